Background: an optimization exercise with open tools, aiming at small area, a short achievable clock period and few clock cycles per item. Do not read the settings as production practice.
RTL that was checked went through simulation tests only; none was proved equivalent to the original.
Order is by start time. A run may have started before the one above it ended, and the first run may already hold edits.
Some runs may be left out. An edit can pass the tests and still lose a function that they never use.
Function not checked in runs 2, 4, 6, 7, 9, 11 to 15, 20, 22 to 24, 27, 30 to 32, 35 to 38, 43, 46, 49, 51 and 52: the RTL went through the layout flow alone.
The flow treats the clock pin as an ideal source, which a real chip does not have.
Power and IR drop assume default switching activity.

===== run.sh =====
#!/bin/bash
# synth_recipe.tcl (not shown) runs the flow's synth.tcl, then flattens the netlist and writes it again
# the make line also repeats each setting of config.mk as NAME=value (left out here)
make -C /OpenROAD-flow-scripts/flow DESIGN_CONFIG=/design/flow/config.mk WORK_HOME=/design/flow/orfs CLKGATE_MAP_FILE= SYNTH_SCRIPT=/design/flow/synth_recipe.tcl finish

===== config.mk =====
export PLATFORM = sky130hd
export DESIGN_NAME = booth
export DESIGN_NICKNAME = booth
export VERILOG_FILES = /design/flow/design.v
export SDC_FILE = /design/flow/constraint.sdc
export NUM_CORES = 4
export LEC_CHECK = 0
export CAP_MARGIN = 20
export CORE_MARGIN = 2
export CORE_UTILIZATION = 40
export SLEW_MARGIN = 20

===== constraint.sdc =====
create_clock -name core_clock -period 4.0 [get_ports {clk}]
set_input_delay 0.8000 -clock core_clock [delete_from_list [all_inputs] [get_ports {clk}]]
set_output_delay 0.8000 -clock core_clock [all_outputs]
set_load 0.01 [all_outputs]

===== design.v =====
module booth (
    input  wire        clk  ,
    input  wire        rst_n,
    input  wire [15:0] x    ,
    input  wire [15:0] y    ,
    input  wire        start,
    output reg  [31:0] z    ,
    output wire        busy
);
assign busy = 1'b0;
wire signed [15:0] xs = x;
wire signed [15:0] ys = y;
wire signed [31:0] p  = xs * ys;
always @(posedge clk)
    if (start)
        z <= p;
endmodule

==> summary.txt, run 1 <==
Layout
  • Final core occ: 57.9%
  • Share of post-route cells with drive strength above 1: 36.0%
  • Ant. Diodes: 0
  • Final nets: 1806
  • Fillers: 2275
  • Top flop regs: z: 32 flops
  • Max reg flops: 32
  • Most flops, register: z
  • Syn-to-layout area delta: 42.9%

STA
  • Min Hold Slack: 1.26 ns
  • Setup violators final: 26
  • Final Hold Fails: 0
  • Upper clock frequency limit: 167 MHz
  • Tcrit/Tclk final: 149%
  • Worst Setup Slack, final: -1.97 ns
  • Slew Limit Fails: 0
  • Sum Neg Setup Slack: -39.36 ns
  • RSZ-0062 raised after global routing: true
  • Tmin final: 5.97 ns

Outcome
  • Violated checks: negative setup slack
  • Status: complete, but fails checks

Synth
  • Post-synth top cells: 287 x inv_1, 262 x fa_1, 131 x nand2_1
  • Synth Instances: 1124
  • Number of synthesized flops with an enable pin: 32
  • Main synth FF type: edfxtp_1
  • Synthesized area: 0.0109 mm^2
  • Post-synthesis sequential area ratio: 8.85%
  • Synth top area share: 48.3%
  • Netlist cell types: 42
  • Synth async-reset ratio: 0%
  • Yosys warnings: 1
  • Register bit total from synthesis: 32
  • Most common cell in the netlist: inv_1
  • Mapped Avg Cell Area: 9.66 um^2
  • Post-synth top area cell: fa_1
  • Top post-synthesis cells by area: fa_1 48%, inv_1 9.9%, ha_1 9.4%

CTS
  • Clk sinks: 32
  • Clock transition at path regs: 0.05 ns
  • CTS tree: built
  • Clock buffer depth: 2
  • H-tree Lvls: 2
  • Hold buffers post-CTS: 0
  • CTS Buf Count: 5
  • Clock tree root buffer cell: clkbuf_16

Global routing
  • Vias in the first global route: 10.1k
  • Largest net degree at the start of global routing: 33
  • Initial antenna violation count: 0
  • Global-route wire length before repair: 48600 um
  • GR Overflow Total: 0
  • Global Route Usage Sum: 22.0%

Min path
  • Min-Delay Path Class: primary input to flop

Critical path
  • CP cell instances: buf_12 > buf_12 > buf_4 > buf_6 > buf_6 > and2_4 > fa_1 > fa_1 > ha_4 > inv_2 > fa_1 > fa_1 > fa_1 > inv_2 > ha_4 > or4_4 > o21ai_4 > buf_4 > a2111oi_4 > o21ai_2 > o21ai_4 > a21o_1 > a21o_1 > xor2_1
  • Crit start category: primary input
  • Kind of critical path: primary input to flop
  • Crit path top cell by count: fa_1
  • Setup crit end kind: flop
  • Worst path required time: 4.03 ns
  • Maximum fanout along the worst path: 5
  • Worst path arrival time: 6.00 ns
  • Max incr delay on CP: 0.54 ns
  • CP max stage cell: fa_1

Die
  • Die width: 169 um
  • I/O pin cnt: 68
  • Die H: 169 um
  • Total die area: 0.0285 mm^2
  • # rows: 60
  • Initial core utilization: 40.5%
  • Core Region: 0.0268 mm^2

Route
  • DRT Wirelength: 28700 um
  • Routed Antenna Nets: 0
  • Via count: 8609
  • DRT Pass-1 Iters: 4
  • WL/cell: 16.2 um
  • Vias per inst: 4.87
  • DRC: 0
  • Initial DRC Count: 302

Place
  • IO Port Bufs: 65
  • Routability cong.: 0.834
  • Detailed placement HPWL: 22100 um

Run
  • Max Cap Viol: 0
==> per-layer routing <==
layer	part of all wire, %	global-route usage, %
met1	37	24.8
met2	55	42.4
met3	5.0	3.46
met4	3.7	6.45
met5	0	0
==> timing repair <==
item / in CTS / in global routing
resized for setup: 268 / 127
gates cloned: 8 / 2
setup endpoints to repair: 27 / 27
buffers inserted: 83 / 19
pin swaps: 113 / 110
==> worst max-delay path, delay by kind of cell <==
| kind | cells | cell delay (ns) |
|---|---|---|
| buf+inv | 8 | 0.79 |
| fa+ha+maj | 7 | 2.80 |
| compound gates | 6 | 0.80 |
| xor+xnor | 1 | 0.13 |
| simple gates | 2 | 0.67 |
==> cell type report <==
cell class / instances / area [um^2] / area share [%]
Tap cell: 341 / 427 / 2.75
Multi-Input combinational cell: 768 / 9550 / 61.5
Clock inverter: 1 / 5.00 / 0.0323
Sequential cell: 32 / 961 / 6.19
Timing Repair Buffer: 333 / 3370 / 21.7
Clock buffer: 6 / 129 / 0.831
Inverter: 287 / 1080 / 6.98
==> metrics by stage <==
step / setup WS (ns) / cell area [um^2] / std cells
finish: -1.97 / 15500 / 1768
global route: -2.13 / 15500 / 1768
CTS: -2.09 / 15100 / 1757
detailed placement: -2.72 / 13700 / 1660
global placement: -2.75 / 13700 / 1660
floorplan: -1.88 / 11500 / 1124
==> kinds of logic (layout without fill, tap and decap cells) <==
group | Yosys count | count (layout) | synth area share [%]
AO/OA/AOI/OAI | 80 | 80 | 5.07
XOR/XNOR | 36 | 36 | 2.90
other | 1 | 1 | 0.0345
flip-flops | 32 | 32 | 8.85
adder cells (fa/ha/maj) | 344 | 344 | 57.7
buffers and inverters | 324 | 627 | 11.3
AND/OR/NAND/NOR | 307 | 307 | 14.1
==> cell usage in the layout, fill, tap and decap left out, types with 7 or more instances in the layout <==
cell	count
fa_1	239
ha_4	23
xor2_1	9
clkbuf_16	7
and2_1	87
nor2_1	20
inv_2	33
and2_4	35
a21o_1	18
xnor2_1	22
nand2_2	28
clkdlybuf4s50_1	34
inv_1	252
a21oi_2	9
buf_12	28
buf_8	12
buf_2	10
fa_2	23
buf_6	52
nand2_1	96
edfxtp_1	32
a21oi_1	10
buf_4	183
ha_1	55
==> final timing paths <==
check | cells past startpoint | start | slack (ns) | end
setup / recovery | 24 | x[7] | -1.97 | z[23]
hold / removal | 5 | y[1] | 1.26 | z[1]
Testbench counts, summed over its fixed seeds: cycles 3,200, items 3,200.
Power of run 1 is left out: the tool's default activity adds up to more than one toggle a clock period on the data nets, which glitch-free logic cannot reach.
--- run 2: outline of the changes from run 1 ---
design.v: 17 -> 404 lines; modules unchanged: 0
  booth: edited, 17 -> 404 lines, not shown
==> run 2 against run 1 <==
Against the previous run: the layout still fails its checks (negative setup slack); sequential share of layout area fell by 0.23 points; global-route usage up 7.3 points; non-clock buffer count increased by 182.
==> summary.txt, run 2 <==
Min path
  • Hold Path Sink: z[0]
  • Worst Min Path Start: y[1]
  • Min-Delay Path Class: primary input to flop
  • Hold Crit Depth: 3 (-2)

Global routing
  • Largest net degree at the start of global routing: 33 (unchanged)
  • Global Route Usage Sum: 29.3% (+7.3 points)
  • Initial antenna violation count: 1 (+1)
  • Global-route wire length before repair: 61700 um (+27%)
  • GR Overflow Total: 0 (unchanged)
  • Vias in the first global route: 11.7k (+16%)

Synth
  • Synth async-reset ratio: 0% (unchanged)
  • Synth Instances: 1384 (+23%)
  • Top post-synthesis cells by area: fa_1 17%, edfxtp_1 9.6%, a21oi_1 8.1%
  • Mapped Avg Cell Area: 7.23 um^2 (-25%)
  • Yosys warnings: 1 (unchanged)
  • Post-synth top cells: 172 x nand2_1, 161 x a21oi_1, 121 x clkbuf_1
  • Main synth FF type: edfxtp_1
  • Synth top area share: 16.6% (-32 points)
  • Number of synthesized flops with an enable pin: 32 (unchanged)
  • Post-synthesis sequential area ratio: 9.61% (+0.76 points)
  • Synthesized area: 0.0100 mm^2 (-7.9%)
  • Netlist cell types: 67 (+60%)
  • Post-synth top area cell: fa_1
  • Most common cell in the netlist: nand2_1
  • Register bit total from synthesis: 32 (unchanged)

CTS
  • Hold buffers post-CTS: 0 (unchanged)
  • CTS Buf Count: 5 (unchanged)
  • Clock buffer depth: 2 (unchanged)
  • Clock transition at path regs: 0.05 ns (about the same)
  • CTS tree: built
  • H-tree Lvls: 2 (unchanged)
  • Clk sinks: 32 (unchanged)
  • Clock tree root buffer cell: clkbuf_16

Route
  • Routed Antenna Nets: 0 (unchanged)
  • WL/cell: 19.3 um (+19%)
  • Initial DRC Count: 1161 (+280%)
  • DRT Wirelength: 40100 um (+40%)
  • Via count: 12.1k (+41%)
  • Vias per inst: 5.83 (+20%)
  • DRC: 0 (unchanged)
  • DRT Pass-1 Iters: 5 (+1)

Layout
  • Fin cells: 2076 (+17%)
  • Max reg flops: 32 (unchanged)
  • Final nets: 1926 (+6.6%)
  • Share of post-route cells with drive strength above 1: 44.9% (+8.9 points)
  • Most frequent cells in the layout: 374 x buf_4, 160 x nand2_1, 124 x a21oi_1
  • Most common cell after layout, fill and taps aside: buf_4
  • Most flops, register: z
  • Top flop regs: z: 32 flops
  • Syn-to-layout area delta: 61.1%

Critical path
  • Max incr delay on CP: 0.57 ns (+0.03 ns)
  • Worst path arrival time: 5.53 ns (-0.47 ns)
  • Kind of critical path: primary input to flop
  • CP max stage cell: fa_2
  • Crit start category: primary input
  • Family with the most delay on the worst path: adder cells
  • Buf/Inv on CP: 7 (-1)
  • Setup crit end kind: flop
  • Worst path required time: 4.03 ns (about the same)
  • CP cell instances: buf_8 > buf_8 > xor2_4 > and2_4 > buf_4 > buf_6 > a22oi_2 > o21ai_2 > fa_1 > fa_2 > inv_2 > fa_2 > fa_2 > ha_4 > ha_4 > buf_6 > buf_6 > nand4_1 > o41ai_4 > o21ai_1 > a211oi_1 > nor2_1
  • Maximum fanout along the worst path: 6 (+1)

Die
  • Initial core utilization: 40.9% (+0.36 points)
  • Core Region: 0.0245 mm^2 (-8.7%)
  • Die H: 162 um (-3.9%)
  • I/O pin cnt: 68 (unchanged)
  • Die width: 162 um (-3.9%)
  • Total die area: 0.0263 mm^2 (-7.7%)
  • # rows: 57 (-5.0%)

Outcome
  • Violated checks: negative setup slack
  • Status: complete, but fails checks

STA
  • Tmin final: 5.50 ns (-0.474 ns)
  • Slew Limit Fails: 0 (unchanged)
  • Tcrit/Tclk final: 137% (-12 points)
  • Setup violators final: 24 (-7.7%)
  • Upper clock frequency limit: 182 MHz (+8.6%)
  • Worst Setup Slack, final: -1.50 ns (+0.474 ns)
  • Slew margin rel.: 51.2%
  • RSZ-0062 raised after global routing: true
  • Min Hold Slack: 1.12 ns (-0.131 ns)
  • Final Hold Fails: 0 (unchanged)
  • Worst Max-Slew Pin Slew: 0.724 ns

Place
  • Detailed placement HPWL: 28100 um (+27%)
  • Routability cong.: 0.970 (+16%)
  • IO Port Bufs: 65 (unchanged)
  • Dpl ws: -2.29 ns (+0.433 ns)
  • DP Cell Count: 1981 (+19%)

Run
  • Max Cap Viol: 0 (unchanged)
-- run 2: changes by cell type after synthesis, moves of 85 or more --
cell,previous run,this run
a21oi_1,23,161
and2_1,122,10
clkbuf_1,31,121
fa_1,262,83
inv_1,287,105
o21ai_0,9,94
-- run 2: how the worst max path moves through the flow --
| stage | start | to | slack [ns] | cells after the start |
|---|---|---|---|---|
| 2_1_floorplan | y[4] | z[28] | -1.62 | 23 |
| 3_3_place_gp | y[5] | z[27] | -2.21 | 19 |
| 3_5_place_dp | y[5] | z[28] | -2.29 | 22 |
| 4_1_cts | y[2] | z[26] | -1.58 | 25 |
| 5_1_grt | x[7] | z[26] | -1.69 | 24 |
| 6_report | y[6] | z[31] | -1.50 | 22 |
-- run 2: layout make-up --
type,count,area (um^2)
antenna,1,2.50
clock buffer,6,129
clock inverter,2,16.3
fill,1915,8360
inverter,108,414
multi-input combinational,1088,9640
sequential,32,961
tap,324,405
timing repair buffer,515,4540
-- run 2: stage by stage --
stage / instance area [um^2] / utilization (%) / setup TNS (ns)
after floorplan: 10300 / - / -26.48
after global placement: 13500 / 55.1 / -44.32
after detailed placement: 13500 / 55.1 / -46.19
after CTS: 15400 / 63.0 / -24.67
after global routing: 16100 / 65.8 / -27.77
final: 16100 / 65.8 / -24.79
-- run 2: metal layers --
layer | up-vias | GRT usage (%) | wire, um
met5 | - | 0 | 0
met4 | 0 | 11.3 | 1810
met3 | 124 | 1.81 | 2770
met2 | 590 | 49.1 | 18800
met1 | 5774 | 39.7 | 16700
li1 | 5617 | - | -
-- run 2: repair_timing --
| item | CTS | global route |
|---|---|---|
| buffers inserted | 67 | 23 |
| cloned | 4 | 1 |
| pin swaps | 117 | 84 |
| setup endpoints to repair | 25 | 25 |
| gates resized for setup | 371 | 151 |
-- run 2: tightest hold or removal path, cell delays in order --
cell     delay [ns]
buf_12         0.12
buf_4          0.21
xnor2_1        0.17
-- run 2: kinds of logic after synthesis --
logic type	Yosys count	synth area share, %
AO/OA/AOI/OAI	497	31.7
XOR/XNOR	58	5.08
adder cells (fa/ha/maj)	181	27.9
buffers and inverters	264	10.5
flip-flops	32	9.61
multiplexers	3	0.300
other	1	0.0375
AND/OR/NAND/NOR	348	14.8
Power of run 2 is not shown: the default activity estimate is doubtful for this run.
--- run 3: outline of the changes from run 2 ---
design.v: 404 -> 434 lines; modules unchanged: 0
  booth: edited, 404 -> 426 lines, shown in part
  mfa: new, 4 lines
  mha: new, 4 lines
==> module booth as of run 3, first 15 of 426 lines <==
module booth (
    input  wire        clk  ,
    input  wire        rst_n,
    input  wire [15:0] x    ,
    input  wire [15:0] y    ,
    input  wire        start,
    output wire [31:0] z    ,
    output wire        busy
);
assign busy = 1'b0;
wire neg0 = y[1];
wire one0 = y[0] ^ 1'b0;
wire two0 = (y[1] & ~y[0] & ~1'b0) | (~y[1] & y[0] & 1'b0);
wire neg1 = y[3];
wire one1 = y[2] ^ y[1];
==> module mfa as of run 3 <==
module mfa (input wire a, input wire b, input wire c, output wire s, output wire co);
assign s  = a ^ b ^ c;
assign co = (a & b) | (a & c) | (b & c);
endmodule
==> module mha as of run 3 <==
module mha (input wire a, input wire b, output wire s, output wire co);
assign s  = a ^ b;
assign co = a & b;
endmodule
--- a/config.mk
+++ b/config.mk
@@ -9,3 +9,5 @@
 export CORE_MARGIN = 2
 export CORE_UTILIZATION = 40
 export SLEW_MARGIN = 20
+export SYNTH_HIERARCHICAL = 1
+export SYNTH_MINIMUM_KEEP_SIZE = 0
==> run 3 against run 2 <==
Against the previous run: now clean on timing, DRC and antenna; maximum frequency up 39%; via count down 6.7%; first-iteration DRC count down 11%; critical endpoint is now qb[20].
==> summary.txt, run 3 <==
CTS
  • Clock tree root buffer cell: clkbuf_16
  • Clock transition at path regs: 0.05 ns (about the same)
  • H-tree Lvls: 3 (+1)
  • Clock buffer depth: 2 (unchanged)
  • CTS tree: built
  • CTS Buf Count: 9 (+4)
  • Clk sinks: 62 (+94%)

Route
  • Routed Antenna Nets: 0 (unchanged)
  • Vias per inst: 5.78 (-0.89%)
  • Via count: 11.3k (-6.7%)
  • DRT Wirelength: 35300 um (-12%)
  • WL/cell: 18.1 um (-6.5%)
  • DRT Pass-1 Iters: 6 (+1)
  • Initial DRC Count: 1039 (-11%)
  • DRC: 0 (unchanged)

Layout
  • Top flop regs: qa: 32 flops, qb: 30 flops
  • Syn-to-layout area delta: 31.5%
  • Share of post-route cells with drive strength above 1: 24.8% (-20 points)
  • Most flops, register: qa
  • Ant. Diodes: 0 (-1)
  • Max reg flops: 32 (unchanged)
  • Most common cell after layout, fill and taps aside: buf_4
  • Final core occ: 53.7% (-12 points)
  • Most frequent cells in the layout: 233 x buf_4, 175 x nand2_1, 143 x a21oi_1
  • Fin cells: 1954 (-5.9%)
  • Final nets: 1793 (-6.9%)

Synth
  • Post-synth top cells: 177 x nand2_1, 162 x a21oi_1, 154 x o21ai_0
  • Top post-synthesis cells by area: edfxtp_1 17%, fa_1 16%, a21oi_1 7.3%
  • Main synth FF type: edfxtp_1
  • Netlist cell types: 46 (-31%)
  • Number of synthesized flops with an enable pin: 62 (+94%)
  • Synth async-reset ratio: 0% (unchanged)
  • Mapped Avg Cell Area: 7.68 um^2 (+6.3%)
  • Register bit total from synthesis: 62 (+94%)
  • Post-synth top area cell: edfxtp_1
  • Synth Instances: 1438 (+3.9%)
  • Synth top area share: 16.9% (+0.24 points)
  • Post-synthesis sequential area ratio: 16.9% (+7.2 points)
  • Most common cell in the netlist: nand2_1
  • Yosys warnings: 7 (+6)
  • Synthesized area: 0.0110 mm^2 (+10%)

Critical path
  • Family with the most delay on the worst path: adder cells
  • CP max stage cell: fa_2
  • Kind of critical path: primary input to flop
  • Crit start category: primary input
  • Worst path required time: 4.07 ns (+0.04 ns)
  • Maximum fanout along the worst path: 5 (-1)
  • CP cell instances: dlygate4sd2_1 > bufbuf_16 > maj3_1 > o22ai_2 > a21oi_1 > fa_1 > fa_2 > fa_1 > fa_2 > ha_4
  • Setup crit end kind: flop
  • Worst path arrival time: 4.03 ns (-1.50 ns)
  • Max incr delay on CP: 0.59 ns (+0.02 ns)
  • Buf/Inv on CP: 2 (-5)

STA
  • Min Hold Slack: 1.07 ns (-0.0573 ns)
  • Setup violators final: 0 (-100%)
  • RSZ-0062 raised after global routing: false
  • Tmin final: 3.95 ns (-1.54 ns)
  • Tcrit/Tclk final: 98.8% (-39 points)
  • Slew margin rel.: 51.9% (+0.68 points)
  • Final Hold Fails: 0 (unchanged)
  • Worst Max-Slew Pin Slew: 0.721 ns (-0.00259 ns)
  • Slew Limit Fails: 0 (unchanged)
  • Worst Setup Slack, final: 0.0465 ns (+1.54 ns)
  • Upper clock frequency limit: 253 MHz (+39%)

Run
  • Max Cap Viol: 0 (unchanged)

Pwr
  • Total power: 8.10 mW
  • Peak supply drop: 0.286 mV
  • PD cells: 558 mW/mm^2
  • Leak: 5.86 nW

Die
  • Die width: 170 um (+5.0%)
  • Die H: 170 um (+5.0%)
  • # rows: 60 (+5.3%)
  • Total die area: 0.0290 mm^2 (+10%)
  • I/O pin cnt: 68 (unchanged)
  • Initial core utilization: 40.9% (about the same)
  • Core Region: 0.0270 mm^2 (+10%)

Min path
  • Hold Crit Depth: 1 (-2)
  • Worst Min Path Start: start
  • Min-Delay Path Class: primary input to flop
  • Hold Path Sink: qa[2]

Global routing
  • Global-route wire length before repair: 56000 um (-9.2%)
  • Global Route Usage Sum: 24.5% (-4.8 points)
  • Initial antenna violation count: 0 (-1)
  • Vias in the first global route: 10.5k (-10%)
  • GR Overflow Total: 0 (unchanged)
  • Largest net degree at the start of global routing: 37 (+12%)

Outcome
  • Status: no timing/DRC/antenna violations

Place
  • Routability cong.: 0.889 (-8.4%)
  • IO Port Bufs: 65 (unchanged)
  • DP Cell Count: 1898 (-4.2%)
  • Dpl ws: -0.609 ns (+1.68 ns)
  • Detailed placement HPWL: 27300 um (-3.1%)
run 3: cell types whose count changed after synthesis, sizes merged, moves of 13 or more:
cell | previous run | this run
inv | 105 | 29
a22oi | 59 | 0
o21ai | 96 | 154
nand3 | 22 | 78
o22ai | 44 | 97
maj3 | 40 | 75
edfxtp | 32 | 62
o221ai | 17 | 0
buf | 33 | 48
a211oi | 16 | 2
nor2b | 17 | 4
run 3: layout make-up:
type	count	area, um^2
clock buffers	11	233
clock inverters	5	50.0
fillers	2502	12500
inverters	29	124
multi-input cells	1173	8860
flip-flops and latches	62	1860
well taps	341	427
repair buffers	333	2960
run 3: repair_timing:
action / in CTS / in global routing
buffers inserted: 30 / 8
gates resized for setup: 102 / 61
pin swaps: 30 / 40
hold buffers: 0 / 0
gates cloned: 3 / 0
endpoints found under the setup margin: 38 / 26
run 3: through the flow:
stage               cell area (um^2)  setup TNS, ns
floorplan                      11200         -0.107
global placement               13400         -12.37
detailed placement             13400         -13.27
CTS                            14300              0
global route                   14500              0
finish                         14500              0
run 3: routing by layer:
| layer | vias to the layer above | share of wire [%] | track usage (%) |
|---|---|---|---|
| met5 | - | 0 | 0 |
| met4 | 0 | 1.7 | 6.39 |
| met3 | 37 | 5.6 | 1.47 |
| met2 | 384 | 47 | 40.6 |
| met1 | 5357 | 46 | 35.0 |
| li1 | 5514 | - | - |
run 3: logic make-up (layout without fill, tap and decap cells):
family	after synthesis	in the layout	share of synthesized area, %
muxes	8	8	0.725
other	1	1	0.0340
and+or+nand+nor	379	379	14.7
AOI/OAI and AO/OA	502	502	26.3
buffers and inverters	203	378	6.93
DFF	62	62	16.9
xor gates and xnor gates	58	58	4.60
adders and majority gates	225	225	29.9
run 3: Yosys stat by module (local to each module, per instance):
module | cells inside | times used | area, um^2
mfa | 1 | 90 | 20.0
mha | 1 | 29 | 12.5
booth | 1319 | 1 | 8880
run 3: worst max-delay path by stage:
stage                     start      to  slack, ns  depth (start not counted)
after CTS                  x[6]  qb[15]      0.001                         11
after global placement     x[9]  qb[16]      -0.58                         11
after floorplan            y[4]  qb[18]      -0.02                         12
final                     x[13]  qb[20]       0.05                         10
after global routing      x[13]  qb[15]      0.002                         12
after detailed placement   x[9]  qb[16]      -0.61                         11
run 3: report_power, final:
group | internal, mW | switching (mW)
combinational | 3.02 | 3.09
sequential | 1.18 | 0.0820
clock | 0.476 | 0.251
total | 4.68 | 3.42
Testbench counts for the RTL of run 3, summed over its fixed seeds: cycles 3,200, items 3,200.
--- run 4: outline of the changes from run 3 ---
design.v: 434 -> 426 lines; modules unchanged: 0
  booth: edited, 426 -> 426 lines, shown in part
  removed: mfa, mha
==> module booth as of run 4, first 24 of 426 lines <==
module booth (
    input  wire        clk  ,
    input  wire        rst_n,
    input  wire [15:0] x    ,
    input  wire [15:0] y    ,
    input  wire        start,
    output wire [31:0] z    ,
    output wire        busy
);
assign busy = 1'b0;
wire neg0 = y[1];
wire one0 = y[0] ^ 1'b0;
wire two0 = (y[1] & ~y[0] & ~1'b0) | (~y[1] & y[0] & 1'b0);
wire neg1 = y[3];
wire one1 = y[2] ^ y[1];
wire two1 = (y[3] & ~y[2] & ~y[1]) | (~y[3] & y[2] & y[1]);
wire neg2 = y[5];
wire one2 = y[4] ^ y[3];
wire two2 = (y[5] & ~y[4] & ~y[3]) | (~y[5] & y[4] & y[3]);
wire neg3 = y[7];
wire one3 = y[6] ^ y[5];
wire two3 = (y[7] & ~y[6] & ~y[5]) | (~y[7] & y[6] & y[5]);
wire neg4 = y[9];
wire one4 = y[8] ^ y[7];
--- a/config.mk
+++ b/config.mk
@@ -9,5 +9,3 @@
 export CORE_MARGIN = 2
 export CORE_UTILIZATION = 40
 export SLEW_MARGIN = 20
-export SYNTH_HIERARCHICAL = 1
-export SYNTH_MINIMUM_KEEP_SIZE = 0
==> run 4 against run 3 <==
Against the previous run: clock power grew 19%; synthesized cell count grew 1.6%; count of clock-buffer cells in the layout grew 1; still clean on timing, DRC and antenna; largest power group unchanged; worst setup slack gained 0.035 ns; critical path depth is the same; highest routed layer unchanged; area after synthesis grew 2.8%; via count grew 2.5%; die area grew 2.8%; critical endpoint is now qb[18].
==> summary.txt, run 4 <==
Min path
  • Min-Delay Path Class: primary input to flop
  • Hold Path Sink: qb[0]
  • Hold Crit Depth: 2 (+1)
  • Worst Min Path Start: y[1]

Place
  • Detailed placement HPWL: 27400 um (+0.56%)
  • Routability cong.: 0.896 (+0.80%)
  • Post-DP Area: 0.0138 mm^2 (+2.8%)
  • IO Port Bufs: 65 (unchanged)
  • Dpl ws: -0.606 ns (+0.00347 ns)
  • DP Cell Count: 1982 (+4.4%)

Critical path
  • Maximum fanout along the worst path: 8 (+3)
  • Kind of critical path: primary input to flop
  • Crit path top cell by count: fa_1
  • CP max stage cell: fa_1
  • Family with the most delay on the worst path: adder cells
  • Buf/Inv on CP: 3 (+1)
  • Setup crit end kind: flop
  • Worst path arrival time: 3.99 ns (-0.04 ns)
  • CP cell instances: dlygate4sd2_1 > buf_4 > maj3_1 > o21ai_2 > fa_1 > fa_2 > fa_1 > fa_1 > inv_1 > ha_1
  • Max incr delay on CP: 0.52 ns (-0.07 ns)
  • Crit start category: primary input
  • Worst path required time: 4.07 ns (about the same)

Synth
  • Top post-synthesis cells by area: edfxtp_1 16%, fa_1 16%, a21oi_1 7.9%
  • Mapped Avg Cell Area: 7.77 um^2 (+1.2%)
  • Register bit total from synthesis: 62 (unchanged)
  • Post-synth top cells: 179 x a21oi_1, 128 x clkbuf_1, 126 x nor2_1
  • Post-synthesis sequential area ratio: 16.4% (-0.47 points)
  • Synth top area share: 16.4% (-0.47 points)
  • Yosys warnings: 1 (-6)
  • Most common cell in the netlist: a21oi_1
  • Synthesized area: 0.0114 mm^2 (+2.8%)
  • Synth Instances: 1461 (+1.6%)
  • Post-synth top area cell: edfxtp_1
  • Number of synthesized flops with an enable pin: 62 (unchanged)
  • Netlist cell types: 70 (+52%)
  • Synth async-reset ratio: 0% (unchanged)
  • Main synth FF type: edfxtp_1

CTS
  • Clock buffer depth: 2 (unchanged)
  • Clock transition at path regs: 0.06 ns (about the same)
  • Clock tree root buffer cell: clkbuf_16
  • Clk sinks: 62 (unchanged)
  • H-tree Lvls: 3 (unchanged)
  • CTS tree: built
  • CTS Buf Count: 9 (unchanged)

Global routing
  • GR Overflow Total: 0 (unchanged)
  • Global Route Usage Sum: 22.9% (-1.6 points)
  • Global-route wire length before repair: 56300 um (+0.46%)
  • Largest net degree at the start of global routing: 58 (+57%)
  • Vias in the first global route: 10.6k (+1.8%)
  • Initial antenna violation count: 0 (unchanged)

Die
  • I/O pin cnt: 68 (unchanged)
  • Core Region: 0.0279 mm^2 (+3.1%)
  • Die H: 173 um (+1.4%)
  • # rows: 61 (+1.7%)
  • Die width: 173 um (+1.4%)
  • Initial core utilization: 40.8% (-0.093 points)
  • Total die area: 0.0298 mm^2 (+2.8%)

Route
  • Via count: 11.6k (+2.5%)
  • Initial DRC Count: 1302 (+25%)
  • Vias per inst: 5.74 (-0.67%)
  • Routed Antenna Nets: 0 (unchanged)
  • DRT Pass-1 Iters: 6 (unchanged)
  • DRC: 0 (unchanged)
  • WL/cell: 17.6 um (-2.3%)
  • DRT Wirelength: 35600 um (+0.82%)

Layout
  • Final nets: 1819 (+1.5%)
  • Share of post-route cells with drive strength above 1: 24.8% (-0.027 points)
  • Final core occ: 53.0% (-0.77 points)
  • Top flop regs: qa: 32 flops, qb: 30 flops
  • Most common cell after layout, fill and taps aside: buf_4
  • Most frequent cells in the layout: 236 x buf_4, 172 x a21oi_1, 124 x nand2_1
  • Fin cells: 2017 (+3.2%)
  • Most flops, register: qa
  • Ant. Diodes: 0 (unchanged)
  • Syn-to-layout area delta: 29.9%
  • Max reg flops: 32 (unchanged)
  • Final instance area: 0.0148 mm^2 (+1.6%)

STA
  • Upper clock frequency limit: 255 MHz (+0.90%)
  • Worst Max-Slew Pin Slew: 0.770 ns (+0.0492 ns)
  • Tmin final: 3.92 ns (-0.0354 ns)
  • Slew Limit Fails: 0 (unchanged)
  • Final Hold Fails: 0 (unchanged)
  • Sum Neg Setup Slack: 0 ns (unchanged)
  • RSZ-0062 raised after global routing: true
  • Setup violators final: 0 (unchanged)
  • Worst Setup Slack, final: 0.0819 ns (+0.0354 ns)
  • Tcrit/Tclk final: 98.0% (-0.89 points)
  • Slew margin rel.: 48.6% (-3.3 points)

Pwr
  • Peak supply drop: 0.313 mV (+9.7%)
  • Leak: 6.04 nW (+3.1%)
  • PD cells: 562 mW/mm^2 (+0.80%)

Outcome
  • Status: no timing/DRC/antenna violations

Run
  • Max Cap Viol: 0 (unchanged)
-- run 4: changes by cell type after synthesis, sizes merged, moves of 40 or more --
cell / change
a211oi: +64
maj3: -44
o22ai: -53
nand3: -59
o21ai: -62
nand2: -52
nor2: +40
inv: +68
-- run 4: how the worst max path moves through the flow --
stage,from,endpoint,slack (ns),depth (start not counted)
2_1_floorplan,y[5],qb[15],-0.02,13
3_3_place_gp,y[2],qb[17],-0.60,13
3_5_place_dp,y[2],qb[15],-0.61,11
4_1_cts,x[10],qb[16],0.001,10
5_1_grt,qb[0],z[26],-0.11,10
6_report,x[14],qb[18],0.08,10
-- run 4: through the flow --
step	hold WS [ns]	power [mW]
2_1_floorplan	0.899	4.97
5_1_grt	0.980	9.09
6_report	0.955	8.30
3_3_place_gp	1.27	7.15
4_1_cts	0.953	8.25
3_5_place_dp	1.28	7.24
-- run 4: kinds of logic (layout without fill, tap and decap cells) --
logic type | Yosys count | after routing | synth area share [%]
buffers and inverters | 267 | 445 | 8.99
AO/OA/AOI/OAI | 541 | 541 | 31.2
adder cells (fa/ha/maj) | 181 | 181 | 25.1
XOR/XNOR | 61 | 61 | 4.70
AND/OR/NAND/NOR | 348 | 348 | 13.6
other | 1 | 1 | 0.0330
flip-flops | 62 | 62 | 16.4
-- run 4: repair_timing --
action                     in CTS  in global routing
setup endpoints to repair      27                 27
cloned                          3                  1
setup buffers                  13                  2
pin swaps                      19                 28
hold buffers                    0                  0
resized for setup             107                 70
-- run 4: layout make-up --
type | count | area [um^2]
Tap cell | 378 | 473
Sequential cell | 62 | 1860
Fill cell | 2618 | 13100
Multi-Input combinational cell | 1132 | 8860
Clock buffer | 12 | 236
Inverter | 100 | 379
Clock inverter | 4 | 95.1
Timing Repair Buffer | 329 | 2840
-- run 4: layer usage --
metal	part of all wire (%)	global-route usage [%]
met5	0	0
met4	2.4	6.45
met3	6.0	2.32
met2	46	37.8
met1	45	32.0
-- run 4: power breakdown --
group | total, mW | internal (mW) | switching (mW)
clock | 0.866 | 0.607 | 0.259
sequential | 1.26 | 1.18 | 0.0830
combinational | 6.17 | 2.97 | 3.20
==> inputs of run 5 (changes only) <==
==> design.v: back to that of run 3 <==
--- a/config.mk
+++ b/config.mk
@@ -5,7 +5,10 @@
 export SDC_FILE = /design/flow/constraint.sdc
 export NUM_CORES = 4
 export LEC_CHECK = 0
+export ABC_AREA = 1
 export CAP_MARGIN = 20
 export CORE_MARGIN = 2
 export CORE_UTILIZATION = 40
 export SLEW_MARGIN = 20
+export SYNTH_HIERARCHICAL = 1
+export SYNTH_MINIMUM_KEEP_SIZE = 0
==> run 5 against run 4 <==
Against the previous run: final cell count is 25% lower; critical endpoint is now qb[20]; total power is 1.0% higher; worst setup slack worse by 0.021 ns; maximum frequency shrank 0.54%; via count shrank 33%.
==> summary.txt, run 5 <==
Layout
  • Register area: 0.00186 mm^2 (unchanged)
  • Syn-to-layout area delta: 30.8%
  • Area of the multi-input gates: 0.00677 mm^2 (-24%)
  • Most common cell after layout, fill and taps aside: nand2_1
  • Most flops, register: qa
  • Max reg flops: 32 (unchanged)
  • Share of post-route cells with drive strength above 1: 21.5% (-3.2 points)
  • Most frequent cells in the layout: 249 x nand2_1, 131 x xor2_1, 129 x inv_1
  • Ant. Diodes: 0 (unchanged)
  • Final nets: 1416 (-22%)
  • Fillers: 1983 (-24%)
  • Top flop regs: qa: 32 flops, qb: 30 flops

Synth
  • Synth Instances: 1067 (-27%)
  • Top post-synthesis cells by area: edfxtp_1 21%, fa_1 20%, xor2_1 14%
  • Netlist cell types: 30 (-57%)
  • Register bit total from synthesis: 62 (unchanged)
  • Most common cell in the netlist: nand2_1
  • Mapped Avg Cell Area: 8.37 um^2 (+7.7%)
  • Synthesized area: 0.00893 mm^2 (-21%)
  • Main synth FF type: edfxtp_1
  • Yosys warnings: 7 (+6)
  • Post-synth top area cell: edfxtp_1
  • Synth top area share: 20.8% (+4.5 points)
  • Number of synthesized flops with an enable pin: 62 (unchanged)
  • Synth async-reset ratio: 0% (unchanged)
  • Post-synth top cells: 264 x nand2_1, 142 x xor2_1, 137 x inv_1
  • Post-synthesis sequential area ratio: 20.8% (+4.5 points)

STA
  • Slew Limit Fails: 0 (unchanged)
  • Sum Neg Setup Slack: 0 ns (unchanged)
  • Upper clock frequency limit: 254 MHz (-0.54%)
  • Tmin final: 3.94 ns (+0.0214 ns)
  • Final Hold Fails: 0 (unchanged)
  • Setup violators final: 0 (unchanged)
  • Worst Setup Slack, final: 0.0605 ns (-0.0214 ns)
  • Slew margin rel.: 60.6% (+12 points)
  • Worst Max-Slew Pin Slew: 0.591 ns (-0.179 ns)
  • Min Hold Slack: 1.00 ns (+0.0497 ns)
  • Tcrit/Tclk final: 98.5% (+0.54 points)
  • RSZ-0062 raised after global routing: true

CTS
  • Clk sinks: 62 (unchanged)
  • H-tree Lvls: 3 (unchanged)
  • CTS tree: built
  • Clock tree root buffer cell: clkbuf_16
  • Clock transition at path regs: 0.06 ns (about the same)
  • Clock buffer depth: 2 (unchanged)
  • CTS Buf Count: 9 (unchanged)

Critical path
  • Worst path required time: 4.07 ns (about the same)
  • Setup crit end kind: flop
  • CP cell instances: clkdlybuf4s15_1 > or2_4 > nand2_4 > nand2_8 > buf_16 > o22ai_4 > xor2_2 > fa_2 > fa_1 > fa_1 > fa_1 > ha_1
  • Maximum fanout along the worst path: 6 (-2)
  • Kind of critical path: primary input to flop
  • Crit start category: primary input
  • CP max stage cell: fa_1
  • Worst path arrival time: 4.01 ns (+0.02 ns)
  • Crit path top cell by count: fa_1
  • Max incr delay on CP: 0.55 ns (+0.03 ns)

Die
  • Initial core utilization: 40.8% (about the same)
  • Die H: 153 um (-11%)
  • Die width: 153 um (-11%)
  • # rows: 54 (-11%)
  • Core Region: 0.0219 mm^2 (-21%)
  • Total die area: 0.0235 mm^2 (-21%)
  • I/O pin cnt: 68 (unchanged)

Global routing
  • Vias in the first global route: 7510 (-29%)
  • Global-route wire length before repair: 38200 um (-32%)
  • Largest net degree at the start of global routing: 28 (-52%)
  • Initial antenna violation count: 0 (unchanged)
  • GR Overflow Total: 0 (unchanged)
  • Global Route Usage Sum: 20.0% (-3.0 points)

Place
  • IO Port Bufs: 65 (unchanged)
  • Routability cong.: 0.903 (+0.86%)
  • Detailed placement HPWL: 18700 um (-32%)
  • Dpl ws: -0.654 ns (-0.0487 ns)

Pwr
  • Logic pwr share: 73.7% (-0.7 points)
  • Internal power: 4.63 mW (-2.6%)
  • Flop pwr share: 16.0% (+0.8 points)
  • Peak supply drop: 0.326 mV (+3.9%)
  • Leak: 5.53 nW (-8.4%)
  • Switching share of power: 44.8% (+2.1 points)
  • Total power: 8.38 mW (+1.0%)
  • Clock share of power: 10.3% (about the same)
  • NetSw: 3.75 mW (+5.9%)
  • PD cells: 718 mW/mm^2 (+28%)

Outcome
  • Status: no timing/DRC/antenna violations

Run
  • Max Cap Viol: 0 (unchanged)

Route
  • DRC: 0 (unchanged)
  • Via count: 7728 (-33%)
  • Routed Antenna Nets: 0 (unchanged)
  • DRT Pass-1 Iters: 5 (-1)
  • WL/cell: 15.9 um (-10%)
  • DRT Wirelength: 24000 um (-32%)
  • Initial DRC Count: 482 (-63%)
  • Vias per inst: 5.10 (-11%)

Min path
  • Min-Delay Path Class: primary input to flop
## run 5: changes by cell type after synthesis, moves of 64 or more
cell	delta
a21oi_1	-157
nand2_1	+139
clkbuf_1	-113
xor2_1	+113
o21ai_0	-88
nor2_1	-71
a211oi_1	-64
o22ai_1	+64
## run 5: through the flow
| stage | utilization [%] | instances | cell area, um^2 |
|---|---|---|---|
| after floorplan | - | 1067 | 8930 |
| after global placement | 47.8 | 1459 | 10500 |
| after detailed placement | 47.8 | 1459 | 10500 |
| after CTS | 50.7 | 1487 | 11100 |
| after global routing | 53.4 | 1515 | 11700 |
| final | 53.4 | 1515 | 11700 |
## run 5: what timing repair did
item	in CTS	in global routing
setup endpoints to repair	23	20
buffers inserted	12	28
hold buffers	0	0
pin swaps	28	44
resized for setup	68	94
cloned	1	1
endpoints found under the hold margin	0	0
## run 5: kinds of logic (layout without fill, tap and decap cells)
kind of cell	Yosys count	count (layout)	share of synthesized area [%]
flip-flops	62	62	20.8
adder cells (fa/ha/maj)	150	150	28.6
AND/OR/NAND/NOR	370	370	16.7
XOR/XNOR	142	142	13.9
buffers and inverters	189	357	8.73
other	1	1	0.0420
AO/OA/AOI/OAI	153	153	11.2
## run 5: area by class of cell
type	instances	area share, %
clock buffers	10	1.96
multi-input cells	816	58.0
repair buffers	201	15.5
flip-flops and latches	62	15.9
well taps	280	3.00
repair inverters	1	0.0643
inverters	140	4.76
clock inverters	5	0.846
## run 5: worst paths after layout
check	slack [ns]	from	end	cells past startpoint
max	0.06	y[7]	qb[20]	12
min	1.00	start	qa[0]	1
## run 5: layer usage
layer  share of wire [%]  global-route usage, %  vias up
met2                  47                   33.0      216
met5                   0                      0        -
met1                  46                   28.0     3676
li1                    -                      -     3801
met4                 2.3                   5.29        0
met3                 4.7                   2.18       35
## run 5: Yosys stat by module, one instance, submodules excluded
module  cell area, um^2  cells inside  flops+latches  times used
mha                12.5             1              0          29
booth              6770           948             62           1
mfa                20.0             1              0          90
## run 5: power groups by stage
stage	combinational [mW]	sequential [mW]	clock, mW
3_5_place_dp	5.98	1.36	0
5_1_grt	7.09	1.37	0.906
4_1_cts	6.12	1.35	0.884
3_3_place_gp	5.90	1.35	0
6_report	6.18	1.34	0.864
2_1_floorplan	3.82	1.32	0
## run 5: worst max-delay path, delay by kind of cell
kind / cells / cell delay [ns]
AO/OA/AOI/OAI: 1 / 0.15
XOR/XNOR: 1 / 0.11
buffers and inverters: 2 / 0.34
AND/OR/NAND/NOR: 3 / 0.45
adder cells (fa/ha/maj): 5 / 2.16
Testbench counts for the RTL of run 5, summed over its fixed seeds: cycles 3,200, items 3,200.
--- run 6: outline of the changes from run 5 ---
design.v: 434 -> 579 lines; modules unchanged: 2
  booth: edited, 426 -> 565 lines, not shown
  mbs: new, 3 lines
  mbsn: new, 3 lines
==> module mbs as of run 6 <==
module mbs (input wire xj, input wire xm, input wire one, input wire two, input wire neg, output wire pp);
assign pp = ((one & xj) | (two & xm)) ^ neg;
endmodule
==> module mbsn as of run 6 <==
module mbsn (input wire xj, input wire xm, input wire one, input wire two, input wire neg, output wire pp);
assign pp = ~(((one & xj) | (two & xm)) ^ neg);
endmodule
==> run 6 against run 5 <==
Against the previous run: still clean; clock power shrank 47%; sequential share of layout area shrank 2.8 points; utilization fell by 2.0 points; final cell count increased by 36%; maximum frequency rose by 0.85%; largest cell class unchanged.
==> summary.txt, run 6 <==
Outcome
  • Status: no timing/DRC/antenna violations

Pwr
  • Leak: 7.04 nW (+27%)
  • PD cells: 578 mW/mm^2 (-20%)
  • Total power: 7.12 mW (-15%)
  • Peak supply drop: 0.615 mV (+89%)

Layout
  • Top flop regs: qa: 22 flops, qb: 21 flops, qlo: 11 flops
  • Most common cell after layout, fill and taps aside: nand2_1
  • Area of the multi-input gates: 0.00748 mm^2 (+11%)
  • Most frequent cells in the layout: 811 x nand2_1, 220 x inv_1, 167 x nand3_1
  • Share of post-route cells with drive strength above 1: 12.9% (-8.7 points)
  • Register area: 0.00162 mm^2 (-13%)
  • Final core occ: 51.3% (-2.0 points)
  • Final nets: 1927 (+36%)
  • Fin cells: 2066 (+36%)
  • Most flops, register: qa
  • Max reg flops: 22 (-31%)
  • Syn-to-layout area delta: 27.1%
  • Fillers: 2398 (+21%)
  • Ant. Diodes: 0 (unchanged)

Synth
  • Complex-gate fraction of the synthesized area: 1.41% (-9.8 points)
  • Simple-gate share of the synthesized area: 43.5% (+27 points)
  • Mapped Avg Cell Area: 6.28 um^2 (-25%)
  • Post-synth top area cell: nand2_1
  • Main synth FF type: edfxtp_1
  • Mux share of post-synthesis cell area: 0.812% (+0.81 points)
  • Synth async-reset ratio: 0% (unchanged)
  • XOR/XNOR Fraction of Synth Area: 1.35% (-13 points)
  • Most common cell in the netlist: nand2_1
  • Main combinational cell family by area after synthesis: simple AND/OR/NAND/NOR gates
  • Register bit total from synthesis: 54 (-13%)
  • Post-synthesis sequential area ratio: 16.7% (-4.1 points)
  • Adder-cell area share of the yosys netlist: 26.6% (-2.0 points)
  • Synthesized area: 0.00971 mm^2 (+8.7%)
  • Post-synth top cells: 830 x nand2_1, 225 x inv_1, 167 x nand3_1
  • Synth Instances: 1545 (+45%)
  • Synth top area share: 32.1% (+11 points)
  • Yosys warnings: 7 (unchanged)
  • Top post-synthesis cells by area: nand2_1 32%, fa_1 19%, edfxtp_1 17%
  • Number of synthesized flops with an enable pin: 54 (-13%)
  • Netlist cell types: 27 (-10%)

STA
  • Worst Max-Slew Pin Slew: 0.773 ns (+0.181 ns)
  • Sum Neg Setup Slack: 0 ns (unchanged)
  • Upper clock frequency limit: 256 MHz (+0.85%)
  • Slew margin rel.: 48.5% (-12 points)
  • Tcrit/Tclk final: 97.7% (-0.83 points)
  • Setup violators final: 0 (unchanged)
  • Final Hold Fails: 0 (unchanged)
  • Slew Limit Fails: 0 (unchanged)
  • Tmin final: 3.91 ns (-0.0332 ns)

Route
  • Vias per inst: 4.90 (-3.9%)
  • Initial DRC Count: 907 (+88%)
  • Via count: 10.1k (+31%)
  • DRT Pass-1 Iters: 5 (unchanged)
  • DRC: 0 (unchanged)
  • Routed Antenna Nets: 0 (unchanged)
  • DRT Wirelength: 28900 um (+20%)
  • WL/cell: 14.0 um (-12%)

Die
  • # rows: 57 (+5.6%)
  • Die H: 160 um (+4.1%)
  • Die width: 160 um (+4.1%)
  • Initial core utilization: 40.4% (-0.42 points)
  • Total die area: 0.0255 mm^2 (+8.4%)
  • I/O pin cnt: 68 (unchanged)
  • Core Region: 0.0240 mm^2 (+9.8%)

Run
  • Max Cap Viol: 0 (unchanged)

Critical path
  • CP max stage cell: fa_1
  • Crit start category: primary input
  • Buf/Inv on CP: 2 (unchanged)
  • Crit path top cell by count: nand2_1
  • Kind of critical path: primary input to flop
  • Worst path required time: 4.05 ns (-0.02 ns)
  • Maximum fanout along the worst path: 5 (-1)
  • Worst path arrival time: 3.96 ns (-0.05 ns)
  • Family with the most delay on the worst path: adder cells
  • CP cell instances: dlygate4sd2_1 > nand2_1 > inv_2 > mux2_4 > nand2_2 > nand2_1 > nand2_1 > nand2_1 > fa_1 > fa_2 > fa_1 > fa_1 > ha_1
  • Max incr delay on CP: 0.51 ns (-0.04 ns)
  • Setup crit end kind: flop

Min path
  • Min-Delay Path Class: primary input to flop

CTS
  • Clock transition at path regs: 0.07 ns (about the same)
  • Clk sinks: 54 (-13%)
  • CTS tree: built
  • Clock buffer depth: 2 (unchanged)
  • H-tree Lvls: 2 (-1)
  • Clock tree root buffer cell: clkbuf_16
  • Hold buffers post-CTS: 0 (unchanged)
  • CTS Buf Count: 5 (-4)

Place
  • IO Port Bufs: 65 (unchanged)
  • DP Cell Count: 2034 (+39%)
  • Detailed placement HPWL: 22100 um (+18%)
  • Routability cong.: 0.860 (-4.8%)

Global routing
  • GR Overflow Total: 0 (unchanged)
  • Vias in the first global route: 9139 (+22%)
  • Initial antenna violation count: 0 (unchanged)
  • Global-route wire length before repair: 46500 um (+22%)
  • Largest net degree at the start of global routing: 36 (+29%)
  • Global Route Usage Sum: 22.6% (+2.7 points)
run 6: changes by cell type in the layout (fill, tap and decap cells not counted), moves of 10 or more:
cell | previous run | this run
buf_12 | 7 | 17
nand2_1 | 249 | 811
xor2_2 | 11 | 0
xor2_1 | 131 | 12
inv_1 | 129 | 220
nor2_4 | 0 | 10
o22ai_2 | 32 | 0
nor2_1 | 55 | 30
buf_4 | 115 | 95
nand2_2 | 11 | 23
nand3_1 | 28 | 167
o22ai_1 | 79 | 0
run 6: layout make-up:
class / count / area share [%]
Multi-Input combinational cell: 1266 / 60.7
Clock buffer: 5 / 1.01
Inverter: 226 / 6.90
Timing Repair Buffer: 188 / 14.8
Sequential cell: 54 / 13.1
Tap cell: 324 / 3.29
Clock inverter: 3 / 0.233
run 6: cells by family after synthesis:
kind of cell    count (synthesis)
compound gates                 24
xor+xnor                       15
fa+ha+maj                     151
buf+inv                       237
flops                          54
mux                             7
other cells                     1
simple gates                 1056
run 6: final timing paths:
kind | start | to | slack [ns] | depth (start not counted)
worst min-delay path | start | qlo[1] | 1.12 | 1
worst max-delay path | y[10] | qb[10] | 0.09 | 13
run 6: through the flow:
step | hold slack, ns | setup WS (ns) | area, um^2
floorplan | 0.912 | 0.00979 | 9750
global placement | 1.44 | -0.648 | 11700
detailed placement | 1.44 | -0.711 | 11700
CTS | 1.13 | 0.00106 | 12100
global route | 1.18 | -0.00218 | 12300
finish | 1.12 | 0.0937 | 12300
run 6: power by group:
| part | total (mW) | switching, mW | internal, mW |
|---|---|---|---|
| clock | 0.455 | 0.215 | 0.240 |
| sequential | 1.16 | 0.0744 | 1.09 |
| combinational | 5.51 | 2.98 | 2.53 |
run 6: layer usage:
| metal | track usage, % | vias up | wire length (um) |
|---|---|---|---|
| met3 | 1.74 | 32 | 1710 |
| met5 | 0 | - | 0 |
| met2 | 36.9 | 316 | 13100 |
| met1 | 32.9 | 4631 | 13600 |
| li1 | - | 5151 | - |
| met4 | 5.36 | 0 | 526 |
run 6: per-module statistics from Yosys (local to each module, per instance):
module	copies in the design	flip-flops and latches	cells inside	cell area, um^2
mfa	90	0	1	20.0
booth	1	54	474	3800
mha	29	0	1	12.5
mbs	128	0	7	27.5
mbsn	8	0	7	27.5
run 6: timing repair:
item / CTS / global route
setup endpoints to repair: 29 / 19
resized for setup: 71 / 53
pin swaps: 26 / 36
setup buffers: 7 / 11
gates cloned: 5 / 1
==> inputs of run 7 (changes only) <==
--- a/design.v
+++ b/design.v
@@ -550,17 +550,14 @@
 wire s243, c244;
 mha us243 (.a(pp7_16), .b(pp7_15), .s(s243), .co(c244));
 wire s245 = ~c244;
-wire [10:0] lo = {s37, c24, s21, s15, s9, s5, c2, pp1_0, pp0_1, pp0_0} + {s39, s31, s23, s17, s11, s7, s3, s1, 1'b0, neg0};
-reg [10:0] qlo;
-reg [21:0] qa;
-reg [20:0] qb;
-wire [21:0] qbw = {1'b0, qb[20], qb[19], qb[18], qb[17], qb[16], qb[15], qb[14], qb[13], qb[12], qb[11], qb[10], qb[9], qb[8], qb[7], qb[6], qb[5], qb[4], qb[3], qb[2], qb[1], qb[0]};
-assign z = {qa + qbw + qlo[10], qlo[9:0]};
+reg [31:0] qa;
+reg [29:0] qb;
+wire [31:0] qbw = {1'b0, qb[29], qb[28], qb[27], qb[26], qb[25], qb[24], qb[23], qb[22], qb[21], qb[20], qb[19], qb[18], qb[17], qb[16], qb[15], qb[14], qb[13], qb[12], qb[11], qb[10], qb[9], qb[8], qb[7], qb[6], qb[5], qb[4], qb[3], qb[2], qb[1], 1'b0, qb[0]};
+assign z = qa + qbw;
 always @(posedge clk)
     if (start) begin
-        qlo <= lo;
-        qa <= {s245, c242, c239, c235, c230, c224, c217, c209, c200, c190, c179, c167, c154, c140, c126, c112, c98, c84, s81, c60, c50, s47};
-        qb <= {s243, s241, s238, s234, s229, s223, s216, s208, s199, s189, s178, s166, s153, s139, s125, s111, s97, s83, s71, s59, s49};
+        qa <= {s245, c242, c239, c235, c230, c224, c217, c209, c200, c190, c179, c167, c154, c140, c126, c112, c98, c84, s81, c60, c50, s47, s37, c24, s21, s15, s9, s5, c2, pp1_0, pp0_1, pp0_0};
+        qb <= {s243, s241, s238, s234, s229, s223, s216, s208, s199, s189, s178, s166, s153, s139, s125, s111, s97, s83, s71, s59, s49, s39, s31, s23, s17, s11, s7, s3, s1, neg0};
     end
 endmodule
 module mfa (input wire a, input wire b, input wire c, output wire s, output wire co);
==> run 7 against run 6 <==
Against the previous run: clock power grew 62%; combinational power grew 4.7%; first-iteration DRC count decreased by 23%; final cell count up 5.8%; wire length increased by 1.7%; critical endpoint is now qb[18].
==> summary.txt, run 7 <==
Route
  • DRT Wirelength: 29400 um (+1.7%)
  • Vias per inst: 4.82 (-1.7%)
  • WL/cell: 13.4 um (-3.9%)
  • Via count: 10.5k (+4.0%)
  • Routed Antenna Nets: 0 (unchanged)
  • DRT Pass-1 Iters: 6 (+1)
  • DRC: 0 (unchanged)
  • Initial DRC Count: 698 (-23%)

Synth
  • Most common cell in the netlist: nand2_1
  • Post-synth top cells: 886 x nand2_1, 249 x inv_1, 156 x nand3_1
  • Post-synth top area cell: nand2_1
  • Register bit total from synthesis: 62 (+15%)
  • Main synth FF type: edfxtp_1
  • Number of synthesized flops with an enable pin: 62 (+15%)
  • Mapped Avg Cell Area: 6.27 um^2 (-0.20%)
  • Post-synthesis sequential area ratio: 17.9% (+1.2 points)
  • Synth Instances: 1658 (+7.3%)
  • Synthesized area: 0.0104 mm^2 (+7.1%)
  • Yosys warnings: 7 (unchanged)
  • Synth top area share: 32.0% (-0.11 points)
  • Synth async-reset ratio: 0% (unchanged)
  • Netlist cell types: 25 (-7.4%)
  • Top post-synthesis cells by area: nand2_1 32%, edfxtp_1 18%, fa_1 17%

Pwr
  • PD cells: 601 mW/mm^2 (+4.1%)
  • Peak supply drop: 0.712 mV (+16%)
  • Leak: 7.42 nW (+5.5%)

Die
  • Initial core utilization: 40.3% (about the same)
  • Core Region: 0.0258 mm^2 (+7.2%)
  • I/O pin cnt: 68 (unchanged)
  • Total die area: 0.0273 mm^2 (+6.9%)
  • # rows: 59 (+3.5%)
  • Die width: 165 um (+3.4%)
  • Die H: 165 um (+3.4%)

Layout
  • Fillers: 2620 (+9.3%)
  • Max reg flops: 32 (+45%)
  • Syn-to-layout area delta: 24.0%
  • Ant. Diodes: 0 (unchanged)
  • Final nets: 2030 (+5.3%)
  • Most flops, register: qa
  • Share of post-route cells with drive strength above 1: 12.5% (-0.37 points)
  • Most frequent cells in the layout: 877 x nand2_1, 245 x inv_1, 156 x nand3_1
  • Most common cell after layout, fill and taps aside: nand2_1
  • Final core occ: 50.0% (-1.3 points)
  • Top flop regs: qa: 32 flops, qb: 30 flops
  • Final instance area: 0.0129 mm^2 (+4.5%)

CTS
  • CTS tree: built
  • Clock buffer depth: 2 (unchanged)
  • Clock transition at path regs: 0.05 ns (-0.02 ns)
  • H-tree Lvls: 3 (+1)
  • Clk sinks: 62 (+15%)
  • Clock tree root buffer cell: clkbuf_16
  • CTS Buf Count: 9 (+4)
  • Hold buffers post-CTS: 0 (unchanged)

Place
  • IO Port Bufs: 65 (unchanged)
  • Dpl ws: -0.666 ns (+0.0458 ns)
  • Detailed placement HPWL: 23700 um (+7.6%)
  • Post-DP Area: 0.0124 mm^2 (+6.1%)
  • Routability cong.: 0.908 (+5.7%)

STA
  • Upper clock frequency limit: 254 MHz (-0.88%)
  • Tmin final: 3.94 ns (+0.0347 ns)
  • Min Hold Slack: 0.934 ns (-0.184 ns)
  • Final Hold Fails: 0 (unchanged)
  • Tcrit/Tclk final: 98.5% (+0.87 points)
  • Setup violators final: 0 (unchanged)
  • Slew Limit Fails: 0 (unchanged)
  • Worst Setup Slack, final: 0.0590 ns (-0.0347 ns)

Global routing
  • Global-route wire length before repair: 48100 um (+3.4%)
  • Largest net degree at the start of global routing: 37 (+2.8%)
  • Global Route Usage Sum: 22.4% (-0.27 points)
  • Initial antenna violation count: 0 (unchanged)
  • Vias in the first global route: 9644 (+5.5%)
  • GR Overflow Total: 0 (unchanged)

Run
  • Max Cap Viol: 0 (unchanged)

Outcome
  • Status: no timing/DRC/antenna violations

Critical path
  • Kind of critical path: primary input to flop
  • Crit start category: primary input
  • Maximum fanout along the worst path: 5 (unchanged)
  • Worst path required time: 4.07 ns (+0.02 ns)
  • Setup crit end kind: flop
  • Worst path arrival time: 4.01 ns (+0.05 ns)

Min path
  • Min-Delay Path Class: primary input to flop
[run 7: logic make-up after synthesis]
logic type	synth area share, %
simple gates	44.6
buf+inv	9.35
flops	17.9
other cells	0.0361
mux	0.758
fa+ha+maj	24.6
compound gates	1.48
xor+xnor	1.26
[run 7: path summary, 6_finish.rpt]
path | start | to | slack, ns | cells after the start
setup / recovery | x[15] | qb[18] | 0.06 | 11
hold / removal | start | qb[0] | 0.93 | 1
[run 7: critical path, cell delays in order]
cell             delay [ns]
clkdlybuf4s50_1        0.46
buf_4                  0.16
nand2_1                0.08
nand3_1                0.10
nand2_2                0.10
buf_4                  0.15
fa_1                   0.52
fa_2                   0.41
fa_1                   0.52
fa_1                   0.42
ha_1                   0.30
[run 7: cell type report]
cell class	instances	area, um^2	area share (%)
Clock buffer	10	229	1.78
Multi-Input combinational cell	1348	7770	60.3
Clock inverter	6	62.6	0.485
Tap cell	335	419	3.25
Sequential cell	62	1860	14.4
Timing Repair Buffer	167	1590	12.3
Inverter	257	965	7.48
[run 7: stage by stage]
stage,cells,power [mW],setup TNS (ns)
floorplan,1666,4.81,0
global placement,2162,6.87,-13.97
detailed placement,2162,6.98,-15.13
CTS,2185,7.81,0
global route,2185,8.64,-0.000205
finish,2185,7.75,0
[run 7: routing by layer]
layer	up-vias	track usage [%]	share of wire (%)
met5	-	0	0
met1	4803	31.4	47
met2	244	37.1	47
li1	5450	-	-
met3	39	1.37	4.3
met4	0	6.76	2.1
[run 7: timing repair]
action                     CTS  global route
pin swaps                   14            18
setup buffers                6             0
cloned                       2             0
resized for setup           51            31
setup endpoints to repair   25            16
[run 7: Yosys stat by module (local to each module, per instance)]
module | area, um^2 | copies in the design | cells inside | flip-flops and latches
mbs | 27.5 | 128 | 7 | 0
mfa | 20.0 | 90 | 1 | 0
mbsn | 27.5 | 8 | 7 | 0
booth | 4490 | 1 | 587 | 62
mha | 12.5 | 29 | 1 | 0
[run 7: where the power goes]
group | switching, mW | internal (mW)
Clock | 0.258 | 0.479
Sequential | 0.0837 | 1.17
Combinational | 3.24 | 2.53
## Run 8: large edit since run 7, in outline
design.v: 576 -> 907 lines; modules unchanged: 4
  booth: edited, 562 -> 877 lines, not shown
  menc: new, 4 lines, not shown
  minv: new, 3 lines
  mand: new, 3 lines
  mxor: new, 3 lines
  mao: new, 3 lines, not shown
==> module minv as of run 8 <==
module minv (input wire a, output wire y);
assign y = ~a;
endmodule
==> module mand as of run 8 <==
module mand (input wire a, input wire b, output wire y);
assign y = a & b;
endmodule
==> module mxor as of run 8 <==
module mxor (input wire a, input wire b, output wire y);
assign y = a ^ b;
endmodule
--- a/config.mk
+++ b/config.mk
@@ -5,7 +5,6 @@
 export SDC_FILE = /design/flow/constraint.sdc
 export NUM_CORES = 4
 export LEC_CHECK = 0
-export ABC_AREA = 1
 export CAP_MARGIN = 20
 export CORE_MARGIN = 2
 export CORE_UTILIZATION = 40
==> run 8 against run 7 <==
Against the previous run: first-iteration DRC count is 58% lower; hold slack better by 0.15 ns; largest power group unchanged; sequential power up 4%; area after synthesis down 18%; utilization is 6.1 points higher; sequential share of layout area decreased by 0.65 points.
==> summary.txt, run 8 <==
Synth
  • Synthesized area: 0.00850 mm^2 (-18%)
  • Post-synth top cells: 136 x a22oi_2, 128 x xnor2_1, 90 x fa_1
  • Synth Instances: 671 (-60%)
  • Post-synthesis sequential area ratio: 19.1% (+1.2 points)
  • Register bit total from synthesis: 54 (-13%)
  • Synth top area share: 21.2% (-11 points)
  • Top post-synthesis cells by area: fa_1 21%, a22oi_2 20%, edfxtp_1 19%
  • Mapped Avg Cell Area: 12.7 um^2 (+100%)
  • Most common cell in the netlist: a22oi_2
  • Netlist cell types: 14 (-44%)
  • Main synth FF type: edfxtp_1
  • Yosys warnings: 7 (unchanged)
  • Post-synth top area cell: fa_1
  • Number of synthesized flops with an enable pin: 54 (-13%)
  • Synth async-reset ratio: 0% (unchanged)

Critical path
  • Kind of critical path: primary input to flop
  • Worst path required time: 4.06 ns (about the same)
  • Worst path arrival time: 3.98 ns (-0.03 ns)
  • Maximum fanout along the worst path: 7 (+2)
  • Max incr delay on CP: 0.53 ns (about the same)
  • CP max stage cell: fa_1
  • CP Capture Point: qb[9]
  • Crit start category: primary input
  • CP cell instances: clkbuf_2 > buf_12 > buf_12 > xor2_4 > buf_12 > a22oi_2 > xnor2_1 > fa_1 > fa_2 > fa_1 > fa_1 > ha_1
  • Setup crit end kind: flop
  • Worst setup path startpoint: y[7]

Die
  • Core Region: 0.0210 mm^2 (-19%)
  • Total die area: 0.0224 mm^2 (-18%)
  • Die width: 150 um (-9.3%)
  • Initial core utilization: 40.6% (+0.22 points)
  • # rows: 53 (-10%)
  • Die H: 150 um (-9.3%)
  • I/O pin cnt: 68 (unchanged)

Global routing
  • GR Overflow Total: 0 (unchanged)
  • Global-route wire length before repair: 35600 um (-26%)
  • Vias in the first global route: 6800 (-29%)
  • Largest net degree at the start of global routing: 27 (-27%)
  • Global Route Usage Sum: 20.4% (-2.0 points)
  • Initial antenna violation count: 0 (unchanged)

Pwr
  • PD cells: 670 mW/mm^2 (+11%)
  • Peak supply drop: 0.343 mV (-52%)
  • Total power: 7.88 mW (+1.6%)
  • Leak: 4.71 nW (-37%)

CTS
  • H-tree Lvls: 2 (-1)
  • Clock buffer depth: 2 (unchanged)
  • CTS resizes: 67 (+31%)
  • CTS Buf Count: 5 (-4)
  • Clk sinks: 54 (-13%)
  • Post-CTS Setup Bufs: 24 (+18)
  • Clock tree root buffer cell: clkbuf_16
  • Hold buffers post-CTS: 0 (unchanged)
  • CTS tree: built
  • Clock transition at path regs: 0.07 ns (+0.02 ns)

Layout
  • Final core occ: 56.1% (+6.1 points)
  • Fillers: 1768 (-33%)
  • Most common cell after layout, fill and taps aside: a22oi_2
  • Most frequent cells in the layout: 136 x a22oi_2, 117 x buf_4, 107 x xnor2_1
  • Final nets: 1075 (-47%)
  • Fin cells: 1167 (-47%)
  • Share of post-route cells with drive strength above 1: 45.2% (+33 points)
  • Syn-to-layout area delta: 38.3%
  • Most flops, register: qa
  • Top flop regs: qa: 22 flops, qb: 21 flops, qlo: 11 flops
  • Final instance area: 0.0118 mm^2 (-8.8%)
  • Max reg flops: 22 (-31%)
  • Ant. Diodes: 0 (unchanged)

STA
  • Min Hold Slack: 1.09 ns (+0.153 ns)
  • Slew Limit Fails: 0 (unchanged)
  • Final Hold Fails: 0 (unchanged)
  • Upper clock frequency limit: 255 MHz (+0.52%)
  • Worst Setup Slack, final: 0.0792 ns (+0.0202 ns)
  • Tcrit/Tclk final: 98.0% (-0.51 points)
  • Tmin final: 3.92 ns (-0.0202 ns)
  • Setup violators final: 0 (unchanged)
  • Slew margin rel.: 53.0%
  • Sum Neg Setup Slack: 0 ns (unchanged)
  • RSZ-0062 raised after global routing: false
  • Worst Max-Slew Pin Slew: 0.704 ns

Min path
  • Min-Delay Path Class: primary input to flop

Route
  • Vias per inst: 5.29 (+9.8%)
  • Via count: 6178 (-41%)
  • Initial DRC Count: 291 (-58%)
  • DRT Pass-1 Iters: 4 (-2)
  • Routed Antenna Nets: 0 (unchanged)
  • DRT Wirelength: 21900 um (-26%)
  • WL/cell: 18.7 um (+39%)
  • DRC: 0 (unchanged)

Place
  • Dpl ws: -0.737 ns (-0.0715 ns)
  • DP Cell Count: 1127 (-48%)
  • Detailed placement HPWL: 16800 um (-29%)
  • Post-DP Area: 0.0110 mm^2 (-12%)
  • Routability cong.: 0.854 (-6.0%)
  • IO Port Bufs: 65 (unchanged)

Run
  • Max Cap Viol: 0 (unchanged)

Outcome
  • Status: no timing/DRC/antenna violations
==> run 8: cell count changes in the layout (fill, tap and decap cells not counted), sizes merged, moves of 58 or more <==
| cell | previous run | this run |
|---|---|---|
| a21o | 1 | 59 |
| xnor2 | 0 | 128 |
| nand3 | 163 | 0 |
| buf | 104 | 175 |
| a22oi | 0 | 136 |
| nor2 | 58 | 0 |
| nand2 | 911 | 8 |
| inv | 256 | 9 |
==> run 8: worst min-delay path by stage <==
stage | from | end | slack (ns) | depth (start not counted)
final | start | qa[21] | 1.09 | 1
after global routing | start | qlo[0] | 1.13 | 1
after CTS | start | qlo[1] | 1.11 | 1
after detailed placement | start | qa[21] | 1.43 | 1
after global placement | start | qb[19] | 1.42 | 1
after floorplan | start | qa[0] | 0.91 | 0
==> run 8: cell families (layout without fill, tap and decap cells) <==
family / Yosys count / after routing / synth area share [%]
compound gates: 203 / 203 / 26.4
xor+xnor: 175 / 175 / 18.0
fa+ha+maj: 149 / 149 / 29.9
flops: 54 / 54 / 19.1
simple gates: 48 / 48 / 3.30
buf+inv: 41 / 251 / 3.27
other cells: 1 / 12 / 0.0441
==> run 8: area by class of cell <==
type | count | area [um^2] | share of cell area, %
flip-flops and latches | 54 | 1620 | 13.8
inverters | 8 | 30.0 | 0.255
multi-input cells | 587 | 7180 | 61.1
clock buffers | 5 | 125 | 1.06
clock inverters | 3 | 43.8 | 0.372
repair buffers | 235 | 2410 | 20.5
well taps | 275 | 344 | 2.93
==> run 8: power breakdown <==
group          switching (mW)  internal [mW]  total [mW]
sequential             0.0792           1.22        1.30
combinational            2.81           3.26        6.07
clock                   0.215          0.297       0.512
==> run 8: per-module statistics from Yosys (local to each module, per instance) <==
module | cells | copies in the design | cell area (um^2) | flops+latches
mfa | 1 | 90 | 20.0 | 0
mao | 1 | 59 | 7.51 | 0
mbsn | 2 | 8 | 21.3 | 0
menc | 4 | 8 | 31.3 | 0
booth | 88 | 1 | 1870 | 54
mxor | 1 | 31 | 8.76 | 0
minv | 1 | 8 | 3.75 | 0
mha | 1 | 59 | 12.5 | 0
mbs | 2 | 128 | 21.3 | 0
mand | 1 | 32 | 6.26 | 0
==> run 8: worst max-delay path, delay by kind of cell <==
kind / cells / cell delay, ns
fa+ha+maj: 5 / 2.16
buf+inv: 4 / 0.50
xor+xnor: 2 / 0.31
compound gates: 1 / 0.19
==> run 8: per-layer routing <==
metal  vias to the layer above  routed length, um  GRT usage (%)
met5                         -                  0              0
met4                         0                301           5.19
met3                        23               1090           2.65
li1                       2868                  -              -
met1                      3130               9530           27.2
met2                       157              10900           35.1
Testbench counts for the RTL of run 8, summed over its fixed seeds: cycles 3,200, items 3,200.
--- run 9: outline of the changes from run 8 ---
design.v: 907 -> 969 lines; modules unchanged: 9
  booth: edited, 877 -> 939 lines, shown in part
==> module booth, changes in run 9, first 25 of 695 lines <==
@@ -550,328 +550,390 @@
 mha us243 (.a(pp7_16), .b(pp7_15), .s(s243), .co(c244));
 wire s245;
 minv us245 (.a(c244), .y(s245));
-wire lp246, lg247;
-mha ulp246 (.a(pp0_0), .b(y[1]), .s(lp246), .co(lg247));
-wire lp248, lg249;
-mha ulp248 (.a(pp1_0), .b(s1), .s(lp248), .co(lg249));
-wire lp250, lg251;
-mha ulp250 (.a(c2), .b(s3), .s(lp250), .co(lg251));
-wire lp252, lg253;
-mha ulp252 (.a(s5), .b(s7), .s(lp252), .co(lg253));
-wire lp254, lg255;
-mha ulp254 (.a(s9), .b(s11), .s(lp254), .co(lg255));
-wire lp256, lg257;
-mha ulp256 (.a(s15), .b(s17), .s(lp256), .co(lg257));
-wire lp258, lg259;
-mha ulp258 (.a(s21), .b(s23), .s(lp258), .co(lg259));
-wire lp260, lg261;
-mha ulp260 (.a(c24), .b(s31), .s(lp260), .co(lg261));
-wire lp262, lg263;
-mha ulp262 (.a(s37), .b(s39), .s(lp262), .co(lg263));
-wire lq264;
-mand ulq264 (.a(lp248), .b(pp0_1), .y(lq264));
-wire lg265;
==> run 9 against run 8 <==
Against the previous run: worst setup slack got worse by 0.016 ns; hold slack got worse by 0.23 ns; wire length increased by 2.1%; critical path depth decreased by 1; still clean on timing, DRC and antenna; count of clock-buffer cells in the layout increased by 4.
==> summary.txt, run 9 <==
STA
  • Tmin final: 3.94 ns (+0.0158 ns)
  • Worst Max-Slew Pin Slew: 0.830 ns (+0.126 ns)
  • Slew margin rel.: 44.7% (-8.4 points)
  • Final Hold Fails: 0 (unchanged)
  • Setup violators final: 0 (unchanged)
  • Slew Limit Fails: 0 (unchanged)
  • Tcrit/Tclk final: 98.4% (+0.40 points)
  • Upper clock frequency limit: 254 MHz (-0.40%)

Pwr
  • Flop pwr share: 16.6% (+0.2 points)
  • Leak: 4.87 nW (+3.3%)
  • Clock share of power: 8.9% (+2.4 points)
  • Internal power: 4.93 mW (+3.2%)
  • Logic pwr share: 74.5% (-2.5 points)
  • PD cells: 687 mW/mm^2 (+2.6%)
  • Switching share of power: 40.3% (+0.94 points)
  • Peak supply drop: 0.320 mV (-6.6%)
  • NetSw: 3.33 mW (+7.4%)

Die
  • Die width: 154 um (+2.8%)
  • Core Region: 0.0220 mm^2 (+4.8%)
  • # rows: 54 (+1.9%)
  • Total die area: 0.0237 mm^2 (+5.6%)
  • I/O pin cnt: 68 (unchanged)
  • Initial core utilization: 40.9% (+0.37 points)
  • Die H: 154 um (+2.8%)

Layout
  • Final nets: 1103 (+2.6%)
  • Share of post-route cells with drive strength above 1: 41.3% (-3.8 points)
  • Most flops, register: qa
  • Fin cells: 1204 (+3.2%)
  • Most common cell after layout, fill and taps aside: a22oi_2
  • Most frequent cells in the layout: 136 x a22oi_2, 108 x xnor2_1, 107 x buf_4
  • Final instance area: 0.0120 mm^2 (+2.2%)
  • Ant. Diodes: 0 (unchanged)
  • Syn-to-layout area delta: 33.7%
  • Max reg flops: 32 (+45%)
  • Top flop regs: qa: 32 flops, qb: 30 flops

Synth
  • Post-synth top cells: 136 x a22oi_2, 128 x xnor2_1, 90 x fa_1
  • Top post-synthesis cells by area: edfxtp_1 21%, fa_1 20%, a22oi_2 19%
  • Synth top area share: 20.7% (-0.48 points)
  • Synth Instances: 715 (+6.6%)
  • Main synth FF type: edfxtp_1
  • Yosys warnings: 7 (unchanged)
  • Mapped Avg Cell Area: 12.6 um^2 (-0.77%)
  • Most common cell in the netlist: a22oi_2
  • Synthesized area: 0.00899 mm^2 (+5.7%)
  • Post-synth top area cell: edfxtp_1
  • Synth async-reset ratio: 0% (unchanged)
  • Number of synthesized flops with an enable pin: 62 (+15%)
  • Netlist cell types: 14 (unchanged)
  • Register bit total from synthesis: 62 (+15%)
  • Post-synthesis sequential area ratio: 20.7% (+1.6 points)

Outcome
  • Status: no timing/DRC/antenna violations

Critical path
  • CP cell instances: dlygate4sd2_1 > buf_6 > xor2_4 > buf_12 > a22oi_2 > xnor2_2 > fa_1 > fa_2 > fa_1 > fa_1 > ha_1
  • Maximum fanout along the worst path: 12 (+5)
  • Worst path arrival time: 4.02 ns (+0.04 ns)
  • Max incr delay on CP: 0.50 ns (-0.03 ns)
  • Crit start category: primary input
  • Family with the most delay on the worst path: adder cells
  • Setup crit end kind: flop
  • Crit path top cell by count: fa_1
  • CP max stage cell: fa_1
  • Buf/Inv on CP: 3 (-1)
  • Kind of critical path: primary input to flop
  • Worst path required time: 4.08 ns (+0.02 ns)

Route
  • Via count: 6393 (+3.5%)
  • Routed Antenna Nets: 0 (unchanged)
  • WL/cell: 18.5 um (-1.1%)
  • DRC: 0 (unchanged)
  • WL met2: 11700 um (+6.7%)
  • Vias per inst: 5.31 (+0.30%)
  • Initial DRC Count: 326 (+12%)
  • Top Metal Used: met4
  • DRT Wirelength: 22300 um (+2.1%)
  • Met1 WL: 9530 um (about the same)
  • DRT Pass-1 Iters: 4 (unchanged)
  • Met3 WL post-DR: 637 um (-42%)

CTS
  • CTS Buf Count: 9 (+4)
  • Clock transition at path regs: 0.06 ns (about the same)
  • Clk sinks: 62 (+15%)
  • CTS tree: built
  • Clock buffer depth: 2 (unchanged)
  • Hold buffers post-CTS: 0 (unchanged)
  • H-tree Lvls: 3 (+1)
  • Clock tree root buffer cell: clkbuf_16

Min path
  • Hold Crit Depth: 2 (+1)
  • Hold Path Sink: qb[0]
  • Min-Delay Path Class: primary input to flop
  • Worst Min Path Start: y[1]

Global routing
  • Layer with the highest usage: met2
  • Largest net degree at the start of global routing: 38 (+41%)
  • Initial antenna violation count: 0 (unchanged)
  • Met3 GRT Util: 2.82% (+0.17 points)
  • Met2 usage: 36.2% (+1.0 points)
  • GR Overflow Total: 0 (unchanged)
  • Grt met1 use: 24.7% (-2.6 points)
  • Vias in the first global route: 7161 (+5.3%)
  • Global-route wire length before repair: 37300 um (+4.8%)
  • Global Route Usage Sum: 19.9% (-0.53 points)

Place
  • Post-DP Area: 0.0113 mm^2 (+3.1%)
  • Detailed placement HPWL: 18200 um (+8.1%)
  • DP Cell Count: 1174 (+4.2%)
  • Routability cong.: 0.868 (+1.6%)
  • IO Port Bufs: 65 (unchanged)

Run
  • Max Cap Viol: 0 (unchanged)
-- run 9: cell types whose count changed after synthesis, sizes merged --
cell	previous run	this run
and2	32	50
a21o	59	77
edfxtp	54	62
-- run 9: how the worst max path moves through the flow --
stage	from	endpoint	slack, ns	cells past startpoint
after global routing	y[6]	qb[18]	-0.008	11
after global placement	y[9]	qb[16]	-0.55	12
after detailed placement	y[9]	qb[13]	-0.60	13
after floorplan	y[8]	qb[16]	-0.03	9
after CTS	y[5]	qb[17]	0.002	12
final	y[6]	qb[18]	0.06	11
-- run 9: kinds of logic (layout without fill, tap and decap cells) --
| group | count (synthesis) | after routing | synth area share (%) |
|---|---|---|---|
| AO/OA/AOI/OAI | 221 | 221 | 26.5 |
| AND/OR/NAND/NOR | 66 | 66 | 4.37 |
| other | 1 | 12 | 0.0417 |
| adder cells (fa/ha/maj) | 149 | 149 | 28.3 |
| buffers and inverters | 41 | 239 | 3.09 |
| XOR/XNOR | 175 | 175 | 17.1 |
| flip-flops | 62 | 62 | 20.7 |
-- run 9: stage by stage --
stage          setup TNS (ns)  power [mW]  utilization (%)  setup slack (ns)  hold WS (ns)
3_3_place_gp           -13.60        7.38             51.4            -0.549          1.44
4_1_cts                     0        8.38             54.0           0.00247         0.981
6_report                    0        8.26             54.7            0.0634         0.860
2_1_floorplan         -0.0894        5.75                -           -0.0344         0.899
3_5_place_dp           -15.57        7.51             51.4            -0.596          1.46
5_1_grt               -0.0112        9.09             54.7          -0.00822         0.862
-- run 9: power by group through the flow --
stage / clock (mW) / combinational (mW) / sequential (mW)
after global routing: 0.793 / 6.91 / 1.40
final: 0.736 / 6.15 / 1.37
after floorplan: 0 / 4.39 / 1.36
after CTS: 0.754 / 6.25 / 1.38
after global placement: 0 / 6.00 / 1.38
after detailed placement: 0 / 6.12 / 1.39
-- run 9: layout make-up --
| type | instances | area (um^2) |
|---|---|---|
| Clock inverter | 7 | 57.6 |
| Inverter | 8 | 30.0 |
| Timing Repair Buffer | 215 | 2130 |
| Fill cell | 1818 | 9940 |
| Sequential cell | 62 | 1860 |
| Clock buffer | 9 | 225 |
| Multi-Input combinational cell | 623 | 7370 |
| Tap cell | 280 | 350 |
-- run 9: timing repair --
| action | in CTS | in global routing |
|---|---|---|
| setup buffers | 9 | 3 |
| endpoints found under the setup margin | 41 | 28 |
| cloned | 2 | 1 |
| resized for setup | 46 | 48 |
| pin swaps | 29 | 27 |
==> inputs of run 10 (changes only) <==
==> design.v: back to that of run 8 <==
--- a/config.mk
+++ b/config.mk
@@ -8,6 +8,7 @@
 export CAP_MARGIN = 20
 export CORE_MARGIN = 2
 export CORE_UTILIZATION = 40
+export GPL_TIMING_DRIVEN = 0
 export SLEW_MARGIN = 20
 export SYNTH_HIERARCHICAL = 1
 export SYNTH_MINIMUM_KEEP_SIZE = 0
==> run 10 against run 9 <==
Against the previous run: still clean; hold slack improved by 0.021 ns; final area fell by 3.7%; non-clock buffer count shrank 8; critical path type unchanged; count of clock-buffer cells in the layout decreased by 4; sequential power decreased by 5%.
==> summary.txt, run 10 <==
Die
  • # rows: 53 (-1.9%)
  • Core Region: 0.0210 mm^2 (-4.6%)
  • Initial core utilization: 40.6% (-0.37 points)
  • Die width: 150 um (-2.7%)
  • Die H: 150 um (-2.7%)
  • I/O pin cnt: 68 (unchanged)
  • Total die area: 0.0224 mm^2 (-5.3%)

STA
  • Tcrit/Tclk final: 98.3% (about the same)
  • Min Hold Slack: 0.882 ns (+0.0215 ns)
  • Final Hold Fails: 0 (unchanged)
  • Tmin final: 3.93 ns (-0.00339 ns)
  • RSZ-0062 raised after global routing: true
  • Setup violators final: 0 (unchanged)
  • Upper clock frequency limit: 254 MHz (about the same)
  • Slew margin rel.: 50.7% (+6.1 points)
  • Worst Max-Slew Pin Slew: 0.739 ns (-0.0911 ns)
  • Slew Limit Fails: 0 (unchanged)

Critical path
  • Maximum fanout along the worst path: 14 (+2)
  • Worst path arrival time: 3.99 ns (-0.03 ns)
  • Worst path required time: 4.06 ns (-0.02 ns)
  • Kind of critical path: primary input to flop
  • Max incr delay on CP: 0.50 ns (about the same)
  • CP cell instances: buf_12 > buf_16 > xor2_4 > buf_12 > buf_4 > a22oi_2 > xnor2_2 > fa_2 > fa_2 > fa_1 > fa_1 > ha_1
  • Crit start category: primary input
  • Setup crit end kind: flop
  • CP max stage cell: fa_1

Pwr
  • Clock share of power: 5.5% (-3.4 points)
  • Peak supply drop: 0.552 mV (+73%)
  • NetSw: 3.21 mW (-3.5%)
  • Total power: 8.38 mW (+1.4%)
  • Flop pwr share: 15.5% (-1.1 points)
  • Internal power: 5.16 mW (+4.8%)
  • Switching share of power: 38.4% (-2.0 points)
  • Logic pwr share: 79.0% (+4.5 points)
  • Leak: 4.63 nW (-5.0%)
  • PD cells: 724 mW/mm^2 (+5.3%)

Place
  • Detailed placement HPWL: 15000 um (-18%)
  • Routability cong.: 0.805 (-7.3%)
  • DP Cell Count: 1028 (-12%)
  • IO Port Bufs: 65 (unchanged)

Global routing
  • Global Route Usage Sum: 20.7% (+0.86 points)
  • Largest net degree at the start of global routing: 55 (+45%)
  • Global-route wire length before repair: 36200 um (-3.1%)
  • Layer with the highest usage: met2
  • Vias in the first global route: 6756 (-5.7%)
  • GR Overflow Total: 0 (unchanged)
  • Met2 usage: 36.7% (+0.51 points)
  • Initial antenna violation count: 0 (unchanged)
  • Met3 GRT Util: 3.02% (+0.20 points)
  • Grt met1 use: 26.3% (+1.6 points)

CTS
  • CTS tree: built
  • Clk sinks: 54 (-13%)
  • Clock buffer depth: 2 (unchanged)
  • H-tree Lvls: 2 (-1)
  • Clock tree root buffer cell: clkbuf_16
  • Hold buffers post-CTS: 0 (unchanged)
  • Clock transition at path regs: 0.08 ns (+0.02 ns)
  • CTS Buf Count: 5 (-4)

Route
  • WL/cell: 19.7 um (+6.5%)
  • DRT Pass-1 Iters: 4 (unchanged)
  • Via count: 6153 (-3.8%)
  • Routed Antenna Nets: 0 (unchanged)
  • DRT Wirelength: 22500 um (+0.72%)
  • Initial DRC Count: 339 (+4.0%)
  • DRC: 0 (unchanged)
  • Vias per inst: 5.40 (+1.7%)

Layout
  • Fin cells: 1139 (-5.4%)
  • Max reg flops: 22 (-31%)
  • Syn-to-layout area delta: 36.2%
  • Most frequent cells in the layout: 136 x a22oi_2, 115 x buf_4, 96 x xnor2_1
  • Most flops, register: qa
  • Final core occ: 55.2% (+0.50 points)
  • Area of the multi-input gates: 0.00729 mm^2 (-1.0%)
  • Ant. Diodes: 0 (unchanged)
  • Top flop regs: qa: 22 flops, qb: 21 flops, qlo: 11 flops
  • Fillers: 1766 (-2.9%)
  • Most common cell after layout, fill and taps aside: a22oi_2
  • Register area: 0.00162 mm^2 (-13%)
  • Final nets: 1047 (-5.1%)
  • Share of post-route cells with drive strength above 1: 46.8% (+5.4 points)

Synth
  • Number of synthesized flops with an enable pin: 54 (-13%)
  • Mapped Avg Cell Area: 12.7 um^2 (+0.77%)
  • Post-synthesis sequential area ratio: 19.1% (-1.6 points)
  • Netlist cell types: 14 (unchanged)
  • Post-synth top cells: 136 x a22oi_2, 128 x xnor2_1, 90 x fa_1
  • Synth Instances: 671 (-6.2%)
  • Main synth FF type: edfxtp_1
  • Synthesized area: 0.00850 mm^2 (-5.4%)
  • Synth top area share: 21.2% (+0.48 points)
  • Synth async-reset ratio: 0% (unchanged)
  • Most common cell in the netlist: a22oi_2
  • Post-synth top area cell: fa_1
  • Top post-synthesis cells by area: fa_1 21%, a22oi_2 20%, edfxtp_1 19%
  • Yosys warnings: 7 (unchanged)
  • Register bit total from synthesis: 54 (-13%)

Run
  • Max Cap Viol: 0 (unchanged)

Outcome
  • Status: no timing/DRC/antenna violations

Min path
  • Min-Delay Path Class: primary input to flop
==> run 10: final cells by class <==
type	instances	area share (%)
Tap cell	275	2.97
Timing Repair Buffer	174	16.3
Buffer	33	2.14
Sequential cell	54	14.0
Clock buffer	5	1.08
Multi-Input combinational cell	587	63.0
Inverter	8	0.259
Clock inverter	3	0.205
==> run 10: worst paths after layout <==
path	startpoint	end	slack, ns	cells past startpoint
worst max-delay path	y[5]	qb[6]	0.07	12
worst min-delay path	y[1]	qlo[0]	0.88	2
==> run 10: per-stage QoR <==
step	setup TNS (ns)	setup slack [ns]	instance area, um^2
finish	0	0.0668	11600
global route	-0.0514	-0.0420	11600
CTS	0	0.00592	11100
detailed placement	-33.36	-1.23	9930
global placement	-90.13	-2.27	9810
floorplan	-0.0894	-0.0344	8810
==> run 10: modules after synthesis, one instance, submodules excluded, a selection <==
module | cells | copies in the design | cell area [um^2] | flip-flops and latches
booth | 88 | 1 | 1870 | 54
menc | 4 | 8 | 31.3 | 0
mbsn | 2 | 8 | 21.3 | 0
mfa | 1 | 90 | 20.0 | 0
mao | 1 | 59 | 7.51 | 0
minv | 1 | 8 | 3.75 | 0
==> run 10: per-layer routing <==
layer	wire [um]	share of wire, %
met1	9550	42
met2	11500	51
met3	806	3.6
met4	587	2.6
met5	0	0
==> run 10: power by group through the flow <==
stage	logic [mW]	clock network, mW	registers [mW]
6_report	6.62	0.462	1.30
5_1_grt	7.46	0.494	1.33
4_1_cts	6.57	0.478	1.30
3_5_place_dp	6.28	0	1.31
3_3_place_gp	6.13	0	1.31
2_1_floorplan	4.20	0	1.29
==> run 10: cells by family after synthesis <==
kind of cell / Yosys count / synth area share [%]
AND/OR/NAND/NOR: 48 / 3.30
flip-flops: 54 / 19.1
XOR/XNOR: 175 / 18.0
other: 1 / 0.0441
adder cells (fa/ha/maj): 149 / 29.9
AO/OA/AOI/OAI: 203 / 26.4
buffers and inverters: 41 / 3.27
==> run 10: worst max-delay path, delay by kind of cell <==
kind	cells	cell delay [ns]
adder cells (fa/ha/maj)	5	2.09
buffers and inverters	4	0.61
XOR/XNOR	2	0.28
AO/OA/AOI/OAI	1	0.19
==> run 10: repair_timing <==
item,CTS,global route
setup endpoints to repair,39,24
buffers inserted,75,28
gates resized for setup,101,68
gates cloned,0,1
pin swaps,33,31
hold endpoints to repair,0,0
Testbench counts for the RTL of run 10, summed over its fixed seeds: cycles 3,200, items 3,200.
==> inputs of run 11 (changes only) <==
==> design.v: back to that of run 9 <==
==> run 11 against run 10 <==
Against the previous run: largest cell class unchanged; largest power group unchanged; first-iteration DRC count up 17%; hold slack worse by 0.17 ns; area after synthesis up 5.7%; maximum frequency down 0.27%; critical path depth up 1; flip-flop and latch count up 8; count of clock-buffer cells in the layout up 5; utilization down 1.1 points; highest routed layer unchanged; non-clock buffer count down 11; sequential share of layout area up 1.6 points; total power up 10%; still clean; critical path type unchanged; sequential power up 5%.
==> summary.txt, run 11 <==
Synth
  • Top post-synthesis cells by area: edfxtp_1 21%, fa_1 20%, a22oi_2 19%
  • Yosys warnings: 7 (unchanged)
  • Mapped Avg Cell Area: 12.6 um^2 (-0.77%)
  • Synth Instances: 715 (+6.6%)
  • Synth top area share: 20.7% (-0.48 points)
  • Main synth FF type: edfxtp_1
  • Synth async-reset ratio: 0% (unchanged)
  • Post-synth top area cell: edfxtp_1
  • Most common cell in the netlist: a22oi_2
  • Number of synthesized flops with an enable pin: 62 (+15%)
  • Netlist cell types: 14 (unchanged)
  • Register bit total from synthesis: 62 (+15%)
  • Post-synth top cells: 136 x a22oi_2, 128 x xnor2_1, 90 x fa_1
  • Post-synthesis sequential area ratio: 20.7% (+1.6 points)
  • Synthesized area: 0.00899 mm^2 (+5.7%)

CTS
  • CTS Buf Count: 9 (+4)
  • Clock tree root buffer cell: clkbuf_16
  • Clock buffer depth: 2 (unchanged)
  • CTS tree: built
  • H-tree Lvls: 3 (+1)
  • Clock transition at path regs: 0.05 ns (-0.03 ns)
  • Clk sinks: 62 (+15%)

Layout
  • Share of post-route cells with drive strength above 1: 41.9% (-4.9 points)
  • Most flops, register: qa
  • Most common cell after layout, fill and taps aside: a22oi_2
  • Most frequent cells in the layout: 136 x a22oi_2, 109 x xnor2_1, 108 x buf_4
  • Final core occ: 54.2% (-1.1 points)
  • Syn-to-layout area delta: 32.3%
  • Final nets: 1085 (+3.6%)
  • Fin cells: 1185 (+4.0%)
  • Ant. Diodes: 0 (unchanged)
  • Top flop regs: qa: 32 flops, qb: 30 flops
  • Max reg flops: 32 (+45%)
  • Register area: 0.00186 mm^2 (+15%)
  • Area of the multi-input gates: 0.00737 mm^2 (+1.1%)
  • Fillers: 1821 (+3.1%)

Pwr
  • PD cells: 777 mW/mm^2 (+7.3%)
  • Peak supply drop: 0.437 mV (-21%)
  • Leak: 4.82 nW (+4.1%)

Die
  • Core Region: 0.0220 mm^2 (+4.8%)
  • Die width: 154 um (+2.8%)
  • Die H: 154 um (+2.8%)
  • Initial core utilization: 40.9% (+0.37 points)
  • Total die area: 0.0237 mm^2 (+5.6%)
  • # rows: 54 (+1.9%)
  • I/O pin cnt: 68 (unchanged)

Route
  • Vias per inst: 5.45 (+0.90%)
  • Via count: 6459 (+5.0%)
  • WL/cell: 20.1 um (+1.8%)
  • Initial DRC Count: 396 (+17%)
  • DRC: 0 (unchanged)
  • DRT Wirelength: 23800 um (+5.9%)
  • Routed Antenna Nets: 0 (unchanged)
  • DRT Pass-1 Iters: 4 (unchanged)

STA
  • Upper clock frequency limit: 254 MHz (-0.27%)
  • Tmin final: 3.94 ns (+0.0107 ns)
  • Slew margin rel.: 57.5% (+6.7 points)
  • Tcrit/Tclk final: 98.6% (+0.27 points)
  • Setup violators final: 0 (unchanged)
  • Worst Max-Slew Pin Slew: 0.638 ns (-0.101 ns)
  • Final Hold Fails: 0 (unchanged)
  • Slew Limit Fails: 0 (unchanged)

Outcome
  • Status: no timing/DRC/antenna violations

Critical path
  • CP max stage cell: fa_2
  • CP cell instances: buf_2 > buf_12 > nand2_1 > o22ai_4 > buf_12 > buf_6 > a22oi_2 > xnor2_2 > fa_2 > fa_2 > fa_1 > fa_1 > ha_1
  • Worst setup path startpoint: y[3]
  • Max incr delay on CP: 0.55 ns (+0.05 ns)
  • Setup crit end kind: flop
  • Family with the most delay on the worst path: adder cells
  • Crit start category: primary input
  • Maximum fanout along the worst path: 7 (-7)
  • Kind of critical path: primary input to flop
  • Worst path required time: 4.08 ns (+0.02 ns)
  • Worst path arrival time: 4.03 ns (+0.04 ns)
  • Buf/Inv on CP: 4 (unchanged)

Global routing
  • Vias in the first global route: 7149 (+5.8%)
  • Initial antenna violation count: 0 (unchanged)
  • Global Route Usage Sum: 20.6% (-0.091 points)
  • Global-route wire length before repair: 38300 um (+5.8%)
  • GR Overflow Total: 0 (unchanged)
  • Largest net degree at the start of global routing: 60 (+9.1%)

Min path
  • Min-Delay Path Class: primary input to flop
  • Worst Min Path Start: start

Place
  • DP Cell Count: 1077 (+4.8%)
  • Detailed placement HPWL: 15400 um (+3.1%)
  • Routability cong.: 0.807 (+0.20%)
  • IO Port Bufs: 65 (unchanged)

Run
  • Max Cap Viol: 0 (unchanged)
==> run 11: changes by cell type after synthesis <==
cell and change:
edfxtp_1 +8, and2_1 +18, a21o_1 +18
==> run 11: modules after synthesis, one instance, submodules excluded, a selection <==
| module | times used | flops+latches | cells inside |
|---|---|---|---|
| mxor | 31 | 0 | 1 |
| mfa | 90 | 0 | 1 |
| mand | 50 | 0 | 1 |
| menc | 8 | 0 | 4 |
| mao | 77 | 0 | 1 |
| mbs | 128 | 0 | 2 |
| mbsn | 8 | 0 | 2 |
==> run 11: repair_timing <==
item                                    in CTS  in global routing
hold buffers                                 0                  0
endpoints found under the setup margin      51                 30
cloned                                       2                  2
gates resized for setup                     74                 49
pin swaps                                   21                 30
buffers inserted                            68                 21
==> run 11: final cells by class <==
type                            instances  share of cell area, %
Clock inverter                          5                  0.631
Multi-Input combinational cell        624                   62.0
Sequential cell                        62                   15.7
Inverter                                8                  0.252
Timing Repair Buffer                  163                   14.5
Buffer                                 33                   2.08
Clock buffer                           10                   1.93
Tap cell                              280                   2.95
==> run 11: cells by family after synthesis <==
group | synth area share [%]
buffers and inverters | 3.09
adders and majority gates | 28.3
xor gates and xnor gates | 17.1
other | 0.0417
AOI/OAI and AO/OA | 26.5
and+or+nand+nor | 4.37
DFF | 20.7
==> run 11: power by group <==
group / total (mW) / switching [mW] / internal (mW)
clock network: 0.843 / 0.304 / 0.539
logic: 7.03 / 3.17 / 3.86
registers: 1.37 / 0.0839 / 1.29
==> run 11: path summary, 6_finish.rpt <==
check / end / depth (start not counted)
worst min-delay path: qa[25] / 1
worst max-delay path: qb[15] / 13
==> run 11: stage by stage <==
stage	setup slack [ns]	power [mW]	instance area (um^2)	hold slack (ns)	setup TNS, ns
2_1_floorplan	-0.0344	5.75	9300	0.899	-0.0894
3_3_place_gp	-2.25	8.05	10300	1.80	-83.67
3_5_place_dp	-1.27	8.15	10400	1.07	-30.92
4_1_cts	0.00511	9.22	11600	0.711	0
5_1_grt	-0.00854	10.1	11900	0.711	-0.00854
6_report	0.0561	9.24	11900	0.716	0
==> run 11: routing by layer <==
metal  wire length, um  part of all wire, %  vias up  track usage (%)
met4               756                  3.2        0             7.92
met5                 0                    0        -                0
li1                  -                    -     2976                -
met2             12000                   51      167             36.5
met1              9880                   42     3272             25.4
met3              1130                  4.7       44             3.27
## Run 12: large edit since run 11, in outline
design.v: 969 -> 939 lines; modules unchanged: 9
  booth: edited, 939 -> 903 lines, not shown
  mx3: new, 3 lines
  mmaj: new, 3 lines
==> module mx3 as of run 12 <==
module mx3 (input wire a, input wire b, input wire c, output wire s);
assign s = a ^ b ^ c;
endmodule
==> module mmaj as of run 12 <==
module mmaj (input wire a, input wire b, input wire c, output wire co);
assign co = (a & b) | (a & c) | (b & c);
endmodule
--- a/config.mk
+++ b/config.mk
@@ -8,7 +8,6 @@
 export CAP_MARGIN = 20
 export CORE_MARGIN = 2
 export CORE_UTILIZATION = 40
-export GPL_TIMING_DRIVEN = 0
 export SLEW_MARGIN = 20
 export SYNTH_HIERARCHICAL = 1
 export SYNTH_MINIMUM_KEEP_SIZE = 0
==> run 12 against run 11 <==
Against the previous run: synthesized cell count fell by 2.5%; flip-flop and latch count fell by 8; final cell count rose by 5.2%; wire length rose by 0.90%; total power fell by 2.1%; count of clock-buffer cells in the layout fell by 5; area after synthesis fell by 1.1%.
==> summary.txt, run 12 <==
Synth
  • Number of synthesized flops with an enable pin: 54 (-13%)
  • Main synth FF type: edfxtp_1
  • Synthesized area: 0.00889 mm^2 (-1.1%)
  • Netlist cell types: 16 (+2)
  • Post-synthesis sequential area ratio: 18.2% (-2.5 points)
  • Simple-gate share of the synthesized area: 3.15% (-1.2 points)
  • Post-synth top area cell: a22oi_2
  • Register bit total from synthesis: 54 (-13%)
  • Top post-synthesis cells by area: a22oi_2 19%, edfxtp_1 18%, fa_1 14%
  • Most common cell in the netlist: a22oi_2
  • Mapped Avg Cell Area: 12.8 um^2 (+1.5%)
  • Complex-gate fraction of the synthesized area: 25.2% (-1.2 points)
  • Main combinational cell family by area after synthesis: adder cells
  • Post-synth top cells: 136 x a22oi_2, 128 x xnor2_1, 64 x fa_1
  • Adder-cell area share of the yosys netlist: 26.0% (-2.3 points)
  • Yosys warnings: 7 (unchanged)
  • Synth async-reset ratio: 0% (unchanged)
  • Mux share of post-synthesis cell area: 0% (unchanged)
  • XOR/XNOR Fraction of Synth Area: 24.2% (+7.1 points)
  • Synth top area share: 19.1% (-1.6 points)
  • Synth Instances: 697 (-2.5%)

Layout
  • Final nets: 1124 (+3.6%)
  • Top flop regs: qa: 22 flops, qb: 21 flops, qlo: 11 flops
  • Share of post-route cells with drive strength above 1: 47.8% (+5.9 points)
  • Final instance area: 0.0124 mm^2 (+4.1%)
  • Syn-to-layout area delta: 39.3%
  • Most flops, register: qa
  • Ant. Diodes: 0 (unchanged)
  • Fin cells: 1247 (+5.2%)
  • Most frequent cells in the layout: 171 x buf_4, 136 x a22oi_2, 109 x xnor2_1
  • Most common cell after layout, fill and taps aside: buf_4
  • Max reg flops: 22 (-31%)

Route
  • Via count: 6578 (+1.8%)
  • WL met2: 11600 um (-3.7%)
  • DRC: 0 (unchanged)
  • Vias per inst: 5.28 (-3.2%)
  • WL/cell: 19.3 um (-4.1%)
  • DRT Pass-1 Iters: 4 (unchanged)
  • Initial DRC Count: 300 (-24%)
  • Top Metal Used: met4
  • Routed Antenna Nets: 0 (unchanged)
  • DRT Wirelength: 24000 um (+0.90%)
  • Met3 WL post-DR: 778 um (-31%)
  • Met1 WL: 11000 um (+12%)

STA
  • Worst Setup Slack, final: 0.0729 ns (+0.0168 ns)
  • Upper clock frequency limit: 255 MHz (+0.43%)
  • Worst Max-Slew Pin Slew: 0.733 ns (+0.0949 ns)
  • RSZ-0062 raised after global routing: true
  • Slew Limit Fails: 0 (unchanged)
  • Min Hold Slack: 1.09 ns (+0.377 ns)
  • Final Hold Fails: 0 (unchanged)
  • Setup violators final: 0 (unchanged)
  • Tmin final: 3.93 ns (-0.0168 ns)
  • Slew margin rel.: 51.1% (-6.3 points)
  • Tcrit/Tclk final: 98.2% (-0.42 points)

Critical path
  • Kind of critical path: primary input to flop
  • Crit start category: primary input
  • Maximum fanout along the worst path: 7 (unchanged)
  • Setup crit end kind: flop
  • Worst path required time: 4.07 ns (about the same)
  • Worst path arrival time: 3.99 ns (-0.04 ns)

Global routing
  • Global-route wire length before repair: 38700 um (+1.0%)
  • GR Overflow Total: 0 (unchanged)
  • Global Route Usage Sum: 20.8% (+0.14 points)
  • Vias in the first global route: 7067 (-1.1%)
  • Initial antenna violation count: 0 (unchanged)
  • Largest net degree at the start of global routing: 29 (-52%)

Pwr
  • PD cells: 731 mW/mm^2 (-5.9%)
  • Peak supply drop: 0.476 mV (+8.9%)
  • Leak: 5.20 nW (+7.9%)

CTS
  • Hold buffers post-CTS: 0 (unchanged)
  • Clock transition at path regs: 0.08 ns (+0.03 ns)
  • H-tree Lvls: 2 (-1)
  • CTS tree: built
  • Clock buffer depth: 2 (unchanged)
  • Clk sinks: 54 (-13%)
  • CTS Buf Count: 5 (-4)
  • Clock tree root buffer cell: clkbuf_16

Die
  • Initial core utilization: 40.7% (-0.19 points)
  • Die H: 153 um (-0.53%)
  • Total die area: 0.0234 mm^2 (-1.1%)
  • Die width: 153 um (-0.53%)
  • I/O pin cnt: 68 (unchanged)
  • # rows: 54 (unchanged)
  • Core Region: 0.0218 mm^2 (-0.62%)

Outcome
  • Status: no timing/DRC/antenna violations

Place
  • IO Port Bufs: 65 (unchanged)
  • Detailed placement HPWL: 18400 um (+19%)
  • Routability cong.: 0.864 (+7.1%)
  • Dpl ws: -0.715 ns (+0.552 ns)
  • Post-DP Area: 0.0114 mm^2 (+10%)
  • DP Cell Count: 1189 (+10%)

Run
  • Max Cap Viol: 0 (unchanged)

Min path
  • Min-Delay Path Class: primary input to flop
run 12: cell types whose count changed in the layout (fill, tap and decap cells not counted), sizes merged, moves of 18 or more:
cell,change
maj3,+26
xor3,+26
and2,-18
clkdlybuf4s50,+18
buf,+82
fa,-26
a21o,-19
run 12: worst max-delay path, stage by stage:
cell           delay, ns
dlygate4sd2_1       0.24
buf_6               0.13
buf_6               0.13
xor2_4              0.16
buf_12              0.14
a22oi_2             0.19
xnor2_2             0.15
fa_1                0.47
fa_2                0.41
xor3_1              0.44
xor3_1              0.47
ha_4                0.25
run 12: layout make-up:
class	count	area, um^2
clock buffers	5	125
clock inverters	3	16.3
fillers	1839	9440
inverters	8	30.0
multi-input cells	613	7510
flip-flops and latches	54	1620
well taps	280	350
repair buffers	284	2730
run 12: timing repair:
item	in CTS	in global routing
setup buffers	27	23
gates resized for setup	61	42
pin swaps	36	37
gates cloned	1	1
endpoints found under the setup margin	30	17
run 12: kinds of logic after synthesis:
group	after synthesis
AO/OA/AOI/OAI	203
XOR/XNOR	201
adder cells (fa/ha/maj)	149
flip-flops	54
AND/OR/NAND/NOR	48
buffers and inverters	41
other	1
run 12: path summary, 6_finish.rpt:
check  startpoint  endpoint  cells after the start
min         start    qlo[5]                      1
max          y[7]     qb[7]                     12
run 12: per-layer routing:
layer / vias up / global-route usage [%]
li1: 3107 / -
met1: 3299 / 28.9
met2: 132 / 34.8
met3: 40 / 2.01
met4: 0 / 5.38
met5: - / 0
run 12: power by group:
group | internal, mW | switching (mW) | leakage [nW]
registers | 1.22 | 0.0894 | 0.525
clock network | 0.230 | 0.230 | 0.0672
logic | 4.20 | 3.08 | 4.61
run 12: stage by stage:
step                total power [mW]  util (%)  TNS (ns)
global route                    9.84      56.7   -0.0229
finish                          9.05      56.7         0
global placement                8.05      52.3    -15.13
CTS                             9.03      55.3         0
detailed placement              8.19      52.3    -16.95
floorplan                       6.32         -         0
run 12: modules after synthesis (local to each module, per instance):
module / copies in the design / flops+latches
booth: 1 / 54
mand: 32 / 0
mao: 59 / 0
mbs: 128 / 0
mbsn: 8 / 0
menc: 8 / 0
mfa: 64 / 0
mha: 59 / 0
minv: 8 / 0
mmaj: 26 / 0
mx3: 26 / 0
mxor: 31 / 0
==> run 13: too many edits to list; what changed since run 12 <==
design.v: 939 -> 1003 lines; modules unchanged: 11
  booth: edited, 903 -> 967 lines, not shown
==> run 13 against run 12 <==
Against the previous run: still clean; count of clock-buffer cells in the layout up 1; worst setup slack improved by 0.031 ns; flip-flop and latch count unchanged; sequential power about the same; sequential share of layout area down 0.76 points; largest power group unchanged; highest routed layer unchanged.
==> summary.txt, run 13 <==
Layout
  • Ant. Diodes: 0 (unchanged)
  • Most flops, register: qa
  • Max reg flops: 22 (unchanged)
  • Most common cell after layout, fill and taps aside: buf_4
  • Fin cells: 1355 (+8.7%)
  • Top flop regs: qa: 22 flops, qb: 21 flops, qlo: 11 flops
  • Final nets: 1124 (unchanged)
  • Most frequent cells in the layout: 189 x buf_4, 136 x a22oi_2, 115 x xnor2_1
  • Share of post-route cells with drive strength above 1: 47.6% (-0.15 points)
  • Fillers: 2110 (+15%)
  • Final instance area: 0.0131 mm^2 (+6.2%)
  • Syn-to-layout area delta: 33.5%
  • Final core occ: 54.2% (-2.5 points)

Global routing
  • GR Overflow Total: 0 (unchanged)
  • Initial antenna violation count: 0 (unchanged)
  • Largest net degree at the start of global routing: 29 (unchanged)
  • Global-route wire length before repair: 39700 um (+2.8%)
  • Global Route Usage Sum: 19.2% (-1.5 points)
  • Vias in the first global route: 7589 (+7.4%)

CTS
  • Clock tree root buffer cell: clkbuf_16
  • H-tree Lvls: 2 (unchanged)
  • Hold buffers post-CTS: 0 (unchanged)
  • Clock buffer depth: 2 (unchanged)
  • CTS Buf Count: 5 (unchanged)
  • Clk sinks: 54 (unchanged)
  • Clock transition at path regs: 0.07 ns (about the same)
  • CTS tree: built

Critical path
  • Maximum fanout along the worst path: 7 (unchanged)
  • Setup crit end kind: flop
  • CP max stage cell: xor3_1
  • Worst path required time: 4.06 ns (about the same)
  • Worst path arrival time: 3.96 ns (-0.03 ns)
  • Max incr delay on CP: 0.47 ns (about the same)
  • CP cell instances: clkdlybuf4s50_1 > buf_4 > nand2b_1 > o22ai_2 > buf_4 > a22oi_2 > xnor2_1 > xor3_1 > maj3_2 > maj3_2 > xor3_1 > ha_1
  • Kind of critical path: primary input to flop
  • Crit start category: primary input
  • CP Capture Point: qb[10]
  • Worst setup path startpoint: y[9]

Route
  • Initial DRC Count: 272 (-9.3%)
  • DRC: 0 (unchanged)
  • DRT Wirelength: 24200 um (+0.84%)
  • Vias per inst: 5.20 (-1.4%)
  • DRT Pass-1 Iters: 4 (unchanged)
  • WL/cell: 17.9 um (-7.2%)
  • Via count: 7051 (+7.2%)
  • Routed Antenna Nets: 0 (unchanged)

Synth
  • Post-synth top area cell: xor3_1
  • Synth Instances: 761 (+9.2%)
  • Top post-synthesis cells by area: xor3_1 22%, a22oi_2 17%, edfxtp_1 16%
  • Post-synthesis sequential area ratio: 16.5% (-1.8 points)
  • Main synth FF type: edfxtp_1
  • Netlist cell types: 15 (-1)
  • Synthesized area: 0.00985 mm^2 (+11%)
  • Synth top area share: 21.7% (+2.6 points)
  • Post-synth top cells: 136 x a22oi_2, 128 x xnor2_1, 90 x maj3_2, 90 x xor3_1
  • Synth async-reset ratio: 0% (unchanged)
  • Number of synthesized flops with an enable pin: 54 (unchanged)
  • Mapped Avg Cell Area: 12.9 um^2 (+1.5%)
  • Most common cell in the netlist: a22oi_2
  • Register bit total from synthesis: 54 (unchanged)
  • Yosys warnings: 7 (unchanged)

Run
  • Max Cap Viol: 0 (unchanged)

STA
  • Upper clock frequency limit: 257 MHz (+0.80%)
  • Slew Limit Fails: 0 (unchanged)
  • RSZ-0062 raised after global routing: false
  • Sum Neg Setup Slack: 0 ns (unchanged)
  • Slew margin rel.: 53.8% (+2.6 points)
  • Tmin final: 3.90 ns (-0.0314 ns)
  • Worst Max-Slew Pin Slew: 0.694 ns (-0.0393 ns)
  • Worst Setup Slack, final: 0.104 ns (+0.0314 ns)
  • Setup violators final: 0 (unchanged)
  • Min Hold Slack: 1.08 ns (-0.00951 ns)
  • Final Hold Fails: 0 (unchanged)
  • Tcrit/Tclk final: 97.4% (-0.78 points)

Min path
  • Min-Delay Path Class: primary input to flop
  • Worst Min Path Start: start

Place
  • Detailed placement HPWL: 19400 um (+5.3%)
  • Routability cong.: 0.855 (-1.1%)
  • DP Cell Count: 1335 (+12%)
  • Post-DP Area: 0.0127 mm^2 (+11%)
  • Dpl ws: -0.451 ns (+0.265 ns)
  • IO Port Bufs: 65 (unchanged)

Die
  • # rows: 57 (+5.6%)
  • Initial core utilization: 40.6% (-0.11 points)
  • Die H: 161 um (+5.1%)
  • Total die area: 0.0259 mm^2 (+11%)
  • I/O pin cnt: 68 (unchanged)
  • Die width: 161 um (+5.1%)
  • Core Region: 0.0242 mm^2 (+11%)

Pwr
  • Peak supply drop: 0.757 mV (+59%)
  • PD cells: 720 mW/mm^2 (-1.5%)
  • Total power: 9.46 mW (+4.5%)
  • Leak: 5.85 nW (+13%)

Outcome
  • Status: no timing/DRC/antenna violations
run 13: cell types whose count changed after synthesis:
cell	previous run	this run
fa_1	64	0
maj3_2	26	90
xor3_1	26	90
run 13: Yosys stat by module (local to each module, per instance):
module / flops+latches / times used
mand: 0 / 32
booth: 54 / 1
mha: 0 / 59
mbsn: 0 / 8
mx3: 0 / 90
mmaj: 0 / 90
mxor: 0 / 31
menc: 0 / 8
mbs: 0 / 128
mao: 0 / 59
minv: 0 / 8
run 13: layout make-up:
class	instances	area [um^2]	share of cell area [%]
well taps	324	405	3.08
repair buffers	284	2660	20.2
clock buffers	6	129	0.980
multi-input cells	677	8270	62.9
flip-flops and latches	54	1620	12.3
clock inverters	2	37.5	0.285
inverters	8	30.0	0.228
run 13: worst min path at each step:
stage | endpoint | slack (ns) | cells past startpoint
floorplan | qa[0] | 0.91 | 0
global placement | qa[5] | 1.40 | 1
detailed placement | qa[5] | 1.42 | 1
CTS | qa[0] | 1.09 | 1
global route | qa[5] | 1.11 | 1
finish | qa[5] | 1.08 | 1
run 13: kinds of logic (layout without fill, tap and decap cells):
| kind of cell | after synthesis | in the layout | share of synthesized area [%] |
|---|---|---|---|
| compound gates | 203 | 203 | 22.8 |
| xor+xnor | 265 | 265 | 37.3 |
| fa+ha+maj | 149 | 149 | 17.8 |
| buf+inv | 41 | 300 | 2.82 |
| flops | 54 | 54 | 16.5 |
| other cells | 1 | 12 | 0.0381 |
| simple gates | 48 | 48 | 2.84 |
run 13: worst max-delay path, delay by kind of cell:
kind            cells  cell delay [ns]
simple gates        1             0.07
xor+xnor            3             1.06
compound gates      2             0.21
fa+ha+maj           3             0.98
buf+inv             3             0.82
run 13: metal layers:
layer | track usage (%) | up-vias | share of wire [%]
met5 | 0 | - | 0
met4 | 4.46 | 0 | 1.7
met3 | 2.17 | 25 | 3.2
met2 | 34.8 | 105 | 50
met1 | 24.6 | 3505 | 45
li1 | - | 3416 | -
run 13: where the power goes:
group	total, mW	switching (mW)	internal, mW
logic	7.64	3.06	4.57
registers	1.31	0.0835	1.23
clock network	0.517	0.220	0.297
total	9.46	3.36	6.10
run 13: timing repair:
item,in CTS,in global routing
gates resized for setup,16,17
setup buffers,9,3
pin swaps,7,11
endpoints found under the setup margin,20,18
--- run 14: outline of the changes from run 13 ---
design.v: 1003 -> 929 lines; modules unchanged: 11
  booth: edited, 967 -> 893 lines, shown in part
==> module booth, changes in run 14, first 23 of 928 lines <==
@@ -8,628 +8,554 @@
     output wire        busy
 );
 assign busy = 1'b0;
-wire one0, two0;
-menc ue0 (.y2(y[1]), .y1(y[0]), .y0(1'b0), .one(one0), .two(two0));
-wire one1, two1;
-menc ue1 (.y2(y[3]), .y1(y[2]), .y0(y[1]), .one(one1), .two(two1));
-wire one2, two2;
-menc ue2 (.y2(y[5]), .y1(y[4]), .y0(y[3]), .one(one2), .two(two2));
-wire one3, two3;
-menc ue3 (.y2(y[7]), .y1(y[6]), .y0(y[5]), .one(one3), .two(two3));
-wire one4, two4;
-menc ue4 (.y2(y[9]), .y1(y[8]), .y0(y[7]), .one(one4), .two(two4));
-wire one5, two5;
-menc ue5 (.y2(y[11]), .y1(y[10]), .y0(y[9]), .one(one5), .two(two5));
-wire one6, two6;
-menc ue6 (.y2(y[13]), .y1(y[12]), .y0(y[11]), .one(one6), .two(two6));
-wire one7, two7;
-menc ue7 (.y2(y[15]), .y1(y[14]), .y0(y[13]), .one(one7), .two(two7));
+wire one0_0, two0_0;
+menc ue0_0 (.y2(y[1]), .y1(y[0]), .y0(1'b0), .one(one0_0), .two(two0_0));
+wire one0_1, two0_1;
==> run 14 against run 13 <==
Against the previous run: total power down 15%; utilization is 2.1 points higher; area after synthesis decreased by 11%; clock power is 14% lower; wire length shrank 8.1%; flip-flop and latch count stayed put; first-iteration DRC count grew 9.6%.
==> summary.txt, run 14 <==
Layout
  • Final core occ: 56.3% (+2.1 points)
  • Most frequent cells in the layout: 149 x buf_4, 136 x a22oi_2, 108 x xnor2_1
  • Share of post-route cells with drive strength above 1: 46.1% (-1.6 points)
  • Max reg flops: 22 (unchanged)
  • Most common cell after layout, fill and taps aside: buf_4
  • Syn-to-layout area delta: 39.1%
  • Final instance area: 0.0122 mm^2 (-7.4%)
  • Most flops, register: qa
  • Ant. Diodes: 0 (unchanged)
  • Final nets: 1139 (+1.3%)
  • Top flop regs: qa: 22 flops, qb: 21 flops, qlo: 11 flops

Synth
  • Most common cell in the netlist: a22oi_2
  • Mapped Avg Cell Area: 12.4 um^2 (-3.8%)
  • Post-synth top area cell: fa_1
  • Yosys warnings: 7 (unchanged)
  • Main synth FF type: edfxtp_1
  • Register bit total from synthesis: 54 (unchanged)
  • Synth Instances: 703 (-7.6%)
  • Post-synthesis sequential area ratio: 18.5% (+2.1 points)
  • Post-synth top cells: 136 x a22oi_2, 128 x xnor2_1, 90 x fa_1
  • Netlist cell types: 14 (-1)
  • Synthesized area: 0.00875 mm^2 (-11%)
  • Top post-synthesis cells by area: fa_1 21%, a22oi_2 19%, edfxtp_1 19%
  • Number of synthesized flops with an enable pin: 54 (unchanged)
  • Synth async-reset ratio: 0% (unchanged)
  • Synth top area share: 20.6% (-1.1 points)

Die
  • # rows: 54 (-5.3%)
  • Total die area: 0.0231 mm^2 (-11%)
  • Die width: 152 um (-5.6%)
  • Core Region: 0.0216 mm^2 (-11%)
  • I/O pin cnt: 68 (unchanged)
  • Initial core utilization: 40.5% (-0.15 points)
  • Die H: 152 um (-5.6%)

STA
  • Min Hold Slack: 1.18 ns (+0.0937 ns)
  • Slew Limit Fails: 0 (unchanged)
  • RSZ-0062 raised after global routing: true
  • Worst Max-Slew Pin Slew: 0.952 ns (+0.258 ns)
  • Setup violators final: 0 (unchanged)
  • Tmin final: 3.94 ns (+0.0453 ns)
  • Final Hold Fails: 0 (unchanged)
  • Upper clock frequency limit: 254 MHz (-1.2%)
  • Tcrit/Tclk final: 98.5% (+1.1 points)
  • Slew margin rel.: 36.6% (-17 points)

CTS
  • Clock buffer depth: 2 (unchanged)
  • CTS Buf Count: 5 (unchanged)
  • H-tree Lvls: 2 (unchanged)
  • CTS tree: built
  • Clock transition at path regs: 0.07 ns (about the same)
  • Clock tree root buffer cell: clkbuf_16
  • Hold buffers post-CTS: 0 (unchanged)
  • Clk sinks: 54 (unchanged)

Route
  • Vias per inst: 5.17 (-0.72%)
  • WL/cell: 18.0 um (+0.88%)
  • DRC: 0 (unchanged)
  • Routed Antenna Nets: 0 (unchanged)
  • Initial DRC Count: 298 (+9.6%)
  • DRT Wirelength: 22300 um (-8.1%)
  • DRT Pass-1 Iters: 4 (unchanged)
  • Via count: 6380 (-9.5%)

Pwr
  • Peak supply drop: 0.305 mV (-60%)
  • Total power: 8.01 mW (-15%)
  • PD cells: 658 mW/mm^2 (-8.5%)
  • Leak: 4.93 nW (-16%)

Outcome
  • Status: no timing/DRC/antenna violations

Global routing
  • Global Route Usage Sum: 19.4% (+0.15 points)
  • Initial antenna violation count: 0 (unchanged)
  • Global-route wire length before repair: 36000 um (-9.4%)
  • GR Overflow Total: 0 (unchanged)
  • Vias in the first global route: 6795 (-10%)
  • Largest net degree at the start of global routing: 39 (+34%)

Critical path
  • Maximum fanout along the worst path: 11 (+4)
  • Setup crit end kind: flop
  • Worst path arrival time: 4.00 ns (+0.04 ns)
  • Crit start category: primary input
  • Worst path required time: 4.06 ns (about the same)
  • Kind of critical path: primary input to flop

Place
  • Routability cong.: 0.846 (-1.0%)
  • Detailed placement HPWL: 17700 um (-8.7%)
  • Post-DP Area: 0.0111 mm^2 (-13%)
  • IO Port Bufs: 65 (unchanged)

Run
  • Max Cap Viol: 0 (unchanged)

Min path
  • Worst Min Path Start: start
  • Min-Delay Path Class: primary input to flop
  • Hold Crit Depth: 1 (unchanged)
  • Hold Path Sink: qlo[3]
run 14: kinds of logic after synthesis:
| kind of cell | Yosys count | share of synthesized area, % |
|---|---|---|
| xor+xnor | 183 | 18.3 |
| flops | 54 | 18.5 |
| fa+ha+maj | 149 | 29.0 |
| compound gates | 211 | 26.8 |
| other cells | 1 | 0.0429 |
| buf+inv | 41 | 3.17 |
| simple gates | 64 | 4.12 |
run 14: metrics by stage:
stage | instances | setup slack (ns) | TNS [ns]
floorplan | 717 | 0.00510 | 0
global placement | 1180 | -0.688 | -19.11
detailed placement | 1180 | -0.792 | -21.71
CTS | 1209 | 0.000982 | 0
global route | 1235 | -0.0108 | -0.0127
finish | 1235 | 0.0589 | 0
run 14: worst max-delay path by stage:
| stage | from | endpoint | cells after the start |
|---|---|---|---|
| after floorplan | y[10] | qb[10] | 8 |
| after global placement | y[4] | qb[6] | 9 |
| after detailed placement | y[4] | qlo[10] | 12 |
| after CTS | y[8] | qb[8] | 10 |
| after global routing | y[10] | qb[10] | 11 |
| final | x[8] | qb[8] | 10 |
run 14: area by class of cell:
class,count,area (um^2)
clock buffers,5,125
clock inverters,2,15.0
fillers,1809,9450
inverters,8,30.0
well taps,280,350
repair buffers,264,2550
multi-input cells,622,7480
flip-flops and latches,54,1620
run 14: power breakdown:
part,internal [mW],total (mW),switching (mW)
registers,1.22,1.30,0.0795
clock network,0.229,0.444,0.215
logic,3.35,6.27,2.93
total,4.79,8.01,3.22
run 14: per-layer routing:
layer / GRT usage [%] / wire [um] / up-vias / part of all wire [%]
li1: - / - / 3035 / -
met3: 2.85 / 867 / 21 / 3.9
met2: 31.8 / 10900 / 121 / 49
met4: 5.38 / 291 / 0 / 1.3
met1: 26.9 / 10300 / 3203 / 46
met5: 0 / 0 / - / 0
run 14: per-module statistics from Yosys (local to each module, per instance), excerpt:
| module | flops+latches | cells |
|---|---|---|
| mha | 0 | 1 |
| mbsn | 0 | 2 |
| mao | 0 | 1 |
| mbs | 0 | 2 |
| mfa | 0 | 1 |
| minv | 0 | 1 |
| mand | 0 | 1 |
| booth | 54 | 88 |
run 14: worst max-delay path, stage by stage:
cell,delay (ns)
clkdlybuf4s50_1,0.45
buf_12,0.17
buf_4,0.13
a22oi_2,0.15
xnor2_2,0.15
fa_2,0.49
fa_2,0.38
fa_1,0.52
fa_1,0.44
ha_1,0.30
run 14: what timing repair did:
item                       4_1_cts  5_1_grt
resized for setup               91       57
pin swaps                       36       36
buffers inserted                25       30
setup endpoints to repair       31       24
## Run 15: large edit since run 14, in outline
design.v: 929 -> 945 lines; modules unchanged: 11
  booth: edited, 893 -> 909 lines, not shown
==> run 15 against run 14 <==
Against the previous run: maximum frequency is essentially flat; count of clock-buffer cells in the layout unchanged; via count rose by 4.3%; final cell count rose by 3.7%; wire length is 1.5% higher; worst setup slack worse by 0.0018 ns; die area is 2.8% higher; combinational power is 1% lower; critical path type unchanged; critical endpoint is now qb[7].
==> summary.txt, run 15 <==
Synth
  • Synth async-reset ratio: 0% (unchanged)
  • Synthesized area: 0.00900 mm^2 (+2.9%)
  • Post-synthesis sequential area ratio: 18.0% (-0.52 points)
  • Post-synth top area cell: fa_1
  • Mapped Avg Cell Area: 12.2 um^2 (-1.6%)
  • Yosys warnings: 7 (unchanged)
  • Number of synthesized flops with an enable pin: 54 (unchanged)
  • Synth Instances: 735 (+4.6%)
  • Post-synth top cells: 136 x a22oi_2, 128 x xnor2_1, 90 x fa_1
  • Top post-synthesis cells by area: fa_1 20%, a22oi_2 19%, edfxtp_1 18%
  • Synth top area share: 20.0% (-0.57 points)
  • Register bit total from synthesis: 54 (unchanged)
  • Most common cell in the netlist: a22oi_2
  • Main synth FF type: edfxtp_1
  • Netlist cell types: 14 (unchanged)

Route
  • Routed Antenna Nets: 0 (unchanged)
  • DRC: 0 (unchanged)
  • DRT Pass-1 Iters: 4 (unchanged)
  • WL/cell: 17.6 um (-2.2%)
  • DRT Wirelength: 22600 um (+1.5%)
  • Via count: 6652 (+4.3%)
  • Vias per inst: 5.19 (+0.52%)
  • Initial DRC Count: 229 (-23%)

CTS
  • Clock tree root buffer cell: clkbuf_16
  • Clk sinks: 54 (unchanged)
  • CTS Buf Count: 5 (unchanged)
  • Clock buffer depth: 2 (unchanged)
  • Clock transition at path regs: 0.07 ns (about the same)
  • H-tree Lvls: 2 (unchanged)
  • CTS tree: built

Pwr
  • PD cells: 646 mW/mm^2 (-1.8%)
  • Peak supply drop: 0.402 mV (+32%)
  • Leak: 5.03 nW (+2.1%)

Place
  • Routability cong.: 0.870 (+2.9%)
  • IO Port Bufs: 65 (unchanged)
  • DP Cell Count: 1257 (+6.5%)
  • Detailed placement HPWL: 18700 um (+5.4%)

Critical path
  • Worst path arrival time: 4.00 ns (about the same)
  • Worst path required time: 4.05 ns (about the same)
  • Maximum fanout along the worst path: 10 (-1)
  • Kind of critical path: primary input to flop
  • Setup crit end kind: flop
  • Crit start category: primary input
  • Worst setup path startpoint: x[11]

Layout
  • Fin cells: 1281 (+3.7%)
  • Final nets: 1184 (+4.0%)
  • Ant. Diodes: 0 (unchanged)
  • Fillers: 1811 (+0.11%)
  • Max reg flops: 22 (unchanged)
  • Share of post-route cells with drive strength above 1: 45.3% (-0.82 points)
  • Most flops, register: qa
  • Area of the multi-input gates: 0.00766 mm^2 (+2.4%)
  • Register area: 0.00162 mm^2 (unchanged)
  • Most frequent cells in the layout: 182 x buf_4, 136 x a22oi_2, 106 x xnor2_1
  • Final core occ: 55.9% (-0.40 points)
  • Most common cell after layout, fill and taps aside: buf_4
  • Top flop regs: qa: 22 flops, qb: 21 flops, qlo: 11 flops
  • Syn-to-layout area delta: 36.4%

Min path
  • Min-Delay Path Class: primary input to flop
  • Worst Min Path Start: start
  • Hold Crit Depth: 1 (unchanged)
  • Hold Path Sink: qb[18]

Die
  • Die H: 154 um (+1.4%)
  • Core Region: 0.0220 mm^2 (+1.6%)
  • Initial core utilization: 41.0% (+0.52 points)
  • Total die area: 0.0237 mm^2 (+2.8%)
  • I/O pin cnt: 68 (unchanged)
  • # rows: 54 (unchanged)
  • Die width: 154 um (+1.4%)

Global routing
  • Vias in the first global route: 7244 (+6.6%)
  • Largest net degree at the start of global routing: 30 (-23%)
  • GR Overflow Total: 0 (unchanged)
  • Initial antenna violation count: 0 (unchanged)
  • Global-route wire length before repair: 37600 um (+4.3%)
  • Global Route Usage Sum: 19.7% (+0.35 points)

STA
  • Tmin final: 3.94 ns (+0.00185 ns)
  • Final Hold Fails: 0 (unchanged)
  • Tcrit/Tclk final: 98.6% (about the same)
  • Slew margin rel.: 49.4% (+13 points)
  • Worst Max-Slew Pin Slew: 0.759 ns (-0.192 ns)
  • Upper clock frequency limit: 254 MHz (about the same)
  • Setup violators final: 0 (unchanged)
  • Slew Limit Fails: 0 (unchanged)

Run
  • Max Cap Viol: 0 (unchanged)

Outcome
  • Status: no timing/DRC/antenna violations
==> run 15: cell types whose count changed after synthesis <==
cell / previous run / this run
nand2_1: 16 / 24
nand2b_1: 16 / 24
o22ai_2: 16 / 24
xor2_1: 55 / 63
==> run 15: kinds of logic (layout without fill, tap and decap cells) <==
group,Yosys count,count (layout),share of synthesized area [%]
other cells,1,18,0.0417
fa+ha+maj,149,149,28.2
simple gates,80,80,4.89
compound gates,219,219,27.2
flops,54,54,18.0
buf+inv,41,290,3.09
xor+xnor,191,191,18.6
==> run 15: report_power, final <==
group | internal, mW | total, mW | switching [mW]
clock network | 0.230 | 0.444 | 0.214
logic | 3.30 | 6.19 | 2.89
registers | 1.22 | 1.30 | 0.0830
==> run 15: area by class of cell <==
type	count	area share, %
clock inverters	3	0.133
well taps	280	2.85
flip-flops and latches	54	13.2
clock buffers	5	1.02
multi-input cells	657	62.4
repair buffers	274	20.1
inverters	8	0.245
==> run 15: worst max path at each step <==
stage	end	cells past startpoint	slack (ns)
finish	qb[7]	10	0.06
global route	qb[4]	12	-0.007
CTS	qb[6]	11	0.005
detailed placement	qb[9]	9	-0.80
global placement	qb[5]	9	-0.74
floorplan	qb[7]	9	0.05
==> run 15: per-module statistics from Yosys (local to each module, per instance), a selection <==
module	cell area [um^2]	cells inside
mand	6.26	1
mbs	21.3	2
mbsn	21.3	2
mfa	20.0	1
mha	12.5	1
minv	3.75	1
mxor	8.76	1
==> run 15: worst max-delay path: stages <==
cell and delay, ns:
clkdlybuf4s50_1 0.45, buf_12 0.17, buf_4 0.14, a22oi_2 0.20
xnor2_2 0.12, fa_2 0.43, fa_2 0.55, fa_1 0.42
fa_1 0.44, ha_1 0.27
==> run 15: repair_timing <==
action,CTS,global route
hold buffers,0,0
resized for setup,77,48
pin swaps,36,25
setup endpoints to repair,32,19
cloned,0,0
setup buffers,9,11
==> run 15: layer usage <==
layer	part of all wire (%)	track usage [%]	up-vias
met5	0	0	-
met4	0.87	3.47	0
met3	3.0	2.25	13
met2	50	34.1	87
met1	47	27.1	3376
li1	-	-	3176
==> run 15: stage by stage <==
stage          setup TNS, ns  worst slack, ns  hold slack, ns  power (mW)  instance area, um^2
3_5_place_dp          -22.74           -0.801            1.46        7.31                11500
4_1_cts                    0          0.00456            1.13        7.99                12000
5_1_grt             -0.00748         -0.00748            1.16        8.72                12300
6_report                   0           0.0570            1.11        7.93                12300
2_1_floorplan              0           0.0461           0.912        5.47                 9080
3_3_place_gp          -20.51           -0.738            1.43        7.14                11500
==> inputs of run 16 (changes only) <==
==> design.v: back to that of run 8 <==
--- a/config.mk
+++ b/config.mk
@@ -7,7 +7,8 @@
 export LEC_CHECK = 0
 export CAP_MARGIN = 20
 export CORE_MARGIN = 2
-export CORE_UTILIZATION = 40
+export CORE_UTILIZATION = 60
+export PLACE_DENSITY = 0.7
 export SLEW_MARGIN = 20
 export SYNTH_HIERARCHICAL = 1
 export SYNTH_MINIMUM_KEEP_SIZE = 0
==> run 16 against run 15 <==
Against the previous run: the layout now fails its checks (negative setup slack); clock power grew 15%; count of clock-buffer cells in the layout grew 1; flip-flop and latch count is the same; first-iteration DRC count grew 86%; die area shrank 36%; maximum frequency shrank 1.8%; area after synthesis shrank 5.6%; sequential share of layout area grew 0.57 points; global-route usage grew 12 points; sequential power is essentially flat; combinational power is essentially flat; non-clock buffer count shrank 25; critical endpoint is now qb[9].
==> summary.txt, run 16 <==
Outcome
  • Status: complete, but fails checks
  • Violated checks: negative setup slack

Layout
  • Final nets: 1089 (-8.0%)
  • Share of post-route cells with drive strength above 1: 46.1% (+0.88 points)
  • Max reg flops: 22 (unchanged)
  • Most common cell after layout, fill and taps aside: a22oi_2
  • Fillers: 704 (-61%)
  • Top flop regs: qa: 22 flops, qb: 21 flops, qlo: 11 flops
  • Most flops, register: qa
  • Syn-to-layout area delta: 38.5%
  • Ant. Diodes: 0 (unchanged)
  • Final core occ: 84.8% (+29 points)
  • Most frequent cells in the layout: 136 x a22oi_2, 125 x buf_4, 102 x xnor2_1

Global routing
  • Global Route Usage Sum: 31.5% (+12 points)
  • Vias in the first global route: 6853 (-5.4%)
  • Initial antenna violation count: 0 (unchanged)
  • GR Overflow Total: 0 (unchanged)
  • Global-route wire length before repair: 35900 um (-4.4%)
  • Largest net degree at the start of global routing: 45 (+50%)

Synth
  • Main combinational cell family by area after synthesis: adder cells
  • XOR/XNOR Fraction of Synth Area: 18.0% (-0.55 points)
  • Mapped Avg Cell Area: 12.7 um^2 (+3.4%)
  • Number of synthesized flops with an enable pin: 54 (unchanged)
  • Main synth FF type: edfxtp_1
  • Complex-gate fraction of the synthesized area: 26.4% (-0.76 points)
  • Simple-gate share of the synthesized area: 3.30% (-1.6 points)
  • Synth top area share: 21.2% (+1.2 points)
  • Adder-cell area share of the yosys netlist: 29.9% (+1.7 points)
  • Netlist cell types: 14 (unchanged)
  • Most common cell in the netlist: a22oi_2
  • Post-synth top cells: 136 x a22oi_2, 128 x xnor2_1, 90 x fa_1
  • Mux share of post-synthesis cell area: 0% (unchanged)
  • Synthesized area: 0.00850 mm^2 (-5.6%)
  • Synth Instances: 671 (-8.7%)
  • Top post-synthesis cells by area: fa_1 21%, a22oi_2 20%, edfxtp_1 19%
  • Yosys warnings: 7 (unchanged)
  • Register bit total from synthesis: 54 (unchanged)
  • Post-synthesis sequential area ratio: 19.1% (+1.1 points)
  • Post-synth top area cell: fa_1
  • Synth async-reset ratio: 0% (unchanged)

Run
  • Max Cap Viol: 0 (unchanged)

Critical path
  • Maximum fanout along the worst path: 3 (-7)
  • Worst path arrival time: 4.07 ns (+0.07 ns)
  • Worst setup path startpoint: y[0]
  • CP cell instances: clkbuf_2 > buf_6 > xor2_4 > a22oi_2 > xor2_2 > buf_4 > fa_2 > fa_2 > fa_1 > fa_1 > ha_1
  • Kind of critical path: primary input to flop
  • Max incr delay on CP: 0.50 ns (-0.05 ns)
  • CP max stage cell: fa_1
  • Worst path required time: 4.06 ns (about the same)
  • Crit start category: primary input
  • CP Capture Point: qb[9]
  • Setup crit end kind: flop

Pwr
  • Leak: 4.83 nW (-4.0%)
  • Total power: 7.98 mW (+0.63%)
  • Peak supply drop: 0.507 mV (+26%)
  • PD cells: 678 mW/mm^2 (+4.9%)

Die
  • Core Region: 0.0139 mm^2 (-37%)
  • Die width: 123 um (-20%)
  • Total die area: 0.0151 mm^2 (-36%)
  • # rows: 43 (-20%)
  • I/O pin cnt: 68 (unchanged)
  • Die H: 123 um (-20%)
  • Initial core utilization: 61.2% (+20 points)

Route
  • Vias per inst: 6.06 (+17%)
  • DRC: 0 (unchanged)
  • Initial DRC Count: 426 (+86%)
  • DRT Wirelength: 24000 um (+6.0%)
  • Via count: 6583 (-1.0%)
  • WL/cell: 22.1 um (+25%)
  • DRT Pass-1 Iters: 5 (+1)
  • Routed Antenna Nets: 0 (unchanged)

Min path
  • Hold Crit Depth: 3 (+2)
  • Min-Delay Path Class: primary input to flop

STA
  • Upper clock frequency limit: 249 MHz (-1.8%)
  • Worst Setup Slack, final: -0.0146 ns (-0.0716 ns)
  • Worst Max-Slew Pin Slew: 1.11 ns (+0.349 ns)
  • Tcrit/Tclk final: 100% (+1.8 points)
  • Slew margin rel.: 26.1% (-23 points)
  • Setup violators final: 2 (+2)
  • Sum Neg Setup Slack: -0.0157 ns (-0.0157 ns)
  • Slew Limit Fails: 0 (unchanged)
  • Tmin final: 4.01 ns (+0.0716 ns)
  • Final Hold Fails: 0 (unchanged)

CTS
  • CTS tree: built
  • Clock buffer depth: 2 (unchanged)
  • Clk sinks: 54 (unchanged)
  • CTS Buf Count: 5 (unchanged)
  • Hold buffers post-CTS: 0 (unchanged)
  • Clock transition at path regs: 0.07 ns (about the same)
  • Clock tree root buffer cell: clkbuf_16
  • H-tree Lvls: 2 (unchanged)

Place
  • Routability cong.: 0.903 (+3.8%)
  • Detailed placement HPWL: 16400 um (-12%)
  • IO Port Bufs: 65 (unchanged)
  • Dpl ws: -0.645 ns (+0.156 ns)
run 16: through the flow:
step | hold WS [ns] | area (um^2) | instances
final | 1.18 | 11800 | 1086
after global placement | 1.54 | 10800 | 1036
after floorplan | 0.912 | 8810 | 682
after global routing | 1.22 | 11800 | 1086
after detailed placement | 1.57 | 10800 | 1036
after CTS | 1.17 | 11500 | 1072
run 16: layout make-up:
class	instances	area (um^2)	share of cell area, %
Multi-Input combinational cell	587	7190	61.1
Clock buffer	6	129	1.09
Timing Repair Buffer	249	2530	21.5
Tap cell	180	225	1.91
Inverter	8	30.0	0.255
Sequential cell	54	1620	13.8
Clock inverter	2	37.5	0.319
run 16: metal layers:
layer  GRT usage (%)  vias up  part of all wire, %
met3            6.04       68                  6.8
met5               0        -                    0
met4            10.8        0                  3.1
met2            52.8      285                   50
li1                -     2890                    -
met1            40.9     3340                   40
run 16: timing repair:
item                       4_1_cts  5_1_grt
gates cloned                     2        2
setup buffers                   28       17
pin swaps                       39       52
setup endpoints to repair       28       21
gates resized for setup         75       54
run 16: cell families after synthesis:
kind of cell | Yosys count
AND/OR/NAND/NOR | 48
flip-flops | 54
AO/OA/AOI/OAI | 203
adder cells (fa/ha/maj) | 149
XOR/XNOR | 175
other | 1
buffers and inverters | 41
run 16: power by group:
| group | total, mW | switching [mW] | internal, mW |
|---|---|---|---|
| clock network | 0.511 | 0.215 | 0.296 |
| logic | 6.17 | 2.91 | 3.26 |
| registers | 1.30 | 0.0833 | 1.22 |
| total | 7.98 | 3.21 | 4.77 |
run 16: modules after synthesis (local to each module, per instance):
module	copies in the design	flops+latches	area, um^2
mand	32	0	6.26
mxor	31	0	8.76
mha	59	0	12.5
mfa	90	0	20.0
booth	1	54	1870
mbsn	8	0	21.3
menc	8	0	31.3
mbs	128	0	21.3
mao	59	0	7.51
minv	8	0	3.75
run 16: worst min path at each step:
| stage | endpoint | from | slack [ns] |
|---|---|---|---|
| 6_report | qlo[0] | y[1] | 1.18 |
| 3_5_place_dp | qa[21] | start | 1.57 |
| 5_1_grt | qlo[0] | y[1] | 1.22 |
| 3_3_place_gp | qa[21] | start | 1.54 |
| 4_1_cts | qlo[0] | y[1] | 1.17 |
| 2_1_floorplan | qa[0] | start | 0.91 |
run 16: critical path: cells and delay by family:
family,cells,cell delay (ns)
compound gates,1,0.27
xor+xnor,2,0.47
buf+inv,3,0.40
fa+ha+maj,5,2.13
Testbench counts for the RTL of run 16, summed over its fixed seeds: cycles 3,200, items 3,200.
==> inputs of run 17 (changes only) <==
--- a/config.mk
+++ b/config.mk
@@ -7,8 +7,8 @@
 export LEC_CHECK = 0
 export CAP_MARGIN = 20
 export CORE_MARGIN = 2
-export CORE_UTILIZATION = 60
-export PLACE_DENSITY = 0.7
+export CORE_UTILIZATION = 80
+export PLACE_DENSITY = 0.9
 export SLEW_MARGIN = 20
 export SYNTH_HIERARCHICAL = 1
 export SYNTH_MINIMUM_KEEP_SIZE = 0
==> run 17 against run 16 <==
Against the previous run: the flow now stops in detailed placement; area after synthesis unchanged; synthesized cell count unchanged.
==> summary.txt, run 17 <==
Outcome
  • Status: stopped before the end
  • Failed at: detailed placement
  • Run Error: [ERROR DPL-0038] Utilization greater than 100%, impossible to legalize

Die
  • # rows: 37 (-14%)
  • Initial core utilization: 82.3% (+21 points)
  • I/O pin cnt: 68 (unchanged)
  • Die H: 107 um (-13%)
  • Die width: 107 um (-13%)

Synth
  • Top post-synthesis cells by area: fa_1 21%, a22oi_2 20%, edfxtp_1 19%
  • Number of synthesized flops with an enable pin: 54 (unchanged)
  • Register bit total from synthesis: 54 (unchanged)
  • Synthesized area: 0.00850 mm^2 (unchanged)
  • Synth Instances: 671 (unchanged)
  • Post-synthesis sequential area ratio: 19.1% (unchanged)
  • Synth async-reset ratio: 0% (unchanged)
  • Post-synth top cells: 136 x a22oi_2, 128 x xnor2_1, 90 x fa_1
  • Main synth FF type: edfxtp_1
  • Most common cell in the netlist: a22oi_2
  • Post-synth top area cell: fa_1
  • Synth top area share: 21.2% (unchanged)
  • Mapped Avg Cell Area: 12.7 um^2 (unchanged)
  • Netlist cell types: 14 (unchanged)
  • Yosys warnings: 7 (unchanged)

Place
  • Routability cong.: 0.941 (+4.2%)
  • IO Port Bufs: 65 (unchanged)
-- run 17: cell families after synthesis --
group,synth area share [%]
AOI/OAI and AO/OA,26.4
xor gates and xnor gates,18.0
other,0.0441
adders and majority gates,29.9
buffers and inverters,3.27
and+or+nand+nor,3.30
DFF,19.1
-- run 17: how the worst min path moves through the flow --
stage | from | cells past startpoint | slack (ns) | endpoint
floorplan | start | 0 | 0.91 | qa[0]
global placement | start | 1 | 1.42 | qa[21]
-- run 17: Yosys stat by module (local to each module, per instance) --
module	cell area, um^2	copies in the design	cells
booth	1870	1	88
mand	6.26	32	1
mao	7.51	59	1
mbs	21.3	128	2
mbsn	21.3	8	2
menc	31.3	8	4
mfa	20.0	90	1
mha	12.5	59	1
minv	3.75	8	1
mxor	8.76	31	1
-- run 17: stage by stage --
stage | instances | TNS (ns) | hold slack, ns | cell area (um^2) | worst slack [ns]
floorplan | 682 | -0.0894 | 0.912 | 8810 | -0.0344
global placement | 982 | -16.42 | 1.42 | 10700 | -0.676
==> inputs of run 18 (changes only) <==
==> flow/run.sh (new file) <==
#!/bin/bash
set -euo pipefail
export RECOVER_POWER=50
bash standard.sh > standard.log 2>&1
==> standard.sh (new file) <==
#!/bin/bash
# synth_recipe.tcl (not shown) runs the flow's synth.tcl, then flattens the netlist and writes it again
# the make line also repeats each setting of config.mk as NAME=value (left out here)
make -C /OpenROAD-flow-scripts/flow DESIGN_CONFIG=/design/flow/config.mk WORK_HOME=/design/flow/orfs CLKGATE_MAP_FILE= SYNTH_SCRIPT=/design/flow/synth_recipe.tcl "${@:-finish}"
--- a/config.mk
+++ b/config.mk
@@ -7,8 +7,7 @@
 export LEC_CHECK = 0
 export CAP_MARGIN = 20
 export CORE_MARGIN = 2
-export CORE_UTILIZATION = 80
-export PLACE_DENSITY = 0.9
+export CORE_UTILIZATION = 40
 export SLEW_MARGIN = 20
 export SYNTH_HIERARCHICAL = 1
 export SYNTH_MINIMUM_KEEP_SIZE = 0
removed: run.sh
==> run 18 against run 17 <==
Against the previous run: the layout now fails its checks (max-capacitance violations, max-slew violations); area after synthesis unchanged; synthesized cell count did not move.
==> summary.txt, run 18 <==
Synth
  • Synth async-reset ratio: 0% (unchanged)
  • Top post-synthesis cells by area: fa_1 21%, a22oi_2 20%, edfxtp_1 19%
  • Main synth FF type: edfxtp_1
  • Mapped Avg Cell Area: 12.7 um^2 (unchanged)
  • Synthesized area: 0.00850 mm^2 (unchanged)
  • Post-synth top cells: 136 x a22oi_2, 128 x xnor2_1, 90 x fa_1
  • Yosys warnings: 7 (unchanged)
  • Register bit total from synthesis: 54 (unchanged)
  • Netlist cell types: 14 (unchanged)
  • Post-synth top area cell: fa_1
  • Post-synthesis sequential area ratio: 19.1% (unchanged)
  • Synth Instances: 671 (unchanged)
  • Most common cell in the netlist: a22oi_2
  • Number of synthesized flops with an enable pin: 54 (unchanged)
  • Synth top area share: 21.2% (unchanged)

STA
  • Setup violators final: 0
  • Slew Limit Fails: 27
  • Worst Max-Slew Pin Slew: 1.67 ns
  • RSZ-0062 raised after global routing: false
  • Final Hold Fails: 0
  • Worst Setup Slack, final: 0.0840 ns
  • Tcrit/Tclk final: 97.9%
  • Slew margin rel.: -11.3%
  • Upper clock frequency limit: 255 MHz
  • Tmin final: 3.92 ns

Die
  • # rows: 53 (+43%)
  • Die width: 150 um (+40%)
  • I/O pin cnt: 68 (unchanged)
  • Core Region: 0.0210 mm^2
  • Die H: 150 um (+40%)
  • Total die area: 0.0224 mm^2
  • Initial core utilization: 40.6% (-42 points)

Global routing
  • Initial antenna violation count: 0
  • Global Route Usage Sum: 20.4%
  • Largest net degree at the start of global routing: 27
  • Vias in the first global route: 6800
  • GR Overflow Total: 0
  • Global-route wire length before repair: 35600 um

Critical path
  • Crit start category: primary input
  • Max incr delay on CP: 0.53 ns
  • Kind of critical path: primary input to flop
  • CP cell instances: clkbuf_2 > buf_12 > buf_12 > xor2_4 > buf_12 > a22oi_2 > xnor2_1 > fa_1 > fa_2 > fa_1 > fa_1 > ha_1
  • Worst path arrival time: 3.97 ns
  • CP max stage cell: fa_1
  • Maximum fanout along the worst path: 7
  • Setup crit end kind: flop
  • Worst path required time: 4.06 ns

Place
  • Dpl ws: -0.737 ns
  • Post-DP Area: 0.0110 mm^2
  • Routability cong.: 0.854 (-9.2%)
  • Detailed placement HPWL: 16800 um
  • IO Port Bufs: 65 (unchanged)

Min path
  • Min-Delay Path Class: primary input to flop

Layout
  • Most common cell after layout, fill and taps aside: a22oi_2
  • Top flop regs: qa: 22 flops, qb: 21 flops, qlo: 11 flops
  • Most flops, register: qa
  • Final nets: 1075
  • Max reg flops: 22
  • Final instance area: 0.0117 mm^2
  • Final core occ: 56.0%
  • Syn-to-layout area delta: 38.0%
  • Ant. Diodes: 0
  • Most frequent cells in the layout: 135 x a22oi_2, 113 x buf_4, 107 x xnor2_1
  • Share of post-route cells with drive strength above 1: 44.5%

Pwr
  • PD cells: 669 mW/mm^2
  • Peak supply drop: 0.343 mV
  • Leak: 4.70 nW

Route
  • Routed Antenna Nets: 0
  • Via count: 6161
  • DRT Wirelength: 21900 um
  • Initial DRC Count: 299
  • DRT Pass-1 Iters: 4
  • Vias per inst: 5.28
  • DRC: 0
  • WL/cell: 18.8 um

CTS
  • CTS Buf Count: 5
  • Clk sinks: 54
  • Clock tree root buffer cell: clkbuf_16
  • Hold buffers post-CTS: 0
  • Clock buffer depth: 2
  • CTS tree: built
  • Clock transition at path regs: 0.07 ns
  • H-tree Lvls: 2

Run
  • Max Cap Viol: 1

Outcome
  • Violated checks: max-capacitance violations, max-slew violations
  • Status: complete, but fails checks
## run 18: cell counts after synthesis
No cell type changed its count.
## run 18: modules after synthesis, one instance, submodules excluded
module / cell area (um^2) / cells inside
mbsn: 21.3 / 2
mbs: 21.3 / 2
mxor: 8.76 / 1
booth: 1870 / 88
mha: 12.5 / 1
mand: 6.26 / 1
mfa: 20.0 / 1
minv: 3.75 / 1
menc: 31.3 / 4
mao: 7.51 / 1
## run 18: cells by family (layout without fill, tap and decap cells)
logic type,after synthesis,in the layout,synth area share [%]
flip-flops,54,54,19.1
AO/OA/AOI/OAI,203,203,26.4
XOR/XNOR,175,175,18.0
buffers and inverters,41,251,3.27
adder cells (fa/ha/maj),149,149,29.9
other,1,12,0.0441
AND/OR/NAND/NOR,48,48,3.30
## run 18: critical path: cells and delay by family
kind / cells / cell delay, ns
buffers and inverters: 4 / 0.50
adder cells (fa/ha/maj): 5 / 2.16
AO/OA/AOI/OAI: 1 / 0.19
XOR/XNOR: 2 / 0.31
## run 18: layout make-up
cell class              instances  area, um^2
clock buffers                   5         125
clock inverters                 3        43.8
fillers                      1773        9220
inverters                       8        30.0
multi-input cells             587        7180
flip-flops and latches         54        1620
well taps                     275         344
repair buffers                235        2390
## run 18: final timing paths
| check | start | to | slack (ns) | cells past startpoint |
|---|---|---|---|---|
| min | y[1] | qlo[0] | 1.34 | 3 |
| max | y[7] | qb[9] | 0.08 | 12 |
## run 18: power breakdown
part | total (mW) | switching, mW | leakage (nW) | internal (mW)
clock | 0.513 | 0.216 | 0.0842 | 0.297
sequential | 1.29 | 0.0773 | 0.526 | 1.22
combinational | 6.05 | 2.81 | 4.09 | 3.24
## run 18: per-stage QoR
stage | hold WS (ns) | std cells | TNS, ns | power [mW]
after global routing | 1.38 | 1167 | 0 | 8.68
after CTS | 1.11 | 1159 | 0 | 7.94
after detailed placement | 1.43 | 1127 | -21.43 | 7.22
after global placement | 1.42 | 1127 | -19.75 | 7.06
after floorplan | 0.912 | 682 | -0.0894 | 5.49
final | 1.34 | 1167 | 0 | 7.85
## run 18: layer usage
layer / up-vias / GRT usage [%] / wire length (um)
li1: 2869 / - / -
met1: 3147 / 27.2 / 9920
met2: 123 / 35.1 / 10900
met3: 22 / 2.65 / 782
met4: 0 / 5.19 / 298
met5: - / 0 / 0
## run 18: repair_timing
| item | in CTS | in global routing |
|---|---|---|
| resized for setup | 67 | 48 |
| cloned | 1 | 0 |
| setup endpoints to repair | 32 | 20 |
| buffers inserted | 24 | 10 |
| pin swaps | 29 | 26 |
==> inputs of run 19 (changes only) <==
==> flow/run.sh (replaced) <==
#!/bin/bash
set -euo pipefail
export RECOVER_POWER=100
bash standard.sh > standard.log 2>&1
==> run 19 against run 18 <==
Against the previous run: the layout still fails its checks (max-capacitance violations, max-slew violations); utilization is 0.27 points lower; final cell count stayed put; total power fell by 2.5%; synthesized cell count is the same; largest power group unchanged.
==> summary.txt, run 19 <==
Outcome
  • Status: complete, but fails checks
  • Violated checks: max-capacitance violations, max-slew violations

Route
  • DRC: 0 (unchanged)
  • DRT Wirelength: 21900 um (-0.33%)
  • Routed Antenna Nets: 0 (unchanged)
  • WL/cell: 18.7 um (-0.33%)
  • Initial DRC Count: 270 (-9.7%)
  • Via count: 6183 (+0.36%)
  • Vias per inst: 5.30 (+0.36%)
  • DRT Pass-1 Iters: 6 (+2)

Synth
  • Post-synth top area cell: fa_1
  • Mux share of post-synthesis cell area: 0% (unchanged)
  • Most common cell in the netlist: a22oi_2
  • Adder-cell area share of the yosys netlist: 29.9% (unchanged)
  • Register bit total from synthesis: 54 (unchanged)
  • Netlist cell types: 14 (unchanged)
  • Top post-synthesis cells by area: fa_1 21%, a22oi_2 20%, edfxtp_1 19%
  • Main synth FF type: edfxtp_1
  • Mapped Avg Cell Area: 12.7 um^2 (unchanged)
  • Synth Instances: 671 (unchanged)
  • Complex-gate fraction of the synthesized area: 26.4% (unchanged)
  • Post-synthesis sequential area ratio: 19.1% (unchanged)
  • Synth top area share: 21.2% (unchanged)
  • Synth async-reset ratio: 0% (unchanged)
  • Yosys warnings: 7 (unchanged)
  • Main combinational cell family by area after synthesis: adder cells
  • XOR/XNOR Fraction of Synth Area: 18.0% (unchanged)
  • Simple-gate share of the synthesized area: 3.30% (unchanged)
  • Number of synthesized flops with an enable pin: 54 (unchanged)
  • Post-synth top cells: 136 x a22oi_2, 128 x xnor2_1, 90 x fa_1
  • Synthesized area: 0.00850 mm^2 (unchanged)

Pwr
  • Flop pwr share: 16.9% (+0.4 points)
  • Leak: 4.69 nW (-0.16%)
  • Internal power: 4.58 mW (-3.6%)
  • Total power: 7.65 mW (-2.5%)
  • Switching share of power: 40.2% (+0.65 points)
  • Peak supply drop: 0.314 mV (-8.3%)
  • NetSw: 3.07 mW (-0.95%)
  • Clock share of power: 6.7% (+0.2 points)
  • PD cells: 655 mW/mm^2 (-2.1%)
  • Logic pwr share: 76.4% (-0.6 points)

Place
  • Dpl ws: -0.737 ns (unchanged)
  • IO Port Bufs: 65 (unchanged)
  • DP Cell Count: 1127 (unchanged)
  • Post-DP Area: 0.0110 mm^2 (unchanged)
  • Routability cong.: 0.854 (unchanged)
  • Detailed placement HPWL: 16800 um (unchanged)

Run
  • Max Cap Viol: 1 (unchanged)

Layout
  • Final instance area: 0.0117 mm^2 (-0.49%)
  • Most frequent cells in the layout: 129 x a22oi_2, 112 x buf_4, 108 x xnor2_1
  • Max reg flops: 22 (unchanged)
  • Share of post-route cells with drive strength above 1: 43.3% (-1.2 points)
  • Ant. Diodes: 0 (unchanged)
  • Most flops, register: qa
  • Final core occ: 55.7% (-0.27 points)
  • Final nets: 1075 (unchanged)
  • Top flop regs: qa: 22 flops, qb: 21 flops, qlo: 11 flops
  • Syn-to-layout area delta: 37.4%
  • Most common cell after layout, fill and taps aside: a22oi_2
  • Fin cells: 1167 (unchanged)

STA
  • Setup violators final: 0 (unchanged)
  • Sum Neg Setup Slack: 0 ns (unchanged)
  • Worst Setup Slack, final: 0.0763 ns (-0.00767 ns)
  • Min Hold Slack: 1.34 ns (+0.00119 ns)
  • Slew margin rel.: -11.6% (-0.24 points)
  • Upper clock frequency limit: 255 MHz (-0.20%)
  • Tcrit/Tclk final: 98.1% (+0.19 points)
  • Worst Max-Slew Pin Slew: 1.67 ns (+0.00363 ns)
  • Final Hold Fails: 0 (unchanged)
  • Slew Limit Fails: 27 (unchanged)
  • Tmin final: 3.92 ns (+0.00767 ns)

Critical path
  • Worst path required time: 4.06 ns (about the same)
  • Kind of critical path: primary input to flop
  • CP cell instances: clkbuf_2 > buf_12 > buf_12 > xor2_4 > buf_12 > a22oi_2 > xnor2_1 > fa_1 > fa_2 > fa_1 > fa_1 > ha_1
  • Maximum fanout along the worst path: 7 (unchanged)
  • CP max stage cell: fa_1
  • Crit start category: primary input
  • Worst path arrival time: 3.98 ns (about the same)
  • Max incr delay on CP: 0.53 ns (about the same)
  • Setup crit end kind: flop

Global routing
  • Global Route Usage Sum: 20.4% (unchanged)
  • Initial antenna violation count: 0 (unchanged)
  • Vias in the first global route: 6800 (unchanged)
  • GR Overflow Total: 0 (unchanged)
  • Largest net degree at the start of global routing: 27 (unchanged)
  • Global-route wire length before repair: 35600 um (unchanged)

Die
  • # rows: 53 (unchanged)
  • Initial core utilization: 40.6% (unchanged)
  • I/O pin cnt: 68 (unchanged)
  • Core Region: 0.0210 mm^2 (unchanged)
  • Total die area: 0.0224 mm^2 (unchanged)
  • Die H: 150 um (unchanged)
  • Die width: 150 um (unchanged)

Min path
  • Hold Path Sink: qlo[0]
  • Hold Crit Depth: 3 (unchanged)
  • Worst Min Path Start: y[1]
  • Min-Delay Path Class: primary input to flop

CTS
  • Hold buffers post-CTS: 0 (unchanged)
  • Clk sinks: 54 (unchanged)
  • H-tree Lvls: 2 (unchanged)
  • CTS Buf Count: 5 (unchanged)
  • Clock transition at path regs: 0.07 ns (about the same)
  • Clock tree root buffer cell: clkbuf_16
  • Clock buffer depth: 2 (unchanged)
  • CTS tree: built
## run 19: cell count changes in the layout (fill, tap and decap cells not counted), moves of 3 or more
cell	change
a22oi_1	+6
a22oi_2	-6
clkdlybuf4s50_1	-21
dlygate4sd3_1	+21
fa_1	+3
fa_2	-3
## run 19: per-layer routing
layer | vias to the layer above | routed length, um | global-route usage (%)
met5 | - | 0 | 0
met4 | 0 | 293 | 5.19
met3 | 24 | 1140 | 2.65
met2 | 164 | 10900 | 35.1
met1 | 3126 | 9550 | 27.2
li1 | 2869 | - | -
## run 19: how the worst max path moves through the flow
stage / slack, ns / from / depth (start not counted) / endpoint
after floorplan: -0.03 / y[8] / 9 / qb[7]
after global placement: -0.71 / y[6] / 9 / qb[11]
after detailed placement: -0.74 / y[1] / 11 / qb[5]
after CTS: 0.004 / y[6] / 15 / qlo[9]
after global routing: -0.002 / y[7] / 16 / qlo[9]
final: 0.08 / y[7] / 12 / qb[9]
## run 19: Yosys stat by module, one instance, submodules excluded
module | times used | cells inside | flip-flops and latches
mxor | 31 | 1 | 0
mao | 59 | 1 | 0
mbsn | 8 | 2 | 0
minv | 8 | 1 | 0
mha | 59 | 1 | 0
menc | 8 | 4 | 0
mfa | 90 | 1 | 0
mand | 32 | 1 | 0
booth | 1 | 88 | 54
mbs | 128 | 2 | 0
## run 19: cell type report
cell class | count | area (um^2)
clock buffer | 5 | 125
clock inverter | 3 | 43.8
fill | 1785 | 9280
inverter | 8 | 30.0
multi-input combinational | 587 | 7130
sequential | 54 | 1620
tap | 275 | 344
timing repair buffer | 235 | 2380
## run 19: critical path, delay by kind of cell
| kind | cells | cell delay, ns |
|---|---|---|
| adders and majority gates | 5 | 2.17 |
| buffers and inverters | 4 | 0.50 |
| xor gates and xnor gates | 2 | 0.32 |
| AOI/OAI and AO/OA | 1 | 0.19 |
## run 19: what timing repair did
action / CTS / global route
pin swaps: 29 / 26
cloned: 1 / 0
setup buffers: 24 / 10
setup endpoints to repair: 32 / 20
gates resized for setup: 67 / 48
## run 19: power groups by stage
stage / sequential [mW] / clock [mW] / combinational (mW)
CTS: 1.30 / 0.530 / 6.11
global placement: 1.31 / 0 / 5.75
detailed placement: 1.31 / 0 / 5.91
global route: 1.32 / 0.547 / 6.62
finish: 1.29 / 0.512 / 5.85
floorplan: 1.29 / 0 / 4.20
==> inputs of run 20 (changes only) <==
==> design.v: back to that of run 9 <==
==> flow/run.sh (replaced) <==
#!/bin/bash
set -euo pipefail
export BUFFER_PORTS_ARGS="-buffer_cell sky130_fd_sc_hd__buf_2"
bash standard.sh > standard.log 2>&1
==> run 20 against run 19 <==
Against the previous run: the run now finishes clean; sequential share of layout area rose by 3.3 points; global-route usage decreased by 1.5 points; non-clock buffer count shrank 78; final area fell by 7.1%; die area rose by 5.6%; area after synthesis grew 5.7%; critical path depth decreased by 3; via count decreased by 0.44%; worst setup slack gained 0.012 ns; maximum frequency rose by 0.31%; clock power increased by 56%; wire length decreased by 3.7%.
==> summary.txt, run 20 <==
Critical path
  • Setup crit end kind: flop
  • CP cell instances: buf_2 > xor2_4 > a22oi_2 > xnor2_1 > fa_2 > fa_2 > fa_1 > fa_1 > ha_1
  • Worst path required time: 4.08 ns (+0.02 ns)
  • CP Capture Point: qb[17]
  • Worst setup path startpoint: y[5]
  • CP max stage cell: fa_1
  • Max incr delay on CP: 0.51 ns (-0.02 ns)
  • Maximum fanout along the worst path: 11 (+4)
  • Crit start category: primary input
  • Kind of critical path: primary input to flop
  • Worst path arrival time: 3.99 ns (about the same)

Synth
  • Synth top area share: 20.7% (-0.48 points)
  • Top post-synthesis cells by area: edfxtp_1 21%, fa_1 20%, a22oi_2 19%
  • Yosys warnings: 7 (unchanged)
  • Netlist cell types: 14 (unchanged)
  • Main synth FF type: edfxtp_1
  • Synth Instances: 715 (+6.6%)
  • Register bit total from synthesis: 62 (+15%)
  • Synth async-reset ratio: 0% (unchanged)
  • Number of synthesized flops with an enable pin: 62 (+15%)
  • Post-synthesis sequential area ratio: 20.7% (+1.6 points)
  • Most common cell in the netlist: a22oi_2
  • Post-synth top cells: 136 x a22oi_2, 128 x xnor2_1, 90 x fa_1
  • Mapped Avg Cell Area: 12.6 um^2 (-0.77%)
  • Synthesized area: 0.00899 mm^2 (+5.7%)
  • Post-synth top area cell: edfxtp_1

Pwr
  • Internal power: 4.33 mW (-5.4%)
  • Flop pwr share: 18.0% (+1.1 points)
  • Clock share of power: 10.5% (+3.8 points)
  • NetSw: 3.26 mW (+6.2%)
  • Logic pwr share: 71.5% (-4.9 points)
  • Switching share of power: 42.9% (+2.8 points)
  • Peak supply drop: 0.338 mV (+7.4%)
  • Leak: 4.38 nW (-6.7%)
  • PD cells: 700 mW/mm^2 (+6.9%)

Layout
  • Final core occ: 49.4% (-6.3 points)
  • Syn-to-layout area delta: 20.7%
  • Most flops, register: qa
  • Max reg flops: 32 (+45%)
  • Final nets: 1045 (-2.8%)
  • Most common cell after layout, fill and taps aside: a22oi_2
  • Most frequent cells in the layout: 136 x a22oi_2, 128 x xnor2_1, 82 x buf_4
  • Fillers: 1943 (+8.9%)
  • Share of post-route cells with drive strength above 1: 39.5% (-3.8 points)
  • Top flop regs: qa: 32 flops, qb: 30 flops
  • Ant. Diodes: 0 (unchanged)

Run
  • Max Cap Viol: 0 (-1)

Global routing
  • GR Overflow Total: 0 (unchanged)
  • Global Route Usage Sum: 18.9% (-1.5 points)
  • Global-route wire length before repair: 35800 um (+0.52%)
  • Largest net degree at the start of global routing: 43 (+59%)
  • Vias in the first global route: 6823 (+0.34%)
  • Initial antenna violation count: 0 (unchanged)

Route
  • WL/cell: 18.4 um (-1.9%)
  • DRC: 0 (unchanged)
  • DRT Wirelength: 21100 um (-3.7%)
  • Routed Antenna Nets: 0 (unchanged)
  • Via count: 6156 (-0.44%)
  • DRT Pass-1 Iters: 4 (-2)
  • Initial DRC Count: 250 (-7.4%)
  • Vias per inst: 5.37 (+1.4%)

Outcome
  • Status: no timing/DRC/antenna violations

Die
  • Die width: 154 um (+2.8%)
  • Die H: 154 um (+2.8%)
  • Total die area: 0.0237 mm^2 (+5.6%)
  • I/O pin cnt: 68 (unchanged)
  • Initial core utilization: 40.9% (+0.37 points)
  • Core Region: 0.0220 mm^2 (+4.8%)
  • # rows: 54 (+1.9%)

CTS
  • Hold buffers post-CTS: 0 (unchanged)
  • Clock transition at path regs: 0.06 ns (about the same)
  • H-tree Lvls: 3 (+1)
  • CTS Buf Count: 9 (+4)
  • Clock tree root buffer cell: clkbuf_16
  • Clock buffer depth: 2 (unchanged)
  • Clk sinks: 62 (+15%)
  • CTS tree: built

STA
  • RSZ-0062 raised after global routing: false
  • Slew margin rel.: 40.6% (+52 points)
  • Tcrit/Tclk final: 97.8% (-0.30 points)
  • Setup violators final: 0 (unchanged)
  • Tmin final: 3.91 ns (-0.0121 ns)
  • Worst Max-Slew Pin Slew: 0.892 ns (-0.782 ns)
  • Final Hold Fails: 0 (unchanged)
  • Slew Limit Fails: 0 (-100%)
  • Sum Neg Setup Slack: 0 ns (unchanged)
  • Upper clock frequency limit: 256 MHz (+0.31%)

Place
  • IO Port Bufs: 65 (unchanged)
  • Routability cong.: 0.855 (about the same)
  • Detailed placement HPWL: 17400 um (+3.4%)

Min path
  • Min-Delay Path Class: primary input to flop
-- run 20: cell families after synthesis --
group,after synthesis,synth area share (%)
AO/OA/AOI/OAI,221,26.5
XOR/XNOR,175,17.1
adder cells (fa/ha/maj),149,28.3
buffers and inverters,41,3.09
flip-flops,62,20.7
other,1,0.0417
AND/OR/NAND/NOR,66,4.37
-- run 20: metrics by stage --
stage               hold WS [ns]  total power [mW]  setup WS (ns)  cell area [um^2]  std cells
detailed placement          1.33              6.94         -0.263             10500       1130
global route                1.06              8.47         0.0137             10800       1146
global placement            1.34              6.82         -0.203             10500       1130
floorplan                  0.899              5.75        -0.0344              9300        726
finish                      1.04              7.60         0.0884             10800       1146
CTS                         1.02              7.79          0.102             10800       1146
-- run 20: worst min-delay path by stage --
| stage | to | from | cells after the start | slack [ns] |
|---|---|---|---|---|
| floorplan | qb[0] | y[1] | 0 | 0.90 |
| global placement | z[31] | qa[31] | 2 | 1.34 |
| detailed placement | z[31] | qa[31] | 2 | 1.33 |
| CTS | qa[1] | x[1] | 3 | 1.02 |
| global route | qa[1] | x[1] | 3 | 1.06 |
| finish | qa[1] | x[1] | 3 | 1.04 |
-- run 20: worst max-delay path: cells and delay by family --
family / cells / cell delay (ns)
compound gates: 1 / 0.16
xor+xnor: 2 / 0.71
fa+ha+maj: 5 / 2.10
buf+inv: 1 / 0.22
-- run 20: repair_timing --
item,4_1_cts,5_1_grt
gates resized for setup,0,0
endpoints found under the setup margin,0,1
buffers inserted,0,0
-- run 20: area by class of cell --
class / count / area, um^2 / area share [%]
clock inverters: 7 / 80.1 / 0.738
well taps: 280 / 350 / 3.23
repair buffers: 157 / 1140 / 10.5
multi-input cells: 623 / 7160 / 66.0
inverters: 8 / 30.0 / 0.277
flip-flops and latches: 62 / 1860 / 17.2
clock buffers: 9 / 225 / 2.08
-- run 20: power by group through the flow --
stage | clock network (mW) | registers [mW] | logic, mW
after global routing | 0.851 | 1.40 | 6.22
after global placement | 0 | 1.38 | 5.44
after floorplan | 0 | 1.36 | 4.39
after CTS | 0.817 | 1.38 | 5.60
after detailed placement | 0 | 1.39 | 5.55
final | 0.798 | 1.37 | 5.43
-- run 20: per-layer routing --
metal  share of wire (%)  global-route usage, %  up-vias
li1                    -                      -     2884
met1                  44                   23.9     3159
met2                  52                   34.4       94
met3                 2.5                   2.51       19
met4                 1.2                   4.36        0
met5                   0                      0        -
==> inputs of run 21 (changes only) <==
==> design.v: back to that of run 8 <==
==> run 21 against run 20 <==
Against the previous run: still clean; critical path depth rose by 2; utilization rose by 0.14 points; via count fell by 5.0%; wire length fell by 1.8%; sequential power fell by 6%; final area fell by 4.3%; area after synthesis fell by 5.4%; sequential share of layout area fell by 1.5 points; maximum frequency rose by 0.32%; synthesized cell count fell by 6.2%; highest routed layer unchanged.
==> summary.txt, run 21 <==
Outcome
  • Status: no timing/DRC/antenna violations

Synth
  • Post-synthesis sequential area ratio: 19.1% (-1.6 points)
  • Post-synth top area cell: fa_1
  • Mapped Avg Cell Area: 12.7 um^2 (+0.77%)
  • Register bit total from synthesis: 54 (-13%)
  • Number of synthesized flops with an enable pin: 54 (-13%)
  • Synth async-reset ratio: 0% (unchanged)
  • Most common cell in the netlist: a22oi_2
  • Main synth FF type: edfxtp_1
  • Netlist cell types: 14 (unchanged)
  • Synthesized area: 0.00850 mm^2 (-5.4%)
  • Top post-synthesis cells by area: fa_1 21%, a22oi_2 20%, edfxtp_1 19%
  • Synth Instances: 671 (-6.2%)
  • Post-synth top cells: 136 x a22oi_2, 128 x xnor2_1, 90 x fa_1
  • Synth top area share: 21.2% (+0.48 points)
  • Yosys warnings: 7 (unchanged)

STA
  • Slew Limit Fails: 0 (unchanged)
  • Tcrit/Tclk final: 97.5% (-0.31 points)
  • Upper clock frequency limit: 256 MHz (+0.32%)
  • Setup violators final: 0 (unchanged)
  • Worst Setup Slack, final: 0.101 ns (+0.0124 ns)
  • Tmin final: 3.90 ns (-0.0124 ns)
  • Worst Max-Slew Pin Slew: 0.697 ns (-0.195 ns)
  • Slew margin rel.: 53.6% (+13 points)
  • RSZ-0062 raised after global routing: false
  • Final Hold Fails: 0 (unchanged)

Pwr
  • Leak: 4.13 nW (-5.7%)
  • PD cells: 680 mW/mm^2 (-2.9%)
  • Peak supply drop: 0.464 mV (+37%)

Die
  • Die H: 150 um (-2.7%)
  • I/O pin cnt: 68 (unchanged)
  • Core Region: 0.0210 mm^2 (-4.6%)
  • Die width: 150 um (-2.7%)
  • # rows: 53 (-1.9%)
  • Total die area: 0.0224 mm^2 (-5.3%)
  • Initial core utilization: 40.6% (-0.37 points)

Place
  • Dpl ws: -0.276 ns (-0.0128 ns)
  • Routability cong.: 0.873 (+2.1%)
  • IO Port Bufs: 65 (unchanged)
  • Detailed placement HPWL: 16600 um (-4.8%)

Global routing
  • Largest net degree at the start of global routing: 28 (-35%)
  • Initial antenna violation count: 0 (unchanged)
  • Global-route wire length before repair: 33900 um (-5.2%)
  • Global Route Usage Sum: 19.5% (+0.63 points)
  • Vias in the first global route: 6454 (-5.4%)
  • GR Overflow Total: 0 (unchanged)

Layout
  • Max reg flops: 22 (-31%)
  • Share of post-route cells with drive strength above 1: 42.3% (+2.8 points)
  • Fillers: 1917 (-1.3%)
  • Ant. Diodes: 0 (unchanged)
  • Register area: 0.00162 mm^2 (-13%)
  • Final nets: 1005 (-3.8%)
  • Final core occ: 49.5% (+0.14 points)
  • Top flop regs: qa: 22 flops, qb: 21 flops, qlo: 11 flops
  • Area of the multi-input gates: 0.00695 mm^2 (-3.0%)
  • Most flops, register: qa
  • Most frequent cells in the layout: 136 x a22oi_2, 125 x xnor2_1, 83 x buf_4
  • Syn-to-layout area delta: 22.1%
  • Most common cell after layout, fill and taps aside: a22oi_2

Critical path
  • Crit start category: primary input
  • Max incr delay on CP: 0.51 ns (about the same)
  • Worst path required time: 4.06 ns (-0.02 ns)
  • Setup crit end kind: flop
  • Family with the most delay on the worst path: adder cells
  • Maximum fanout along the worst path: 6 (-5)
  • Worst path arrival time: 3.96 ns (-0.03 ns)
  • Crit path top cell by count: fa_1
  • CP max stage cell: fa_2
  • Buf/Inv on CP: 3 (+2)
  • Kind of critical path: primary input to flop
  • CP cell instances: clkbuf_4 > buf_12 > xor2_4 > buf_4 > a22oi_2 > xnor2_1 > fa_2 > fa_1 > fa_1 > fa_1 > ha_1

CTS
  • H-tree Lvls: 2 (-1)
  • Clock buffer depth: 2 (unchanged)
  • CTS Buf Count: 5 (-4)
  • Clock tree root buffer cell: clkbuf_16
  • CTS tree: built
  • Hold buffers post-CTS: 0 (unchanged)
  • Clk sinks: 54 (-13%)
  • Clock transition at path regs: 0.08 ns (+0.02 ns)

Route
  • WL/cell: 18.9 um (+2.6%)
  • DRC: 0 (unchanged)
  • Via count: 5850 (-5.0%)
  • DRT Wirelength: 20700 um (-1.8%)
  • Vias per inst: 5.33 (-0.73%)
  • Routed Antenna Nets: 0 (unchanged)
  • DRT Pass-1 Iters: 4 (unchanged)
  • Initial DRC Count: 283 (+13%)

Min path
  • Min-Delay Path Class: primary input to flop

Run
  • Max Cap Viol: 0 (unchanged)
-- run 21: logic make-up after synthesis --
kind of cell | share of synthesized area, %
other cells | 0.0441
flops | 19.1
compound gates | 26.4
fa+ha+maj | 29.9
simple gates | 3.30
buf+inv | 3.27
xor+xnor | 18.0
-- run 21: cell type report --
| class | instances | area share, % |
|---|---|---|
| sequential | 54 | 15.6 |
| clock buffer | 5 | 1.21 |
| clock inverter | 3 | 0.458 |
| inverter | 8 | 0.289 |
| multi-input combinational | 587 | 66.9 |
| tap | 275 | 3.31 |
| timing repair buffer | 165 | 12.2 |
-- run 21: per-stage QoR --
stage	cell area [um^2]	power, mW	std cells	hold WS (ns)	TNS, ns
2_1_floorplan	8810	5.49	682	0.912	-0.0894
3_3_place_gp	10100	6.47	1088	1.21	-3.43
3_5_place_dp	10100	6.62	1088	1.21	-4.61
4_1_cts	10300	7.20	1096	1.10	0
5_1_grt	10400	7.88	1097	1.11	0
6_report	10400	7.06	1097	1.07	0
-- run 21: where the power goes --
group | total (mW) | switching (mW) | internal [mW]
registers | 1.29 | 0.0761 | 1.22
clock network | 0.529 | 0.230 | 0.300
logic | 5.24 | 2.69 | 2.54
total | 7.06 | 3.00 | 4.06
-- run 21: timing repair --
action / 4_1_cts / 5_1_grt
setup buffers: 0 / 1
setup endpoints to repair: 0 / 10
resized for setup: 0 / 15
-- run 21: Yosys stat by module (local to each module, per instance), a selection --
module	flip-flops and latches	times used	cell area, um^2
minv	0	8	3.75
mha	0	59	12.5
menc	0	8	31.3
mxor	0	31	8.76
mao	0	59	7.51
mand	0	32	6.26
mfa	0	90	20.0
mbs	0	128	21.3
booth	54	1	1870
-- run 21: worst paths after layout --
kind,from,end,slack [ns],cells after the start
worst max-delay path,y[1],qb[5],0.10,11
worst min-delay path,start,qb[18],1.07,1
-- run 21: layer usage --
layer  GRT usage, %  wire length (um)  part of all wire [%]  vias to the layer above
met5              0                 0                     0                        -
met2           34.7             10500                    51                      111
met3           2.29               800                   3.9                       22
met4           4.76               360                   1.7                        0
met1           25.4              9030                    44                     2991
li1               -                 -                     -                     2726
Testbench counts for the RTL of run 21, summed over its fixed seeds: cycles 3,200, items 3,200.
==> run 22: too many edits to list; what changed since run 21 <==
design.v: 907 -> 909 lines; modules unchanged: 9
  booth: edited, 877 -> 873 lines, shown in part
  mx3: new, 3 lines
  mmaj: new, 3 lines
==> module booth, changes in run 22, first 17 of 1077 lines <==
@@ -8,296 +8,296 @@
     output wire        busy
 );
 assign busy = 1'b0;
-wire one0, two0;
-menc ue0 (.y2(y[1]), .y1(y[0]), .y0(1'b0), .one(one0), .two(two0));
-wire one1, two1;
-menc ue1 (.y2(y[3]), .y1(y[2]), .y0(y[1]), .one(one1), .two(two1));
-wire one2, two2;
-menc ue2 (.y2(y[5]), .y1(y[4]), .y0(y[3]), .one(one2), .two(two2));
-wire one3, two3;
-menc ue3 (.y2(y[7]), .y1(y[6]), .y0(y[5]), .one(one3), .two(two3));
-wire one4, two4;
-menc ue4 (.y2(y[9]), .y1(y[8]), .y0(y[7]), .one(one4), .two(two4));
-wire one5, two5;
-menc ue5 (.y2(y[11]), .y1(y[10]), .y0(y[9]), .one(one5), .two(two5));
-wire one6, two6;
==> module mx3 as of run 22 <==
module mx3 (input wire a, input wire b, input wire c, output wire s);
assign s = a ^ b ^ c;
endmodule
==> module mmaj as of run 22 <==
module mmaj (input wire a, input wire b, input wire c, output wire co);
assign co = (a & b) | (a & c) | (b & c);
endmodule
==> run 22 against run 21 <==
Against the previous run: the layout now fails its checks (negative setup slack); hold slack better by 0.0062 ns; sequential power hardly changed; combinational power is 12% higher; total power is 7.7% higher; global-route usage is 0.90 points higher; largest cell class unchanged; largest power group unchanged.
==> summary.txt, run 22 <==
Outcome
  • Status: complete, but fails checks
  • Violated checks: negative setup slack

Global routing
  • Initial antenna violation count: 1 (+1)
  • Global Route Usage Sum: 20.4% (+0.90 points)
  • Largest net degree at the start of global routing: 30 (+7.1%)
  • GR Overflow Total: 0 (unchanged)
  • Global-route wire length before repair: 35300 um (+4.1%)
  • Vias in the first global route: 6685 (+3.6%)

STA
  • Slew Limit Fails: 0 (unchanged)
  • Worst Max-Slew Pin Slew: 0.699 ns (+0.00245 ns)
  • Slew margin rel.: 53.4% (-0.16 points)
  • Final Hold Fails: 0 (unchanged)
  • Setup violators final: 2 (+2)
  • Sum Neg Setup Slack: -0.114 ns (-0.114 ns)
  • Tcrit/Tclk final: 102% (+4.0 points)
  • Worst Setup Slack, final: -0.0605 ns (-0.161 ns)
  • Tmin final: 4.06 ns (+0.161 ns)
  • Min Hold Slack: 1.08 ns (+0.00622 ns)
  • Upper clock frequency limit: 246 MHz (-4.0%)
  • RSZ-0062 raised after global routing: true

Synth
  • Synth async-reset ratio: 0% (unchanged)
  • Mux share of post-synthesis cell area: 0% (unchanged)
  • Synthesized area: 0.00844 mm^2 (-0.71%)
  • Simple-gate share of the synthesized area: 3.32% (+0.023 points)
  • Synth top area share: 21.3% (+0.15 points)
  • Post-synth top cells: 136 x a22oi_2, 128 x xnor2_1, 90 x fa_1
  • Post-synthesis sequential area ratio: 18.5% (-0.58 points)
  • Yosys warnings: 7 (unchanged)
  • Adder-cell area share of the yosys netlist: 30.1% (+0.21 points)
  • Main combinational cell family by area after synthesis: adder cells
  • Top post-synthesis cells by area: fa_1 21%, a22oi_2 20%, edfxtp_1 18%
  • Complex-gate fraction of the synthesized area: 26.6% (+0.19 points)
  • Main synth FF type: edfxtp_1
  • Post-synth top area cell: fa_1
  • Register bit total from synthesis: 52 (-3.7%)
  • XOR/XNOR Fraction of Synth Area: 18.2% (+0.13 points)
  • Mapped Avg Cell Area: 12.6 um^2 (-0.41%)
  • Most common cell in the netlist: a22oi_2
  • Netlist cell types: 14 (unchanged)
  • Synth Instances: 669 (-0.30%)
  • Number of synthesized flops with an enable pin: 52 (-3.7%)

Layout
  • Most flops, register: qa
  • Top flop regs: qa: 20 flops, qb: 19 flops, qlo: 13 flops
  • Most frequent cells in the layout: 136 x a22oi_2, 118 x buf_4, 110 x xnor2_1
  • Syn-to-layout area delta: 28.9%
  • Max reg flops: 20 (-9.1%)
  • Most common cell after layout, fill and taps aside: a22oi_2
  • Share of post-route cells with drive strength above 1: 48.9% (+6.6 points)
  • Final nets: 1040 (+3.5%)

Route
  • WL/cell: 19.2 um (+1.6%)
  • Vias per inst: 5.32 (-0.30%)
  • Via count: 6024 (+3.0%)
  • DRT Pass-1 Iters: 4 (unchanged)
  • DRT Wirelength: 21700 um (+5.0%)
  • Initial DRC Count: 297 (+4.9%)
  • DRC: 0 (unchanged)
  • Routed Antenna Nets: 0 (unchanged)

CTS
  • Clock tree root buffer cell: clkbuf_16
  • Clock buffer depth: 2 (unchanged)
  • CTS tree: built
  • Clk sinks: 52 (-3.7%)
  • CTS Buf Count: 5 (unchanged)
  • Hold buffers post-CTS: 0 (unchanged)
  • H-tree Lvls: 2 (unchanged)
  • Clock transition at path regs: 0.09 ns (about the same)

Die
  • Core Region: 0.0209 mm^2 (-0.32%)
  • I/O pin cnt: 68 (unchanged)
  • # rows: 53 (unchanged)
  • Total die area: 0.0223 mm^2 (-0.69%)
  • Initial core utilization: 40.4% (-0.16 points)
  • Die H: 149 um (-0.34%)
  • Die width: 149 um (-0.34%)

Place
  • IO Port Bufs: 65 (unchanged)
  • Routability cong.: 0.858 (-1.8%)
  • Detailed placement HPWL: 17200 um (+3.9%)
  • Dpl ws: -0.553 ns (-0.277 ns)

Pwr
  • Clock share of power: 6.1% (-1.4 points)
  • Total power: 7.60 mW (+7.7%)
  • NetSw: 3.18 mW (+6.1%)
  • Switching share of power: 41.9% (-0.60 points)
  • Logic pwr share: 77.1% (+2.9 points)
  • Internal power: 4.41 mW (+8.8%)
  • Flop pwr share: 16.8% (-1.5 points)
  • Leak: 4.39 nW (+6.3%)
  • PD cells: 698 mW/mm^2 (+2.7%)
  • Peak supply drop: 0.441 mV (-5.1%)

Run
  • Max Cap Viol: 0 (unchanged)

Critical path
  • Worst setup path startpoint: y[1]
  • CP Capture Point: qlo[11]
  • Maximum fanout along the worst path: 5 (-1)
  • Setup crit end kind: flop
  • Kind of critical path: primary input to flop
  • Worst path required time: 4.06 ns (about the same)
  • Crit start category: primary input
  • Worst path arrival time: 4.12 ns (+0.16 ns)

Min path
  • Hold Crit Depth: 3 (+2)
  • Min-Delay Path Class: primary input to flop
  • Worst Min Path Start: y[1]
  • Hold Path Sink: qlo[0]
[run 22: cell count changes after synthesis, sizes merged]
cell	change
edfxtp	-2
[run 22: cells by family after synthesis]
family / Yosys count
AND/OR/NAND/NOR: 48
AO/OA/AOI/OAI: 203
adder cells (fa/ha/maj): 149
XOR/XNOR: 175
flip-flops: 52
other: 1
buffers and inverters: 41
[run 22: metrics by stage]
stage	cell area (um^2)	cells	utilization, %
2_1_floorplan	8800	680	-
3_3_place_gp	10200	1104	48.9
3_5_place_dp	10200	1104	48.9
4_1_cts	10700	1133	51.1
5_1_grt	10900	1132	52.1
6_report	10900	1133	52.1
[run 22: per-layer routing]
metal	track usage (%)	share of wire (%)
met5	0	0
met4	4.00	1.0
met3	2.45	4.4
met2	35.0	50
met1	28.0	44
[run 22: cell type report]
type	instances	area [um^2]
Multi-Input combinational cell	587	7210
Sequential cell	52	1560
Clock buffer	5	125
Fill cell	1818	10000
Tap cell	275	344
Clock inverter	3	21.3
Timing Repair Buffer	202	1590
Antenna cell	1	2.50
Inverter	8	30.0
[run 22: worst max-delay path, stage by stage]
cell	delay [ns]
buf_12	0.11
buf_12	0.12
xor2_4	0.20
buf_6	0.13
a22oi_2	0.23
xnor2_2	0.14
fa_1	0.44
fa_1	0.45
ha_2	0.21
ha_4	0.17
ha_4	0.24
ha_4	0.24
a21o_1	0.15
a21o_1	0.16
a21o_1	0.16
xor2_1	0.15
[run 22: modules after synthesis (local to each module, per instance), a selection]
module / copies in the design / cell area, um^2 / cells inside / flops+latches
booth: 1 / 1810 / 86 / 52
mand: 32 / 6.26 / 1 / 0
mao: 59 / 7.51 / 1 / 0
mbsn: 8 / 21.3 / 2 / 0
menc: 8 / 31.3 / 4 / 0
mha: 59 / 12.5 / 1 / 0
minv: 8 / 3.75 / 1 / 0
[run 22: power by group through the flow]
stage / clock network, mW / logic [mW] / registers (mW)
3_3_place_gp: 0 / 5.49 / 1.29
6_report: 0.463 / 5.86 / 1.28
3_5_place_dp: 0 / 5.68 / 1.30
2_1_floorplan: 0 / 4.41 / 1.27
4_1_cts: 0.485 / 5.86 / 1.28
5_1_grt: 0.498 / 6.62 / 1.31
[run 22: what timing repair did]
| item | in CTS | in global routing |
|---|---|---|
| resized for setup | 27 | 39 |
| pin swaps | 33 | 32 |
| setup buffers | 21 | 0 |
| endpoints found under the setup margin | 16 | 16 |
==> run 23: too many edits to list; what changed since run 22 <==
design.v: 909 -> 921 lines; modules unchanged: 11
  booth: edited, 873 -> 885 lines, not shown
==> run 23 against run 22 <==
Against the previous run: now clean on timing, DRC and antenna; critical path depth down 5; first-iteration DRC count up 0.67%; worst setup slack better by 0.16 ns; wire length down 1.9%.
==> summary.txt, run 23 <==
STA
  • RSZ-0062 raised after global routing: false
  • Final Hold Fails: 0 (unchanged)
  • Worst Max-Slew Pin Slew: 0.776 ns (+0.0774 ns)
  • Tcrit/Tclk final: 97.4% (-4.1 points)
  • Sum Neg Setup Slack: 0 ns (+0.114 ns)
  • Slew Limit Fails: 0 (unchanged)
  • Tmin final: 3.90 ns (-0.163 ns)
  • Upper clock frequency limit: 257 MHz (+4.2%)
  • Slew margin rel.: 48.2% (-5.2 points)
  • Setup violators final: 0 (-2)

Min path
  • Min-Delay Path Class: primary input to flop
  • Worst Min Path Start: start

CTS
  • Hold buffers post-CTS: 0 (unchanged)
  • Clock transition at path regs: 0.08 ns (about the same)
  • H-tree Lvls: 2 (unchanged)
  • Clock tree root buffer cell: clkbuf_16
  • CTS Buf Count: 5 (unchanged)
  • Clock buffer depth: 2 (unchanged)
  • Clk sinks: 56 (+7.7%)
  • CTS tree: built

Synth
  • Main combinational cell family by area after synthesis: adder cells
  • Synth Instances: 679 (+1.5%)
  • Simple-gate share of the synthesized area: 3.48% (+0.16 points)
  • Adder-cell area share of the yosys netlist: 29.5% (-0.56 points)
  • Number of synthesized flops with an enable pin: 56 (+7.7%)
  • Main synth FF type: edfxtp_1
  • Synthesized area: 0.00860 mm^2 (+1.9%)
  • Mux share of post-synthesis cell area: 0% (unchanged)
  • Register bit total from synthesis: 56 (+7.7%)
  • Complex-gate fraction of the synthesized area: 26.4% (-0.24 points)
  • Mapped Avg Cell Area: 12.7 um^2 (+0.41%)
  • Most common cell in the netlist: a22oi_2
  • Post-synth top area cell: fa_1
  • Post-synth top cells: 136 x a22oi_2, 128 x xnor2_1, 90 x fa_1
  • Synth async-reset ratio: 0% (unchanged)
  • XOR/XNOR Fraction of Synth Area: 17.8% (-0.34 points)
  • Top post-synthesis cells by area: fa_1 21%, a22oi_2 20%, edfxtp_1 20%
  • Synth top area share: 20.9% (-0.40 points)
  • Netlist cell types: 14 (unchanged)
  • Yosys warnings: 7 (unchanged)
  • Post-synthesis sequential area ratio: 19.5% (+1.0 points)

Die
  • Die H: 151 um (+0.92%)
  • Total die area: 0.0227 mm^2 (+1.9%)
  • Initial core utilization: 40.8% (+0.38 points)
  • Core Region: 0.0211 mm^2 (+0.95%)
  • Die width: 151 um (+0.92%)
  • # rows: 53 (unchanged)
  • I/O pin cnt: 68 (unchanged)

Layout
  • Max reg flops: 24 (+20%)
  • Fillers: 1916 (+5.4%)
  • Most frequent cells in the layout: 136 x a22oi_2, 125 x xnor2_1, 87 x buf_4
  • Most flops, register: qa
  • Most common cell after layout, fill and taps aside: a22oi_2
  • Ant. Diodes: 0 (-1)
  • Top flop regs: qa: 24 flops, qb: 23 flops, qlo: 9 flops
  • Syn-to-layout area delta: 20.4%
  • Final nets: 1009 (-3.0%)
  • Final core occ: 49.1% (-3.0 points)
  • Final instance area: 0.0104 mm^2 (-4.8%)
  • Share of post-route cells with drive strength above 1: 41.3% (-7.6 points)
  • Fin cells: 1101 (-2.8%)

Critical path
  • Worst path required time: 4.05 ns (about the same)
  • Crit start category: primary input
  • Kind of critical path: primary input to flop
  • Setup crit end kind: flop
  • Maximum fanout along the worst path: 4 (-1)
  • Worst setup path startpoint: y[0]
  • Worst path arrival time: 3.95 ns (-0.17 ns)

Global routing
  • Vias in the first global route: 6409 (-4.1%)
  • Initial antenna violation count: 0 (-1)
  • Global-route wire length before repair: 34900 um (-1.2%)
  • Largest net degree at the start of global routing: 30 (unchanged)
  • GR Overflow Total: 0 (unchanged)
  • Global Route Usage Sum: 20.0% (-0.38 points)

Place
  • Detailed placement HPWL: 17200 um (-0.42%)
  • Routability cong.: 0.885 (+3.2%)
  • IO Port Bufs: 65 (unchanged)
  • DP Cell Count: 1093 (-1.0%)
  • Post-DP Area: 0.0102 mm^2 (-0.40%)

Route
  • Vias per inst: 5.34 (+0.34%)
  • DRT Pass-1 Iters: 4 (unchanged)
  • DRC: 0 (unchanged)
  • Routed Antenna Nets: 0 (unchanged)
  • WL/cell: 19.4 um (+0.96%)
  • Initial DRC Count: 299 (+0.67%)
  • Via count: 5874 (-2.5%)
  • DRT Wirelength: 21300 um (-1.9%)

Pwr
  • Peak supply drop: 0.314 mV (-29%)
  • Leak: 4.11 nW (-6.3%)
  • PD cells: 676 mW/mm^2 (-3.2%)
  • Total power: 7.00 mW (-7.8%)

Outcome
  • Status: no timing/DRC/antenna violations

Run
  • Max Cap Viol: 0 (unchanged)
[run 23: cell types whose count changed after synthesis, sizes merged]
cell,change
a21o,+3
and2,+3
edfxtp,+4
[run 23: worst paths after layout]
check                    end  slack [ns]  depth (start not counted)
worst max-delay path   qb[8]        0.10                         11
worst min-delay path  qb[19]        1.11                          1
[run 23: through the flow]
step	hold WS, ns	worst slack [ns]
after floorplan	0.912	-0.0357
after global placement	1.21	-0.211
after detailed placement	1.21	-0.231
after CTS	1.13	0.0854
after global routing	1.14	0.0136
final	1.11	0.102
[run 23: kinds of logic after synthesis]
| logic type | count (synthesis) |
|---|---|
| simple gates | 51 |
| flops | 56 |
| xor+xnor | 175 |
| compound gates | 206 |
| buf+inv | 41 |
| other cells | 1 |
| fa+ha+maj | 149 |
[run 23: routing by layer]
metal / track usage, % / up-vias / routed length [um]
li1: - / 2748 / -
met5: 0 / - / 0
met1: 27.4 / 2977 / 9700
met2: 32.9 / 124 / 10100
met3: 3.52 / 25 / 1120
met4: 5.09 / 0 / 411
[run 23: where the power goes]
group | internal (mW) | switching [mW]
sequential | 1.23 | 0.0811
clock | 0.296 | 0.225
combinational | 2.46 | 2.71
[run 23: repair_timing]
item	4_1_cts	5_1_grt
buffers inserted	0	0
gates resized for setup	0	4
endpoints found under the setup margin	0	6
[run 23: area by class of cell]
class | count | area (um^2) | area share (%)
multi-input cells | 593 | 6980 | 67.4
flip-flops and latches | 56 | 1680 | 16.2
repair buffers | 161 | 1160 | 11.2
well taps | 275 | 344 | 3.32
clock buffers | 6 | 129 | 1.24
clock inverters | 2 | 35.0 | 0.338
inverters | 8 | 30.0 | 0.290
[run 23: worst max-delay path: stages]
cell      delay (ns)
buf_2           0.13
nand2b_1        0.17
o22ai_4         0.22
buf_4           0.17
a22oi_2         0.05
xnor2_1         0.17
fa_1            0.49
fa_1            0.47
fa_1            0.57
fa_1            0.42
ha_1            0.28
[run 23: modules after synthesis, one instance, submodules excluded]
module / cells / area [um^2] / flops+latches
menc: 4 / 31.3 / 0
minv: 1 / 3.75 / 0
mand: 1 / 6.26 / 0
mbs: 2 / 21.3 / 0
mfa: 1 / 20.0 / 0
mbsn: 2 / 21.3 / 0
mha: 1 / 12.5 / 0
mao: 1 / 7.51 / 0
booth: 90 / 1930 / 56
mxor: 1 / 8.76 / 0
## Run 24: large edit since run 23, in outline
design.v: 921 -> 913 lines; modules unchanged: 11
  booth: edited, 885 -> 877 lines, shown in part
==> module booth, changes in run 24, first 26 of 522 lines <==
@@ -564,322 +564,314 @@
 mha ulp256 (.a(s15), .b(s17), .s(lp256), .co(lg257));
 wire lp258, lg259;
 mha ulp258 (.a(s21), .b(s23), .s(lp258), .co(lg259));
-wire lq260;
-mand ulq260 (.a(lp248), .b(pp0_1), .y(lq260));
-wire lg261;
-mao ulg261 (.g1(lg253), .p1(lp252), .g0(lg251), .g(lg261));
-wire lq262;
-mand ulq262 (.a(lp252), .b(lp250), .y(lq262));
-wire lg263;
-mao ulg263 (.g1(lg257), .p1(lp256), .g0(lg255), .g(lg263));
+wire lp260, lg261;
+mha ulp260 (.a(c24), .b(s31), .s(lp260), .co(lg261));
+wire lp262, lg263;
+mha ulp262 (.a(s37), .b(s39), .s(lp262), .co(lg263));
 wire lq264;
-mand ulq264 (.a(lp256), .b(lp254), .y(lq264));
-wire la265;
-mand ula265 (.a(pp0_1), .b(lg247), .y(la265));
-wire lg266;
-mao ulg266 (.g1(lg249), .p1(lq260), .g0(lg247), .g(lg266));
+mand ulq264 (.a(lp248), .b(pp0_1), .y(lq264));
+wire lg265;
+mao ulg265 (.g1(lg253), .p1(lp252), .g0(lg251), .g(lg265));
+wire lq266;
==> run 24 against run 23 <==
Against the previous run: synthesized cell count decreased by 1.2%; final cell count increased by 1.5%; critical path depth increased by 1; worst setup slack got worse by 0.056 ns.
==> summary.txt, run 24 <==
Outcome
  • Status: no timing/DRC/antenna violations

Synth
  • Post-synth top area cell: fa_1
  • Synth Instances: 671 (-1.2%)
  • Top post-synthesis cells by area: fa_1 21%, a22oi_2 20%, edfxtp_1 19%
  • XOR/XNOR Fraction of Synth Area: 18.0% (+0.21 points)
  • Register bit total from synthesis: 54 (-3.6%)
  • Number of synthesized flops with an enable pin: 54 (-3.6%)
  • Most common cell in the netlist: a22oi_2
  • Post-synth top cells: 136 x a22oi_2, 128 x xnor2_1, 90 x fa_1
  • Simple-gate share of the synthesized area: 3.30% (-0.18 points)
  • Mapped Avg Cell Area: 12.7 um^2 (about the same)
  • Synth async-reset ratio: 0% (unchanged)
  • Mux share of post-synthesis cell area: 0% (unchanged)
  • Netlist cell types: 14 (unchanged)
  • Main combinational cell family by area after synthesis: adder cells
  • Post-synthesis sequential area ratio: 19.1% (-0.47 points)
  • Main synth FF type: edfxtp_1
  • Synthesized area: 0.00850 mm^2 (-1.2%)
  • Complex-gate fraction of the synthesized area: 26.4% (+0.049 points)
  • Adder-cell area share of the yosys netlist: 29.9% (+0.35 points)
  • Yosys warnings: 7 (unchanged)
  • Synth top area share: 21.2% (+0.25 points)

Global routing
  • Global-route wire length before repair: 35300 um (+0.99%)
  • Largest net degree at the start of global routing: 29 (-3.3%)
  • Vias in the first global route: 6601 (+3.0%)
  • Global Route Usage Sum: 20.3% (+0.25 points)
  • GR Overflow Total: 0 (unchanged)
  • Initial antenna violation count: 0 (unchanged)

CTS
  • Clock transition at path regs: 0.08 ns (about the same)
  • H-tree Lvls: 2 (unchanged)
  • Clk sinks: 54 (-3.6%)
  • Clock tree root buffer cell: clkbuf_16
  • Clock buffer depth: 2 (unchanged)
  • CTS tree: built
  • CTS Buf Count: 5 (unchanged)
  • Hold buffers post-CTS: 0 (unchanged)

Layout
  • Ant. Diodes: 0 (unchanged)
  • Final nets: 1026 (+1.7%)
  • Final core occ: 50.7% (+1.6 points)
  • Share of post-route cells with drive strength above 1: 43.7% (+2.4 points)
  • Syn-to-layout area delta: 25.1%
  • Most frequent cells in the layout: 136 x a22oi_2, 125 x xnor2_1, 98 x buf_4
  • Fillers: 1875 (-2.1%)
  • Top flop regs: qa: 22 flops, qb: 21 flops, qlo: 11 flops
  • Most common cell after layout, fill and taps aside: a22oi_2
  • Most flops, register: qa
  • Max reg flops: 22 (-8.3%)

Die
  • # rows: 53 (unchanged)
  • Initial core utilization: 40.6% (-0.23 points)
  • Core Region: 0.0210 mm^2 (-0.63%)
  • I/O pin cnt: 68 (unchanged)
  • Die width: 150 um (-0.57%)
  • Die H: 150 um (-0.57%)
  • Total die area: 0.0224 mm^2 (-1.1%)

Critical path
  • Crit start category: primary input
  • Setup crit end kind: flop
  • Worst path required time: 4.06 ns (about the same)
  • Maximum fanout along the worst path: 8 (+4)
  • Family with the most delay on the worst path: adder cells
  • Worst setup path startpoint: y[3]
  • Buf/Inv on CP: 3 (+1)
  • CP cell instances: clkbuf_4 > buf_6 > nand2b_4 > o22ai_4 > buf_12 > a22oi_2 > xnor2_1 > fa_1 > fa_2 > fa_1 > fa_1 > ha_1
  • Max incr delay on CP: 0.53 ns (-0.04 ns)
  • CP max stage cell: fa_1
  • Kind of critical path: primary input to flop
  • Worst path arrival time: 4.01 ns (+0.06 ns)
  • Crit path top cell by count: fa_1

STA
  • Setup violators final: 0 (unchanged)
  • Tcrit/Tclk final: 98.8% (+1.4 points)
  • Tmin final: 3.95 ns (+0.0560 ns)
  • Slew margin rel.: 49.6% (+1.4 points)
  • Slew Limit Fails: 0 (unchanged)
  • Worst Setup Slack, final: 0.0462 ns (-0.0560 ns)
  • Worst Max-Slew Pin Slew: 0.755 ns (-0.0210 ns)
  • Upper clock frequency limit: 253 MHz (-1.4%)
  • Final Hold Fails: 0 (unchanged)

Place
  • Dpl ws: -0.302 ns (-0.0710 ns)
  • Detailed placement HPWL: 16800 um (-1.9%)
  • Routability cong.: 0.935 (+5.7%)
  • IO Port Bufs: 65 (unchanged)

Route
  • Routed Antenna Nets: 0 (unchanged)
  • DRC: 0 (unchanged)
  • DRT Wirelength: 21300 um (+0.10%)
  • Vias per inst: 5.29 (-0.77%)
  • WL/cell: 19.1 um (-1.4%)
  • Via count: 5919 (+0.77%)
  • Initial DRC Count: 299 (unchanged)
  • DRT Pass-1 Iters: 4 (unchanged)

Min path
  • Worst Min Path Start: start
  • Min-Delay Path Class: primary input to flop

Pwr
  • PD cells: 666 mW/mm^2 (-1.4%)
  • Leak: 4.25 nW (+3.4%)
  • Peak supply drop: 0.413 mV (+31%)

Run
  • Max Cap Viol: 0 (unchanged)
[run 24: changes by cell type after synthesis]
cell      delta
edfxtp_1     -2
and2_1       -3
a21o_1       -3
[run 24: Yosys stat by module (local to each module, per instance), a selection]
module / times used / area, um^2 / cells inside / flip-flops and latches
menc: 8 / 31.3 / 4 / 0
mha: 59 / 12.5 / 1 / 0
booth: 1 / 1870 / 88 / 54
mand: 32 / 6.26 / 1 / 0
mao: 59 / 7.51 / 1 / 0
mfa: 90 / 20.0 / 1 / 0
mbs: 128 / 21.3 / 2 / 0
[run 24: path summary, 6_finish.rpt]
path                     end  slack (ns)  cells past startpoint
worst max-delay path   qb[6]        0.05                     12
worst min-delay path  qa[21]        1.11                      1
[run 24: power by group]
group | switching, mW | total, mW | leakage [nW] | internal [mW]
Combinational | 2.71 | 5.27 | 3.64 | 2.57
Sequential | 0.0762 | 1.29 | 0.526 | 1.21
Clock | 0.226 | 0.524 | 0.0842 | 0.297
Total | 3.01 | 7.09 | 4.25 | 4.08
[run 24: per-layer routing]
layer / wire length (um) / GRT usage [%]
met3: 906 / 2.44
met1: 9570 / 27.8
met2: 10600 / 34.5
met4: 265 / 4.58
met5: 0 / 0
[run 24: through the flow]
stage | area [um^2] | std cells | setup TNS, ns | hold WS, ns | power [mW]
final | 10600 | 1118 | 0 | 1.11 | 7.09
after global routing | 10600 | 1118 | -0.0191 | 1.14 | 7.90
after CTS | 10400 | 1105 | 0 | 1.13 | 7.18
after detailed placement | 10300 | 1097 | -5.05 | 1.21 | 6.61
after global placement | 10300 | 1097 | -3.82 | 1.21 | 6.46
after floorplan | 8820 | 682 | -0.0973 | 0.912 | 5.48
[run 24: cells by family (layout without fill, tap and decap cells)]
kind of cell	after synthesis	in the layout
other	1	12
flip-flops	54	54
AO/OA/AOI/OAI	203	203
XOR/XNOR	175	175
AND/OR/NAND/NOR	48	48
buffers and inverters	41	202
adder cells (fa/ha/maj)	149	149
[run 24: final cells by class]
class | instances | area (um^2) | area share (%)
Inverter | 8 | 30.0 | 0.282
Tap cell | 275 | 344 | 3.24
Timing Repair Buffer | 186 | 1510 | 14.2
Clock buffer | 5 | 125 | 1.18
Clock inverter | 3 | 43.8 | 0.412
Sequential cell | 54 | 1620 | 15.2
Multi-Input combinational cell | 587 | 6960 | 65.4
[run 24: repair_timing]
action | CTS | global route
setup endpoints to repair | 0 | 12
hold endpoints to repair | 0 | 0
resized for setup | 0 | 8
setup buffers | 0 | 12
==> inputs of run 25 (changes only) <==
==> design.v: back to that of run 8 <==
==> flow/run.sh (replaced) <==
#!/bin/bash
set -euo pipefail
export BUFFER_PORTS_ARGS="-buffer_cell sky130_fd_sc_hd__buf_2"
export PRE_FLOORPLAN_TCL="$PWD/flow/downsize.tcl"
bash standard.sh > standard.log 2>&1
==> flow/downsize.tcl (new file) <==
# Start the layout from the smallest drive strength of each combinational
# cell that synthesis picked; timing repair later sizes up what it needs.
set db [ord::get_db]
set block [ord::get_db_block]
set n 0
foreach inst [$block getInsts] {
  set m [[$inst getMaster] getName]
  if {![regexp {^(sky130_fd_sc_hd__([a-z0-9]+))_([0-9]+)$} $m -> base short drive]} { continue }
  if {[regexp {^(s?e?df|dl|conb|tap|fill|decap|clk)} $short]} { continue }
  foreach d {0 1 2} {
    if {$d >= $drive} { break }
    set cand ${base}_$d
    set cm [$db findMaster $cand]
    if {$cm eq "NULL" || $cm eq ""} { continue }
    replace_cell [$inst getName] $cand
    incr n
    break
  }
}
puts "downsize.tcl: resized $n instances"
==> run 25 against run 24 <==
Against the previous run: global-route usage fell by 0.31 points; final cell count fell by 7.2%; clock power fell by 2%; first-iteration DRC count rose by 12%.
==> summary.txt, run 25 <==
Outcome
  • Status: no timing/DRC/antenna violations

STA
  • Setup violators final: 0 (unchanged)
  • Upper clock frequency limit: 255 MHz (+0.74%)
  • Tcrit/Tclk final: 98.1% (-0.73 points)
  • Worst Setup Slack, final: 0.0752 ns (+0.0290 ns)
  • RSZ-0062 raised after global routing: true
  • Slew margin rel.: 39.0% (-11 points)
  • Tmin final: 3.92 ns (-0.0290 ns)
  • Worst Max-Slew Pin Slew: 0.915 ns (+0.160 ns)
  • Slew Limit Fails: 0 (unchanged)
  • Final Hold Fails: 0 (unchanged)
  • Sum Neg Setup Slack: 0 ns (unchanged)

CTS
  • Clock buffer depth: 2 (unchanged)
  • H-tree Lvls: 2 (unchanged)
  • Clk sinks: 54 (unchanged)
  • CTS tree: built
  • CTS Buf Count: 5 (unchanged)
  • Clock transition at path regs: 0.07 ns (about the same)
  • Clock tree root buffer cell: clkbuf_16

Critical path
  • CP cell instances: buf_8 > buf_8 > buf_6 > o22ai_4 > buf_4 > buf_8 > a22oi_1 > xnor2_1 > fa_1 > fa_1 > fa_1 > fa_1 > ha_1
  • Max incr delay on CP: 0.55 ns (+0.02 ns)
  • Crit start category: primary input
  • Crit path top cell by count: fa_1
  • Maximum fanout along the worst path: 6 (-2)
  • Worst path arrival time: 3.98 ns (-0.03 ns)
  • Worst path required time: 4.05 ns (about the same)
  • Kind of critical path: primary input to flop
  • CP max stage cell: fa_1
  • Setup crit end kind: flop

Place
  • Post-DP Area: 0.00893 mm^2 (-13%)
  • Routability cong.: 0.890 (-4.8%)
  • Detailed placement HPWL: 15000 um (-11%)
  • IO Port Bufs: 65 (unchanged)
  • Dpl ws: -0.403 ns (-0.101 ns)

Layout
  • Share of post-route cells with drive strength above 1: 24.0% (-20 points)
  • Ant. Diodes: 0 (unchanged)
  • Fillers: 1662 (-11%)
  • Most flops, register: qa
  • Final nets: 986 (-3.9%)
  • Most frequent cells in the layout: 132 x a22oi_1, 124 x xnor2_1, 77 x fa_1
  • Most common cell after layout, fill and taps aside: a22oi_1
  • Top flop regs: qa: 22 flops, qb: 21 flops, qlo: 11 flops
  • Max reg flops: 22 (unchanged)
  • Final instance area: 0.00937 mm^2 (-12%)

Min path
  • Hold Path Sink: qa[19]
  • Worst Min Path Start: start
  • Min-Delay Path Class: primary input to flop
  • Hold Crit Depth: 1 (unchanged)

Route
  • Initial DRC Count: 334 (+12%)
  • DRT Pass-1 Iters: 5 (+1)
  • Routed Antenna Nets: 0 (unchanged)
  • DRC: 0 (unchanged)
  • WL/cell: 19.1 um (about the same)
  • Vias per inst: 5.65 (+6.7%)
  • DRT Wirelength: 19800 um (-7.3%)
  • Via count: 5857 (-1.0%)

Global routing
  • Vias in the first global route: 6090 (-7.7%)
  • GR Overflow Total: 0 (unchanged)
  • Initial antenna violation count: 0 (unchanged)
  • Largest net degree at the start of global routing: 38 (+31%)
  • Global Route Usage Sum: 20.0% (-0.31 points)
  • Global-route wire length before repair: 31900 um (-9.6%)

Synth
  • Synth Instances: 671 (unchanged)
  • Yosys warnings: 7 (unchanged)

Die
  • Total die area: 0.0202 mm^2 (-9.8%)
  • Die H: 142 um (-5.0%)
  • Die width: 142 um (-5.0%)
  • Core Region: 0.0187 mm^2 (-11%)
  • I/O pin cnt: 68 (unchanged)
  • # rows: 50 (-5.7%)
  • Initial core utilization: 40.9% (+0.31 points)

Pwr
  • PD cells: 739 mW/mm^2 (+11%)
  • Peak supply drop: 0.267 mV (-35%)
  • Leak: 3.92 nW (-7.7%)

Run
  • Max Cap Viol: 0 (unchanged)
[run 25: per-stage QoR]
stage               utilization [%]  hold slack, ns  total power, mW  instances
CTS                            49.0            1.20             6.99       1032
finish                         50.1            1.18             6.92       1037
global placement               47.7            1.22             6.19       1022
floorplan                         -           0.912             4.95        682
global route                   50.1            1.23             7.75       1037
detailed placement             47.7            1.21             6.39       1022
[run 25: how the worst max path moves through the flow]
| stage | to | from | depth (start not counted) |
|---|---|---|---|
| after floorplan | qb[11] | y[4] | 9 |
| after detailed placement | qb[11] | y[4] | 9 |
| after global placement | qb[6] | y[4] | 9 |
| final | qb[4] | y[3] | 13 |
| after global routing | qlo[9] | y[3] | 15 |
| after CTS | qb[10] | y[0] | 13 |
[run 25: layout make-up]
class                           count  area (um^2)  area share, %
Multi-Input combinational cell    587         6190           66.0
Sequential cell                    54         1620           17.3
Timing Repair Buffer              146         1070           11.5
Tap cell                          234          293           3.12
Clock buffer                        6          129           1.37
Clock inverter                      2         37.5          0.400
Inverter                            8         30.0          0.320
[run 25: what timing repair did]
item,in CTS,in global routing
hold buffers,0,0
resized for setup,8,36
setup endpoints to repair,9,13
pin swaps,4,22
setup buffers,2,5
cloned,0,2
[run 25: critical path, delay by kind of cell]
family	cells	cell delay [ns]
xor+xnor	1	0.17
fa+ha+maj	5	2.12
buf+inv	5	0.63
compound gates	2	0.24
[run 25: metal layers]
metal  wire length [um]  share of wire, %  GRT usage (%)
met5                  0                 0              0
met4                168              0.85           3.47
met3               1070               5.4           3.06
met2               9670                49           34.8
met1               8870                45           26.7
[run 25: power by group]
group	leakage (nW)	internal, mW	switching, mW
registers	0.526	1.22	0.0803
logic	3.32	2.44	2.67
clock network	0.0771	0.296	0.216
Testbench counts for the RTL of run 25, summed over its fixed seeds: cycles 3,200, items 3,200.
==> inputs of run 26 (changes only) <==
==> flow/run.sh (replaced) <==
#!/bin/bash
set -euo pipefail
export BUFFER_PORTS_ARGS="-buffer_cell sky130_fd_sc_hd__buf_1"
export PRE_FLOORPLAN_TCL="$PWD/flow/downsize.tcl"
bash standard.sh > standard.log 2>&1
--- a/config.mk
+++ b/config.mk
@@ -8,6 +8,7 @@
 export CAP_MARGIN = 20
 export CORE_MARGIN = 2
 export CORE_UTILIZATION = 40
+export CTS_BUF_LIST = sky130_fd_sc_hd__clkbuf_8
 export SLEW_MARGIN = 20
 export SYNTH_HIERARCHICAL = 1
 export SYNTH_MINIMUM_KEEP_SIZE = 0
==> run 26 against run 25 <==
Against the previous run: count of clock-buffer cells in the layout down 1; utilization grew 0.11 points; still clean; non-clock buffer count increased by 17; die area did not move.
==> summary.txt, run 26 <==
STA
  • Final Hold Fails: 0 (unchanged)
  • Tcrit/Tclk final: 98.6% (+0.50 points)
  • Slew margin rel.: 50.1% (+11 points)
  • Upper clock frequency limit: 253 MHz (-0.51%)
  • Setup violators final: 0 (unchanged)
  • Slew Limit Fails: 0 (unchanged)
  • Worst Max-Slew Pin Slew: 0.748 ns (-0.167 ns)
  • Min Hold Slack: 0.934 ns (-0.251 ns)
  • Tmin final: 3.94 ns (+0.0201 ns)
  • Worst Setup Slack, final: 0.0551 ns (-0.0201 ns)

CTS
  • Clock transition at path regs: 0.10 ns (+0.03 ns)
  • Clock tree root buffer cell: clkbuf_8
  • H-tree Lvls: 2 (unchanged)
  • CTS Buf Count: 5 (unchanged)
  • Clock buffer depth: 2 (unchanged)
  • Clk sinks: 54 (unchanged)
  • CTS tree: built

Die
  • # rows: 50 (unchanged)
  • Die width: 142 um (unchanged)
  • I/O pin cnt: 68 (unchanged)
  • Core Region: 0.0187 mm^2 (unchanged)
  • Die H: 142 um (unchanged)
  • Total die area: 0.0202 mm^2 (unchanged)
  • Initial core utilization: 40.9% (unchanged)

Critical path
  • Crit start category: primary input
  • Worst path required time: 4.08 ns (+0.03 ns)
  • Worst path arrival time: 4.03 ns (+0.05 ns)
  • Kind of critical path: primary input to flop
  • Setup crit end kind: flop
  • Maximum fanout along the worst path: 6 (unchanged)
  • CP cell instances: buf_6 > buf_4 > nand2b_4 > o22ai_4 > buf_12 > buf_4 > a22oi_1 > xnor2_1 > fa_1 > fa_1 > ha_4 > and2_0 > and2_0 > a21o_1 > a21o_1 > xor2_1
  • Max incr delay on CP: 0.54 ns (about the same)
  • Worst setup path startpoint: y[4]
  • CP max stage cell: fa_1

Synth
  • Yosys warnings: 7 (unchanged)
  • Synth Instances: 671 (unchanged)

Route
  • DRT Pass-1 Iters: 5 (unchanged)
  • DRT Wirelength: 19600 um (-0.77%)
  • Initial DRC Count: 365 (+9.3%)
  • Routed Antenna Nets: 0 (unchanged)
  • Vias per inst: 5.57 (-1.4%)
  • WL/cell: 18.6 um (-2.3%)
  • DRC: 0 (unchanged)
  • Via count: 5864 (+0.12%)

Pwr
  • Leak: 3.81 nW (-3.0%)
  • PD cells: 716 mW/mm^2 (-3.1%)
  • Peak supply drop: 0.319 mV (+20%)

Layout
  • Final instance area: 0.00939 mm^2 (+0.21%)
  • Register area: 0.00162 mm^2 (unchanged)
  • Ant. Diodes: 0 (unchanged)
  • Top flop regs: qa: 22 flops, qb: 21 flops, qlo: 11 flops
  • Final core occ: 50.2% (+0.11 points)
  • Most common cell after layout, fill and taps aside: a22oi_1
  • Fin cells: 1053 (+1.5%)
  • Most frequent cells in the layout: 133 x a22oi_1, 127 x xnor2_1, 87 x buf_4
  • Max reg flops: 22 (unchanged)
  • Most flops, register: qa
  • Fillers: 1673 (+0.66%)
  • Final nets: 1003 (+1.7%)
  • Share of post-route cells with drive strength above 1: 18.7% (-5.4 points)
  • Area of the multi-input gates: 0.00622 mm^2 (+0.55%)

Global routing
  • Global Route Usage Sum: 19.8% (-0.17 points)
  • GR Overflow Total: 0 (unchanged)
  • Global-route wire length before repair: 31700 um (-0.45%)
  • Vias in the first global route: 6310 (+3.6%)
  • Initial antenna violation count: 0 (unchanged)
  • Largest net degree at the start of global routing: 41 (+7.9%)

Place
  • Post-DP Area: 0.00891 mm^2 (-0.25%)
  • IO Port Bufs: 65 (unchanged)
  • DP Cell Count: 1033 (+1.1%)
  • Detailed placement HPWL: 15100 um (+1.2%)
  • Dpl ws: -0.509 ns (-0.106 ns)
  • Routability cong.: 0.880 (-1.2%)

Min path
  • Min-Delay Path Class: primary input to flop
  • Worst Min Path Start: start

Run
  • Max Cap Viol: 0 (unchanged)

Outcome
  • Status: no timing/DRC/antenna violations
==> run 26: worst max-delay path, delay by kind of cell <==
family	cells	cell delay (ns)
simple gates	3	0.47
compound gates	4	0.74
fa+ha+maj	3	1.15
buf+inv	4	0.53
xor+xnor	2	0.34
==> run 26: routing by layer <==
layer	global-route usage (%)	vias to the layer above	wire length, um
li1	-	2723	-
met1	26.0	2943	8430
met2	33.8	182	9830
met3	3.84	16	1180
met4	4.79	0	186
met5	0	-	0
==> run 26: path summary, 6_finish.rpt <==
check | slack, ns | cells past startpoint | end
hold / removal | 0.93 | 1 | qb[18]
setup / recovery | 0.06 | 16 | qlo[9]
==> run 26: what timing repair did <==
item                       CTS  global route
pin swaps                    0            30
gates cloned                 0             2
gates resized for setup      5            51
setup endpoints to repair   17            22
hold buffers                 0             0
setup buffers                0            10
==> run 26: stage by stage <==
step           total power [mW]    TNS, ns
2_1_floorplan              4.95          0
3_3_place_gp               6.07      -9.52
3_5_place_dp               6.24     -10.82
4_1_cts                    6.67  -0.000189
5_1_grt                    7.52    -0.0148
6_report                   6.72          0
==> run 26: area by class of cell <==
type                    instances  area share [%]
clock buffers                   5           0.733
clock inverters                 2           0.360
inverters                       8           0.320
multi-input cells             587            66.2
flip-flops and latches         54            17.3
well taps                     234            3.12
repair buffers                163            12.0
==> run 26: where the power goes <==
| part | internal (mW) | switching [mW] | leakage (nW) |
|---|---|---|---|
| sequential | 1.22 | 0.0807 | 0.526 |
| combinational | 2.36 | 2.69 | 3.23 |
| clock | 0.182 | 0.202 | 0.0517 |
| total | 3.75 | 2.97 | 3.81 |
==> inputs of run 27 (changes only) <==
==> design.v: back to that of run 23 <==
==> flow/run.sh (replaced) <==
#!/bin/bash
set -euo pipefail
export BUFFER_PORTS_ARGS="-buffer_cell sky130_fd_sc_hd__buf_2"
export PRE_FLOORPLAN_TCL="$PWD/flow/downsize.tcl"
bash standard.sh > standard.log 2>&1
--- a/config.mk
+++ b/config.mk
@@ -8,7 +8,6 @@
 export CAP_MARGIN = 20
 export CORE_MARGIN = 2
 export CORE_UTILIZATION = 40
-export CTS_BUF_LIST = sky130_fd_sc_hd__clkbuf_8
 export SLEW_MARGIN = 20
 export SYNTH_HIERARCHICAL = 1
 export SYNTH_MINIMUM_KEEP_SIZE = 0
==> run 27 against run 26 <==
Against the previous run: hold slack worse by 0.055 ns; utilization is 0.17 points lower; sequential power hardly changed; count of clock-buffer cells in the layout is 1 higher; clock power is 34% higher.
==> summary.txt, run 27 <==
Layout
  • Final nets: 1001 (-0.20%)
  • Fillers: 1696 (+1.4%)
  • Fin cells: 1078 (+2.4%)
  • Share of post-route cells with drive strength above 1: 22.6% (+3.9 points)
  • Most flops, register: qa
  • Most common cell after layout, fill and taps aside: a22oi_1
  • Top flop regs: qa: 24 flops, qb: 23 flops, qlo: 9 flops
  • Ant. Diodes: 0 (unchanged)
  • Max reg flops: 24 (+9.1%)
  • Most frequent cells in the layout: 135 x a22oi_1, 128 x xnor2_1, 88 x fa_1

Pwr
  • Peak supply drop: 0.370 mV (+16%)
  • PD cells: 720 mW/mm^2 (+0.62%)
  • Leak: 3.95 nW (+3.6%)

Critical path
  • Crit start category: primary input
  • Maximum fanout along the worst path: 5 (-1)
  • Kind of critical path: primary input to flop
  • Setup crit end kind: flop
  • Worst path required time: 4.06 ns (-0.02 ns)
  • Worst path arrival time: 4.00 ns (-0.03 ns)
  • CP Capture Point: qb[7]
  • Worst setup path startpoint: y[4]

Run
  • Max Cap Viol: 0 (unchanged)

Min path
  • Min-Delay Path Class: primary input to flop
  • Hold Crit Depth: 2 (+1)

Global routing
  • Largest net degree at the start of global routing: 37 (-9.8%)
  • GR Overflow Total: 0 (unchanged)
  • Initial antenna violation count: 0 (unchanged)
  • Global-route wire length before repair: 32700 um (+3.1%)
  • Vias in the first global route: 6142 (-2.7%)
  • Global Route Usage Sum: 20.5% (+0.71 points)

STA
  • Worst Max-Slew Pin Slew: 0.890 ns (+0.142 ns)
  • Slew Limit Fails: 0 (unchanged)
  • Setup violators final: 0 (unchanged)
  • Min Hold Slack: 0.879 ns (-0.0553 ns)
  • Slew margin rel.: 40.7% (-9.4 points)
  • Tcrit/Tclk final: 98.7% (about the same)
  • Tmin final: 3.95 ns (+0.00345 ns)
  • Upper clock frequency limit: 253 MHz (about the same)
  • Final Hold Fails: 0 (unchanged)

CTS
  • H-tree Lvls: 2 (unchanged)
  • Hold buffers post-CTS: 0 (unchanged)
  • Clock transition at path regs: 0.08 ns (-0.02 ns)
  • Clock tree root buffer cell: clkbuf_16
  • CTS Buf Count: 5 (unchanged)
  • CTS tree: built
  • Clock buffer depth: 2 (unchanged)
  • Clk sinks: 56 (+3.7%)

Route
  • Vias per inst: 5.54 (-0.44%)
  • DRC: 0 (unchanged)
  • WL/cell: 19.0 um (+1.8%)
  • Via count: 5977 (+1.9%)
  • DRT Pass-1 Iters: 6 (+1)
  • Routed Antenna Nets: 0 (unchanged)
  • Initial DRC Count: 294 (-19%)
  • DRT Wirelength: 20500 um (+4.2%)

Die
  • Die width: 143 um (+0.64%)
  • Initial core utilization: 41.1% (+0.27 points)
  • # rows: 50 (unchanged)
  • Core Region: 0.0188 mm^2 (+0.67%)
  • Die H: 143 um (+0.64%)
  • I/O pin cnt: 68 (unchanged)
  • Total die area: 0.0205 mm^2 (+1.3%)

Place
  • Routability cong.: 0.894 (+1.6%)
  • IO Port Bufs: 65 (unchanged)
  • DP Cell Count: 1063 (+2.9%)
  • Detailed placement HPWL: 15600 um (+3.2%)

Outcome
  • Status: no timing/DRC/antenna violations

Synth
  • Synth Instances: 679 (+1.2%)
  • Yosys warnings: 7 (unchanged)
==> run 27: final cells by class <==
cell class                      count  area (um^2)  area share, %
Tap cell                          260          325           3.45
Sequential cell                    56         1680           17.8
Timing Repair Buffer              151          998           10.6
Clock inverter                      2         35.0          0.372
Clock buffer                        6          129           1.37
Multi-Input combinational cell    595         6230           66.1
Inverter                            8         30.0          0.319
==> run 27: what timing repair did <==
action / 4_1_cts / 5_1_grt
setup buffers: 0 / 5
cloned: 0 / 2
hold endpoints to repair: 0 / 0
setup endpoints to repair: 2 / 11
pin swaps: 2 / 12
gates resized for setup: 1 / 20
==> run 27: how the worst min path moves through the flow <==
stage	from	to	slack [ns]
floorplan	start	qa[0]	0.91
global placement	qlo[7]	z[7]	1.21
detailed placement	qlo[6]	z[6]	1.21
CTS	y[1]	qlo[0]	0.93
global route	y[1]	qlo[0]	0.90
finish	y[1]	qlo[0]	0.88
==> run 27: where the power goes <==
group | switching, mW | internal [mW] | leakage, nW
logic | 2.64 | 2.32 | 3.32
registers | 0.0798 | 1.23 | 0.545
clock network | 0.218 | 0.295 | 0.0808
total | 2.94 | 3.85 | 3.95
==> run 27: routing by layer <==
layer	GRT usage (%)	wire, um
met1	28.7	9060
met2	33.3	9760
met3	3.66	1330
met4	4.79	312
met5	0	0
==> run 27: worst max-delay path: stages <==
cell and delay [ns]:
buf_2 0.14, nand2b_2 0.25, o22ai_4 0.27, buf_4 0.16
a22oi_1 0.07, xnor2_1 0.16, fa_1 0.44, fa_1 0.48
fa_1 0.54, fa_1 0.41, ha_1 0.28
==> run 27: through the flow <==
stage               worst slack (ns)  power, mW  util (%)  setup TNS, ns  instance area (um^2)
finish                        0.0517       6.79      50.1              0                  9430
global route                -0.00311       7.58      50.1       -0.00311                  9430
CTS                          0.00530       6.86      49.2              0                  9260
detailed placement            -0.366       6.30      48.2          -5.35                  9080
global placement              -0.330       6.13      48.2          -4.74                  9080
floorplan                    0.00740       4.96         -              0                  7950
==> inputs of run 28 (changes only) <==
==> design.v: back to that of run 8 <==
--- a/config.mk
+++ b/config.mk
@@ -8,6 +8,7 @@
 export CAP_MARGIN = 20
 export CORE_MARGIN = 2
 export CORE_UTILIZATION = 40
+export SETUP_SLACK_MARGIN = 0.3
 export SLEW_MARGIN = 20
 export SYNTH_HIERARCHICAL = 1
 export SYNTH_MINIMUM_KEEP_SIZE = 0
==> run 28 against run 27 <==
Against the previous run: hold slack better by 0.25 ns; die area is 1.3% lower; largest cell class unchanged; still clean; count of clock-buffer cells in the layout shrank 1; final area up 9.0%.
==> summary.txt, run 28 <==
Outcome
  • Status: no timing/DRC/antenna violations

Critical path
  • Kind of critical path: primary input to flop
  • Worst path required time: 4.06 ns (about the same)
  • Worst path arrival time: 3.89 ns (-0.11 ns)
  • Maximum fanout along the worst path: 6 (+1)
  • Setup crit end kind: flop
  • Crit start category: primary input

STA
  • Slew margin rel.: 34.7% (-6.0 points)
  • Slew Limit Fails: 0 (unchanged)
  • Worst Max-Slew Pin Slew: 0.980 ns (+0.0896 ns)
  • Setup violators final: 0 (unchanged)
  • Tmin final: 3.84 ns (-0.113 ns)
  • Tcrit/Tclk final: 95.9% (-2.8 points)
  • Final Hold Fails: 0 (unchanged)
  • Upper clock frequency limit: 261 MHz (+2.9%)
  • RSZ-0062 raised after global routing: true

Layout
  • Most frequent cells in the layout: 117 x xnor2_1, 107 x a22oi_1, 73 x buf_4
  • Final nets: 1010 (+0.90%)
  • Ant. Diodes: 0 (unchanged)
  • Max reg flops: 22 (-8.3%)
  • Fillers: 1554 (-8.4%)
  • Area of the multi-input gates: 0.00666 mm^2 (+7.0%)
  • Register area: 0.00162 mm^2 (-3.6%)
  • Final instance area: 0.0103 mm^2 (+9.0%)
  • Most common cell after layout, fill and taps aside: xnor2_1
  • Most flops, register: qa
  • Share of post-route cells with drive strength above 1: 35.6% (+13 points)
  • Top flop regs: qa: 22 flops, qb: 21 flops, qlo: 11 flops

Pwr
  • Total power: 7.26 mW (+7.0%)
  • PD cells: 707 mW/mm^2 (-1.8%)
  • Leak: 4.18 nW (+5.9%)
  • Peak supply drop: 0.341 mV (-7.8%)

Global routing
  • Global Route Usage Sum: 21.1% (+0.60 points)
  • Layer with the highest usage: met2
  • Met3 GRT Util: 2.79% (-0.86 points)
  • Vias in the first global route: 6359 (+3.5%)
  • Initial antenna violation count: 0 (unchanged)
  • Largest net degree at the start of global routing: 40 (+8.1%)
  • Global-route wire length before repair: 33300 um (+1.7%)
  • GR Overflow Total: 0 (unchanged)
  • Met2 usage: 36.6% (+3.3 points)
  • Grt met1 use: 28.0% (-0.70 points)

Min path
  • Min-Delay Path Class: primary input to flop

Synth
  • Synth Instances: 671 (-1.2%)
  • Yosys warnings: 7 (unchanged)

CTS
  • H-tree Lvls: 2 (unchanged)
  • Clock transition at path regs: 0.07 ns (about the same)
  • Clock buffer depth: 2 (unchanged)
  • CTS tree: built
  • Clk sinks: 54 (-3.6%)
  • Clock tree root buffer cell: clkbuf_16
  • CTS Buf Count: 5 (unchanged)

Place
  • Post-DP Area: 0.00918 mm^2 (+1.0%)
  • IO Port Bufs: 65 (unchanged)
  • Detailed placement HPWL: 15300 um (-2.3%)
  • Routability cong.: 0.879 (-1.6%)

Die
  • Die H: 142 um (-0.64%)
  • I/O pin cnt: 68 (unchanged)
  • Die width: 142 um (-0.64%)
  • Initial core utilization: 40.9% (-0.27 points)
  • # rows: 50 (unchanged)
  • Core Region: 0.0187 mm^2 (-0.66%)
  • Total die area: 0.0202 mm^2 (-1.3%)

Route
  • Vias per inst: 5.72 (+3.1%)
  • WL/cell: 19.9 um (+5.1%)
  • Initial DRC Count: 490 (+67%)
  • Via count: 6068 (+1.5%)
  • DRT Pass-1 Iters: 5 (-1)
  • DRT Wirelength: 21200 um (+3.4%)
  • DRC: 0 (unchanged)
  • Routed Antenna Nets: 0 (unchanged)

Run
  • Max Cap Viol: 0 (unchanged)
-- run 28: path summary, 6_finish.rpt --
check             endpoint  start  slack [ns]  cells past startpoint
hold / removal      qlo[0]   y[1]        1.13                      3
setup / recovery     qb[4]   y[1]        0.16                     13
-- run 28: per-stage QoR --
| stage | std cells | utilization [%] | hold WS (ns) | TNS (ns) | setup WS (ns) |
|---|---|---|---|---|---|
| after floorplan | 682 | - | 0.912 | 0 | 0.105 |
| after global placement | 1019 | 49.1 | 1.21 | -5.12 | -0.321 |
| after detailed placement | 1019 | 49.1 | 1.21 | -5.65 | -0.350 |
| after CTS | 1047 | 52.6 | 1.12 | 0 | 0.197 |
| after global routing | 1061 | 54.9 | 1.14 | 0 | 0.0599 |
| final | 1061 | 54.9 | 1.13 | 0 | 0.164 |
-- run 28: metal layers --
layer	part of all wire, %	vias up
met4	1.6	0
met5	0	-
li1	-	2740
met3	5.6	26
met1	43	3087
met2	50	215
-- run 28: cell type report --
cell class	instances	area share (%)
repair buffers	170	14.8
clock inverters	3	0.195
clock buffers	5	1.22
multi-input cells	587	64.9
inverters	8	0.292
well taps	234	2.85
flip-flops and latches	54	15.8
-- run 28: critical path, cell delays in order --
cell and delay [ns]:
buf_12 0.11, buf_6 0.11, o22ai_4 0.21, buf_6 0.13
buf_12 0.09, buf_16 0.11, a22oi_1 0.08, xnor2_1 0.22
fa_2 0.45, fa_1 0.40, fa_1 0.39, fa_1 0.47
ha_1 0.31
-- run 28: timing repair --
item | CTS | global route
setup endpoints to repair | 24 | 24
pin swaps | 39 | 55
gates resized for setup | 60 | 59
hold buffers | 0 | 0
endpoints found under the hold margin | 0 | 0
gates cloned | 2 | 2
buffers inserted | 18 | 12
-- run 28: where the power goes --
group / switching [mW] / internal, mW / leakage (nW)
registers: 0.0771 / 1.22 / 0.526
logic: 2.80 / 2.71 / 3.58
clock network: 0.225 / 0.233 / 0.0679
total: 3.10 / 4.16 / 4.18
Testbench counts for the RTL of run 28, summed over its fixed seeds: cycles 3,200, items 3,200.
==> inputs of run 29 (changes only) <==
--- a/config.mk
+++ b/config.mk
@@ -8,7 +8,7 @@
 export CAP_MARGIN = 20
 export CORE_MARGIN = 2
 export CORE_UTILIZATION = 40
-export SETUP_SLACK_MARGIN = 0.3
+export SETUP_SLACK_MARGIN = 0.6
 export SLEW_MARGIN = 20
 export SYNTH_HIERARCHICAL = 1
 export SYNTH_MINIMUM_KEEP_SIZE = 0
==> run 29 against run 28 <==
Against the previous run: global-route usage rose by 0.94 points; sequential power barely moved; total power rose by 7.3%; count of clock-buffer cells in the layout did not move; worst setup slack got worse by 0.049 ns; first-iteration DRC count fell by 36%; clock power fell by 1%.
==> summary.txt, run 29 <==
Die
  • Die H: 142 um (unchanged)
  • Core Region: 0.0187 mm^2 (unchanged)
  • Die width: 142 um (unchanged)
  • # rows: 50 (unchanged)
  • Initial core utilization: 40.9% (unchanged)
  • I/O pin cnt: 68 (unchanged)
  • Total die area: 0.0202 mm^2 (unchanged)

Route
  • Vias per inst: 5.68 (-0.64%)
  • DRT Pass-1 Iters: 9 (+4)
  • DRC: 0 (unchanged)
  • WL/cell: 20.2 um (+1.2%)
  • Via count: 6177 (+1.8%)
  • Routed Antenna Nets: 0 (unchanged)
  • DRT Wirelength: 21900 um (+3.6%)
  • Initial DRC Count: 316 (-36%)

CTS
  • Clock buffer depth: 2 (unchanged)
  • Clk sinks: 54 (unchanged)
  • H-tree Lvls: 2 (unchanged)
  • CTS tree: built
  • Clock tree root buffer cell: clkbuf_16
  • CTS Buf Count: 5 (unchanged)
  • Clock transition at path regs: 0.07 ns (about the same)

STA
  • Slew margin rel.: 36.3% (+1.6 points)
  • Setup violators final: 0 (unchanged)
  • Final Hold Fails: 0 (unchanged)
  • Worst Max-Slew Pin Slew: 0.956 ns (-0.0238 ns)
  • Upper clock frequency limit: 257 MHz (-1.3%)
  • Min Hold Slack: 1.20 ns (+0.0705 ns)
  • Tcrit/Tclk final: 97.1% (+1.2 points)
  • Sum Neg Setup Slack: 0 ns (unchanged)
  • Tmin final: 3.88 ns (+0.0486 ns)
  • Worst Setup Slack, final: 0.116 ns (-0.0486 ns)
  • Slew Limit Fails: 0 (unchanged)
  • RSZ-0062 raised after global routing: true

Layout
  • Top flop regs: qa: 22 flops, qb: 21 flops, qlo: 11 flops
  • Most common cell after layout, fill and taps aside: xnor2_1
  • Max reg flops: 22 (unchanged)
  • Fillers: 1477 (-5.0%)
  • Share of post-route cells with drive strength above 1: 42.9% (+7.4 points)
  • Final nets: 1036 (+2.6%)
  • Ant. Diodes: 0 (unchanged)
  • Most flops, register: qa
  • Most frequent cells in the layout: 106 x xnor2_1, 101 x a22oi_1, 82 x buf_4
  • Fin cells: 1087 (+2.5%)

Critical path
  • Crit start category: primary input
  • Setup crit end kind: flop
  • Worst path arrival time: 3.95 ns (+0.06 ns)
  • Worst path required time: 4.07 ns (about the same)
  • Kind of critical path: primary input to flop
  • Maximum fanout along the worst path: 4 (-2)

Global routing
  • Met2 usage: 36.8% (+0.15 points)
  • Met3 GRT Util: 3.47% (+0.67 points)
  • Grt met1 use: 29.4% (+1.4 points)
  • Layer with the highest usage: met2
  • Vias in the first global route: 6581 (+3.5%)
  • Largest net degree at the start of global routing: 41 (+2.5%)
  • Global Route Usage Sum: 22.0% (+0.94 points)
  • GR Overflow Total: 0 (unchanged)
  • Global-route wire length before repair: 34800 um (+4.5%)
  • Initial antenna violation count: 0 (unchanged)

Min path
  • Min-Delay Path Class: primary input to flop
  • Hold Path Sink: qb[18]
  • Hold Crit Depth: 1 (-2)
  • Worst Min Path Start: start

Run
  • Max Cap Viol: 0 (unchanged)

Pwr
  • PD cells: 712 mW/mm^2 (+0.68%)
  • Peak supply drop: 0.380 mV (+12%)
  • Total power: 7.79 mW (+7.3%)
  • Leak: 4.42 nW (+5.8%)

Synth
  • Synth Instances: 671 (unchanged)
  • Yosys warnings: 7 (unchanged)

Place
  • DP Cell Count: 1028 (+0.88%)
  • Detailed placement HPWL: 15100 um (-0.94%)
  • Routability cong.: 0.906 (+3.1%)
  • Dpl ws: -0.353 ns (-0.00339 ns)
  • IO Port Bufs: 65 (unchanged)

Outcome
  • Status: no timing/DRC/antenna violations
run 29: worst max path at each step:
stage,slack (ns),startpoint,endpoint,cells after the start
after floorplan,0.10,y[2],qb[7],9
after detailed placement,-0.35,y[5],qb[6],9
final,0.12,y[1],qb[6],12
after CTS,0.1,y[2],qb[6],11
after global placement,-0.30,y[5],qb[7],9
after global routing,0.05,y[1],qb[7],12
run 29: power by group:
part | internal (mW) | switching, mW
Sequential | 1.22 | 0.0773
Combinational | 3.05 | 2.99
Clock | 0.233 | 0.219
run 29: what timing repair did:
action                                  CTS  global route
cloned                                    6             1
resized for setup                       124            69
endpoints found under the setup margin   42            42
pin swaps                                60            65
hold buffers                              0             0
setup buffers                            30            14
run 29: worst max-delay path, stage by stage:
cell	delay [ns]
buf_12	0.11
buf_6	0.12
o22ai_4	0.22
buf_12	0.16
buf_4	0.10
a22oi_2	0.06
xnor2_2	0.18
fa_2	0.38
fa_2	0.55
fa_2	0.50
fa_2	0.58
ha_4	0.19
run 29: per-stage QoR:
step                util, %  area [um^2]
detailed placement     49.5         9260
CTS                    55.7        10400
floorplan                 -         8060
global route           58.5        10900
global placement       49.5         9260
finish                 58.5        10900
run 29: routing by layer:
metal | part of all wire (%) | up-vias
met3 | 5.9 | 36
met5 | 0 | -
met4 | 2.2 | 0
met1 | 42 | 3144
li1 | - | 2797
met2 | 50 | 200
run 29: cell type report:
type,count,area (um^2),area share (%)
tap,234,293,2.68
clock buffer,5,125,1.14
multi-input combinational,588,6980,63.8
clock inverter,3,20.0,0.183
inverter,8,30.0,0.274
timing repair buffer,195,1870,17.1
sequential,54,1620,14.8
==> inputs of run 30 (changes only) <==
--- a/design.v
+++ b/design.v
@@ -718,156 +718,112 @@
 wire hq357;
 mand uhq357 (.a(hp335), .b(hp333), .y(hq357));
 wire hg358;
-mao uhg358 (.g1(hg298), .p1(hp297), .g0(hg337), .g(hg358));
+mao uhg358 (.g1(hg338), .p1(hq339), .g0(hg337), .g(hg358));
 wire hg359;
-mao uhg359 (.g1(hg338), .p1(hq339), .g0(hg337), .g(hg359));
-wire hg360;
-mao uhg360 (.g1(hg306), .p1(hp305), .g0(hg340), .g(hg360));
-wire hq361;
-mand uhq361 (.a(hp305), .b(hq341), .y(hq361));
-wire hg362;
-mao uhg362 (.g1(hg342), .p1(hq343), .g0(hg340), .g(hg362));
-wire hq363;
-mand uhq363 (.a(hq343), .b(hq341), .y(hq363));
-wire hg364;
-mao uhg364 (.g1(hg314), .p1(hp313), .g0(hg344), .g(hg364));
-wire hq365;
-mand uhq365 (.a(hp313), .b(hq345), .y(hq365));
-wire hg366;
-mao uhg366 (.g1(hg346), .p1(hq347), .g0(hg344), .g(hg366));
-wire hq367;
-mand uhq367 (.a(hq347), .b(hq345), .y(hq367));
+mao uhg359 (.g1(hg342), .p1(hq343), .g0(hg340), .g(hg359));
+wire hq360;
+mand uhq360 (.a(hq343), .b(hq341), .y(hq360));
+wire hg361;
+mao uhg361 (.g1(hg346), .p1(hq347), .g0(hg344), .g(hg361));
+wire hq362;
+mand uhq362 (.a(hq347), .b(hq345), .y(hq362));
+wire hg363;
+mao uhg363 (.g1(hg350), .p1(hq351), .g0(hg348), .g(hg363));
+wire hq364;
+mand uhq364 (.a(hq351), .b(hq349), .y(hq364));
+wire hg365;
+mao uhg365 (.g1(hg354), .p1(hq355), .g0(hg352), .g(hg365));
+wire hq366;
+mand uhq366 (.a(hq355), .b(hq353), .y(hq366));
+wire hg367;
+mao uhg367 (.g1(hg359), .p1(hq360), .g0(hg358), .g(hg367));
 wire hg368;
-mao uhg368 (.g1(hg322), .p1(hp321), .g0(hg348), .g(hg368));
+mao uhg368 (.g1(hg363), .p1(hq364), .g0(hg361), .g(hg368));
 wire hq369;
-mand uhq369 (.a(hp321), .b(hq349), .y(hq369));
+mand uhq369 (.a(hq364), .b(hq362), .y(hq369));
 wire hg370;
-mao uhg370 (.g1(hg350), .p1(hq351), .g0(hg348), .g(hg370));
-wire hq371;
-mand uhq371 (.a(hq351), .b(hq349), .y(hq371));
+mao uhg370 (.g1(hg368), .p1(hq369), .g0(hg367), .g(hg370));
+wire hg371;
+mao uhg371 (.g1(hg361), .p1(hq362), .g0(hg367), .g(hg371));
 wire hg372;
-mao uhg372 (.g1(hg330), .p1(hp329), .g0(hg352), .g(hg372));
-wire hq373;
-mand uhq373 (.a(hp329), .b(hq353), .y(hq373));
+mao uhg372 (.g1(hg365), .p1(hq366), .g0(hg370), .g(hg372));
+wire hg373;
+mao uhg373 (.g1(hg340), .p1(hq341), .g0(hg358), .g(hg373));
 wire hg374;
-mao uhg374 (.g1(hg354), .p1(hq355), .g0(hg352), .g(hg374));
-wire hq375;
-mand uhq375 (.a(hq355), .b(hq353), .y(hq375));
-wire ha376;
-mand uha376 (.a(qa[21]), .b(hg356), .y(ha376));
-wire hq377;
-mand uhq377 (.a(qa[21]), .b(hq357), .y(hq377));
+mao uhg374 (.g1(hg344), .p1(hq345), .g0(hg367), .g(hg374));
+wire hg375;
+mao uhg375 (.g1(hg348), .p1(hq349), .g0(hg371), .g(hg375));
+wire hg376;
+mao uhg376 (.g1(hg352), .p1(hq353), .g0(hg370), .g(hg376));
+wire hg377;
+mao uhg377 (.g1(hg356), .p1(hq357), .g0(hg372), .g(hg377));
 wire hg378;
-mao uhg378 (.g1(hg302), .p1(hp301), .g0(hg359), .g(hg378));
+mao uhg378 (.g1(hg298), .p1(hp297), .g0(hg337), .g(hg378));
 wire hg379;
-mao uhg379 (.g1(hg340), .p1(hq341), .g0(hg359), .g(hg379));
+mao uhg379 (.g1(hg302), .p1(hp301), .g0(hg358), .g(hg379));
 wire hg380;
-mao uhg380 (.g1(hg360), .p1(hq361), .g0(hg359), .g(hg380));
+mao uhg380 (.g1(hg306), .p1(hp305), .g0(hg373), .g(hg380));
 wire hg381;
-mao uhg381 (.g1(hg362), .p1(hq363), .g0(hg359), .g(hg381));
+mao uhg381 (.g1(hg310), .p1(hp309), .g0(hg367), .g(hg381));
 wire hg382;
-mao uhg382 (.g1(hg318), .p1(hp317), .g0(hg366), .g(hg382));
-wire hq383;
-mand uhq383 (.a(hp317), .b(hq367), .y(hq383));
+mao uhg382 (.g1(hg314), .p1(hp313), .g0(hg374), .g(hg382));
+wire hg383;
+mao uhg383 (.g1(hg318), .p1(hp317), .g0(hg371), .g(hg383));
 wire hg384;
-mao uhg384 (.g1(hg348), .p1(hq349), .g0(hg366), .g(hg384));
-wire hq385;
-mand uhq385 (.a(hq349), .b(hq367), .y(hq385));
+mao uhg384 (.g1(hg322), .p1(hp321), .g0(hg375), .g(hg384));
+wire hg385;
+mao uhg385 (.g1(hg326), .p1(hp325), .g0(hg370), .g(hg385));
 wire hg386;
-mao uhg386 (.g1(hg368), .p1(hq369), .g0(hg366), .g(hg386));
-wire hq387;
-mand uhq387 (.a(hq369), .b(hq367), .y(hq387));
-wire hg388;
-mao uhg388 (.g1(hg370), .p1(hq371), .g0(hg366), .g(hg388));
-wire hq389;
-mand uhq389 (.a(hq371), .b(hq367), .y(hq389));
-wire hg390;
-mao uhg390 (.g1(hg334), .p1(hp333), .g0(hg374), .g(hg390));
-wire hq391;
-mand uhq391 (.a(hp333), .b(hq375), .y(hq391));
-wire hg392;
-mao uhg392 (.g1(hg356), .p1(hq357), .g0(hg374), .g(hg392));
-wire hq393;
-mand uhq393 (.a(hq357), .b(hq375), .y(hq393));
-wire hg394;
-mao uhg394 (.g1(ha376), .p1(hq377), .g0(hg374), .g(hg394));
-wire hq395;
-mand uhq395 (.a(hq377), .b(hq375), .y(hq395));
-wire hg396;
-mao uhg396 (.g1(hg310), .p1(hp309), .g0(hg381), .g(hg396));
-wire hg397;
-mao uhg397 (.g1(hg344), .p1(hq345), .g0(hg381), .g(hg397));
-wire hg398;
-mao uhg398 (.g1(hg364), .p1(hq365), .g0(hg381), .g(hg398));
-wire hg399;
-mao uhg399 (.g1(hg366), .p1(hq367), .g0(hg381), .g(hg399));
-wire hg400;
-mao uhg400 (.g1(hg382), .p1(hq383), .g0(hg381), .g(hg400));
-wire hg401;
-mao uhg401 (.g1(hg384), .p1(hq385), .g0(hg381), .g(hg401));
-wire hg402;
-mao uhg402 (.g1(hg386), .p1(hq387), .g0(hg381), .g(hg402));
-wire hg403;
-mao uhg403 (.g1(hg388), .p1(hq389), .g0(hg381), .g(hg403));
-wire hg404;
-mao uhg404 (.g1(hg326), .p1(hp325), .g0(hg403), .g(hg404));
-wire hg405;
-mao uhg405 (.g1(hg352), .p1(hq353), .g0(hg403), .g(hg405));
-wire hg406;
-mao uhg406 (.g1(hg372), .p1(hq373), .g0(hg403), .g(hg406));
-wire hg407;
-mao uhg407 (.g1(hg374), .p1(hq375), .g0(hg403), .g(hg407));
-wire hg408;
-mao uhg408 (.g1(hg390), .p1(hq391), .g0(hg403), .g(hg408));
-wire hg409;
-mao uhg409 (.g1(hg392), .p1(hq393), .g0(hg403), .g(hg409));
-wire hg410;
-mao uhg410 (.g1(hg394), .p1(hq395), .g0(hg403), .g(hg410));
-wire hs411;
-mxor uhs411 (.a(hp295), .b(qlo[10]), .y(hs411));
-wire hs412;
-mxor uhs412 (.a(hp297), .b(hg337), .y(hs412));
-wire hs413;
-mxor uhs413 (.a(hp299), .b(hg358), .y(hs413));
-wire hs414;
-mxor uhs414 (.a(hp301), .b(hg359), .y(hs414));
-wire hs415;
-mxor uhs415 (.a(hp303), .b(hg378), .y(hs415));
-wire hs416;
-mxor uhs416 (.a(hp305), .b(hg379), .y(hs416));
-wire hs417;
-mxor uhs417 (.a(hp307), .b(hg380), .y(hs417));
-wire hs418;
-mxor uhs418 (.a(hp309), .b(hg381), .y(hs418));
-wire hs419;
-mxor uhs419 (.a(hp311), .b(hg396), .y(hs419));
-wire hs420;
-mxor uhs420 (.a(hp313), .b(hg397), .y(hs420));
-wire hs421;
-mxor uhs421 (.a(hp315), .b(hg398), .y(hs421));
-wire hs422;
-mxor uhs422 (.a(hp317), .b(hg399), .y(hs422));
-wire hs423;
-mxor uhs423 (.a(hp319), .b(hg400), .y(hs423));
-wire hs424;
-mxor uhs424 (.a(hp321), .b(hg401), .y(hs424));
-wire hs425;
-mxor uhs425 (.a(hp323), .b(hg402), .y(hs425));
-wire hs426;
-mxor uhs426 (.a(hp325), .b(hg403), .y(hs426));
-wire hs427;
-mxor uhs427 (.a(hp327), .b(hg404), .y(hs427));
-wire hs428;
-mxor uhs428 (.a(hp329), .b(hg405), .y(hs428));
-wire hs429;
-mxor uhs429 (.a(hp331), .b(hg406), .y(hs429));
-wire hs430;
-mxor uhs430 (.a(hp333), .b(hg407), .y(hs430));
-wire hs431;
-mxor uhs431 (.a(hp335), .b(hg408), .y(hs431));
-wire hs432;
-mxor uhs432 (.a(qa[21]), .b(hg409), .y(hs432));
-assign z = {hs432, hs431, hs430, hs429, hs428, hs427, hs426, hs425, hs424, hs423, hs422, hs421, hs420, hs419, hs418, hs417, hs416, hs415, hs414, hs413, hs412, hs411, qlo[9], qlo[8], qlo[7], qlo[6], qlo[5], qlo[4], qlo[3], qlo[2], qlo[1], qlo[0]};
+mao uhg386 (.g1(hg330), .p1(hp329), .g0(hg376), .g(hg386));
+wire hg387;
+mao uhg387 (.g1(hg334), .p1(hp333), .g0(hg372), .g(hg387));
+wire ha388;
+mand uha388 (.a(qa[21]), .b(hg377), .y(ha388));
+wire hs389;
+mxor uhs389 (.a(hp295), .b(qlo[10]), .y(hs389));
+wire hs390;
+mxor uhs390 (.a(hp297), .b(hg337), .y(hs390));
+wire hs391;
+mxor uhs391 (.a(hp299), .b(hg378), .y(hs391));
+wire hs392;
+mxor uhs392 (.a(hp301), .b(hg358), .y(hs392));
+wire hs393;
+mxor uhs393 (.a(hp303), .b(hg379), .y(hs393));
+wire hs394;
+mxor uhs394 (.a(hp305), .b(hg373), .y(hs394));
+wire hs395;
+mxor uhs395 (.a(hp307), .b(hg380), .y(hs395));
+wire hs396;
+mxor uhs396 (.a(hp309), .b(hg367), .y(hs396));
+wire hs397;
+mxor uhs397 (.a(hp311), .b(hg381), .y(hs397));
+wire hs398;
+mxor uhs398 (.a(hp313), .b(hg374), .y(hs398));
+wire hs399;
+mxor uhs399 (.a(hp315), .b(hg382), .y(hs399));
+wire hs400;
+mxor uhs400 (.a(hp317), .b(hg371), .y(hs400));
+wire hs401;
+mxor uhs401 (.a(hp319), .b(hg383), .y(hs401));
+wire hs402;
+mxor uhs402 (.a(hp321), .b(hg375), .y(hs402));
+wire hs403;
+mxor uhs403 (.a(hp323), .b(hg384), .y(hs403));
+wire hs404;
+mxor uhs404 (.a(hp325), .b(hg370), .y(hs404));
+wire hs405;
+mxor uhs405 (.a(hp327), .b(hg385), .y(hs405));
+wire hs406;
+mxor uhs406 (.a(hp329), .b(hg376), .y(hs406));
+wire hs407;
+mxor uhs407 (.a(hp331), .b(hg386), .y(hs407));
+wire hs408;
+mxor uhs408 (.a(hp333), .b(hg372), .y(hs408));
+wire hs409;
+mxor uhs409 (.a(hp335), .b(hg387), .y(hs409));
+wire hs410;
+mxor uhs410 (.a(qa[21]), .b(hg377), .y(hs410));
+assign z = {hs410, hs409, hs408, hs407, hs406, hs405, hs404, hs403, hs402, hs401, hs400, hs399, hs398, hs397, hs396, hs395, hs394, hs393, hs392, hs391, hs390, hs389, qlo[9], qlo[8], qlo[7], qlo[6], qlo[5], qlo[4], qlo[3], qlo[2], qlo[1], qlo[0]};
 always @(posedge clk)
     if (start) begin
         qlo <= {lg285, ls294, ls293, ls292, ls291, ls290, ls289, ls288, ls287, ls286, lp246};
--- a/config.mk
+++ b/config.mk
@@ -8,7 +8,6 @@
 export CAP_MARGIN = 20
 export CORE_MARGIN = 2
 export CORE_UTILIZATION = 40
-export SETUP_SLACK_MARGIN = 0.6
 export SLEW_MARGIN = 20
 export SYNTH_HIERARCHICAL = 1
 export SYNTH_MINIMUM_KEEP_SIZE = 0
==> run 30 against run 29 <==
Against the previous run: still clean; synthesized cell count down 2.7%; final cell count down 6.6%; critical path depth down 1; first-iteration DRC count up 63%; sequential power about the same; via count down 7.8%; maximum frequency down 1.9%; flip-flop and latch count unchanged; combinational power down 19%; wire length down 12%; final area down 17%.
==> summary.txt, run 30 <==
Outcome
  • Status: no timing/DRC/antenna violations

STA
  • Final Hold Fails: 0 (unchanged)
  • Slew margin rel.: 61.5% (+25 points)
  • Worst Setup Slack, final: 0.0389 ns (-0.0767 ns)
  • Tmin final: 3.96 ns (+0.0767 ns)
  • Slew Limit Fails: 0 (unchanged)
  • Tcrit/Tclk final: 99.0% (+1.9 points)
  • Min Hold Slack: 1.00 ns (-0.193 ns)
  • RSZ-0062 raised after global routing: true
  • Worst Max-Slew Pin Slew: 0.578 ns (-0.378 ns)
  • Upper clock frequency limit: 252 MHz (-1.9%)
  • Setup violators final: 0 (unchanged)

Layout
  • Most frequent cells in the layout: 135 x a22oi_1, 127 x xnor2_1, 78 x fa_1
  • Most flops, register: qa
  • Final core occ: 49.0% (-9.5 points)
  • Final nets: 964 (-6.9%)
  • Share of post-route cells with drive strength above 1: 22.9% (-20 points)
  • Top flop regs: qa: 22 flops, qb: 21 flops, qlo: 11 flops
  • Ant. Diodes: 0 (unchanged)
  • Final instance area: 0.00911 mm^2 (-17%)
  • Max reg flops: 22 (unchanged)
  • Most common cell after layout, fill and taps aside: a22oi_1

Critical path
  • Kind of critical path: primary input to flop
  • Worst path required time: 4.06 ns (about the same)
  • Crit start category: primary input
  • Setup crit end kind: flop
  • Maximum fanout along the worst path: 13 (+9)
  • Worst path arrival time: 4.02 ns (+0.07 ns)

Place
  • Dpl ws: -0.352 ns (+0.000697 ns)
  • Detailed placement HPWL: 14600 um (-3.2%)
  • IO Port Bufs: 65 (unchanged)
  • Routability cong.: 0.876 (-3.3%)
  • Post-DP Area: 0.00886 mm^2 (-4.3%)

Global routing
  • Global Route Usage Sum: 19.8% (-2.2 points)
  • Initial antenna violation count: 0 (unchanged)
  • Largest net degree at the start of global routing: 32 (-22%)
  • Vias in the first global route: 5984 (-9.1%)
  • GR Overflow Total: 0 (unchanged)
  • Global-route wire length before repair: 31200 um (-10%)

Route
  • Vias per inst: 5.61 (-1.3%)
  • Top Metal Used: met4
  • DRT Pass-1 Iters: 7 (-2)
  • Met1 WL: 8210 um (-11%)
  • Routed Antenna Nets: 0 (unchanged)
  • WL met2: 9620 um (-12%)
  • DRT Wirelength: 19200 um (-12%)
  • Initial DRC Count: 515 (+63%)
  • DRC: 0 (unchanged)
  • Via count: 5694 (-7.8%)
  • WL/cell: 18.9 um (-6.2%)
  • Met3 WL post-DR: 1090 um (-16%)

Pwr
  • Peak supply drop: 0.307 mV (-19%)
  • Total power: 6.63 mW (-15%)
  • PD cells: 727 mW/mm^2 (+2.2%)
  • Leak: 3.76 nW (-15%)

CTS
  • H-tree Lvls: 2 (unchanged)
  • Clock transition at path regs: 0.09 ns (+0.02 ns)
  • Hold buffers post-CTS: 0 (unchanged)
  • CTS tree: built
  • Clock tree root buffer cell: clkbuf_16
  • CTS Buf Count: 5 (unchanged)
  • Clk sinks: 54 (unchanged)
  • Clock buffer depth: 2 (unchanged)

Die
  • Die width: 141 um (-0.79%)
  • Initial core utilization: 40.5% (-0.39 points)
  • # rows: 50 (unchanged)
  • Die H: 141 um (-0.79%)
  • I/O pin cnt: 68 (unchanged)
  • Total die area: 0.0199 mm^2 (-1.6%)
  • Core Region: 0.0186 mm^2 (-0.67%)

Min path
  • Min-Delay Path Class: primary input to flop

Synth
  • Yosys warnings: 7 (unchanged)
  • Synth Instances: 653 (-2.7%)

Run
  • Max Cap Viol: 0 (unchanged)
## run 30: power by group
part / leakage, nW / internal, mW / total [mW] / switching, mW
logic: 3.17 / 2.34 / 4.88 / 2.53
clock network: 0.0679 / 0.233 / 0.461 / 0.228
registers: 0.526 / 1.22 / 1.29 / 0.0753
## run 30: critical path, cell delays in order
cell and delay (ns):
buf_2 0.14, nand2b_1 0.18, o22ai_4 0.21, buf_8 0.17
a22oi_1 0.10, xnor2_2 0.17, fa_1 0.48, fa_2 0.55
fa_1 0.47, fa_1 0.45, ha_1 0.28
## run 30: path summary, 6_finish.rpt
kind	from	endpoint	cells after the start
worst max-delay path	y[0]	qb[6]	11
worst min-delay path	y[1]	qlo[0]	3
## run 30: routing by layer
layer,global-route usage [%],vias to the layer above
li1,-,2608
met1,26.4,2877
met2,33.6,190
met3,3.06,19
met4,5.89,0
met5,0,-
## run 30: area by class of cell
type | count | area [um^2]
clock buffers | 5 | 125
well taps | 234 | 293
clock inverters | 3 | 20.0
fillers | 1675 | 9470
repair buffers | 142 | 1030
multi-input cells | 569 | 6000
inverters | 8 | 30.0
flip-flops and latches | 54 | 1620
## run 30: metrics by stage
stage               instances  TNS, ns
floorplan                 664        0
global placement         1005    -5.41
detailed placement       1005    -5.71
CTS                      1014        0
global route             1015  -0.0850
finish                   1015        0
## run 30: timing repair
| action | 4_1_cts | 5_1_grt |
|---|---|---|
| pin swaps | 1 | 4 |
| resized for setup | 3 | 17 |
| setup buffers | 1 | 1 |
| setup endpoints to repair | 7 | 11 |
==> inputs of run 31 (changes only) <==
--- a/design.v
+++ b/design.v
@@ -582,251 +582,243 @@
 mao ulg269 (.g1(lg261), .p1(lp260), .g0(lg259), .g(lg269));
 wire lq270;
 mand ulq270 (.a(lp260), .b(lp258), .y(lq270));
-wire la271;
-mand ula271 (.a(pp0_1), .b(lg247), .y(la271));
+wire lg271;
+mao ulg271 (.g1(lg249), .p1(lq264), .g0(lg247), .g(lg271));
 wire lg272;
-mao ulg272 (.g1(lg249), .p1(lq264), .g0(lg247), .g(lg272));
-wire lg273;
-mao ulg273 (.g1(lg255), .p1(lp254), .g0(lg265), .g(lg273));
-wire lq274;
-mand ulq274 (.a(lp254), .b(lq266), .y(lq274));
+mao ulg272 (.g1(lg267), .p1(lq268), .g0(lg265), .g(lg272));
+wire lq273;
+mand ulq273 (.a(lq268), .b(lq266), .y(lq273));
+wire lg274;
+mao ulg274 (.g1(lg272), .p1(lq273), .g0(lg271), .g(lg274));
 wire lg275;
-mao ulg275 (.g1(lg267), .p1(lq268), .g0(lg265), .g(lg275));
-wire lq276;
-mand ulq276 (.a(lq268), .b(lq266), .y(lq276));
-wire lg277;
-mao ulg277 (.g1(lg263), .p1(lp262), .g0(lg269), .g(lg277));
-wire lq278;
-mand ulq278 (.a(lp262), .b(lq270), .y(lq278));
+mao ulg275 (.g1(lg265), .p1(lq266), .g0(lg271), .g(lg275));
+wire lg276;
+mao ulg276 (.g1(lg269), .p1(lq270), .g0(lg274), .g(lg276));
+wire la277;
+mand ula277 (.a(pp0_1), .b(lg247), .y(la277));
+wire lg278;
+mao ulg278 (.g1(lg251), .p1(lp250), .g0(lg271), .g(lg278));
 wire lg279;
-mao ulg279 (.g1(lg251), .p1(lp250), .g0(lg272), .g(lg279));
+mao ulg279 (.g1(lg255), .p1(lp254), .g0(lg275), .g(lg279));
 wire lg280;
-mao ulg280 (.g1(lg265), .p1(lq266), .g0(lg272), .g(lg280));
+mao ulg280 (.g1(lg259), .p1(lp258), .g0(lg274), .g(lg280));
 wire lg281;
-mao ulg281 (.g1(lg273), .p1(lq274), .g0(lg272), .g(lg281));
-wire lg282;
-mao ulg282 (.g1(lg275), .p1(lq276), .g0(lg272), .g(lg282));
-wire lg283;
-mao ulg283 (.g1(lg259), .p1(lp258), .g0(lg282), .g(lg283));
-wire lg284;
-mao ulg284 (.g1(lg269), .p1(lq270), .g0(lg282), .g(lg284));
-wire lg285;
-mao ulg285 (.g1(lg277), .p1(lq278), .g0(lg282), .g(lg285));
+mao ulg281 (.g1(lg263), .p1(lp262), .g0(lg276), .g(lg281));
+wire ls282;
+mxor uls282 (.a(pp0_1), .b(lg247), .y(ls282));
+wire ls283;
+mxor uls283 (.a(lp248), .b(la277), .y(ls283));
+wire ls284;
+mxor uls284 (.a(lp250), .b(lg271), .y(ls284));
+wire ls285;
+mxor uls285 (.a(lp252), .b(lg278), .y(ls285));
 wire ls286;
-mxor uls286 (.a(pp0_1), .b(lg247), .y(ls286));
+mxor uls286 (.a(lp254), .b(lg275), .y(ls286));
 wire ls287;
-mxor uls287 (.a(lp248), .b(la271), .y(ls287));
+mxor uls287 (.a(lp256), .b(lg279), .y(ls287));
 wire ls288;
-mxor uls288 (.a(lp250), .b(lg272), .y(ls288));
+mxor uls288 (.a(lp258), .b(lg274), .y(ls288));
 wire ls289;
-mxor uls289 (.a(lp252), .b(lg279), .y(ls289));
+mxor uls289 (.a(lp260), .b(lg280), .y(ls289));
 wire ls290;
-mxor uls290 (.a(lp254), .b(lg280), .y(ls290));
-wire ls291;
-mxor uls291 (.a(lp256), .b(lg281), .y(ls291));
-wire ls292;
-mxor uls292 (.a(lp258), .b(lg282), .y(ls292));
-wire ls293;
-mxor uls293 (.a(lp260), .b(lg283), .y(ls293));
-wire ls294;
-mxor uls294 (.a(lp262), .b(lg284), .y(ls294));
+mxor uls290 (.a(lp262), .b(lg276), .y(ls290));
 reg [10:0] qlo;
 reg [21:0] qa;
 reg [20:0] qb;
+wire hp291, hg292;
+mha uhp291 (.a(qa[0]), .b(qb[0]), .s(hp291), .co(hg292));
+wire hp293, hg294;
+mha uhp293 (.a(qa[1]), .b(qb[1]), .s(hp293), .co(hg294));
 wire hp295, hg296;
-mha uhp295 (.a(qa[0]), .b(qb[0]), .s(hp295), .co(hg296));
+mha uhp295 (.a(qa[2]), .b(qb[2]), .s(hp295), .co(hg296));
 wire hp297, hg298;
-mha uhp297 (.a(qa[1]), .b(qb[1]), .s(hp297), .co(hg298));
+mha uhp297 (.a(qa[3]), .b(qb[3]), .s(hp297), .co(hg298));
 wire hp299, hg300;
-mha uhp299 (.a(qa[2]), .b(qb[2]), .s(hp299), .co(hg300));
+mha uhp299 (.a(qa[4]), .b(qb[4]), .s(hp299), .co(hg300));
 wire hp301, hg302;
-mha uhp301 (.a(qa[3]), .b(qb[3]), .s(hp301), .co(hg302));
+mha uhp301 (.a(qa[5]), .b(qb[5]), .s(hp301), .co(hg302));
 wire hp303, hg304;
-mha uhp303 (.a(qa[4]), .b(qb[4]), .s(hp303), .co(hg304));
+mha uhp303 (.a(qa[6]), .b(qb[6]), .s(hp303), .co(hg304));
 wire hp305, hg306;
-mha uhp305 (.a(qa[5]), .b(qb[5]), .s(hp305), .co(hg306));
+mha uhp305 (.a(qa[7]), .b(qb[7]), .s(hp305), .co(hg306));
 wire hp307, hg308;
-mha uhp307 (.a(qa[6]), .b(qb[6]), .s(hp307), .co(hg308));
+mha uhp307 (.a(qa[8]), .b(qb[8]), .s(hp307), .co(hg308));
 wire hp309, hg310;
-mha uhp309 (.a(qa[7]), .b(qb[7]), .s(hp309), .co(hg310));
+mha uhp309 (.a(qa[9]), .b(qb[9]), .s(hp309), .co(hg310));
 wire hp311, hg312;
-mha uhp311 (.a(qa[8]), .b(qb[8]), .s(hp311), .co(hg312));
+mha uhp311 (.a(qa[10]), .b(qb[10]), .s(hp311), .co(hg312));
 wire hp313, hg314;
-mha uhp313 (.a(qa[9]), .b(qb[9]), .s(hp313), .co(hg314));
+mha uhp313 (.a(qa[11]), .b(qb[11]), .s(hp313), .co(hg314));
 wire hp315, hg316;
-mha uhp315 (.a(qa[10]), .b(qb[10]), .s(hp315), .co(hg316));
+mha uhp315 (.a(qa[12]), .b(qb[12]), .s(hp315), .co(hg316));
 wire hp317, hg318;
-mha uhp317 (.a(qa[11]), .b(qb[11]), .s(hp317), .co(hg318));
+mha uhp317 (.a(qa[13]), .b(qb[13]), .s(hp317), .co(hg318));
 wire hp319, hg320;
-mha uhp319 (.a(qa[12]), .b(qb[12]), .s(hp319), .co(hg320));
+mha uhp319 (.a(qa[14]), .b(qb[14]), .s(hp319), .co(hg320));
 wire hp321, hg322;
-mha uhp321 (.a(qa[13]), .b(qb[13]), .s(hp321), .co(hg322));
+mha uhp321 (.a(qa[15]), .b(qb[15]), .s(hp321), .co(hg322));
 wire hp323, hg324;
-mha uhp323 (.a(qa[14]), .b(qb[14]), .s(hp323), .co(hg324));
+mha uhp323 (.a(qa[16]), .b(qb[16]), .s(hp323), .co(hg324));
 wire hp325, hg326;
-mha uhp325 (.a(qa[15]), .b(qb[15]), .s(hp325), .co(hg326));
+mha uhp325 (.a(qa[17]), .b(qb[17]), .s(hp325), .co(hg326));
 wire hp327, hg328;
-mha uhp327 (.a(qa[16]), .b(qb[16]), .s(hp327), .co(hg328));
+mha uhp327 (.a(qa[18]), .b(qb[18]), .s(hp327), .co(hg328));
 wire hp329, hg330;
-mha uhp329 (.a(qa[17]), .b(qb[17]), .s(hp329), .co(hg330));
+mha uhp329 (.a(qa[19]), .b(qb[19]), .s(hp329), .co(hg330));
 wire hp331, hg332;
-mha uhp331 (.a(qa[18]), .b(qb[18]), .s(hp331), .co(hg332));
-wire hp333, hg334;
-mha uhp333 (.a(qa[19]), .b(qb[19]), .s(hp333), .co(hg334));
-wire hp335, hg336;
-mha uhp335 (.a(qa[20]), .b(qb[20]), .s(hp335), .co(hg336));
-wire hg337;
-mao uhg337 (.g1(hg296), .p1(hp295), .g0(qlo[10]), .g(hg337));
+mha uhp331 (.a(qa[20]), .b(qb[20]), .s(hp331), .co(hg332));
+wire hg333;
+mao uhg333 (.g1(hg292), .p1(hp291), .g0(qlo[10]), .g(hg333));
+wire hg334;
+mao uhg334 (.g1(hg296), .p1(hp295), .g0(hg294), .g(hg334));
+wire hq335;
+mand uhq335 (.a(hp295), .b(hp293), .y(hq335));
+wire hg336;
+mao uhg336 (.g1(hg300), .p1(hp299), .g0(hg298), .g(hg336));
+wire hq337;
+mand uhq337 (.a(hp299), .b(hp297), .y(hq337));
 wire hg338;
-mao uhg338 (.g1(hg300), .p1(hp299), .g0(hg298), .g(hg338));
+mao uhg338 (.g1(hg304), .p1(hp303), .g0(hg302), .g(hg338));
 wire hq339;
-mand uhq339 (.a(hp299), .b(hp297), .y(hq339));
+mand uhq339 (.a(hp303), .b(hp301), .y(hq339));
 wire hg340;
-mao uhg340 (.g1(hg304), .p1(hp303), .g0(hg302), .g(hg340));
+mao uhg340 (.g1(hg308), .p1(hp307), .g0(hg306), .g(hg340));
 wire hq341;
-mand uhq341 (.a(hp303), .b(hp301), .y(hq341));
+mand uhq341 (.a(hp307), .b(hp305), .y(hq341));
 wire hg342;
-mao uhg342 (.g1(hg308), .p1(hp307), .g0(hg306), .g(hg342));
+mao uhg342 (.g1(hg312), .p1(hp311), .g0(hg310), .g(hg342));
 wire hq343;
-mand uhq343 (.a(hp307), .b(hp305), .y(hq343));
+mand uhq343 (.a(hp311), .b(hp309), .y(hq343));
 wire hg344;
-mao uhg344 (.g1(hg312), .p1(hp311), .g0(hg310), .g(hg344));
+mao uhg344 (.g1(hg316), .p1(hp315), .g0(hg314), .g(hg344));
 wire hq345;
-mand uhq345 (.a(hp311), .b(hp309), .y(hq345));
+mand uhq345 (.a(hp315), .b(hp313), .y(hq345));
 wire hg346;
-mao uhg346 (.g1(hg316), .p1(hp315), .g0(hg314), .g(hg346));
+mao uhg346 (.g1(hg320), .p1(hp319), .g0(hg318), .g(hg346));
 wire hq347;
-mand uhq347 (.a(hp315), .b(hp313), .y(hq347));
+mand uhq347 (.a(hp319), .b(hp317), .y(hq347));
 wire hg348;
-mao uhg348 (.g1(hg320), .p1(hp319), .g0(hg318), .g(hg348));
+mao uhg348 (.g1(hg324), .p1(hp323), .g0(hg322), .g(hg348));
 wire hq349;
-mand uhq349 (.a(hp319), .b(hp317), .y(hq349));
+mand uhq349 (.a(hp323), .b(hp321), .y(hq349));
 wire hg350;
-mao uhg350 (.g1(hg324), .p1(hp323), .g0(hg322), .g(hg350));
+mao uhg350 (.g1(hg328), .p1(hp327), .g0(hg326), .g(hg350));
 wire hq351;
-mand uhq351 (.a(hp323), .b(hp321), .y(hq351));
+mand uhq351 (.a(hp327), .b(hp325), .y(hq351));
 wire hg352;
-mao uhg352 (.g1(hg328), .p1(hp327), .g0(hg326), .g(hg352));
+mao uhg352 (.g1(hg332), .p1(hp331), .g0(hg330), .g(hg352));
 wire hq353;
-mand uhq353 (.a(hp327), .b(hp325), .y(hq353));
+mand uhq353 (.a(hp331), .b(hp329), .y(hq353));
 wire hg354;
-mao uhg354 (.g1(hg332), .p1(hp331), .g0(hg330), .g(hg354));
-wire hq355;
-mand uhq355 (.a(hp331), .b(hp329), .y(hq355));
-wire hg356;
-mao uhg356 (.g1(hg336), .p1(hp335), .g0(hg334), .g(hg356));
-wire hq357;
-mand uhq357 (.a(hp335), .b(hp333), .y(hq357));
-wire hg358;
-mao uhg358 (.g1(hg338), .p1(hq339), .g0(hg337), .g(hg358));
+mao uhg354 (.g1(hg334), .p1(hq335), .g0(hg333), .g(hg354));
+wire hg355;
+mao uhg355 (.g1(hg338), .p1(hq339), .g0(hg336), .g(hg355));
+wire hq356;
+mand uhq356 (.a(hq339), .b(hq337), .y(hq356));
+wire hg357;
+mao uhg357 (.g1(hg342), .p1(hq343), .g0(hg340), .g(hg357));
+wire hq358;
+mand uhq358 (.a(hq343), .b(hq341), .y(hq358));
 wire hg359;
-mao uhg359 (.g1(hg342), .p1(hq343), .g0(hg340), .g(hg359));
+mao uhg359 (.g1(hg346), .p1(hq347), .g0(hg344), .g(hg359));
 wire hq360;
-mand uhq360 (.a(hq343), .b(hq341), .y(hq360));
+mand uhq360 (.a(hq347), .b(hq345), .y(hq360));
 wire hg361;
-mao uhg361 (.g1(hg346), .p1(hq347), .g0(hg344), .g(hg361));
+mao uhg361 (.g1(hg350), .p1(hq351), .g0(hg348), .g(hg361));
 wire hq362;
-mand uhq362 (.a(hq347), .b(hq345), .y(hq362));
+mand uhq362 (.a(hq351), .b(hq349), .y(hq362));
 wire hg363;
-mao uhg363 (.g1(hg350), .p1(hq351), .g0(hg348), .g(hg363));
-wire hq364;
-mand uhq364 (.a(hq351), .b(hq349), .y(hq364));
-wire hg365;
-mao uhg365 (.g1(hg354), .p1(hq355), .g0(hg352), .g(hg365));
-wire hq366;
-mand uhq366 (.a(hq355), .b(hq353), .y(hq366));
+mao uhg363 (.g1(hg355), .p1(hq356), .g0(hg354), .g(hg363));
+wire hg364;
+mao uhg364 (.g1(hg359), .p1(hq360), .g0(hg357), .g(hg364));
+wire hq365;
+mand uhq365 (.a(hq360), .b(hq358), .y(hq365));
+wire hg366;
+mao uhg366 (.g1(hg364), .p1(hq365), .g0(hg363), .g(hg366));
 wire hg367;
-mao uhg367 (.g1(hg359), .p1(hq360), .g0(hg358), .g(hg367));
+mao uhg367 (.g1(hg357), .p1(hq358), .g0(hg363), .g(hg367));
 wire hg368;
-mao uhg368 (.g1(hg363), .p1(hq364), .g0(hg361), .g(hg368));
-wire hq369;
-mand uhq369 (.a(hq364), .b(hq362), .y(hq369));
+mao uhg368 (.g1(hg361), .p1(hq362), .g0(hg366), .g(hg368));
+wire hg369;
+mao uhg369 (.g1(hg336), .p1(hq337), .g0(hg354), .g(hg369));
 wire hg370;
-mao uhg370 (.g1(hg368), .p1(hq369), .g0(hg367), .g(hg370));
+mao uhg370 (.g1(hg340), .p1(hq341), .g0(hg363), .g(hg370));
 wire hg371;
-mao uhg371 (.g1(hg361), .p1(hq362), .g0(hg367), .g(hg371));
+mao uhg371 (.g1(hg344), .p1(hq345), .g0(hg367), .g(hg371));
 wire hg372;
-mao uhg372 (.g1(hg365), .p1(hq366), .g0(hg370), .g(hg372));
+mao uhg372 (.g1(hg348), .p1(hq349), .g0(hg366), .g(hg372));
 wire hg373;
-mao uhg373 (.g1(hg340), .p1(hq341), .g0(hg358), .g(hg373));
+mao uhg373 (.g1(hg352), .p1(hq353), .g0(hg368), .g(hg373));
 wire hg374;
-mao uhg374 (.g1(hg344), .p1(hq345), .g0(hg367), .g(hg374));
+mao uhg374 (.g1(hg294), .p1(hp293), .g0(hg333), .g(hg374));
 wire hg375;
-mao uhg375 (.g1(hg348), .p1(hq349), .g0(hg371), .g(hg375));
+mao uhg375 (.g1(hg298), .p1(hp297), .g0(hg354), .g(hg375));
 wire hg376;
-mao uhg376 (.g1(hg352), .p1(hq353), .g0(hg370), .g(hg376));
+mao uhg376 (.g1(hg302), .p1(hp301), .g0(hg369), .g(hg376));
 wire hg377;
-mao uhg377 (.g1(hg356), .p1(hq357), .g0(hg372), .g(hg377));
+mao uhg377 (.g1(hg306), .p1(hp305), .g0(hg363), .g(hg377));
 wire hg378;
-mao uhg378 (.g1(hg298), .p1(hp297), .g0(hg337), .g(hg378));
+mao uhg378 (.g1(hg310), .p1(hp309), .g0(hg370), .g(hg378));
 wire hg379;
-mao uhg379 (.g1(hg302), .p1(hp301), .g0(hg358), .g(hg379));
+mao uhg379 (.g1(hg314), .p1(hp313), .g0(hg367), .g(hg379));
 wire hg380;
-mao uhg380 (.g1(hg306), .p1(hp305), .g0(hg373), .g(hg380));
+mao uhg380 (.g1(hg318), .p1(hp317), .g0(hg371), .g(hg380));
 wire hg381;
-mao uhg381 (.g1(hg310), .p1(hp309), .g0(hg367), .g(hg381));
+mao uhg381 (.g1(hg322), .p1(hp321), .g0(hg366), .g(hg381));
 wire hg382;
-mao uhg382 (.g1(hg314), .p1(hp313), .g0(hg374), .g(hg382));
+mao uhg382 (.g1(hg326), .p1(hp325), .g0(hg372), .g(hg382));
 wire hg383;
-mao uhg383 (.g1(hg318), .p1(hp317), .g0(hg371), .g(hg383));
-wire hg384;
-mao uhg384 (.g1(hg322), .p1(hp321), .g0(hg375), .g(hg384));
-wire hg385;
-mao uhg385 (.g1(hg326), .p1(hp325), .g0(hg370), .g(hg385));
-wire hg386;
-mao uhg386 (.g1(hg330), .p1(hp329), .g0(hg376), .g(hg386));
-wire hg387;
-mao uhg387 (.g1(hg334), .p1(hp333), .g0(hg372), .g(hg387));
-wire ha388;
-mand uha388 (.a(qa[21]), .b(hg377), .y(ha388));
+mao uhg383 (.g1(hg330), .p1(hp329), .g0(hg368), .g(hg383));
+wire ha384;
+mand uha384 (.a(qa[21]), .b(hg373), .y(ha384));
+wire hs385;
+mxor uhs385 (.a(hp291), .b(qlo[10]), .y(hs385));
+wire hs386;
+mxor uhs386 (.a(hp293), .b(hg333), .y(hs386));
+wire hs387;
+mxor uhs387 (.a(hp295), .b(hg374), .y(hs387));
+wire hs388;
+mxor uhs388 (.a(hp297), .b(hg354), .y(hs388));
 wire hs389;
-mxor uhs389 (.a(hp295), .b(qlo[10]), .y(hs389));
+mxor uhs389 (.a(hp299), .b(hg375), .y(hs389));
 wire hs390;
-mxor uhs390 (.a(hp297), .b(hg337), .y(hs390));
+mxor uhs390 (.a(hp301), .b(hg369), .y(hs390));
 wire hs391;
-mxor uhs391 (.a(hp299), .b(hg378), .y(hs391));
+mxor uhs391 (.a(hp303), .b(hg376), .y(hs391));
 wire hs392;
-mxor uhs392 (.a(hp301), .b(hg358), .y(hs392));
+mxor uhs392 (.a(hp305), .b(hg363), .y(hs392));
 wire hs393;
-mxor uhs393 (.a(hp303), .b(hg379), .y(hs393));
+mxor uhs393 (.a(hp307), .b(hg377), .y(hs393));
 wire hs394;
-mxor uhs394 (.a(hp305), .b(hg373), .y(hs394));
+mxor uhs394 (.a(hp309), .b(hg370), .y(hs394));
 wire hs395;
-mxor uhs395 (.a(hp307), .b(hg380), .y(hs395));
+mxor uhs395 (.a(hp311), .b(hg378), .y(hs395));
 wire hs396;
-mxor uhs396 (.a(hp309), .b(hg367), .y(hs396));
+mxor uhs396 (.a(hp313), .b(hg367), .y(hs396));
 wire hs397;
-mxor uhs397 (.a(hp311), .b(hg381), .y(hs397));
+mxor uhs397 (.a(hp315), .b(hg379), .y(hs397));
 wire hs398;
-mxor uhs398 (.a(hp313), .b(hg374), .y(hs398));
+mxor uhs398 (.a(hp317), .b(hg371), .y(hs398));
 wire hs399;
-mxor uhs399 (.a(hp315), .b(hg382), .y(hs399));
+mxor uhs399 (.a(hp319), .b(hg380), .y(hs399));
 wire hs400;
-mxor uhs400 (.a(hp317), .b(hg371), .y(hs400));
+mxor uhs400 (.a(hp321), .b(hg366), .y(hs400));
 wire hs401;
-mxor uhs401 (.a(hp319), .b(hg383), .y(hs401));
+mxor uhs401 (.a(hp323), .b(hg381), .y(hs401));
 wire hs402;
-mxor uhs402 (.a(hp321), .b(hg375), .y(hs402));
+mxor uhs402 (.a(hp325), .b(hg372), .y(hs402));
 wire hs403;
-mxor uhs403 (.a(hp323), .b(hg384), .y(hs403));
+mxor uhs403 (.a(hp327), .b(hg382), .y(hs403));
 wire hs404;
-mxor uhs404 (.a(hp325), .b(hg370), .y(hs404));
+mxor uhs404 (.a(hp329), .b(hg368), .y(hs404));
 wire hs405;
-mxor uhs405 (.a(hp327), .b(hg385), .y(hs405));
+mxor uhs405 (.a(hp331), .b(hg383), .y(hs405));
 wire hs406;
-mxor uhs406 (.a(hp329), .b(hg376), .y(hs406));
-wire hs407;
-mxor uhs407 (.a(hp331), .b(hg386), .y(hs407));
-wire hs408;
-mxor uhs408 (.a(hp333), .b(hg372), .y(hs408));
-wire hs409;
-mxor uhs409 (.a(hp335), .b(hg387), .y(hs409));
-wire hs410;
-mxor uhs410 (.a(qa[21]), .b(hg377), .y(hs410));
-assign z = {hs410, hs409, hs408, hs407, hs406, hs405, hs404, hs403, hs402, hs401, hs400, hs399, hs398, hs397, hs396, hs395, hs394, hs393, hs392, hs391, hs390, hs389, qlo[9], qlo[8], qlo[7], qlo[6], qlo[5], qlo[4], qlo[3], qlo[2], qlo[1], qlo[0]};
+mxor uhs406 (.a(qa[21]), .b(hg373), .y(hs406));
+assign z = {hs406, hs405, hs404, hs403, hs402, hs401, hs400, hs399, hs398, hs397, hs396, hs395, hs394, hs393, hs392, hs391, hs390, hs389, hs388, hs387, hs386, hs385, qlo[9], qlo[8], qlo[7], qlo[6], qlo[5], qlo[4], qlo[3], qlo[2], qlo[1], qlo[0]};
 always @(posedge clk)
     if (start) begin
-        qlo <= {lg285, ls294, ls293, ls292, ls291, ls290, ls289, ls288, ls287, ls286, lp246};
+        qlo <= {lg281, ls290, ls289, ls288, ls287, ls286, ls285, ls284, ls283, ls282, lp246};
         qa <= {s245, c242, c239, c235, c230, c224, c217, c209, c200, c190, c179, c167, c154, c140, c126, c112, c98, c84, s81, c60, c50, s47};
         qb <= {s243, s241, s238, s234, s229, s223, s216, s208, s199, s189, s178, s166, s153, s139, s125, s111, s97, s83, s71, s59, s49};
     end
==> run 31 against run 30 <==
Against the previous run: still clean; hold slack improved by 0.0051 ns; wire length increased by 2.2%; critical path depth unchanged; combinational power decreased by 3%; worst setup slack improved by 0.053 ns; sequential share of layout area about the same; total power decreased by 2.2%; utilization about the same; sequential power about the same; global-route usage increased by 0.24 points; first-iteration DRC count decreased by 16%; count of clock-buffer cells in the layout unchanged; critical path type unchanged; largest power group unchanged.
==> summary.txt, run 31 <==
Die
  • # rows: 50 (unchanged)
  • Initial core utilization: 40.5% (about the same)
  • Die width: 141 um (-0.18%)
  • Core Region: 0.0185 mm^2 (-0.34%)
  • I/O pin cnt: 68 (unchanged)
  • Total die area: 0.0198 mm^2 (-0.36%)
  • Die H: 141 um (-0.18%)

STA
  • Tmin final: 3.91 ns (-0.0529 ns)
  • Tcrit/Tclk final: 97.7% (-1.3 points)
  • RSZ-0062 raised after global routing: true
  • Upper clock frequency limit: 256 MHz (+1.4%)
  • Slew Limit Fails: 0 (unchanged)
  • Final Hold Fails: 0 (unchanged)
  • Worst Max-Slew Pin Slew: 0.565 ns (-0.0130 ns)
  • Slew margin rel.: 62.3% (+0.87 points)
  • Setup violators final: 0 (unchanged)

Critical path
  • Worst path arrival time: 3.96 ns (-0.06 ns)
  • Crit start category: primary input
  • Maximum fanout along the worst path: 4 (-9)
  • Worst path required time: 4.06 ns (about the same)
  • Kind of critical path: primary input to flop
  • Setup crit end kind: flop

Layout
  • Most common cell after layout, fill and taps aside: a22oi_1
  • Max reg flops: 22 (unchanged)
  • Most flops, register: qa
  • Top flop regs: qa: 22 flops, qb: 21 flops, qlo: 11 flops
  • Most frequent cells in the layout: 135 x a22oi_1, 128 x xnor2_1, 80 x fa_1
  • Final nets: 962 (-0.21%)
  • Register area: 0.00162 mm^2 (unchanged)
  • Fillers: 1690 (+0.90%)
  • Area of the multi-input gates: 0.00597 mm^2 (-0.50%)
  • Share of post-route cells with drive strength above 1: 23.1% (+0.19 points)
  • Fin cells: 1014 (-0.099%)

Pwr
  • Switching share of power: 42.7% (-0.076 points)
  • Flop pwr share: 19.9% (+0.4 points)
  • Peak supply drop: 0.286 mV (-6.8%)
  • PD cells: 713 mW/mm^2 (-1.9%)
  • Leak: 3.75 nW (-0.24%)
  • Total power: 6.48 mW (-2.2%)
  • Internal power: 3.72 mW (-2.0%)
  • Logic pwr share: 73.1% (-0.5 points)
  • Clock share of power: 7.0% (about the same)
  • NetSw: 2.77 mW (-2.3%)

Min path
  • Min-Delay Path Class: primary input to flop
  • Hold Path Sink: qlo[0]
  • Worst Min Path Start: start
  • Hold Crit Depth: 1 (-2)

Route
  • WL/cell: 19.3 um (+2.3%)
  • DRC: 0 (unchanged)
  • Via count: 5697 (+0.053%)
  • Initial DRC Count: 433 (-16%)
  • DRT Pass-1 Iters: 6 (-1)
  • Routed Antenna Nets: 0 (unchanged)
  • Vias per inst: 5.62 (+0.15%)
  • DRT Wirelength: 19600 um (+2.2%)

Synth
  • Yosys warnings: 7 (unchanged)
  • Synth Instances: 649 (-0.61%)

CTS
  • Hold buffers post-CTS: 0 (unchanged)
  • CTS Buf Count: 5 (unchanged)
  • Clock buffer depth: 2 (unchanged)
  • Clock tree root buffer cell: clkbuf_16
  • CTS tree: built
  • Clock transition at path regs: 0.08 ns (about the same)
  • Clk sinks: 54 (unchanged)
  • H-tree Lvls: 2 (unchanged)

Global routing
  • Vias in the first global route: 6025 (+0.69%)
  • Global-route wire length before repair: 31400 um (+0.78%)
  • Initial antenna violation count: 1 (+1)
  • Global Route Usage Sum: 20.1% (+0.24 points)
  • Largest net degree at the start of global routing: 32 (unchanged)
  • GR Overflow Total: 0 (unchanged)

Place
  • Detailed placement HPWL: 14900 um (+1.6%)
  • Routability cong.: 0.911 (+3.9%)
  • IO Port Bufs: 65 (unchanged)
  • DP Cell Count: 992 (-1.3%)

Run
  • Max Cap Viol: 0 (unchanged)

Outcome
  • Status: no timing/DRC/antenna violations
==> run 31: critical path, stage by stage <==
cell,delay (ns)
buf_2,0.14
nand2b_1,0.18
o22ai_4,0.23
a22oi_2,0.12
xor2_2,0.18
buf_4,0.16
fa_1,0.48
fa_1,0.47
fa_1,0.51
fa_1,0.42
ha_1,0.28
==> run 31: metal layers <==
| metal | vias up | track usage (%) | share of wire, % |
|---|---|---|---|
| li1 | 2607 | - | - |
| met3 | 20 | 3.63 | 5.7 |
| met2 | 188 | 34.4 | 51 |
| met1 | 2882 | 25.8 | 41 |
| met4 | 0 | 6.63 | 1.8 |
| met5 | - | 0 | 0 |
==> run 31: worst max path at each step <==
| stage | startpoint | end |
|---|---|---|
| after CTS | y[0] | qb[8] |
| after detailed placement | y[9] | qb[6] |
| after floorplan | y[4] | qb[11] |
| after global placement | y[0] | qb[8] |
| final | y[0] | qb[10] |
| after global routing | y[2] | qlo[9] |
==> run 31: area by class of cell <==
type,instances,share of cell area (%)
multi-input cells,565,65.6
flip-flops and latches,54,17.8
repair buffers,144,11.4
well taps,234,3.22
clock buffers,5,1.38
inverters,8,0.330
clock inverters,3,0.179
diodes,1,0.0275
==> run 31: timing repair <==
item	4_1_cts	5_1_grt
cloned	0	2
pin swaps	0	15
buffers inserted	0	11
gates resized for setup	4	17
endpoints found under the setup margin	11	11
==> run 31: per-stage QoR <==
stage          area, um^2  setup TNS (ns)  setup slack [ns]  utilization, %  hold WS [ns]
2_1_floorplan        7670               0           0.00226               -         0.912
3_3_place_gp         8740           -4.49            -0.310            47.2          1.21
3_5_place_dp         8740           -7.03            -0.418            47.2          1.21
4_1_cts              8920               0            0.0167            48.2          1.03
5_1_grt              9090         -0.0200           -0.0117            49.1          1.04
6_report             9090               0            0.0918            49.1          1.01
==> run 31: power groups by stage <==
stage / clock network (mW) / logic [mW] / registers, mW
global route: 0.486 / 5.43 / 1.32
global placement: 0 / 4.62 / 1.30
CTS: 0.463 / 4.78 / 1.30
floorplan: 0 / 3.49 / 1.28
finish: 0.451 / 4.74 / 1.29
detailed placement: 0 / 4.73 / 1.31
==> run 32: too many edits to list; what changed since run 31 <==
design.v: 855 -> 878 lines; modules unchanged: 9
  booth: edited, 825 -> 841 lines, not shown
  menc0: new, 4 lines
  mbs0: new, 3 lines
==> module menc0 as of run 32 <==
module menc0 (input wire y2, input wire y1, output wire one, output wire two);
assign one = y1;
assign two = y2 & ~y1;
endmodule
==> module mbs0 as of run 32 <==
module mbs0 (input wire xj, input wire one, input wire neg, output wire pp);
assign pp = (one & xj) ^ neg;
endmodule
==> run 32 against run 31 <==
Against the previous run: still clean on timing, DRC and antenna; combinational power down 2%; synthesized cell count increased by 4.3%; count of clock-buffer cells in the layout unchanged; via count increased by 0.28%; highest routed layer unchanged.
==> summary.txt, run 32 <==
Run
  • Max Cap Viol: 0 (unchanged)

Layout
  • Final nets: 992 (+3.1%)
  • Most common cell after layout, fill and taps aside: a22oi_1
  • Ant. Diodes: 0 (-1)
  • Register area: 0.00162 mm^2 (unchanged)
  • Fillers: 1686 (-0.24%)
  • Max reg flops: 22 (unchanged)
  • Top flop regs: qa: 22 flops, qb: 21 flops, qlo: 11 flops
  • Area of the multi-input gates: 0.00590 mm^2 (-1.2%)
  • Final core occ: 48.3% (-0.77 points)
  • Final instance area: 0.00904 mm^2 (-0.58%)
  • Fin cells: 1042 (+2.8%)
  • Most flops, register: qa
  • Share of post-route cells with drive strength above 1: 21.3% (-1.8 points)
  • Most frequent cells in the layout: 128 x a22oi_1, 127 x xnor2_1, 93 x buf_4

Die
  • I/O pin cnt: 68 (unchanged)
  • Die width: 142 um (+0.91%)
  • Die H: 142 um (+0.91%)
  • Initial core utilization: 40.8% (+0.34 points)
  • # rows: 50 (unchanged)
  • Total die area: 0.0202 mm^2 (+1.8%)
  • Core Region: 0.0187 mm^2 (+1.0%)

Route
  • DRT Pass-1 Iters: 5 (-1)
  • WL/cell: 17.6 um (-9.2%)
  • DRT Wirelength: 18300 um (-6.7%)
  • Routed Antenna Nets: 0 (unchanged)
  • Vias per inst: 5.48 (-2.4%)
  • Via count: 5713 (+0.28%)
  • Initial DRC Count: 348 (-20%)
  • DRC: 0 (unchanged)

Global routing
  • Global-route wire length before repair: 30200 um (-3.7%)
  • Met2 usage: 31.7% (-2.8 points)
  • Met3 GRT Util: 3.57% (-0.068 points)
  • Global Route Usage Sum: 19.0% (-1.1 points)
  • Grt met1 use: 24.9% (-0.94 points)
  • Largest net degree at the start of global routing: 30 (-6.3%)
  • Layer with the highest usage: met2
  • Vias in the first global route: 5939 (-1.4%)
  • Initial antenna violation count: 0 (-1)
  • GR Overflow Total: 0 (unchanged)

Critical path
  • Crit start category: primary input
  • CP Capture Point: qb[7]
  • Worst setup path startpoint: y[9]
  • Setup crit end kind: flop
  • Crit path top cell by count: fa_1
  • CP max stage cell: fa_1
  • CP cell instances: buf_2 > nand2b_1 > o22ai_1 > buf_4 > a22oi_1 > xnor2_1 > fa_1 > fa_1 > fa_1 > fa_1 > ha_1
  • Family with the most delay on the worst path: adder cells
  • Worst path arrival time: 3.96 ns (about the same)
  • Kind of critical path: primary input to flop
  • Max incr delay on CP: 0.51 ns (about the same)
  • Maximum fanout along the worst path: 11 (+7)
  • Worst path required time: 4.05 ns (about the same)
  • WP depth: 11 (unchanged)
  • Buf/Inv on CP: 2 (unchanged)

STA
  • RSZ-0062 raised after global routing: true
  • Tmin final: 3.91 ns (+0.00120 ns)
  • Setup violators final: 0 (unchanged)
  • Tcrit/Tclk final: 97.7% (about the same)
  • Slew margin rel.: 56.5% (-5.8 points)
  • Final Hold Fails: 0 (unchanged)
  • Upper clock frequency limit: 256 MHz (about the same)
  • Worst Max-Slew Pin Slew: 0.652 ns (+0.0873 ns)
  • Slew Limit Fails: 0 (unchanged)

CTS
  • Hold buffers post-CTS: 0 (unchanged)
  • Clock buffer depth: 2 (unchanged)
  • CTS Buf Count: 5 (unchanged)
  • H-tree Lvls: 2 (unchanged)
  • CTS tree: built
  • Clk sinks: 54 (unchanged)
  • Clock transition at path regs: 0.08 ns (about the same)
  • Clock tree root buffer cell: clkbuf_16

Place
  • Routability cong.: 0.880 (-3.4%)
  • IO Port Bufs: 65 (unchanged)
  • DP Cell Count: 1034 (+4.2%)
  • Detailed placement HPWL: 14900 um (+0.44%)
  • Post-DP Area: 0.00883 mm^2 (+1.0%)

Pwr
  • Peak supply drop: 0.310 mV (+8.1%)
  • Leak: 3.81 nW (+1.4%)
  • PD cells: 706 mW/mm^2 (-1.1%)

Min path
  • Min-Delay Path Class: primary input to flop

Synth
  • Synth Instances: 677 (+4.3%)
  • Yosys warnings: 7 (unchanged)

Outcome
  • Status: no timing/DRC/antenna violations
==> run 32: through the flow <==
step           setup TNS (ns)  total power [mW]  setup slack [ns]  hold WS [ns]
3_5_place_dp            -4.69              5.99            -0.290          1.21
5_1_grt             -0.000591              7.14         -0.000591          1.08
3_3_place_gp            -3.74              5.88            -0.261          1.21
4_1_cts                     0              6.48            0.0223          1.06
2_1_floorplan               0              4.68            0.0195         0.912
6_report                    0              6.38            0.0906          1.05
==> run 32: cell type report <==
cell class / count / share of cell area [%]
timing repair buffer: 159 / 11.7
sequential: 54 / 17.9
inverter: 8 / 0.332
clock buffer: 5 / 1.38
tap: 234 / 3.24
multi-input combinational: 580 / 65.2
clock inverter: 2 / 0.166
==> run 32: metal layers <==
layer,vias up,share of wire (%)
li1,2694,-
met1,2836,45
met4,0,2.5
met5,-,0
met2,151,48
met3,32,5.1
==> run 32: power by group <==
part / leakage [nW] / internal, mW / switching, mW
sequential: 0.526 / 1.20 / 0.0753
clock: 0.0619 / 0.229 / 0.213
combinational: 3.22 / 2.23 / 2.43
total: 3.81 / 3.66 / 2.72
==> run 32: worst min path at each step <==
stage / cells after the start / endpoint / start / slack, ns
floorplan: 0 / qa[0] / start / 0.91
global placement: 1 / z[3] / qlo[3] / 1.21
detailed placement: 1 / z[0] / qlo[0] / 1.21
CTS: 1 / qlo[3] / start / 1.06
global route: 1 / qlo[4] / start / 1.08
finish: 1 / qlo[4] / start / 1.05
==> run 32: timing repair <==
item	CTS	global route
buffers inserted	0	1
gates resized for setup	0	11
endpoints found under the setup margin	0	16
--- run 33: outline of the changes from run 32 ---
design.v: 878 -> 862 lines; modules unchanged: 11
  booth: edited, 841 -> 825 lines, not shown
==> run 33 against run 32 <==
Against the previous run: still clean on timing, DRC and antenna; hold slack got worse by 0.019 ns; die area shrank 2.4%; non-clock buffer count shrank 28; total power decreased by 1.4%; wire length is 0.98% higher; critical path depth fell by 1; global-route usage grew 0.49 points; flip-flop and latch count stayed put; sequential share of layout area increased by 0.52 points; largest cell class unchanged; largest power group unchanged.
==> summary.txt, run 33 <==
Die
  • Die H: 140 um (-1.2%)
  • Core Region: 0.0181 mm^2 (-3.0%)
  • Die width: 140 um (-1.2%)
  • Initial core utilization: 41.1% (+0.23 points)
  • Total die area: 0.0197 mm^2 (-2.4%)
  • # rows: 49 (-2.0%)
  • I/O pin cnt: 68 (unchanged)

Pwr
  • Leak: 3.64 nW (-4.4%)
  • PD cells: 717 mW/mm^2 (+1.5%)
  • Peak supply drop: 0.358 mV (+16%)

STA
  • Worst Setup Slack, final: 0.139 ns (+0.0482 ns)
  • Upper clock frequency limit: 259 MHz (+1.2%)
  • Slew margin rel.: 59.6% (+3.1 points)
  • Tcrit/Tclk final: 96.5% (-1.2 points)
  • Final Hold Fails: 0 (unchanged)
  • Setup violators final: 0 (unchanged)
  • Sum Neg Setup Slack: 0 ns (unchanged)
  • Worst Max-Slew Pin Slew: 0.605 ns (-0.0470 ns)
  • RSZ-0062 raised after global routing: false
  • Tmin final: 3.86 ns (-0.0482 ns)
  • Slew Limit Fails: 0 (unchanged)

Route
  • Vias per inst: 5.57 (+1.7%)
  • Routed Antenna Nets: 0 (unchanged)
  • Initial DRC Count: 385 (+11%)
  • Met3 WL post-DR: 1070 um (+15%)
  • Top Metal Used: met4
  • DRT Wirelength: 18500 um (+0.98%)
  • WL met2: 9170 um (+5.3%)
  • Met1 WL: 8030 um (-2.0%)
  • DRT Pass-1 Iters: 6 (+1)
  • WL/cell: 18.9 um (+7.4%)
  • Via count: 5463 (-4.4%)
  • DRC: 0 (unchanged)

Layout
  • Ant. Diodes: 0 (unchanged)
  • Share of post-route cells with drive strength above 1: 20.1% (-1.2 points)
  • Top flop regs: qa: 22 flops, qb: 21 flops, qlo: 11 flops
  • Max reg flops: 22 (unchanged)
  • Most frequent cells in the layout: 128 x xnor2_1, 128 x a22oi_1, 90 x fa_1
  • Most flops, register: qa
  • Final nets: 935 (-5.7%)

Min path
  • Min-Delay Path Class: primary input to flop
  • Hold Crit Depth: 1 (unchanged)
  • Worst Min Path Start: start
  • Hold Path Sink: qlo[0]

Critical path
  • Crit start category: primary input
  • Setup crit end kind: flop
  • Worst path arrival time: 3.91 ns (-0.05 ns)
  • Worst path required time: 4.05 ns (about the same)
  • Worst setup path startpoint: y[9]
  • Maximum fanout along the worst path: 7 (-4)
  • Kind of critical path: primary input to flop

Outcome
  • Status: no timing/DRC/antenna violations

Global routing
  • Initial antenna violation count: 0 (unchanged)
  • GR Overflow Total: 0 (unchanged)
  • Global Route Usage Sum: 19.4% (+0.49 points)
  • Global-route wire length before repair: 30300 um (+0.27%)
  • Vias in the first global route: 5722 (-3.7%)
  • Largest net degree at the start of global routing: 31 (+3.3%)

Place
  • IO Port Bufs: 65 (unchanged)
  • Routability cong.: 0.888 (+0.92%)
  • Dpl ws: -0.228 ns (+0.0624 ns)
  • Detailed placement HPWL: 14400 um (-3.9%)

Run
  • Max Cap Viol: 0 (unchanged)

CTS
  • CTS Buf Count: 5 (unchanged)
  • Clock tree root buffer cell: clkbuf_16
  • Post-CTS Setup Bufs: 0 (unchanged)
  • Clock buffer depth: 2 (unchanged)
  • Clock transition at path regs: 0.08 ns (about the same)
  • H-tree Lvls: 2 (unchanged)
  • Clk sinks: 54 (unchanged)
  • Hold buffers post-CTS: 0 (unchanged)
  • CTS tree: built

Synth
  • Yosys warnings: 7 (unchanged)
  • Synth Instances: 647 (-4.4%)
run 33: changes by cell type in the layout (fill, tap and decap cells not counted), moves of 7 or more:
cell / change
nand2_1: -7
xor2_1: -12
o22ai_1: -12
buf_12: +8
nand2b_1: -7
buf_4: -37
run 33: layout make-up:
cell class	instances	area (um^2)
timing repair buffer	131	937
multi-input combinational	551	5770
fill	1672	9370
clock buffer	6	129
inverter	8	30.0
clock inverter	1	7.51
sequential	54	1620
tap	229	287
run 33: critical path, stage by stage:
cell     delay, ns
buf_2         0.20
xor2_2        0.26
buf_4         0.22
a22oi_1       0.12
xnor2_1       0.25
fa_1          0.48
fa_1          0.39
fa_1          0.51
fa_1          0.41
ha_1          0.28
run 33: where the power goes:
part	total [mW]	switching, mW	internal [mW]
registers	1.28	0.0768	1.20
clock network	0.438	0.208	0.230
logic	4.57	2.40	2.18
total	6.29	2.68	3.61
run 33: worst max-delay path by stage:
stage,depth (start not counted),endpoint,slack [ns]
2_1_floorplan,9,qb[7],0.009
3_3_place_gp,10,qb[8],-0.20
3_5_place_dp,10,qb[7],-0.23
4_1_cts,10,qb[7],0.09
5_1_grt,11,qb[9],0.001
6_report,10,qb[7],0.14
run 33: metrics by stage:
| step | util, % | std cells | hold slack, ns | total power [mW] | area (um^2) |
|---|---|---|---|---|---|
| after floorplan | - | 647 | 0.912 | 4.68 | 7540 |
| after global placement | 47.6 | 973 | 1.21 | 5.81 | 8630 |
| after detailed placement | 47.6 | 973 | 1.21 | 5.94 | 8630 |
| after CTS | 48.3 | 980 | 1.04 | 6.43 | 8770 |
| after global routing | 48.4 | 980 | 1.06 | 7.02 | 8780 |
| final | 48.4 | 980 | 1.03 | 6.29 | 8780 |
run 33: timing repair:
item / 4_1_cts / 5_1_grt
gates resized for setup: 0 / 2
endpoints found under the setup margin: 0 / 2
hold endpoints to repair: 0 / 0
run 33: layer usage:
layer,vias to the layer above,global-route usage [%]
li1,2539,-
met1,2721,26.6
met2,190,33.0
met3,13,2.50
met4,0,4.63
met5,-,0
Testbench counts for the RTL of run 33, summed over its fixed seeds: cycles 3,200, items 3,200.
==> inputs of run 34 (changes only) <==
--- a/config.mk
+++ b/config.mk
@@ -8,6 +8,7 @@
 export CAP_MARGIN = 20
 export CORE_MARGIN = 2
 export CORE_UTILIZATION = 40
+export GPL_TIMING_DRIVEN = 0
 export SLEW_MARGIN = 20
 export SYNTH_HIERARCHICAL = 1
 export SYNTH_MINIMUM_KEEP_SIZE = 0
==> run 34 against run 33 <==
Against the previous run: still clean; count of clock-buffer cells in the layout decreased by 1; hold slack got worse by 0.12 ns; worst setup slack got worse by 0.041 ns; maximum frequency decreased by 1.1%; sequential power about the same; final cell count increased by 1.1%; utilization increased by 1.4 points; synthesized cell count unchanged; critical path depth increased by 1; sequential share of layout area decreased by 0.52 points; wire length increased by 1.9%; clock power about the same; largest power group unchanged; highest routed layer unchanged.
==> summary.txt, run 34 <==
Die
  • Core Region: 0.0181 mm^2 (unchanged)
  • Initial core utilization: 41.1% (unchanged)
  • Total die area: 0.0197 mm^2 (unchanged)
  • I/O pin cnt: 68 (unchanged)
  • # rows: 49 (unchanged)
  • Die width: 140 um (unchanged)
  • Die H: 140 um (unchanged)

Layout
  • Most common cell after layout, fill and taps aside: xnor2_1
  • Most flops, register: qa
  • Most frequent cells in the layout: 128 x xnor2_1, 127 x a22oi_1, 87 x fa_1
  • Share of post-route cells with drive strength above 1: 17.6% (-2.5 points)
  • Max reg flops: 22 (unchanged)
  • Top flop regs: qa: 22 flops, qb: 21 flops, qlo: 11 flops
  • Ant. Diodes: 0 (unchanged)
  • Final nets: 945 (+1.1%)
  • Final instance area: 0.00903 mm^2 (+2.9%)

STA
  • Tcrit/Tclk final: 97.6% (+1.0 points)
  • Setup violators final: 0 (unchanged)
  • RSZ-0062 raised after global routing: true
  • Tmin final: 3.90 ns (+0.0414 ns)
  • Upper clock frequency limit: 256 MHz (-1.1%)
  • Slew margin rel.: 53.0% (-6.7 points)
  • Final Hold Fails: 0 (unchanged)
  • Slew Limit Fails: 0 (unchanged)
  • Worst Max-Slew Pin Slew: 0.706 ns (+0.100 ns)

Place
  • Detailed placement HPWL: 12900 um (-10%)
  • Routability cong.: 0.858 (-3.3%)
  • IO Port Bufs: 65 (unchanged)
  • Post-DP Area: 0.00817 mm^2 (-5.4%)

Route
  • Vias per inst: 5.69 (+2.1%)
  • Routed Antenna Nets: 0 (unchanged)
  • Via count: 5638 (+3.2%)
  • DRC: 0 (unchanged)
  • DRT Pass-1 Iters: 5 (-1)
  • WL/cell: 19.0 um (+0.81%)
  • DRT Wirelength: 18800 um (+1.9%)
  • Initial DRC Count: 401 (+4.2%)

Pwr
  • PD cells: 735 mW/mm^2 (+2.5%)
  • Peak supply drop: 0.433 mV (+21%)
  • Leak: 3.64 nW (about the same)
  • Total power: 6.64 mW (+5.5%)

CTS
  • Clk sinks: 54 (unchanged)
  • Clock buffer depth: 2 (unchanged)
  • Hold buffers post-CTS: 0 (unchanged)
  • Clock transition at path regs: 0.08 ns (about the same)
  • H-tree Lvls: 2 (unchanged)
  • CTS tree: built
  • Clock tree root buffer cell: clkbuf_16
  • CTS Buf Count: 5 (unchanged)

Min path
  • Hold Crit Depth: 2 (+1)
  • Worst Min Path Start: y[1]
  • Min-Delay Path Class: primary input to flop

Synth
  • Synth Instances: 647 (unchanged)
  • Yosys warnings: 7 (unchanged)

Run
  • Max Cap Viol: 0 (unchanged)

Critical path
  • Worst path arrival time: 3.96 ns (+0.05 ns)
  • Setup crit end kind: flop
  • Crit start category: primary input
  • Maximum fanout along the worst path: 6 (-1)
  • Worst setup path startpoint: y[4]
  • Worst path required time: 4.05 ns (about the same)
  • Kind of critical path: primary input to flop

Outcome
  • Status: no timing/DRC/antenna violations

Global routing
  • Global-route wire length before repair: 30600 um (+0.89%)
  • Initial antenna violation count: 0 (unchanged)
  • Largest net degree at the start of global routing: 55 (+77%)
  • GR Overflow Total: 0 (unchanged)
  • Global Route Usage Sum: 19.4% (about the same)
  • Vias in the first global route: 5869 (+2.6%)
==> run 34: area by class of cell <==
| class | count | area (um^2) |
|---|---|---|
| plain buffers | 34 | 129 |
| clock buffers | 5 | 125 |
| clock inverters | 3 | 16.3 |
| fillers | 1653 | 9110 |
| inverters | 8 | 30.0 |
| multi-input cells | 551 | 5920 |
| flip-flops and latches | 54 | 1620 |
| well taps | 229 | 287 |
| repair buffers | 107 | 906 |
==> run 34: what timing repair did <==
action | in CTS | in global routing
pin swaps | 12 | 6
resized for setup | 29 | 23
cloned | 0 | 1
endpoints found under the hold margin | 0 | 0
setup buffers | 36 | 5
setup endpoints to repair | 38 | 18
==> run 34: critical path: stages <==
cell and delay (ns):
buf_2 0.13, nand2b_1 0.18, o22ai_4 0.19, buf_6 0.15, a22oi_1 0.07, xnor2_1 0.29
fa_2 0.52, fa_2 0.37, fa_1 0.53, fa_1 0.43, ha_1 0.28
==> run 34: metrics by stage <==
stage	hold slack, ns	std cells	util (%)	worst slack (ns)	TNS, ns
floorplan	0.912	647	-	0.00875	0
global placement	1.29	941	44.9	-1.04	-30.36
detailed placement	1.29	941	45.0	-1.08	-31.21
CTS	1.02	985	48.8	0.00108	0
global route	0.938	991	49.8	-0.0118	-0.0190
finish	0.917	991	49.8	0.0974	0
==> run 34: layer usage <==
layer / vias to the layer above / track usage [%] / share of wire [%]
met5: - / 0 / 0
met3: 37 / 3.08 / 5.4
li1: 2566 / - / -
met4: 0 / 6.63 / 2.2
met2: 186 / 32.7 / 50
met1: 2849 / 25.8 / 42
==> run 34: worst paths after layout <==
kind,to,slack (ns)
min,qlo[0],0.92
max,qb[8],0.1
==> run 34: report_power, final <==
part | internal, mW | switching [mW] | leakage, nW
logic | 2.38 | 2.53 | 3.05
registers | 1.20 | 0.0780 | 0.526
clock network | 0.229 | 0.212 | 0.0672
total | 3.82 | 2.82 | 3.64
## Run 35: large edit since run 34, in outline
design.v: 862 -> 866 lines; modules unchanged: 11
  booth: edited, 825 -> 829 lines, shown in part
==> module booth, changes in run 35, first 18 of 443 lines <==
@@ -568,258 +568,262 @@
 mha ulp260 (.a(c24), .b(s31), .s(lp260), .co(lg261));
 wire lp262, lg263;
 mha ulp262 (.a(s37), .b(s39), .s(lp262), .co(lg263));
-wire lq264;
-mand ulq264 (.a(lp248), .b(pp0_1), .y(lq264));
-wire lg265;
-mao ulg265 (.g1(lg253), .p1(lp252), .g0(lg251), .g(lg265));
-wire lq266;
-mand ulq266 (.a(lp252), .b(lp250), .y(lq266));
-wire lg267;
-mao ulg267 (.g1(lg257), .p1(lp256), .g0(lg255), .g(lg267));
+wire lp264, lg265;
+mha ulp264 (.a(s47), .b(s49), .s(lp264), .co(lg265));
+wire lp266, lg267;
+mha ulp266 (.a(c50), .b(s59), .s(lp266), .co(lg267));
 wire lq268;
-mand ulq268 (.a(lp256), .b(lp254), .y(lq268));
--- a/config.mk
+++ b/config.mk
@@ -8,7 +8,6 @@
 export CAP_MARGIN = 20
 export CORE_MARGIN = 2
 export CORE_UTILIZATION = 40
-export GPL_TIMING_DRIVEN = 0
 export SLEW_MARGIN = 20
 export SYNTH_HIERARCHICAL = 1
 export SYNTH_MINIMUM_KEEP_SIZE = 0
==> run 35 against run 34 <==
Against the previous run: now fails the layout checks on negative setup slack; count of clock-buffer cells in the layout unchanged; sequential power about the same; utilization up 2.7 points; die area down 0.60%; critical path type unchanged; critical endpoint is now qlo[12].
==> summary.txt, run 35 <==
STA
  • Worst Setup Slack, final: -0.0260 ns (-0.123 ns)
  • Slew margin rel.: 58.9% (+5.9 points)
  • Tmin final: 4.03 ns (+0.123 ns)
  • Final Hold Fails: 0 (unchanged)
  • Tcrit/Tclk final: 101% (+3.1 points)
  • RSZ-0062 raised after global routing: true
  • Upper clock frequency limit: 248 MHz (-3.1%)
  • Worst Max-Slew Pin Slew: 0.617 ns (-0.0888 ns)
  • Slew Limit Fails: 0 (unchanged)
  • Setup violators final: 2 (+2)

Synth
  • Yosys warnings: 7 (unchanged)
  • Synth Instances: 647 (unchanged)

Min path
  • Min-Delay Path Class: primary input to flop
  • Worst Min Path Start: start
  • Hold Path Sink: qa[15]
  • Hold Crit Depth: 1 (-1)

Critical path
  • Worst path required time: 4.06 ns (about the same)
  • Setup crit end kind: flop
  • Maximum fanout along the worst path: 7 (+1)
  • Worst path arrival time: 4.08 ns (+0.12 ns)
  • Crit start category: primary input
  • Kind of critical path: primary input to flop

Global routing
  • Global Route Usage Sum: 20.0% (+0.52 points)
  • Largest net degree at the start of global routing: 28 (-49%)
  • Initial antenna violation count: 0 (unchanged)
  • Vias in the first global route: 6155 (+4.9%)
  • Global-route wire length before repair: 31400 um (+2.7%)
  • GR Overflow Total: 0 (unchanged)

Layout
  • Register area: 0.00156 mm^2 (-3.7%)
  • Top flop regs: qa: 20 flops, qb: 19 flops, qlo: 13 flops
  • Area of the multi-input gates: 0.00612 mm^2 (+3.4%)
  • Most frequent cells in the layout: 119 x xnor2_1, 113 x a22oi_1, 89 x buf_4
  • Final core occ: 52.5% (+2.7 points)
  • Max reg flops: 20 (-9.1%)
  • Share of post-route cells with drive strength above 1: 30.4% (+13 points)
  • Most common cell after layout, fill and taps aside: xnor2_1
  • Final nets: 977 (+3.4%)
  • Ant. Diodes: 0 (unchanged)
  • Most flops, register: qa
  • Fillers: 1561 (-5.6%)

Die
  • Die width: 140 um (-0.30%)
  • Initial core utilization: 40.9% (-0.12 points)
  • Die H: 140 um (-0.30%)
  • I/O pin cnt: 68 (unchanged)
  • Total die area: 0.0196 mm^2 (-0.60%)
  • Core Region: 0.0181 mm^2 (-0.34%)
  • # rows: 49 (unchanged)

CTS
  • Clock transition at path regs: 0.07 ns (about the same)
  • H-tree Lvls: 2 (unchanged)
  • Clock buffer depth: 2 (unchanged)
  • Clk sinks: 52 (-3.7%)
  • CTS Buf Count: 5 (unchanged)
  • Clock tree root buffer cell: clkbuf_16
  • CTS tree: built

Place
  • IO Port Bufs: 65 (unchanged)
  • Dpl ws: -0.455 ns (+0.625 ns)
  • Routability cong.: 0.871 (+1.5%)
  • Detailed placement HPWL: 15000 um (+16%)

Route
  • WL/cell: 19.3 um (+1.3%)
  • Via count: 5763 (+2.2%)
  • Routed Antenna Nets: 0 (unchanged)
  • Met1 WL: 8500 um (+6.3%)
  • DRT Wirelength: 19700 um (+4.6%)
  • WL met2: 9650 um (+2.5%)
  • Met3 WL post-DR: 1320 um (+29%)
  • DRC: 0 (unchanged)
  • Vias per inst: 5.63 (-0.98%)
  • DRT Pass-1 Iters: 24 (+19)
  • Initial DRC Count: 392 (-2.2%)
  • Top Metal Used: met4

Pwr
  • Peak supply drop: 0.367 mV (-15%)
  • PD cells: 725 mW/mm^2 (-1.3%)
  • Leak: 3.97 nW (+8.9%)

Outcome
  • Violated checks: negative setup slack
  • Status: complete, but fails checks

Run
  • Max Cap Viol: 0 (unchanged)
## run 35: power by group
group | switching (mW) | total [mW] | leakage [nW] | internal, mW
registers | 0.0731 | 1.26 | 0.506 | 1.19
clock network | 0.217 | 0.449 | 0.0716 | 0.232
logic | 2.61 | 5.17 | 3.39 | 2.56
## run 35: critical path: stages
cell,delay [ns]
buf_8,0.10
buf_12,0.12
xor2_4,0.25
buf_4,0.19
a22oi_2,0.08
xnor2_1,0.15
fa_1,0.44
fa_1,0.43
ha_2,0.21
ha_4,0.16
ha_4,0.26
ha_4,0.19
a21o_1,0.17
a21o_1,0.16
a21o_1,0.18
a21o_1,0.18
## run 35: worst max path at each step
stage          from       to  slack [ns]  cells past startpoint
6_report       y[2]  qlo[12]       -0.03                     16
2_1_floorplan  y[6]  qlo[11]       -0.18                     14
5_1_grt        y[2]  qlo[12]       -0.13                     16
3_5_place_dp   y[1]  qlo[11]       -0.46                     15
4_1_cts        y[2]  qlo[12]       -0.02                     15
3_3_place_gp   y[1]  qlo[11]       -0.37                     15
## run 35: area by class of cell
cell class              instances  share of cell area, %
repair buffers                173                   14.3
clock inverters                 3                  0.184
inverters                       8                  0.316
clock buffers                   5                   1.32
well taps                     229                   3.02
multi-input cells             553                   64.4
flip-flops and latches         52                   16.4
## run 35: metrics by stage
step	TNS [ns]	instance area [um^2]	hold slack, ns	cells	total power [mW]
4_1_cts	-0.0171	9060	1.05	1002	6.85
6_report	-0.0514	9500	1.05	1023	6.88
5_1_grt	-0.728	9500	1.08	1023	7.63
3_5_place_dp	-6.67	8890	1.21	993	6.35
3_3_place_gp	-5.55	8890	1.21	993	6.16
2_1_floorplan	-0.344	7660	0.912	647	4.90
## run 35: timing repair
action                     CTS  global route
buffers inserted             1            20
setup endpoints to repair    7            13
cloned                       0             1
gates resized for setup      8            63
hold buffers                 0             0
pin swaps                   14            37
## run 35: routing by layer
layer | up-vias | GRT usage (%)
met5 | - | 0
met4 | 0 | 4.36
met3 | 18 | 3.76
met2 | 229 | 33.7
met1 | 2888 | 26.9
li1 | 2628 | -
## Run 36: large edit since run 35, in outline
design.v: 866 -> 870 lines; modules unchanged: 11
  booth: edited, 829 -> 833 lines, not shown
==> run 36 against run 35 <==
Against the previous run: now clean on timing, DRC and antenna; utilization decreased by 4.8 points; final area shrank 6.6%; critical endpoint is now qb[10]; synthesized cell count is 0.93% higher; maximum frequency rose by 4.9%; clock power up 17%; critical path depth decreased by 5; non-clock buffer count down 42; largest cell class unchanged; final cell count decreased by 3.0%; hold slack gained 0.14 ns; worst setup slack better by 0.19 ns; critical path type unchanged.
==> summary.txt, run 36 <==
Critical path
  • Kind of critical path: primary input to flop
  • Worst path required time: 4.06 ns (about the same)
  • Crit start category: primary input
  • Maximum fanout along the worst path: 8 (+1)
  • Worst path arrival time: 3.90 ns (-0.18 ns)
  • Setup crit end kind: flop
  • Worst setup path startpoint: y[3]

Route
  • WL/cell: 19.0 um (-1.1%)
  • Vias per inst: 5.60 (-0.53%)
  • DRC: 0 (unchanged)
  • DRT Wirelength: 18900 um (-4.1%)
  • Via count: 5559 (-3.5%)
  • Routed Antenna Nets: 0 (unchanged)
  • Initial DRC Count: 390 (-0.51%)
  • DRT Pass-1 Iters: 6 (-75%)

STA
  • RSZ-0062 raised after global routing: false
  • Worst Max-Slew Pin Slew: 0.955 ns (+0.338 ns)
  • Slew margin rel.: 36.3% (-23 points)
  • Tcrit/Tclk final: 95.9% (-4.7 points)
  • Tmin final: 3.84 ns (-0.190 ns)
  • Final Hold Fails: 0 (unchanged)
  • Worst Setup Slack, final: 0.164 ns (+0.190 ns)
  • Upper clock frequency limit: 261 MHz (+4.9%)
  • Setup violators final: 0 (-2)
  • Slew Limit Fails: 0 (unchanged)

Layout
  • Most flops, register: qa
  • Ant. Diodes: 0 (unchanged)
  • Final core occ: 47.7% (-4.8 points)
  • Fin cells: 992 (-3.0%)
  • Share of post-route cells with drive strength above 1: 20.1% (-10 points)
  • Area of the multi-input gates: 0.00579 mm^2 (-5.4%)
  • Max reg flops: 24 (+20%)
  • Top flop regs: qa: 24 flops, qb: 23 flops, qlo: 9 flops
  • Register area: 0.00168 mm^2 (+7.7%)
  • Fillers: 1667 (+6.8%)
  • Most frequent cells in the layout: 128 x xnor2_1, 128 x a22oi_1, 90 x fa_1
  • Final nets: 941 (-3.7%)

Die
  • Core Region: 0.0186 mm^2 (+2.7%)
  • Initial core utilization: 40.6% (-0.37 points)
  • Total die area: 0.0200 mm^2 (+1.8%)
  • Die H: 141 um (+0.87%)
  • Die width: 141 um (+0.87%)
  • # rows: 50 (+2.0%)
  • I/O pin cnt: 68 (unchanged)

Global routing
  • Global Route Usage Sum: 19.9% (about the same)
  • Vias in the first global route: 5968 (-3.0%)
  • Initial antenna violation count: 0 (unchanged)
  • GR Overflow Total: 0 (unchanged)
  • Largest net degree at the start of global routing: 40 (+43%)
  • Global-route wire length before repair: 31300 um (-0.31%)

Run
  • Max Cap Viol: 0 (unchanged)

CTS
  • Clock tree root buffer cell: clkbuf_16
  • Clk sinks: 56 (+7.7%)
  • Clock buffer depth: 2 (unchanged)
  • CTS resizes: 0 (-8)
  • H-tree Lvls: 2 (unchanged)
  • CTS tree: built
  • Clock transition at path regs: 0.09 ns (+0.02 ns)
  • Hold buffers post-CTS: 0 (unchanged)
  • CTS Buf Count: 5 (unchanged)
  • Post-CTS Setup Bufs: 0 (-1)

Synth
  • Yosys warnings: 7 (unchanged)
  • Synth Instances: 653 (+0.93%)

Min path
  • Min-Delay Path Class: primary input to flop
  • Worst Min Path Start: x[15]

Pwr
  • Leak: 3.68 nW (-7.2%)
  • Peak supply drop: 0.401 mV (+9.3%)
  • PD cells: 723 mW/mm^2 (-0.24%)
  • Total power: 6.41 mW (-6.8%)

Outcome
  • Status: no timing/DRC/antenna violations

Place
  • DP Cell Count: 984 (-0.91%)
  • Routability cong.: 0.870 (-0.11%)
  • IO Port Bufs: 65 (unchanged)
  • Detailed placement HPWL: 14500 um (-3.6%)
  • Dpl ws: -0.153 ns (+0.302 ns)
-- run 36: changes by cell type in the layout (fill, tap and decap cells not counted), moves of 6 or more --
cell | previous run | this run
ha_1 | 53 | 59
xnor2_2 | 9 | 0
a22oi_2 | 15 | 0
buf_6 | 12 | 0
xnor2_1 | 119 | 128
buf_4 | 89 | 59
fa_1 | 79 | 90
buf_2 | 58 | 65
fa_2 | 11 | 0
a22oi_1 | 113 | 128
-- run 36: final cells by class --
class / count / area share (%)
Multi-Input combinational cell: 555 / 65.3
Sequential cell: 56 / 19.0
Timing Repair Buffer: 131 / 10.2
Tap cell: 234 / 3.30
Clock buffer: 5 / 1.41
Clock inverter: 3 / 0.480
Inverter: 8 / 0.339
-- run 36: per-layer routing --
| layer | vias to the layer above | GRT usage [%] | part of all wire (%) |
|---|---|---|---|
| met3 | 21 | 3.14 | 6.9 |
| li1 | 2555 | - | - |
| met5 | - | 0 | 0 |
| met2 | 226 | 33.9 | 49 |
| met1 | 2757 | 26.8 | 43 |
| met4 | 0 | 5.05 | 1.4 |
-- run 36: final timing paths --
kind | slack (ns) | end | cells past startpoint
worst min-delay path | 1.18 | qb[22] | 4
worst max-delay path | 0.16 | qb[10] | 11
-- run 36: metrics by stage --
stage / instance area (um^2) / setup TNS [ns] / hold WS, ns
after detailed placement: 8700 / -1.37 / 1.21
final: 8870 / 0 / 1.18
after global routing: 8870 / 0 / 1.22
after floorplan: 7630 / 0 / 0.912
after CTS: 8870 / 0 / 1.17
after global placement: 8700 / -1.08 / 1.21
-- run 36: worst max-delay path, cell delays in order --
cell,delay (ns)
buf_2,0.20
nand2b_1,0.09
o22ai_2,0.13
buf_4,0.17
a22oi_1,0.08
xnor2_1,0.29
fa_1,0.50
fa_1,0.42
fa_1,0.51
fa_1,0.42
ha_1,0.28
-- run 36: where the power goes --
part / switching, mW / leakage, nW / internal (mW) / total [mW]
combinational: 2.42 / 3.06 / 2.16 / 4.59
clock: 0.229 / 0.0798 / 0.295 / 0.524
sequential: 0.0797 / 0.545 / 1.22 / 1.30
total: 2.73 / 3.68 / 3.68 / 6.41
--- run 37: outline of the changes from run 36 ---
design.v: 870 -> 1048 lines; modules unchanged: 11
  booth: edited, 833 -> 1005 lines, not shown
  mx2: new, 3 lines
  mmux: new, 3 lines
==> module mx2 as of run 37 <==
module mx2 (input wire a, input wire b, output wire y);
assign y = a ^ b;
endmodule
==> module mmux as of run 37 <==
module mmux (input wire s, input wire a, input wire b, output wire y);
assign y = s ? b : a;
endmodule
==> run 37 against run 36 <==
Against the previous run: non-clock buffer count is 74 higher; largest cell class unchanged; worst setup slack got worse by 0.032 ns; hold slack got worse by 0.20 ns; flip-flop and latch count shrank 2; critical path depth rose by 3; die area increased by 9.0%; count of clock-buffer cells in the layout up 1; clock power shrank 17%.
==> summary.txt, run 37 <==
Critical path
  • WP depth: 14 (+3)
  • Family with the most delay on the worst path: multiplexers
  • Kind of critical path: primary input to flop
  • Worst path arrival time: 3.92 ns (+0.02 ns)
  • Crit start category: primary input
  • Worst path required time: 4.06 ns (about the same)
  • CP max stage cell: mux2_1
  • CP cell instances: clkbuf_4 > nand2b_1 > o22ai_2 > buf_4 > a22oi_1 > xnor2_1 > xor2_1 > mux2_1 > xor2_1 > buf_4 > mux2_1 > xor2_1 > mux2_1 > ha_1
  • Setup crit end kind: flop
  • Buf/Inv on CP: 3 (+1)
  • Maximum fanout along the worst path: 8 (unchanged)
  • Max incr delay on CP: 0.36 ns (-0.15 ns)

Layout
  • Area of the multi-input gates: 0.00667 mm^2 (+15%)
  • Top flop regs: qa: 22 flops, qb: 21 flops, qlo: 11 flops
  • Share of post-route cells with drive strength above 1: 24.1% (+4.0 points)
  • Most common cell after layout, fill and taps aside: xor2_1
  • Most frequent cells in the layout: 215 x xor2_1, 133 x buf_4, 127 x xnor2_1
  • Most flops, register: qa
  • Final nets: 1099 (+17%)
  • Register area: 0.00162 mm^2 (-3.6%)
  • Fillers: 1924 (+15%)
  • Max reg flops: 22 (-8.3%)
  • Ant. Diodes: 0 (unchanged)

Place
  • Detailed placement HPWL: 15500 um (+7.1%)
  • Routability cong.: 0.833 (-4.3%)
  • IO Port Bufs: 65 (unchanged)
  • Dpl ws: -0.170 ns (-0.0171 ns)

STA
  • Slew margin rel.: 56.6% (+20 points)
  • Worst Max-Slew Pin Slew: 0.651 ns (-0.304 ns)
  • Setup violators final: 0 (unchanged)
  • Slew Limit Fails: 0 (unchanged)
  • Upper clock frequency limit: 259 MHz (-0.82%)
  • Final Hold Fails: 0 (unchanged)
  • Tcrit/Tclk final: 96.7% (+0.79 points)
  • Min Hold Slack: 0.982 ns (-0.202 ns)
  • Tmin final: 3.87 ns (+0.0317 ns)
  • Worst Setup Slack, final: 0.132 ns (-0.0317 ns)
  • RSZ-0062 raised after global routing: true

Die
  • I/O pin cnt: 68 (unchanged)
  • Die width: 148 um (+4.4%)
  • # rows: 52 (+4.0%)
  • Total die area: 0.0218 mm^2 (+9.0%)
  • Die H: 148 um (+4.4%)
  • Core Region: 0.0202 mm^2 (+8.9%)
  • Initial core utilization: 40.7% (+0.15 points)

Global routing
  • GR Overflow Total: 0 (unchanged)
  • Global Route Usage Sum: 18.3% (-1.6 points)
  • Largest net degree at the start of global routing: 51 (+28%)
  • Global-route wire length before repair: 32100 um (+2.6%)
  • Initial antenna violation count: 0 (unchanged)
  • Vias in the first global route: 6367 (+6.7%)

Route
  • WL/cell: 15.6 um (-18%)
  • Initial DRC Count: 369 (-5.4%)
  • Via count: 6630 (+19%)
  • Met3 WL post-DR: 718 um (-45%)
  • Top Metal Used: met4
  • Met1 WL: 9430 um (+17%)
  • DRC: 0 (unchanged)
  • DRT Wirelength: 19900 um (+5.4%)
  • Routed Antenna Nets: 0 (unchanged)
  • Vias per inst: 5.20 (-7.2%)
  • WL met2: 9520 um (+3.1%)
  • DRT Pass-1 Iters: 5 (-1)

Pwr
  • PD cells: 871 mW/mm^2 (+21%)
  • Leak: 4.52 nW (+23%)
  • Peak supply drop: 0.439 mV (+9.6%)

Run
  • Max Cap Viol: 0 (unchanged)

CTS
  • Clock tree root buffer cell: clkbuf_16
  • H-tree Lvls: 2 (unchanged)
  • CTS Buf Count: 5 (unchanged)
  • Clock buffer depth: 2 (unchanged)
  • Clock transition at path regs: 0.07 ns (-0.02 ns)
  • CTS tree: built
  • Clk sinks: 54 (-3.6%)
  • Hold buffers post-CTS: 0 (unchanged)

Min path
  • Worst Min Path Start: y[1]
  • Hold Path Sink: qlo[0]
  • Min-Delay Path Class: primary input to flop
  • Hold Crit Depth: 3 (-1)

Synth
  • Synth Instances: 827 (+27%)
  • Yosys warnings: 7 (unchanged)

Outcome
  • Status: no timing/DRC/antenna violations
[run 37: cell types whose count changed in the layout (fill, tap and decap cells not counted), sizes merged]
| cell | delta |
|---|---|
| clkinv | -1 |
| a21o | -2 |
| buf | +70 |
| xor2 | +180 |
| edfxtp | -2 |
| and2 | -2 |
| bufinv | -1 |
| clkbuf | +5 |
| mux2 | +90 |
| fa | -90 |
[run 37: metrics by stage]
stage	power [mW]	cell area (um^2)	utilization [%]	instances	setup TNS, ns
3_3_place_gp	8.28	9920	49.0	1260	-0.798
2_1_floorplan	6.24	8320	-	827	0
5_1_grt	9.87	10300	50.8	1275	-0.160
4_1_cts	8.88	10100	49.7	1267	0
6_report	8.95	10300	50.8	1275	0
3_5_place_dp	8.37	9920	49.0	1260	-1.61
[run 37: repair_timing]
action	CTS	global route
endpoints found under the setup margin	0	11
resized for setup	0	33
setup buffers	0	8
[run 37: how the worst max path moves through the flow]
stage               start  endpoint  slack, ns
floorplan           y[14]    qb[10]       0.01
global placement     y[3]    qlo[9]      -0.11
detailed placement   y[3]    qlo[9]      -0.17
CTS                  y[3]   qlo[10]       0.13
global route         y[8]    qb[10]      -0.05
finish               y[3]     qb[8]       0.13
[run 37: layer usage]
metal	vias to the layer above	global-route usage (%)
li1	3324	-
met1	3157	25.2
met2	134	31.1
met3	15	2.16
met4	0	3.51
met5	-	0
[run 37: report_power, final]
part | switching, mW | total (mW) | internal, mW
combinational | 3.50 | 7.09 | 3.59
sequential | 0.0826 | 1.42 | 1.34
clock | 0.206 | 0.435 | 0.230
[run 37: cell type report]
class,count,share of cell area [%]
multi-input combinational,731,64.9
sequential,54,15.8
timing repair buffer,205,14.4
tap,270,3.29
clock buffer,6,1.25
inverter,8,0.292
clock inverter,1,0.0731
==> run 38: too many edits to list; what changed since run 37 <==
design.v: 1048 -> 1056 lines; modules unchanged: 13
  booth: edited, 1005 -> 1013 lines, not shown
==> run 38 against run 37 <==
Against the previous run: the layout now fails its checks (negative setup slack); wire length rose by 1.9%; flip-flop and latch count decreased by 3; sequential power about the same; non-clock buffer count is 24 higher; first-iteration DRC count shrank 31%; sequential share of layout area down 1.8 points; critical path depth rose by 1; highest routed layer unchanged.
==> summary.txt, run 38 <==
Global routing
  • Global-route wire length before repair: 32700 um (+1.6%)
  • Global Route Usage Sum: 18.5% (+0.22 points)
  • Largest net degree at the start of global routing: 38 (-25%)
  • Initial antenna violation count: 1 (+1)
  • Vias in the first global route: 6575 (+3.3%)
  • GR Overflow Total: 0 (unchanged)

CTS
  • Clock transition at path regs: 0.07 ns (about the same)
  • Clock tree root buffer cell: clkbuf_16
  • Clock buffer depth: 2 (unchanged)
  • H-tree Lvls: 2 (unchanged)
  • Hold buffers post-CTS: 0 (unchanged)
  • CTS Buf Count: 5 (unchanged)
  • CTS tree: built
  • Clk sinks: 51 (-5.6%)

Layout
  • Max reg flops: 19 (-14%)
  • Share of post-route cells with drive strength above 1: 32.2% (+8.2 points)
  • Final nets: 1120 (+1.9%)
  • Most common cell after layout, fill and taps aside: xor2_1
  • Top flop regs: qa: 19 flops, qb: 18 flops, qlo: 14 flops
  • Most frequent cells in the layout: 195 x xor2_1, 147 x buf_4, 118 x xnor2_1
  • Most flops, register: qa
  • Final instance area: 0.0109 mm^2 (+6.5%)

Die
  • Core Region: 0.0201 mm^2 (-0.64%)
  • I/O pin cnt: 68 (unchanged)
  • Initial core utilization: 40.5% (-0.18 points)
  • # rows: 52 (unchanged)
  • Die H: 147 um (-0.54%)
  • Total die area: 0.0215 mm^2 (-1.1%)
  • Die width: 147 um (-0.54%)

Critical path
  • Kind of critical path: primary input to flop
  • CP cell instances: buf_8 > nand2b_4 > o22ai_4 > a22oi_2 > xnor2_1 > xor2_1 > xor2_1 > xor2_1 > mux2_1 > xor2_1 > xor2_1 > ha_4 > ha_4 > and2_4 > a21o_1
  • Crit start category: primary input
  • Setup crit end kind: flop
  • Crit path top cell by count: xor2_1
  • CP max stage cell: mux2_1
  • Max incr delay on CP: 0.36 ns (about the same)
  • Worst path required time: 4.05 ns (about the same)
  • Maximum fanout along the worst path: 8 (unchanged)
  • Worst path arrival time: 4.11 ns (+0.19 ns)

STA
  • Worst Max-Slew Pin Slew: 0.923 ns (+0.272 ns)
  • Final Hold Fails: 0 (unchanged)
  • Slew Limit Fails: 0 (unchanged)
  • Tcrit/Tclk final: 101% (+4.6 points)
  • Setup violators final: 3 (+3)
  • Worst Setup Slack, final: -0.0528 ns (-0.185 ns)
  • Slew margin rel.: 38.5% (-18 points)
  • Sum Neg Setup Slack: -0.0853 ns (-0.0853 ns)
  • Upper clock frequency limit: 247 MHz (-4.6%)
  • RSZ-0062 raised after global routing: true
  • Tmin final: 4.05 ns (+0.185 ns)

Place
  • Routability cong.: 0.838 (+0.64%)
  • Dpl ws: -0.433 ns (-0.264 ns)
  • IO Port Bufs: 65 (unchanged)
  • Post-DP Area: 0.0102 mm^2 (+2.3%)
  • Detailed placement HPWL: 15900 um (+2.4%)

Pwr
  • Peak supply drop: 0.866 mV (+97%)
  • Leak: 4.76 nW (+5.4%)
  • Total power: 10.2 mW (+13%)
  • PD cells: 929 mW/mm^2 (+6.6%)

Route
  • Routed Antenna Nets: 0 (unchanged)
  • Met1 WL: 8870 um (-5.9%)
  • Initial DRC Count: 256 (-31%)
  • Met3 WL post-DR: 730 um (+1.7%)
  • Vias per inst: 5.20 (about the same)
  • DRT Wirelength: 20300 um (+1.9%)
  • WL met2: 10100 um (+6.0%)
  • DRC: 0 (unchanged)
  • Via count: 6751 (+1.8%)
  • Top Metal Used: met4
  • WL/cell: 15.6 um (+0.13%)
  • DRT Pass-1 Iters: 5 (unchanged)

Synth
  • Synth Instances: 824 (-0.36%)
  • Yosys warnings: 7 (unchanged)

Min path
  • Hold Path Sink: qlo[0]
  • Worst Min Path Start: y[1]
  • Min-Delay Path Class: primary input to flop
  • Hold Crit Depth: 3 (unchanged)

Run
  • Max Cap Viol: 0 (unchanged)

Outcome
  • Status: complete, but fails checks
  • Violated checks: negative setup slack
==> run 38: worst max path at each step <==
stage,end,slack (ns),from
6_report,qlo[13],-0.05,y[2]
5_1_grt,qlo[12],-0.17,y[2]
4_1_cts,qlo[12],-0.04,y[1]
3_5_place_dp,qlo[12],-0.43,y[1]
3_3_place_gp,qlo[12],-0.40,y[1]
2_1_floorplan,qlo[12],-0.16,y[4]
==> run 38: layout make-up <==
cell class / count / area, um^2
Fill cell: 1801 / 9170
Antenna cell: 1 / 2.50
Clock buffer: 6 / 129
Inverter: 8 / 30.0
Clock inverter: 2 / 12.5
Timing Repair Buffer: 229 / 1690
Tap cell: 270 / 338
Sequential cell: 51 / 1530
Multi-Input combinational cell: 731 / 7200
==> run 38: stage by stage <==
step	hold slack, ns	std cells	utilization, %
2_1_floorplan	0.912	824	-
3_5_place_dp	1.22	1272	50.5
5_1_grt	1.21	1298	54.4
6_report	1.16	1298	54.4
3_3_place_gp	1.23	1272	50.5
4_1_cts	1.19	1286	51.9
==> run 38: worst max-delay path, delay by kind of cell <==
| kind | cells | cell delay, ns |
|---|---|---|
| adders and majority gates | 2 | 0.46 |
| and+or+nand+nor | 2 | 0.29 |
| buffers and inverters | 1 | 0.11 |
| xor gates and xnor gates | 6 | 1.50 |
| AOI/OAI and AO/OA | 3 | 0.59 |
| muxes | 1 | 0.36 |
==> run 38: metal layers <==
metal / vias to the layer above / GRT usage, %
met3: 27 / 2.20
met1: 3251 / 23.4
met4: 0 / 6.07
met2: 130 / 32.9
met5: - / 0
li1: 3343 / -
==> run 38: timing repair <==
item	in CTS	in global routing
buffers inserted	6	10
setup endpoints to repair	10	23
cloned	0	2
pin swaps	24	73
resized for setup	16	75
==> run 38: power breakdown <==
| part | internal (mW) | total, mW | switching [mW] |
|---|---|---|---|
| clock network | 0.232 | 0.432 | 0.200 |
| logic | 4.45 | 8.33 | 3.88 |
| registers | 1.32 | 1.39 | 0.0721 |
| total | 6.00 | 10.2 | 4.15 |
==> inputs of run 39 (changes only) <==
==> design.v: back to that of run 33 <==
--- a/config.mk
+++ b/config.mk
@@ -6,6 +6,8 @@
 export NUM_CORES = 4
 export LEC_CHECK = 0
 export CAP_MARGIN = 20
+export CELL_PAD_IN_SITES_DETAIL_PLACEMENT = 0
+export CELL_PAD_IN_SITES_GLOBAL_PLACEMENT = 0
 export CORE_MARGIN = 2
 export CORE_UTILIZATION = 40
 export SLEW_MARGIN = 20
==> run 39 against run 38 <==
Against the previous run: the run now finishes clean; utilization down 6.0 points; combinational power down 45%; critical path depth down 5; sequential power down 8%; first-iteration DRC count up 50%; hold slack worse by 0.13 ns; non-clock buffer count down 98; via count down 19%; critical endpoint is now qb[7].
==> summary.txt, run 39 <==
STA
  • Worst Max-Slew Pin Slew: 0.605 ns (-0.317 ns)
  • Final Hold Fails: 0 (unchanged)
  • Slew Limit Fails: 0 (unchanged)
  • Slew margin rel.: 59.6% (+21 points)
  • Setup violators final: 0 (-3)
  • Sum Neg Setup Slack: 0 ns (+0.0853 ns)
  • Tcrit/Tclk final: 96.5% (-4.8 points)
  • Tmin final: 3.86 ns (-0.192 ns)
  • Upper clock frequency limit: 259 MHz (+5.0%)
  • RSZ-0062 raised after global routing: false

Critical path
  • CP cell instances: buf_2 > xor2_2 > buf_4 > a22oi_1 > xnor2_1 > fa_1 > fa_1 > fa_1 > fa_1 > ha_1
  • Crit start category: primary input
  • Worst path required time: 4.05 ns (about the same)
  • Worst path arrival time: 3.91 ns (-0.20 ns)
  • Crit path top cell by count: fa_1
  • Kind of critical path: primary input to flop
  • Max incr delay on CP: 0.51 ns (+0.15 ns)
  • Setup crit end kind: flop
  • CP max stage cell: fa_1
  • Maximum fanout along the worst path: 7 (-1)

Layout
  • Final core occ: 48.4% (-6.0 points)
  • Fin cells: 980 (-24%)
  • Ant. Diodes: 0 (-1)
  • Share of post-route cells with drive strength above 1: 20.1% (-12 points)
  • Final nets: 935 (-17%)
  • Final instance area: 0.00878 mm^2 (-20%)
  • Top flop regs: qa: 22 flops, qb: 21 flops, qlo: 11 flops
  • Max reg flops: 22 (+3)
  • Most frequent cells in the layout: 128 x xnor2_1, 128 x a22oi_1, 90 x fa_1
  • Most flops, register: qa

Pwr
  • Internal power: 3.61 mW (-40%)
  • Leak: 3.64 nW (-24%)
  • Clock share of power: 7.0% (+2.7 points)
  • Switching share of power: 42.6% (+1.7 points)
  • NetSw: 2.68 mW (-35%)
  • Flop pwr share: 20.4% (+6.7 points)
  • Peak supply drop: 0.358 mV (-59%)
  • PD cells: 717 mW/mm^2 (-23%)
  • Total power: 6.29 mW (-38%)
  • Logic pwr share: 72.7% (-9.3 points)

Die
  • Die width: 140 um (-4.3%)
  • Total die area: 0.0197 mm^2 (-8.3%)
  • Core Region: 0.0181 mm^2 (-9.7%)
  • I/O pin cnt: 68 (unchanged)
  • Die H: 140 um (-4.3%)
  • Initial core utilization: 41.1% (+0.52 points)
  • # rows: 49 (-5.8%)

Route
  • DRT Wirelength: 18500 um (-8.9%)
  • Initial DRC Count: 385 (+50%)
  • WL/cell: 18.9 um (+21%)
  • Vias per inst: 5.57 (+7.2%)
  • Routed Antenna Nets: 0 (unchanged)
  • DRC: 0 (unchanged)
  • Via count: 5463 (-19%)
  • DRT Pass-1 Iters: 6 (+1)

Place
  • Detailed placement HPWL: 14400 um (-9.7%)
  • Post-DP Area: 0.00863 mm^2 (-15%)
  • DP Cell Count: 973 (-24%)
  • IO Port Bufs: 65 (unchanged)
  • Routability cong.: 0.888 (+5.9%)

Global routing
  • Vias in the first global route: 5722 (-13%)
  • Global Route Usage Sum: 19.4% (+0.92 points)
  • Global-route wire length before repair: 30300 um (-7.1%)
  • Initial antenna violation count: 0 (-1)
  • GR Overflow Total: 0 (unchanged)
  • Largest net degree at the start of global routing: 31 (-18%)

Outcome
  • Status: no timing/DRC/antenna violations

CTS
  • H-tree Lvls: 2 (unchanged)
  • CTS Buf Count: 5 (unchanged)
  • Post-CTS Setup Bufs: 0 (-6)
  • Clock tree root buffer cell: clkbuf_16
  • Clk sinks: 54 (+5.9%)
  • CTS tree: built
  • Clock transition at path regs: 0.08 ns (about the same)
  • Clock buffer depth: 2 (unchanged)

Min path
  • Min-Delay Path Class: primary input to flop

Run
  • Max Cap Viol: 0 (unchanged)

Synth
  • Yosys warnings: 7 (unchanged)
  • Synth Instances: 647 (-21%)
## run 39: stage by stage
stage	setup WS [ns]	hold slack [ns]
global route	0.00110	1.06
CTS	0.0895	1.04
detailed placement	-0.228	1.21
floorplan	0.00875	0.912
finish	0.139	1.03
global placement	-0.203	1.21
## run 39: path summary, 6_finish.rpt
kind	cells after the start	slack, ns	startpoint	end
setup / recovery	10	0.14	y[9]	qb[7]
hold / removal	1	1.03	start	qlo[0]
## run 39: power groups by stage
| stage | Sequential, mW | Combinational (mW) | Clock (mW) |
|---|---|---|---|
| 4_1_cts | 1.29 | 4.69 | 0.460 |
| 6_report | 1.28 | 4.57 | 0.438 |
| 3_3_place_gp | 1.29 | 4.53 | 0 |
| 2_1_floorplan | 1.27 | 3.41 | 0 |
| 3_5_place_dp | 1.30 | 4.65 | 0 |
| 5_1_grt | 1.31 | 5.23 | 0.477 |
## run 39: final cells by class
| type | instances | area (um^2) |
|---|---|---|
| timing repair buffer | 131 | 937 |
| fill | 1672 | 9370 |
| clock inverter | 1 | 7.51 |
| sequential | 54 | 1620 |
| multi-input combinational | 551 | 5770 |
| clock buffer | 6 | 129 |
| inverter | 8 | 30.0 |
| tap | 229 | 287 |
## run 39: critical path: cells and delay by family
kind	cells	cell delay, ns
buffers and inverters	2	0.42
adders and majority gates	5	2.07
xor gates and xnor gates	2	0.51
AOI/OAI and AO/OA	1	0.12
## run 39: timing repair
item / CTS / global route
endpoints found under the setup margin: 0 / 2
hold buffers: 0 / 0
resized for setup: 0 / 2
## run 39: metal layers
| metal | global-route usage, % | routed length [um] |
|---|---|---|
| met5 | 0 | 0 |
| met3 | 2.50 | 1070 |
| met1 | 26.6 | 8030 |
| met2 | 33.0 | 9170 |
| met4 | 4.63 | 199 |
Testbench counts for the RTL of run 39, summed over its fixed seeds: cycles 3,200, items 3,200.
==> inputs of run 40 (changes only) <==
--- a/config.mk
+++ b/config.mk
@@ -6,10 +6,9 @@
 export NUM_CORES = 4
 export LEC_CHECK = 0
 export CAP_MARGIN = 20
-export CELL_PAD_IN_SITES_DETAIL_PLACEMENT = 0
-export CELL_PAD_IN_SITES_GLOBAL_PLACEMENT = 0
 export CORE_MARGIN = 2
 export CORE_UTILIZATION = 40
+export PLACE_DENSITY = 0.75
 export SLEW_MARGIN = 20
 export SYNTH_HIERARCHICAL = 1
 export SYNTH_MINIMUM_KEEP_SIZE = 0
==> run 40 against run 39 <==
Against the previous run: largest power group unchanged; utilization grew 0.055 points; still clean on timing, DRC and antenna; highest routed layer unchanged; largest cell class unchanged; sequential power hardly changed; die area unchanged; global-route usage down 0.44 points; count of clock-buffer cells in the layout fell by 1; synthesized cell count did not move; final cell count down 0.41%; combinational power up 0.9%; final area increased by 0.11%; first-iteration DRC count rose by 4.4%; flip-flop and latch count unchanged; sequential share of layout area barely moved.
==> summary.txt, run 40 <==
Critical path
  • CP Capture Point: qlo[9]
  • Worst setup path startpoint: y[1]
  • Worst path arrival time: 3.98 ns (+0.07 ns)
  • Crit start category: primary input
  • Worst path required time: 4.06 ns (about the same)
  • Kind of critical path: primary input to flop
  • Maximum fanout along the worst path: 8 (+1)
  • Setup crit end kind: flop

STA
  • Min Hold Slack: 1.04 ns (+0.0101 ns)
  • RSZ-0062 raised after global routing: false
  • Worst Max-Slew Pin Slew: 0.636 ns (+0.0307 ns)
  • Worst Setup Slack, final: 0.0749 ns (-0.0638 ns)
  • Slew Limit Fails: 0 (unchanged)
  • Upper clock frequency limit: 255 MHz (-1.6%)
  • Tmin final: 3.93 ns (+0.0638 ns)
  • Sum Neg Setup Slack: 0 ns (unchanged)
  • Final Hold Fails: 0 (unchanged)
  • Tcrit/Tclk final: 98.1% (+1.6 points)
  • Slew margin rel.: 57.6% (-2.0 points)
  • Setup violators final: 0 (unchanged)

Global routing
  • Grt met1 use: 26.4% (-0.21 points)
  • Vias in the first global route: 5703 (-0.33%)
  • Met2 usage: 31.3% (-1.8 points)
  • Met3 GRT Util: 3.38% (+0.89 points)
  • Largest net degree at the start of global routing: 30 (-3.2%)
  • Global Route Usage Sum: 19.0% (-0.44 points)
  • GR Overflow Total: 0 (unchanged)
  • Initial antenna violation count: 0 (unchanged)
  • Layer with the highest usage: met2
  • Global-route wire length before repair: 29900 um (-1.4%)

CTS
  • Clock transition at path regs: 0.08 ns (about the same)
  • CTS tree: built
  • Hold buffers post-CTS: 0 (unchanged)
  • Clock tree root buffer cell: clkbuf_16
  • CTS Buf Count: 5 (unchanged)
  • Clk sinks: 54 (unchanged)
  • Clock buffer depth: 2 (unchanged)
  • H-tree Lvls: 2 (unchanged)

Die
  • # rows: 49 (unchanged)
  • Die H: 140 um (unchanged)
  • I/O pin cnt: 68 (unchanged)
  • Initial core utilization: 41.1% (unchanged)
  • Total die area: 0.0197 mm^2 (unchanged)
  • Core Region: 0.0181 mm^2 (unchanged)
  • Die width: 140 um (unchanged)

Layout
  • Fin cells: 976 (-0.41%)
  • Final core occ: 48.4% (+0.055 points)
  • Top flop regs: qa: 22 flops, qb: 21 flops, qlo: 11 flops
  • Share of post-route cells with drive strength above 1: 19.8% (-0.29 points)
  • Most frequent cells in the layout: 128 x xnor2_1, 128 x a22oi_1, 88 x fa_1
  • Most flops, register: qa
  • Ant. Diodes: 0 (unchanged)
  • Final nets: 930 (-0.53%)
  • Final instance area: 0.00879 mm^2 (+0.11%)
  • Max reg flops: 22 (unchanged)

Synth
  • Yosys warnings: 7 (unchanged)
  • Synth Instances: 647 (unchanged)

Route
  • DRT Wirelength: 18000 um (-2.4%)
  • Vias per inst: 5.64 (+1.2%)
  • Via count: 5505 (+0.77%)
  • Initial DRC Count: 402 (+4.4%)
  • Routed Antenna Nets: 0 (unchanged)
  • WL/cell: 18.5 um (-2.0%)
  • DRT Pass-1 Iters: 6 (unchanged)
  • DRC: 0 (unchanged)

Place
  • Dpl ws: -0.213 ns (+0.0142 ns)
  • Post-DP Area: 0.00857 mm^2 (-0.75%)
  • DP Cell Count: 966 (-0.72%)
  • Routability cong.: 0.918 (+3.3%)
  • Detailed placement HPWL: 13800 um (-3.6%)
  • IO Port Bufs: 65 (unchanged)

Pwr
  • Total power: 6.46 mW (+2.7%)
  • Switching share of power: 42.1% (-0.53 points)
  • Internal power: 3.74 mW (+3.6%)
  • NetSw: 2.72 mW (+1.4%)
  • Peak supply drop: 0.442 mV (+23%)
  • Flop pwr share: 19.8% (-0.6 points)
  • PD cells: 735 mW/mm^2 (+2.6%)
  • Clock share of power: 8.9% (+1.9 points)
  • Logic pwr share: 71.3% (-1.4 points)
  • Leak: 3.64 nW (about the same)

Outcome
  • Status: no timing/DRC/antenna violations

Min path
  • Min-Delay Path Class: primary input to flop

Run
  • Max Cap Viol: 0 (unchanged)
==> run 40: worst min-delay path by stage <==
stage,depth (start not counted),slack (ns),from,to
global placement,1,1.21,qlo[6],z[6]
floorplan,0,0.91,start,qa[0]
finish,1,1.04,start,qb[19]
global route,1,1.08,start,qb[19]
detailed placement,1,1.21,qlo[5],z[5]
CTS,1,1.06,start,qb[19]
==> run 40: area by class of cell <==
cell class	instances	area, um^2
Clock buffer	5	125
Fill cell	1651	9360
Tap cell	229	287
Inverter	8	30.0
Multi-Input combinational cell	551	5770
Clock inverter	3	63.8
Sequential cell	54	1620
Timing Repair Buffer	126	890
==> run 40: metal layers <==
layer | share of wire [%] | vias to the layer above
met5 | 0 | -
met4 | 1.8 | 0
met3 | 7.7 | 26
met1 | 43 | 2716
li1 | - | 2531
met2 | 48 | 232
==> run 40: repair_timing <==
action / 4_1_cts / 5_1_grt
buffers inserted: 0 / 2
setup endpoints to repair: 0 / 2
gates resized for setup: 0 / 5
==> run 40: critical path, stage by stage <==
cell	delay, ns
buf_2	0.15
xor2_2	0.14
buf_4	0.18
buf_12	0.14
a22oi_1	0.25
xnor2_1	0.21
fa_1	0.51
fa_1	0.48
ha_1	0.28
ha_1	0.31
a21o_1	0.20
a21o_1	0.17
xor2_1	0.15
==> run 40: power by group through the flow <==
stage                     combinational [mW]  sequential (mW)  clock (mW)
final                                   4.61             1.28       0.576
after detailed placement                4.66             1.30           0
after global routing                    5.36             1.31       0.610
after global placement                  4.49             1.29           0
after CTS                               4.70             1.29       0.590
after floorplan                         3.41             1.27           0
==> inputs of run 41 (changes only) <==
==> flow/run.sh (replaced) <==
#!/bin/bash
set -euo pipefail
export BUFFER_PORTS_ARGS="-buffer_cell sky130_fd_sc_hd__buf_2"
export PRE_FLOORPLAN_TCL="$PWD/flow/downsize.tcl"
export POST_CTS_TCL="$PWD/flow/recover.tcl"
bash standard.sh > standard.log 2>&1
==> flow/recover.tcl (new file) <==
# After clock tree synthesis and its timing repair: slow down (downsize)
# cells on paths with positive slack; global routing's repair runs after.
estimate_parasitics -placement
repair_timing -recover_power 100 -verbose
--- a/config.mk
+++ b/config.mk
@@ -8,7 +8,6 @@
 export CAP_MARGIN = 20
 export CORE_MARGIN = 2
 export CORE_UTILIZATION = 40
-export PLACE_DENSITY = 0.75
 export SLEW_MARGIN = 20
 export SYNTH_HIERARCHICAL = 1
 export SYNTH_MINIMUM_KEEP_SIZE = 0
==> run 41 against run 40 <==
Against the previous run: still clean on timing, DRC and antenna; wire length increased by 4.3%; final cell count grew 1.0%; total power down 3.6%; clock power is 24% lower; flip-flop and latch count is the same; utilization grew 0.27 points; hold slack worse by 0.011 ns; worst setup slack better by 0.0088 ns; critical endpoint is now qb[8]; largest cell class unchanged; highest routed layer unchanged.
==> summary.txt, run 41 <==
Min path
  • Min-Delay Path Class: primary input to flop
  • Worst Min Path Start: y[1]
  • Hold Crit Depth: 3 (+2)
  • Hold Path Sink: qlo[0]

Route
  • Top Metal Used: met4
  • DRT Wirelength: 18800 um (+4.3%)
  • Via count: 5502 (-0.054%)
  • Met1 WL: 8230 um (+6.6%)
  • Met3 WL post-DR: 1050 um (-24%)
  • Routed Antenna Nets: 0 (unchanged)
  • WL met2: 9360 um (+8.7%)
  • WL/cell: 19.1 um (+3.2%)
  • DRT Pass-1 Iters: 5 (-1)
  • DRC: 0 (unchanged)
  • Initial DRC Count: 407 (+1.2%)
  • Vias per inst: 5.58 (-1.1%)

Die
  • Core Region: 0.0181 mm^2 (unchanged)
  • I/O pin cnt: 68 (unchanged)
  • # rows: 49 (unchanged)
  • Initial core utilization: 41.1% (unchanged)
  • Die width: 140 um (unchanged)
  • Total die area: 0.0197 mm^2 (unchanged)
  • Die H: 140 um (unchanged)

Place
  • DP Cell Count: 973 (+0.72%)
  • IO Port Bufs: 65 (unchanged)
  • Detailed placement HPWL: 14400 um (+3.7%)
  • Post-DP Area: 0.00863 mm^2 (+0.76%)
  • Dpl ws: -0.228 ns (-0.0142 ns)
  • Routability cong.: 0.888 (-3.2%)

STA
  • Setup violators final: 0 (unchanged)
  • Sum Neg Setup Slack: 0 ns (unchanged)
  • Slew Limit Fails: 0 (unchanged)
  • Min Hold Slack: 1.03 ns (-0.0108 ns)
  • Final Hold Fails: 0 (unchanged)
  • Upper clock frequency limit: 255 MHz (+0.23%)
  • Tcrit/Tclk final: 97.9% (-0.22 points)
  • Slew margin rel.: 49.5% (-8.1 points)
  • Tmin final: 3.92 ns (-0.00883 ns)
  • Worst Max-Slew Pin Slew: 0.757 ns (+0.121 ns)
  • Worst Setup Slack, final: 0.0837 ns (+0.00883 ns)

Critical path
  • Worst path arrival time: 3.97 ns (about the same)
  • Setup crit end kind: flop
  • Worst path required time: 4.05 ns (about the same)
  • Maximum fanout along the worst path: 5 (-3)
  • Crit start category: primary input
  • Kind of critical path: primary input to flop

Layout
  • Top flop regs: qa: 22 flops, qb: 21 flops, qlo: 11 flops
  • Final nets: 941 (+1.2%)
  • Fillers: 1682 (+1.9%)
  • Max reg flops: 22 (unchanged)
  • Share of post-route cells with drive strength above 1: 17.0% (-2.8 points)
  • Area of the multi-input gates: 0.00581 mm^2 (+0.65%)
  • Final core occ: 48.7% (+0.27 points)
  • Fin cells: 986 (+1.0%)
  • Ant. Diodes: 0 (unchanged)
  • Most frequent cells in the layout: 128 x xnor2_1, 128 x a22oi_1, 87 x fa_1
  • Most flops, register: qa
  • Register area: 0.00162 mm^2 (unchanged)
  • Final instance area: 0.00884 mm^2 (+0.56%)

Global routing
  • Vias in the first global route: 5722 (+0.33%)
  • Global-route wire length before repair: 30400 um (+1.9%)
  • Initial antenna violation count: 0 (unchanged)
  • Largest net degree at the start of global routing: 31 (+3.3%)
  • GR Overflow Total: 0 (unchanged)
  • Global Route Usage Sum: 19.5% (+0.52 points)

Pwr
  • Clock share of power: 7.1% (-1.8 points)
  • Internal power: 3.51 mW (-6.3%)
  • Total power: 6.23 mW (-3.6%)
  • Leak: 3.59 nW (-1.4%)
  • PD cells: 704 mW/mm^2 (-4.2%)
  • Peak supply drop: 0.337 mV (-24%)
  • NetSw: 2.72 mW (about the same)
  • Logic pwr share: 72.4% (+1.1 points)
  • Flop pwr share: 20.6% (+0.8 points)
  • Switching share of power: 43.7% (+1.6 points)

CTS
  • Clk sinks: 54 (unchanged)
  • CTS tree: built
  • Clock transition at path regs: 0.08 ns (about the same)

Synth
  • Synth Instances: 647 (unchanged)
  • Yosys warnings: 7 (unchanged)

Run
  • Max Cap Viol: 0 (unchanged)

Outcome
  • Status: no timing/DRC/antenna violations
run 41: cell count changes in the layout (fill, tap and decap cells not counted), moves of 2 or more:
cell       change
clkbuf_2       +5
clkbuf_1      +34
clkbuf_4       +3
buf_2         -35
bufinv_16      -2
buf_4          +3
run 41: cell type report:
class                      count  area share (%)
timing repair buffer         137            10.8
clock buffer                   6            1.46
tap                          229            3.24
inverter                       8           0.340
multi-input combinational    551            65.7
sequential                    54            18.3
clock inverter                 1          0.0849
run 41: worst max path at each step:
stage               slack (ns)  start    end  cells past startpoint
floorplan                0.009   y[2]  qb[7]                      9
global placement         -0.20   y[1]  qb[8]                     10
detailed placement       -0.23   y[1]  qb[7]                     10
global route             -0.03   y[4]  qb[8]                     12
finish                    0.08   y[4]  qb[8]                     12
run 41: power groups by stage:
stage          Combinational (mW)  Sequential, mW  Clock (mW)
6_report                     4.51            1.28       0.439
5_1_grt                      5.17            1.31       0.477
3_5_place_dp                 4.65            1.30           0
3_3_place_gp                 4.53            1.29           0
2_1_floorplan                3.41            1.27           0
run 41: worst max-delay path, cell delays in order:
cell	delay, ns
clkbuf_2	0.14
nand2b_4	0.17
o22ai_4	0.22
buf_6	0.16
buf_4	0.11
a22oi_1	0.07
xnor2_1	0.26
fa_2	0.49
fa_2	0.37
fa_1	0.50
fa_1	0.41
ha_1	0.27
run 41: layer usage:
layer,up-vias,GRT usage (%)
met3,16,2.53
met5,-,0
met1,2757,26.8
met4,0,4.63
li1,2554,-
met2,175,33.0
==> inputs of run 42 (changes only) <==
==> flow/run.sh (replaced) <==
#!/bin/bash
set -euo pipefail
export BUFFER_PORTS_ARGS="-buffer_cell sky130_fd_sc_hd__buf_2"
export PRE_FLOORPLAN_TCL="$PWD/flow/downsize.tcl"
bash standard.sh > standard.log 2>&1
--- a/config.mk
+++ b/config.mk
@@ -8,6 +8,7 @@
 export CAP_MARGIN = 20
 export CORE_MARGIN = 2
 export CORE_UTILIZATION = 40
+export GPL_ROUTABILITY_DRIVEN = 0
 export SLEW_MARGIN = 20
 export SYNTH_HIERARCHICAL = 1
 export SYNTH_MINIMUM_KEEP_SIZE = 0
removed: flow/recover.tcl
==> run 42 against run 41 <==
Against the previous run: critical endpoint is now qb[7]; final area shrank 1.1%; total power rose by 2.5%; worst setup slack gained 0.013 ns; synthesized cell count unchanged; still clean on timing, DRC and antenna; utilization shrank 0.52 points; flip-flop and latch count is the same; non-clock buffer count shrank 12; clock power up 18%; via count is 1.0% lower; count of clock-buffer cells in the layout is the same; hold slack worse by 0.022 ns; final cell count decreased by 1.1%.
==> summary.txt, run 42 <==
STA
  • Min Hold Slack: 1.01 ns (-0.0217 ns)
  • Worst Setup Slack, final: 0.0963 ns (+0.0126 ns)
  • Setup violators final: 0 (unchanged)
  • Slew margin rel.: 60.9% (+11 points)
  • Tcrit/Tclk final: 97.6% (-0.31 points)
  • Worst Max-Slew Pin Slew: 0.587 ns (-0.170 ns)
  • RSZ-0062 raised after global routing: false
  • Tmin final: 3.90 ns (-0.0126 ns)
  • Final Hold Fails: 0 (unchanged)
  • Sum Neg Setup Slack: 0 ns (unchanged)
  • Upper clock frequency limit: 256 MHz (+0.32%)
  • Slew Limit Fails: 0 (unchanged)

Route
  • Top Metal Used: met4
  • DRT Pass-1 Iters: 5 (unchanged)
  • Routed Antenna Nets: 0 (unchanged)
  • Via count: 5446 (-1.0%)
  • Met1 WL: 8230 um (about the same)
  • WL/cell: 18.8 um (-1.5%)
  • Met3 WL post-DR: 800 um (-24%)
  • WL met2: 9040 um (-3.4%)
  • Initial DRC Count: 330 (-19%)
  • Vias per inst: 5.59 (about the same)
  • DRT Wirelength: 18300 um (-2.6%)
  • DRC: 0 (unchanged)

Layout
  • Most flops, register: qa
  • Top flop regs: qa: 22 flops, qb: 21 flops, qlo: 11 flops
  • Area of the multi-input gates: 0.00576 mm^2 (-0.82%)
  • Ant. Diodes: 0 (unchanged)
  • Max reg flops: 22 (unchanged)
  • Final core occ: 48.2% (-0.52 points)
  • Share of post-route cells with drive strength above 1: 19.6% (+2.5 points)
  • Final nets: 929 (-1.3%)
  • Fin cells: 975 (-1.1%)
  • Final instance area: 0.00874 mm^2 (-1.1%)
  • Most frequent cells in the layout: 128 x xnor2_1, 128 x a22oi_1, 89 x fa_1
  • Register area: 0.00162 mm^2 (unchanged)
  • Fillers: 1653 (-1.7%)

CTS
  • Hold buffers post-CTS: 0
  • Clock tree root buffer cell: clkbuf_16
  • CTS tree: built
  • Clk sinks: 54 (unchanged)
  • Clock transition at path regs: 0.08 ns (about the same)
  • H-tree Lvls: 2
  • CTS Buf Count: 5
  • Clock buffer depth: 2

Die
  • Initial core utilization: 41.1% (unchanged)
  • Core Region: 0.0181 mm^2 (unchanged)
  • Total die area: 0.0197 mm^2 (unchanged)
  • Die H: 140 um (unchanged)
  • I/O pin cnt: 68 (unchanged)
  • # rows: 49 (unchanged)
  • Die width: 140 um (unchanged)

Global routing
  • Global-route wire length before repair: 30100 um (-1.2%)
  • Vias in the first global route: 5782 (+1.0%)
  • GR Overflow Total: 0 (unchanged)
  • Largest net degree at the start of global routing: 31 (unchanged)
  • Initial antenna violation count: 0 (unchanged)
  • Global Route Usage Sum: 19.2% (-0.33 points)

Pwr
  • Total power: 6.38 mW (+2.5%)
  • Peak supply drop: 0.442 mV (+31%)
  • PD cells: 730 mW/mm^2 (+3.6%)
  • Leak: 3.62 nW (+0.87%)

Place
  • IO Port Bufs: 65 (unchanged)
  • Post-DP Area: 0.00857 mm^2 (-0.67%)
  • Detailed placement HPWL: 14200 um (-0.91%)
  • DP Cell Count: 967 (-0.62%)
  • Dpl ws: -0.219 ns (+0.00886 ns)

Min path
  • Hold Path Sink: qlo[1]
  • Hold Crit Depth: 1 (-2)
  • Min-Delay Path Class: primary input to flop
  • Worst Min Path Start: start

Synth
  • Yosys warnings: 7 (unchanged)
  • Synth Instances: 647 (unchanged)

Critical path
  • Worst path required time: 4.06 ns (about the same)
  • Worst path arrival time: 3.96 ns (about the same)
  • Kind of critical path: primary input to flop
  • Maximum fanout along the worst path: 15 (+10)
  • Crit start category: primary input
  • Setup crit end kind: flop

Outcome
  • Status: no timing/DRC/antenna violations

Run
  • Max Cap Viol: 0 (unchanged)
## run 42: changes by cell type in the layout (fill, tap and decap cells not counted), moves of 2 or more
cell | before | now
buf_2 | 29 | 65
buf_4 | 55 | 52
clkbuf_1 | 34 | 1
clkbuf_2 | 5 | 0
clkbuf_4 | 4 | 0
fa_1 | 87 | 89
fa_2 | 3 | 1
o22ai_2 | 4 | 6
o22ai_4 | 2 | 0
## run 42: final cells by class
class / instances / share of cell area, %
multi-input cells: 551 / 65.9
flip-flops and latches: 54 / 18.5
repair buffers: 125 / 10.0
well taps: 229 / 3.28
clock buffers: 6 / 1.47
clock inverters: 2 / 0.429
inverters: 8 / 0.343
## run 42: worst max-delay path by stage
stage	to	start	slack (ns)	cells past startpoint
3_3_place_gp	qb[8]	y[1]	-0.15	10
2_1_floorplan	qb[7]	y[2]	0.009	9
5_1_grt	qlo[10]	y[1]	0.03	14
3_5_place_dp	qb[6]	y[4]	-0.22	11
4_1_cts	qb[6]	y[4]	0.10	11
6_report	qb[7]	y[1]	0.1	9
## run 42: routing by layer
layer | vias to the layer above | global-route usage (%)
met2 | 164 | 32.7
met4 | 0 | 5.00
met1 | 2733 | 25.8
met3 | 20 | 2.80
li1 | 2529 | -
met5 | - | 0
## run 42: where the power goes
| group | total [mW] | switching, mW | internal, mW |
|---|---|---|---|
| Combinational | 4.58 | 2.40 | 2.18 |
| Clock | 0.520 | 0.224 | 0.297 |
| Sequential | 1.28 | 0.0749 | 1.20 |
| Total | 6.38 | 2.70 | 3.68 |
## run 42: timing repair
| item | CTS | global route |
|---|---|---|
| setup endpoints to repair | 0 | 1 |
| setup buffers | 0 | 0 |
| gates resized for setup | 0 | 1 |
## run 42: worst max-delay path, cell delays in order
cell	delay, ns
buf_2	0.16
buf_4	0.30
xor2_1	0.34
inv_1	0.16
fa_1	0.45
fa_1	0.49
fa_1	0.55
fa_1	0.42
ha_1	0.28
--- run 43: outline of the changes from run 42 ---
design.v: 862 -> 870 lines; modules unchanged: 11
  booth: edited, 825 -> 833 lines, shown in part
==> module booth, changes in run 43, first 17 of 438 lines <==
@@ -568,258 +568,266 @@
 mha ulp260 (.a(c24), .b(s31), .s(lp260), .co(lg261));
 wire lp262, lg263;
 mha ulp262 (.a(s37), .b(s39), .s(lp262), .co(lg263));
-wire lq264;
-mand ulq264 (.a(lp248), .b(pp0_1), .y(lq264));
-wire lg265;
-mao ulg265 (.g1(lg253), .p1(lp252), .g0(lg251), .g(lg265));
+wire lp264, lg265;
+mha ulp264 (.a(s47), .b(s49), .s(lp264), .co(lg265));
 wire lq266;
-mand ulq266 (.a(lp252), .b(lp250), .y(lq266));
+mand ulq266 (.a(lp248), .b(pp0_1), .y(lq266));
 wire lg267;
-mao ulg267 (.g1(lg257), .p1(lp256), .g0(lg255), .g(lg267));
+mao ulg267 (.g1(lg253), .p1(lp252), .g0(lg251), .g(lg267));
 wire lq268;
--- a/config.mk
+++ b/config.mk
@@ -8,7 +8,6 @@
 export CAP_MARGIN = 20
 export CORE_MARGIN = 2
 export CORE_UTILIZATION = 40
-export GPL_ROUTABILITY_DRIVEN = 0
 export SLEW_MARGIN = 20
 export SYNTH_HIERARCHICAL = 1
 export SYNTH_MINIMUM_KEEP_SIZE = 0
==> run 43 against run 42 <==
Against the previous run: final area up 5.0%; wire length is 5.0% higher; worst setup slack worse by 0.060 ns; utilization is 2.6 points higher; largest cell class unchanged.
==> summary.txt, run 43 <==
Layout
  • Final nets: 959 (+3.2%)
  • Max reg flops: 21 (-4.5%)
  • Most common cell after layout, fill and taps aside: xnor2_1
  • Fillers: 1591 (-3.8%)
  • Top flop regs: qa: 21 flops, qb: 20 flops, qlo: 12 flops
  • Most frequent cells in the layout: 124 x xnor2_1, 119 x a22oi_1, 82 x fa_1
  • Share of post-route cells with drive strength above 1: 26.0% (+6.5 points)
  • Final instance area: 0.00918 mm^2 (+5.0%)
  • Ant. Diodes: 0 (unchanged)
  • Register area: 0.00159 mm^2 (-1.9%)
  • Area of the multi-input gates: 0.00601 mm^2 (+4.2%)
  • Most flops, register: qa

Die
  • I/O pin cnt: 68 (unchanged)
  • Die width: 140 um (-0.11%)
  • # rows: 49 (unchanged)
  • Total die area: 0.0197 mm^2 (-0.21%)
  • Die H: 140 um (-0.11%)
  • Core Region: 0.0181 mm^2 (-0.34%)
  • Initial core utilization: 41.1% (+0.049 points)

Global routing
  • Global-route wire length before repair: 31100 um (+3.5%)
  • Initial antenna violation count: 0 (unchanged)
  • Global Route Usage Sum: 20.0% (+0.80 points)
  • Largest net degree at the start of global routing: 32 (+3.2%)
  • Vias in the first global route: 5897 (+2.0%)
  • GR Overflow Total: 0 (unchanged)

CTS
  • Clock transition at path regs: 0.07 ns (about the same)
  • CTS tree: built
  • CTS Buf Count: 5 (unchanged)
  • Clock buffer depth: 2 (unchanged)
  • H-tree Lvls: 2 (unchanged)
  • Clk sinks: 53 (-1.9%)
  • Clock tree root buffer cell: clkbuf_16

STA
  • Tmin final: 3.96 ns (+0.0596 ns)
  • Slew Limit Fails: 0 (unchanged)
  • Tcrit/Tclk final: 99.1% (+1.5 points)
  • Slew margin rel.: 58.4% (-2.5 points)
  • RSZ-0062 raised after global routing: true
  • Final Hold Fails: 0 (unchanged)
  • Upper clock frequency limit: 252 MHz (-1.5%)
  • Worst Setup Slack, final: 0.0367 ns (-0.0596 ns)
  • Setup violators final: 0 (unchanged)
  • Worst Max-Slew Pin Slew: 0.624 ns (+0.0372 ns)
  • Sum Neg Setup Slack: 0 ns (unchanged)

Critical path
  • Maximum fanout along the worst path: 4 (-11)
  • Kind of critical path: primary input to flop
  • Setup crit end kind: flop
  • Worst path arrival time: 4.02 ns (+0.06 ns)
  • Family with the most delay on the worst path: adder cells
  • Max incr delay on CP: 0.47 ns (-0.08 ns)
  • Crit start category: primary input
  • CP cell instances: buf_4 > nand2b_4 > o22ai_4 > buf_4 > a22oi_2 > xnor2_1 > fa_1 > fa_1 > ha_1 > ha_1 > ha_4 > ha_4 > and2_0 > a21o_1 > a21o_1
  • Buf/Inv on CP: 2 (-1)
  • CP max stage cell: fa_1
  • Worst path required time: 4.06 ns (about the same)

Route
  • WL/cell: 19.1 um (+1.8%)
  • DRC: 0 (unchanged)
  • Routed Antenna Nets: 0 (unchanged)
  • DRT Pass-1 Iters: 6 (+1)
  • Initial DRC Count: 380 (+15%)
  • Via count: 5595 (+2.7%)
  • DRT Wirelength: 19200 um (+5.0%)
  • Vias per inst: 5.57 (-0.33%)

Min path
  • Hold Path Sink: qa[17]
  • Min-Delay Path Class: primary input to flop
  • Worst Min Path Start: start
  • Hold Crit Depth: 1 (unchanged)

Place
  • Routability cong.: 0.912
  • IO Port Bufs: 65 (unchanged)
  • Detailed placement HPWL: 14900 um (+4.5%)
  • Post-DP Area: 0.00877 mm^2 (+2.3%)
  • Dpl ws: -0.369 ns (-0.150 ns)

Synth
  • Synth Instances: 648 (+0.15%)
  • Yosys warnings: 7 (unchanged)

Pwr
  • PD cells: 730 mW/mm^2 (about the same)
  • Peak supply drop: 0.450 mV (+1.6%)
  • Total power: 6.71 mW (+5.1%)
  • Leak: 3.80 nW (+4.9%)

Run
  • Max Cap Viol: 0 (unchanged)

Outcome
  • Status: no timing/DRC/antenna violations
run 43: cell types whose count changed in the layout (fill, tap and decap cells not counted), sizes merged:
cell | before | now
buf | 125 | 154
a21o | 48 | 49
and2 | 21 | 22
bufinv | 1 | 0
clkbuf | 6 | 7
edfxtp | 54 | 53
run 43: power breakdown:
part           total, mW  switching [mW]  leakage [nW]  internal (mW)
Clock              0.439           0.206        0.0641          0.233
Sequential          1.27          0.0757         0.516           1.20
Combinational       5.00            2.55          3.22           2.44
Total               6.71            2.83          3.80           3.87
run 43: area by class of cell:
cell class / count / area share (%)
clock buffers: 7 / 1.44
clock inverters: 1 / 0.0817
inverters: 8 / 0.327
multi-input cells: 553 / 65.4
flip-flops and latches: 53 / 17.3
well taps: 229 / 3.12
repair buffers: 154 / 12.3
run 43: stage by stage:
| step | util [%] | cells | hold WS, ns |
|---|---|---|---|
| after global routing | 50.8 | 1005 | 1.08 |
| after floorplan | - | 648 | 0.912 |
| after detailed placement | 48.5 | 988 | 1.21 |
| after global placement | 48.5 | 988 | 1.21 |
| after CTS | 49.6 | 999 | 1.06 |
| final | 50.8 | 1005 | 1.05 |
run 43: worst max path at each step:
| stage | start | to | slack [ns] | cells after the start |
|---|---|---|---|---|
| global placement | y[2] | qb[7] | -0.35 | 11 |
| detailed placement | y[2] | qb[6] | -0.37 | 11 |
| CTS | y[2] | qb[6] | 0.007 | 11 |
| global route | y[2] | qlo[11] | -0.03 | 13 |
| floorplan | y[4] | qlo[11] | -0.1 | 13 |
| finish | y[2] | qlo[11] | 0.04 | 15 |
run 43: routing by layer:
layer / wire length [um] / vias to the layer above / GRT usage [%]
met4: 201 / 0 / 4.36
met2: 9320 / 191 / 32.9
li1: - / 2587 / -
met5: 0 / - / 0
met3: 1090 / 16 / 2.97
met1: 8630 / 2801 / 28.1
run 43: repair_timing:
item                       CTS  global route
gates resized for setup      9            37
gates cloned                 0             1
hold buffers                 0             0
setup endpoints to repair    7            15
pin swaps                    6            38
setup buffers                3             6
==> inputs of run 44 (changes only) <==
==> design.v: back to that of run 33 <==
--- a/config.mk
+++ b/config.mk
@@ -8,6 +8,8 @@
 export CAP_MARGIN = 20
 export CORE_MARGIN = 2
 export CORE_UTILIZATION = 40
+export CTS_BUF_LIST = sky130_fd_sc_hd__clkbuf_8
+export CTS_CLUSTER_SIZE = 30
 export SLEW_MARGIN = 20
 export SYNTH_HIERARCHICAL = 1
 export SYNTH_MINIMUM_KEEP_SIZE = 0
==> run 44 against run 43 <==
Against the previous run: still clean; critical path depth down 5; global-route usage is 0.52 points lower; first-iteration DRC count decreased by 0.26%; flip-flop and latch count is 1 higher; synthesized cell count decreased by 0.15%; hold slack worse by 0.056 ns; die area increased by 0.21%; wire length fell by 4.0%; clock power shrank 28%; non-clock buffer count decreased by 23.
==> summary.txt, run 44 <==
Pwr
  • Total power: 6.18 mW (-7.9%)
  • Leak: 3.62 nW (-4.7%)
  • PD cells: 709 mW/mm^2 (-2.9%)
  • Peak supply drop: 0.362 mV (-20%)

STA
  • Setup violators final: 0 (unchanged)
  • Min Hold Slack: 0.995 ns (-0.0556 ns)
  • Worst Setup Slack, final: 0.122 ns (+0.0852 ns)
  • Tmin final: 3.88 ns (-0.0852 ns)
  • Slew margin rel.: 59.2% (+0.83 points)
  • Slew Limit Fails: 0 (unchanged)
  • Final Hold Fails: 0 (unchanged)
  • Worst Max-Slew Pin Slew: 0.611 ns (-0.0124 ns)
  • Upper clock frequency limit: 258 MHz (+2.2%)
  • RSZ-0062 raised after global routing: false
  • Tcrit/Tclk final: 97.0% (-2.1 points)

Route
  • Via count: 5458 (-2.4%)
  • Top Metal Used: met4
  • DRT Pass-1 Iters: 8 (+2)
  • Vias per inst: 5.57 (about the same)
  • WL/cell: 18.9 um (-1.5%)
  • DRT Wirelength: 18500 um (-4.0%)
  • Met3 WL post-DR: 1000 um (-7.7%)
  • Met1 WL: 8120 um (-5.8%)
  • WL met2: 9200 um (-1.3%)
  • Initial DRC Count: 379 (-0.26%)
  • DRC: 0 (unchanged)
  • Routed Antenna Nets: 0 (unchanged)

Die
  • Initial core utilization: 41.1% (-0.049 points)
  • I/O pin cnt: 68 (unchanged)
  • Die width: 140 um (+0.11%)
  • Total die area: 0.0197 mm^2 (+0.21%)
  • # rows: 49 (unchanged)
  • Core Region: 0.0181 mm^2 (+0.34%)
  • Die H: 140 um (+0.11%)

Critical path
  • Crit path top cell by count: fa_1
  • Worst setup path startpoint: y[1]
  • Worst path arrival time: 3.97 ns (-0.05 ns)
  • Crit start category: primary input
  • Max incr delay on CP: 0.54 ns (+0.07 ns)
  • Worst path required time: 4.09 ns (+0.03 ns)
  • CP cell instances: buf_2 > nor2b_4 > a22oi_1 > xor2_1 > inv_1 > fa_1 > fa_1 > fa_1 > fa_1 > ha_1
  • Kind of critical path: primary input to flop
  • CP max stage cell: fa_1
  • Maximum fanout along the worst path: 7 (+3)
  • Setup crit end kind: flop
  • CP Capture Point: qb[7]

Layout
  • Share of post-route cells with drive strength above 1: 20.0% (-6.1 points)
  • Fillers: 1685 (+5.9%)
  • Final nets: 935 (-2.5%)
  • Final instance area: 0.00871 mm^2 (-5.1%)
  • Most flops, register: qa
  • Max reg flops: 22 (+4.8%)
  • Fin cells: 980 (-2.5%)
  • Top flop regs: qa: 22 flops, qb: 21 flops, qlo: 11 flops
  • Most frequent cells in the layout: 128 x xnor2_1, 128 x a22oi_1, 90 x fa_1
  • Ant. Diodes: 0 (unchanged)

Run
  • Max Cap Viol: 0 (unchanged)

Global routing
  • Global Route Usage Sum: 19.5% (-0.52 points)
  • Largest net degree at the start of global routing: 31 (-3.1%)
  • Global-route wire length before repair: 30300 um (-2.8%)
  • GR Overflow Total: 0 (unchanged)
  • Initial antenna violation count: 0 (unchanged)
  • Vias in the first global route: 5722 (-3.0%)

Outcome
  • Status: no timing/DRC/antenna violations

Synth
  • Yosys warnings: 7 (unchanged)
  • Synth Instances: 647 (-0.15%)

CTS
  • CTS tree: built
  • Clock tree root buffer cell: clkbuf_8
  • Hold buffers post-CTS: 0 (unchanged)
  • CTS resizes: 0 (-9)
  • CTS Buf Count: 5 (unchanged)
  • H-tree Lvls: 2 (unchanged)
  • Clock buffer depth: 2 (unchanged)
  • Clock transition at path regs: 0.11 ns (+0.04 ns)
  • Post-CTS Setup Bufs: 0 (-3)
  • Clk sinks: 54 (+1.9%)

Place
  • Routability cong.: 0.888 (-2.7%)
  • Post-DP Area: 0.00863 mm^2 (-1.6%)
  • IO Port Bufs: 65 (unchanged)
  • Dpl ws: -0.228 ns (+0.141 ns)
  • Detailed placement HPWL: 14400 um (-3.4%)
  • DP Cell Count: 973 (-1.5%)

Min path
  • Min-Delay Path Class: primary input to flop
==> run 44: how the worst min path moves through the flow <==
stage,start,to,depth (start not counted)
finish,start,qlo[0],1
global route,y[1],qlo[0],3
CTS,start,qlo[0],1
detailed placement,qlo[9],z[9],1
global placement,qlo[8],z[8],1
floorplan,start,qa[0],0
==> run 44: critical path: cells and delay by family <==
kind | cells | cell delay (ns)
AND/OR/NAND/NOR | 1 | 0.14
AO/OA/AOI/OAI | 1 | 0.20
buffers and inverters | 2 | 0.31
XOR/XNOR | 1 | 0.35
adder cells (fa/ha/maj) | 5 | 2.17
==> run 44: layer usage <==
metal,track usage (%),vias to the layer above
li1,-,2536
met1,26.5,2722
met2,33.1,187
met3,2.56,13
met4,4.84,0
met5,0,-
==> run 44: cell type report <==
class | instances | area [um^2] | share of cell area (%)
repair buffers | 131 | 933 | 10.7
flip-flops and latches | 54 | 1620 | 18.6
well taps | 229 | 287 | 3.29
clock inverters | 2 | 11.3 | 0.129
multi-input cells | 551 | 5760 | 66.1
clock buffers | 5 | 68.8 | 0.790
inverters | 8 | 30.0 | 0.345
==> run 44: power by group <==
group          internal (mW)  switching [mW]  total [mW]
combinational           2.18            2.40        4.58
sequential              1.20          0.0768        1.28
clock                  0.118           0.199       0.317
total                   3.50            2.68        6.18
==> run 44: stage by stage <==
| step | utilization (%) | TNS, ns |
|---|---|---|
| after floorplan | - | 0 |
| after global placement | 47.6 | -1.98 |
| after detailed placement | 47.6 | -2.64 |
| after CTS | 48.0 | 0 |
| after global routing | 48.0 | 0 |
| final | 48.0 | 0 |
Testbench counts for the RTL of run 44, summed over its fixed seeds: cycles 3,200, items 3,200.
==> inputs of run 45 (changes only) <==
==> flow/run.sh (replaced) <==
#!/bin/bash
set -euo pipefail
export BUFFER_PORTS_ARGS="-buffer_cell sky130_fd_sc_hd__buf_1"
export PRE_FLOORPLAN_TCL="$PWD/flow/downsize.tcl"
bash standard.sh > standard.log 2>&1
--- a/config.mk
+++ b/config.mk
@@ -8,8 +8,6 @@
 export CAP_MARGIN = 20
 export CORE_MARGIN = 2
 export CORE_UTILIZATION = 40
-export CTS_BUF_LIST = sky130_fd_sc_hd__clkbuf_8
-export CTS_CLUSTER_SIZE = 30
 export SLEW_MARGIN = 20
 export SYNTH_HIERARCHICAL = 1
 export SYNTH_MINIMUM_KEEP_SIZE = 0
==> run 45 against run 44 <==
Against the previous run: non-clock buffer count increased by 17; hold slack improved by 0.057 ns; combinational power decreased by 2%; still clean; critical endpoint is now qb[5].
==> summary.txt, run 45 <==
Route
  • Initial DRC Count: 299 (-21%)
  • Via count: 5530 (+1.3%)
  • WL met2: 9170 um (-0.30%)
  • Vias per inst: 5.54 (-0.51%)
  • WL/cell: 18.6 um (-1.2%)
  • DRT Wirelength: 18600 um (+0.64%)
  • Met3 WL post-DR: 993 um (-1.1%)
  • Top Metal Used: met4
  • DRC: 0 (unchanged)
  • DRT Pass-1 Iters: 5 (-3)
  • Met1 WL: 8190 um (+0.79%)
  • Routed Antenna Nets: 0 (unchanged)

CTS
  • Clock tree root buffer cell: clkbuf_16
  • Clk sinks: 54 (unchanged)
  • Clock transition at path regs: 0.08 ns (-0.03 ns)
  • CTS tree: built
  • H-tree Lvls: 2 (unchanged)
  • CTS Buf Count: 5 (unchanged)
  • Clock buffer depth: 2 (unchanged)

Layout
  • Final instance area: 0.00893 mm^2 (+2.5%)
  • Max reg flops: 22 (unchanged)
  • Final nets: 952 (+1.8%)
  • Most frequent cells in the layout: 127 x xnor2_1, 127 x a22oi_1, 81 x fa_1
  • Ant. Diodes: 0 (unchanged)
  • Most flops, register: qa
  • Top flop regs: qa: 22 flops, qb: 21 flops, qlo: 11 flops
  • Fillers: 1642 (-2.6%)
  • Share of post-route cells with drive strength above 1: 15.5% (-4.5 points)

Place
  • Dpl ws: -0.271 ns (-0.0439 ns)
  • Routability cong.: 0.908 (+2.3%)
  • IO Port Bufs: 65 (unchanged)
  • Detailed placement HPWL: 14300 um (-0.19%)
  • Post-DP Area: 0.00869 mm^2 (+0.67%)

Critical path
  • Worst path required time: 4.06 ns (-0.03 ns)
  • Maximum fanout along the worst path: 10 (+3)
  • CP cell instances: buf_1 > buf_6 > nand2b_1 > o22ai_2 > buf_12 > buf_4 > a22oi_1 > xnor2_1 > fa_2 > fa_2 > fa_1 > fa_1 > ha_1
  • Family with the most delay on the worst path: adder cells
  • WP depth: 13 (+3)
  • Worst setup path startpoint: y[3]
  • Setup crit end kind: flop
  • CP max stage cell: fa_2
  • Max incr delay on CP: 0.60 ns (+0.06 ns)
  • Crit start category: primary input
  • Worst path arrival time: 4.00 ns (+0.03 ns)
  • Kind of critical path: primary input to flop
  • CP Capture Point: qb[5]
  • Buf/Inv on CP: 4 (+2)

Pwr
  • NetSw: 2.72 mW (+1.6%)
  • Internal power: 3.53 mW (+0.94%)
  • Leak: 3.57 nW (-1.3%)
  • Switching share of power: 43.5% (+0.15 points)
  • Flop pwr share: 20.5% (-0.2 points)
  • Logic pwr share: 72.1% (-2.1 points)
  • PD cells: 700 mW/mm^2 (-1.2%)
  • Peak supply drop: 0.400 mV (+11%)
  • Clock share of power: 7.4% (+2.3 points)

STA
  • Slew Limit Fails: 0 (unchanged)
  • Final Hold Fails: 0 (unchanged)
  • Tcrit/Tclk final: 98.5% (+1.5 points)
  • Upper clock frequency limit: 254 MHz (-1.6%)
  • Slew margin rel.: 39.4% (-20 points)
  • RSZ-0062 raised after global routing: true
  • Worst Setup Slack, final: 0.0606 ns (-0.0614 ns)
  • Min Hold Slack: 1.05 ns (+0.0573 ns)
  • Worst Max-Slew Pin Slew: 0.909 ns (+0.297 ns)
  • Tmin final: 3.94 ns (+0.0614 ns)
  • Setup violators final: 0 (unchanged)

Run
  • Max Cap Viol: 0 (unchanged)

Die
  • I/O pin cnt: 68 (unchanged)
  • Die H: 140 um (unchanged)
  • Die width: 140 um (unchanged)
  • # rows: 49 (unchanged)
  • Total die area: 0.0197 mm^2 (unchanged)
  • Core Region: 0.0181 mm^2 (unchanged)
  • Initial core utilization: 41.1% (unchanged)

Global routing
  • Vias in the first global route: 5763 (+0.72%)
  • Initial antenna violation count: 0 (unchanged)
  • Global-route wire length before repair: 30600 um (+1.1%)
  • Largest net degree at the start of global routing: 35 (+13%)
  • Global Route Usage Sum: 19.7% (+0.19 points)
  • GR Overflow Total: 0 (unchanged)

Synth
  • Synth Instances: 647 (unchanged)
  • Yosys warnings: 7 (unchanged)

Outcome
  • Status: no timing/DRC/antenna violations

Min path
  • Min-Delay Path Class: primary input to flop
## run 45: what timing repair did
action,CTS,global route
hold buffers,0,0
gates resized for setup,0,19
setup buffers,0,2
endpoints found under the setup margin,0,9
## run 45: worst min-delay path by stage
stage	slack, ns	cells past startpoint	end	from
CTS	1.09	4	qlo[0]	y[1]
global route	1.09	4	qlo[0]	y[1]
detailed placement	1.24	1	z[0]	qlo[0]
floorplan	0.91	0	qa[0]	start
finish	1.05	4	qlo[0]	y[1]
global placement	1.24	1	z[8]	qlo[8]
## run 45: worst min-delay path, cell delays in order
cell	delay (ns)
clkbuf_2	0.11
buf_12	0.12
buf_4	0.12
ha_1	0.12
## run 45: power groups by stage
stage / clock (mW) / sequential, mW / combinational (mW)
floorplan: 0 / 1.27 / 3.41
global placement: 0 / 1.29 / 4.42
global route: 0.495 / 1.31 / 5.18
CTS: 0.478 / 1.28 / 4.58
finish: 0.460 / 1.28 / 4.51
detailed placement: 0 / 1.30 / 4.53
## run 45: area by class of cell
cell class | count | area [um^2] | share of cell area, %
clock inverters | 3 | 20.0 | 0.224
well taps | 229 | 287 | 3.21
inverters | 8 | 30.0 | 0.336
flip-flops and latches | 54 | 1620 | 18.2
clock buffers | 5 | 125 | 1.40
multi-input cells | 551 | 5830 | 65.3
repair buffers | 148 | 1020 | 11.4
## run 45: through the flow
stage	instances	util, %	setup TNS [ns]	power, mW
after detailed placement	988	47.9	-3.97	5.83
after floorplan	647	-	0	4.68
after global routing	998	49.2	-0.150	6.99
after global placement	988	47.9	-3.27	5.71
after CTS	996	48.7	0	6.34
final	998	49.2	0	6.25
## run 45: per-layer routing
| layer | global-route usage [%] | vias to the layer above |
|---|---|---|
| li1 | - | 2573 |
| met1 | 26.3 | 2764 |
| met2 | 34.3 | 176 |
| met3 | 2.53 | 17 |
| met4 | 4.37 | 0 |
| met5 | 0 | - |
==> run 46: too many edits to list; what changed since run 45 <==
design.v: 862 -> 856 lines; modules unchanged: 11
  booth: edited, 825 -> 819 lines, shown in part
==> module booth, changes in run 46, first 20 of 545 lines <==
@@ -545,281 +545,275 @@
 wire s240;
 minv us240 (.a(pp7_15), .y(s240));
 wire s241, c242;
-mha us241 (.a(s240), .b(c237), .s(s241), .co(c242));
+mfa us241 (.a(s240), .b(c237), .c(c239), .s(s241), .co(c242));
 wire s243, c244;
-mha us243 (.a(pp7_16), .b(pp7_15), .s(s243), .co(c244));
+mfa us243 (.a(pp7_16), .b(pp7_15), .c(c242), .s(s243), .co(c244));
 wire s245;
 minv us245 (.a(c244), .y(s245));
-wire lp246, lg247;
-mha ulp246 (.a(pp0_0), .b(y[1]), .s(lp246), .co(lg247));
-wire lp248, lg249;
-mha ulp248 (.a(pp1_0), .b(s1), .s(lp248), .co(lg249));
-wire lp250, lg251;
-mha ulp250 (.a(c2), .b(s3), .s(lp250), .co(lg251));
-wire lp252, lg253;
-mha ulp252 (.a(s5), .b(s7), .s(lp252), .co(lg253));
-wire lp254, lg255;
==> flow/run.sh (replaced) <==
#!/bin/bash
set -euo pipefail
export BUFFER_PORTS_ARGS="-buffer_cell sky130_fd_sc_hd__buf_2"
export PRE_FLOORPLAN_TCL="$PWD/flow/downsize.tcl"
bash standard.sh > standard.log 2>&1
==> run 46 against run 45 <==
Against the previous run: critical path depth down 2; synthesized cell count down 0.77%; worst setup slack better by 0.054 ns; still clean; final cell count down 1.8%; critical path type unchanged; maximum frequency up 1.4%; sequential share of layout area down 0.27 points; flip-flop and latch count down 2; total power up 2.4%; first-iteration DRC count up 34%; combinational power up 2%; final area down 2.3%.
==> summary.txt, run 46 <==
STA
  • Slew margin rel.: 48.0% (+8.6 points)
  • Worst Max-Slew Pin Slew: 0.780 ns (-0.129 ns)
  • Tcrit/Tclk final: 97.1% (-1.4 points)
  • Upper clock frequency limit: 257 MHz (+1.4%)
  • Setup violators final: 0 (unchanged)
  • Slew Limit Fails: 0 (unchanged)
  • Sum Neg Setup Slack: 0 ns (unchanged)
  • Tmin final: 3.89 ns (-0.0542 ns)
  • Final Hold Fails: 0 (unchanged)
  • Worst Setup Slack, final: 0.115 ns (+0.0542 ns)
  • RSZ-0062 raised after global routing: false

Place
  • Routability cong.: 0.885 (-2.6%)
  • Detailed placement HPWL: 14600 um (+1.9%)
  • IO Port Bufs: 65 (unchanged)
  • Dpl ws: -0.184 ns (+0.0877 ns)
  • DP Cell Count: 973 (-1.5%)

Global routing
  • Global Route Usage Sum: 19.5% (-0.18 points)
  • Largest net degree at the start of global routing: 33 (-5.7%)
  • Vias in the first global route: 5809 (+0.80%)
  • GR Overflow Total: 0 (unchanged)
  • Initial antenna violation count: 0 (unchanged)
  • Global-route wire length before repair: 30300 um (-0.88%)

Layout
  • Most frequent cells in the layout: 128 x xnor2_1, 128 x a22oi_1, 92 x fa_1
  • Ant. Diodes: 0 (unchanged)
  • Final nets: 933 (-2.0%)
  • Final core occ: 48.4% (-0.79 points)
  • Most flops, register: qa
  • Max reg flops: 22 (unchanged)
  • Fin cells: 980 (-1.8%)
  • Top flop regs: qa: 22 flops, qb: 19 flops, qlo: 11 flops
  • Fillers: 1697 (+3.3%)
  • Share of post-route cells with drive strength above 1: 20.8% (+5.3 points)
  • Register area: 0.00156 mm^2 (-3.7%)
  • Area of the multi-input gates: 0.00574 mm^2 (-1.5%)

CTS
  • Post-CTS Setup Bufs: 0 (unchanged)
  • Clock buffer depth: 2 (unchanged)
  • CTS Buf Count: 5 (unchanged)
  • Hold buffers post-CTS: 0 (unchanged)
  • Clock tree root buffer cell: clkbuf_16
  • CTS tree: built
  • Clock transition at path regs: 0.08 ns (about the same)
  • H-tree Lvls: 2 (unchanged)
  • Clk sinks: 52 (-3.7%)
  • CTS resizes: 0 (unchanged)

Route
  • WL/cell: 18.9 um (+1.3%)
  • Routed Antenna Nets: 0 (unchanged)
  • Via count: 5477 (-0.96%)
  • DRT Wirelength: 18500 um (-0.51%)
  • DRC: 0 (unchanged)
  • Vias per inst: 5.59 (+0.86%)
  • DRT Pass-1 Iters: 6 (+1)
  • Initial DRC Count: 402 (+34%)

Die
  • Total die area: 0.0195 mm^2 (-1.0%)
  • Die H: 140 um (-0.52%)
  • Initial core utilization: 40.9% (-0.17 points)
  • Core Region: 0.0180 mm^2 (-0.68%)
  • # rows: 49 (unchanged)
  • Die width: 140 um (-0.52%)
  • I/O pin cnt: 68 (unchanged)

Run
  • Max Cap Viol: 0 (unchanged)

Critical path
  • Setup crit end kind: flop
  • Maximum fanout along the worst path: 12 (+2)
  • Worst path required time: 4.05 ns (about the same)
  • Buf/Inv on CP: 2 (-2)
  • Crit path top cell by count: fa_1
  • Worst setup path startpoint: y[3]
  • Crit start category: primary input
  • Kind of critical path: primary input to flop
  • Max incr delay on CP: 0.51 ns (-0.09 ns)
  • CP cell instances: buf_2 > nand2b_1 > o22ai_2 > buf_4 > a22oi_1 > xnor2_1 > fa_1 > fa_1 > fa_1 > fa_1 > ha_1
  • Worst path arrival time: 3.94 ns (-0.06 ns)
  • CP max stage cell: fa_1
  • Family with the most delay on the worst path: adder cells

Pwr
  • PD cells: 734 mW/mm^2 (+4.8%)
  • Peak supply drop: 0.516 mV (+29%)
  • Leak: 3.62 nW (+1.5%)

Synth
  • Yosys warnings: 7 (unchanged)
  • Synth Instances: 642 (-0.77%)

Min path
  • Min-Delay Path Class: primary input to flop
  • Worst Min Path Start: start

Outcome
  • Status: no timing/DRC/antenna violations
run 46: worst paths after layout:
check / end / slack [ns] / cells after the start
min: qlo[2] / 1.11 / 1
max: qb[5] / 0.11 / 11
run 46: stage by stage:
step                hold WS, ns  instance area (um^2)  power, mW
finish                     1.11                  8720       6.40
global route               1.16                  8720       7.14
CTS                        1.13                  8720       6.52
detailed placement         1.21                  8540       5.92
global placement           1.21                  8540       5.78
floorplan                 0.912                  7460       4.65
run 46: final cells by class:
cell class,instances,share of cell area (%)
clock inverters,2,0.688
clock buffers,5,1.43
repair buffers,136,10.6
flip-flops and latches,52,17.9
inverters,8,0.344
well taps,229,3.28
multi-input cells,548,65.8
run 46: where the power goes:
group,internal (mW),total [mW],switching (mW)
sequential,1.18,1.26,0.0806
clock,0.355,0.557,0.202
combinational,2.18,4.58,2.40
run 46: routing by layer:
| layer | wire length [um] | track usage [%] |
|---|---|---|
| met1 | 8170 | 26.5 |
| met5 | 0 | 0 |
| met3 | 935 | 2.86 |
| met2 | 9100 | 32.6 |
| met4 | 297 | 5.42 |
--- run 47: outline of the changes from run 46 ---
design.v: 856 -> 864 lines; modules unchanged: 11
  booth: edited, 819 -> 827 lines, not shown
==> run 47 against run 46 <==
Against the previous run: highest routed layer unchanged; largest power group unchanged; wire length down 0.58%; synthesized cell count up 0.93%; largest cell class unchanged; maximum frequency up 1.4%; flip-flop and latch count up 2; critical path depth down 1; non-clock buffer count down 1; critical endpoint is now qb[8]; global-route usage about the same; clock power down 9.5%; worst setup slack better by 0.053 ns; final area up 0.80%; sequential share of layout area up 0.54 points; count of clock-buffer cells in the layout up 2.
==> summary.txt, run 47 <==
Pwr
  • Total power: 6.31 mW (-1.5%)
  • Leak: 3.65 nW (+0.72%)
  • Peak supply drop: 0.422 mV (-18%)
  • PD cells: 717 mW/mm^2 (-2.3%)

Place
  • IO Port Bufs: 65 (unchanged)
  • Detailed placement HPWL: 14400 um (-1.4%)
  • Routability cong.: 0.901 (+1.9%)

Route
  • DRT Wirelength: 18400 um (-0.58%)
  • DRT Pass-1 Iters: 5 (-1)
  • DRC: 0 (unchanged)
  • Vias per inst: 5.57 (-0.41%)
  • Initial DRC Count: 426 (+6.0%)
  • WL/cell: 18.7 um (-1.2%)
  • Routed Antenna Nets: 0 (unchanged)
  • Via count: 5488 (+0.20%)

CTS
  • Clock transition at path regs: 0.07 ns (about the same)
  • CTS Buf Count: 5 (unchanged)
  • CTS tree: built
  • H-tree Lvls: 2 (unchanged)
  • Post-CTS Setup Bufs: 0 (unchanged)
  • Clk sinks: 54 (+3.8%)
  • Clock tree root buffer cell: clkbuf_16
  • Hold buffers post-CTS: 0 (unchanged)
  • Clock buffer depth: 2 (unchanged)
  • CTS resizes: 0 (unchanged)

Die
  • I/O pin cnt: 68 (unchanged)
  • Die width: 141 um (+0.58%)
  • Total die area: 0.0198 mm^2 (+1.2%)
  • Initial core utilization: 41.1% (+0.21 points)
  • Die H: 141 um (+0.58%)
  • Core Region: 0.0181 mm^2 (+0.68%)
  • # rows: 49 (unchanged)

Global routing
  • GR Overflow Total: 0 (unchanged)
  • Global Route Usage Sum: 19.5% (about the same)
  • Largest net degree at the start of global routing: 37 (+12%)
  • Initial antenna violation count: 0 (unchanged)
  • Vias in the first global route: 5819 (+0.17%)
  • Global-route wire length before repair: 30500 um (+0.52%)

Layout
  • Most flops, register: qa
  • Final nets: 938 (+0.54%)
  • Area of the multi-input gates: 0.00577 mm^2 (+0.48%)
  • Max reg flops: 24 (+9.1%)
  • Register area: 0.00162 mm^2 (+3.8%)
  • Top flop regs: qa: 24 flops, qb: 21 flops, qlo: 9 flops
  • Share of post-route cells with drive strength above 1: 20.3% (-0.43 points)
  • Most frequent cells in the layout: 128 x xnor2_1, 128 x a22oi_1, 92 x fa_1
  • Fillers: 1692 (-0.29%)
  • Ant. Diodes: 0 (unchanged)

STA
  • Upper clock frequency limit: 261 MHz (+1.4%)
  • Tmin final: 3.83 ns (-0.0528 ns)
  • RSZ-0062 raised after global routing: false
  • Slew margin rel.: 41.0% (-7.1 points)
  • Worst Max-Slew Pin Slew: 0.885 ns (+0.106 ns)
  • Tcrit/Tclk final: 95.8% (-1.3 points)
  • Slew Limit Fails: 0 (unchanged)
  • Min Hold Slack: 1.10 ns (-0.0121 ns)
  • Setup violators final: 0 (unchanged)
  • Final Hold Fails: 0 (unchanged)

Critical path
  • Crit path top cell by count: fa_1
  • Kind of critical path: primary input to flop
  • Crit start category: primary input
  • CP cell instances: buf_2 > nor2b_4 > buf_4 > a22oi_1 > xnor2_1 > fa_1 > fa_1 > fa_1 > fa_1 > ha_1
  • CP max stage cell: fa_1
  • Worst path arrival time: 3.89 ns (-0.05 ns)
  • Maximum fanout along the worst path: 15 (+3)
  • Max incr delay on CP: 0.57 ns (+0.06 ns)
  • CP Capture Point: qb[8]
  • Worst path required time: 4.05 ns (about the same)
  • WP depth: 10 (-1)
  • Buf/Inv on CP: 2 (unchanged)
  • Family with the most delay on the worst path: adder cells
  • Worst setup path startpoint: y[1]
  • Setup crit end kind: flop

Synth
  • Yosys warnings: 7 (unchanged)
  • Synth Instances: 648 (+0.93%)

Outcome
  • Status: no timing/DRC/antenna violations

Min path
  • Min-Delay Path Class: primary input to flop

Run
  • Max Cap Viol: 0 (unchanged)
[run 47: how the worst min path moves through the flow]
stage                         to  slack (ns)  cells after the start   start
after detailed placement    z[3]        1.21                      1  qlo[3]
after global routing      qlo[0]        1.11                      4    x[0]
after global placement      z[4]        1.21                      1  qlo[4]
after floorplan            qa[0]        0.91                      0   start
after CTS                 qlo[0]        1.10                      4    x[0]
final                     qlo[0]        1.10                      4    x[0]
[run 47: stage by stage]
step | cell area (um^2) | setup slack (ns) | instances | util [%] | setup TNS [ns]
global route | 8790 | 0.0216 | 986 | 48.5 | 0
floorplan | 7550 | 0.00875 | 648 | - | 0
CTS | 8790 | 0.160 | 986 | 48.5 | 0
finish | 8790 | 0.168 | 986 | 48.5 | 0
detailed placement | 8630 | -0.151 | 978 | 47.6 | -1.20
global placement | 8630 | -0.137 | 978 | 47.6 | -0.906
[run 47: power breakdown]
part           switching [mW]  total [mW]  internal (mW)  leakage [nW]
Combinational            2.38        4.52           2.14          3.05
Sequential             0.0833        1.29           1.20         0.525
Clock                   0.207       0.504          0.297        0.0781
Total                    2.67        6.31           3.64          3.65
[run 47: area by class of cell]
cell class	count	area share, %
Clock buffer	7	1.51
Clock inverter	1	0.341
Inverter	8	0.341
Multi-Input combinational cell	552	65.6
Sequential cell	54	18.4
Tap cell	229	3.26
Timing Repair Buffer	135	10.5
[run 47: per-layer routing]
| metal | up-vias | global-route usage (%) | share of wire [%] |
|---|---|---|---|
| li1 | 2545 | - | - |
| met2 | 169 | 33.0 | 49 |
| met4 | 0 | 3.95 | 1.0 |
| met1 | 2761 | 26.6 | 44 |
| met5 | - | 0 | 0 |
| met3 | 13 | 3.15 | 6.1 |
[run 47: worst min-delay path: cells and delay by family]
family,cells,cell delay (ns)
XOR/XNOR,1,0.12
buffers and inverters,1,0.17
adder cells (fa/ha/maj),1,0.12
AND/OR/NAND/NOR,1,0.09
Testbench counts for the RTL of run 47, summed over its fixed seeds: cycles 3,200, items 3,200.
==> inputs of run 48 (changes only) <==
--- a/config.mk
+++ b/config.mk
@@ -8,6 +8,7 @@
 export CAP_MARGIN = 20
 export CORE_MARGIN = 2
 export CORE_UTILIZATION = 40
+export SETUP_SLACK_MARGIN = 0.2
 export SLEW_MARGIN = 20
 export SYNTH_HIERARCHICAL = 1
 export SYNTH_MINIMUM_KEEP_SIZE = 0
==> run 48 against run 47 <==
Against the previous run: synthesized cell count stayed put; die area did not move; first-iteration DRC count fell by 18%; total power is 2.0% higher; final cell count grew 1.7%; sequential share of layout area is 1.2 points lower; clock power down 13%; count of clock-buffer cells in the layout shrank 2; global-route usage fell by 0.054 points; critical path type unchanged.
==> summary.txt, run 48 <==
Global routing
  • GR Overflow Total: 0 (unchanged)
  • Vias in the first global route: 5885 (+1.1%)
  • Global Route Usage Sum: 19.4% (-0.054 points)
  • Initial antenna violation count: 0 (unchanged)
  • Global-route wire length before repair: 30600 um (+0.30%)
  • Largest net degree at the start of global routing: 37 (unchanged)

Run
  • Max Cap Viol: 0 (unchanged)

Die
  • Core Region: 0.0181 mm^2 (unchanged)
  • Initial core utilization: 41.1% (unchanged)
  • # rows: 49 (unchanged)
  • Total die area: 0.0198 mm^2 (unchanged)
  • I/O pin cnt: 68 (unchanged)
  • Die H: 141 um (unchanged)
  • Die width: 141 um (unchanged)

Min path
  • Worst Min Path Start: start
  • Hold Crit Depth: 1 (-3)
  • Min-Delay Path Class: primary input to flop
  • Hold Path Sink: qa[19]

Critical path
  • Crit start category: primary input
  • Worst path required time: 4.05 ns (about the same)
  • Maximum fanout along the worst path: 4 (-11)
  • Setup crit end kind: flop
  • Kind of critical path: primary input to flop
  • Worst path arrival time: 3.87 ns (-0.02 ns)

Layout
  • Area of the multi-input gates: 0.00613 mm^2 (+6.3%)
  • Share of post-route cells with drive strength above 1: 29.6% (+9.2 points)
  • Max reg flops: 24 (unchanged)
  • Top flop regs: qa: 24 flops, qb: 21 flops, qlo: 9 flops
  • Most common cell after layout, fill and taps aside: xnor2_1
  • Register area: 0.00162 mm^2 (unchanged)
  • Most flops, register: qa
  • Most frequent cells in the layout: 120 x xnor2_1, 110 x a22oi_1, 74 x buf_4
  • Final nets: 955 (+1.8%)
  • Ant. Diodes: 0 (unchanged)
  • Fillers: 1599 (-5.5%)
  • Final instance area: 0.00941 mm^2 (+7.0%)

Synth
  • Synth Instances: 648 (unchanged)
  • Yosys warnings: 7 (unchanged)

Route
  • WL/cell: 18.8 um (+0.76%)
  • DRC: 0 (unchanged)
  • Routed Antenna Nets: 0 (unchanged)
  • DRT Pass-1 Iters: 5 (unchanged)
  • Via count: 5568 (+1.5%)
  • Initial DRC Count: 349 (-18%)
  • DRT Wirelength: 18800 um (+2.5%)
  • Vias per inst: 5.55 (-0.26%)

STA
  • Worst Max-Slew Pin Slew: 0.914 ns (+0.0284 ns)
  • RSZ-0062 raised after global routing: true
  • Tmin final: 3.81 ns (-0.0187 ns)
  • Upper clock frequency limit: 262 MHz (+0.49%)
  • Slew margin rel.: 39.1% (-1.9 points)
  • Min Hold Slack: 1.18 ns (+0.0849 ns)
  • Final Hold Fails: 0 (unchanged)
  • Slew Limit Fails: 0 (unchanged)
  • Setup violators final: 0 (unchanged)
  • Tcrit/Tclk final: 95.3% (-0.47 points)

Pwr
  • PD cells: 684 mW/mm^2 (-4.7%)
  • Switching share of power: 42.8% (+0.48 points)
  • Logic pwr share: 73.1% (+1.5 points)
  • Peak supply drop: 0.410 mV (-2.9%)
  • Clock share of power: 6.9% (-1.1 points)
  • Internal power: 3.68 mW (+1.2%)
  • Flop pwr share: 20.0% (-0.4 points)
  • Total power: 6.43 mW (+2.0%)
  • Leak: 3.84 nW (+5.1%)
  • NetSw: 2.75 mW (+3.2%)

CTS
  • CTS Buf Count: 5 (unchanged)
  • CTS tree: built
  • Clock transition at path regs: 0.07 ns (about the same)
  • Clock tree root buffer cell: clkbuf_16
  • H-tree Lvls: 2 (unchanged)
  • Clock buffer depth: 2 (unchanged)
  • Clk sinks: 54 (unchanged)

Place
  • Detailed placement HPWL: 14600 um (+1.4%)
  • Post-DP Area: 0.00890 mm^2 (+3.2%)
  • Routability cong.: 0.901 (about the same)
  • IO Port Bufs: 65 (unchanged)

Outcome
  • Status: no timing/DRC/antenna violations
-- run 48: per-layer routing --
metal  up-vias  track usage, %  part of all wire (%)
met3        22            3.38                   5.7
met4         0            4.68                   1.2
met5         -               0                     0
li1       2588               -                     -
met2       167            32.8                    49
met1      2791            26.2                    44
-- run 48: power by group through the flow --
stage | combinational (mW) | sequential (mW) | clock [mW]
after floorplan | 3.42 | 1.27 | 0
after global placement | 4.53 | 1.29 | 0
after detailed placement | 4.67 | 1.30 | 0
after CTS | 4.72 | 1.29 | 0.456
after global routing | 5.42 | 1.32 | 0.470
final | 4.70 | 1.29 | 0.441
-- run 48: repair_timing --
| item | 4_1_cts | 5_1_grt |
|---|---|---|
| setup buffers | 1 | 7 |
| endpoints found under the setup margin | 11 | 21 |
| pin swaps | 2 | 32 |
| resized for setup | 6 | 55 |
| hold buffers | 0 | 0 |
| gates cloned | 0 | 2 |
-- run 48: cell type report --
class | count | area share (%)
Multi-Input combinational cell | 552 | 65.1
Sequential cell | 54 | 17.2
Timing Repair Buffer | 152 | 12.8
Tap cell | 229 | 3.04
Clock buffer | 5 | 1.33
Inverter | 8 | 0.319
Clock inverter | 3 | 0.173
-- run 48: stage by stage --
stage | util [%] | instances | setup TNS (ns) | setup slack [ns]
after floorplan | - | 648 | 0 | 0.117
after global placement | 49.1 | 985 | -2.16 | -0.195
after detailed placement | 49.1 | 985 | -2.85 | -0.256
after CTS | 50.1 | 994 | 0 | 0.167
after global routing | 51.9 | 1003 | 0 | 0.0958
final | 51.9 | 1003 | 0 | 0.186
-- run 48: worst max-delay path by stage --
stage | startpoint | to | slack (ns)
CTS | y[10] | qb[10] | 0.17
floorplan | y[2] | qb[10] | 0.12
detailed placement | y[3] | qb[10] | -0.26
global route | y[10] | qb[10] | 0.1
finish | y[10] | qb[10] | 0.19
global placement | y[3] | qb[10] | -0.19
-- run 48: critical path: stages --
cell	delay (ns)
buf_6	0.11
nand2b_4	0.14
o22ai_4	0.21
buf_6	0.16
buf_6	0.10
a22oi_2	0.07
xnor2_2	0.21
fa_1	0.46
fa_2	0.35
fa_1	0.46
fa_1	0.49
ha_1	0.30
--- run 49: outline of the changes from run 48 ---
design.v: 864 -> 868 lines; modules unchanged: 11
  booth: edited, 827 -> 831 lines, not shown
--- a/config.mk
+++ b/config.mk
@@ -8,7 +8,6 @@
 export CAP_MARGIN = 20
 export CORE_MARGIN = 2
 export CORE_UTILIZATION = 40
-export SETUP_SLACK_MARGIN = 0.2
 export SLEW_MARGIN = 20
 export SYNTH_HIERARCHICAL = 1
 export SYNTH_MINIMUM_KEEP_SIZE = 0
==> run 49 against run 48 <==
Against the previous run: still clean on timing, DRC and antenna; utilization is 3.5 points lower; maximum frequency is 1.7% lower; non-clock buffer count is 23 lower; critical path depth is 1 lower; first-iteration DRC count is 10% higher; largest cell class unchanged; largest power group unchanged; highest routed layer unchanged.
==> summary.txt, run 49 <==
Die
  • # rows: 49 (unchanged)
  • Core Region: 0.0181 mm^2 (-0.34%)
  • Die H: 140 um (-0.33%)
  • Die width: 140 um (-0.33%)
  • Initial core utilization: 41.0% (-0.14 points)
  • Total die area: 0.0196 mm^2 (-0.65%)
  • I/O pin cnt: 68 (unchanged)

Synth
  • Synth Instances: 644 (-0.62%)
  • Yosys warnings: 7 (unchanged)

Run
  • Max Cap Viol: 0 (unchanged)

Global routing
  • Initial antenna violation count: 0 (unchanged)
  • Global Route Usage Sum: 19.5% (+0.12 points)
  • Largest net degree at the start of global routing: 38 (+2.7%)
  • Vias in the first global route: 5901 (+0.27%)
  • GR Overflow Total: 0 (unchanged)
  • Global-route wire length before repair: 30400 um (-0.47%)

STA
  • Tmin final: 3.88 ns (+0.0656 ns)
  • Slew margin rel.: 40.5% (+1.4 points)
  • Upper clock frequency limit: 258 MHz (-1.7%)
  • Setup violators final: 0 (unchanged)
  • Min Hold Slack: 1.13 ns (-0.0533 ns)
  • Tcrit/Tclk final: 97.0% (+1.6 points)
  • Slew Limit Fails: 0 (unchanged)
  • Final Hold Fails: 0 (unchanged)
  • Worst Max-Slew Pin Slew: 0.893 ns (-0.0210 ns)
  • RSZ-0062 raised after global routing: false

Route
  • Vias per inst: 5.69 (+2.6%)
  • Initial DRC Count: 384 (+10%)
  • DRT Wirelength: 18600 um (-1.1%)
  • Via count: 5557 (-0.20%)
  • DRC: 0 (unchanged)
  • Routed Antenna Nets: 0 (unchanged)
  • DRT Pass-1 Iters: 19 (+14)
  • WL/cell: 19.1 um (+1.6%)

CTS
  • Clk sinks: 53 (-1.9%)
  • Clock tree root buffer cell: clkbuf_16
  • CTS tree: built
  • H-tree Lvls: 2 (unchanged)
  • Clock buffer depth: 2 (unchanged)
  • Clock transition at path regs: 0.08 ns (about the same)
  • CTS Buf Count: 5 (unchanged)

Critical path
  • Max incr delay on CP: 0.52 ns (+0.03 ns)
  • CP max stage cell: fa_1
  • Family with the most delay on the worst path: adder cells
  • Crit start category: primary input
  • Worst path required time: 4.05 ns (about the same)
  • Crit path top cell by count: fa_1
  • Setup crit end kind: flop
  • Maximum fanout along the worst path: 9 (+5)
  • CP cell instances: buf_2 > nand2b_1 > o22ai_2 > buf_4 > a22oi_1 > xor2_1 > fa_1 > fa_1 > fa_1 > fa_1 > ha_1
  • Kind of critical path: primary input to flop
  • Worst path arrival time: 3.93 ns (+0.06 ns)
  • Buf/Inv on CP: 2 (-1)

Pwr
  • Peak supply drop: 0.498 mV (+22%)
  • PD cells: 737 mW/mm^2 (+7.8%)
  • Leak: 3.61 nW (-5.8%)

Min path
  • Min-Delay Path Class: primary input to flop

Layout
  • Most flops, register: qa
  • Top flop regs: qa: 23 flops, qb: 20 flops, qlo: 10 flops
  • Ant. Diodes: 0 (unchanged)
  • Final core occ: 48.3% (-3.5 points)
  • Register area: 0.00159 mm^2 (-1.9%)
  • Most frequent cells in the layout: 128 x xnor2_1, 128 x a22oi_1, 91 x fa_1
  • Fillers: 1651 (+3.3%)
  • Area of the multi-input gates: 0.00576 mm^2 (-6.0%)
  • Max reg flops: 23 (-4.2%)
  • Final instance area: 0.00874 mm^2 (-7.1%)
  • Share of post-route cells with drive strength above 1: 20.2% (-9.4 points)
  • Final nets: 928 (-2.8%)

Place
  • Routability cong.: 0.900 (about the same)
  • Detailed placement HPWL: 14300 um (-1.8%)
  • IO Port Bufs: 65 (unchanged)
  • Post-DP Area: 0.00854 mm^2 (-4.1%)

Outcome
  • Status: no timing/DRC/antenna violations
## run 49: layout make-up
cell class | count | area share (%)
multi-input combinational | 549 | 65.9
sequential | 53 | 18.2
tap | 229 | 3.28
timing repair buffer | 129 | 10.1
clock inverter | 3 | 0.744
inverter | 8 | 0.344
clock buffer | 5 | 1.43
## run 49: where the power goes
| group | switching [mW] | leakage (nW) | internal, mW |
|---|---|---|---|
| combinational | 2.41 | 3.00 | 2.18 |
| sequential | 0.0835 | 0.516 | 1.19 |
| clock | 0.217 | 0.0938 | 0.358 |
## run 49: metal layers
metal  part of all wire, %  vias up  wire length, um  GRT usage (%)
met2                    48      184             8950           32.7
met3                   5.8       15             1090           4.00
li1                      -     2517                -              -
met4                   1.4        0              269           5.58
met1                    45     2841             8330           25.9
met5                     0        -                0              0
## run 49: final timing paths
path,startpoint,end,slack [ns],cells after the start
worst max-delay path,y[2],qb[10],0.12,11
worst min-delay path,x[0],qlo[0],1.13,4
## run 49: through the flow
stage          setup slack, ns  total power [mW]  cells  setup TNS, ns
6_report                 0.121              6.44    976              0
5_1_grt                 0.0308              7.21    976              0
4_1_cts                  0.133              6.57    976              0
3_5_place_dp            -0.182              5.94    968          -2.12
3_3_place_gp            -0.135              5.81    968          -1.23
2_1_floorplan          0.00875              4.67    644              0
## run 49: what timing repair did
item,4_1_cts,5_1_grt
setup endpoints to repair,0,2
buffers inserted,0,0
hold buffers,0,0
gates resized for setup,0,2
## run 49: worst min-delay path: cells and delay by family
kind	cells	cell delay, ns
AND/OR/NAND/NOR	1	0.11
XOR/XNOR	1	0.12
adder cells (fa/ha/maj)	1	0.12
buffers and inverters	1	0.19
==> inputs of run 50 (changes only) <==
==> design.v: back to that of run 47 <==
==> flow/run.sh (replaced) <==
#!/bin/bash
set -euo pipefail
export BUFFER_PORTS_ARGS="-buffer_cell sky130_fd_sc_hd__buf_4"
export PRE_FLOORPLAN_TCL="$PWD/flow/downsize.tcl"
bash standard.sh > standard.log 2>&1
==> run 50 against run 49 <==
Against the previous run: die area increased by 0.66%; highest routed layer unchanged; sequential share of layout area grew 0.17 points; non-clock buffer count shrank 17; hold slack lost 0.090 ns; final area increased by 0.93%; critical path depth unchanged; final cell count decreased by 1.3%; total power rose by 3.6%; first-iteration DRC count up 20%.
==> summary.txt, run 50 <==
Outcome
  • Status: no timing/DRC/antenna violations

STA
  • Slew Limit Fails: 0 (unchanged)
  • RSZ-0062 raised after global routing: false
  • Worst Max-Slew Pin Slew: 0.700 ns (-0.193 ns)
  • Tmin final: 3.84 ns (-0.0403 ns)
  • Sum Neg Setup Slack: 0 ns (unchanged)
  • Worst Setup Slack, final: 0.161 ns (+0.0403 ns)
  • Final Hold Fails: 0 (unchanged)
  • Upper clock frequency limit: 260 MHz (+1.0%)
  • Tcrit/Tclk final: 96.0% (-1.0 points)
  • Setup violators final: 0 (unchanged)
  • Slew margin rel.: 53.3% (+13 points)

Die
  • Initial core utilization: 41.1% (+0.14 points)
  • Core Region: 0.0181 mm^2 (+0.34%)
  • # rows: 49 (unchanged)
  • I/O pin cnt: 68 (unchanged)
  • Die H: 141 um (+0.33%)
  • Total die area: 0.0198 mm^2 (+0.66%)
  • Die width: 141 um (+0.33%)

Global routing
  • Global Route Usage Sum: 19.3% (-0.18 points)
  • Global-route wire length before repair: 30200 um (-0.70%)
  • Largest net degree at the start of global routing: 55 (+45%)
  • Vias in the first global route: 5873 (-0.47%)
  • Initial antenna violation count: 0 (unchanged)
  • GR Overflow Total: 0 (unchanged)

Critical path
  • CP cell instances: buf_4 > nand2b_1 > o22ai_2 > buf_4 > a22oi_1 > xnor2_1 > fa_1 > fa_1 > fa_1 > fa_1 > ha_1
  • Maximum fanout along the worst path: 6 (-3)
  • Worst path arrival time: 3.89 ns (-0.04 ns)
  • Worst path required time: 4.05 ns (about the same)
  • Max incr delay on CP: 0.52 ns (about the same)
  • Kind of critical path: primary input to flop
  • CP max stage cell: fa_1
  • Setup crit end kind: flop
  • Crit start category: primary input
  • Crit path top cell by count: fa_1

CTS
  • Post-CTS Setup Bufs: 0 (unchanged)
  • CTS Buf Count: 5 (unchanged)
  • Clk sinks: 54 (+1.9%)
  • Hold buffers post-CTS: 0 (unchanged)
  • CTS tree: built
  • Clock buffer depth: 2 (unchanged)
  • H-tree Lvls: 2 (unchanged)
  • Clock tree root buffer cell: clkbuf_16
  • Clock transition at path regs: 0.08 ns (about the same)
  • CTS resizes: 0 (unchanged)

Route
  • Routed Antenna Nets: 0 (unchanged)
  • Initial DRC Count: 460 (+20%)
  • Via count: 5420 (-2.5%)
  • DRT Pass-1 Iters: 6 (-13)
  • DRT Wirelength: 18500 um (-0.81%)
  • Met1 WL: 8110 um (-2.5%)
  • DRC: 0 (unchanged)
  • Vias per inst: 5.63 (-1.1%)
  • WL/cell: 19.2 um (+0.53%)
  • Met3 WL post-DR: 1040 um (-5.0%)
  • WL met2: 9100 um (+1.8%)
  • Top Metal Used: met4

Layout
  • Max reg flops: 24 (+4.3%)
  • Top flop regs: qa: 24 flops, qb: 21 flops, qlo: 9 flops
  • Register area: 0.00162 mm^2 (+1.9%)
  • Final core occ: 48.6% (+0.28 points)
  • Share of post-route cells with drive strength above 1: 17.8% (-2.4 points)
  • Most frequent cells in the layout: 128 x xnor2_1, 128 x a22oi_1, 103 x buf_4
  • Fillers: 1649 (-0.12%)
  • Final nets: 915 (-1.4%)
  • Final instance area: 0.00882 mm^2 (+0.93%)
  • Area of the multi-input gates: 0.00577 mm^2 (+0.11%)
  • Most flops, register: qa
  • Ant. Diodes: 0 (unchanged)

Run
  • Max Cap Viol: 0 (unchanged)

Place
  • Dpl ws: -0.145 ns (+0.0375 ns)
  • Detailed placement HPWL: 14200 um (-0.86%)
  • Routability cong.: 0.885 (-1.7%)
  • Post-DP Area: 0.00866 mm^2 (+1.4%)
  • IO Port Bufs: 65 (unchanged)

Pwr
  • PD cells: 756 mW/mm^2 (+2.6%)
  • Peak supply drop: 0.351 mV (-29%)
  • Total power: 6.67 mW (+3.6%)
  • Leak: 3.61 nW (-0.17%)

Min path
  • Hold Crit Depth: 1 (-3)
  • Min-Delay Path Class: primary input to flop
  • Worst Min Path Start: start
  • Hold Path Sink: qa[19]

Synth
  • Synth Instances: 648 (+0.62%)
  • Yosys warnings: 7 (unchanged)
-- run 50: worst max-delay path, delay by kind of cell --
kind            cells  cell delay, ns
fa+ha+maj           5            2.20
compound gates      2            0.24
buf+inv             2            0.30
xor+xnor            1            0.20
simple gates        1            0.15
-- run 50: per-stage QoR --
stage / instances / hold slack (ns)
global placement: 955 / 1.21
finish: 963 / 1.04
global route: 963 / 1.09
CTS: 963 / 1.08
detailed placement: 955 / 1.21
floorplan: 648 / 0.912
-- run 50: how the worst max path moves through the flow --
stage	from	to	slack (ns)
CTS	y[4]	qb[11]	0.16
floorplan	y[2]	qb[10]	0.009
detailed placement	y[8]	qb[11]	-0.14
global route	y[8]	qb[11]	0.03
finish	y[4]	qb[11]	0.16
global placement	y[2]	qb[11]	-0.12
-- run 50: area by class of cell --
| type | count | area share, % |
|---|---|---|
| multi-input cells | 552 | 65.4 |
| flip-flops and latches | 54 | 18.4 |
| repair buffers | 112 | 10.8 |
| well taps | 229 | 3.25 |
| clock buffers | 7 | 1.50 |
| clock inverters | 1 | 0.340 |
| inverters | 8 | 0.340 |
-- run 50: power breakdown --
part / switching (mW) / internal, mW
registers: 0.0875 / 1.20
clock network: 0.208 / 0.297
logic: 2.45 / 2.43
total: 2.74 / 3.93
-- run 50: routing by layer --
layer / vias up / track usage, %
li1: 2493 / -
met1: 2729 / 25.7
met2: 182 / 33.4
met3: 16 / 2.91
met4: 0 / 4.95
met5: - / 0
Testbench counts for the RTL of run 50, summed over its fixed seeds: cycles 3,200, items 3,200.
--- run 51: outline of the changes from run 50 ---
design.v: 864 -> 892 lines; modules unchanged: 11
  booth: edited, 827 -> 843 lines, not shown
  mx2: new, 3 lines
  mmux: new, 3 lines
  mx3: new, 3 lines
  mmaj: new, 3 lines, not shown
==> module mx2 as of run 51 <==
module mx2 (input wire a, input wire b, output wire y);
assign y = a ^ b;
endmodule
==> module mmux as of run 51 <==
module mmux (input wire s, input wire a, input wire b, output wire y);
assign y = s ? b : a;
endmodule
==> module mx3 as of run 51 <==
module mx3 (input wire a, input wire b, input wire c, output wire y);
assign y = a ^ b ^ c;
endmodule
==> flow/run.sh (replaced) <==
#!/bin/bash
set -euo pipefail
export BUFFER_PORTS_ARGS="-buffer_cell sky130_fd_sc_hd__buf_2"
export PRE_FLOORPLAN_TCL="$PWD/flow/downsize.tcl"
bash standard.sh > standard.log 2>&1
==> run 51 against run 50 <==
Against the previous run: still clean; flip-flop and latch count is 2 higher; non-clock buffer count grew 16; sequential power about the same; total power up 2.9%; final area up 1.6%; highest routed layer unchanged.
==> summary.txt, run 51 <==
Die
  • Initial core utilization: 40.9% (-0.20 points)
  • Die width: 143 um (+1.4%)
  • Total die area: 0.0203 mm^2 (+2.8%)
  • Die H: 143 um (+1.4%)
  • # rows: 50 (+2.0%)
  • I/O pin cnt: 68 (unchanged)
  • Core Region: 0.0188 mm^2 (+3.4%)

Place
  • Routability cong.: 0.913 (+3.2%)
  • DP Cell Count: 991 (+3.8%)
  • Dpl ws: -0.156 ns (-0.0108 ns)
  • IO Port Bufs: 65 (unchanged)
  • Detailed placement HPWL: 14900 um (+5.2%)
  • Post-DP Area: 0.00880 mm^2 (+1.6%)

STA
  • Final Hold Fails: 0 (unchanged)
  • Worst Setup Slack, final: 0.157 ns (-0.00366 ns)
  • Setup violators final: 0 (unchanged)
  • Sum Neg Setup Slack: 0 ns (unchanged)
  • Slew margin rel.: 35.4% (-18 points)
  • Tcrit/Tclk final: 96.1% (about the same)
  • Worst Max-Slew Pin Slew: 0.970 ns (+0.270 ns)
  • Upper clock frequency limit: 260 MHz (about the same)
  • Tmin final: 3.84 ns (+0.00366 ns)
  • Min Hold Slack: 1.08 ns (+0.0367 ns)
  • Slew Limit Fails: 0 (unchanged)
  • RSZ-0062 raised after global routing: false

CTS
  • H-tree Lvls: 2 (unchanged)
  • Clk sinks: 56 (+3.7%)
  • CTS resizes: 0 (unchanged)
  • CTS tree: built
  • Clock buffer depth: 2 (unchanged)
  • Clock tree root buffer cell: clkbuf_16
  • Post-CTS Setup Bufs: 0 (unchanged)
  • Hold buffers post-CTS: 0 (unchanged)
  • Clock transition at path regs: 0.09 ns (about the same)
  • CTS Buf Count: 5 (unchanged)

Layout
  • Ant. Diodes: 0 (unchanged)
  • Final instance area: 0.00896 mm^2 (+1.6%)
  • Max reg flops: 24 (unchanged)
  • Share of post-route cells with drive strength above 1: 19.3% (+1.5 points)
  • Most frequent cells in the layout: 128 x xnor2_1, 128 x a22oi_1, 80 x fa_1
  • Final nets: 938 (+2.5%)
  • Fillers: 1763 (+6.9%)
  • Fin cells: 999 (+3.7%)
  • Top flop regs: qa: 24 flops, qb: 23 flops, qlo: 9 flops
  • Final core occ: 47.8% (-0.86 points)
  • Most flops, register: qa

Critical path
  • Crit start category: primary input
  • Maximum fanout along the worst path: 8 (+2)
  • Buf/Inv on CP: 2 (unchanged)
  • Worst path required time: 4.05 ns (about the same)
  • Setup crit end kind: flop
  • Worst path arrival time: 3.89 ns (about the same)
  • Max incr delay on CP: 0.49 ns (-0.03 ns)
  • CP cell instances: buf_2 > nand2b_1 > o22ai_2 > buf_4 > a22oi_1 > xnor2_1 > fa_1 > fa_1 > fa_1 > maj3_1 > ha_1
  • Crit path top cell by count: fa_1
  • Family with the most delay on the worst path: adder cells
  • CP max stage cell: fa_1
  • Kind of critical path: primary input to flop

Pwr
  • Peak supply drop: 0.378 mV (+7.6%)
  • Total power: 6.87 mW (+2.9%)
  • Leak: 3.76 nW (+4.2%)
  • PD cells: 766 mW/mm^2 (+1.3%)

Route
  • WL/cell: 19.3 um (+0.64%)
  • DRT Pass-1 Iters: 6 (unchanged)
  • Vias per inst: 5.66 (+0.61%)
  • Via count: 5657 (+4.4%)
  • Routed Antenna Nets: 0 (unchanged)
  • Initial DRC Count: 428 (-7.0%)
  • DRC: 0 (unchanged)
  • DRT Wirelength: 19300 um (+4.4%)

Run
  • Max Cap Viol: 0 (unchanged)

Global routing
  • Global-route wire length before repair: 31300 um (+3.5%)
  • Initial antenna violation count: 0 (unchanged)
  • Vias in the first global route: 6116 (+4.1%)
  • Largest net degree at the start of global routing: 44 (-20%)
  • Global Route Usage Sum: 19.6% (+0.23 points)
  • GR Overflow Total: 0 (unchanged)

Outcome
  • Status: no timing/DRC/antenna violations

Synth
  • Synth Instances: 663 (+2.3%)
  • Yosys warnings: 7 (unchanged)

Min path
  • Min-Delay Path Class: primary input to flop
[run 51: where the power goes]
part	switching, mW	internal, mW
Clock	0.224	0.296
Combinational	2.53	2.51
Sequential	0.0814	1.23
Total	2.83	4.03
[run 51: final cells by class]
class	count	area [um^2]	area share (%)
sequential	56	1680	18.8
tap	234	293	3.27
inverter	8	30.0	0.335
multi-input combinational	565	5920	66.1
timing repair buffer	128	873	9.74
clock inverter	2	35.0	0.391
clock buffer	6	129	1.44
[run 51: tightest hold or removal path: stages]
cell and delay (ns):
buf_2 0.15, nand2_1 0.08, xnor2_1 0.12, ha_1 0.13
[run 51: path summary, 6_finish.rpt]
path	end	slack, ns	from	cells after the start
max	qb[11]	0.16	y[3]	11
min	qlo[0]	1.08	x[0]	4
[run 51: metal layers]
| layer | vias up | routed length [um] | track usage, % |
|---|---|---|---|
| met5 | - | 0 | 0 |
| met4 | 0 | 295 | 5.00 |
| met3 | 26 | 1140 | 3.06 |
| met2 | 190 | 9400 | 33.7 |
| met1 | 2839 | 8460 | 25.8 |
| li1 | 2602 | - | - |
--- run 52: outline of the changes from run 51 ---
design.v: 892 -> 972 lines; modules unchanged: 15
  booth: edited, 843 -> 923 lines, not shown
==> run 52 against run 51 <==
Against the previous run: still clean; final cell count rose by 15%; non-clock buffer count rose by 27; count of clock-buffer cells in the layout fell by 1; combinational power rose by 23%; first-iteration DRC count fell by 10%; utilization fell by 0.64 points; critical endpoint is now qb[6]; largest cell class unchanged.
==> summary.txt, run 52 <==
Outcome
  • Status: no timing/DRC/antenna violations

Place
  • IO Port Bufs: 65 (unchanged)
  • Dpl ws: -0.262 ns (-0.107 ns)
  • Post-DP Area: 0.0101 mm^2 (+14%)
  • Routability cong.: 0.845 (-7.5%)
  • Detailed placement HPWL: 17200 um (+15%)

Min path
  • Min-Delay Path Class: primary input to flop

Global routing
  • Largest net degree at the start of global routing: 34 (-23%)
  • Global Route Usage Sum: 18.5% (-1.1 points)
  • Global-route wire length before repair: 34300 um (+9.9%)
  • GR Overflow Total: 0 (unchanged)
  • Initial antenna violation count: 0 (unchanged)
  • Vias in the first global route: 6440 (+5.3%)

STA
  • Slew Limit Fails: 0 (unchanged)
  • Setup violators final: 0 (unchanged)
  • Tmin final: 3.88 ns (+0.0387 ns)
  • Worst Max-Slew Pin Slew: 0.582 ns (-0.388 ns)
  • Slew margin rel.: 61.2% (+26 points)
  • Tcrit/Tclk final: 97.0% (+0.97 points)
  • Sum Neg Setup Slack: 0 ns (unchanged)
  • Final Hold Fails: 0 (unchanged)
  • Min Hold Slack: 1.02 ns (-0.0580 ns)
  • RSZ-0062 raised after global routing: false
  • Worst Setup Slack, final: 0.119 ns (-0.0387 ns)
  • Upper clock frequency limit: 258 MHz (-1.0%)

Route
  • DRT Wirelength: 21400 um (+11%)
  • Routed Antenna Nets: 0 (unchanged)
  • Via count: 6390 (+13%)
  • DRT Pass-1 Iters: 5 (-1)
  • Vias per inst: 5.55 (-2.0%)
  • DRC: 0 (unchanged)
  • Initial DRC Count: 385 (-10%)
  • WL/cell: 18.6 um (-3.8%)

Critical path
  • CP max stage cell: xor3_1
  • Max incr delay on CP: 0.44 ns (-0.05 ns)
  • Worst path arrival time: 3.94 ns (+0.05 ns)
  • Maximum fanout along the worst path: 8 (unchanged)
  • Crit path top cell by count: xor3_1
  • Setup crit end kind: flop
  • CP cell instances: buf_2 > nand2b_1 > o22ai_2 > buf_4 > a22oi_1 > xnor2_2 > xor3_1 > xor3_1 > xor3_1 > xor3_1 > ha_1
  • Worst path required time: 4.06 ns (about the same)
  • Crit start category: primary input
  • Kind of critical path: primary input to flop

Pwr
  • PD cells: 783 mW/mm^2 (+2.2%)
  • Peak supply drop: 0.333 mV (-12%)
  • Leak: 4.66 nW (+24%)
  • Total power: 8.00 mW (+16%)

CTS
  • Hold buffers post-CTS: 0 (unchanged)
  • Post-CTS Setup Bufs: 0 (unchanged)
  • Clk sinks: 56 (unchanged)
  • CTS tree: built
  • H-tree Lvls: 2 (unchanged)
  • Clock tree root buffer cell: clkbuf_16
  • Clock transition at path regs: 0.08 ns (about the same)
  • CTS Buf Count: 5 (unchanged)
  • Clock buffer depth: 2 (unchanged)

Layout
  • Top flop regs: qa: 24 flops, qb: 23 flops, qlo: 9 flops
  • Final nets: 965 (+2.9%)
  • Most frequent cells in the layout: 128 x a22oi_1, 127 x xnor2_1, 90 x maj3_1, 90 x xor3_1, 90 x buf_4
  • Final instance area: 0.0102 mm^2 (+14%)
  • Fillers: 2023 (+15%)
  • Max reg flops: 24 (unchanged)
  • Most common cell after layout, fill and taps aside: a22oi_1
  • Ant. Diodes: 0 (unchanged)
  • Most flops, register: qa
  • Share of post-route cells with drive strength above 1: 20.0% (+0.61 points)

Die
  • Die H: 152 um (+6.7%)
  • Total die area: 0.0231 mm^2 (+14%)
  • Initial core utilization: 40.5% (-0.43 points)
  • Core Region: 0.0217 mm^2 (+16%)
  • I/O pin cnt: 68 (unchanged)
  • # rows: 54 (+8.0%)
  • Die width: 152 um (+6.7%)

Run
  • Max Cap Viol: 0 (unchanged)

Synth
  • Synth Instances: 743 (+12%)
  • Yosys warnings: 7 (unchanged)
==> run 52: changes by cell type in the layout (fill, tap and decap cells not counted), sizes merged, moves of 2 or more <==
cell,before,now
maj3,10,90
buf,128,155
xor3,10,90
clkinvlp,0,2
fa,80,0
==> run 52: final timing paths <==
path,start,end,slack [ns],depth (start not counted)
setup / recovery,y[9],qb[6],0.12,11
hold / removal,start,qlo[5],1.02,1
==> run 52: cell type report <==
| type | count | area, um^2 | share of cell area, % |
|---|---|---|---|
| multi-input cells | 645 | 7010 | 68.6 |
| well taps | 280 | 350 | 3.43 |
| clock buffers | 5 | 125 | 1.22 |
| repair buffers | 155 | 1000 | 9.80 |
| flip-flops and latches | 56 | 1680 | 16.5 |
| clock inverters | 3 | 23.8 | 0.233 |
| inverters | 8 | 30.0 | 0.294 |
==> run 52: layer usage <==
| layer | track usage, % | wire, um | share of wire (%) |
|---|---|---|---|
| met4 | 3.52 | 191 | 0.89 |
| met1 | 25.0 | 9870 | 46 |
| met5 | 0 | 0 | 0 |
| met2 | 31.6 | 10300 | 48 |
| met3 | 2.94 | 1030 | 4.8 |
==> run 52: worst max-delay path, delay by kind of cell <==
family,cells,cell delay (ns)
adder cells (fa/ha/maj),1,0.33
AO/OA/AOI/OAI,2,0.47
AND/OR/NAND/NOR,1,0.11
XOR/XNOR,5,1.77
buffers and inverters,2,0.46
==> run 52: per-stage QoR <==
stage / util, % / instances
CTS: 47.1 / 1152
detailed placement: 46.4 / 1144
finish: 47.1 / 1152
floorplan: - / 743
global route: 47.1 / 1152
global placement: 46.4 / 1144
==> run 52: report_power, final <==
part	switching (mW)	internal, mW	leakage [nW]
sequential	0.0862	1.26	0.545
clock	0.230	0.234	0.0660
combinational	2.69	3.50	4.05
==> run 52: repair_timing <==
item	in CTS	in global routing
setup endpoints to repair	0	5
resized for setup	0	1
hold endpoints to repair	0	0

[afterwards: timing with drivers on the ports]
The flow's constraints put no driver on any port. The routed layouts listed below were extracted and timed again, unchanged, in two steps.
Step 1 (the two cells are an assumption about what drives the block):
set clk [get_ports {clk}]
set_driving_cell -lib_cell sky130_fd_sc_hd__clkbuf_16 $clk
set_driving_cell -lib_cell sky130_fd_sc_hd__buf_2 [delete_from_list [all_inputs] $clk]
Step 2 times the ports against the registers' clock, not the clock port: input delays grow and output delays shrink by t, the midpoint of the rising clock arrivals with the driver on.
Three values: ideal ports, drivers, drivers and shift; two values: the first two.
run	t (ns)	setup slack, ns	cell pins on the clock port's net
run 1	0.317	-1.970 / -1.975 / -2.292	1
run 2	0.314	-1.496 / -1.514 / -1.827	1
run 3	0.362	0.046 / 0.066 / -0.296	1
run 4	0.362	0.082 / 0.082 / -0.257	1
run 5	0.368	0.061 / 0.084 / -0.284	1
run 6	0.338	0.094 / 0.100 / -0.238	1
run 7	0.359	0.059 / 0.046 / -0.313	1
run 8	0.350	0.079 / 0.095 / -0.255	1
run 9	0.383	0.063 / 0.073 / -0.309	1
run 10	0.353	0.067 / -0.016 / -0.369	1
run 11	0.389	0.056 / 0.075 / -0.314	1
run 12	0.345	0.073 / 0.098 / -0.247	1
run 13	0.348	0.104 / 0.120 / -0.228	1
run 14	0.352	0.059 / 0.079 / -0.273	1
run 15	0.352	0.057 / 0.080 / -0.272	1
run 16	0.348	-0.015 / -0.003 / -0.351	1
run 18	0.351	0.084 / 0.099 / -0.252	1
run 19	0.350	0.076 / 0.087 / -0.264	1
run 20	0.384	0.088 / 0.111 / -0.273	1
run 21	0.354	0.101 / 0.109 / -0.245	1
run 22	0.351	-0.061 / -0.080 / -0.431	1
run 23	0.346	0.102 / 0.124 / -0.222	1
run 24	0.354	0.046 / 0.061 / -0.294	1
run 25	0.349	0.075 / 0.052 / -0.297	1
run 26	0.369	0.055 / 0.053 / -0.316	1
run 27	0.352	0.052 / 0.065 / -0.287	1
run 28	0.349	0.164 / 0.149 / -0.200	1
run 29	0.352	0.116 / 0.112 / -0.241	1
run 30	0.351	0.039 / 0.061 / -0.291	1
run 31	0.349	0.092 / 0.115 / -0.234	1
run 32	0.346	0.091 / 0.106 / -0.240	1
run 33	0.340	0.139 / 0.153 / -0.187	1
run 34	0.348	0.097 / 0.043 / -0.305	1
run 35	0.344	-0.026 / -0.031 / -0.375	1
run 36	0.352	0.164 / 0.175 / -0.176	1
run 37	0.344	0.132 / 0.119 / -0.225	1
run 38	0.344	-0.053 / -0.046 / -0.389	1
run 39	0.340	0.139 / 0.153 / -0.187	1
run 40	0.353	0.075 / 0.082 / -0.271	1
run 41	0.341	0.084 / 0.097 / -0.243	1
run 42	0.351	0.096 / 0.089 / -0.261	1
run 43	0.348	0.037 / 0.061 / -0.287	1
run 44	0.369	0.122 / 0.123 / -0.246	1
run 45	0.349	0.061 / 0.075 / -0.274	1
run 46	0.342	0.115 / 0.133 / -0.209	1
run 47	0.346	0.168 / 0.186 / -0.160	1
run 48	0.349	0.186 / 0.193 / -0.156	1
run 49	0.348	0.121 / 0.119 / -0.229	1
run 50	0.343	0.161 / 0.176 / -0.167	1
run 51	0.350	0.157 / 0.176 / -0.174	1
run 52	0.351	0.119 / 0.133 / -0.218	1
The setup slack of run 10, which loses most, moves by -0.083 ns with the drivers and by -0.436 ns with both steps.
